Source: an optimization exercise on an open RTL-to-GDS flow (aim: small area, a short achievable clock period and few clock cycles per item). Production flows keep margins and buffers that such runs may drop. RTL that was checked went through simulation tests only; none was proved equivalent to the original. The runs stand in the order in which they began. Some may have run side by side, so a run need not build on the results above it, and the first need not be the original design. Some runs may be left out. An edit can pass the tests and still lose a function that they never use. No functional check of the RTL was part of runs 2 to 4, 6, 7, 11, 14, 15 and 17.

==> flow/design.v <==
module calc(clk,rst,A,B,C,pushA,stopA,pushB,stopB,pushC,stopC,Z,pushZ);
  input [31:0] A,B,C;
  input pushA,pushB,pushC;
  output stopA,stopB,stopC;
  output [31:0] Z;
  output pushZ;
  input clk,rst;
  reg [2:0] seen,seen_d,newin;
  reg all_in,all_in_d,all_in1,all_in2,all_in3,all_in4,all_in5,all_in6,all_in7;
  integer captA,captA_d,captB,captB_d,captC,captC_d;
  integer res,res_d;
  reg _stopA,_stopB,_stopC;
  reg pushOut;
  reg[31:0] s01,s02,s03,s11,s12,s13,s14,s15,s16,s17,s21,s22,s23,s24,s25,s26,s27,s30,s31,s32,s33,s34,s41,s42,s43,s51,s52,s61,res_temp;
  reg[31:0] f01,f02,f03,f11,f12,f13,f14,f15,f16,f17,f21,f22,f23,f24,f25,f26,f27,f30,f31,f32,f33,f34,f41,f42,f43,f51,f52;
  assign stopA=_stopA;
  assign stopB=_stopB;
  assign stopC=_stopC;
  assign pushZ=pushOut;
  assign Z = res;
  always @(posedge(clk) or posedge(rst)) begin
     if(rst) begin
       seen <=0;
       captA <=0;
       captB <=0;
       captC <=0;
       all_in <= 0;
       pushOut <= 0;
       res <= 0;
       f01 <=0;
       f02 <= 0;
       f03 <=0;
       f11 <=0;
       f12<= 0;
       f13 <= 0;
       f14<=0;
       f15<=0;
       f16<=0;
       f17<=0;
       f21<=0;
       f22<=0;
       f23<=0;
       f24<=0;
       f25<=0;
       f26<=0;
       f27<=0;
       f30<=0;
       f31<=0;
       f32<=0;
       f33<=0;
       f34<=0;
       f41<=0;
       f42<=0;
       f43<=0;
       f51<=0;
       f52<=0;
       res_d <= 0;
       all_in1 <=0;
       all_in2 <=0;
       all_in3 <=0;
       all_in4 <=0;
       all_in5 <=0;
       all_in6 <=0;
       all_in7 <=0;
     end else begin
       seen<= seen_d;
       captA <= captA_d;
       captB <= captB_d;
       captC <= captC_d;
       f01 <= s01;  
       f02 <= s02;  
       f03 <= s03;  
       f11 <= s11;   
       f12 <= s12; 
       f13 <= s13;  
       f14<= s14;  
       f15<= s15;  
       f16 <= s16;  
       f17 <= s17;  
       f21 <= s21;  
       f22 <= s22;  
       f23 <= s23;  
       f24 <= s24;  
       f25 <= s25;  
       f26 <= s26;  
       f27 <= s27; 
       f30 <= s30; 
       f31 <= s31;  
       f32 <= s32; 
       f33 <= s33; 
       f34 <= s34; 
       f41 <= s41;  
       f42 <=s42;   
       f43 <= s43;  
       f51 <= s51;  
       f52 <= s52;  
       res_d <= res_temp; 
       all_in <= all_in_d;
       all_in1 <= all_in;
       all_in2 <= all_in1;
       all_in3 <= all_in2;
       all_in4 <= all_in3;
       all_in5 <= all_in4;
       all_in6 <= all_in5;
       all_in7 <= all_in6;
       pushOut <= all_in7;
       res <= res_d;
     end
  end
  always @(*) begin
    captA_d = captA;
    captB_d = captB;
    captC_d = captC;
    all_in_d=0;
    newin = {pushA,pushB,pushC} & ~seen;
    seen_d = newin | seen;
    if(newin[2]) captA_d = A;
    if(newin[1]) captB_d = B;
    if(newin[0]) captC_d = C;
    if( (newin | seen)==3'b111) begin
      seen_d=0;
      all_in_d=1;
    end
    _stopA=seen[2];
    _stopB=seen[1];
    _stopC=seen[0];
  end
  always @(*) begin
      s01=captA;      
      s02=captB;      
      s03=captC;       
      s11=f01;   
      s12=f01*f01;   
      s13=f02;    
      s14=f02*f02;    
      s15=f03*f03;  
      s16=f01*f03;  
      s17=f02*f03;    
      s21=f11; 	       
      s22=f11*f13;    
      s23=f12*f11;  
      s24=f12*f17;  
      s25=f15;  
      s26=f13*f14;  
      s27=f16+f17;  
      s30=f21; 
      s31=f23*f21;  
      s32=f26+f27;  
      s33=f24+f22;  
      s34=f25;  
      s41=f31*f30;   
      s42=f32;  
      s43=f33+f34; 
      s51= f41+f42;  
      s52 = f43;  
      s61 = (f51+f52);   
      res_temp = s61;
  end
endmodule
==> flow/run.sh <==
#!/bin/bash
# synth_recipe.tcl (not shown) runs the flow's synth.tcl, then flattens the netlist and writes it again
# the make line also repeats each setting of config.mk as NAME=value (left out here)
make -C /OpenROAD-flow-scripts/flow DESIGN_CONFIG=/design/flow/config.mk WORK_HOME=/design/flow/orfs CLKGATE_MAP_FILE= SYNTH_SCRIPT=/design/flow/synth_recipe.tcl finish
==> flow/config.mk <==
export PLATFORM = sky130hd
export DESIGN_NAME = calc
export DESIGN_NICKNAME = calc
export VERILOG_FILES = /design/flow/design.v
export SDC_FILE = /design/flow/constraint.sdc
export NUM_CORES = 4
export LEC_CHECK = 0
export CAP_MARGIN = 20
export CORE_MARGIN = 2
export CORE_UTILIZATION = 40
export SLEW_MARGIN = 20
==> flow/constraint.sdc <==
create_clock -name core_clock -period 9.0 [get_ports {clk}]
set_input_delay 1.8000 -clock core_clock [delete_from_list [all_inputs] [get_ports {clk}]]
set_output_delay 1.8000 -clock core_clock [all_outputs]
set_load 0.01 [all_outputs]
==> impl_metrics.prom, run 1 <==
# TYPE chip_impl_metric gauge
chip_impl_metric{name="total_number_of_cells_along_the_worst_setup_path",unit=""} 24
chip_impl_info{name="cts_tree",value="built"} 1
chip_impl_metric{name="synthArstFlopShare",unit="%"} 100
chip_impl_metric{name="worstSkewPairLatency",unit="ns"} 0.87
chip_impl_info{name="rsz0062_at_grt",value="no"} 1
chip_impl_metric{name="report.final.hold_viol_count",unit=""} 0
chip_impl_metric{name="drive_above_1_share",unit="%"} 4.26
chip_impl_metric{name="post_layout_nets",unit=""} 26173
chip_impl_metric{name="via_count",unit=""} 136956
chip_impl_info{name="critical_path.top_delay_family",value="adder cells"} 1
chip_impl_metric{name="core",unit="um^2"} 497000
chip_impl_info{name="critPathCaptureType",value="flip-flop"} 1
chip_impl_metric{name="grt_pass1_wl",unit="um"} 939000
chip_impl_metric{name="syn-cell-area",unit="um^2"} 199000
chip_impl_metric{name="path_clk_slew",unit="ns"} 0.06
chip_impl_metric{name="number_of_standard_cells_after_synthesis",unit=""} 20416
chip_impl_metric{name="timing.final.crit_period",unit="ns"} 8.07
chip_impl_metric{name="max_transition_margin",unit="%"} 6.53
chip_impl_info{name="top_reg_cell_synth",value="sky130_fd_sc_hd__dfrtp_1"} 1
chip_impl_metric{name="total_die_area",unit="um^2"} 504000
chip_impl_metric{name="required",unit="ns"} 9.77
chip_impl_metric{name="drt_drc_violations_left",unit=""} 0
chip_impl_metric{name="floorplan.io_pins",unit=""} 137
chip_impl_metric{name="worstRegToRegCells",unit=""} 24
chip_impl_metric{name="die_height",unit="um"} 710
chip_impl_metric{name="cts_setup_buffers",unit=""} 0
chip_impl_metric{name="overflow",unit=""} 0
chip_impl_metric{name="effective_utilization_at_floorplan",unit="%"} 40.1
chip_impl_metric{name="port-buffer-count",unit=""} 136
chip_impl_info{name="clockRootBuffer",value="sky130_fd_sc_hd__clkbuf_16"} 1
chip_impl_metric{name="synth_enable_flop_cells",unit=""} 0
chip_impl_metric{name="final_max_slew_viol_count",unit=""} 0
chip_impl_metric{name="timing.clock.skew",unit="ns"} 0.0633
chip_impl_metric{name="max-cap-violations",unit=""} 0
chip_impl_metric{name="synth_top_cell_area_share",unit="%"} 43.3
chip_impl_metric{name="worst_path_largest_cell_delay",unit="ns"} 0.66
chip_impl_info{name="synthMostInstantiatedCell",value="sky130_fd_sc_hd__inv_1"} 1
chip_impl_metric{name="numClockSinks",unit=""} 1027
chip_impl_metric{name="yosysSeqAreaShare",unit="%"} 12.9
chip_impl_metric{name="rows",unit=""} 259
chip_impl_info{name="synthDominantAreaCellType",value="sky130_fd_sc_hd__fa_1"} 1
chip_impl_metric{name="timing.critical_path.buf_inv",unit=""} 5
chip_impl_metric{name="grt_antenna_before_repair",unit=""} 82
chip_impl_metric{name="worst-slew-pin-transition",unit="ns"} 1.39
chip_impl_metric{name="flow.area_growth_from_synthesis",unit="%"} 7.21
chip_impl_metric{name="global_route.usage.total",unit="%"} 24.7
chip_impl_metric{name="synthesized_area_per_cell",unit="um^2"} 9.76
chip_impl_metric{name="setup_viol",unit=""} 0
chip_impl_metric{name="worst-r2r-setup-slack",unit="ns"} 0.93
chip_impl_metric{name="h-tree-depth",unit=""} 4
chip_impl_info{name="cpMaxStageDelayCell",value="sky130_fd_sc_hd__dfrtp_2"} 1
chip_impl_info{name="crit_path_start_kind",value="flip-flop"} 1
chip_impl_metric{name="detailed_route_wl",unit="um"} 604000
chip_impl_metric{name="synth-seq-cells",unit=""} 1027
chip_impl_info{name="timing_worst_setup_path_type",value="flip-flop to flip-flop"} 1
chip_impl_metric{name="vias_per_cell",unit=""} 5.07
chip_impl_metric{name="first_global_vias",unit=""} 150522
chip_impl_metric{name="detailed_place_hpwl",unit="um"} 485000
chip_impl_metric{name="postCtsResizedCells",unit=""} 0
chip_impl_metric{name="fmaxAchievable",unit="GHz"} 0.124
chip_impl_metric{name="chipWidth",unit="um"} 710
chip_impl_metric{name="place.gp.congestion",unit=""} 0.959
chip_impl_info{name="worst_path_most_repeated_cell",value="sky130_fd_sc_hd__fa_1"} 1
chip_impl_info{name="hold_class",value="flip-flop to flip-flop"} 1
chip_impl_metric{name="cts-hold-fix-buffers",unit=""} 0
chip_impl_metric{name="dr.pass1.iters",unit=""} 6
chip_impl_metric{name="wire_per_inst",unit="um"} 22.3
chip_impl_info{name="synth.cells.most_frequent",value="4,453 x sky130_fd_sc_hd__inv_1, 4,308 x sky130_fd_sc_hd__fa_1, 2,572 x sky130_fd_sc_hd__and2_1"} 1
chip_impl_metric{name="synth_cell_types",unit=""} 105
chip_impl_info{name="result_of_the_run",value="finished clean"} 1
chip_impl_metric{name="cts_buffers",unit=""} 139
chip_impl_metric{name="ctsLongestPathBuffers",unit=""} 4
chip_impl_metric{name="largest_net_degree_at_the_start_of_global_routing",unit=""} 169
chip_impl_metric{name="final_antenna_net_count",unit=""} 0
chip_impl_metric{name="yosysWarnings",unit=""} 1
chip_impl_metric{name="crit_fanout",unit=""} 52
chip_impl_metric{name="timing.critical_path.arrival",unit="ns"} 8.84
chip_impl_metric{name="fin_tns_setup",unit="ns"} 0
chip_impl_metric{name="drt_first_iter_violations",unit=""} 9912
chip_impl_info{name="yosys-top-cells-area",value="sky130_fd_sc_hd__fa_1 43%, sky130_fd_sc_hd__dfrtp_1 13%, sky130_fd_sc_hd__ha_1 10%, sky130_fd_sc_hd__inv_1 8.4%, sky130_fd_sc_hd__and2_1 8.1%"} 1
chip_impl_metric{name="min_period_over_period",unit="%"} 89.7
chip_impl_info{name="cp_cell_sequence",value="buf_4 -> and2_1 -> inv_1 -> fa_1 -> fa_1 -> inv_1 -> fa_1 -> inv_1 -> fa_1 -> inv_1 -> ha_1 -> ha_1 -> fa_1 -> fa_1 -> ha_1 -> a21o_1 -> a21oi_1 -> nand2_1 -> o211ai_1 -> o221ai_1 -> a41oi_1 -> o21ai_1 -> o41ai_1 -> xnor2_1"} 1
chip_impl_metric{name="hold_depth",unit=""} 0
cells in the final DEF (no fill, tap or decap), types with 96 or more instances in the layout:
cell,synthesis,layout
sky130_fd_sc_hd__buf_4,0,361
sky130_fd_sc_hd__nor2_1,351,350
sky130_fd_sc_hd__clkbuf_16,0,143
sky130_fd_sc_hd__nand2_1,2376,2376
sky130_fd_sc_hd__diode_2,0,99
sky130_fd_sc_hd__ha_1,1591,1591
sky130_fd_sc_hd__xnor2_1,777,775
sky130_fd_sc_hd__a21oi_1,390,390
sky130_fd_sc_hd__fa_1,4308,4308
sky130_fd_sc_hd__clkdlybuf4s50_1,0,136
sky130_fd_sc_hd__inv_1,4453,4452
sky130_fd_sc_hd__and2_1,2572,2572
sky130_fd_sc_hd__dfrtp_1,1027,946
sky130_fd_sc_hd__o21ai_0,185,185
sky130_fd_sc_hd__a21o_1,194,194
sky130_fd_sc_hd__xor2_1,225,223
sky130_fd_sc_hd__mux2_2,96,96
through the flow:
| stage | hold WS [ns] | utilization [%] | cells | setup slack, ns | area [um^2] |
|---|---|---|---|---|---|
| after floorplan | 0.331 | - | 20450 | -6.96 | 199000 |
| after global placement | 0.332 | 42.0 | 26687 | 1.06 | 209000 |
| after detailed placement | 0.335 | 42.0 | 26687 | 0.952 | 209000 |
| after CTS | 0.337 | 42.9 | 26930 | 0.909 | 213000 |
| after global routing | 0.350 | 42.9 | 26934 | 0.528 | 213000 |
| final | 0.341 | 43.0 | 27029 | 0.929 | 214000 |
layer usage:
metal	GRT usage, %	vias up	share of wire (%)
met5	0	-	0.026
li1	-	59517	-
met1	32.2	71813	40
met2	40.9	4495	47
met3	4.29	1107	7.2
met4	9.82	24	4.9
cell type report:
class,instances,area (um^2)
Antenna cell,99,248
Clock buffer,177,3860
Clock inverter,66,768
Fill cell,48120,283000
Inverter,4464,16800
Multi-Input combinational cell,14031,153000
Sequential cell,1027,25800
Tap cell,6655,8330
Timing Repair Buffer,510,4330
worst paths after layout:
kind	endpoint	startpoint
max	f15[31]	f03[4]
min	f34[22]	f25[22]
max reg2reg	f15[31]	f03[4]
min reg2reg	f34[22]	f25[22]
max in group asynchronous	f01[1]	rst
min in group asynchronous	f12[14]	rst
logic make-up (layout without fill, tap and decap cells):
family	Yosys count	count (layout)	synth area share (%)
adders and majority gates	5899	5899	53.3
and+or+nand+nor	5738	5738	14.5
buffers and inverters	5392	5217	10.2
AOI/OAI and AO/OA	1252	1252	4.12
DFF	1027	1027	12.9
xor gates and xnor gates	1002	1002	4.40
muxes	104	104	0.583
other	2	135	0.00377
Testbench counts, summed over its fixed seeds: cycles 16,064, items 16,000.
Power of run 1 is not shown: default switching activity piles up to over one toggle a cycle in this logic, so the estimate is an artifact.
## Run 2: large edit since run 1, in outline
flow/design.v: 159 -> 10699 lines; modules unchanged: 0
  calc: edited, 159 -> 10699 lines, shown in part
==> module calc as of run 2, first 48 of 10699 lines <==
module calc(clk,rst,A,B,C,pushA,stopA,pushB,stopB,pushC,stopC,Z,pushZ);
  input [31:0] A,B,C;
  input pushA,pushB,pushC;
  output stopA,stopB,stopC;
  output [31:0] Z;
  output pushZ;
  input clk,rst;
  reg [2:0] seen;
  reg [31:0] holdA, holdB, holdC;
  reg [31:0] ra, rb, rc;
  reg [10:0] valid;
  wire [2:0] have = seen | {pushA, pushB, pushC};
  wire fire = &have;
  assign stopA = seen[2];
  assign stopB = seen[1];
  assign stopC = seen[0];
  always @(posedge clk or posedge rst) begin
    if (rst) begin
      seen <= 3'b000;
      valid <= 0;
    end else begin
      seen <= fire ? 3'b000 : have;
      valid <= {valid[9:0], fire};
    end
  end
  always @(posedge clk) begin
    if (!seen[2]) holdA <= A;
    if (!seen[1]) holdB <= B;
    if (!seen[0]) holdC <= C;
    ra <= seen[2] ? holdA : A;
    rb <= seen[1] ? holdB : B;
    rc <= seen[0] ? holdC : C;
  end
  assign pushZ = valid[10];
  assign Z = {p10_sum509931, p10_sum509930, p10_sum509929, p10_sum509928, p10_sum509927, p10_sum509926, p10_sum509925, p10_sum509924, p10_sum509923, p10_sum509922, p10_sum509921, p10_sum509920, p10_sum509919, p10_sum509918, p10_sum509917, p10_sum509916, p10_sum509915, p10_sum509914, p10_sum509913, p10_sum509912, p10_sum509911, p10_sum509910, p10_sum50999, p10_sum50998, p10_sum50997, p10_sum50996, p10_sum50995, p10_sum50994, p10_sum50993, p10_sum50992, p10_sum50991, p10_sum50990};
  wire w96 = p1_ra0 & p1_ra1;
  wire w97 = p1_ra0 & p1_ra2;
  wire w98 = p1_ra0 & p1_ra3;
  wire w99 = p1_ra0 & p1_ra4;
  wire w100 = p1_ra0 & p1_ra5;
  wire w101 = p1_ra0 & p1_ra6;
  wire w102 = p1_ra0 & p1_ra7;
  wire w103 = p1_ra0 & p1_ra8;
  wire w104 = p1_ra0 & p1_ra9;
  wire w105 = p1_ra0 & p1_ra10;
  wire w106 = p1_ra0 & p1_ra11;
  wire w107 = p1_ra0 & p1_ra12;
  wire w108 = p1_ra0 & p1_ra13;
==> impl_metrics.prom, run 2 <==
# TYPE chip_impl_metric gauge
chip_impl_info{name="result_of_the_run",value="finished clean"} 1
chip_impl_metric{name="fmaxAchievable",unit="GHz"} 0.271
chip_impl_metric{name="synth_top_cell_area_share",unit="%"} 36.0
chip_impl_info{name="mostFrequentLayoutCells",value="2,132 x sky130_fd_sc_hd__inv_1, 2,038 x sky130_fd_sc_hd__fa_1, 1,630 x sky130_fd_sc_hd__dfxtp_1, 1,310 x sky130_fd_sc_hd__and2_1, 1,246 x sky130_fd_sc_hd__nand2_1"} 1
chip_impl_info{name="yosys-top-cells-area",value="sky130_fd_sc_hd__fa_1 36%, sky130_fd_sc_hd__dfxtp_1 29%, sky130_fd_sc_hd__and2_1 7.2%, sky130_fd_sc_hd__inv_1 7.1%, sky130_fd_sc_hd__ha_1 4.2%"} 1
chip_impl_metric{name="crit_fanout",unit=""} 3
chip_impl_metric{name="max-cap-violations",unit=""} 0
chip_impl_info{name="layout_commonest_cell",value="sky130_fd_sc_hd__inv_1"} 1
chip_impl_metric{name="cts-hold-fix-buffers",unit=""} 0
chip_impl_metric{name="chipWidth",unit="um"} 536
chip_impl_metric{name="grt_pass1_wl",unit="um"} 503000
chip_impl_metric{name="drt_drc_violations_left",unit=""} 0
chip_impl_metric{name="worstRegToRegCells",unit=""} 6
chip_impl_metric{name="total_die_area",unit="um^2"} 287000
chip_impl_metric{name="first_global_vias",unit=""} 79210
chip_impl_info{name="synth.cells.most_frequent",value="2,133 x sky130_fd_sc_hd__inv_1, 2,038 x sky130_fd_sc_hd__fa_1, 1,666 x sky130_fd_sc_hd__dfxtp_1"} 1
chip_impl_metric{name="number_of_standard_cells_after_synthesis",unit=""} 10512
chip_impl_metric{name="core",unit="um^2"} 282000
chip_impl_info{name="worstReg2RegStart",value="p6_ra1"} 1
chip_impl_info{name="synthDominantAreaCellType",value="sky130_fd_sc_hd__fa_1"} 1
chip_impl_info{name="crit_path_start_kind",value="flip-flop"} 1
chip_impl_metric{name="drive_above_1_share",unit="%"} 4.63
chip_impl_info{name="hold_class",value="flip-flop to flip-flop"} 1
chip_impl_metric{name="timing.critical_path.buf_inv",unit=""} 1
chip_impl_metric{name="floorplan.io_pins",unit=""} 137
chip_impl_metric{name="synth_enable_flop_cells",unit=""} 96
chip_impl_info{name="cpMaxStageDelayCell",value="sky130_fd_sc_hd__clkdlybuf4s50_1"} 1
chip_impl_metric{name="final_antenna_net_count",unit=""} 0
chip_impl_info{name="hold-path-endpoint",value="p1_rb15"} 1
chip_impl_metric{name="dr.pass1.iters",unit=""} 6
chip_impl_metric{name="via_count",unit=""} 71386
chip_impl_metric{name="grt_use_met1",unit="%"} 29.9
chip_impl_metric{name="worstSkewPairLatency",unit="ns"} 0.91
chip_impl_metric{name="path_clk_slew",unit="ns"} 0.07
chip_impl_metric{name="syn-cell-area",unit="um^2"} 113000
chip_impl_metric{name="synth_cell_types",unit=""} 70
chip_impl_metric{name="port-buffer-count",unit=""} 136
chip_impl_metric{name="timing.final.crit_period",unit="ns"} 3.68
chip_impl_metric{name="effective_utilization_at_floorplan",unit="%"} 40.1
chip_impl_info{name="clockRootBuffer",value="sky130_fd_sc_hd__clkbuf_16"} 1
chip_impl_metric{name="yosysWarnings",unit=""} 1
chip_impl_info{name="top_reg_cell_synth",value="sky130_fd_sc_hd__dfxtp_1"} 1
chip_impl_info{name="cts_tree",value="built"} 1
chip_impl_metric{name="overflow",unit=""} 0
chip_impl_metric{name="required",unit="ns"} 7.20
chip_impl_info{name="critical_path.top_delay_family",value="buffers and inverters"} 1
chip_impl_metric{name="place.gp.congestion",unit=""} 0.944
chip_impl_metric{name="largest_net_degree_at_the_start_of_global_routing",unit=""} 42
chip_impl_metric{name="ctsLongestPathBuffers",unit=""} 4
chip_impl_metric{name="synth-seq-cells",unit=""} 1776
chip_impl_metric{name="wire_per_inst",unit="um"} 23.3
chip_impl_metric{name="max_transition_margin",unit="%"} 11.8
chip_impl_metric{name="post_layout_nets",unit=""} 13014
chip_impl_metric{name="numClockSinks",unit=""} 1776
chip_impl_info{name="cp_cell_sequence",value="clkdlybuf4s50_1"} 1
chip_impl_metric{name="final_max_slew_viol_count",unit=""} 0
chip_impl_metric{name="cts_setup_buffers",unit=""} 0
chip_impl_metric{name="rows",unit=""} 195
chip_impl_metric{name="worst_path_largest_cell_delay",unit="ns"} 0.58
chip_impl_metric{name="synthesized_area_per_cell",unit="um^2"} 10.8
chip_impl_metric{name="setup_viol",unit=""} 0
chip_impl_metric{name="hold_depth",unit=""} 0
chip_impl_metric{name="cts_buffers",unit=""} 192
chip_impl_metric{name="h-tree-depth",unit=""} 4
chip_impl_metric{name="report.final.hold_viol_count",unit=""} 0
chip_impl_metric{name="yosysSeqAreaShare",unit="%"} 32.3
chip_impl_metric{name="timing.clock.skew",unit="ns"} 0.0835
chip_impl_metric{name="worst-slew-pin-transition",unit="ns"} 1.32
chip_impl_info{name="synthMostInstantiatedCell",value="sky130_fd_sc_hd__inv_1"} 1
chip_impl_info{name="critPathCaptureType",value="primary output"} 1
chip_impl_metric{name="die_height",unit="um"} 536
chip_impl_info{name="largest_registers",value="holdA: 32 flops, holdC: 32 flops, rb: 32 flops"} 1
chip_impl_metric{name="timing.critical_path.arrival",unit="ns"} 1.88
chip_impl_metric{name="detailed_route_wl",unit="um"} 335000
chip_impl_info{name="rr_endpoint",value="p7_s4991"} 1
chip_impl_info{name="setup.worst_path.start",value="seen[1]"} 1
chip_impl_metric{name="fin_tns_setup",unit="ns"} 0
chip_impl_metric{name="grt_util_met3",unit="%"} 5.30
chip_impl_metric{name="synthArstFlopShare",unit="%"} 0.788
chip_impl_metric{name="worst-r2r-setup-slack",unit="ns"} 5.35
chip_impl_metric{name="min_period_over_period",unit="%"} 40.9
chip_impl_metric{name="met2_track_demand_over_resource",unit="%"} 38.3
chip_impl_info{name="timing_worst_setup_path_type",value="flip-flop to primary output"} 1
chip_impl_info{name="hold_path.startpoint",value="rb[15]"} 1
chip_impl_metric{name="grt_antenna_before_repair",unit=""} 28
chip_impl_metric{name="vias_per_cell",unit=""} 4.96
chip_impl_metric{name="global_route.usage.total",unit="%"} 23.7
chip_impl_metric{name="postCtsResizedCells",unit=""} 0
chip_impl_metric{name="total_number_of_cells_along_the_worst_setup_path",unit=""} 1
chip_impl_info{name="rsz0062_at_grt",value="no"} 1
chip_impl_metric{name="detailed_place_hpwl",unit="um"} 237000
chip_impl_metric{name="drt_first_iter_violations",unit=""} 5230
chip_impl_metric{name="flow.area_growth_from_synthesis",unit="%"} 10.3
chip_impl_info{name="global_route.peak_usage_layer",value="met2"} 1
-- run 2: cell types whose count changed after synthesis, moves of 479 or more --
cell                       change
sky130_fd_sc_hd__dfrtp_1    -1013
sky130_fd_sc_hd__nand2_1    -1130
sky130_fd_sc_hd__dfxtp_1    +1666
sky130_fd_sc_hd__and2_1     -1262
sky130_fd_sc_hd__clkbuf_1    -479
sky130_fd_sc_hd__fa_1       -2270
sky130_fd_sc_hd__inv_1      -2320
sky130_fd_sc_hd__ha_1       -1215
-- run 2: area by class of cell --
type | instances | area [um^2]
fill | 26379 | 157000
antenna | 11 | 27.5
clock buffer | 246 | 5280
clock inverter | 101 | 1230
sequential | 1776 | 36600
inverter | 2133 | 8010
tap | 3743 | 4680
timing repair buffer | 254 | 2250
multi-input combinational | 6142 | 66800
-- run 2: per-stage QoR --
stage                     cells  worst slack, ns  cell area, um^2  util (%)  hold slack, ns
final                     14406             5.32           125000      44.3           0.273
after global routing      14396             5.21           125000      44.3           0.278
after CTS                 14395             5.19           125000      44.3           0.271
after detailed placement  14048             5.42           118000      42.0           0.312
after global placement    14048             5.45           118000      42.0           0.310
after floorplan           10512             5.68           113000         -           0.310
-- run 2: per-layer routing --
metal  vias up  wire length, um
met5         -               32
met4         6            19300
met3       982            29600
met2      3313           154000
met1     36615           132000
li1      30470                -
-- run 2: worst max-delay path by stage --
stage	end	slack, ns
after floorplan	p4_s2506	5.68
after global placement	p10_sum509928	5.45
after detailed placement	p10_sum509924	5.42
after CTS	stopB	5.19
after global routing	stopB	5.21
final	stopB	5.32
-- run 2: cells by family after synthesis --
family,after synthesis,share of synthesized area (%)
compound gates,474,2.73
xor+xnor,465,3.60
fa+ha+maj,2414,40.2
buf+inv,2594,8.71
flops,1776,32.3
mux,5,0.0453
simple gates,2784,12.4
Power of run 2 is left out for the same reason.
## Run 3: large edit since run 2, in outline
flow/design.v: 10699 -> 9047 lines; modules unchanged: 0
  calc: edited, 10699 -> 9047 lines, shown in part
==> module calc, changes in run 3, first 31 of 14117 lines <==
@@ -8,5 +8,4 @@
   reg [2:0] seen;
-  reg [31:0] holdA, holdB, holdC;
   reg [31:0] ra, rb, rc;
-  reg [10:0] valid;
+  reg [9:0] valid;
   wire [2:0] have = seen | {pushA, pushB, pushC};
@@ -22,3 +21,3 @@
       seen <= fire ? 3'b000 : have;
-      valid <= {valid[9:0], fire};
+      valid <= {valid[8:0], fire};
     end
@@ -26,11 +25,8 @@
   always @(posedge clk) begin
-    if (!seen[2]) holdA <= A;
-    if (!seen[1]) holdB <= B;
-    if (!seen[0]) holdC <= C;
-    ra <= seen[2] ? holdA : A;
-    rb <= seen[1] ? holdB : B;
-    rc <= seen[0] ? holdC : C;
+    if (!seen[2]) ra <= A;
+    if (!seen[1]) rb <= B;
+    if (!seen[0]) rc <= C;
   end
-  assign pushZ = valid[10];
-  assign Z = {p10_sum509931, p10_sum509930, p10_sum509929, p10_sum509928, p10_sum509927, p10_sum509926, p10_sum509925, p10_sum509924, p10_sum509923, p10_sum509922, p10_sum509921, p10_sum509920, p10_sum509919, p10_sum509918, p10_sum509917, p10_sum509916, p10_sum509915, p10_sum509914, p10_sum509913, p10_sum509912, p10_sum509911, p10_sum509910, p10_sum50999, p10_sum50998, p10_sum50997, p10_sum50996, p10_sum50995, p10_sum50994, p10_sum50993, p10_sum50992, p10_sum50991, p10_sum50990};
+  assign pushZ = valid[9];
+  assign Z = {p9_sum375031, p9_sum375030, p9_sum375029, p9_sum375028, p9_sum375027, p9_sum375026, p9_sum375025, p9_sum375024, p9_sum375023, p9_sum375022, p9_sum375021, p9_sum375020, p9_sum375019, p9_sum375018, p9_sum375017, p9_sum375016, p9_sum375015, p9_sum375014, p9_sum375013, p9_sum375012, p9_sum375011, p9_sum375010, p9_sum37509, p9_sum37508, p9_sum37507, p9_sum37506, p9_sum37505, p9_sum37504, p9_sum37503, p9_sum37502, p9_sum37501, p9_sum37500};
   wire w96 = p1_ra0 & p1_ra1;
@@ -559,18 +555,18 @@
   wire c482 = (c428 & c429) | (c428 & c430) | (c429 & c430);
removed: flow/run.sh
==> flow/flow/run.sh (new file) <==
#!/bin/bash
set -euo pipefail
bash standard.sh SETUP_SLACK_MARGIN=6.0 finish > standard_make.log 2>&1
==> flow/standard.sh (new file) <==
#!/bin/bash
# synth_recipe.tcl (not shown) runs the flow's synth.tcl, then flattens the netlist and writes it again
# the make line also repeats each setting of config.mk as NAME=value (left out here)
make -C /OpenROAD-flow-scripts/flow DESIGN_CONFIG=/design/flow/config.mk WORK_HOME=/design/flow/orfs CLKGATE_MAP_FILE= SYNTH_SCRIPT=/design/flow/synth_recipe.tcl "${@:-finish}"
--- a/flow/config.mk
+++ b/flow/config.mk
@@ -9,3 +9,3 @@
 export CORE_MARGIN = 2
-export CORE_UTILIZATION = 40
+export CORE_UTILIZATION = 50
 export SLEW_MARGIN = 20
==> impl_metrics.prom, run 3 <==
# TYPE chip_impl_metric gauge
chip_impl_metric{name="final_core_utilization",unit="%"} 55.6
chip_impl_metric{name="h-tree-depth",unit=""} 4
chip_impl_info{name="cpMaxStageDelayCell",value="sky130_fd_sc_hd__dfrtp_1"} 1
chip_impl_info{name="result_of_the_run",value="finished clean"} 1
chip_impl_metric{name="min_period_over_period",unit="%"} 35.2
chip_impl_metric{name="yosysSeqAreaShare",unit="%"} 37.2
chip_impl_metric{name="timing.clock.skew",unit="ns"} 0.0832
chip_impl_metric{name="port-buffer-count",unit=""} 136
chip_impl_metric{name="worstSkewPairLatency",unit="ns"} 0.90
chip_impl_metric{name="chipWidth",unit="um"} 467
chip_impl_metric{name="total_die_area",unit="um^2"} 218000
chip_impl_metric{name="number_of_standard_cells_after_synthesis",unit=""} 9557
chip_impl_metric{name="grt_pass1_wl",unit="um"} 459000
chip_impl_metric{name="worst_path_largest_cell_delay",unit="ns"} 0.37
chip_impl_info{name="critical_path.top_delay_family",value="flip-flops"} 1
chip_impl_info{name="critPathCaptureType",value="primary output"} 1
chip_impl_metric{name="n_fill_cell",unit=""} 18355
chip_impl_metric{name="detailed_route_wl",unit="um"} 304000
chip_impl_metric{name="yosysWarnings",unit=""} 1
chip_impl_metric{name="floorplan.io_pins",unit=""} 137
chip_impl_info{name="hold_class",value="flip-flop to flip-flop"} 1
chip_impl_metric{name="first_global_vias",unit=""} 74012
chip_impl_info{name="synthDominantAreaCellType",value="sky130_fd_sc_hd__dfxtp_1"} 1
chip_impl_metric{name="synth_top_cell_area_share",unit="%"} 34.2
chip_impl_info{name="crit_path_start_kind",value="flip-flop"} 1
chip_impl_metric{name="path_clk_slew",unit="ns"} 0.06
chip_impl_metric{name="synthArstFlopShare",unit="%"} 0.670
chip_impl_metric{name="largest_net_degree_at_the_start_of_global_routing",unit=""} 43
chip_impl_metric{name="fin_tns_setup",unit="ns"} 0
chip_impl_metric{name="drive_above_1_share",unit="%"} 7.55
chip_impl_info{name="rsz0062_at_grt",value="yes"} 1
chip_impl_info{name="cts_tree",value="built"} 1
chip_impl_metric{name="max_transition_margin",unit="%"} 22.0
chip_impl_metric{name="vias_per_cell",unit=""} 5.42
chip_impl_metric{name="synth-seq-cells",unit=""} 1941
chip_impl_metric{name="final_antenna_net_count",unit=""} 0
chip_impl_metric{name="drt_drc_violations_left",unit=""} 0
chip_impl_metric{name="synthesized_area_per_cell",unit="um^2"} 11.2
chip_impl_info{name="timing_worst_setup_path_type",value="flip-flop to primary output"} 1
chip_impl_metric{name="grt_antenna_before_repair",unit=""} 6
chip_impl_metric{name="dp_area",unit="um^2"} 111000
chip_impl_metric{name="timing.final.crit_period",unit="ns"} 3.17
chip_impl_info{name="clockRootBuffer",value="sky130_fd_sc_hd__clkbuf_16"} 1
chip_impl_metric{name="detailed_place_hpwl",unit="um"} 217000
chip_impl_metric{name="syn-cell-area",unit="um^2"} 107000
chip_impl_metric{name="global_route.usage.total",unit="%"} 28.2
chip_impl_info{name="largest_registers",value="ra: 32 flops, rb: 32 flops, rc: 32 flops"} 1
chip_impl_info{name="cp_cell_sequence",value="buf_2"} 1
chip_impl_metric{name="synth_enable_flop_cells",unit=""} 96
chip_impl_info{name="synth.cells.most_frequent",value="1,832 x sky130_fd_sc_hd__dfxtp_1, 1,413 x sky130_fd_sc_hd__fa_1, 1,379 x sky130_fd_sc_hd__inv_1"} 1
chip_impl_metric{name="report.final.hold_viol_count",unit=""} 0
chip_impl_metric{name="dr.pass1.iters",unit=""} 6
chip_impl_metric{name="drt_first_iter_violations",unit=""} 5713
chip_impl_metric{name="timing.critical_path.arrival",unit="ns"} 1.37
chip_impl_metric{name="overflow",unit=""} 0
chip_impl_metric{name="final_design_area_no_fill",unit="um^2"} 119000
chip_impl_metric{name="die_height",unit="um"} 467
chip_impl_metric{name="synth_cell_types",unit=""} 81
chip_impl_metric{name="cts-hold-fix-buffers",unit=""} 0
chip_impl_metric{name="via_count",unit=""} 67712
chip_impl_info{name="layout_commonest_cell",value="sky130_fd_sc_hd__dfxtp_1"} 1
chip_impl_info{name="top_reg_cell_synth",value="sky130_fd_sc_hd__dfxtp_1"} 1
chip_impl_metric{name="numClockSinks",unit=""} 1941
chip_impl_metric{name="effective_utilization_at_floorplan",unit="%"} 50.1
chip_impl_metric{name="timing.critical_path.buf_inv",unit=""} 1
chip_impl_info{name="mostFrequentLayoutCells",value="1,773 x sky130_fd_sc_hd__dfxtp_1, 1,390 x sky130_fd_sc_hd__fa_1, 1,365 x sky130_fd_sc_hd__inv_1, 827 x sky130_fd_sc_hd__xnor2_1, 729 x sky130_fd_sc_hd__a22oi_1"} 1
chip_impl_metric{name="ctsLongestPathBuffers",unit=""} 3
chip_impl_info{name="synthMostInstantiatedCell",value="sky130_fd_sc_hd__dfxtp_1"} 1
chip_impl_metric{name="core",unit="um^2"} 214000
chip_impl_metric{name="required",unit="ns"} 7.20
chip_impl_metric{name="cts_buffers",unit=""} 207
chip_impl_metric{name="rows",unit=""} 170
chip_impl_metric{name="setup_viol",unit=""} 0
chip_impl_metric{name="flow.area_growth_from_synthesis",unit="%"} 10.9
chip_impl_metric{name="max-cap-violations",unit=""} 0
chip_impl_metric{name="post_layout_nets",unit=""} 11335
chip_impl_metric{name="place.gp.congestion",unit=""} 0.888
chip_impl_info{name="yosys-top-cells-area",value="sky130_fd_sc_hd__dfxtp_1 34%, sky130_fd_sc_hd__fa_1 26%, sky130_fd_sc_hd__xnor2_1 6.8%, sky130_fd_sc_hd__a22oi_1 5.1%, sky130_fd_sc_hd__inv_1 4.8%"} 1
chip_impl_metric{name="final_max_slew_viol_count",unit=""} 0
chip_impl_metric{name="wire_per_inst",unit="um"} 24.3
chip_impl_metric{name="fmaxAchievable",unit="GHz"} 0.315
chip_impl_metric{name="worst-slew-pin-transition",unit="ns"} 1.17
chip_impl_metric{name="crit_fanout",unit=""} 2
chip_impl_metric{name="fin_hold_ws",unit="ns"} 0.322
==> run 3: cell types whose count changed in the layout (fill, tap and decap cells not counted), sizes merged, moves of 29 or more <==
| cell | before | now |
|---|---|---|
| fa | 2038 | 1413 |
| nand3b | 5 | 34 |
| dfxtp | 1666 | 1832 |
| o21ai | 102 | 143 |
| clkbuf | 246 | 285 |
| inv | 2152 | 1390 |
| clkdlybuf4s50 | 136 | 100 |
| xor2 | 106 | 406 |
| xnor2 | 359 | 828 |
| nand2b | 24 | 65 |
| buf | 118 | 190 |
| and2 | 1310 | 653 |
| a22oi | 2 | 729 |
| nand2 | 1246 | 438 |
==> run 3: what timing repair did <==
item | CTS | global route
resized for setup | 193 | 97
hold endpoints to repair | 0 | 0
pin swaps | 26 | 40
endpoints found under the setup margin | 88 | 100
buffers inserted | 7 | 11
==> run 3: final timing paths <==
path	from	to	slack [ns]	cells past startpoint
max in group asynchronous	rst	valid[3]	7.41	2
max	seen[2]	stopA	5.83	1
min	p4_rb9	p5_rb9	0.32	0
min in group asynchronous	rst	seen[1]	1.27	2
min reg2reg	p4_rb9	p5_rb9	0.32	0
max reg2reg	p3_c1412	p4_s1943	5.95	7
==> run 3: cell type report <==
| type | instances | area, um^2 | area share (%) |
|---|---|---|---|
| tap | 2838 | 3550 | 2.99 |
| inverter | 1381 | 5190 | 4.36 |
| multi-input combinational | 5649 | 60300 | 50.7 |
| clock inverter | 108 | 1560 | 1.31 |
| antenna | 7 | 17.5 | 0.0147 |
| timing repair buffer | 290 | 2420 | 2.04 |
| clock buffer | 285 | 5950 | 5.00 |
| sequential | 1941 | 40000 | 33.6 |
==> run 3: kinds of logic (layout without fill, tap and decap cells) <==
kind of cell | Yosys count | count (layout) | share of synthesized area (%)
mux | 22 | 22 | 0.227
flops | 1941 | 1941 | 37.2
xor+xnor | 1234 | 1234 | 10.1
other cells | 0 | 7 | 0
buf+inv | 1967 | 2064 | 7.00
simple gates | 1390 | 1390 | 6.91
fa+ha+maj | 1768 | 1768 | 30.5
compound gates | 1235 | 1235 | 8.12
==> run 3: metal layers <==
| metal | share of wire, % | global-route usage (%) | vias up |
|---|---|---|---|
| met3 | 7.2 | 5.10 | 846 |
| met2 | 48 | 46.9 | 2911 |
| met1 | 39 | 35.0 | 34355 |
| met4 | 6.1 | 14.9 | 0 |
| met5 | 0 | 0 | - |
| li1 | - | - | 29600 |
==> run 3: worst register-to-register path, delay by kind of cell (launching register included) <==
family                   cells  cell delay (ns)
buffers and inverters        2             0.10
adder cells (fa/ha/maj)      5             2.57
flip-flops                   1             0.32
==> run 3: metrics by stage <==
| step | cells | setup WS, ns |
|---|---|---|
| floorplan | 9557 | 6.00 |
| global placement | 12081 | 5.83 |
| detailed placement | 12081 | 5.79 |
| CTS | 12481 | 5.76 |
| global route | 12492 | 5.75 |
| finish | 12499 | 5.83 |
Power of run 3 is left out for the same reason.
==> run 4: too many edits to list; what changed since run 3 <==
flow/design.v: 9047 -> 7537 lines; modules unchanged: 0
  calc: edited, 9047 -> 7537 lines, shown in part
==> module calc, changes in run 4, first 33 of 11791 lines <==
@@ -9,3 +9,3 @@
   reg [31:0] ra, rb, rc;
-  reg [9:0] valid;
+  reg [7:0] valid;
   wire [2:0] have = seen | {pushA, pushB, pushC};
@@ -21,3 +21,3 @@
       seen <= fire ? 3'b000 : have;
-      valid <= {valid[8:0], fire};
+      valid <= {valid[6:0], fire};
     end
@@ -29,4 +29,4 @@
   end
-  assign pushZ = valid[9];
-  assign Z = {p9_sum375031, p9_sum375030, p9_sum375029, p9_sum375028, p9_sum375027, p9_sum375026, p9_sum375025, p9_sum375024, p9_sum375023, p9_sum375022, p9_sum375021, p9_sum375020, p9_sum375019, p9_sum375018, p9_sum375017, p9_sum375016, p9_sum375015, p9_sum375014, p9_sum375013, p9_sum375012, p9_sum375011, p9_sum375010, p9_sum37509, p9_sum37508, p9_sum37507, p9_sum37506, p9_sum37505, p9_sum37504, p9_sum37503, p9_sum37502, p9_sum37501, p9_sum37500};
+  assign pushZ = valid[7];
+  assign Z = {p7_sum375031, p7_sum375030, p7_sum375029, p7_sum375028, p7_sum375027, p7_sum375026, p7_sum375025, p7_sum375024, p7_sum375023, p7_sum375022, p7_sum375021, p7_sum375020, p7_sum375019, p7_sum375018, p7_sum375017, p7_sum375016, p7_sum375015, p7_sum375014, p7_sum375013, p7_sum375012, p7_sum375011, p7_sum375010, p7_sum37509, p7_sum37508, p7_sum37507, p7_sum37506, p7_sum37505, p7_sum37504, p7_sum37503, p7_sum37502, p7_sum37501, p7_sum37500};
   wire w96 = p1_ra0 & p1_ra1;
@@ -35,14 +35,14 @@
   wire w99 = p1_ra0 & p1_ra4;
-  wire w100 = p1_ra0 & p1_ra5;
-  wire w101 = p1_ra0 & p1_ra6;
-  wire w102 = p1_ra0 & p1_ra7;
-  wire w103 = p1_ra0 & p1_ra8;
-  wire w104 = p1_ra0 & p1_ra9;
-  wire w105 = p1_ra0 & p1_ra10;
-  wire w106 = p1_ra0 & p1_ra11;
-  wire w107 = p1_ra0 & p1_ra12;
-  wire w108 = p1_ra0 & p1_ra13;
-  wire w109 = p1_ra0 & p1_ra14;
-  wire w110 = p1_ra0 & p1_ra15;
-  wire w111 = p1_ra0 & p1_ra16;
+  wire w100 = ra[0] & ra[5];
+  wire w101 = ra[0] & ra[6];
==> flow/flow/run.sh (replaced) <==
#!/bin/bash
set -euo pipefail
bash standard.sh SETUP_SLACK_MARGIN=5.5 finish > standard_make.log 2>&1
==> impl_metrics.prom, run 4 <==
# TYPE chip_impl_metric gauge
chip_impl_info{name="yosys-top-cells-area",value="sky130_fd_sc_hd__fa_1 31%, sky130_fd_sc_hd__dfxtp_1 23%, sky130_fd_sc_hd__xnor2_1 7.0%, sky130_fd_sc_hd__inv_1 6.2%, sky130_fd_sc_hd__a22oi_1 5.9%"} 1
chip_impl_info{name="layout_commonest_cell",value="sky130_fd_sc_hd__inv_1"} 1
chip_impl_metric{name="routed-wl-met3",unit="um"} 25300
chip_impl_info{name="highest_routing_layer_actually_used",value="met5"} 1
chip_impl_metric{name="vias_per_cell",unit=""} 5.61
chip_impl_info{name="mostFrequentLayoutCells",value="1,513 x sky130_fd_sc_hd__inv_1, 1,394 x sky130_fd_sc_hd__fa_1, 965 x sky130_fd_sc_hd__dfxtp_1, 736 x sky130_fd_sc_hd__xnor2_1, 722 x sky130_fd_sc_hd__a22oi_1"} 1
chip_impl_info{name="worstReg2RegStart",value="p2_rc24"} 1
chip_impl_metric{name="yosysWarnings",unit=""} 1
chip_impl_info{name="timing_worst_setup_path_type",value="flip-flop to flip-flop"} 1
chip_impl_metric{name="largest_net_degree_at_the_start_of_global_routing",unit=""} 57
chip_impl_metric{name="detailroute.wirelength.met2",unit="um"} 134000
chip_impl_metric{name="final-seq-area",unit="um^2"} 25000
chip_impl_metric{name="n_fill_cell",unit=""} 16046
chip_impl_info{name="setup.worst_path.start",value="p2_rc24"} 1
chip_impl_info{name="crit_path_start_kind",value="flip-flop"} 1
chip_impl_metric{name="overflow",unit=""} 0
chip_impl_metric{name="report.final.hold_viol_count",unit=""} 0
chip_impl_metric{name="worst-r2r-setup-slack",unit="ns"} 5.55
chip_impl_metric{name="effective_utilization_at_floorplan",unit="%"} 50.2
chip_impl_metric{name="flow.area_growth_from_synthesis",unit="%"} 11.9
chip_impl_info{name="largest_registers",value="ra: 32 flops, rb: 32 flops, rc: 32 flops"} 1
chip_impl_metric{name="setup_viol",unit=""} 0
chip_impl_metric{name="rows",unit=""} 158
chip_impl_metric{name="yosysSeqAreaShare",unit="%"} 26.7
chip_impl_metric{name="syn-cell-area",unit="um^2"} 92700
chip_impl_metric{name="drt_drc_violations_left",unit=""} 0
chip_impl_metric{name="final_antenna_net_count",unit=""} 0
chip_impl_info{name="clockRootBuffer",value="sky130_fd_sc_hd__clkbuf_16"} 1
chip_impl_info{name="synth.cells.most_frequent",value="1,528 x sky130_fd_sc_hd__inv_1, 1,414 x sky130_fd_sc_hd__fa_1, 1,080 x sky130_fd_sc_hd__dfxtp_1"} 1
chip_impl_metric{name="synth_top_cell_area_share",unit="%"} 30.5
chip_impl_metric{name="total_die_area",unit="um^2"} 189000
chip_impl_metric{name="fin_tns_setup",unit="ns"} 0
chip_impl_info{name="cts_tree",value="built"} 1
chip_impl_metric{name="wl_met1",unit="um"} 112000
chip_impl_metric{name="synth_enable_flop_cells",unit=""} 96
chip_impl_metric{name="worstSkewPairLatency",unit="ns"} 0.84
chip_impl_metric{name="fmaxAchievable",unit="GHz"} 0.290
chip_impl_metric{name="multi_input_comb_area",unit="um^2"} 60100
chip_impl_metric{name="timing.clock.skew",unit="ns"} 0.0785
chip_impl_info{name="rr_endpoint",value="p3_s2592"} 1
chip_impl_metric{name="synthArstFlopShare",unit="%"} 0.927
chip_impl_metric{name="via_count",unit=""} 64739
chip_impl_metric{name="wire_per_inst",unit="um"} 25.2
chip_impl_metric{name="number_of_standard_cells_after_synthesis",unit=""} 9000
chip_impl_metric{name="final_max_slew_viol_count",unit=""} 0
chip_impl_metric{name="drt_first_iter_violations",unit=""} 6121
chip_impl_metric{name="core",unit="um^2"} 185000
chip_impl_metric{name="port-buffer-count",unit=""} 136
chip_impl_metric{name="worst-slew-pin-transition",unit="ns"} 1.08
chip_impl_metric{name="crit_fanout",unit=""} 9
chip_impl_metric{name="worstRegToRegCells",unit=""} 8
chip_impl_metric{name="max-cap-violations",unit=""} 0
chip_impl_metric{name="numClockSinks",unit=""} 1187
chip_impl_info{name="top_reg_cell_synth",value="sky130_fd_sc_hd__dfxtp_1"} 1
chip_impl_metric{name="min_period_over_period",unit="%"} 38.3
chip_impl_metric{name="grt_pass1_wl",unit="um"} 427000
chip_impl_info{name="critPathCaptureType",value="flip-flop"} 1
chip_impl_metric{name="dr.pass1.iters",unit=""} 9
chip_impl_metric{name="timing.final.crit_period",unit="ns"} 3.45
chip_impl_metric{name="floorplan.io_pins",unit=""} 137
chip_impl_metric{name="max_transition_margin",unit="%"} 27.7
chip_impl_metric{name="first_global_vias",unit=""} 68206
chip_impl_metric{name="chipWidth",unit="um"} 435
chip_impl_metric{name="post_layout_nets",unit=""} 10812
chip_impl_metric{name="global_route.usage.total",unit="%"} 30.5
chip_impl_metric{name="worst_slack",unit="ns"} 5.55
chip_impl_metric{name="synth-seq-cells",unit=""} 1187
chip_impl_metric{name="cts_buffers",unit=""} 137
chip_impl_info{name="hold_class",value="flip-flop to flip-flop"} 1
chip_impl_metric{name="ctsLongestPathBuffers",unit=""} 3
chip_impl_metric{name="grt_antenna_before_repair",unit=""} 15
chip_impl_metric{name="h-tree-depth",unit=""} 4
chip_impl_info{name="result_of_the_run",value="finished clean"} 1
chip_impl_metric{name="required",unit="ns"} 9.67
chip_impl_metric{name="die_height",unit="um"} 435
chip_impl_metric{name="drive_above_1_share",unit="%"} 8.08
chip_impl_metric{name="timing.critical_path.arrival",unit="ns"} 4.12
chip_impl_metric{name="path_clk_slew",unit="ns"} 0.06
chip_impl_metric{name="synth_cell_types",unit=""} 80
chip_impl_metric{name="setup_slack_placement",unit="ns"} 4.75
chip_impl_info{name="synthDominantAreaCellType",value="sky130_fd_sc_hd__fa_1"} 1
chip_impl_metric{name="detailed_place_hpwl",unit="um"} 203000
chip_impl_info{name="cp-endpoint",value="p3_s2592"} 1
chip_impl_metric{name="detailed_route_wl",unit="um"} 291000
chip_impl_metric{name="synthesized_area_per_cell",unit="um^2"} 10.3
chip_impl_info{name="rsz0062_at_grt",value="yes"} 1
chip_impl_metric{name="place.gp.congestion",unit=""} 0.966
chip_impl_info{name="synthMostInstantiatedCell",value="sky130_fd_sc_hd__inv_1"} 1
run 4: worst min path at each step:
stage                  start  depth (start not counted)        to
floorplan            p1_rb31                          0   p2_rb31
finish              p5_c3720                          0  p6_c3720
global placement      p2_rb6                          0    p3_rb6
detailed placement   p1_rb31                          0   p2_rb31
global route        p5_c3720                          0  p6_c3720
CTS                  p2_rb15                          0   p3_rb15
run 4: kinds of logic after synthesis:
logic type | after synthesis | synth area share [%]
mux | 22 | 0.251
fa+ha+maj | 1766 | 35.3
xor+xnor | 1212 | 11.5
compound gates | 1220 | 9.27
simple gates | 1449 | 8.21
flops | 1187 | 26.7
buf+inv | 2144 | 8.82
run 4: layout make-up:
cell class	count	share of cell area (%)
clock inverters	58	0.871
repair buffers	421	4.68
clock buffers	192	3.83
multi-input cells	5669	57.9
diodes	6	0.0145
well taps	2480	2.99
flip-flops and latches	1187	24.1
inverters	1532	5.57
run 4: per-layer routing:
| layer | GRT usage [%] | vias up |
|---|---|---|
| met3 | 5.95 | 905 |
| met1 | 38.6 | 32800 |
| met2 | 48.9 | 3253 |
| met4 | 17.6 | 16 |
| li1 | - | 27765 |
| met5 | 0.0768 | - |
run 4: what timing repair did:
item,CTS,global route
pin swaps,6,44
cloned,10,22
gates resized for setup,189,236
setup endpoints to repair,261,148
hold buffers,0,0
setup buffers,53,40
run 4: through the flow:
stage / cell area (um^2) / hold slack, ns / std cells / utilization [%]
after floorplan: 92800 / 0.310 / 9000 / -
after global placement: 96000 / 0.310 / 11164 / 51.9
after detailed placement: 96000 / 0.312 / 11164 / 51.9
after CTS: 102000 / 0.318 / 11477 / 55.3
after global routing: 104000 / 0.325 / 11539 / 56.1
final: 104000 / 0.315 / 11545 / 56.1
run 4: critical path: stages, from the launching register on:
cell and delay [ns]:
sky130_fd_sc_hd__dfxtp_1 0.47, sky130_fd_sc_hd__and2_1 0.26, sky130_fd_sc_hd__fa_1 0.50, sky130_fd_sc_hd__inv_1 0.07
sky130_fd_sc_hd__fa_1 0.44, sky130_fd_sc_hd__fa_1 0.47, sky130_fd_sc_hd__fa_1 0.54, sky130_fd_sc_hd__inv_1 0.05
sky130_fd_sc_hd__fa_1 0.48
Power of run 4 is left out for the same reason.
--- run 5: outline of the changes from run 4 ---
flow/design.v: 7537 -> 7549 lines; modules unchanged: 0
  calc: edited, 7537 -> 7537 lines, shown in part
  calc_fa: new, 6 lines
  calc_ha: new, 6 lines
==> module calc as of run 5, first 50 of 7537 lines <==
module calc(clk,rst,A,B,C,pushA,stopA,pushB,stopB,pushC,stopC,Z,pushZ);
  input [31:0] A,B,C;
  input pushA,pushB,pushC;
  output stopA,stopB,stopC;
  output [31:0] Z;
  output pushZ;
  input clk,rst;
  reg [2:0] seen;
  reg [31:0] ra, rb, rc;
  reg [7:0] valid;
  wire [2:0] have = seen | {pushA, pushB, pushC};
  wire fire = &have;
  assign stopA = seen[2];
  assign stopB = seen[1];
  assign stopC = seen[0];
  always @(posedge clk or posedge rst) begin
    if (rst) begin
      seen <= 3'b000;
      valid <= 0;
    end else begin
      seen <= fire ? 3'b000 : have;
      valid <= {valid[6:0], fire};
    end
  end
  always @(posedge clk) begin
    if (!seen[2]) ra <= A;
    if (!seen[1]) rb <= B;
    if (!seen[0]) rc <= C;
  end
  assign pushZ = valid[7];
  assign Z = {p7_sum375131, p7_sum375130, p7_sum375129, p7_sum375128, p7_sum375127, p7_sum375126, p7_sum375125, p7_sum375124, p7_sum375123, p7_sum375122, p7_sum375121, p7_sum375120, p7_sum375119, p7_sum375118, p7_sum375117, p7_sum375116, p7_sum375115, p7_sum375114, p7_sum375113, p7_sum375112, p7_sum375111, p7_sum375110, p7_sum37519, p7_sum37518, p7_sum37517, p7_sum37516, p7_sum37515, p7_sum37514, p7_sum37513, p7_sum37512, p7_sum37511, p7_sum37510};
  wire w97 = p1_ra0 & p1_ra1;
  wire w98 = p1_ra0 & p1_ra2;
  wire w99 = p1_ra0 & p1_ra3;
  wire w100 = p1_ra0 & p1_ra4;
  wire w101 = ra[0] & ra[5];
  wire w102 = ra[0] & ra[6];
  wire w103 = ra[0] & ra[7];
  wire w104 = ra[0] & ra[8];
  wire w105 = ra[0] & ra[9];
  wire w106 = ra[0] & ra[10];
  wire w107 = ra[0] & ra[11];
  wire w108 = ra[0] & ra[12];
  wire w109 = ra[0] & ra[13];
  wire w110 = ra[0] & ra[14];
  wire w111 = ra[0] & ra[15];
  wire w112 = ra[0] & ra[16];
  wire w113 = ra[0] & ra[17];
  wire w114 = ra[0] & ra[18];
  wire w115 = ra[0] & ra[19];
==> module calc_fa as of run 5 <==
module calc_fa(a, b, c, s, co);
  input a, b, c;
  output s, co;
  assign s = a ^ b ^ c;
  assign co = (a & b) | (c & (a ^ b));
endmodule
==> module calc_ha as of run 5 <==
module calc_ha(a, b, s, co);
  input a, b;
  output s, co;
  assign s = a ^ b;
  assign co = a & b;
endmodule
--- a/flow/flow/run.sh
+++ b/flow/flow/run.sh
@@ -1,2 +1,4 @@
 #!/bin/bash
+# The standard layout (standard.sh: ORFS synthesis, floorplan, placement, CTS and
+# routing, unchanged) with its timing repair aiming for a setup slack of 5.5 ns.
 set -euo pipefail
--- a/flow/config.mk
+++ b/flow/config.mk
@@ -10,2 +10,6 @@
 export CORE_UTILIZATION = 50
+export CTS_CLUSTER_DIAMETER = 80
+export CTS_CLUSTER_SIZE = 24
 export SLEW_MARGIN = 20
+export SYNTH_HIERARCHICAL = 1
+export SYNTH_MINIMUM_KEEP_SIZE = 0
==> impl_metrics.prom, run 5 <==
# TYPE chip_impl_metric gauge
chip_impl_info{name="result_of_the_run",value="finished clean"} 1
chip_impl_metric{name="yosysSeqAreaShare",unit="%"} 28.1
chip_impl_metric{name="effective_utilization_at_floorplan",unit="%"} 50.2
chip_impl_metric{name="synth-seq-cells",unit=""} 1187
chip_impl_metric{name="timing.final.crit_period",unit="ns"} 3.46
chip_impl_info{name="mostFrequentLayoutCells",value="1,496 x sky130_fd_sc_hd__fa_1, 1,042 x sky130_fd_sc_hd__xnor2_1, 992 x sky130_fd_sc_hd__dfxtp_1, 880 x sky130_fd_sc_hd__and2_1, 722 x sky130_fd_sc_hd__a22oi_1"} 1
chip_impl_metric{name="setup_slack_placement",unit="ns"} 5.07
chip_impl_metric{name="rows",unit=""} 154
chip_impl_metric{name="fin_hold_ws",unit="ns"} 0.330
chip_impl_metric{name="floorplan.io_pins",unit=""} 137
chip_impl_info{name="top_reg_cell_synth",value="sky130_fd_sc_hd__dfxtp_1"} 1
chip_impl_info{name="cts_tree",value="built"} 1
chip_impl_metric{name="cts-hold-fix-buffers",unit=""} 0
chip_impl_info{name="critical_path.top_delay_family",value="adder cells"} 1
chip_impl_metric{name="timing.critical_path.buf_inv",unit=""} 0
chip_impl_metric{name="cts_buffers",unit=""} 79
chip_impl_info{name="layout_commonest_cell",value="sky130_fd_sc_hd__fa_1"} 1
chip_impl_metric{name="synthArstFlopShare",unit="%"} 0.927
chip_impl_info{name="clockRootBuffer",value="sky130_fd_sc_hd__clkbuf_16"} 1
chip_impl_metric{name="place.gp.congestion",unit=""} 0.917
chip_impl_metric{name="timing.critical_path.arrival",unit="ns"} 4.08
chip_impl_metric{name="report.final.hold_viol_count",unit=""} 0
chip_impl_metric{name="final_max_slew_viol_count",unit=""} 0
chip_impl_metric{name="timing.clock.skew",unit="ns"} 0.0484
chip_impl_metric{name="fin_tns_setup",unit="ns"} 0
chip_impl_metric{name="grt_pass1_wl",unit="um"} 396000
chip_impl_info{name="synthDominantAreaCellType",value="sky130_fd_sc_hd__fa_1"} 1
chip_impl_metric{name="vias_per_cell",unit=""} 5.88
chip_impl_metric{name="overflow",unit=""} 0
chip_impl_metric{name="dp_area",unit="um^2"} 91500
chip_impl_metric{name="yosysWarnings",unit=""} 7
chip_impl_metric{name="synthesized_area_per_cell",unit="um^2"} 11.9
chip_impl_metric{name="drt_drc_violations_left",unit=""} 0
chip_impl_metric{name="required",unit="ns"} 9.62
chip_impl_metric{name="detailed_route_wl",unit="um"} 263000
chip_impl_metric{name="worstSkewPairLatency",unit="ns"} 0.76
chip_impl_info{name="synthMostInstantiatedCell",value="sky130_fd_sc_hd__fa_1"} 1
chip_impl_metric{name="detailed_place_hpwl",unit="um"} 190000
chip_impl_info{name="cpMaxStageDelayCell",value="sky130_fd_sc_hd__dfxtp_1"} 1
chip_impl_info{name="cp_cell_sequence",value="and2_1 -> fa_1 -> fa_1 -> fa_1 -> fa_1 -> fa_1"} 1
chip_impl_metric{name="dr.pass1.iters",unit=""} 9
chip_impl_metric{name="wire_per_inst",unit="um"} 27.2
chip_impl_metric{name="largest_net_degree_at_the_start_of_global_routing",unit=""} 66
chip_impl_metric{name="core",unit="um^2"} 176000
chip_impl_metric{name="min_period_over_period",unit="%"} 38.5
chip_impl_info{name="worst_path_most_repeated_cell",value="sky130_fd_sc_hd__fa_1"} 1
chip_impl_metric{name="post_layout_nets",unit=""} 9194
chip_impl_metric{name="numClockSinks",unit=""} 1187
chip_impl_metric{name="final_design_area_no_fill",unit="um^2"} 95300
chip_impl_metric{name="drive_above_1_share",unit="%"} 6.59
chip_impl_metric{name="drt_first_iter_violations",unit=""} 5395
chip_impl_metric{name="global_route.usage.total",unit="%"} 29.6
chip_impl_metric{name="max_transition_margin",unit="%"} 22.4
chip_impl_metric{name="max-cap-violations",unit=""} 0
chip_impl_metric{name="final_antenna_net_count",unit=""} 0
chip_impl_metric{name="setup_viol",unit=""} 0
chip_impl_metric{name="number_of_standard_cells_after_synthesis",unit=""} 7428
chip_impl_metric{name="path_clk_slew",unit="ns"} 0.09
chip_impl_metric{name="synth_top_cell_area_share",unit="%"} 33.9
chip_impl_info{name="rsz0062_at_grt",value="yes"} 1
chip_impl_info{name="synth.cells.most_frequent",value="1,497 x sky130_fd_sc_hd__fa_1, 1,080 x sky130_fd_sc_hd__dfxtp_1, 1,048 x sky130_fd_sc_hd__xnor2_1"} 1
chip_impl_metric{name="first_global_vias",unit=""} 61736
chip_impl_info{name="timing_worst_setup_path_type",value="flip-flop to flip-flop"} 1
chip_impl_metric{name="synth_cell_types",unit=""} 94
chip_impl_metric{name="ctsLongestPathBuffers",unit=""} 3
chip_impl_metric{name="flow.area_growth_from_synthesis",unit="%"} 7.94
chip_impl_info{name="crit_path_start_kind",value="flip-flop"} 1
chip_impl_metric{name="h-tree-depth",unit=""} 3
chip_impl_metric{name="chipWidth",unit="um"} 424
chip_impl_metric{name="port-buffer-count",unit=""} 136
chip_impl_info{name="yosys-top-cells-area",value="sky130_fd_sc_hd__fa_1 34%, sky130_fd_sc_hd__dfxtp_1 24%, sky130_fd_sc_hd__xnor2_1 10%, sky130_fd_sc_hd__and2_1 6.2%, sky130_fd_sc_hd__a22oi_1 6.1%"} 1
chip_impl_metric{name="worst-slew-pin-transition",unit="ns"} 1.16
chip_impl_metric{name="worst_slack",unit="ns"} 5.54
chip_impl_metric{name="crit_fanout",unit=""} 13
chip_impl_metric{name="syn-cell-area",unit="um^2"} 88300
chip_impl_metric{name="fmaxAchievable",unit="GHz"} 0.289
chip_impl_info{name="hold_class",value="flip-flop to flip-flop"} 1
chip_impl_metric{name="via_count",unit=""} 56808
chip_impl_info{name="largest_registers",value="ra: 32 flops, rb: 32 flops, rc: 32 flops"} 1
chip_impl_metric{name="grt_antenna_before_repair",unit=""} 7
chip_impl_metric{name="die_height",unit="um"} 424
chip_impl_metric{name="total_die_area",unit="um^2"} 180000
chip_impl_info{name="critPathCaptureType",value="flip-flop"} 1
chip_impl_metric{name="synth_enable_flop_cells",unit=""} 96
chip_impl_metric{name="worst_path_largest_cell_delay",unit="ns"} 0.78
-- run 5: cell count changes after synthesis, moves of 18 or more --
cell,previous run,this run
sky130_fd_sc_hd__o21ai_0,138,78
sky130_fd_sc_hd__fa_1,1414,1497
sky130_fd_sc_hd__xor2_1,467,135
sky130_fd_sc_hd__ha_1,349,327
sky130_fd_sc_hd__nand2_1,462,217
sky130_fd_sc_hd__xnor2_1,745,1048
sky130_fd_sc_hd__and2_1,612,880
sky130_fd_sc_hd__nor2_1,114,94
sky130_fd_sc_hd__nor2b_1,40,22
sky130_fd_sc_hd__inv_1,1528,41
sky130_fd_sc_hd__clkbuf_1,466,448
-- run 5: per-layer routing --
metal  vias to the layer above  GRT usage (%)  routed length, um
li1                      24129              -                  -
met1                     29415           37.1             102000
met2                      2607           48.0             123000
met3                       649           5.63              20100
met4                         8           16.8              17800
met5                         -              0                 57
-- run 5: metrics by stage --
stage | util [%] | std cells
2_1_floorplan | - | 7457
3_3_place_gp | 52.0 | 9483
3_5_place_dp | 52.1 | 9483
4_1_cts | 53.9 | 9636
5_1_grt | 54.2 | 9667
6_report | 54.2 | 9668
-- run 5: cell families (layout without fill, tap and decap cells) --
kind of cell             Yosys count  in the layout  synth area share (%)
XOR/XNOR                        1183           1183                  11.7
AO/OA/AOI/OAI                   1155           1155                  9.41
multiplexers                       1              1                0.0128
AND/OR/NAND/NOR                 1439           1439                  9.36
buffers and inverters            638            508                  2.85
adder cells (fa/ha/maj)         1824           1824                  38.6
other                              1             31               0.00425
flip-flops                      1187           1187                  28.1
-- run 5: final timing paths --
check | end | cells after the start | start | slack [ns]
min in group asynchronous | valid[7] | 2 | rst | 1.34
setup reg to reg | p2_s1531 | 6 | p1_rb19 | 5.54
max in group asynchronous | valid[6] | 2 | rst | 7.38
hold / removal | p3_rb14 | 0 | p2_rb14 | 0.33
hold reg to reg | p3_rb14 | 0 | p2_rb14 | 0.33
setup / recovery | p2_s1531 | 6 | p1_rb19 | 5.54
-- run 5: Yosys stat by module (local to each module, per instance) --
module | copies in the design | cell area, um^2 | cells inside | flip-flops and latches
calc | 1 | 56100 | 5755 | 1187
calc_ha | 178 | 12.5 | 1 | 0
calc_fa | 1495 | 20.0 | 1 | 0
-- run 5: repair_timing --
item / CTS / global route
pin swaps: 5 / 3
endpoints found under the setup margin: 304 / 130
buffers inserted: 14 / 30
cloned: 0 / 1
resized for setup: 93 / 114
-- run 5: cell type report --
| class | count | area (um^2) |
|---|---|---|
| multi-input combinational | 5632 | 61300 |
| timing repair buffer | 328 | 3130 |
| sequential | 1187 | 24900 |
| tap | 2340 | 2930 |
| inverter | 41 | 154 |
| clock buffer | 93 | 2080 |
| antenna | 1 | 2.50 |
| fill | 15042 | 80400 |
| clock inverter | 46 | 752 |
-- run 5: worst register-to-register path: stages, from the launching register on --
cell	delay (ns)
sky130_fd_sc_hd__dfxtp_1	0.78
sky130_fd_sc_hd__and2_1	0.26
sky130_fd_sc_hd__fa_1	0.46
sky130_fd_sc_hd__fa_1	0.47
sky130_fd_sc_hd__fa_1	0.43
sky130_fd_sc_hd__fa_1	0.53
sky130_fd_sc_hd__fa_1	0.42
Testbench counts for the RTL of run 5, summed over its fixed seeds: cycles 16,056, items 16,000.
Power of run 5 is left out for the same reason.
==> inputs of run 6 (changes only) <==
--- a/flow/design.v
+++ b/flow/design.v
@@ -33,4 +33,4 @@
   wire w98 = p1_ra0 & p1_ra2;
-  wire w99 = p1_ra0 & p1_ra3;
-  wire w100 = p1_ra0 & p1_ra4;
+  wire w99 = ra[0] & ra[3];
+  wire w100 = ra[0] & ra[4];
   wire w101 = ra[0] & ra[5];
@@ -61,4 +61,4 @@
   wire w126 = ra[0] & ra[30];
-  wire w127 = p1_ra1 & p1_ra2;
-  wire w128 = p1_ra1 & p1_ra3;
+  wire w127 = ra[1] & ra[2];
+  wire w128 = ra[1] & ra[3];
   wire w129 = ra[1] & ra[4];
@@ -90,3 +90,3 @@
   wire w155 = ra[2] & ra[3];
-  wire w156 = p1_ra2 & p1_ra4;
+  wire w156 = ra[2] & ra[4];
   wire w157 = ra[2] & ra[5];
@@ -618,6 +618,6 @@
   wire s516, c516;
-  calc_fa u516 (.a(c485), .b(c486), .c(s487), .s(s516), .co(c516));
+  calc_fa u516 (.a(p1_c485), .b(p1_c486), .c(p1_s487), .s(s516), .co(c516));
   wire s517, c517;
-  calc_fa u517 (.a(c487), .b(c488), .c(s489), .s(s517), .co(c517));
-  wire w518 = c489 ^ c490 ^ w491;
+  calc_fa u517 (.a(p1_c487), .b(p1_c488), .c(p1_s489), .s(s517), .co(c517));
+  wire w518 = p1_c489 ^ p1_c490 ^ p1_w491;
   wire s519, c519;
@@ -627,5 +627,5 @@
   wire s521, c521;
-  calc_fa u521 (.a(p1_w155), .b(p1_ra3), .c(p1_s493), .s(s521), .co(c521));
+  calc_fa u521 (.a(w155), .b(ra[3]), .c(s493), .s(s521), .co(c521));
   wire s522, c522;
-  calc_fa u522 (.a(w156), .b(p1_c493), .c(p1_s494), .s(s522), .co(c522));
+  calc_fa u522 (.a(w156), .b(c493), .c(s494), .s(s522), .co(c522));
   wire s523, c523;
@@ -657,15 +657,15 @@
   wire s536, c536;
-  calc_fa u536 (.a(s472), .b(c507), .c(s508), .s(s536), .co(c536));
+  calc_fa u536 (.a(p1_s472), .b(p1_c507), .c(p1_s508), .s(s536), .co(c536));
   wire s537, c537;
-  calc_fa u537 (.a(s474), .b(c508), .c(s509), .s(s537), .co(c537));
+  calc_fa u537 (.a(p1_s474), .b(p1_c508), .c(p1_s509), .s(s537), .co(c537));
   wire s538, c538;
-  calc_fa u538 (.a(s476), .b(c509), .c(s510), .s(s538), .co(c538));
+  calc_fa u538 (.a(p1_s476), .b(p1_c509), .c(p1_s510), .s(s538), .co(c538));
   wire s539, c539;
-  calc_fa u539 (.a(s478), .b(c510), .c(s511), .s(s539), .co(c539));
+  calc_fa u539 (.a(p1_s478), .b(p1_c510), .c(p1_s511), .s(s539), .co(c539));
   wire s540, c540;
-  calc_fa u540 (.a(s480), .b(c511), .c(s512), .s(s540), .co(c540));
+  calc_fa u540 (.a(p1_s480), .b(p1_c511), .c(p1_s512), .s(s540), .co(c540));
   wire s541, c541;
-  calc_fa u541 (.a(s482), .b(c512), .c(s513), .s(s541), .co(c541));
+  calc_fa u541 (.a(p1_s482), .b(p1_c512), .c(p1_s513), .s(s541), .co(c541));
   wire s542, c542;
-  calc_fa u542 (.a(s484), .b(c513), .c(s514), .s(s542), .co(c542));
+  calc_fa u542 (.a(p1_s484), .b(p1_c513), .c(p1_s514), .s(s542), .co(c542));
   wire s543, c543;
@@ -673,10 +673,10 @@
   wire s544, c544;
-  calc_fa u544 (.a(p1_s488), .b(p1_c515), .c(p1_s516), .s(s544), .co(c544));
+  calc_fa u544 (.a(p1_s488), .b(p1_c515), .c(s516), .s(s544), .co(c544));
   wire s545, c545;
-  calc_fa u545 (.a(p1_s490), .b(p1_c516), .c(p1_s517), .s(s545), .co(c545));
-  wire w546 = p1_w492 ^ p1_c517 ^ p1_w518;
-  wire [31:0] sum547 = {c545, c544, c543, p1_c542, p1_c541, p1_c540, p1_c539, p1_c538, p1_c537, p1_c536, p1_c535, p1_c534, p1_c533, p1_c532, p1_c531, p1_c530, p1_c529, p1_c528, p1_c527, p1_c526, p1_c525, p1_c524, p1_c523, c522, c521, c520, c519, p1_ra2, w98, w97, 1'b0, p1_ra0} +
-      {w546, s545, s544, s543, p1_s542, p1_s541, p1_s540, p1_s539, p1_s538, p1_s537, p1_s536, p1_s535, p1_s534, p1_s533, p1_s532, p1_s531, p1_s530, p1_s529, p1_s528, p1_s527, p1_s526, p1_s525, p1_s524, p1_s523, s522, s521, s520, s519, 1'b0, p1_ra1, 1'b0, 1'b0};
-  wire w548 = p3_sum5470 & p3_sum5471;
-  wire w549 = p3_sum5470 & p3_sum5472;
+  calc_fa u545 (.a(p1_s490), .b(c516), .c(s517), .s(s545), .co(c545));
+  wire w546 = p1_w492 ^ c517 ^ w518;
+  wire [31:0] sum547 = {c545, c544, c543, c542, c541, c540, c539, c538, c537, c536, p1_c535, p1_c534, p1_c533, p1_c532, p1_c531, p1_c530, p1_c529, p1_c528, p1_c527, p1_c526, p1_c525, p1_c524, p1_c523, p1_c522, p1_c521, p1_c520, p1_c519, p1_ra2, w98, w97, 1'b0, p1_ra0} +
+      {w546, s545, s544, s543, s542, s541, s540, s539, s538, s537, s536, p1_s535, p1_s534, p1_s533, p1_s532, p1_s531, p1_s530, p1_s529, p1_s528, p1_s527, p1_s526, p1_s525, p1_s524, p1_s523, p1_s522, p1_s521, p1_s520, p1_s519, 1'b0, p1_ra1, 1'b0, 1'b0};
+  wire w548 = p2_sum5470 & p2_sum5471;
+  wire w549 = p2_sum5470 & p2_sum5472;
   wire w550 = p2_sum5470 & p2_sum5473;
@@ -1317,16 +1317,16 @@
   wire s993, c993;
-  calc_fa u993 (.a(c958), .b(c959), .c(s960), .s(s993), .co(c993));
+  calc_fa u993 (.a(p3_c958), .b(p3_c959), .c(p3_s960), .s(s993), .co(c993));
   wire s994, c994;
-  calc_fa u994 (.a(c960), .b(c961), .c(s962), .s(s994), .co(c994));
+  calc_fa u994 (.a(p3_c960), .b(p3_c961), .c(p3_s962), .s(s994), .co(c994));
   wire s995, c995;
-  calc_fa u995 (.a(c962), .b(c963), .c(s964), .s(s995), .co(c995));
+  calc_fa u995 (.a(p3_c962), .b(p3_c963), .c(p3_s964), .s(s995), .co(c995));
   wire s996, c996;
-  calc_fa u996 (.a(c964), .b(c965), .c(s966), .s(s996), .co(c996));
-  wire w997 = c966 ^ c967 ^ w968;
+  calc_fa u996 (.a(p3_c964), .b(p3_c965), .c(p3_s966), .s(s996), .co(c996));
+  wire w997 = p3_c966 ^ p3_c967 ^ p3_w968;
   wire s998, c998;
-  calc_ha u998 (.a(w548), .b(p3_sum5471), .s(s998), .co(c998));
+  calc_ha u998 (.a(w548), .b(p2_sum5471), .s(s998), .co(c998));
   wire s999, c999;
-  calc_ha u999 (.a(w549), .b(p3_rc3), .s(s999), .co(c999));
+  calc_ha u999 (.a(w549), .b(p2_rc3), .s(s999), .co(c999));
   wire s1000, c1000;
-  calc_fa u1000 (.a(p3_sum5472), .b(p3_rc4), .c(p3_s970), .s(s1000), .co(c1000));
+  calc_fa u1000 (.a(p2_sum5472), .b(p2_rc4), .c(s970), .s(s1000), .co(c1000));
   wire s1001, c1001;
@@ -1360,15 +1360,15 @@
   wire s1015, c1015;
-  calc_fa u1015 (.a(s945), .b(c984), .c(s985), .s(s1015), .co(c1015));
+  calc_fa u1015 (.a(p3_s945), .b(p3_c984), .c(p3_s985), .s(s1015), .co(c1015));
   wire s1016, c1016;
-  calc_fa u1016 (.a(s947), .b(c985), .c(s986), .s(s1016), .co(c1016));
+  calc_fa u1016 (.a(p3_s947), .b(p3_c985), .c(p3_s986), .s(s1016), .co(c1016));
   wire s1017, c1017;
-  calc_fa u1017 (.a(s949), .b(c986), .c(s987), .s(s1017), .co(c1017));
+  calc_fa u1017 (.a(p3_s949), .b(p3_c986), .c(p3_s987), .s(s1017), .co(c1017));
   wire s1018, c1018;
-  calc_fa u1018 (.a(s951), .b(c987), .c(s988), .s(s1018), .co(c1018));
+  calc_fa u1018 (.a(p3_s951), .b(p3_c987), .c(p3_s988), .s(s1018), .co(c1018));
   wire s1019, c1019;
-  calc_fa u1019 (.a(s953), .b(c988), .c(s989), .s(s1019), .co(c1019));
+  calc_fa u1019 (.a(p3_s953), .b(p3_c988), .c(p3_s989), .s(s1019), .co(c1019));
   wire s1020, c1020;
-  calc_fa u1020 (.a(s955), .b(c989), .c(s990), .s(s1020), .co(c1020));
+  calc_fa u1020 (.a(p3_s955), .b(p3_c989), .c(p3_s990), .s(s1020), .co(c1020));
   wire s1021, c1021;
-  calc_fa u1021 (.a(s957), .b(c990), .c(s991), .s(s1021), .co(c1021));
+  calc_fa u1021 (.a(p3_s957), .b(p3_c990), .c(p3_s991), .s(s1021), .co(c1021));
   wire s1022, c1022;
@@ -1376,12 +1376,12 @@
   wire s1023, c1023;
-  calc_fa u1023 (.a(p3_s961), .b(p3_c992), .c(p3_s993), .s(s1023), .co(c1023));
+  calc_fa u1023 (.a(p3_s961), .b(p3_c992), .c(s993), .s(s1023), .co(c1023));
   wire s1024, c1024;
-  calc_fa u1024 (.a(p3_s963), .b(p3_c993), .c(p3_s994), .s(s1024), .co(c1024));
+  calc_fa u1024 (.a(p3_s963), .b(c993), .c(s994), .s(s1024), .co(c1024));
   wire s1025, c1025;
-  calc_fa u1025 (.a(p3_s965), .b(p3_c994), .c(p3_s995), .s(s1025), .co(c1025));
+  calc_fa u1025 (.a(p3_s965), .b(c994), .c(s995), .s(s1025), .co(c1025));
   wire s1026, c1026;
-  calc_fa u1026 (.a(p3_s967), .b(p3_c995), .c(p3_s996), .s(s1026), .co(c1026));
-  wire w1027 = p3_w969 ^ p3_c996 ^ p3_w997;
-  wire [31:0] sum1028 = {c1026, c1025, c1024, c1023, c1022, p3_c1021, p3_c1020, p3_c1019, p3_c1018, p3_c1017, p3_c1016, p3_c1015, p3_c1014, p3_c1013, p3_c1012, p3_c1011, p3_c1010, p3_c1009, p3_c1008, p3_c1007, p3_c1006, p3_c1005, p3_c1004, p3_c1003, p3_c1002, p3_c1001, c1000, c999, c998, p3_rc2, p3_rc1, p3_sum5470} +
-      {w1027, s1026, s1025, s1024, s1023, s1022, p3_s1021, p3_s1020, p3_s1019, p3_s1018, p3_s1017, p3_s1016, p3_s1015, p3_s1014, p3_s1013, p3_s1012, p3_s1011, p3_s1010, p3_s1009, p3_s1008, p3_s1007, p3_s1006, p3_s1005, p3_s1004, p3_s1003, p3_s1002, p3_s1001, s1000, s999, s998, 1'b0, p3_rc0};
+  calc_fa u1026 (.a(p3_s967), .b(c995), .c(s996), .s(s1026), .co(c1026));
+  wire w1027 = p3_w969 ^ c996 ^ w997;
+  wire [31:0] sum1028 = {c1026, c1025, c1024, c1023, c1022, c1021, c1020, c1019, c1018, c1017, c1016, c1015, p3_c1014, p3_c1013, p3_c1012, p3_c1011, p3_c1010, p3_c1009, p3_c1008, p3_c1007, p3_c1006, p3_c1005, p3_c1004, p3_c1003, p3_c1002, p3_c1001, p3_c1000, p3_c999, p3_c998, p3_rc2, p3_rc1, p3_sum5470} +
+      {w1027, s1026, s1025, s1024, s1023, s1022, s1021, s1020, s1019, s1018, s1017, s1016, s1015, p3_s1014, p3_s1013, p3_s1012, p3_s1011, p3_s1010, p3_s1009, p3_s1008, p3_s1007, p3_s1006, p3_s1005, p3_s1004, p3_s1003, p3_s1002, p3_s1001, p3_s1000, p3_s999, p3_s998, 1'b0, p3_rc0};
   wire w1029 = p2_rb0 & p2_rb1;
@@ -2037,3 +2037,3 @@
   wire s1481, c1481;
-  calc_fa u1481 (.a(p2_rb2), .b(p2_ra4), .c(p2_rc4), .s(s1481), .co(c1481));
+  calc_fa u1481 (.a(p1_rb2), .b(p1_ra4), .c(p1_rc4), .s(s1481), .co(c1481));
   wire s1482, c1482;
@@ -2079,14 +2079,14 @@
   wire s1502, c1502;
-  calc_fa u1502 (.a(c1463), .b(c1464), .c(s1465), .s(s1502), .co(c1502));
+  calc_fa u1502 (.a(p2_c1463), .b(p2_c1464), .c(p2_s1465), .s(s1502), .co(c1502));
   wire s1503, c1503;
-  calc_fa u1503 (.a(c1465), .b(c1466), .c(s1467), .s(s1503), .co(c1503));
+  calc_fa u1503 (.a(p2_c1465), .b(p2_c1466), .c(p2_s1467), .s(s1503), .co(c1503));
   wire s1504, c1504;
-  calc_fa u1504 (.a(c1467), .b(c1468), .c(s1469), .s(s1504), .co(c1504));
+  calc_fa u1504 (.a(p2_c1467), .b(p2_c1468), .c(p2_s1469), .s(s1504), .co(c1504));
   wire s1505, c1505;
-  calc_fa u1505 (.a(c1469), .b(c1470), .c(s1471), .s(s1505), .co(c1505));
+  calc_fa u1505 (.a(p2_c1469), .b(p2_c1470), .c(p2_s1471), .s(s1505), .co(c1505));
   wire s1506, c1506;
-  calc_fa u1506 (.a(c1471), .b(c1472), .c(s1473), .s(s1506), .co(c1506));
+  calc_fa u1506 (.a(p2_c1471), .b(p2_c1472), .c(p2_s1473), .s(s1506), .co(c1506));
   wire s1507, c1507;
-  calc_fa u1507 (.a(c1473), .b(c1474), .c(s1475), .s(s1507), .co(c1507));
-  wire w1508 = c1475 ^ c1476 ^ w1477;
+  calc_fa u1507 (.a(p2_c1473), .b(p2_c1474), .c(p2_s1475), .s(s1507), .co(c1507));
+  wire w1508 = p2_c1475 ^ p2_c1476 ^ p2_w1477;
   wire s1509, c1509;
@@ -2100,5 +2100,5 @@
   wire s1513, c1513;
-  calc_fa u1513 (.a(p2_s1425), .b(c1480), .c(s1481), .s(s1513), .co(c1513));
+  calc_fa u1513 (.a(p2_s1425), .b(c1480), .c(p2_s1481), .s(s1513), .co(c1513));
   wire s1514, c1514;
-  calc_fa u1514 (.a(p2_s1426), .b(c1481), .c(p2_s1482), .s(s1514), .co(c1514));
+  calc_fa u1514 (.a(s1426), .b(c1481), .c(s1482), .s(s1514), .co(c1514));
   wire s1515, c1515;
@@ -2126,15 +2126,15 @@
   wire s1526, c1526;
-  calc_fa u1526 (.a(s1450), .b(c1493), .c(s1494), .s(s1526), .co(c1526));
+  calc_fa u1526 (.a(p2_s1450), .b(p2_c1493), .c(p2_s1494), .s(s1526), .co(c1526));
   wire s1527, c1527;
-  calc_fa u1527 (.a(s1452), .b(c1494), .c(s1495), .s(s1527), .co(c1527));
+  calc_fa u1527 (.a(p2_s1452), .b(p2_c1494), .c(p2_s1495), .s(s1527), .co(c1527));
   wire s1528, c1528;
-  calc_fa u1528 (.a(s1454), .b(c1495), .c(s1496), .s(s1528), .co(c1528));
+  calc_fa u1528 (.a(p2_s1454), .b(p2_c1495), .c(p2_s1496), .s(s1528), .co(c1528));
   wire s1529, c1529;
-  calc_fa u1529 (.a(s1456), .b(c1496), .c(s1497), .s(s1529), .co(c1529));
+  calc_fa u1529 (.a(p2_s1456), .b(p2_c1496), .c(p2_s1497), .s(s1529), .co(c1529));
   wire s1530, c1530;
-  calc_fa u1530 (.a(s1458), .b(c1497), .c(s1498), .s(s1530), .co(c1530));
+  calc_fa u1530 (.a(p2_s1458), .b(p2_c1497), .c(p2_s1498), .s(s1530), .co(c1530));
   wire s1531, c1531;
-  calc_fa u1531 (.a(s1460), .b(c1498), .c(s1499), .s(s1531), .co(c1531));
+  calc_fa u1531 (.a(p2_s1460), .b(p2_c1498), .c(p2_s1499), .s(s1531), .co(c1531));
   wire s1532, c1532;
-  calc_fa u1532 (.a(s1462), .b(c1499), .c(s1500), .s(s1532), .co(c1532));
+  calc_fa u1532 (.a(p2_s1462), .b(p2_c1499), .c(p2_s1500), .s(s1532), .co(c1532));
   wire s1533, c1533;
@@ -2142,14 +2142,14 @@
   wire s1534, c1534;
-  calc_fa u1534 (.a(p2_s1466), .b(p2_c1501), .c(p2_s1502), .s(s1534), .co(c1534));
+  calc_fa u1534 (.a(p2_s1466), .b(p2_c1501), .c(s1502), .s(s1534), .co(c1534));
   wire s1535, c1535;
-  calc_fa u1535 (.a(p2_s1468), .b(p2_c1502), .c(p2_s1503), .s(s1535), .co(c1535));
+  calc_fa u1535 (.a(p2_s1468), .b(c1502), .c(s1503), .s(s1535), .co(c1535));
   wire s1536, c1536;
-  calc_fa u1536 (.a(p2_s1470), .b(p2_c1503), .c(p2_s1504), .s(s1536), .co(c1536));
+  calc_fa u1536 (.a(p2_s1470), .b(c1503), .c(s1504), .s(s1536), .co(c1536));
   wire s1537, c1537;
-  calc_fa u1537 (.a(p2_s1472), .b(p2_c1504), .c(p2_s1505), .s(s1537), .co(c1537));
+  calc_fa u1537 (.a(p2_s1472), .b(c1504), .c(s1505), .s(s1537), .co(c1537));
   wire s1538, c1538;
-  calc_fa u1538 (.a(p2_s1474), .b(p2_c1505), .c(p2_s1506), .s(s1538), .co(c1538));
+  calc_fa u1538 (.a(p2_s1474), .b(c1505), .c(s1506), .s(s1538), .co(c1538));
   wire s1539, c1539;
-  calc_fa u1539 (.a(p2_s1476), .b(p2_c1506), .c(p2_s1507), .s(s1539), .co(c1539));
-  wire w1540 = p2_w1478 ^ p2_c1507 ^ p2_w1508;
+  calc_fa u1539 (.a(p2_s1476), .b(c1506), .c(s1507), .s(s1539), .co(c1539));
+  wire w1540 = p2_w1478 ^ c1507 ^ w1508;
   wire w1541 = p1_rc1 & ~p1_rc0;
@@ -2439,10 +2439,10 @@
   wire w1825 = ((p2_w1816 & p2_sum5477) | (p2_w1817 & p2_sum5476)) ^ p2_rc25;
-  wire w1826 = p1_rc26 ^ p1_rc25;
+  wire w1826 = p2_rc26 ^ p2_rc25;
   wire w1827 = (p2_rc27 & ~p2_rc26 & ~p2_rc25) | (~p2_rc27 & p2_rc26 & p2_rc25);
-  wire w1828 = (p2_w1826 & p2_sum5470) ^ p2_rc27;
-  wire w1829 = ((p2_w1826 & p2_sum5471) | (w1827 & p2_sum5470)) ^ p2_rc27;
-  wire w1830 = ((p2_w1826 & p2_sum5472) | (w1827 & p2_sum5471)) ^ p2_rc27;
-  wire w1831 = ((p2_w1826 & p2_sum5473) | (w1827 & p2_sum5472)) ^ p2_rc27;
-  wire w1832 = ((p2_w1826 & p2_sum5474) | (w1827 & p2_sum5473)) ^ p2_rc27;
-  wire w1833 = ((p2_w1826 & p2_sum5475) | (w1827 & p2_sum5474)) ^ p2_rc27;
+  wire w1828 = (w1826 & p2_sum5470) ^ p2_rc27;
+  wire w1829 = ((w1826 & p2_sum5471) | (w1827 & p2_sum5470)) ^ p2_rc27;
+  wire w1830 = ((w1826 & p2_sum5472) | (w1827 & p2_sum5471)) ^ p2_rc27;
+  wire w1831 = ((w1826 & p2_sum5473) | (w1827 & p2_sum5472)) ^ p2_rc27;
+  wire w1832 = ((w1826 & p2_sum5474) | (w1827 & p2_sum5473)) ^ p2_rc27;
+  wire w1833 = ((w1826 & p2_sum5475) | (w1827 & p2_sum5474)) ^ p2_rc27;
   wire w1834 = p2_rc28 ^ p2_rc27;
@@ -2458,7 +2458,7 @@
   wire s1844, c1844;
-  calc_ha u1844 (.a(p2_c1528), .b(p2_s1529), .s(s1844), .co(c1844));
+  calc_ha u1844 (.a(c1528), .b(s1529), .s(s1844), .co(c1844));
   wire s1845, c1845;
-  calc_ha u1845 (.a(p2_c1529), .b(p2_s1530), .s(s1845), .co(c1845));
+  calc_ha u1845 (.a(c1529), .b(s1530), .s(s1845), .co(c1845));
   wire s1846, c1846;
-  calc_fa u1846 (.a(p2_c1530), .b(p2_s1531), .c(w1564), .s(s1846), .co(c1846));
+  calc_fa u1846 (.a(c1530), .b(s1531), .c(w1564), .s(s1846), .co(c1846));
   wire s1847, c1847;
@@ -2466,3 +2466,3 @@
   wire s1848, c1848;
-  calc_fa u1848 (.a(p2_c1531), .b(p2_s1532), .c(w1565), .s(s1848), .co(c1848));
+  calc_fa u1848 (.a(c1531), .b(s1532), .c(w1565), .s(s1848), .co(c1848));
   wire s1849, c1849;
@@ -2470,3 +2470,3 @@
   wire s1850, c1850;
-  calc_fa u1850 (.a(p2_c1532), .b(s1533), .c(w1566), .s(s1850), .co(c1850));
+  calc_fa u1850 (.a(c1532), .b(s1533), .c(w1566), .s(s1850), .co(c1850));
   wire s1851, c1851;
@@ -2554,3 +2554,3 @@
   wire s1895, c1895;
-  calc_fa u1895 (.a(p2_c1525), .b(p2_s1526), .c(w1559), .s(s1895), .co(c1895));
+  calc_fa u1895 (.a(p2_c1525), .b(s1526), .c(w1559), .s(s1895), .co(c1895));
   wire s1896, c1896;
@@ -2560,3 +2560,3 @@
   wire s1898, c1898;
-  calc_fa u1898 (.a(p2_c1526), .b(p2_s1527), .c(w1560), .s(s1898), .co(c1898));
+  calc_fa u1898 (.a(c1526), .b(s1527), .c(w1560), .s(s1898), .co(c1898));
   wire s1899, c1899;
@@ -2568,3 +2568,3 @@
   wire s1902, c1902;
-  calc_fa u1902 (.a(p2_c1527), .b(p2_s1528), .c(w1561), .s(s1902), .co(c1902));
+  calc_fa u1902 (.a(c1527), .b(s1528), .c(w1561), .s(s1902), .co(c1902));
   wire s1903, c1903;
@@ -2668,5 +2668,5 @@
   wire s1954, c1954;
-  calc_ha u1954 (.a(c1514), .b(p2_s1515), .s(s1954), .co(c1954));
+  calc_ha u1954 (.a(p2_c1514), .b(p2_s1515), .s(s1954), .co(c1954));
   wire s1955, c1955;
-  calc_ha u1955 (.a(c1515), .b(s1516), .s(s1955), .co(c1955));
+  calc_ha u1955 (.a(p2_c1515), .b(p2_s1516), .s(s1955), .co(c1955));
   wire s1956, c1956;
@@ -2817,3 +2817,3 @@
   wire s2030, c2030;
-  calc_fa u2030 (.a(c1513), .b(s1514), .c(w1547), .s(s2030), .co(c2030));
+  calc_fa u2030 (.a(c1513), .b(p2_s1514), .c(w1547), .s(s2030), .co(c2030));
   wire s2031, c2031;
@@ -2827,3 +2827,3 @@
   wire s2035, c2035;
-  calc_fa u2035 (.a(w1639), .b(c1954), .c(p2_s1955), .s(s2035), .co(c2035));
+  calc_fa u2035 (.a(w1639), .b(c1954), .c(s1955), .s(s2035), .co(c2035));
   wire s2036, c2036;
@@ -2831,3 +2831,3 @@
   wire s2037, c2037;
-  calc_fa u2037 (.a(p2_c1955), .b(s1956), .c(s1957), .s(s2037), .co(c2037));
+  calc_fa u2037 (.a(c1955), .b(s1956), .c(s1957), .s(s2037), .co(c2037));
   wire s2038, c2038;
@@ -2921,3 +2921,3 @@
   wire w2082 = c2020 ^ c2021 ^ c2022;
-  wire w2083 = w2023 ^ w2024 ^ w2025;
+  wire w2083 = p3_w2023 ^ p3_w2024 ^ p3_w2025;
   wire s2084, c2084;
@@ -3047,3 +3047,3 @@
   calc_fa u2146 (.a(p3_s2081), .b(c2113), .c(s2114), .s(s2146), .co(c2146));
-  wire w2147 = p3_w2083 ^ c2114 ^ w2115;
+  wire w2147 = w2083 ^ c2114 ^ w2115;
   wire [31:0] sum2148 = {c2146, c2145, c2144, c2143, c2142, c2141, c2140, c2139, c2138, c2137, c2136, c2135, c2134, c2133, c2132, c2131, p3_c2130, p3_c2129, p3_c2128, p3_c2127, p3_c2126, p3_c2125, p3_c2124, p3_c2123, p3_c2122, p3_c2121, p3_c2120, p3_c2119, p3_c2118, p3_c2117, c2116, p3_s2084} +
@@ -3052,4 +3052,4 @@
   wire w2150 = p3_rc0 & p3_rc2;
-  wire w2151 = p3_rc0 & p3_rc3;
-  wire w2152 = p3_rc0 & p3_rc4;
+  wire w2151 = p2_rc0 & p2_rc3;
+  wire w2152 = p2_rc0 & p2_rc4;
   wire w2153 = p2_rc0 & p2_rc5;
@@ -3080,4 +3080,4 @@
   wire w2178 = p2_rc0 & p2_rc30;
-  wire w2179 = p3_rc1 & p3_rc2;
-  wire w2180 = p3_rc1 & p3_rc3;
+  wire w2179 = p2_rc1 & p2_rc2;
+  wire w2180 = p2_rc1 & p2_rc3;
   wire w2181 = p2_rc1 & p2_rc4;
@@ -3637,6 +3637,6 @@
   wire s2568, c2568;
-  calc_fa u2568 (.a(c2537), .b(c2538), .c(s2539), .s(s2568), .co(c2568));
+  calc_fa u2568 (.a(p3_c2537), .b(p3_c2538), .c(p3_s2539), .s(s2568), .co(c2568));
   wire s2569, c2569;
-  calc_fa u2569 (.a(c2539), .b(c2540), .c(s2541), .s(s2569), .co(c2569));
-  wire w2570 = c2541 ^ c2542 ^ w2543;
+  calc_fa u2569 (.a(p3_c2539), .b(p3_c2540), .c(p3_s2541), .s(s2569), .co(c2569));
+  wire w2570 = p3_c2541 ^ p3_c2542 ^ p3_w2543;
   wire s2571, c2571;
@@ -3644,5 +3644,5 @@
   wire s2572, c2572;
-  calc_ha u2572 (.a(w2152), .b(w2180), .s(s2572), .co(c2572));
+  calc_ha u2572 (.a(p3_w2152), .b(p3_w2180), .s(s2572), .co(c2572));
   wire s2573, c2573;
-  calc_fa u2573 (.a(p3_w2207), .b(p3_rc3), .c(p3_s2545), .s(s2573), .co(c2573));
+  calc_fa u2573 (.a(w2207), .b(p2_rc3), .c(s2545), .s(s2573), .co(c2573));
   wire s2574, c2574;
@@ -3676,15 +3676,15 @@
   wire s2588, c2588;
-  calc_fa u2588 (.a(s2524), .b(c2559), .c(s2560), .s(s2588), .co(c2588));
+  calc_fa u2588 (.a(p3_s2524), .b(p3_c2559), .c(p3_s2560), .s(s2588), .co(c2588));
   wire s2589, c2589;
-  calc_fa u2589 (.a(s2526), .b(c2560), .c(s2561), .s(s2589), .co(c2589));
+  calc_fa u2589 (.a(p3_s2526), .b(p3_c2560), .c(p3_s2561), .s(s2589), .co(c2589));
   wire s2590, c2590;
-  calc_fa u2590 (.a(s2528), .b(c2561), .c(s2562), .s(s2590), .co(c2590));
+  calc_fa u2590 (.a(p3_s2528), .b(p3_c2561), .c(p3_s2562), .s(s2590), .co(c2590));
   wire s2591, c2591;
-  calc_fa u2591 (.a(s2530), .b(c2562), .c(s2563), .s(s2591), .co(c2591));
+  calc_fa u2591 (.a(p3_s2530), .b(p3_c2562), .c(p3_s2563), .s(s2591), .co(c2591));
   wire s2592, c2592;
-  calc_fa u2592 (.a(s2532), .b(c2563), .c(s2564), .s(s2592), .co(c2592));
+  calc_fa u2592 (.a(p3_s2532), .b(p3_c2563), .c(p3_s2564), .s(s2592), .co(c2592));
   wire s2593, c2593;
-  calc_fa u2593 (.a(s2534), .b(c2564), .c(s2565), .s(s2593), .co(c2593));
+  calc_fa u2593 (.a(p3_s2534), .b(p3_c2564), .c(p3_s2565), .s(s2593), .co(c2593));
   wire s2594, c2594;
-  calc_fa u2594 (.a(s2536), .b(c2565), .c(s2566), .s(s2594), .co(c2594));
+  calc_fa u2594 (.a(p3_s2536), .b(p3_c2565), .c(p3_s2566), .s(s2594), .co(c2594));
   wire s2595, c2595;
@@ -3692,8 +3692,8 @@
   wire s2596, c2596;
-  calc_fa u2596 (.a(p3_s2540), .b(p3_c2567), .c(p3_s2568), .s(s2596), .co(c2596));
+  calc_fa u2596 (.a(p3_s2540), .b(p3_c2567), .c(s2568), .s(s2596), .co(c2596));
   wire s2597, c2597;
-  calc_fa u2597 (.a(p3_s2542), .b(p3_c2568), .c(p3_s2569), .s(s2597), .co(c2597));
-  wire w2598 = p3_w2544 ^ p3_c2569 ^ p3_w2570;
-  wire [31:0] sum2599 = {c2597, c2596, c2595, p3_c2594, p3_c2593, p3_c2592, p3_c2591, p3_c2590, p3_c2589, p3_c2588, p3_c2587, p3_c2586, p3_c2585, p3_c2584, p3_c2583, p3_c2582, p3_c2581, p3_c2580, p3_c2579, p3_c2578, p3_c2577, p3_c2576, p3_c2575, p3_c2574, c2573, c2572, c2571, p3_rc2, w2150, w2149, 1'b0, p3_rc0} +
-      {w2598, s2597, s2596, s2595, p3_s2594, p3_s2593, p3_s2592, p3_s2591, p3_s2590, p3_s2589, p3_s2588, p3_s2587, p3_s2586, p3_s2585, p3_s2584, p3_s2583, p3_s2582, p3_s2581, p3_s2580, p3_s2579, p3_s2578, p3_s2577, p3_s2576, p3_s2575, p3_s2574, s2573, s2572, s2571, 1'b0, p3_rc1, 1'b0, 1'b0};
+  calc_fa u2597 (.a(p3_s2542), .b(c2568), .c(s2569), .s(s2597), .co(c2597));
+  wire w2598 = p3_w2544 ^ c2569 ^ w2570;
+  wire [31:0] sum2599 = {c2597, c2596, c2595, c2594, c2593, c2592, c2591, c2590, c2589, c2588, p3_c2587, p3_c2586, p3_c2585, p3_c2584, p3_c2583, p3_c2582, p3_c2581, p3_c2580, p3_c2579, p3_c2578, p3_c2577, p3_c2576, p3_c2575, p3_c2574, p3_c2573, c2572, p3_c2571, p3_rc2, w2150, w2149, 1'b0, p3_rc0} +
+      {w2598, s2597, s2596, s2595, s2594, s2593, s2592, s2591, s2590, s2589, s2588, p3_s2587, p3_s2586, p3_s2585, p3_s2584, p3_s2583, p3_s2582, p3_s2581, p3_s2580, p3_s2579, p3_s2578, p3_s2577, p3_s2576, p3_s2575, p3_s2574, p3_s2573, s2572, p3_s2571, 1'b0, p3_rc1, 1'b0, 1'b0};
   wire w2600 = p3_ra1 & ~p3_ra0;
@@ -5300,3 +5300,3 @@
   wire s3719, c3719;
-  calc_ha u3719 (.a(p4_rb1), .b(s3627), .s(s3719), .co(c3719));
+  calc_ha u3719 (.a(p5_rb1), .b(p5_s3627), .s(s3719), .co(c3719));
   wire s3720, c3720;
@@ -5487,2 +5487,3 @@
   reg p4_rb1;
+  reg p5_rb1;
   reg p1_rb2;
@@ -5607,6 +5608,4 @@
   reg p2_rc3;
-  reg p3_rc3;
   reg p1_rc4;
   reg p2_rc4;
-  reg p3_rc4;
   reg p1_rc5;
@@ -5665,10 +5664,36 @@
   reg p2_rc31;
-  reg p1_w155;
+  reg p1_s472;
+  reg p1_s474;
+  reg p1_s476;
+  reg p1_s478;
+  reg p1_s480;
+  reg p1_s482;
+  reg p1_s484;
+  reg p1_c485;
   reg p1_s486;
+  reg p1_c486;
+  reg p1_s487;
+  reg p1_c487;
   reg p1_s488;
+  reg p1_c488;
+  reg p1_s489;
+  reg p1_c489;
   reg p1_s490;
+  reg p1_c490;
+  reg p1_w491;
   reg p1_w492;
-  reg p1_s493;
-  reg p1_c493;
-  reg p1_s494;
+  reg p1_c507;
+  reg p1_s508;
+  reg p1_c508;
+  reg p1_s509;
+  reg p1_c509;
+  reg p1_s510;
+  reg p1_c510;
+  reg p1_s511;
+  reg p1_c511;
+  reg p1_s512;
+  reg p1_c512;
+  reg p1_s513;
+  reg p1_c513;
+  reg p1_s514;
   reg p1_c514;
@@ -5676,7 +5701,10 @@
   reg p1_c515;
-  reg p1_s516;
-  reg p1_c516;
-  reg p1_s517;
-  reg p1_c517;
-  reg p1_w518;
+  reg p1_s519;
+  reg p1_c519;
+  reg p1_s520;
+  reg p1_c520;
+  reg p1_s521;
+  reg p1_c521;
+  reg p1_s522;
+  reg p1_c522;
   reg p1_s523;
@@ -5707,16 +5735,2 @@
   reg p1_c535;
-  reg p1_s536;
-  reg p1_c536;
-  reg p1_s537;
-  reg p1_c537;
-  reg p1_s538;
-  reg p1_c538;
-  reg p1_s539;
-  reg p1_c539;
-  reg p1_s540;
-  reg p1_c540;
-  reg p1_s541;
-  reg p1_c541;
-  reg p1_s542;
-  reg p1_c542;
   reg p2_sum5470;
@@ -5724,5 +5738,3 @@
   reg p2_sum5471;
-  reg p3_sum5471;
   reg p2_sum5472;
-  reg p3_sum5472;
   reg p2_sum5473;
@@ -5756,9 +5768,44 @@
   reg p2_sum54731;
+  reg p3_s945;
+  reg p3_s947;
+  reg p3_s949;
+  reg p3_s951;
+  reg p3_s953;
+  reg p3_s955;
+  reg p3_s957;
+  reg p3_c958;
   reg p3_s959;
+  reg p3_c959;
+  reg p3_s960;
+  reg p3_c960;
   reg p3_s961;
+  reg p3_c961;
+  reg p3_s962;
+  reg p3_c962;
   reg p3_s963;
+  reg p3_c963;
+  reg p3_s964;
+  reg p3_c964;
   reg p3_s965;
+  reg p3_c965;
+  reg p3_s966;
+  reg p3_c966;
   reg p3_s967;
+  reg p3_c967;
+  reg p3_w968;
   reg p3_w969;
-  reg p3_s970;
+  reg p3_c984;
+  reg p3_s985;
+  reg p3_c985;
+  reg p3_s986;
+  reg p3_c986;
+  reg p3_s987;
+  reg p3_c987;
+  reg p3_s988;
+  reg p3_c988;
+  reg p3_s989;
+  reg p3_c989;
+  reg p3_s990;
+  reg p3_c990;
+  reg p3_s991;
   reg p3_c991;
@@ -5766,11 +5813,8 @@
   reg p3_c992;
-  reg p3_s993;
-  reg p3_c993;
-  reg p3_s994;
-  reg p3_c994;
-  reg p3_s995;
-  reg p3_c995;
-  reg p3_s996;
-  reg p3_c996;
-  reg p3_w997;
+  reg p3_s998;
+  reg p3_c998;
+  reg p3_s999;
+  reg p3_c999;
+  reg p3_s1000;
+  reg p3_c1000;
   reg p3_s1001;
@@ -5803,16 +5847,2 @@
   reg p3_c1014;
-  reg p3_s1015;
-  reg p3_c1015;
-  reg p3_s1016;
-  reg p3_c1016;
-  reg p3_s1017;
-  reg p3_c1017;
-  reg p3_s1018;
-  reg p3_c1018;
-  reg p3_s1019;
-  reg p3_c1019;
-  reg p3_s1020;
-  reg p3_c1020;
-  reg p3_s1021;
-  reg p3_c1021;
   reg p4_sum10280;
@@ -5850,12 +5880,53 @@
   reg p2_s1425;
-  reg p2_s1426;
+  reg p2_s1450;
+  reg p2_s1452;
+  reg p2_s1454;
+  reg p2_s1456;
+  reg p2_s1458;
+  reg p2_s1460;
+  reg p2_s1462;
+  reg p2_c1463;
   reg p2_s1464;
+  reg p2_c1464;
+  reg p2_s1465;
+  reg p2_c1465;
   reg p2_s1466;
+  reg p2_c1466;
+  reg p2_s1467;
+  reg p2_c1467;
   reg p2_s1468;
+  reg p2_c1468;
+  reg p2_s1469;
+  reg p2_c1469;
   reg p2_s1470;
+  reg p2_c1470;
+  reg p2_s1471;
+  reg p2_c1471;
   reg p2_s1472;
+  reg p2_c1472;
+  reg p2_s1473;
+  reg p2_c1473;
   reg p2_s1474;
+  reg p2_c1474;
+  reg p2_s1475;
+  reg p2_c1475;
   reg p2_s1476;
+  reg p2_c1476;
+  reg p2_w1477;
   reg p2_w1478;
-  reg p2_s1482;
+  reg p2_s1481;
+  reg p2_c1493;
+  reg p2_s1494;
+  reg p2_c1494;
+  reg p2_s1495;
+  reg p2_c1495;
+  reg p2_s1496;
+  reg p2_c1496;
+  reg p2_s1497;
+  reg p2_c1497;
+  reg p2_s1498;
+  reg p2_c1498;
+  reg p2_s1499;
+  reg p2_c1499;
+  reg p2_s1500;
   reg p2_c1500;
@@ -5863,16 +5934,7 @@
   reg p2_c1501;
-  reg p2_s1502;
-  reg p2_c1502;
-  reg p2_s1503;
-  reg p2_c1503;
-  reg p2_s1504;
-  reg p2_c1504;
-  reg p2_s1505;
-  reg p2_c1505;
-  reg p2_s1506;
-  reg p2_c1506;
-  reg p2_s1507;
-  reg p2_c1507;
-  reg p2_w1508;
+  reg p2_s1514;
+  reg p2_c1514;
   reg p2_s1515;
+  reg p2_c1515;
+  reg p2_s1516;
   reg p2_c1516;
@@ -5896,16 +5958,2 @@
   reg p2_c1525;
-  reg p2_s1526;
-  reg p2_c1526;
-  reg p2_s1527;
-  reg p2_c1527;
-  reg p2_s1528;
-  reg p2_c1528;
-  reg p2_s1529;
-  reg p2_c1529;
-  reg p2_s1530;
-  reg p2_c1530;
-  reg p2_s1531;
-  reg p2_c1531;
-  reg p2_s1532;
-  reg p2_c1532;
   reg p2_w1541;
@@ -5936,5 +5984,5 @@
   reg p2_w1817;
-  reg p2_w1826;
-  reg p2_s1955;
-  reg p2_c1955;
+  reg p3_w2023;
+  reg p3_w2024;
+  reg p3_w2025;
   reg p3_s2051;
@@ -5982,3 +6030,2 @@
   reg p3_w2082;
-  reg p3_w2083;
   reg p3_s2084;
@@ -6061,8 +6108,38 @@
   reg p4_sum214831;
-  reg p3_w2207;
+  reg p3_w2152;
+  reg p3_w2180;
+  reg p3_s2524;
+  reg p3_s2526;
+  reg p3_s2528;
+  reg p3_s2530;
+  reg p3_s2532;
+  reg p3_s2534;
+  reg p3_s2536;
+  reg p3_c2537;
   reg p3_s2538;
+  reg p3_c2538;
+  reg p3_s2539;
+  reg p3_c2539;
   reg p3_s2540;
+  reg p3_c2540;
+  reg p3_s2541;
+  reg p3_c2541;
   reg p3_s2542;
+  reg p3_c2542;
+  reg p3_w2543;
   reg p3_w2544;
-  reg p3_s2545;
+  reg p3_c2559;
+  reg p3_s2560;
+  reg p3_c2560;
+  reg p3_s2561;
+  reg p3_c2561;
+  reg p3_s2562;
+  reg p3_c2562;
+  reg p3_s2563;
+  reg p3_c2563;
+  reg p3_s2564;
+  reg p3_c2564;
+  reg p3_s2565;
+  reg p3_c2565;
+  reg p3_s2566;
   reg p3_c2566;
@@ -6070,7 +6147,6 @@
   reg p3_c2567;
-  reg p3_s2568;
-  reg p3_c2568;
-  reg p3_s2569;
-  reg p3_c2569;
-  reg p3_w2570;
+  reg p3_s2571;
+  reg p3_c2571;
+  reg p3_s2573;
+  reg p3_c2573;
   reg p3_s2574;
@@ -6103,16 +6179,2 @@
   reg p3_c2587;
-  reg p3_s2588;
-  reg p3_c2588;
-  reg p3_s2589;
-  reg p3_c2589;
-  reg p3_s2590;
-  reg p3_c2590;
-  reg p3_s2591;
-  reg p3_c2591;
-  reg p3_s2592;
-  reg p3_c2592;
-  reg p3_s2593;
-  reg p3_c2593;
-  reg p3_s2594;
-  reg p3_c2594;
   reg p4_sum25990;
@@ -6295,2 +6357,3 @@
   reg p5_c3615;
+  reg p5_s3627;
   reg p5_s3640;
@@ -6338,5 +6401,3 @@
   reg p5_c3698;
-  reg p5_s3719;
   reg p6_s3719;
-  reg p5_c3719;
   reg p6_c3719;
@@ -6573,2 +6634,3 @@
     p4_rb1 <= p3_rb1;
+    p5_rb1 <= p4_rb1;
     p1_rb2 <= rb[2];
@@ -6693,6 +6755,4 @@
     p2_rc3 <= p1_rc3;
-    p3_rc3 <= p2_rc3;
     p1_rc4 <= rc[4];
     p2_rc4 <= p1_rc4;
-    p3_rc4 <= p2_rc4;
     p1_rc5 <= rc[5];
@@ -6751,10 +6811,36 @@
     p2_rc31 <= p1_rc31;
-    p1_w155 <= w155;
+    p1_s472 <= s472;
+    p1_s474 <= s474;
+    p1_s476 <= s476;
+    p1_s478 <= s478;
+    p1_s480 <= s480;
+    p1_s482 <= s482;
+    p1_s484 <= s484;
+    p1_c485 <= c485;
     p1_s486 <= s486;
+    p1_c486 <= c486;
+    p1_s487 <= s487;
+    p1_c487 <= c487;
     p1_s488 <= s488;
+    p1_c488 <= c488;
+    p1_s489 <= s489;
+    p1_c489 <= c489;
     p1_s490 <= s490;
+    p1_c490 <= c490;
+    p1_w491 <= w491;
     p1_w492 <= w492;
-    p1_s493 <= s493;
-    p1_c493 <= c493;
-    p1_s494 <= s494;
+    p1_c507 <= c507;
+    p1_s508 <= s508;
+    p1_c508 <= c508;
+    p1_s509 <= s509;
+    p1_c509 <= c509;
+    p1_s510 <= s510;
+    p1_c510 <= c510;
+    p1_s511 <= s511;
+    p1_c511 <= c511;
+    p1_s512 <= s512;
+    p1_c512 <= c512;
+    p1_s513 <= s513;
+    p1_c513 <= c513;
+    p1_s514 <= s514;
     p1_c514 <= c514;
@@ -6762,7 +6848,10 @@
     p1_c515 <= c515;
-    p1_s516 <= s516;
-    p1_c516 <= c516;
-    p1_s517 <= s517;
-    p1_c517 <= c517;
-    p1_w518 <= w518;
+    p1_s519 <= s519;
+    p1_c519 <= c519;
+    p1_s520 <= s520;
+    p1_c520 <= c520;
+    p1_s521 <= s521;
+    p1_c521 <= c521;
+    p1_s522 <= s522;
+    p1_c522 <= c522;
     p1_s523 <= s523;
@@ -6793,16 +6882,2 @@
     p1_c535 <= c535;
-    p1_s536 <= s536;
-    p1_c536 <= c536;
-    p1_s537 <= s537;
-    p1_c537 <= c537;
-    p1_s538 <= s538;
-    p1_c538 <= c538;
-    p1_s539 <= s539;
-    p1_c539 <= c539;
-    p1_s540 <= s540;
-    p1_c540 <= c540;
-    p1_s541 <= s541;
-    p1_c541 <= c541;
-    p1_s542 <= s542;
-    p1_c542 <= c542;
     p2_sum5470 <= sum547[0];
@@ -6810,5 +6885,3 @@
     p2_sum5471 <= sum547[1];
-    p3_sum5471 <= p2_sum5471;
     p2_sum5472 <= sum547[2];
-    p3_sum5472 <= p2_sum5472;
     p2_sum5473 <= sum547[3];
@@ -6842,9 +6915,44 @@
     p2_sum54731 <= sum547[31];
+    p3_s945 <= s945;
+    p3_s947 <= s947;
+    p3_s949 <= s949;
+    p3_s951 <= s951;
+    p3_s953 <= s953;
+    p3_s955 <= s955;
+    p3_s957 <= s957;
+    p3_c958 <= c958;
     p3_s959 <= s959;
+    p3_c959 <= c959;
+    p3_s960 <= s960;
+    p3_c960 <= c960;
     p3_s961 <= s961;
+    p3_c961 <= c961;
+    p3_s962 <= s962;
+    p3_c962 <= c962;
     p3_s963 <= s963;
+    p3_c963 <= c963;
+    p3_s964 <= s964;
+    p3_c964 <= c964;
     p3_s965 <= s965;
+    p3_c965 <= c965;
+    p3_s966 <= s966;
+    p3_c966 <= c966;
     p3_s967 <= s967;
+    p3_c967 <= c967;
+    p3_w968 <= w968;
     p3_w969 <= w969;
-    p3_s970 <= s970;
+    p3_c984 <= c984;
+    p3_s985 <= s985;
+    p3_c985 <= c985;
+    p3_s986 <= s986;
+    p3_c986 <= c986;
+    p3_s987 <= s987;
+    p3_c987 <= c987;
+    p3_s988 <= s988;
+    p3_c988 <= c988;
+    p3_s989 <= s989;
+    p3_c989 <= c989;
+    p3_s990 <= s990;
+    p3_c990 <= c990;
+    p3_s991 <= s991;
     p3_c991 <= c991;
@@ -6852,11 +6960,8 @@
     p3_c992 <= c992;
-    p3_s993 <= s993;
-    p3_c993 <= c993;
-    p3_s994 <= s994;
-    p3_c994 <= c994;
-    p3_s995 <= s995;
-    p3_c995 <= c995;
-    p3_s996 <= s996;
-    p3_c996 <= c996;
-    p3_w997 <= w997;
+    p3_s998 <= s998;
+    p3_c998 <= c998;
+    p3_s999 <= s999;
+    p3_c999 <= c999;
+    p3_s1000 <= s1000;
+    p3_c1000 <= c1000;
     p3_s1001 <= s1001;
@@ -6889,16 +6994,2 @@
     p3_c1014 <= c1014;
-    p3_s1015 <= s1015;
-    p3_c1015 <= c1015;
-    p3_s1016 <= s1016;
-    p3_c1016 <= c1016;
-    p3_s1017 <= s1017;
-    p3_c1017 <= c1017;
-    p3_s1018 <= s1018;
-    p3_c1018 <= c1018;
-    p3_s1019 <= s1019;
-    p3_c1019 <= c1019;
-    p3_s1020 <= s1020;
-    p3_c1020 <= c1020;
-    p3_s1021 <= s1021;
-    p3_c1021 <= c1021;
     p4_sum10280 <= sum1028[0];
@@ -6936,12 +7027,53 @@
     p2_s1425 <= s1425;
-    p2_s1426 <= s1426;
+    p2_s1450 <= s1450;
+    p2_s1452 <= s1452;
+    p2_s1454 <= s1454;
+    p2_s1456 <= s1456;
+    p2_s1458 <= s1458;
+    p2_s1460 <= s1460;
+    p2_s1462 <= s1462;
+    p2_c1463 <= c1463;
     p2_s1464 <= s1464;
+    p2_c1464 <= c1464;
+    p2_s1465 <= s1465;
+    p2_c1465 <= c1465;
     p2_s1466 <= s1466;
+    p2_c1466 <= c1466;
+    p2_s1467 <= s1467;
+    p2_c1467 <= c1467;
     p2_s1468 <= s1468;
+    p2_c1468 <= c1468;
+    p2_s1469 <= s1469;
+    p2_c1469 <= c1469;
     p2_s1470 <= s1470;
+    p2_c1470 <= c1470;
+    p2_s1471 <= s1471;
+    p2_c1471 <= c1471;
     p2_s1472 <= s1472;
+    p2_c1472 <= c1472;
+    p2_s1473 <= s1473;
+    p2_c1473 <= c1473;
     p2_s1474 <= s1474;
+    p2_c1474 <= c1474;
+    p2_s1475 <= s1475;
+    p2_c1475 <= c1475;
     p2_s1476 <= s1476;
+    p2_c1476 <= c1476;
+    p2_w1477 <= w1477;
     p2_w1478 <= w1478;
-    p2_s1482 <= s1482;
+    p2_s1481 <= s1481;
+    p2_c1493 <= c1493;
+    p2_s1494 <= s1494;
+    p2_c1494 <= c1494;
+    p2_s1495 <= s1495;
+    p2_c1495 <= c1495;
+    p2_s1496 <= s1496;
+    p2_c1496 <= c1496;
+    p2_s1497 <= s1497;
+    p2_c1497 <= c1497;
+    p2_s1498 <= s1498;
+    p2_c1498 <= c1498;
+    p2_s1499 <= s1499;
+    p2_c1499 <= c1499;
+    p2_s1500 <= s1500;
     p2_c1500 <= c1500;
@@ -6949,16 +7081,7 @@
     p2_c1501 <= c1501;
-    p2_s1502 <= s1502;
-    p2_c1502 <= c1502;
-    p2_s1503 <= s1503;
-    p2_c1503 <= c1503;
-    p2_s1504 <= s1504;
-    p2_c1504 <= c1504;
-    p2_s1505 <= s1505;
-    p2_c1505 <= c1505;
-    p2_s1506 <= s1506;
-    p2_c1506 <= c1506;
-    p2_s1507 <= s1507;
-    p2_c1507 <= c1507;
-    p2_w1508 <= w1508;
+    p2_s1514 <= s1514;
+    p2_c1514 <= c1514;
     p2_s1515 <= s1515;
+    p2_c1515 <= c1515;
+    p2_s1516 <= s1516;
     p2_c1516 <= c1516;
@@ -6982,16 +7105,2 @@
     p2_c1525 <= c1525;
-    p2_s1526 <= s1526;
-    p2_c1526 <= c1526;
-    p2_s1527 <= s1527;
-    p2_c1527 <= c1527;
-    p2_s1528 <= s1528;
-    p2_c1528 <= c1528;
-    p2_s1529 <= s1529;
-    p2_c1529 <= c1529;
-    p2_s1530 <= s1530;
-    p2_c1530 <= c1530;
-    p2_s1531 <= s1531;
-    p2_c1531 <= c1531;
-    p2_s1532 <= s1532;
-    p2_c1532 <= c1532;
     p2_w1541 <= w1541;
@@ -7022,5 +7131,5 @@
     p2_w1817 <= w1817;
-    p2_w1826 <= w1826;
-    p2_s1955 <= s1955;
-    p2_c1955 <= c1955;
+    p3_w2023 <= w2023;
+    p3_w2024 <= w2024;
+    p3_w2025 <= w2025;
     p3_s2051 <= s2051;
@@ -7068,3 +7177,2 @@
     p3_w2082 <= w2082;
-    p3_w2083 <= w2083;
     p3_s2084 <= s2084;
@@ -7147,8 +7255,38 @@
     p4_sum214831 <= sum2148[31];
-    p3_w2207 <= w2207;
+    p3_w2152 <= w2152;
+    p3_w2180 <= w2180;
+    p3_s2524 <= s2524;
+    p3_s2526 <= s2526;
+    p3_s2528 <= s2528;
+    p3_s2530 <= s2530;
+    p3_s2532 <= s2532;
+    p3_s2534 <= s2534;
+    p3_s2536 <= s2536;
+    p3_c2537 <= c2537;
     p3_s2538 <= s2538;
+    p3_c2538 <= c2538;
+    p3_s2539 <= s2539;
+    p3_c2539 <= c2539;
     p3_s2540 <= s2540;
+    p3_c2540 <= c2540;
+    p3_s2541 <= s2541;
+    p3_c2541 <= c2541;
     p3_s2542 <= s2542;
+    p3_c2542 <= c2542;
+    p3_w2543 <= w2543;
     p3_w2544 <= w2544;
-    p3_s2545 <= s2545;
+    p3_c2559 <= c2559;
+    p3_s2560 <= s2560;
+    p3_c2560 <= c2560;
+    p3_s2561 <= s2561;
+    p3_c2561 <= c2561;
+    p3_s2562 <= s2562;
+    p3_c2562 <= c2562;
+    p3_s2563 <= s2563;
+    p3_c2563 <= c2563;
+    p3_s2564 <= s2564;
+    p3_c2564 <= c2564;
+    p3_s2565 <= s2565;
+    p3_c2565 <= c2565;
+    p3_s2566 <= s2566;
     p3_c2566 <= c2566;
@@ -7156,7 +7294,6 @@
     p3_c2567 <= c2567;
-    p3_s2568 <= s2568;
-    p3_c2568 <= c2568;
-    p3_s2569 <= s2569;
-    p3_c2569 <= c2569;
-    p3_w2570 <= w2570;
+    p3_s2571 <= s2571;
+    p3_c2571 <= c2571;
+    p3_s2573 <= s2573;
+    p3_c2573 <= c2573;
     p3_s2574 <= s2574;
@@ -7189,16 +7326,2 @@
     p3_c2587 <= c2587;
-    p3_s2588 <= s2588;
-    p3_c2588 <= c2588;
-    p3_s2589 <= s2589;
-    p3_c2589 <= c2589;
-    p3_s2590 <= s2590;
-    p3_c2590 <= c2590;
-    p3_s2591 <= s2591;
-    p3_c2591 <= c2591;
-    p3_s2592 <= s2592;
-    p3_c2592 <= c2592;
-    p3_s2593 <= s2593;
-    p3_c2593 <= c2593;
-    p3_s2594 <= s2594;
-    p3_c2594 <= c2594;
     p4_sum25990 <= sum2599[0];
@@ -7381,2 +7504,3 @@
     p5_c3615 <= c3615;
+    p5_s3627 <= s3627;
     p5_s3640 <= s3640;
@@ -7424,6 +7548,4 @@
     p5_c3698 <= c3698;
-    p5_s3719 <= s3719;
-    p6_s3719 <= p5_s3719;
-    p5_c3719 <= c3719;
-    p6_c3719 <= p5_c3719;
+    p6_s3719 <= s3719;
+    p6_c3719 <= c3719;
     p5_s3720 <= s3720;
==> flow/flow/run.sh (replaced) <==
#!/bin/bash
# The standard layout (standard.sh: ORFS synthesis, floorplan, placement, CTS and
# routing, unchanged) with its timing repair aiming for a setup slack of 5.75 ns.
set -euo pipefail
bash standard.sh SETUP_SLACK_MARGIN=5.75 finish > standard_make.log 2>&1
==> impl_metrics.prom, run 6 <==
# TYPE chip_impl_metric gauge
chip_impl_info{name="result_of_the_run",value="finished clean"} 1
chip_impl_info{name="timing_worst_setup_path_type",value="flip-flop to flip-flop"} 1
chip_impl_metric{name="core",unit="um^2"} 178000
chip_impl_metric{name="yosysWarnings",unit=""} 7
chip_impl_metric{name="report.final.hold_viol_count",unit=""} 0
chip_impl_info{name="yosys-top-cells-area",value="sky130_fd_sc_hd__fa_1 33%, sky130_fd_sc_hd__dfxtp_1 26%, sky130_fd_sc_hd__xnor2_1 10%, sky130_fd_sc_hd__and2_1 6.1%, sky130_fd_sc_hd__a22oi_1 6.0%"} 1
chip_impl_info{name="clockRootBuffer",value="sky130_fd_sc_hd__clkbuf_16"} 1
chip_impl_metric{name="worstRegToRegCells",unit=""} 6
chip_impl_metric{name="effective_utilization_at_floorplan",unit="%"} 50.3
chip_impl_info{name="synthMostInstantiatedCell",value="sky130_fd_sc_hd__fa_1"} 1
chip_impl_info{name="synth.cells.most_frequent",value="1,497 x sky130_fd_sc_hd__fa_1, 1,142 x sky130_fd_sc_hd__dfxtp_1, 1,061 x sky130_fd_sc_hd__xnor2_1"} 1
chip_impl_metric{name="yosys.area_share.adder",unit="%"} 38.0
chip_impl_metric{name="final-seq-area",unit="um^2"} 26300
chip_impl_metric{name="global_route.usage.total",unit="%"} 29.6
chip_impl_metric{name="synthArstFlopShare",unit="%"} 0.881
chip_impl_metric{name="drive_above_1_share",unit="%"} 7.75
chip_impl_metric{name="worst-slew-pin-transition",unit="ns"} 1.12
chip_impl_metric{name="grt_antenna_before_repair",unit=""} 6
chip_impl_metric{name="syn-cell-area",unit="um^2"} 89600
chip_impl_metric{name="synth_xor_xnor_area_share",unit="%"} 11.6
chip_impl_metric{name="place.gp.congestion",unit=""} 0.940
chip_impl_metric{name="total_die_area",unit="um^2"} 183000
chip_impl_metric{name="max_transition_margin",unit="%"} 24.6
chip_impl_metric{name="largest_net_degree_at_the_start_of_global_routing",unit=""} 67
chip_impl_metric{name="fmaxAchievable",unit="GHz"} 0.283
chip_impl_metric{name="fin_tns_setup",unit="ns"} 0
chip_impl_metric{name="numClockSinks",unit=""} 1249
chip_impl_metric{name="detailed_route_wl",unit="um"} 270000
chip_impl_metric{name="yosysSeqAreaShare",unit="%"} 29.0
chip_impl_metric{name="wire_per_inst",unit="um"} 27.5
chip_impl_info{name="top_reg_cell_synth",value="sky130_fd_sc_hd__dfxtp_1"} 1
chip_impl_info{name="crit_path_start_kind",value="flip-flop"} 1
chip_impl_metric{name="synth-seq-cells",unit=""} 1249
chip_impl_metric{name="timing.clock.skew",unit="ns"} 0.0484
chip_impl_metric{name="die_height",unit="um"} 427
chip_impl_metric{name="post_layout_nets",unit=""} 9316
chip_impl_metric{name="min_period_over_period",unit="%"} 39.2
chip_impl_metric{name="synth_enable_flop_cells",unit=""} 96
chip_impl_metric{name="rows",unit=""} 155
chip_impl_metric{name="h-tree-depth",unit=""} 3
chip_impl_metric{name="floorplan.io_pins",unit=""} 137
chip_impl_metric{name="drt_first_iter_violations",unit=""} 5188
chip_impl_metric{name="via_count",unit=""} 57844
chip_impl_metric{name="first_global_vias",unit=""} 62839
chip_impl_metric{name="chipWidth",unit="um"} 427
chip_impl_metric{name="muxShareOfSynthArea",unit="%"} 0
chip_impl_info{name="rsz0062_at_grt",value="yes"} 1
chip_impl_metric{name="timing.critical_path.arrival",unit="ns"} 4.16
chip_impl_metric{name="synth-compound-area-share",unit="%"} 9.47
chip_impl_metric{name="dr.pass1.iters",unit=""} 8
chip_impl_metric{name="port-buffer-count",unit=""} 136
chip_impl_metric{name="overflow",unit=""} 0
chip_impl_metric{name="number_of_standard_cells_after_synthesis",unit=""} 7534
chip_impl_info{name="synth_top_family_by_area",value="adder cells"} 1
chip_impl_metric{name="worstSkewPairLatency",unit="ns"} 0.77
chip_impl_metric{name="final_max_slew_viol_count",unit=""} 0
chip_impl_info{name="mostFrequentLayoutCells",value="1,458 x sky130_fd_sc_hd__fa_1, 1,053 x sky130_fd_sc_hd__xnor2_1, 1,029 x sky130_fd_sc_hd__dfxtp_1, 878 x sky130_fd_sc_hd__and2_1, 711 x sky130_fd_sc_hd__a22oi_1"} 1
chip_impl_metric{name="grt_pass1_wl",unit="um"} 400000
chip_impl_metric{name="timing.final.crit_period",unit="ns"} 3.53
chip_impl_info{name="hold_class",value="flip-flop to flip-flop"} 1
chip_impl_metric{name="multi_input_comb_area",unit="um^2"} 61600
chip_impl_metric{name="synth_cell_types",unit=""} 78
chip_impl_metric{name="synth_simple_gate_area_share",unit="%"} 8.99
chip_impl_metric{name="synth_top_cell_area_share",unit="%"} 33.5
chip_impl_metric{name="crit_fanout",unit=""} 1
chip_impl_metric{name="cts_buffers",unit=""} 85
chip_impl_metric{name="vias_per_cell",unit=""} 5.89
chip_impl_info{name="critPathCaptureType",value="flip-flop"} 1
chip_impl_info{name="layout_commonest_cell",value="sky130_fd_sc_hd__fa_1"} 1
chip_impl_info{name="synthDominantAreaCellType",value="sky130_fd_sc_hd__fa_1"} 1
chip_impl_info{name="largest_registers",value="ra: 32 flops, rb: 32 flops, rc: 32 flops"} 1
chip_impl_metric{name="hold_depth",unit=""} 0
chip_impl_info{name="cts_tree",value="built"} 1
chip_impl_metric{name="ctsLongestPathBuffers",unit=""} 3
chip_impl_metric{name="cts-hold-fix-buffers",unit=""} 0
chip_impl_metric{name="required",unit="ns"} 9.63
chip_impl_metric{name="max-cap-violations",unit=""} 0
chip_impl_metric{name="detailed_place_hpwl",unit="um"} 190000
chip_impl_metric{name="n_fill_cell",unit=""} 15046
chip_impl_metric{name="drt_drc_violations_left",unit=""} 0
chip_impl_metric{name="flow.area_growth_from_synthesis",unit="%"} 8.91
chip_impl_metric{name="path_clk_slew",unit="ns"} 0.09
chip_impl_metric{name="final_antenna_net_count",unit=""} 0
chip_impl_metric{name="setup_viol",unit=""} 0
chip_impl_metric{name="synthesized_area_per_cell",unit="um^2"} 11.9
-- run 6: cell types whose count changed after synthesis, sizes merged, moves of 7 or more --
cell,before,now
dfxtp,1080,1142
o21ai,84,114
nand2,217,239
nor2,94,112
a21oi,145,158
xnor2,1048,1061
clkbuf,448,460
nor3,30,22
or3,9,1
a21o,52,59
buf,149,142
o21bai,25,18
xor2,135,128
-- run 6: cells by family (layout without fill, tap and decap cells) --
| logic type | after synthesis | count (layout) |
|---|---|---|
| compound gates | 1200 | 1200 |
| other cells | 1 | 33 |
| simple gates | 1429 | 1429 |
| fa+ha+maj | 1826 | 1826 |
| xor+xnor | 1189 | 1189 |
| buf+inv | 640 | 536 |
| flops | 1249 | 1249 |
-- run 6: timing repair --
action	in CTS	in global routing
buffers inserted	17	40
gates cloned	0	4
pin swaps	14	49
setup endpoints to repair	324	160
resized for setup	204	183
endpoints found under the hold margin	0	0
-- run 6: critical path, cell delays in order (launching register included) --
cell and delay [ns]:
sky130_fd_sc_hd__dfxtp_2 0.33, sky130_fd_sc_hd__fa_2 0.50, sky130_fd_sc_hd__fa_2 0.69, sky130_fd_sc_hd__fa_1 0.47, sky130_fd_sc_hd__fa_1 0.44, sky130_fd_sc_hd__fa_1 0.58, sky130_fd_sc_hd__fa_1 0.41
-- run 6: Yosys stat by module, one instance, submodules excluded --
module   flops+latches  area (um^2)  cells  times used
calc              1249        57400   5861           1
calc_fa              0         20.0      1        1495
calc_ha              0         12.5      1         178
-- run 6: final timing paths --
kind	from	end	slack [ns]
min	p5_s3720	p6_s3720	0.31
max reg2reg	p2_s1473	p3_s2081	5.47
min in group asynchronous	rst	valid[2]	1.33
max	p2_s1473	p3_s2081	5.47
max in group asynchronous	rst	valid[7]	7.39
min reg2reg	p5_s3720	p6_s3720	0.31
-- run 6: per-stage QoR --
| stage | instances | util (%) | worst slack [ns] | hold slack (ns) | area [um^2] |
|---|---|---|---|---|---|
| 2_1_floorplan | 7563 | - | 5.69 | 0.310 | 89700 |
| 3_3_place_gp | 9598 | 52.0 | 5.11 | 0.310 | 92800 |
| 3_5_place_dp | 9598 | 52.0 | 5.10 | 0.312 | 92800 |
| 4_1_cts | 9770 | 54.1 | 5.46 | 0.313 | 96400 |
| 5_1_grt | 9814 | 54.7 | 5.42 | 0.320 | 97600 |
| 6_report | 9817 | 54.7 | 5.47 | 0.312 | 97600 |
-- run 6: metal layers --
| layer | global-route usage (%) | routed length (um) | up-vias |
|---|---|---|---|
| met3 | 5.36 | 21300 | 669 |
| met5 | 0 | 29 | - |
| met4 | 16.5 | 17200 | 4 |
| met2 | 48.2 | 127000 | 2795 |
| met1 | 37.3 | 104000 | 29882 |
| li1 | - | - | 24494 |
-- run 6: area by class of cell --
class | count | area share, %
multi-input cells | 5674 | 63.1
clock inverters | 60 | 0.901
well taps | 2355 | 3.02
diodes | 3 | 0.00769
inverters | 38 | 0.146
repair buffers | 343 | 3.69
clock buffers | 95 | 2.22
flip-flops and latches | 1249 | 26.9
Power of run 6 is left out for the same reason.
==> inputs of run 7 (changes only) <==
--- a/flow/design.v
+++ b/flow/design.v
@@ -9,3 +9,3 @@
   reg [31:0] ra, rb, rc;
-  reg [7:0] valid;
+  reg [6:0] valid;
   wire [2:0] have = seen | {pushA, pushB, pushC};
@@ -21,3 +21,3 @@
       seen <= fire ? 3'b000 : have;
-      valid <= {valid[6:0], fire};
+      valid <= {valid[5:0], fire};
     end
@@ -29,8 +29,8 @@
   end
-  assign pushZ = valid[7];
-  assign Z = {p7_sum375131, p7_sum375130, p7_sum375129, p7_sum375128, p7_sum375127, p7_sum375126, p7_sum375125, p7_sum375124, p7_sum375123, p7_sum375122, p7_sum375121, p7_sum375120, p7_sum375119, p7_sum375118, p7_sum375117, p7_sum375116, p7_sum375115, p7_sum375114, p7_sum375113, p7_sum375112, p7_sum375111, p7_sum375110, p7_sum37519, p7_sum37518, p7_sum37517, p7_sum37516, p7_sum37515, p7_sum37514, p7_sum37513, p7_sum37512, p7_sum37511, p7_sum37510};
+  assign pushZ = valid[6];
+  assign Z = {p6_sum375131, p6_sum375130, p6_sum375129, p6_sum375128, p6_sum375127, p6_sum375126, p6_sum375125, p6_sum375124, p6_sum375123, p6_sum375122, p6_sum375121, p6_sum375120, p6_sum375119, p6_sum375118, p6_sum375117, p6_sum375116, p6_sum375115, p6_sum375114, p6_sum375113, p6_sum375112, p6_sum375111, p6_sum375110, p6_sum37519, p6_sum37518, p6_sum37517, p6_sum37516, p6_sum37515, p6_sum37514, p6_sum37513, p6_sum37512, p6_sum37511, p6_sum37510};
   wire w97 = p1_ra0 & p1_ra1;
   wire w98 = p1_ra0 & p1_ra2;
-  wire w99 = ra[0] & ra[3];
-  wire w100 = ra[0] & ra[4];
+  wire w99 = p1_ra0 & p1_ra3;
+  wire w100 = p1_ra0 & p1_ra4;
   wire w101 = ra[0] & ra[5];
@@ -61,4 +61,4 @@
   wire w126 = ra[0] & ra[30];
-  wire w127 = ra[1] & ra[2];
-  wire w128 = ra[1] & ra[3];
+  wire w127 = p1_ra1 & p1_ra2;
+  wire w128 = p1_ra1 & p1_ra3;
   wire w129 = ra[1] & ra[4];
@@ -89,3 +89,3 @@
   wire w154 = ra[1] & ra[29];
-  wire w155 = ra[2] & ra[3];
+  wire w155 = p1_ra2 & p1_ra3;
   wire w156 = ra[2] & ra[4];
@@ -618,6 +618,6 @@
   wire s516, c516;
-  calc_fa u516 (.a(p1_c485), .b(p1_c486), .c(p1_s487), .s(s516), .co(c516));
+  calc_fa u516 (.a(c485), .b(c486), .c(s487), .s(s516), .co(c516));
   wire s517, c517;
-  calc_fa u517 (.a(p1_c487), .b(p1_c488), .c(p1_s489), .s(s517), .co(c517));
-  wire w518 = p1_c489 ^ p1_c490 ^ p1_w491;
+  calc_fa u517 (.a(c487), .b(c488), .c(s489), .s(s517), .co(c517));
+  wire w518 = c489 ^ c490 ^ w491;
   wire s519, c519;
@@ -627,3 +627,3 @@
   wire s521, c521;
-  calc_fa u521 (.a(w155), .b(ra[3]), .c(s493), .s(s521), .co(c521));
+  calc_fa u521 (.a(w155), .b(p1_ra3), .c(p1_s493), .s(s521), .co(c521));
   wire s522, c522;
@@ -657,15 +657,15 @@
   wire s536, c536;
-  calc_fa u536 (.a(p1_s472), .b(p1_c507), .c(p1_s508), .s(s536), .co(c536));
+  calc_fa u536 (.a(s472), .b(c507), .c(s508), .s(s536), .co(c536));
   wire s537, c537;
-  calc_fa u537 (.a(p1_s474), .b(p1_c508), .c(p1_s509), .s(s537), .co(c537));
+  calc_fa u537 (.a(s474), .b(c508), .c(s509), .s(s537), .co(c537));
   wire s538, c538;
-  calc_fa u538 (.a(p1_s476), .b(p1_c509), .c(p1_s510), .s(s538), .co(c538));
+  calc_fa u538 (.a(s476), .b(c509), .c(s510), .s(s538), .co(c538));
   wire s539, c539;
-  calc_fa u539 (.a(p1_s478), .b(p1_c510), .c(p1_s511), .s(s539), .co(c539));
+  calc_fa u539 (.a(s478), .b(c510), .c(s511), .s(s539), .co(c539));
   wire s540, c540;
-  calc_fa u540 (.a(p1_s480), .b(p1_c511), .c(p1_s512), .s(s540), .co(c540));
+  calc_fa u540 (.a(s480), .b(c511), .c(s512), .s(s540), .co(c540));
   wire s541, c541;
-  calc_fa u541 (.a(p1_s482), .b(p1_c512), .c(p1_s513), .s(s541), .co(c541));
+  calc_fa u541 (.a(s482), .b(c512), .c(s513), .s(s541), .co(c541));
   wire s542, c542;
-  calc_fa u542 (.a(p1_s484), .b(p1_c513), .c(p1_s514), .s(s542), .co(c542));
+  calc_fa u542 (.a(s484), .b(c513), .c(s514), .s(s542), .co(c542));
   wire s543, c543;
@@ -673,8 +673,8 @@
   wire s544, c544;
-  calc_fa u544 (.a(p1_s488), .b(p1_c515), .c(s516), .s(s544), .co(c544));
+  calc_fa u544 (.a(p1_s488), .b(p1_c515), .c(p1_s516), .s(s544), .co(c544));
   wire s545, c545;
-  calc_fa u545 (.a(p1_s490), .b(c516), .c(s517), .s(s545), .co(c545));
-  wire w546 = p1_w492 ^ c517 ^ w518;
-  wire [31:0] sum547 = {c545, c544, c543, c542, c541, c540, c539, c538, c537, c536, p1_c535, p1_c534, p1_c533, p1_c532, p1_c531, p1_c530, p1_c529, p1_c528, p1_c527, p1_c526, p1_c525, p1_c524, p1_c523, p1_c522, p1_c521, p1_c520, p1_c519, p1_ra2, w98, w97, 1'b0, p1_ra0} +
-      {w546, s545, s544, s543, s542, s541, s540, s539, s538, s537, s536, p1_s535, p1_s534, p1_s533, p1_s532, p1_s531, p1_s530, p1_s529, p1_s528, p1_s527, p1_s526, p1_s525, p1_s524, p1_s523, p1_s522, p1_s521, p1_s520, p1_s519, 1'b0, p1_ra1, 1'b0, 1'b0};
+  calc_fa u545 (.a(p1_s490), .b(p1_c516), .c(p1_s517), .s(s545), .co(c545));
+  wire w546 = p1_w492 ^ p1_c517 ^ p1_w518;
+  wire [31:0] sum547 = {c545, c544, c543, p1_c542, p1_c541, p1_c540, p1_c539, p1_c538, p1_c537, p1_c536, p1_c535, p1_c534, p1_c533, p1_c532, p1_c531, p1_c530, p1_c529, p1_c528, p1_c527, p1_c526, p1_c525, p1_c524, p1_c523, p1_c522, c521, c520, c519, p1_ra2, w98, w97, 1'b0, p1_ra0} +
+      {w546, s545, s544, s543, p1_s542, p1_s541, p1_s540, p1_s539, p1_s538, p1_s537, p1_s536, p1_s535, p1_s534, p1_s533, p1_s532, p1_s531, p1_s530, p1_s529, p1_s528, p1_s527, p1_s526, p1_s525, p1_s524, p1_s523, p1_s522, s521, s520, s519, 1'b0, p1_ra1, 1'b0, 1'b0};
   wire w548 = p2_sum5470 & p2_sum5471;
@@ -1317,10 +1317,10 @@
   wire s993, c993;
-  calc_fa u993 (.a(p3_c958), .b(p3_c959), .c(p3_s960), .s(s993), .co(c993));
+  calc_fa u993 (.a(c958), .b(c959), .c(s960), .s(s993), .co(c993));
   wire s994, c994;
-  calc_fa u994 (.a(p3_c960), .b(p3_c961), .c(p3_s962), .s(s994), .co(c994));
+  calc_fa u994 (.a(c960), .b(c961), .c(s962), .s(s994), .co(c994));
   wire s995, c995;
-  calc_fa u995 (.a(p3_c962), .b(p3_c963), .c(p3_s964), .s(s995), .co(c995));
+  calc_fa u995 (.a(c962), .b(c963), .c(s964), .s(s995), .co(c995));
   wire s996, c996;
-  calc_fa u996 (.a(p3_c964), .b(p3_c965), .c(p3_s966), .s(s996), .co(c996));
-  wire w997 = p3_c966 ^ p3_c967 ^ p3_w968;
+  calc_fa u996 (.a(c964), .b(c965), .c(s966), .s(s996), .co(c996));
+  wire w997 = c966 ^ c967 ^ w968;
   wire s998, c998;
@@ -1360,15 +1360,15 @@
   wire s1015, c1015;
-  calc_fa u1015 (.a(p3_s945), .b(p3_c984), .c(p3_s985), .s(s1015), .co(c1015));
+  calc_fa u1015 (.a(s945), .b(c984), .c(s985), .s(s1015), .co(c1015));
   wire s1016, c1016;
-  calc_fa u1016 (.a(p3_s947), .b(p3_c985), .c(p3_s986), .s(s1016), .co(c1016));
+  calc_fa u1016 (.a(s947), .b(c985), .c(s986), .s(s1016), .co(c1016));
   wire s1017, c1017;
-  calc_fa u1017 (.a(p3_s949), .b(p3_c986), .c(p3_s987), .s(s1017), .co(c1017));
+  calc_fa u1017 (.a(s949), .b(c986), .c(s987), .s(s1017), .co(c1017));
   wire s1018, c1018;
-  calc_fa u1018 (.a(p3_s951), .b(p3_c987), .c(p3_s988), .s(s1018), .co(c1018));
+  calc_fa u1018 (.a(s951), .b(c987), .c(s988), .s(s1018), .co(c1018));
   wire s1019, c1019;
-  calc_fa u1019 (.a(p3_s953), .b(p3_c988), .c(p3_s989), .s(s1019), .co(c1019));
+  calc_fa u1019 (.a(s953), .b(c988), .c(s989), .s(s1019), .co(c1019));
   wire s1020, c1020;
-  calc_fa u1020 (.a(p3_s955), .b(p3_c989), .c(p3_s990), .s(s1020), .co(c1020));
+  calc_fa u1020 (.a(s955), .b(c989), .c(s990), .s(s1020), .co(c1020));
   wire s1021, c1021;
-  calc_fa u1021 (.a(p3_s957), .b(p3_c990), .c(p3_s991), .s(s1021), .co(c1021));
+  calc_fa u1021 (.a(s957), .b(c990), .c(s991), .s(s1021), .co(c1021));
   wire s1022, c1022;
@@ -1376,12 +1376,12 @@
   wire s1023, c1023;
-  calc_fa u1023 (.a(p3_s961), .b(p3_c992), .c(s993), .s(s1023), .co(c1023));
+  calc_fa u1023 (.a(p3_s961), .b(p3_c992), .c(p3_s993), .s(s1023), .co(c1023));
   wire s1024, c1024;
-  calc_fa u1024 (.a(p3_s963), .b(c993), .c(s994), .s(s1024), .co(c1024));
+  calc_fa u1024 (.a(p3_s963), .b(p3_c993), .c(p3_s994), .s(s1024), .co(c1024));
   wire s1025, c1025;
-  calc_fa u1025 (.a(p3_s965), .b(c994), .c(s995), .s(s1025), .co(c1025));
+  calc_fa u1025 (.a(p3_s965), .b(p3_c994), .c(p3_s995), .s(s1025), .co(c1025));
   wire s1026, c1026;
-  calc_fa u1026 (.a(p3_s967), .b(c995), .c(s996), .s(s1026), .co(c1026));
-  wire w1027 = p3_w969 ^ c996 ^ w997;
-  wire [31:0] sum1028 = {c1026, c1025, c1024, c1023, c1022, c1021, c1020, c1019, c1018, c1017, c1016, c1015, p3_c1014, p3_c1013, p3_c1012, p3_c1011, p3_c1010, p3_c1009, p3_c1008, p3_c1007, p3_c1006, p3_c1005, p3_c1004, p3_c1003, p3_c1002, p3_c1001, p3_c1000, p3_c999, p3_c998, p3_rc2, p3_rc1, p3_sum5470} +
-      {w1027, s1026, s1025, s1024, s1023, s1022, s1021, s1020, s1019, s1018, s1017, s1016, s1015, p3_s1014, p3_s1013, p3_s1012, p3_s1011, p3_s1010, p3_s1009, p3_s1008, p3_s1007, p3_s1006, p3_s1005, p3_s1004, p3_s1003, p3_s1002, p3_s1001, p3_s1000, p3_s999, p3_s998, 1'b0, p3_rc0};
+  calc_fa u1026 (.a(p3_s967), .b(p3_c995), .c(p3_s996), .s(s1026), .co(c1026));
+  wire w1027 = p3_w969 ^ p3_c996 ^ p3_w997;
+  wire [31:0] sum1028 = {c1026, c1025, c1024, c1023, c1022, p3_c1021, p3_c1020, p3_c1019, p3_c1018, p3_c1017, p3_c1016, p3_c1015, p3_c1014, p3_c1013, p3_c1012, p3_c1011, p3_c1010, p3_c1009, p3_c1008, p3_c1007, p3_c1006, p3_c1005, p3_c1004, p3_c1003, p3_c1002, p3_c1001, p3_c1000, p3_c999, p3_c998, p3_rc2, p3_rc1, p3_sum5470} +
+      {w1027, s1026, s1025, s1024, s1023, s1022, p3_s1021, p3_s1020, p3_s1019, p3_s1018, p3_s1017, p3_s1016, p3_s1015, p3_s1014, p3_s1013, p3_s1012, p3_s1011, p3_s1010, p3_s1009, p3_s1008, p3_s1007, p3_s1006, p3_s1005, p3_s1004, p3_s1003, p3_s1002, p3_s1001, p3_s1000, p3_s999, p3_s998, 1'b0, p3_rc0};
   wire w1029 = p2_rb0 & p2_rb1;
@@ -2037,3 +2037,3 @@
   wire s1481, c1481;
-  calc_fa u1481 (.a(p1_rb2), .b(p1_ra4), .c(p1_rc4), .s(s1481), .co(c1481));
+  calc_fa u1481 (.a(p2_rb2), .b(p2_ra4), .c(p2_rc4), .s(s1481), .co(c1481));
   wire s1482, c1482;
@@ -2079,14 +2079,14 @@
   wire s1502, c1502;
-  calc_fa u1502 (.a(p2_c1463), .b(p2_c1464), .c(p2_s1465), .s(s1502), .co(c1502));
+  calc_fa u1502 (.a(c1463), .b(c1464), .c(s1465), .s(s1502), .co(c1502));
   wire s1503, c1503;
-  calc_fa u1503 (.a(p2_c1465), .b(p2_c1466), .c(p2_s1467), .s(s1503), .co(c1503));
+  calc_fa u1503 (.a(c1465), .b(c1466), .c(s1467), .s(s1503), .co(c1503));
   wire s1504, c1504;
-  calc_fa u1504 (.a(p2_c1467), .b(p2_c1468), .c(p2_s1469), .s(s1504), .co(c1504));
+  calc_fa u1504 (.a(c1467), .b(c1468), .c(s1469), .s(s1504), .co(c1504));
   wire s1505, c1505;
-  calc_fa u1505 (.a(p2_c1469), .b(p2_c1470), .c(p2_s1471), .s(s1505), .co(c1505));
+  calc_fa u1505 (.a(c1469), .b(c1470), .c(s1471), .s(s1505), .co(c1505));
   wire s1506, c1506;
-  calc_fa u1506 (.a(p2_c1471), .b(p2_c1472), .c(p2_s1473), .s(s1506), .co(c1506));
+  calc_fa u1506 (.a(c1471), .b(c1472), .c(s1473), .s(s1506), .co(c1506));
   wire s1507, c1507;
-  calc_fa u1507 (.a(p2_c1473), .b(p2_c1474), .c(p2_s1475), .s(s1507), .co(c1507));
-  wire w1508 = p2_c1475 ^ p2_c1476 ^ p2_w1477;
+  calc_fa u1507 (.a(c1473), .b(c1474), .c(s1475), .s(s1507), .co(c1507));
+  wire w1508 = c1475 ^ c1476 ^ w1477;
   wire s1509, c1509;
@@ -2100,5 +2100,5 @@
   wire s1513, c1513;
-  calc_fa u1513 (.a(p2_s1425), .b(c1480), .c(p2_s1481), .s(s1513), .co(c1513));
+  calc_fa u1513 (.a(p2_s1425), .b(c1480), .c(s1481), .s(s1513), .co(c1513));
   wire s1514, c1514;
-  calc_fa u1514 (.a(s1426), .b(c1481), .c(s1482), .s(s1514), .co(c1514));
+  calc_fa u1514 (.a(p2_s1426), .b(c1481), .c(p2_s1482), .s(s1514), .co(c1514));
   wire s1515, c1515;
@@ -2126,15 +2126,15 @@
   wire s1526, c1526;
-  calc_fa u1526 (.a(p2_s1450), .b(p2_c1493), .c(p2_s1494), .s(s1526), .co(c1526));
+  calc_fa u1526 (.a(s1450), .b(c1493), .c(s1494), .s(s1526), .co(c1526));
   wire s1527, c1527;
-  calc_fa u1527 (.a(p2_s1452), .b(p2_c1494), .c(p2_s1495), .s(s1527), .co(c1527));
+  calc_fa u1527 (.a(s1452), .b(c1494), .c(s1495), .s(s1527), .co(c1527));
   wire s1528, c1528;
-  calc_fa u1528 (.a(p2_s1454), .b(p2_c1495), .c(p2_s1496), .s(s1528), .co(c1528));
+  calc_fa u1528 (.a(s1454), .b(c1495), .c(s1496), .s(s1528), .co(c1528));
   wire s1529, c1529;
-  calc_fa u1529 (.a(p2_s1456), .b(p2_c1496), .c(p2_s1497), .s(s1529), .co(c1529));
+  calc_fa u1529 (.a(s1456), .b(c1496), .c(s1497), .s(s1529), .co(c1529));
   wire s1530, c1530;
-  calc_fa u1530 (.a(p2_s1458), .b(p2_c1497), .c(p2_s1498), .s(s1530), .co(c1530));
+  calc_fa u1530 (.a(s1458), .b(c1497), .c(s1498), .s(s1530), .co(c1530));
   wire s1531, c1531;
-  calc_fa u1531 (.a(p2_s1460), .b(p2_c1498), .c(p2_s1499), .s(s1531), .co(c1531));
+  calc_fa u1531 (.a(s1460), .b(c1498), .c(s1499), .s(s1531), .co(c1531));
   wire s1532, c1532;
-  calc_fa u1532 (.a(p2_s1462), .b(p2_c1499), .c(p2_s1500), .s(s1532), .co(c1532));
+  calc_fa u1532 (.a(s1462), .b(c1499), .c(s1500), .s(s1532), .co(c1532));
   wire s1533, c1533;
@@ -2142,16 +2142,16 @@
   wire s1534, c1534;
-  calc_fa u1534 (.a(p2_s1466), .b(p2_c1501), .c(s1502), .s(s1534), .co(c1534));
+  calc_fa u1534 (.a(p2_s1466), .b(p2_c1501), .c(p2_s1502), .s(s1534), .co(c1534));
   wire s1535, c1535;
-  calc_fa u1535 (.a(p2_s1468), .b(c1502), .c(s1503), .s(s1535), .co(c1535));
+  calc_fa u1535 (.a(p2_s1468), .b(p2_c1502), .c(p2_s1503), .s(s1535), .co(c1535));
   wire s1536, c1536;
-  calc_fa u1536 (.a(p2_s1470), .b(c1503), .c(s1504), .s(s1536), .co(c1536));
+  calc_fa u1536 (.a(p2_s1470), .b(p2_c1503), .c(p2_s1504), .s(s1536), .co(c1536));
   wire s1537, c1537;
-  calc_fa u1537 (.a(p2_s1472), .b(c1504), .c(s1505), .s(s1537), .co(c1537));
+  calc_fa u1537 (.a(p2_s1472), .b(p2_c1504), .c(p2_s1505), .s(s1537), .co(c1537));
   wire s1538, c1538;
-  calc_fa u1538 (.a(p2_s1474), .b(c1505), .c(s1506), .s(s1538), .co(c1538));
+  calc_fa u1538 (.a(p2_s1474), .b(p2_c1505), .c(p2_s1506), .s(s1538), .co(c1538));
   wire s1539, c1539;
-  calc_fa u1539 (.a(p2_s1476), .b(c1506), .c(s1507), .s(s1539), .co(c1539));
-  wire w1540 = p2_w1478 ^ c1507 ^ w1508;
+  calc_fa u1539 (.a(p2_s1476), .b(p2_c1506), .c(p2_s1507), .s(s1539), .co(c1539));
+  wire w1540 = p2_w1478 ^ p2_c1507 ^ p2_w1508;
   wire w1541 = p1_rc1 & ~p1_rc0;
-  wire w1542 = (p2_rc0 & p2_sum5470) ^ p2_rc1;
+  wire w1542 = (p3_rc0 & p3_sum5470) ^ p3_rc1;
   wire w1543 = ((p2_rc0 & p2_sum5471) | (p2_w1541 & p2_sum5470)) ^ p2_rc1;
@@ -2458,7 +2458,7 @@
   wire s1844, c1844;
-  calc_ha u1844 (.a(c1528), .b(s1529), .s(s1844), .co(c1844));
+  calc_ha u1844 (.a(p2_c1528), .b(p2_s1529), .s(s1844), .co(c1844));
   wire s1845, c1845;
-  calc_ha u1845 (.a(c1529), .b(s1530), .s(s1845), .co(c1845));
+  calc_ha u1845 (.a(p2_c1529), .b(p2_s1530), .s(s1845), .co(c1845));
   wire s1846, c1846;
-  calc_fa u1846 (.a(c1530), .b(s1531), .c(w1564), .s(s1846), .co(c1846));
+  calc_fa u1846 (.a(p2_c1530), .b(p2_s1531), .c(w1564), .s(s1846), .co(c1846));
   wire s1847, c1847;
@@ -2466,3 +2466,3 @@
   wire s1848, c1848;
-  calc_fa u1848 (.a(c1531), .b(s1532), .c(w1565), .s(s1848), .co(c1848));
+  calc_fa u1848 (.a(p2_c1531), .b(p2_s1532), .c(w1565), .s(s1848), .co(c1848));
   wire s1849, c1849;
@@ -2470,3 +2470,3 @@
   wire s1850, c1850;
-  calc_fa u1850 (.a(c1532), .b(s1533), .c(w1566), .s(s1850), .co(c1850));
+  calc_fa u1850 (.a(p2_c1532), .b(s1533), .c(w1566), .s(s1850), .co(c1850));
   wire s1851, c1851;
@@ -2554,3 +2554,3 @@
   wire s1895, c1895;
-  calc_fa u1895 (.a(p2_c1525), .b(s1526), .c(w1559), .s(s1895), .co(c1895));
+  calc_fa u1895 (.a(p2_c1525), .b(p2_s1526), .c(w1559), .s(s1895), .co(c1895));
   wire s1896, c1896;
@@ -2560,3 +2560,3 @@
   wire s1898, c1898;
-  calc_fa u1898 (.a(c1526), .b(s1527), .c(w1560), .s(s1898), .co(c1898));
+  calc_fa u1898 (.a(p2_c1526), .b(p2_s1527), .c(w1560), .s(s1898), .co(c1898));
   wire s1899, c1899;
@@ -2568,3 +2568,3 @@
   wire s1902, c1902;
-  calc_fa u1902 (.a(c1527), .b(s1528), .c(w1561), .s(s1902), .co(c1902));
+  calc_fa u1902 (.a(p2_c1527), .b(p2_s1528), .c(w1561), .s(s1902), .co(c1902));
   wire s1903, c1903;
@@ -2668,3 +2668,3 @@
   wire s1954, c1954;
-  calc_ha u1954 (.a(p2_c1514), .b(p2_s1515), .s(s1954), .co(c1954));
+  calc_ha u1954 (.a(c1514), .b(p2_s1515), .s(s1954), .co(c1954));
   wire s1955, c1955;
@@ -2817,3 +2817,3 @@
   wire s2030, c2030;
-  calc_fa u2030 (.a(c1513), .b(p2_s1514), .c(w1547), .s(s2030), .co(c2030));
+  calc_fa u2030 (.a(c1513), .b(s1514), .c(w1547), .s(s2030), .co(c2030));
   wire s2031, c2031;
@@ -2921,3 +2921,3 @@
   wire w2082 = c2020 ^ c2021 ^ c2022;
-  wire w2083 = p3_w2023 ^ p3_w2024 ^ p3_w2025;
+  wire w2083 = w2023 ^ w2024 ^ w2025;
   wire s2084, c2084;
@@ -2986,3 +2986,3 @@
   wire s2116, c2116;
-  calc_ha u2116 (.a(p3_w1542), .b(p3_rc1), .s(s2116), .co(c2116));
+  calc_ha u2116 (.a(w1542), .b(p3_rc1), .s(s2116), .co(c2116));
   wire s2117, c2117;
@@ -3047,3 +3047,3 @@
   calc_fa u2146 (.a(p3_s2081), .b(c2113), .c(s2114), .s(s2146), .co(c2146));
-  wire w2147 = w2083 ^ c2114 ^ w2115;
+  wire w2147 = p3_w2083 ^ c2114 ^ w2115;
   wire [31:0] sum2148 = {c2146, c2145, c2144, c2143, c2142, c2141, c2140, c2139, c2138, c2137, c2136, c2135, c2134, c2133, c2132, c2131, p3_c2130, p3_c2129, p3_c2128, p3_c2127, p3_c2126, p3_c2125, p3_c2124, p3_c2123, p3_c2122, p3_c2121, p3_c2120, p3_c2119, p3_c2118, p3_c2117, c2116, p3_s2084} +
@@ -3052,4 +3052,4 @@
   wire w2150 = p3_rc0 & p3_rc2;
-  wire w2151 = p2_rc0 & p2_rc3;
-  wire w2152 = p2_rc0 & p2_rc4;
+  wire w2151 = p3_rc0 & p3_rc3;
+  wire w2152 = p3_rc0 & p3_rc4;
   wire w2153 = p2_rc0 & p2_rc5;
@@ -3080,4 +3080,4 @@
   wire w2178 = p2_rc0 & p2_rc30;
-  wire w2179 = p2_rc1 & p2_rc2;
-  wire w2180 = p2_rc1 & p2_rc3;
+  wire w2179 = p3_rc1 & p3_rc2;
+  wire w2180 = p3_rc1 & p3_rc3;
   wire w2181 = p2_rc1 & p2_rc4;
@@ -3108,4 +3108,4 @@
   wire w2206 = p2_rc1 & p2_rc29;
-  wire w2207 = p2_rc2 & p2_rc3;
-  wire w2208 = p2_rc2 & p2_rc4;
+  wire w2207 = p3_rc2 & p3_rc3;
+  wire w2208 = p3_rc2 & p3_rc4;
   wire w2209 = p2_rc2 & p2_rc5;
@@ -3637,6 +3637,6 @@
   wire s2568, c2568;
-  calc_fa u2568 (.a(p3_c2537), .b(p3_c2538), .c(p3_s2539), .s(s2568), .co(c2568));
+  calc_fa u2568 (.a(c2537), .b(c2538), .c(s2539), .s(s2568), .co(c2568));
   wire s2569, c2569;
-  calc_fa u2569 (.a(p3_c2539), .b(p3_c2540), .c(p3_s2541), .s(s2569), .co(c2569));
-  wire w2570 = p3_c2541 ^ p3_c2542 ^ p3_w2543;
+  calc_fa u2569 (.a(c2539), .b(c2540), .c(s2541), .s(s2569), .co(c2569));
+  wire w2570 = c2541 ^ c2542 ^ w2543;
   wire s2571, c2571;
@@ -3644,7 +3644,7 @@
   wire s2572, c2572;
-  calc_ha u2572 (.a(p3_w2152), .b(p3_w2180), .s(s2572), .co(c2572));
+  calc_ha u2572 (.a(w2152), .b(w2180), .s(s2572), .co(c2572));
   wire s2573, c2573;
-  calc_fa u2573 (.a(w2207), .b(p2_rc3), .c(s2545), .s(s2573), .co(c2573));
+  calc_fa u2573 (.a(w2207), .b(p3_rc3), .c(p3_s2545), .s(s2573), .co(c2573));
   wire s2574, c2574;
-  calc_fa u2574 (.a(w2208), .b(c2545), .c(s2546), .s(s2574), .co(c2574));
+  calc_fa u2574 (.a(w2208), .b(p3_c2545), .c(p3_s2546), .s(s2574), .co(c2574));
   wire s2575, c2575;
@@ -3676,15 +3676,15 @@
   wire s2588, c2588;
-  calc_fa u2588 (.a(p3_s2524), .b(p3_c2559), .c(p3_s2560), .s(s2588), .co(c2588));
+  calc_fa u2588 (.a(s2524), .b(c2559), .c(s2560), .s(s2588), .co(c2588));
   wire s2589, c2589;
-  calc_fa u2589 (.a(p3_s2526), .b(p3_c2560), .c(p3_s2561), .s(s2589), .co(c2589));
+  calc_fa u2589 (.a(s2526), .b(c2560), .c(s2561), .s(s2589), .co(c2589));
   wire s2590, c2590;
-  calc_fa u2590 (.a(p3_s2528), .b(p3_c2561), .c(p3_s2562), .s(s2590), .co(c2590));
+  calc_fa u2590 (.a(s2528), .b(c2561), .c(s2562), .s(s2590), .co(c2590));
   wire s2591, c2591;
-  calc_fa u2591 (.a(p3_s2530), .b(p3_c2562), .c(p3_s2563), .s(s2591), .co(c2591));
+  calc_fa u2591 (.a(s2530), .b(c2562), .c(s2563), .s(s2591), .co(c2591));
   wire s2592, c2592;
-  calc_fa u2592 (.a(p3_s2532), .b(p3_c2563), .c(p3_s2564), .s(s2592), .co(c2592));
+  calc_fa u2592 (.a(s2532), .b(c2563), .c(s2564), .s(s2592), .co(c2592));
   wire s2593, c2593;
-  calc_fa u2593 (.a(p3_s2534), .b(p3_c2564), .c(p3_s2565), .s(s2593), .co(c2593));
+  calc_fa u2593 (.a(s2534), .b(c2564), .c(s2565), .s(s2593), .co(c2593));
   wire s2594, c2594;
-  calc_fa u2594 (.a(p3_s2536), .b(p3_c2565), .c(p3_s2566), .s(s2594), .co(c2594));
+  calc_fa u2594 (.a(s2536), .b(c2565), .c(s2566), .s(s2594), .co(c2594));
   wire s2595, c2595;
@@ -3692,8 +3692,8 @@
   wire s2596, c2596;
-  calc_fa u2596 (.a(p3_s2540), .b(p3_c2567), .c(s2568), .s(s2596), .co(c2596));
+  calc_fa u2596 (.a(p3_s2540), .b(p3_c2567), .c(p3_s2568), .s(s2596), .co(c2596));
   wire s2597, c2597;
-  calc_fa u2597 (.a(p3_s2542), .b(c2568), .c(s2569), .s(s2597), .co(c2597));
-  wire w2598 = p3_w2544 ^ c2569 ^ w2570;
-  wire [31:0] sum2599 = {c2597, c2596, c2595, c2594, c2593, c2592, c2591, c2590, c2589, c2588, p3_c2587, p3_c2586, p3_c2585, p3_c2584, p3_c2583, p3_c2582, p3_c2581, p3_c2580, p3_c2579, p3_c2578, p3_c2577, p3_c2576, p3_c2575, p3_c2574, p3_c2573, c2572, p3_c2571, p3_rc2, w2150, w2149, 1'b0, p3_rc0} +
-      {w2598, s2597, s2596, s2595, s2594, s2593, s2592, s2591, s2590, s2589, s2588, p3_s2587, p3_s2586, p3_s2585, p3_s2584, p3_s2583, p3_s2582, p3_s2581, p3_s2580, p3_s2579, p3_s2578, p3_s2577, p3_s2576, p3_s2575, p3_s2574, p3_s2573, s2572, p3_s2571, 1'b0, p3_rc1, 1'b0, 1'b0};
+  calc_fa u2597 (.a(p3_s2542), .b(p3_c2568), .c(p3_s2569), .s(s2597), .co(c2597));
+  wire w2598 = p3_w2544 ^ p3_c2569 ^ p3_w2570;
+  wire [31:0] sum2599 = {c2597, c2596, c2595, p3_c2594, p3_c2593, p3_c2592, p3_c2591, p3_c2590, p3_c2589, p3_c2588, p3_c2587, p3_c2586, p3_c2585, p3_c2584, p3_c2583, p3_c2582, p3_c2581, p3_c2580, p3_c2579, p3_c2578, p3_c2577, p3_c2576, p3_c2575, c2574, c2573, c2572, c2571, p3_rc2, w2150, w2149, 1'b0, p3_rc0} +
+      {w2598, s2597, s2596, s2595, p3_s2594, p3_s2593, p3_s2592, p3_s2591, p3_s2590, p3_s2589, p3_s2588, p3_s2587, p3_s2586, p3_s2585, p3_s2584, p3_s2583, p3_s2582, p3_s2581, p3_s2580, p3_s2579, p3_s2578, p3_s2577, p3_s2576, p3_s2575, s2574, s2573, s2572, s2571, 1'b0, p3_rc1, 1'b0, 1'b0};
   wire w2600 = p3_ra1 & ~p3_ra0;
@@ -3715,3 +3715,3 @@
   wire w2616 = ((p4_ra0 & p4_sum102815) | (p4_w2600 & p4_sum102814)) ^ p4_ra1;
-  wire w2617 = ((p4_ra0 & p4_sum102816) | (p4_w2600 & p4_sum102815)) ^ p4_ra1;
+  wire w2617 = ((p3_ra0 & sum1028[16]) | (w2600 & sum1028[15])) ^ p3_ra1;
   wire w2618 = ((p4_ra0 & p4_sum102817) | (p4_w2600 & p4_sum102816)) ^ p4_ra1;
@@ -3725,6 +3725,6 @@
   wire w2626 = ((p4_ra0 & p4_sum102825) | (p4_w2600 & p4_sum102824)) ^ p4_ra1;
-  wire w2627 = ((p4_ra0 & p4_sum102826) | (p4_w2600 & p4_sum102825)) ^ p4_ra1;
-  wire w2628 = ((p4_ra0 & p4_sum102827) | (p4_w2600 & p4_sum102826)) ^ p4_ra1;
-  wire w2629 = ((p4_ra0 & p4_sum102828) | (p4_w2600 & p4_sum102827)) ^ p4_ra1;
-  wire w2630 = ((p4_ra0 & p4_sum102829) | (p4_w2600 & p4_sum102828)) ^ p4_ra1;
+  wire w2627 = ((p3_ra0 & sum1028[26]) | (w2600 & sum1028[25])) ^ p3_ra1;
+  wire w2628 = ((p3_ra0 & sum1028[27]) | (w2600 & sum1028[26])) ^ p3_ra1;
+  wire w2629 = ((p3_ra0 & sum1028[28]) | (w2600 & sum1028[27])) ^ p3_ra1;
+  wire w2630 = ((p3_ra0 & sum1028[29]) | (w2600 & sum1028[28])) ^ p3_ra1;
   wire w2631 = ((p4_ra0 & p4_sum102830) | (p4_w2600 & p4_sum102829)) ^ p4_ra1;
@@ -3747,3 +3747,3 @@
   wire w2648 = ((p4_w2633 & p4_sum102813) | (p4_w2634 & p4_sum102812)) ^ p4_ra3;
-  wire w2649 = ((p4_w2633 & p4_sum102814) | (p4_w2634 & p4_sum102813)) ^ p4_ra3;
+  wire w2649 = ((w2633 & sum1028[14]) | (w2634 & sum1028[13])) ^ p3_ra3;
   wire w2650 = ((p4_w2633 & p4_sum102815) | (p4_w2634 & p4_sum102814)) ^ p4_ra3;
@@ -3757,6 +3757,6 @@
   wire w2658 = ((p4_w2633 & p4_sum102823) | (p4_w2634 & p4_sum102822)) ^ p4_ra3;
-  wire w2659 = ((p4_w2633 & p4_sum102824) | (p4_w2634 & p4_sum102823)) ^ p4_ra3;
-  wire w2660 = ((p4_w2633 & p4_sum102825) | (p4_w2634 & p4_sum102824)) ^ p4_ra3;
-  wire w2661 = ((p4_w2633 & p4_sum102826) | (p4_w2634 & p4_sum102825)) ^ p4_ra3;
-  wire w2662 = ((p4_w2633 & p4_sum102827) | (p4_w2634 & p4_sum102826)) ^ p4_ra3;
+  wire w2659 = ((w2633 & sum1028[24]) | (w2634 & sum1028[23])) ^ p3_ra3;
+  wire w2660 = ((w2633 & sum1028[25]) | (w2634 & sum1028[24])) ^ p3_ra3;
+  wire w2661 = ((w2633 & sum1028[26]) | (w2634 & sum1028[25])) ^ p3_ra3;
+  wire w2662 = ((w2633 & sum1028[27]) | (w2634 & sum1028[26])) ^ p3_ra3;
   wire w2663 = ((p4_w2633 & p4_sum102828) | (p4_w2634 & p4_sum102827)) ^ p4_ra3;
@@ -3789,4 +3789,4 @@
   wire w2690 = ((p4_w2665 & p4_sum102823) | (p4_w2666 & p4_sum102822)) ^ p4_ra5;
-  wire w2691 = ((p4_w2665 & p4_sum102824) | (p4_w2666 & p4_sum102823)) ^ p4_ra5;
-  wire w2692 = ((p4_w2665 & p4_sum102825) | (p4_w2666 & p4_sum102824)) ^ p4_ra5;
+  wire w2691 = ((w2665 & sum1028[24]) | (w2666 & sum1028[23])) ^ p3_ra5;
+  wire w2692 = ((w2665 & sum1028[25]) | (w2666 & sum1028[24])) ^ p3_ra5;
   wire w2693 = ((p4_w2665 & p4_sum102826) | (p4_w2666 & p4_sum102825)) ^ p4_ra5;
@@ -3817,4 +3817,4 @@
   wire w2718 = ((p4_w2695 & p4_sum102821) | (p4_w2696 & p4_sum102820)) ^ p4_ra7;
-  wire w2719 = ((p4_w2695 & p4_sum102822) | (p4_w2696 & p4_sum102821)) ^ p4_ra7;
-  wire w2720 = ((p4_w2695 & p4_sum102823) | (p4_w2696 & p4_sum102822)) ^ p4_ra7;
+  wire w2719 = ((w2695 & sum1028[22]) | (w2696 & sum1028[21])) ^ p3_ra7;
+  wire w2720 = ((w2695 & sum1028[23]) | (w2696 & sum1028[22])) ^ p3_ra7;
   wire w2721 = ((p4_w2695 & p4_sum102824) | (p4_w2696 & p4_sum102823)) ^ p4_ra7;
@@ -3843,4 +3843,4 @@
   wire w2744 = ((p4_w2723 & p4_sum102819) | (p4_w2724 & p4_sum102818)) ^ p4_ra9;
-  wire w2745 = ((p4_w2723 & p4_sum102820) | (p4_w2724 & p4_sum102819)) ^ p4_ra9;
-  wire w2746 = ((p4_w2723 & p4_sum102821) | (p4_w2724 & p4_sum102820)) ^ p4_ra9;
+  wire w2745 = ((w2723 & sum1028[20]) | (w2724 & sum1028[19])) ^ p3_ra9;
+  wire w2746 = ((w2723 & sum1028[21]) | (w2724 & sum1028[20])) ^ p3_ra9;
   wire w2747 = ((p4_w2723 & p4_sum102822) | (p4_w2724 & p4_sum102821)) ^ p4_ra9;
@@ -3867,4 +3867,4 @@
   wire w2768 = ((p4_w2749 & p4_sum102817) | (p4_w2750 & p4_sum102816)) ^ p4_ra11;
-  wire w2769 = ((p4_w2749 & p4_sum102818) | (p4_w2750 & p4_sum102817)) ^ p4_ra11;
-  wire w2770 = ((p4_w2749 & p4_sum102819) | (p4_w2750 & p4_sum102818)) ^ p4_ra11;
+  wire w2769 = ((w2749 & sum1028[18]) | (w2750 & sum1028[17])) ^ p3_ra11;
+  wire w2770 = ((w2749 & sum1028[19]) | (w2750 & sum1028[18])) ^ p3_ra11;
   wire w2771 = ((p4_w2749 & p4_sum102820) | (p4_w2750 & p4_sum102819)) ^ p4_ra11;
@@ -3889,4 +3889,4 @@
   wire w2790 = ((p4_w2773 & p4_sum102815) | (p4_w2774 & p4_sum102814)) ^ p4_ra13;
-  wire w2791 = ((p4_w2773 & p4_sum102816) | (p4_w2774 & p4_sum102815)) ^ p4_ra13;
-  wire w2792 = ((p4_w2773 & p4_sum102817) | (p4_w2774 & p4_sum102816)) ^ p4_ra13;
+  wire w2791 = ((w2773 & sum1028[16]) | (w2774 & sum1028[15])) ^ p3_ra13;
+  wire w2792 = ((w2773 & sum1028[17]) | (w2774 & sum1028[16])) ^ p3_ra13;
   wire w2793 = ((p4_w2773 & p4_sum102818) | (p4_w2774 & p4_sum102817)) ^ p4_ra13;
@@ -4276,20 +4276,20 @@
   wire w3177 = ((p4_w3166 & p4_sum21489) | (p4_w3167 & p4_sum21488)) ^ p4_rb23;
-  wire w3178 = p4_rb24 ^ p4_rb23;
-  wire w3179 = (p4_rb25 & ~p4_rb24 & ~p4_rb23) | (~p4_rb25 & p4_rb24 & p4_rb23);
-  wire w3180 = (w3178 & p4_sum21480) ^ p4_rb25;
-  wire w3181 = ((w3178 & p4_sum21481) | (w3179 & p4_sum21480)) ^ p4_rb25;
-  wire w3182 = ((w3178 & p4_sum21482) | (w3179 & p4_sum21481)) ^ p4_rb25;
-  wire w3183 = ((w3178 & p4_sum21483) | (w3179 & p4_sum21482)) ^ p4_rb25;
-  wire w3184 = ((w3178 & p4_sum21484) | (w3179 & p4_sum21483)) ^ p4_rb25;
-  wire w3185 = ((w3178 & p4_sum21485) | (w3179 & p4_sum21484)) ^ p4_rb25;
-  wire w3186 = ((w3178 & p4_sum21486) | (w3179 & p4_sum21485)) ^ p4_rb25;
-  wire w3187 = ((w3178 & p4_sum21487) | (w3179 & p4_sum21486)) ^ p4_rb25;
-  wire w3188 = p4_rb26 ^ p4_rb25;
-  wire w3189 = (p4_rb27 & ~p4_rb26 & ~p4_rb25) | (~p4_rb27 & p4_rb26 & p4_rb25);
-  wire w3190 = (w3188 & p4_sum21480) ^ p4_rb27;
-  wire w3191 = ((w3188 & p4_sum21481) | (w3189 & p4_sum21480)) ^ p4_rb27;
-  wire w3192 = ((w3188 & p4_sum21482) | (w3189 & p4_sum21481)) ^ p4_rb27;
-  wire w3193 = ((w3188 & p4_sum21483) | (w3189 & p4_sum21482)) ^ p4_rb27;
-  wire w3194 = ((w3188 & p4_sum21484) | (w3189 & p4_sum21483)) ^ p4_rb27;
-  wire w3195 = ((w3188 & p4_sum21485) | (w3189 & p4_sum21484)) ^ p4_rb27;
+  wire w3178 = p3_rb24 ^ p3_rb23;
+  wire w3179 = (p3_rb25 & ~p3_rb24 & ~p3_rb23) | (~p3_rb25 & p3_rb24 & p3_rb23);
+  wire w3180 = (p4_w3178 & p4_sum21480) ^ p4_rb25;
+  wire w3181 = ((p4_w3178 & p4_sum21481) | (p4_w3179 & p4_sum21480)) ^ p4_rb25;
+  wire w3182 = ((p4_w3178 & p4_sum21482) | (p4_w3179 & p4_sum21481)) ^ p4_rb25;
+  wire w3183 = ((p4_w3178 & p4_sum21483) | (p4_w3179 & p4_sum21482)) ^ p4_rb25;
+  wire w3184 = ((p4_w3178 & p4_sum21484) | (p4_w3179 & p4_sum21483)) ^ p4_rb25;
+  wire w3185 = ((p4_w3178 & p4_sum21485) | (p4_w3179 & p4_sum21484)) ^ p4_rb25;
+  wire w3186 = ((p4_w3178 & p4_sum21486) | (p4_w3179 & p4_sum21485)) ^ p4_rb25;
+  wire w3187 = ((p4_w3178 & p4_sum21487) | (p4_w3179 & p4_sum21486)) ^ p4_rb25;
+  wire w3188 = p3_rb26 ^ p3_rb25;
+  wire w3189 = (p3_rb27 & ~p3_rb26 & ~p3_rb25) | (~p3_rb27 & p3_rb26 & p3_rb25);
+  wire w3190 = (p4_w3188 & p4_sum21480) ^ p4_rb27;
+  wire w3191 = ((p4_w3188 & p4_sum21481) | (p4_w3189 & p4_sum21480)) ^ p4_rb27;
+  wire w3192 = ((p4_w3188 & p4_sum21482) | (p4_w3189 & p4_sum21481)) ^ p4_rb27;
+  wire w3193 = ((p4_w3188 & p4_sum21483) | (p4_w3189 & p4_sum21482)) ^ p4_rb27;
+  wire w3194 = ((p4_w3188 & p4_sum21484) | (p4_w3189 & p4_sum21483)) ^ p4_rb27;
+  wire w3195 = ((p4_w3188 & p4_sum21485) | (p4_w3189 & p4_sum21484)) ^ p4_rb27;
   wire w3196 = p4_rb28 ^ p4_rb27;
@@ -4307,3 +4307,3 @@
   wire s3207, c3207;
-  calc_fa u3207 (.a(p4_sum259926), .b(w2627), .c(w2659), .s(s3207), .co(c3207));
+  calc_fa u3207 (.a(p4_sum259926), .b(p4_w2627), .c(p4_w2659), .s(s3207), .co(c3207));
   wire s3208, c3208;
@@ -4311,3 +4311,3 @@
   wire s3209, c3209;
-  calc_fa u3209 (.a(p4_sum259927), .b(w2628), .c(w2660), .s(s3209), .co(c3209));
+  calc_fa u3209 (.a(p4_sum259927), .b(p4_w2628), .c(p4_w2660), .s(s3209), .co(c3209));
   wire s3210, c3210;
@@ -4315,7 +4315,7 @@
   wire s3211, c3211;
-  calc_fa u3211 (.a(p4_sum259928), .b(w2629), .c(w2661), .s(s3211), .co(c3211));
+  calc_fa u3211 (.a(p4_sum259928), .b(p4_w2629), .c(p4_w2661), .s(s3211), .co(c3211));
   wire s3212, c3212;
-  calc_fa u3212 (.a(w2691), .b(w2719), .c(w2745), .s(s3212), .co(c3212));
+  calc_fa u3212 (.a(p4_w2691), .b(p4_w2719), .c(p4_w2745), .s(s3212), .co(c3212));
   wire s3213, c3213;
-  calc_fa u3213 (.a(w2769), .b(w2791), .c(w2811), .s(s3213), .co(c3213));
+  calc_fa u3213 (.a(p4_w2769), .b(p4_w2791), .c(w2811), .s(s3213), .co(c3213));
   wire s3214, c3214;
@@ -4323,7 +4323,7 @@
   wire s3215, c3215;
-  calc_fa u3215 (.a(p4_sum259929), .b(w2630), .c(w2662), .s(s3215), .co(c3215));
+  calc_fa u3215 (.a(p4_sum259929), .b(p4_w2630), .c(p4_w2662), .s(s3215), .co(c3215));
   wire s3216, c3216;
-  calc_fa u3216 (.a(w2692), .b(w2720), .c(w2746), .s(s3216), .co(c3216));
+  calc_fa u3216 (.a(p4_w2692), .b(p4_w2720), .c(p4_w2746), .s(s3216), .co(c3216));
   wire s3217, c3217;
-  calc_fa u3217 (.a(w2770), .b(w2792), .c(w2812), .s(s3217), .co(c3217));
+  calc_fa u3217 (.a(p4_w2770), .b(p4_w2792), .c(w2812), .s(s3217), .co(c3217));
   wire s3218, c3218;
@@ -4349,3 +4349,3 @@
   wire s3231, c3231;
-  calc_fa u3231 (.a(p4_sum259916), .b(w2617), .c(w2649), .s(s3231), .co(c3231));
+  calc_fa u3231 (.a(p4_sum259916), .b(p4_w2617), .c(p4_w2649), .s(s3231), .co(c3231));
   wire s3232, c3232;
@@ -5096,3 +5096,3 @@
   wire s3614, c3614;
-  calc_fa u3614 (.a(p5_s3525), .b(p5_s3526), .c(p5_s3527), .s(s3614), .co(c3614));
+  calc_fa u3614 (.a(s3525), .b(s3526), .c(s3527), .s(s3614), .co(c3614));
   wire s3615, c3615;
@@ -5100,19 +5100,19 @@
   wire s3616, c3616;
-  calc_fa u3616 (.a(p5_c3526), .b(p5_c3527), .c(p5_s3528), .s(s3616), .co(c3616));
+  calc_fa u3616 (.a(c3526), .b(c3527), .c(s3528), .s(s3616), .co(c3616));
   wire s3617, c3617;
-  calc_fa u3617 (.a(p5_s3529), .b(p5_s3530), .c(p5_s3531), .s(s3617), .co(c3617));
+  calc_fa u3617 (.a(s3529), .b(s3530), .c(s3531), .s(s3617), .co(c3617));
   wire s3618, c3618;
-  calc_fa u3618 (.a(p5_s3435), .b(p5_c3528), .c(p5_c3529), .s(s3618), .co(c3618));
+  calc_fa u3618 (.a(s3435), .b(c3528), .c(c3529), .s(s3618), .co(c3618));
   wire s3619, c3619;
-  calc_fa u3619 (.a(p5_c3530), .b(p5_c3531), .c(p5_s3532), .s(s3619), .co(c3619));
+  calc_fa u3619 (.a(c3530), .b(c3531), .c(s3532), .s(s3619), .co(c3619));
   wire s3620, c3620;
-  calc_fa u3620 (.a(p5_s3533), .b(p5_s3534), .c(p5_s3535), .s(s3620), .co(c3620));
+  calc_fa u3620 (.a(s3533), .b(s3534), .c(s3535), .s(s3620), .co(c3620));
   wire s3621, c3621;
-  calc_fa u3621 (.a(p5_s3441), .b(p5_c3532), .c(p5_c3533), .s(s3621), .co(c3621));
+  calc_fa u3621 (.a(s3441), .b(c3532), .c(c3533), .s(s3621), .co(c3621));
   wire s3622, c3622;
-  calc_fa u3622 (.a(p5_c3534), .b(p5_c3535), .c(p5_s3536), .s(s3622), .co(c3622));
+  calc_fa u3622 (.a(c3534), .b(c3535), .c(s3536), .s(s3622), .co(c3622));
   wire s3623, c3623;
-  calc_fa u3623 (.a(p5_s3537), .b(p5_s3538), .c(p5_s3539), .s(s3623), .co(c3623));
-  wire w3624 = p5_w3447 ^ p5_c3536 ^ p5_c3537;
-  wire w3625 = p5_c3538 ^ p5_c3539 ^ p5_w3540;
+  calc_fa u3623 (.a(s3537), .b(s3538), .c(s3539), .s(s3623), .co(c3623));
+  wire w3624 = w3447 ^ c3536 ^ c3537;
+  wire w3625 = c3538 ^ c3539 ^ w3540;
   wire w3626 = p5_w3541 ^ p5_w3542 ^ p5_w3543;
@@ -5185,5 +5185,5 @@
   wire s3660, c3660;
-  calc_fa u3660 (.a(p5_s3585), .b(p5_s3586), .c(p5_s3587), .s(s3660), .co(c3660));
+  calc_fa u3660 (.a(s3585), .b(s3586), .c(s3587), .s(s3660), .co(c3660));
   wire s3661, c3661;
-  calc_fa u3661 (.a(p5_c3585), .b(p5_c3586), .c(p5_c3587), .s(s3661), .co(c3661));
+  calc_fa u3661 (.a(c3585), .b(c3586), .c(c3587), .s(s3661), .co(c3661));
   wire s3662, c3662;
@@ -5221,17 +5221,17 @@
   wire s3678, c3678;
-  calc_fa u3678 (.a(p5_s3612), .b(p5_s3613), .c(s3614), .s(s3678), .co(c3678));
+  calc_fa u3678 (.a(p5_s3612), .b(p5_s3613), .c(p5_s3614), .s(s3678), .co(c3678));
   wire s3679, c3679;
-  calc_fa u3679 (.a(p5_c3612), .b(p5_c3613), .c(c3614), .s(s3679), .co(c3679));
+  calc_fa u3679 (.a(p5_c3612), .b(p5_c3613), .c(p5_c3614), .s(s3679), .co(c3679));
   wire s3680, c3680;
-  calc_fa u3680 (.a(p5_s3615), .b(s3616), .c(s3617), .s(s3680), .co(c3680));
+  calc_fa u3680 (.a(p5_s3615), .b(p5_s3616), .c(p5_s3617), .s(s3680), .co(c3680));
   wire s3681, c3681;
-  calc_fa u3681 (.a(p5_c3615), .b(c3616), .c(c3617), .s(s3681), .co(c3681));
+  calc_fa u3681 (.a(p5_c3615), .b(p5_c3616), .c(p5_c3617), .s(s3681), .co(c3681));
   wire s3682, c3682;
-  calc_fa u3682 (.a(s3618), .b(s3619), .c(s3620), .s(s3682), .co(c3682));
+  calc_fa u3682 (.a(p5_s3618), .b(p5_s3619), .c(p5_s3620), .s(s3682), .co(c3682));
   wire s3683, c3683;
-  calc_fa u3683 (.a(c3618), .b(c3619), .c(c3620), .s(s3683), .co(c3683));
+  calc_fa u3683 (.a(p5_c3618), .b(p5_c3619), .c(p5_c3620), .s(s3683), .co(c3683));
   wire s3684, c3684;
-  calc_fa u3684 (.a(s3621), .b(s3622), .c(s3623), .s(s3684), .co(c3684));
-  wire w3685 = c3621 ^ c3622 ^ c3623;
-  wire w3686 = w3624 ^ w3625 ^ w3626;
+  calc_fa u3684 (.a(p5_s3621), .b(p5_s3622), .c(p5_s3623), .s(s3684), .co(c3684));
+  wire w3685 = p5_c3621 ^ p5_c3622 ^ p5_c3623;
+  wire w3686 = p5_w3624 ^ p5_w3625 ^ w3626;
   wire s3687, c3687;
@@ -5275,5 +5275,5 @@
   wire s3706, c3706;
-  calc_fa u3706 (.a(p5_c3659), .b(c3660), .c(s3661), .s(s3706), .co(c3706));
+  calc_fa u3706 (.a(p5_c3659), .b(p5_c3660), .c(p5_s3661), .s(s3706), .co(c3706));
   wire s3707, c3707;
-  calc_fa u3707 (.a(c3661), .b(c3662), .c(s3663), .s(s3707), .co(c3707));
+  calc_fa u3707 (.a(p5_c3661), .b(c3662), .c(s3663), .s(s3707), .co(c3707));
   wire s3708, c3708;
@@ -5300,3 +5300,3 @@
   wire s3719, c3719;
-  calc_ha u3719 (.a(p5_rb1), .b(p5_s3627), .s(s3719), .co(c3719));
+  calc_ha u3719 (.a(p4_rb1), .b(s3627), .s(s3719), .co(c3719));
   wire s3720, c3720;
@@ -5336,3 +5336,3 @@
   wire s3737, c3737;
-  calc_fa u3737 (.a(s3660), .b(c3704), .c(s3705), .s(s3737), .co(c3737));
+  calc_fa u3737 (.a(p5_s3660), .b(c3704), .c(s3705), .s(s3737), .co(c3737));
   wire s3738, c3738;
@@ -5362,4 +5362,4 @@
   wire w3750 = w3686 ^ c3717 ^ w3718;
-  wire [31:0] sum3751 = {p6_c3749, p6_c3748, p6_c3747, p6_c3746, p6_c3745, p6_c3744, p6_c3743, p6_c3742, p6_c3741, p6_c3740, p6_c3739, p6_c3738, p6_c3737, p6_c3736, p6_c3735, p6_c3734, p6_c3733, p6_c3732, p6_c3731, p6_c3730, p6_c3729, p6_c3728, p6_c3727, p6_c3726, p6_c3725, p6_c3724, p6_c3723, p6_c3722, p6_c3721, p6_c3720, p6_c3719, p6_s3687} +
-      {p6_w3750, p6_s3749, p6_s3748, p6_s3747, p6_s3746, p6_s3745, p6_s3744, p6_s3743, p6_s3742, p6_s3741, p6_s3740, p6_s3739, p6_s3738, p6_s3737, p6_s3736, p6_s3735, p6_s3734, p6_s3733, p6_s3732, p6_s3731, p6_s3730, p6_s3729, p6_s3728, p6_s3727, p6_s3726, p6_s3725, p6_s3724, p6_s3723, p6_s3722, p6_s3721, p6_s3720, p6_s3719};
+  wire [31:0] sum3751 = {c3749, c3748, c3747, c3746, c3745, c3744, c3743, c3742, c3741, c3740, c3739, c3738, c3737, c3736, c3735, c3734, c3733, c3732, c3731, c3730, c3729, c3728, c3727, p5_c3726, p5_c3725, p5_c3724, p5_c3723, p5_c3722, p5_c3721, p5_c3720, p5_c3719, p5_s3687} +
+      {w3750, s3749, s3748, s3747, s3746, s3745, s3744, s3743, s3742, s3741, s3740, s3739, s3738, s3737, s3736, s3735, s3734, s3733, s3732, s3731, s3730, s3729, s3728, s3727, p5_s3726, p5_s3725, p5_s3724, p5_s3723, p5_s3722, p5_s3721, p5_s3720, p5_s3719};
   reg p1_ra0;
@@ -5487,3 +5487,2 @@
   reg p4_rb1;
-  reg p5_rb1;
   reg p1_rb2;
@@ -5568,3 +5567,2 @@
   reg p3_rb24;
-  reg p4_rb24;
   reg p1_rb25;
@@ -5576,3 +5574,2 @@
   reg p3_rb26;
-  reg p4_rb26;
   reg p1_rb27;
@@ -5608,4 +5605,6 @@
   reg p2_rc3;
+  reg p3_rc3;
   reg p1_rc4;
   reg p2_rc4;
+  reg p3_rc4;
   reg p1_rc5;
@@ -5664,36 +5663,7 @@
   reg p2_rc31;
-  reg p1_s472;
-  reg p1_s474;
-  reg p1_s476;
-  reg p1_s478;
-  reg p1_s480;
-  reg p1_s482;
-  reg p1_s484;
-  reg p1_c485;
   reg p1_s486;
-  reg p1_c486;
-  reg p1_s487;
-  reg p1_c487;
   reg p1_s488;
-  reg p1_c488;
-  reg p1_s489;
-  reg p1_c489;
   reg p1_s490;
-  reg p1_c490;
-  reg p1_w491;
   reg p1_w492;
-  reg p1_c507;
-  reg p1_s508;
-  reg p1_c508;
-  reg p1_s509;
-  reg p1_c509;
-  reg p1_s510;
-  reg p1_c510;
-  reg p1_s511;
-  reg p1_c511;
-  reg p1_s512;
-  reg p1_c512;
-  reg p1_s513;
-  reg p1_c513;
-  reg p1_s514;
+  reg p1_s493;
   reg p1_c514;
@@ -5701,8 +5671,7 @@
   reg p1_c515;
-  reg p1_s519;
-  reg p1_c519;
-  reg p1_s520;
-  reg p1_c520;
-  reg p1_s521;
-  reg p1_c521;
+  reg p1_s516;
+  reg p1_c516;
+  reg p1_s517;
+  reg p1_c517;
+  reg p1_w518;
   reg p1_s522;
@@ -5735,2 +5704,16 @@
   reg p1_c535;
+  reg p1_s536;
+  reg p1_c536;
+  reg p1_s537;
+  reg p1_c537;
+  reg p1_s538;
+  reg p1_c538;
+  reg p1_s539;
+  reg p1_c539;
+  reg p1_s540;
+  reg p1_c540;
+  reg p1_s541;
+  reg p1_c541;
+  reg p1_s542;
+  reg p1_c542;
   reg p2_sum5470;
@@ -5768,44 +5751,8 @@
   reg p2_sum54731;
-  reg p3_s945;
-  reg p3_s947;
-  reg p3_s949;
-  reg p3_s951;
-  reg p3_s953;
-  reg p3_s955;
-  reg p3_s957;
-  reg p3_c958;
   reg p3_s959;
-  reg p3_c959;
-  reg p3_s960;
-  reg p3_c960;
   reg p3_s961;
-  reg p3_c961;
-  reg p3_s962;
-  reg p3_c962;
   reg p3_s963;
-  reg p3_c963;
-  reg p3_s964;
-  reg p3_c964;
   reg p3_s965;
-  reg p3_c965;
-  reg p3_s966;
-  reg p3_c966;
   reg p3_s967;
-  reg p3_c967;
-  reg p3_w968;
   reg p3_w969;
-  reg p3_c984;
-  reg p3_s985;
-  reg p3_c985;
-  reg p3_s986;
-  reg p3_c986;
-  reg p3_s987;
-  reg p3_c987;
-  reg p3_s988;
-  reg p3_c988;
-  reg p3_s989;
-  reg p3_c989;
-  reg p3_s990;
-  reg p3_c990;
-  reg p3_s991;
   reg p3_c991;
@@ -5813,2 +5760,11 @@
   reg p3_c992;
+  reg p3_s993;
+  reg p3_c993;
+  reg p3_s994;
+  reg p3_c994;
+  reg p3_s995;
+  reg p3_c995;
+  reg p3_s996;
+  reg p3_c996;
+  reg p3_w997;
   reg p3_s998;
@@ -5847,2 +5803,16 @@
   reg p3_c1014;
+  reg p3_s1015;
+  reg p3_c1015;
+  reg p3_s1016;
+  reg p3_c1016;
+  reg p3_s1017;
+  reg p3_c1017;
+  reg p3_s1018;
+  reg p3_c1018;
+  reg p3_s1019;
+  reg p3_c1019;
+  reg p3_s1020;
+  reg p3_c1020;
+  reg p3_s1021;
+  reg p3_c1021;
   reg p4_sum10280;
@@ -5880,53 +5850,12 @@
   reg p2_s1425;
-  reg p2_s1450;
-  reg p2_s1452;
-  reg p2_s1454;
-  reg p2_s1456;
-  reg p2_s1458;
-  reg p2_s1460;
-  reg p2_s1462;
-  reg p2_c1463;
+  reg p2_s1426;
   reg p2_s1464;
-  reg p2_c1464;
-  reg p2_s1465;
-  reg p2_c1465;
   reg p2_s1466;
-  reg p2_c1466;
-  reg p2_s1467;
-  reg p2_c1467;
   reg p2_s1468;
-  reg p2_c1468;
-  reg p2_s1469;
-  reg p2_c1469;
   reg p2_s1470;
-  reg p2_c1470;
-  reg p2_s1471;
-  reg p2_c1471;
   reg p2_s1472;
-  reg p2_c1472;
-  reg p2_s1473;
-  reg p2_c1473;
   reg p2_s1474;
-  reg p2_c1474;
-  reg p2_s1475;
-  reg p2_c1475;
   reg p2_s1476;
-  reg p2_c1476;
-  reg p2_w1477;
   reg p2_w1478;
-  reg p2_s1481;
-  reg p2_c1493;
-  reg p2_s1494;
-  reg p2_c1494;
-  reg p2_s1495;
-  reg p2_c1495;
-  reg p2_s1496;
-  reg p2_c1496;
-  reg p2_s1497;
-  reg p2_c1497;
-  reg p2_s1498;
-  reg p2_c1498;
-  reg p2_s1499;
-  reg p2_c1499;
-  reg p2_s1500;
+  reg p2_s1482;
   reg p2_c1500;
@@ -5934,4 +5863,15 @@
   reg p2_c1501;
-  reg p2_s1514;
-  reg p2_c1514;
+  reg p2_s1502;
+  reg p2_c1502;
+  reg p2_s1503;
+  reg p2_c1503;
+  reg p2_s1504;
+  reg p2_c1504;
+  reg p2_s1505;
+  reg p2_c1505;
+  reg p2_s1506;
+  reg p2_c1506;
+  reg p2_s1507;
+  reg p2_c1507;
+  reg p2_w1508;
   reg p2_s1515;
@@ -5958,4 +5898,17 @@
   reg p2_c1525;
+  reg p2_s1526;
+  reg p2_c1526;
+  reg p2_s1527;
+  reg p2_c1527;
+  reg p2_s1528;
+  reg p2_c1528;
+  reg p2_s1529;
+  reg p2_c1529;
+  reg p2_s1530;
+  reg p2_c1530;
+  reg p2_s1531;
+  reg p2_c1531;
+  reg p2_s1532;
+  reg p2_c1532;
   reg p2_w1541;
-  reg p3_w1542;
   reg p2_w1574;
@@ -5984,5 +5937,2 @@
   reg p2_w1817;
-  reg p3_w2023;
-  reg p3_w2024;
-  reg p3_w2025;
   reg p3_s2051;
@@ -6030,2 +5980,3 @@
   reg p3_w2082;
+  reg p3_w2083;
   reg p3_s2084;
@@ -6108,38 +6059,9 @@
   reg p4_sum214831;
-  reg p3_w2152;
-  reg p3_w2180;
-  reg p3_s2524;
-  reg p3_s2526;
-  reg p3_s2528;
-  reg p3_s2530;
-  reg p3_s2532;
-  reg p3_s2534;
-  reg p3_s2536;
-  reg p3_c2537;
   reg p3_s2538;
-  reg p3_c2538;
-  reg p3_s2539;
-  reg p3_c2539;
   reg p3_s2540;
-  reg p3_c2540;
-  reg p3_s2541;
-  reg p3_c2541;
   reg p3_s2542;
-  reg p3_c2542;
-  reg p3_w2543;
   reg p3_w2544;
-  reg p3_c2559;
-  reg p3_s2560;
-  reg p3_c2560;
-  reg p3_s2561;
-  reg p3_c2561;
-  reg p3_s2562;
-  reg p3_c2562;
-  reg p3_s2563;
-  reg p3_c2563;
-  reg p3_s2564;
-  reg p3_c2564;
-  reg p3_s2565;
-  reg p3_c2565;
-  reg p3_s2566;
+  reg p3_s2545;
+  reg p3_c2545;
+  reg p3_s2546;
   reg p3_c2566;
@@ -6147,8 +6069,7 @@
   reg p3_c2567;
-  reg p3_s2571;
-  reg p3_c2571;
-  reg p3_s2573;
-  reg p3_c2573;
-  reg p3_s2574;
-  reg p3_c2574;
+  reg p3_s2568;
+  reg p3_c2568;
+  reg p3_s2569;
+  reg p3_c2569;
+  reg p3_w2570;
   reg p3_s2575;
@@ -6179,2 +6100,16 @@
   reg p3_c2587;
+  reg p3_s2588;
+  reg p3_c2588;
+  reg p3_s2589;
+  reg p3_c2589;
+  reg p3_s2590;
+  reg p3_c2590;
+  reg p3_s2591;
+  reg p3_c2591;
+  reg p3_s2592;
+  reg p3_c2592;
+  reg p3_s2593;
+  reg p3_c2593;
+  reg p3_s2594;
+  reg p3_c2594;
   reg p4_sum25990;
@@ -6212,14 +6147,34 @@
   reg p4_w2600;
+  reg p4_w2617;
+  reg p4_w2627;
+  reg p4_w2628;
+  reg p4_w2629;
+  reg p4_w2630;
   reg p4_w2633;
   reg p4_w2634;
+  reg p4_w2649;
+  reg p4_w2659;
+  reg p4_w2660;
+  reg p4_w2661;
+  reg p4_w2662;
   reg p4_w2665;
   reg p4_w2666;
+  reg p4_w2691;
+  reg p4_w2692;
   reg p4_w2695;
   reg p4_w2696;
+  reg p4_w2719;
+  reg p4_w2720;
   reg p4_w2723;
   reg p4_w2724;
+  reg p4_w2745;
+  reg p4_w2746;
   reg p4_w2749;
   reg p4_w2750;
+  reg p4_w2769;
+  reg p4_w2770;
   reg p4_w2773;
   reg p4_w2774;
+  reg p4_w2791;
+  reg p4_w2792;
   reg p4_w2795;
@@ -6261,35 +6216,6 @@
   reg p4_w3167;
-  reg p5_s3435;
-  reg p5_s3441;
-  reg p5_w3447;
-  reg p5_s3525;
-  reg p5_s3526;
-  reg p5_c3526;
-  reg p5_s3527;
-  reg p5_c3527;
-  reg p5_s3528;
-  reg p5_c3528;
-  reg p5_s3529;
-  reg p5_c3529;
-  reg p5_s3530;
-  reg p5_c3530;
-  reg p5_s3531;
-  reg p5_c3531;
-  reg p5_s3532;
-  reg p5_c3532;
-  reg p5_s3533;
-  reg p5_c3533;
-  reg p5_s3534;
-  reg p5_c3534;
-  reg p5_s3535;
-  reg p5_c3535;
-  reg p5_s3536;
-  reg p5_c3536;
-  reg p5_s3537;
-  reg p5_c3537;
-  reg p5_s3538;
-  reg p5_c3538;
-  reg p5_s3539;
-  reg p5_c3539;
-  reg p5_w3540;
+  reg p4_w3178;
+  reg p4_w3179;
+  reg p4_w3188;
+  reg p4_w3189;
   reg p5_w3541;
@@ -6297,8 +6223,2 @@
   reg p5_w3543;
-  reg p5_s3585;
-  reg p5_c3585;
-  reg p5_s3586;
-  reg p5_c3586;
-  reg p5_s3587;
-  reg p5_c3587;
   reg p5_s3588;
@@ -6355,5 +6275,24 @@
   reg p5_c3613;
+  reg p5_s3614;
+  reg p5_c3614;
   reg p5_s3615;
   reg p5_c3615;
-  reg p5_s3627;
+  reg p5_s3616;
+  reg p5_c3616;
+  reg p5_s3617;
+  reg p5_c3617;
+  reg p5_s3618;
+  reg p5_c3618;
+  reg p5_s3619;
+  reg p5_c3619;
+  reg p5_s3620;
+  reg p5_c3620;
+  reg p5_s3621;
+  reg p5_c3621;
+  reg p5_s3622;
+  reg p5_c3622;
+  reg p5_s3623;
+  reg p5_c3623;
+  reg p5_w3624;
+  reg p5_w3625;
   reg p5_s3640;
@@ -6390,4 +6329,7 @@
   reg p5_c3659;
+  reg p5_s3660;
+  reg p5_c3660;
+  reg p5_s3661;
+  reg p5_c3661;
   reg p5_s3687;
-  reg p6_s3687;
   reg p5_c3694;
@@ -6401,111 +6343,50 @@
   reg p5_c3698;
-  reg p6_s3719;
-  reg p6_c3719;
+  reg p5_s3719;
+  reg p5_c3719;
   reg p5_s3720;
-  reg p6_s3720;
   reg p5_c3720;
-  reg p6_c3720;
   reg p5_s3721;
-  reg p6_s3721;
   reg p5_c3721;
-  reg p6_c3721;
   reg p5_s3722;
-  reg p6_s3722;
   reg p5_c3722;
-  reg p6_c3722;
   reg p5_s3723;
-  reg p6_s3723;
   reg p5_c3723;
-  reg p6_c3723;
   reg p5_s3724;
-  reg p6_s3724;
   reg p5_c3724;
-  reg p6_c3724;
   reg p5_s3725;
-  reg p6_s3725;
   reg p5_c3725;
-  reg p6_c3725;
   reg p5_s3726;
-  reg p6_s3726;
   reg p5_c3726;
-  reg p6_c3726;
-  reg p6_s3727;
-  reg p6_c3727;
-  reg p6_s3728;
-  reg p6_c3728;
-  reg p6_s3729;
-  reg p6_c3729;
-  reg p6_s3730;
-  reg p6_c3730;
-  reg p6_s3731;
-  reg p6_c3731;
-  reg p6_s3732;
-  reg p6_c3732;
-  reg p6_s3733;
-  reg p6_c3733;
-  reg p6_s3734;
-  reg p6_c3734;
-  reg p6_s3735;
-  reg p6_c3735;
-  reg p6_s3736;
-  reg p6_c3736;
-  reg p6_s3737;
-  reg p6_c3737;
-  reg p6_s3738;
-  reg p6_c3738;
-  reg p6_s3739;
-  reg p6_c3739;
-  reg p6_s3740;
-  reg p6_c3740;
-  reg p6_s3741;
-  reg p6_c3741;
-  reg p6_s3742;
-  reg p6_c3742;
-  reg p6_s3743;
-  reg p6_c3743;
-  reg p6_s3744;
-  reg p6_c3744;
-  reg p6_s3745;
-  reg p6_c3745;
-  reg p6_s3746;
-  reg p6_c3746;
-  reg p6_s3747;
-  reg p6_c3747;
-  reg p6_s3748;
-  reg p6_c3748;
-  reg p6_s3749;
-  reg p6_c3749;
-  reg p6_w3750;
-  reg p7_sum37510;
-  reg p7_sum37511;
-  reg p7_sum37512;
-  reg p7_sum37513;
-  reg p7_sum37514;
-  reg p7_sum37515;
-  reg p7_sum37516;
-  reg p7_sum37517;
-  reg p7_sum37518;
-  reg p7_sum37519;
-  reg p7_sum375110;
-  reg p7_sum375111;
-  reg p7_sum375112;
-  reg p7_sum375113;
-  reg p7_sum375114;
-  reg p7_sum375115;
-  reg p7_sum375116;
-  reg p7_sum375117;
-  reg p7_sum375118;
-  reg p7_sum375119;
-  reg p7_sum375120;
-  reg p7_sum375121;
-  reg p7_sum375122;
-  reg p7_sum375123;
-  reg p7_sum375124;
-  reg p7_sum375125;
-  reg p7_sum375126;
-  reg p7_sum375127;
-  reg p7_sum375128;
-  reg p7_sum375129;
-  reg p7_sum375130;
-  reg p7_sum375131;
+  reg p6_sum37510;
+  reg p6_sum37511;
+  reg p6_sum37512;
+  reg p6_sum37513;
+  reg p6_sum37514;
+  reg p6_sum37515;
+  reg p6_sum37516;
+  reg p6_sum37517;
+  reg p6_sum37518;
+  reg p6_sum37519;
+  reg p6_sum375110;
+  reg p6_sum375111;
+  reg p6_sum375112;
+  reg p6_sum375113;
+  reg p6_sum375114;
+  reg p6_sum375115;
+  reg p6_sum375116;
+  reg p6_sum375117;
+  reg p6_sum375118;
+  reg p6_sum375119;
+  reg p6_sum375120;
+  reg p6_sum375121;
+  reg p6_sum375122;
+  reg p6_sum375123;
+  reg p6_sum375124;
+  reg p6_sum375125;
+  reg p6_sum375126;
+  reg p6_sum375127;
+  reg p6_sum375128;
+  reg p6_sum375129;
+  reg p6_sum375130;
+  reg p6_sum375131;
   always @(posedge clk) begin
@@ -6634,3 +6515,2 @@
     p4_rb1 <= p3_rb1;
-    p5_rb1 <= p4_rb1;
     p1_rb2 <= rb[2];
@@ -6715,3 +6595,2 @@
     p3_rb24 <= p2_rb24;
-    p4_rb24 <= p3_rb24;
     p1_rb25 <= rb[25];
@@ -6723,3 +6602,2 @@
     p3_rb26 <= p2_rb26;
-    p4_rb26 <= p3_rb26;
     p1_rb27 <= rb[27];
@@ -6755,4 +6633,6 @@
     p2_rc3 <= p1_rc3;
+    p3_rc3 <= p2_rc3;
     p1_rc4 <= rc[4];
     p2_rc4 <= p1_rc4;
+    p3_rc4 <= p2_rc4;
     p1_rc5 <= rc[5];
@@ -6811,36 +6691,7 @@
     p2_rc31 <= p1_rc31;
-    p1_s472 <= s472;
-    p1_s474 <= s474;
-    p1_s476 <= s476;
-    p1_s478 <= s478;
-    p1_s480 <= s480;
-    p1_s482 <= s482;
-    p1_s484 <= s484;
-    p1_c485 <= c485;
     p1_s486 <= s486;
-    p1_c486 <= c486;
-    p1_s487 <= s487;
-    p1_c487 <= c487;
     p1_s488 <= s488;
-    p1_c488 <= c488;
-    p1_s489 <= s489;
-    p1_c489 <= c489;
     p1_s490 <= s490;
-    p1_c490 <= c490;
-    p1_w491 <= w491;
     p1_w492 <= w492;
-    p1_c507 <= c507;
-    p1_s508 <= s508;
-    p1_c508 <= c508;
-    p1_s509 <= s509;
-    p1_c509 <= c509;
-    p1_s510 <= s510;
-    p1_c510 <= c510;
-    p1_s511 <= s511;
-    p1_c511 <= c511;
-    p1_s512 <= s512;
-    p1_c512 <= c512;
-    p1_s513 <= s513;
-    p1_c513 <= c513;
-    p1_s514 <= s514;
+    p1_s493 <= s493;
     p1_c514 <= c514;
@@ -6848,8 +6699,7 @@
     p1_c515 <= c515;
-    p1_s519 <= s519;
-    p1_c519 <= c519;
-    p1_s520 <= s520;
-    p1_c520 <= c520;
-    p1_s521 <= s521;
-    p1_c521 <= c521;
+    p1_s516 <= s516;
+    p1_c516 <= c516;
+    p1_s517 <= s517;
+    p1_c517 <= c517;
+    p1_w518 <= w518;
     p1_s522 <= s522;
@@ -6882,2 +6732,16 @@
     p1_c535 <= c535;
+    p1_s536 <= s536;
+    p1_c536 <= c536;
+    p1_s537 <= s537;
+    p1_c537 <= c537;
+    p1_s538 <= s538;
+    p1_c538 <= c538;
+    p1_s539 <= s539;
+    p1_c539 <= c539;
+    p1_s540 <= s540;
+    p1_c540 <= c540;
+    p1_s541 <= s541;
+    p1_c541 <= c541;
+    p1_s542 <= s542;
+    p1_c542 <= c542;
     p2_sum5470 <= sum547[0];
@@ -6915,44 +6779,8 @@
     p2_sum54731 <= sum547[31];
-    p3_s945 <= s945;
-    p3_s947 <= s947;
-    p3_s949 <= s949;
-    p3_s951 <= s951;
-    p3_s953 <= s953;
-    p3_s955 <= s955;
-    p3_s957 <= s957;
-    p3_c958 <= c958;
     p3_s959 <= s959;
-    p3_c959 <= c959;
-    p3_s960 <= s960;
-    p3_c960 <= c960;
     p3_s961 <= s961;
-    p3_c961 <= c961;
-    p3_s962 <= s962;
-    p3_c962 <= c962;
     p3_s963 <= s963;
-    p3_c963 <= c963;
-    p3_s964 <= s964;
-    p3_c964 <= c964;
     p3_s965 <= s965;
-    p3_c965 <= c965;
-    p3_s966 <= s966;
-    p3_c966 <= c966;
     p3_s967 <= s967;
-    p3_c967 <= c967;
-    p3_w968 <= w968;
     p3_w969 <= w969;
-    p3_c984 <= c984;
-    p3_s985 <= s985;
-    p3_c985 <= c985;
-    p3_s986 <= s986;
-    p3_c986 <= c986;
-    p3_s987 <= s987;
-    p3_c987 <= c987;
-    p3_s988 <= s988;
-    p3_c988 <= c988;
-    p3_s989 <= s989;
-    p3_c989 <= c989;
-    p3_s990 <= s990;
-    p3_c990 <= c990;
-    p3_s991 <= s991;
     p3_c991 <= c991;
@@ -6960,2 +6788,11 @@
     p3_c992 <= c992;
+    p3_s993 <= s993;
+    p3_c993 <= c993;
+    p3_s994 <= s994;
+    p3_c994 <= c994;
+    p3_s995 <= s995;
+    p3_c995 <= c995;
+    p3_s996 <= s996;
+    p3_c996 <= c996;
+    p3_w997 <= w997;
     p3_s998 <= s998;
@@ -6994,2 +6831,16 @@
     p3_c1014 <= c1014;
+    p3_s1015 <= s1015;
+    p3_c1015 <= c1015;
+    p3_s1016 <= s1016;
+    p3_c1016 <= c1016;
+    p3_s1017 <= s1017;
+    p3_c1017 <= c1017;
+    p3_s1018 <= s1018;
+    p3_c1018 <= c1018;
+    p3_s1019 <= s1019;
+    p3_c1019 <= c1019;
+    p3_s1020 <= s1020;
+    p3_c1020 <= c1020;
+    p3_s1021 <= s1021;
+    p3_c1021 <= c1021;
     p4_sum10280 <= sum1028[0];
@@ -7027,53 +6878,12 @@
     p2_s1425 <= s1425;
-    p2_s1450 <= s1450;
-    p2_s1452 <= s1452;
-    p2_s1454 <= s1454;
-    p2_s1456 <= s1456;
-    p2_s1458 <= s1458;
-    p2_s1460 <= s1460;
-    p2_s1462 <= s1462;
-    p2_c1463 <= c1463;
+    p2_s1426 <= s1426;
     p2_s1464 <= s1464;
-    p2_c1464 <= c1464;
-    p2_s1465 <= s1465;
-    p2_c1465 <= c1465;
     p2_s1466 <= s1466;
-    p2_c1466 <= c1466;
-    p2_s1467 <= s1467;
-    p2_c1467 <= c1467;
     p2_s1468 <= s1468;
-    p2_c1468 <= c1468;
-    p2_s1469 <= s1469;
-    p2_c1469 <= c1469;
     p2_s1470 <= s1470;
-    p2_c1470 <= c1470;
-    p2_s1471 <= s1471;
-    p2_c1471 <= c1471;
     p2_s1472 <= s1472;
-    p2_c1472 <= c1472;
-    p2_s1473 <= s1473;
-    p2_c1473 <= c1473;
     p2_s1474 <= s1474;
-    p2_c1474 <= c1474;
-    p2_s1475 <= s1475;
-    p2_c1475 <= c1475;
     p2_s1476 <= s1476;
-    p2_c1476 <= c1476;
-    p2_w1477 <= w1477;
     p2_w1478 <= w1478;
-    p2_s1481 <= s1481;
-    p2_c1493 <= c1493;
-    p2_s1494 <= s1494;
-    p2_c1494 <= c1494;
-    p2_s1495 <= s1495;
-    p2_c1495 <= c1495;
-    p2_s1496 <= s1496;
-    p2_c1496 <= c1496;
-    p2_s1497 <= s1497;
-    p2_c1497 <= c1497;
-    p2_s1498 <= s1498;
-    p2_c1498 <= c1498;
-    p2_s1499 <= s1499;
-    p2_c1499 <= c1499;
-    p2_s1500 <= s1500;
+    p2_s1482 <= s1482;
     p2_c1500 <= c1500;
@@ -7081,4 +6891,15 @@
     p2_c1501 <= c1501;
-    p2_s1514 <= s1514;
-    p2_c1514 <= c1514;
+    p2_s1502 <= s1502;
+    p2_c1502 <= c1502;
+    p2_s1503 <= s1503;
+    p2_c1503 <= c1503;
+    p2_s1504 <= s1504;
+    p2_c1504 <= c1504;
+    p2_s1505 <= s1505;
+    p2_c1505 <= c1505;
+    p2_s1506 <= s1506;
+    p2_c1506 <= c1506;
+    p2_s1507 <= s1507;
+    p2_c1507 <= c1507;
+    p2_w1508 <= w1508;
     p2_s1515 <= s1515;
@@ -7105,4 +6926,17 @@
     p2_c1525 <= c1525;
+    p2_s1526 <= s1526;
+    p2_c1526 <= c1526;
+    p2_s1527 <= s1527;
+    p2_c1527 <= c1527;
+    p2_s1528 <= s1528;
+    p2_c1528 <= c1528;
+    p2_s1529 <= s1529;
+    p2_c1529 <= c1529;
+    p2_s1530 <= s1530;
+    p2_c1530 <= c1530;
+    p2_s1531 <= s1531;
+    p2_c1531 <= c1531;
+    p2_s1532 <= s1532;
+    p2_c1532 <= c1532;
     p2_w1541 <= w1541;
-    p3_w1542 <= w1542;
     p2_w1574 <= w1574;
@@ -7131,5 +6965,2 @@
     p2_w1817 <= w1817;
-    p3_w2023 <= w2023;
-    p3_w2024 <= w2024;
-    p3_w2025 <= w2025;
     p3_s2051 <= s2051;
@@ -7177,2 +7008,3 @@
     p3_w2082 <= w2082;
+    p3_w2083 <= w2083;
     p3_s2084 <= s2084;
@@ -7255,38 +7087,9 @@
     p4_sum214831 <= sum2148[31];
-    p3_w2152 <= w2152;
-    p3_w2180 <= w2180;
-    p3_s2524 <= s2524;
-    p3_s2526 <= s2526;
-    p3_s2528 <= s2528;
-    p3_s2530 <= s2530;
-    p3_s2532 <= s2532;
-    p3_s2534 <= s2534;
-    p3_s2536 <= s2536;
-    p3_c2537 <= c2537;
     p3_s2538 <= s2538;
-    p3_c2538 <= c2538;
-    p3_s2539 <= s2539;
-    p3_c2539 <= c2539;
     p3_s2540 <= s2540;
-    p3_c2540 <= c2540;
-    p3_s2541 <= s2541;
-    p3_c2541 <= c2541;
     p3_s2542 <= s2542;
-    p3_c2542 <= c2542;
-    p3_w2543 <= w2543;
     p3_w2544 <= w2544;
-    p3_c2559 <= c2559;
-    p3_s2560 <= s2560;
-    p3_c2560 <= c2560;
-    p3_s2561 <= s2561;
-    p3_c2561 <= c2561;
-    p3_s2562 <= s2562;
-    p3_c2562 <= c2562;
-    p3_s2563 <= s2563;
-    p3_c2563 <= c2563;
-    p3_s2564 <= s2564;
-    p3_c2564 <= c2564;
-    p3_s2565 <= s2565;
-    p3_c2565 <= c2565;
-    p3_s2566 <= s2566;
+    p3_s2545 <= s2545;
+    p3_c2545 <= c2545;
+    p3_s2546 <= s2546;
     p3_c2566 <= c2566;
@@ -7294,8 +7097,7 @@
     p3_c2567 <= c2567;
-    p3_s2571 <= s2571;
-    p3_c2571 <= c2571;
-    p3_s2573 <= s2573;
-    p3_c2573 <= c2573;
-    p3_s2574 <= s2574;
-    p3_c2574 <= c2574;
+    p3_s2568 <= s2568;
+    p3_c2568 <= c2568;
+    p3_s2569 <= s2569;
+    p3_c2569 <= c2569;
+    p3_w2570 <= w2570;
     p3_s2575 <= s2575;
@@ -7326,2 +7128,16 @@
     p3_c2587 <= c2587;
+    p3_s2588 <= s2588;
+    p3_c2588 <= c2588;
+    p3_s2589 <= s2589;
+    p3_c2589 <= c2589;
+    p3_s2590 <= s2590;
+    p3_c2590 <= c2590;
+    p3_s2591 <= s2591;
+    p3_c2591 <= c2591;
+    p3_s2592 <= s2592;
+    p3_c2592 <= c2592;
+    p3_s2593 <= s2593;
+    p3_c2593 <= c2593;
+    p3_s2594 <= s2594;
+    p3_c2594 <= c2594;
     p4_sum25990 <= sum2599[0];
@@ -7359,14 +7175,34 @@
     p4_w2600 <= w2600;
+    p4_w2617 <= w2617;
+    p4_w2627 <= w2627;
+    p4_w2628 <= w2628;
+    p4_w2629 <= w2629;
+    p4_w2630 <= w2630;
     p4_w2633 <= w2633;
     p4_w2634 <= w2634;
+    p4_w2649 <= w2649;
+    p4_w2659 <= w2659;
+    p4_w2660 <= w2660;
+    p4_w2661 <= w2661;
+    p4_w2662 <= w2662;
     p4_w2665 <= w2665;
     p4_w2666 <= w2666;
+    p4_w2691 <= w2691;
+    p4_w2692 <= w2692;
     p4_w2695 <= w2695;
     p4_w2696 <= w2696;
+    p4_w2719 <= w2719;
+    p4_w2720 <= w2720;
     p4_w2723 <= w2723;
     p4_w2724 <= w2724;
+    p4_w2745 <= w2745;
+    p4_w2746 <= w2746;
     p4_w2749 <= w2749;
     p4_w2750 <= w2750;
+    p4_w2769 <= w2769;
+    p4_w2770 <= w2770;
     p4_w2773 <= w2773;
     p4_w2774 <= w2774;
+    p4_w2791 <= w2791;
+    p4_w2792 <= w2792;
     p4_w2795 <= w2795;
@@ -7408,35 +7244,6 @@
     p4_w3167 <= w3167;
-    p5_s3435 <= s3435;
-    p5_s3441 <= s3441;
-    p5_w3447 <= w3447;
-    p5_s3525 <= s3525;
-    p5_s3526 <= s3526;
-    p5_c3526 <= c3526;
-    p5_s3527 <= s3527;
-    p5_c3527 <= c3527;
-    p5_s3528 <= s3528;
-    p5_c3528 <= c3528;
-    p5_s3529 <= s3529;
-    p5_c3529 <= c3529;
-    p5_s3530 <= s3530;
-    p5_c3530 <= c3530;
-    p5_s3531 <= s3531;
-    p5_c3531 <= c3531;
-    p5_s3532 <= s3532;
-    p5_c3532 <= c3532;
-    p5_s3533 <= s3533;
-    p5_c3533 <= c3533;
-    p5_s3534 <= s3534;
-    p5_c3534 <= c3534;
-    p5_s3535 <= s3535;
-    p5_c3535 <= c3535;
-    p5_s3536 <= s3536;
-    p5_c3536 <= c3536;
-    p5_s3537 <= s3537;
-    p5_c3537 <= c3537;
-    p5_s3538 <= s3538;
-    p5_c3538 <= c3538;
-    p5_s3539 <= s3539;
-    p5_c3539 <= c3539;
-    p5_w3540 <= w3540;
+    p4_w3178 <= w3178;
+    p4_w3179 <= w3179;
+    p4_w3188 <= w3188;
+    p4_w3189 <= w3189;
     p5_w3541 <= w3541;
@@ -7444,8 +7251,2 @@
     p5_w3543 <= w3543;
-    p5_s3585 <= s3585;
-    p5_c3585 <= c3585;
-    p5_s3586 <= s3586;
-    p5_c3586 <= c3586;
-    p5_s3587 <= s3587;
-    p5_c3587 <= c3587;
     p5_s3588 <= s3588;
@@ -7502,5 +7303,24 @@
     p5_c3613 <= c3613;
+    p5_s3614 <= s3614;
+    p5_c3614 <= c3614;
     p5_s3615 <= s3615;
     p5_c3615 <= c3615;
-    p5_s3627 <= s3627;
+    p5_s3616 <= s3616;
+    p5_c3616 <= c3616;
+    p5_s3617 <= s3617;
+    p5_c3617 <= c3617;
+    p5_s3618 <= s3618;
+    p5_c3618 <= c3618;
+    p5_s3619 <= s3619;
+    p5_c3619 <= c3619;
+    p5_s3620 <= s3620;
+    p5_c3620 <= c3620;
+    p5_s3621 <= s3621;
+    p5_c3621 <= c3621;
+    p5_s3622 <= s3622;
+    p5_c3622 <= c3622;
+    p5_s3623 <= s3623;
+    p5_c3623 <= c3623;
+    p5_w3624 <= w3624;
+    p5_w3625 <= w3625;
     p5_s3640 <= s3640;
@@ -7537,4 +7357,7 @@
     p5_c3659 <= c3659;
+    p5_s3660 <= s3660;
+    p5_c3660 <= c3660;
+    p5_s3661 <= s3661;
+    p5_c3661 <= c3661;
     p5_s3687 <= s3687;
-    p6_s3687 <= p5_s3687;
     p5_c3694 <= c3694;
@@ -7548,111 +7371,50 @@
     p5_c3698 <= c3698;
-    p6_s3719 <= s3719;
-    p6_c3719 <= c3719;
+    p5_s3719 <= s3719;
+    p5_c3719 <= c3719;
     p5_s3720 <= s3720;
-    p6_s3720 <= p5_s3720;
     p5_c3720 <= c3720;
-    p6_c3720 <= p5_c3720;
     p5_s3721 <= s3721;
-    p6_s3721 <= p5_s3721;
     p5_c3721 <= c3721;
-    p6_c3721 <= p5_c3721;
     p5_s3722 <= s3722;
-    p6_s3722 <= p5_s3722;
     p5_c3722 <= c3722;
-    p6_c3722 <= p5_c3722;
     p5_s3723 <= s3723;
-    p6_s3723 <= p5_s3723;
     p5_c3723 <= c3723;
-    p6_c3723 <= p5_c3723;
     p5_s3724 <= s3724;
-    p6_s3724 <= p5_s3724;
     p5_c3724 <= c3724;
-    p6_c3724 <= p5_c3724;
     p5_s3725 <= s3725;
-    p6_s3725 <= p5_s3725;
     p5_c3725 <= c3725;
-    p6_c3725 <= p5_c3725;
     p5_s3726 <= s3726;
-    p6_s3726 <= p5_s3726;
     p5_c3726 <= c3726;
-    p6_c3726 <= p5_c3726;
-    p6_s3727 <= s3727;
-    p6_c3727 <= c3727;
-    p6_s3728 <= s3728;
-    p6_c3728 <= c3728;
-    p6_s3729 <= s3729;
-    p6_c3729 <= c3729;
-    p6_s3730 <= s3730;
-    p6_c3730 <= c3730;
-    p6_s3731 <= s3731;
-    p6_c3731 <= c3731;
-    p6_s3732 <= s3732;
-    p6_c3732 <= c3732;
-    p6_s3733 <= s3733;
-    p6_c3733 <= c3733;
-    p6_s3734 <= s3734;
-    p6_c3734 <= c3734;
-    p6_s3735 <= s3735;
-    p6_c3735 <= c3735;
-    p6_s3736 <= s3736;
-    p6_c3736 <= c3736;
-    p6_s3737 <= s3737;
-    p6_c3737 <= c3737;
-    p6_s3738 <= s3738;
-    p6_c3738 <= c3738;
-    p6_s3739 <= s3739;
-    p6_c3739 <= c3739;
-    p6_s3740 <= s3740;
-    p6_c3740 <= c3740;
-    p6_s3741 <= s3741;
-    p6_c3741 <= c3741;
-    p6_s3742 <= s3742;
-    p6_c3742 <= c3742;
-    p6_s3743 <= s3743;
-    p6_c3743 <= c3743;
-    p6_s3744 <= s3744;
-    p6_c3744 <= c3744;
-    p6_s3745 <= s3745;
-    p6_c3745 <= c3745;
-    p6_s3746 <= s3746;
-    p6_c3746 <= c3746;
-    p6_s3747 <= s3747;
-    p6_c3747 <= c3747;
-    p6_s3748 <= s3748;
-    p6_c3748 <= c3748;
-    p6_s3749 <= s3749;
-    p6_c3749 <= c3749;
-    p6_w3750 <= w3750;
-    p7_sum37510 <= sum3751[0];
-    p7_sum37511 <= sum3751[1];
-    p7_sum37512 <= sum3751[2];
-    p7_sum37513 <= sum3751[3];
-    p7_sum37514 <= sum3751[4];
-    p7_sum37515 <= sum3751[5];
-    p7_sum37516 <= sum3751[6];
-    p7_sum37517 <= sum3751[7];
-    p7_sum37518 <= sum3751[8];
-    p7_sum37519 <= sum3751[9];
-    p7_sum375110 <= sum3751[10];
-    p7_sum375111 <= sum3751[11];
-    p7_sum375112 <= sum3751[12];
-    p7_sum375113 <= sum3751[13];
-    p7_sum375114 <= sum3751[14];
-    p7_sum375115 <= sum3751[15];
-    p7_sum375116 <= sum3751[16];
-    p7_sum375117 <= sum3751[17];
-    p7_sum375118 <= sum3751[18];
-    p7_sum375119 <= sum3751[19];
-    p7_sum375120 <= sum3751[20];
-    p7_sum375121 <= sum3751[21];
-    p7_sum375122 <= sum3751[22];
-    p7_sum375123 <= sum3751[23];
-    p7_sum375124 <= sum3751[24];
-    p7_sum375125 <= sum3751[25];
-    p7_sum375126 <= sum3751[26];
-    p7_sum375127 <= sum3751[27];
-    p7_sum375128 <= sum3751[28];
-    p7_sum375129 <= sum3751[29];
-    p7_sum375130 <= sum3751[30];
-    p7_sum375131 <= sum3751[31];
+    p6_sum37510 <= sum3751[0];
+    p6_sum37511 <= sum3751[1];
+    p6_sum37512 <= sum3751[2];
+    p6_sum37513 <= sum3751[3];
+    p6_sum37514 <= sum3751[4];
+    p6_sum37515 <= sum3751[5];
+    p6_sum37516 <= sum3751[6];
+    p6_sum37517 <= sum3751[7];
+    p6_sum37518 <= sum3751[8];
+    p6_sum37519 <= sum3751[9];
+    p6_sum375110 <= sum3751[10];
+    p6_sum375111 <= sum3751[11];
+    p6_sum375112 <= sum3751[12];
+    p6_sum375113 <= sum3751[13];
+    p6_sum375114 <= sum3751[14];
+    p6_sum375115 <= sum3751[15];
+    p6_sum375116 <= sum3751[16];
+    p6_sum375117 <= sum3751[17];
+    p6_sum375118 <= sum3751[18];
+    p6_sum375119 <= sum3751[19];
+    p6_sum375120 <= sum3751[20];
+    p6_sum375121 <= sum3751[21];
+    p6_sum375122 <= sum3751[22];
+    p6_sum375123 <= sum3751[23];
+    p6_sum375124 <= sum3751[24];
+    p6_sum375125 <= sum3751[25];
+    p6_sum375126 <= sum3751[26];
+    p6_sum375127 <= sum3751[27];
+    p6_sum375128 <= sum3751[28];
+    p6_sum375129 <= sum3751[29];
+    p6_sum375130 <= sum3751[30];
+    p6_sum375131 <= sum3751[31];
   end
==> flow/flow/run.sh (replaced) <==
#!/bin/bash
# The standard layout (standard.sh: ORFS synthesis, floorplan, placement, CTS and
# routing, unchanged) with its timing repair aiming for a setup slack of 5.5 ns.
set -euo pipefail
bash standard.sh SETUP_SLACK_MARGIN=5.5 finish > standard_make.log 2>&1
--- a/flow/config.mk
+++ b/flow/config.mk
@@ -9,3 +9,3 @@
 export CORE_MARGIN = 2
-export CORE_UTILIZATION = 50
+export CORE_UTILIZATION = 55
 export CTS_CLUSTER_DIAMETER = 80
==> impl_metrics.prom, run 7 <==
# TYPE chip_impl_metric gauge
chip_impl_info{name="clockRootBuffer",value="sky130_fd_sc_hd__clkbuf_16"} 1
chip_impl_metric{name="path_clk_slew",unit="ns"} 0.09
chip_impl_metric{name="fin_tns_setup",unit="ns"} 0
chip_impl_metric{name="first_global_vias",unit=""} 63006
chip_impl_metric{name="timing.critical_path.buf_inv",unit=""} 0
chip_impl_metric{name="timing.clock.skew",unit="ns"} 0.0496
chip_impl_metric{name="number_of_standard_cells_after_synthesis",unit=""} 7522
chip_impl_metric{name="largest_net_degree_at_the_start_of_global_routing",unit=""} 61
chip_impl_metric{name="max_transition_margin",unit="%"} 35.7
chip_impl_metric{name="drt_drc_violations_left",unit=""} 0
chip_impl_metric{name="required",unit="ns"} 9.63
chip_impl_info{name="cts_tree",value="built"} 1
chip_impl_metric{name="grt_pass1_wl",unit="um"} 413000
chip_impl_info{name="timing_worst_setup_path_type",value="flip-flop to flip-flop"} 1
chip_impl_metric{name="total_die_area",unit="um^2"} 163000
chip_impl_metric{name="ctsLongestPathBuffers",unit=""} 3
chip_impl_metric{name="yosysSeqAreaShare",unit="%"} 26.9
chip_impl_metric{name="synth_cell_types",unit=""} 83
chip_impl_metric{name="die_height",unit="um"} 403
chip_impl_metric{name="n_fill_cell",unit=""} 12904
chip_impl_metric{name="max-cap-violations",unit=""} 0
chip_impl_metric{name="crit_fanout",unit=""} 2
chip_impl_metric{name="final_antenna_net_count",unit=""} 0
chip_impl_metric{name="worst-slew-pin-transition",unit="ns"} 0.958
chip_impl_metric{name="chipWidth",unit="um"} 403
chip_impl_metric{name="flow.area_growth_from_synthesis",unit="%"} 10.2
chip_impl_metric{name="floorplan.io_pins",unit=""} 137
chip_impl_metric{name="via_count",unit=""} 59038
chip_impl_metric{name="synthesized_area_per_cell",unit="um^2"} 11.7
chip_impl_metric{name="rows",unit=""} 146
chip_impl_metric{name="dr.pass1.iters",unit=""} 9
chip_impl_metric{name="timing.final.crit_period",unit="ns"} 3.75
chip_impl_info{name="critPathCaptureType",value="flip-flop"} 1
chip_impl_metric{name="synth-seq-cells",unit=""} 1129
chip_impl_metric{name="port-buffer-count",unit=""} 136
chip_impl_info{name="synth.cells.most_frequent",value="1,497 x sky130_fd_sc_hd__fa_1, 1,049 x sky130_fd_sc_hd__xnor2_1, 1,023 x sky130_fd_sc_hd__dfxtp_1"} 1
chip_impl_metric{name="min_period_over_period",unit="%"} 41.7
chip_impl_metric{name="h-tree-depth",unit=""} 3
chip_impl_metric{name="final_max_slew_viol_count",unit=""} 0
chip_impl_metric{name="detailed_route_wl",unit="um"} 284000
chip_impl_metric{name="synth_top_cell_area_share",unit="%"} 34.2
chip_impl_info{name="synthMostInstantiatedCell",value="sky130_fd_sc_hd__fa_1"} 1
chip_impl_metric{name="cts-hold-fix-buffers",unit=""} 0
chip_impl_metric{name="drt_first_iter_violations",unit=""} 6015
chip_impl_info{name="worst_path_most_repeated_cell",value="sky130_fd_sc_hd__fa_1"} 1
chip_impl_metric{name="setup_viol",unit=""} 0
chip_impl_metric{name="worstSkewPairLatency",unit="ns"} 0.74
chip_impl_info{name="cp_cell_sequence",value="fa_1 -> fa_1 -> fa_1 -> ha_4 -> a21o_1 -> a21o_1 -> or3_4 -> o21ai_4 -> nand2_2 -> o211a_1 -> o21a_1 -> nor2_2 -> xnor2_1"} 1
chip_impl_info{name="crit_path_start_kind",value="flip-flop"} 1
chip_impl_info{name="largest_registers",value="ra: 32 flops, rb: 32 flops, rc: 32 flops"} 1
chip_impl_metric{name="worst_path_largest_cell_delay",unit="ns"} 0.56
chip_impl_info{name="top_reg_cell_synth",value="sky130_fd_sc_hd__dfxtp_1"} 1
chip_impl_metric{name="fmaxAchievable",unit="GHz"} 0.267
chip_impl_metric{name="timing.critical_path.arrival",unit="ns"} 4.38
chip_impl_metric{name="effective_utilization_at_floorplan",unit="%"} 55.4
chip_impl_info{name="synthDominantAreaCellType",value="sky130_fd_sc_hd__fa_1"} 1
chip_impl_metric{name="yosysWarnings",unit=""} 7
chip_impl_metric{name="post_layout_nets",unit=""} 9387
chip_impl_metric{name="report.final.hold_viol_count",unit=""} 0
chip_impl_info{name="yosys-top-cells-area",value="sky130_fd_sc_hd__fa_1 34%, sky130_fd_sc_hd__dfxtp_1 23%, sky130_fd_sc_hd__xnor2_1 10%, sky130_fd_sc_hd__and2_1 6.3%, sky130_fd_sc_hd__a22oi_1 6.1%"} 1
chip_impl_metric{name="wire_per_inst",unit="um"} 29.6
chip_impl_info{name="hold_class",value="flip-flop to flip-flop"} 1
chip_impl_info{name="mostFrequentLayoutCells",value="1,483 x sky130_fd_sc_hd__fa_1, 1,037 x sky130_fd_sc_hd__xnor2_1, 887 x sky130_fd_sc_hd__dfxtp_1, 878 x sky130_fd_sc_hd__and2_1, 703 x sky130_fd_sc_hd__a22oi_1"} 1
chip_impl_info{name="critical_path.top_delay_family",value="adder cells"} 1
chip_impl_metric{name="overflow",unit=""} 0
chip_impl_metric{name="synth_enable_flop_cells",unit=""} 96
chip_impl_metric{name="global_route.usage.total",unit="%"} 34.5
chip_impl_info{name="cpMaxStageDelayCell",value="sky130_fd_sc_hd__fa_1"} 1
chip_impl_metric{name="drive_above_1_share",unit="%"} 9.48
chip_impl_info{name="layout_commonest_cell",value="sky130_fd_sc_hd__fa_1"} 1
chip_impl_metric{name="syn-cell-area",unit="um^2"} 87700
chip_impl_metric{name="cts_buffers",unit=""} 81
chip_impl_metric{name="place.gp.congestion",unit=""} 0.957
chip_impl_info{name="result_of_the_run",value="finished clean"} 1
chip_impl_metric{name="vias_per_cell",unit=""} 6.15
chip_impl_metric{name="numClockSinks",unit=""} 1129
chip_impl_info{name="rsz0062_at_grt",value="yes"} 1
chip_impl_metric{name="core",unit="um^2"} 158000
chip_impl_metric{name="synthArstFlopShare",unit="%"} 0.886
chip_impl_metric{name="detailed_place_hpwl",unit="um"} 198000
chip_impl_metric{name="grt_antenna_before_repair",unit=""} 7
run 7: routing by layer:
metal  global-route usage [%]  vias up  wire, um
met5                        0        -        28
met4                     19.1        4     18600
met3                     5.99      740     23400
met2                     55.6     3141    133000
met1                     44.5    30439    109000
li1                         -    24714         -
run 7: cells by family (layout without fill, tap and decap cells):
group / count (synthesis) / in the layout / synth area share [%]
xor+xnor: 1170 / 1170 / 11.7
other cells: 1 / 33 / 0.00428
simple gates: 1506 / 1506 / 9.60
mux: 3 / 3 / 0.0357
flops: 1129 / 1129 / 26.9
buf+inv: 648 / 621 / 2.91
compound gates: 1227 / 1227 / 9.85
fa+ha+maj: 1838 / 1838 / 39.0
run 7: area by class of cell:
type                            instances  area [um^2]  area share [%]
Inverter                               47          176           0.183
Antenna cell                            3         7.51         0.00777
Sequential cell                      1129        24000            24.8
Clock inverter                         53          741           0.767
Timing Repair Buffer                  429         4690            4.85
Clock buffer                           92         2110            2.18
Multi-Input combinational cell       5774        62300            64.5
Tap cell                             2072         2590            2.68
run 7: final timing paths:
kind	startpoint	end	slack (ns)	cells past startpoint
hold reg to reg	p2_rb4	p3_rb4	0.32	0
setup / recovery	p5_c3590	p6_sum375129	5.25	13
hold / removal	p2_rb4	p3_rb4	0.32	0
setup reg to reg	p5_c3590	p6_sum375129	5.25	13
max in group asynchronous	rst	valid[0]	7.35	2
min in group asynchronous	rst	valid[6]	1.37	2
run 7: Yosys stat by module, one instance, submodules excluded:
module | times used | flops+latches
calc | 1 | 1129
calc_ha | 178 | 0
calc_fa | 1495 | 0
run 7: per-stage QoR:
step	area [um^2]	hold slack (ns)	util [%]	worst slack, ns	std cells
finish	96600	0.318	61.0	5.25	9599
global route	96600	0.329	61.0	5.09	9597
CTS	94600	0.322	59.7	5.25	9500
detailed placement	90600	0.312	57.2	4.83	9304
global placement	90600	0.310	57.2	4.80	9304
floorplan	87900	0.310	-	5.36	7551
run 7: what timing repair did:
action | 4_1_cts | 5_1_grt
pin swaps | 32 | 81
buffers inserted | 49 | 83
gates cloned | 2 | 13
setup endpoints to repair | 295 | 115
gates resized for setup | 216 | 275
run 7: worst register-to-register path: stages (launching register included):
cell and delay [ns]:
sky130_fd_sc_hd__dfxtp_2 0.33, sky130_fd_sc_hd__fa_1 0.55, sky130_fd_sc_hd__fa_1 0.44, sky130_fd_sc_hd__fa_1 0.56, sky130_fd_sc_hd__ha_4 0.21, sky130_fd_sc_hd__a21o_1 0.16
sky130_fd_sc_hd__a21o_1 0.17, sky130_fd_sc_hd__or3_4 0.39, sky130_fd_sc_hd__o21ai_4 0.16, sky130_fd_sc_hd__nand2_2 0.09, sky130_fd_sc_hd__o211a_1 0.23, sky130_fd_sc_hd__o21a_1 0.17
sky130_fd_sc_hd__nor2_2 0.09, sky130_fd_sc_hd__xnor2_1 0.12
Power of run 7 is left out for the same reason.
==> inputs of run 8 (changes only) <==
==> flow/design.v: back to that of run 5 <==
--- a/flow/config.mk
+++ b/flow/config.mk
@@ -9,3 +9,3 @@
 export CORE_MARGIN = 2
-export CORE_UTILIZATION = 55
+export CORE_UTILIZATION = 62
 export CTS_CLUSTER_DIAMETER = 80
==> impl_metrics.prom, run 8 <==
# TYPE chip_impl_metric gauge
chip_impl_metric{name="grt_antenna_before_repair",unit=""} 11
chip_impl_metric{name="timing.clock.skew",unit="ns"} 0.0487
chip_impl_info{name="mostFrequentLayoutCells",value="1,496 x sky130_fd_sc_hd__fa_1, 1,041 x sky130_fd_sc_hd__xnor2_1, 980 x sky130_fd_sc_hd__dfxtp_1, 880 x sky130_fd_sc_hd__and2_1, 722 x sky130_fd_sc_hd__a22oi_1"} 1
chip_impl_metric{name="timing.final.crit_period",unit="ns"} 3.44
chip_impl_metric{name="grt_pass1_wl",unit="um"} 392000
chip_impl_info{name="hold_class",value="flip-flop to flip-flop"} 1
chip_impl_info{name="synthDominantAreaCellType",value="sky130_fd_sc_hd__fa_1"} 1
chip_impl_info{name="clockRootBuffer",value="sky130_fd_sc_hd__clkbuf_16"} 1
chip_impl_metric{name="total_die_area",unit="um^2"} 145000
chip_impl_metric{name="floorplan.io_pins",unit=""} 137
chip_impl_info{name="rsz0062_at_grt",value="yes"} 1
chip_impl_metric{name="via_count",unit=""} 57576
chip_impl_metric{name="min_period_over_period",unit="%"} 38.2
chip_impl_metric{name="numClockSinks",unit=""} 1187
chip_impl_metric{name="drt_first_iter_violations",unit=""} 5761
chip_impl_info{name="largest_registers",value="ra: 32 flops, rb: 32 flops, rc: 32 flops"} 1
chip_impl_metric{name="worst-slew-pin-transition",unit="ns"} 1.06
chip_impl_metric{name="yosysWarnings",unit=""} 7
chip_impl_info{name="result_of_the_run",value="finished clean"} 1
chip_impl_metric{name="place.gp.congestion",unit=""} 0.934
chip_impl_metric{name="max-cap-violations",unit=""} 0
chip_impl_metric{name="dr.pass1.iters",unit=""} 6
chip_impl_metric{name="post_layout_nets",unit=""} 9191
chip_impl_metric{name="yosysSeqAreaShare",unit="%"} 28.1
chip_impl_info{name="yosys-top-cells-area",value="sky130_fd_sc_hd__fa_1 34%, sky130_fd_sc_hd__dfxtp_1 24%, sky130_fd_sc_hd__xnor2_1 10%, sky130_fd_sc_hd__and2_1 6.2%, sky130_fd_sc_hd__a22oi_1 6.1%"} 1
chip_impl_metric{name="cts_buffers",unit=""} 69
chip_impl_metric{name="effective_utilization_at_floorplan",unit="%"} 62.4
chip_impl_metric{name="ctsLongestPathBuffers",unit=""} 3
chip_impl_metric{name="crit_fanout",unit=""} 12
chip_impl_metric{name="core",unit="um^2"} 141000
chip_impl_metric{name="final_antenna_net_count",unit=""} 0
chip_impl_metric{name="path_clk_slew",unit="ns"} 0.09
chip_impl_metric{name="drive_above_1_share",unit="%"} 6.37
chip_impl_info{name="layout_commonest_cell",value="sky130_fd_sc_hd__fa_1"} 1
chip_impl_metric{name="vias_per_cell",unit=""} 6.26
chip_impl_metric{name="rows",unit=""} 138
chip_impl_info{name="timing_worst_setup_path_type",value="flip-flop to flip-flop"} 1
chip_impl_info{name="synthMostInstantiatedCell",value="sky130_fd_sc_hd__fa_1"} 1
chip_impl_metric{name="h-tree-depth",unit=""} 3
chip_impl_metric{name="detailed_route_wl",unit="um"} 261000
chip_impl_metric{name="chipWidth",unit="um"} 381
chip_impl_metric{name="drt_drc_violations_left",unit=""} 0
chip_impl_metric{name="die_height",unit="um"} 381
chip_impl_metric{name="required",unit="ns"} 9.60
chip_impl_metric{name="syn-cell-area",unit="um^2"} 88300
chip_impl_metric{name="fin_hold_ws",unit="ns"} 0.315
chip_impl_metric{name="cts-hold-fix-buffers",unit=""} 0
chip_impl_metric{name="n_fill_cell",unit=""} 10653
chip_impl_metric{name="first_global_vias",unit=""} 62399
chip_impl_metric{name="fin_tns_setup",unit="ns"} 0
chip_impl_metric{name="max_transition_margin",unit="%"} 28.8
chip_impl_metric{name="fmaxAchievable",unit="GHz"} 0.291
chip_impl_metric{name="report.final.hold_viol_count",unit=""} 0
chip_impl_metric{name="overflow",unit=""} 0
chip_impl_metric{name="number_of_standard_cells_after_synthesis",unit=""} 7428
chip_impl_info{name="crit_path_start_kind",value="flip-flop"} 1
chip_impl_metric{name="synth-seq-cells",unit=""} 1187
chip_impl_metric{name="global_route.usage.total",unit="%"} 36.4
chip_impl_info{name="cts_tree",value="built"} 1
chip_impl_metric{name="setup_viol",unit=""} 0
chip_impl_metric{name="port-buffer-count",unit=""} 136
chip_impl_metric{name="worstSkewPairLatency",unit="ns"} 0.73
chip_impl_metric{name="detailed_place_hpwl",unit="um"} 187000
chip_impl_metric{name="synth_cell_types",unit=""} 94
chip_impl_metric{name="synthesized_area_per_cell",unit="um^2"} 11.9
chip_impl_metric{name="synth_enable_flop_cells",unit=""} 96
chip_impl_metric{name="flow.area_growth_from_synthesis",unit="%"} 6.88
chip_impl_info{name="critPathCaptureType",value="flip-flop"} 1
chip_impl_metric{name="wire_per_inst",unit="um"} 28.4
chip_impl_info{name="top_reg_cell_synth",value="sky130_fd_sc_hd__dfxtp_1"} 1
chip_impl_metric{name="synth_top_cell_area_share",unit="%"} 33.9
chip_impl_metric{name="timing.critical_path.arrival",unit="ns"} 4.04
chip_impl_metric{name="final_max_slew_viol_count",unit=""} 0
chip_impl_metric{name="synthArstFlopShare",unit="%"} 0.927
chip_impl_info{name="synth.cells.most_frequent",value="1,497 x sky130_fd_sc_hd__fa_1, 1,080 x sky130_fd_sc_hd__dfxtp_1, 1,048 x sky130_fd_sc_hd__xnor2_1"} 1
chip_impl_metric{name="largest_net_degree_at_the_start_of_global_routing",unit=""} 66
[run 8: final timing paths]
check / start / end / slack (ns) / depth (start not counted)
setup / recovery: ra[11] / p1_s542 / 5.56 / 6
hold / removal: p2_ra9 / p3_ra9 / 0.31 / 0
setup reg to reg: ra[11] / p1_s542 / 5.56 / 6
hold reg to reg: p2_ra9 / p3_ra9 / 0.31 / 0
max in group asynchronous: rst / valid[7] / 7.31 / 2
min in group asynchronous: rst / valid[6] / 1.38 / 2
[run 8: routing by layer]
layer | share of wire (%) | wire length [um] | vias up | global-route usage [%]
met2 | 47 | 122000 | 3018 | 58.7
li1 | - | - | 24109 | -
met1 | 37 | 97600 | 29697 | 45.5
met3 | 8.5 | 22100 | 750 | 7.31
met5 | 0.0061 | 16 | - | 0
met4 | 7.2 | 18800 | 2 | 21.7
[run 8: worst max-delay path, stage by stage (launching register included)]
cell and delay, ns:
sky130_fd_sc_hd__edfxtp_1 0.67, sky130_fd_sc_hd__and2_1 0.27, sky130_fd_sc_hd__fa_1 0.58, sky130_fd_sc_hd__fa_1 0.44, sky130_fd_sc_hd__fa_1 0.40, sky130_fd_sc_hd__fa_1 0.55
sky130_fd_sc_hd__fa_1 0.41
[run 8: timing repair]
| item | in CTS | in global routing |
|---|---|---|
| setup buffers | 38 | 24 |
| resized for setup | 89 | 123 |
| gates cloned | 0 | 3 |
| pin swaps | 1 | 10 |
| endpoints found under the setup margin | 279 | 149 |
[run 8: final cells by class]
cell class	instances	area, um^2	area share [%]
diodes	2	5.00	0.00530
clock buffers	85	1850	1.96
clock inverters	25	417	0.441
inverters	41	154	0.163
multi-input cells	5632	61200	64.9
flip-flops and latches	1187	25000	26.5
well taps	1890	2360	2.51
repair buffers	335	3380	3.58
[run 8: logic make-up (layout without fill, tap and decap cells)]
logic type | count (synthesis) | count (layout) | synth area share, %
adder cells (fa/ha/maj) | 1824 | 1824 | 38.6
AND/OR/NAND/NOR | 1439 | 1439 | 9.36
flip-flops | 1187 | 1187 | 28.1
XOR/XNOR | 1183 | 1183 | 11.7
AO/OA/AOI/OAI | 1155 | 1155 | 9.41
buffers and inverters | 638 | 486 | 2.85
other | 1 | 32 | 0.00425
multiplexers | 1 | 1 | 0.0128
[run 8: stage by stage]
| step | instances | util, % | setup WS, ns | cell area (um^2) |
|---|---|---|---|---|
| after CTS | 9168 | 66.3 | 5.50 | 93700 |
| after global routing | 9195 | 66.7 | 5.46 | 94400 |
| after floorplan | 7457 | - | 5.52 | 88400 |
| after detailed placement | 9020 | 64.2 | 4.96 | 90800 |
| after global placement | 9019 | 64.2 | 5.00 | 90800 |
| final | 9197 | 66.7 | 5.56 | 94400 |
[run 8: Yosys stat by module, one instance, submodules excluded]
module / area (um^2) / times used / flops+latches / cells
calc_fa: 20.0 / 1495 / 0 / 1
calc_ha: 12.5 / 178 / 0 / 1
calc: 56100 / 1 / 1187 / 5755
Testbench counts for the RTL of run 8, summed over its fixed seeds: cycles 16,056, items 16,000.
Power of run 8 is left out for the same reason.
==> run 9: too many edits to list; what changed since run 8 <==
flow/design.v: 7549 -> 7551 lines; modules unchanged: 2
  calc: edited, 7537 -> 7539 lines, shown in part
==> module calc as of run 9, first 50 of 7539 lines <==
module calc(clk,rst,A,B,C,pushA,stopA,pushB,stopB,pushC,stopC,Z,pushZ);
  input [31:0] A,B,C;
  input pushA,pushB,pushC;
  output stopA,stopB,stopC;
  output [31:0] Z;
  output pushZ;
  input clk,rst;
  reg [2:0] seen;
  reg [31:0] ra, rb, rc;
  reg [7:0] valid;
  wire [2:0] have = seen | {pushA, pushB, pushC};
  wire fire = &have;
  assign stopA = seen[2];
  assign stopB = seen[1];
  assign stopC = seen[0];
  always @(posedge clk or posedge rst) begin
    if (rst) begin
      seen <= 3'b000;
      valid <= 0;
    end else begin
      seen <= fire ? 3'b000 : have;
      valid <= {valid[6:0], fire};
    end
  end
  always @(posedge clk) begin
    if (!seen[2]) ra <= A;
    if (!seen[1]) rb <= B;
    if (!seen[0]) rc <= C;
  end
  assign pushZ = valid[7];
  assign Z = {p7_sum375031, p7_sum375030, p7_sum375029, p7_sum375028, p7_sum375027, p7_sum375026, p7_sum375025, p7_sum375024, p7_sum375023, p7_sum375022, p7_sum375021, p7_sum375020, p7_sum375019, p7_sum375018, p7_sum375017, p7_sum375016, p7_sum375015, p7_sum375014, p7_sum375013, p7_sum375012, p7_sum375011, p7_sum375010, p7_sum37509, p7_sum37508, p7_sum37507, p7_sum37506, p7_sum37505, p7_sum37504, p7_sum37503, p7_sum37502, p7_sum37501, p7_sum37500};
  wire w97 = p1_ra0 & p1_ra1;
  wire w98 = p1_ra0 & p1_ra2;
  wire w99 = p1_ra0 & p1_ra3;
  wire w100 = p1_ra0 & p1_ra4;
  wire w101 = ra[0] & ra[5];
  wire w102 = ra[0] & ra[6];
  wire w103 = ra[0] & ra[7];
  wire w104 = ra[0] & ra[8];
  wire w105 = ra[0] & ra[9];
  wire w106 = ra[0] & ra[10];
  wire w107 = ra[0] & ra[11];
  wire w108 = ra[0] & ra[12];
  wire w109 = ra[0] & ra[13];
  wire w110 = ra[0] & ra[14];
  wire w111 = ra[0] & ra[15];
  wire w112 = ra[0] & ra[16];
  wire w113 = ra[0] & ra[17];
  wire w114 = ra[0] & ra[18];
  wire w115 = ra[0] & ra[19];
==> flow/flow/run.sh (replaced) <==
#!/bin/bash
# The standard layout (standard.sh: ORFS synthesis, floorplan, placement, CTS and
# routing, unchanged) with its timing repair aiming for a setup slack of 5.5 ns, and with buf_1 as the cell that buffers each port.
set -euo pipefail
bash standard.sh SETUP_SLACK_MARGIN=5.5 "BUFFER_PORTS_ARGS=-buffer_cell sky130_fd_sc_hd__buf_1" finish > standard_make.log 2>&1
==> impl_metrics.prom, run 9 <==
# TYPE chip_impl_metric gauge
chip_impl_info{name="result_of_the_run",value="finished clean"} 1
chip_impl_metric{name="floorplan.io_pins",unit=""} 137
chip_impl_metric{name="timing.critical_path.arrival",unit="ns"} 4.14
chip_impl_metric{name="fmaxAchievable",unit="GHz"} 0.282
chip_impl_metric{name="total_die_area",unit="um^2"} 143000
chip_impl_metric{name="grt_util_met3",unit="%"} 8.22
chip_impl_info{name="layout_commonest_cell",value="sky130_fd_sc_hd__fa_1"} 1
chip_impl_info{name="synthMostInstantiatedCell",value="sky130_fd_sc_hd__fa_1"} 1
chip_impl_metric{name="port-buffer-count",unit=""} 136
chip_impl_metric{name="min_period_over_period",unit="%"} 39.4
chip_impl_metric{name="drive_above_1_share",unit="%"} 6.31
chip_impl_metric{name="yosysSeqAreaShare",unit="%"} 28.5
chip_impl_metric{name="yosys.area_share.adder",unit="%"} 38.9
chip_impl_metric{name="global_route.usage.total",unit="%"} 38.6
chip_impl_metric{name="synthesized_area_per_cell",unit="um^2"} 12.0
chip_impl_info{name="timing_worst_setup_path_type",value="flip-flop to flip-flop"} 1
chip_impl_metric{name="grt_antenna_before_repair",unit=""} 12
chip_impl_info{name="synth.cells.most_frequent",value="1,524 x sky130_fd_sc_hd__fa_1, 1,083 x sky130_fd_sc_hd__dfxtp_1, 1,044 x sky130_fd_sc_hd__xnor2_1"} 1
chip_impl_metric{name="post_layout_nets",unit=""} 9004
chip_impl_metric{name="vias_per_cell",unit=""} 6.31
chip_impl_info{name="rsz0062_at_grt",value="yes"} 1
chip_impl_info{name="synth_top_family_by_area",value="adder cells"} 1
chip_impl_metric{name="cts_buffers",unit=""} 76
chip_impl_metric{name="synth_top_cell_area_share",unit="%"} 35.0
chip_impl_metric{name="number_of_standard_cells_after_synthesis",unit=""} 7243
chip_impl_metric{name="dr.pass1.iters",unit=""} 10
chip_impl_metric{name="synth_cell_types",unit=""} 63
chip_impl_metric{name="max-cap-violations",unit=""} 0
chip_impl_metric{name="grt_use_met1",unit="%"} 47.9
chip_impl_metric{name="muxShareOfSynthArea",unit="%"} 0.0115
chip_impl_metric{name="ctsLongestPathBuffers",unit=""} 3
chip_impl_metric{name="die_height",unit="um"} 379
chip_impl_metric{name="largest_net_degree_at_the_start_of_global_routing",unit=""} 59
chip_impl_info{name="crit_path_start_kind",value="flip-flop"} 1
chip_impl_metric{name="detailed_route_wl",unit="um"} 271000
chip_impl_metric{name="overflow",unit=""} 0
chip_impl_info{name="cts_tree",value="built"} 1
chip_impl_metric{name="synth_simple_gate_area_share",unit="%"} 9.05
chip_impl_info{name="largest_registers",value="ra: 32 flops, rb: 32 flops, rc: 32 flops"} 1
chip_impl_metric{name="synthArstFlopShare",unit="%"} 0.924
chip_impl_info{name="global_route.peak_usage_layer",value="met2"} 1
chip_impl_metric{name="n_fill_cell",unit=""} 10702
chip_impl_metric{name="timing.clock.skew",unit="ns"} 0.0501
chip_impl_info{name="top_reg_cell_synth",value="sky130_fd_sc_hd__dfxtp_1"} 1
chip_impl_info{name="hold_class",value="flip-flop to flip-flop"} 1
chip_impl_metric{name="final_max_slew_viol_count",unit=""} 0
chip_impl_metric{name="wire_per_inst",unit="um"} 30.0
chip_impl_metric{name="synth-seq-cells",unit=""} 1190
chip_impl_metric{name="via_count",unit=""} 57022
chip_impl_metric{name="drt_first_iter_violations",unit=""} 6058
chip_impl_metric{name="final_antenna_net_count",unit=""} 0
chip_impl_metric{name="synth_enable_flop_cells",unit=""} 96
chip_impl_metric{name="yosysWarnings",unit=""} 7
chip_impl_metric{name="first_global_vias",unit=""} 61170
chip_impl_metric{name="crit_fanout",unit=""} 19
chip_impl_metric{name="worstSkewPairLatency",unit="ns"} 0.74
chip_impl_metric{name="worst-slew-pin-transition",unit="ns"} 0.880
chip_impl_metric{name="rows",unit=""} 137
chip_impl_metric{name="synth_xor_xnor_area_share",unit="%"} 11.7
chip_impl_info{name="yosys-top-cells-area",value="sky130_fd_sc_hd__fa_1 35%, sky130_fd_sc_hd__dfxtp_1 25%, sky130_fd_sc_hd__xnor2_1 11%, sky130_fd_sc_hd__a22oi_1 6.3%, sky130_fd_sc_hd__and2_1 6.3%"} 1
chip_impl_info{name="synthDominantAreaCellType",value="sky130_fd_sc_hd__fa_1"} 1
chip_impl_metric{name="place.gp.congestion",unit=""} 1.00
chip_impl_metric{name="synth-compound-area-share",unit="%"} 8.92
chip_impl_metric{name="grt_pass1_wl",unit="um"} 400000
chip_impl_metric{name="timing.final.crit_period",unit="ns"} 3.55
chip_impl_metric{name="syn-cell-area",unit="um^2"} 87100
chip_impl_metric{name="drt_drc_violations_left",unit=""} 0
chip_impl_metric{name="fin_tns_setup",unit="ns"} 0
chip_impl_metric{name="max_transition_margin",unit="%"} 41.3
chip_impl_metric{name="flow.area_growth_from_synthesis",unit="%"} 6.40
chip_impl_metric{name="numClockSinks",unit=""} 1190
chip_impl_metric{name="path_clk_slew",unit="ns"} 0.09
chip_impl_info{name="mostFrequentLayoutCells",value="1,522 x sky130_fd_sc_hd__fa_1, 1,043 x sky130_fd_sc_hd__xnor2_1, 984 x sky130_fd_sc_hd__dfxtp_1, 877 x sky130_fd_sc_hd__and2_1, 736 x sky130_fd_sc_hd__a22oi_1"} 1
chip_impl_metric{name="effective_utilization_at_floorplan",unit="%"} 62.4
chip_impl_info{name="critPathCaptureType",value="flip-flop"} 1
chip_impl_metric{name="setup_viol",unit=""} 0
chip_impl_metric{name="met2_track_demand_over_resource",unit="%"} 60.2
chip_impl_info{name="clockRootBuffer",value="sky130_fd_sc_hd__clkbuf_16"} 1
chip_impl_metric{name="detailed_place_hpwl",unit="um"} 195000
chip_impl_metric{name="h-tree-depth",unit=""} 3
chip_impl_metric{name="chipWidth",unit="um"} 379
chip_impl_metric{name="core",unit="um^2"} 140000
chip_impl_metric{name="required",unit="ns"} 9.59
chip_impl_metric{name="report.final.hold_viol_count",unit=""} 0
run 9: changes by cell type after synthesis, sizes merged, moves of 16 or more:
cell and delta:
nand2 -20, nand3 -17, a21oi -43, fa +27, ha -55, o21ai +16
a221oi -17
run 9: repair_timing:
action,CTS,global route
pin swaps,6,11
hold buffers,0,0
buffers inserted,31,24
endpoints found under the setup margin,240,110
resized for setup,87,99
run 9: kinds of logic after synthesis:
kind of cell | after synthesis
mux | 1
flops | 1190
buf+inv | 614
fa+ha+maj | 1796
simple gates | 1378
compound gates | 1095
other cells | 1
xor+xnor | 1168
run 9: critical path, stage by stage (launching register included):
cell                      delay (ns)
sky130_fd_sc_hd__dfxtp_1        0.32
sky130_fd_sc_hd__buf_4          0.35
sky130_fd_sc_hd__a22oi_1        0.14
sky130_fd_sc_hd__xnor2_1        0.18
sky130_fd_sc_hd__fa_1           0.73
sky130_fd_sc_hd__fa_1           0.49
sky130_fd_sc_hd__fa_1           0.43
sky130_fd_sc_hd__xnor2_1        0.19
sky130_fd_sc_hd__xnor2_1        0.16
sky130_fd_sc_hd__xnor2_1        0.17
sky130_fd_sc_hd__xnor2_1        0.16
sky130_fd_sc_hd__xnor2_1        0.09
run 9: cell type report:
cell class	count	area [um^2]	area share, %
Inverter	36	135	0.146
Timing Repair Buffer	336	2360	2.55
Sequential cell	1190	25100	27.0
Tap cell	1876	2350	2.53
Antenna cell	3	7.51	0.00810
Clock inverter	42	614	0.663
Clock buffer	90	2030	2.19
Multi-Input combinational cell	5467	60100	64.9
run 9: through the flow:
step | util, % | hold slack [ns] | cell area, um^2 | cells | worst slack (ns)
after floorplan | - | 0.310 | 87200 | 7271 | 5.51
after global placement | 63.7 | 0.310 | 88900 | 8849 | 5.07
after detailed placement | 63.7 | 0.312 | 88900 | 8850 | 5.03
after CTS | 66.0 | 0.323 | 92100 | 9013 | 5.35
after global routing | 66.4 | 0.322 | 92600 | 9037 | 5.37
final | 66.4 | 0.320 | 92600 | 9040 | 5.45
run 9: final timing paths:
check / slack [ns] / to / depth (start not counted) / startpoint
worst max-delay path: 5.45 / p5_w3540 / 11 / p4_sum214813
worst min-delay path: 0.32 / p3_ra8 / 0 / p2_ra8
worst max register to register: 5.45 / p5_w3540 / 11 / p4_sum214813
worst min register to register: 0.32 / p3_ra8 / 0 / p2_ra8
max in group asynchronous: 7.69 / valid[6] / 2 / rst
min in group asynchronous: 1.02 / seen[0] / 2 / rst
run 9: Yosys stat by module (local to each module, per instance):
module   cells  flip-flops and latches  area [um^2]
calc_ha      1                       0         12.5
calc_fa      1                       0         20.0
calc      5570                    1190        54700
run 9: routing by layer:
metal | wire length, um | share of wire (%)
met5 | 26 | 0.0096
met4 | 24600 | 9.0
met3 | 24800 | 9.1
met2 | 123000 | 45
met1 | 99500 | 37
Testbench counts for the RTL of run 9, summed over its fixed seeds: cycles 16,056, items 16,000.
Power of run 9 is left out for the same reason.
==> inputs of run 10 (changes only) <==
==> flow/flow/run.sh (replaced) <==
#!/bin/bash
# The standard layout (standard.sh: ORFS synthesis, floorplan, placement, CTS and
# routing, unchanged) with its timing repair aiming for a setup slack of 5.6 ns.
set -euo pipefail
bash standard.sh SETUP_SLACK_MARGIN=5.6 finish > standard_make.log 2>&1
==> impl_metrics.prom, run 10 <==
# TYPE chip_impl_metric gauge
chip_impl_info{name="crit_path_start_kind",value="flip-flop"} 1
chip_impl_metric{name="min_period_over_period",unit="%"} 37.9
chip_impl_metric{name="wire_per_inst",unit="um"} 31.0
chip_impl_metric{name="number_of_standard_cells_after_synthesis",unit=""} 7243
chip_impl_metric{name="grt_antenna_before_repair",unit=""} 9
chip_impl_metric{name="synth_simple_gate_area_share",unit="%"} 9.05
chip_impl_metric{name="max-cap-violations",unit=""} 0
chip_impl_metric{name="final_max_slew_viol_count",unit=""} 0
chip_impl_info{name="cts_tree",value="built"} 1
chip_impl_info{name="critPathCaptureType",value="flip-flop"} 1
chip_impl_metric{name="synth_top_cell_area_share",unit="%"} 35.0
chip_impl_metric{name="crit_fanout",unit=""} 20
chip_impl_info{name="yosys-top-cells-area",value="sky130_fd_sc_hd__fa_1 35%, sky130_fd_sc_hd__dfxtp_1 25%, sky130_fd_sc_hd__xnor2_1 11%, sky130_fd_sc_hd__a22oi_1 6.3%, sky130_fd_sc_hd__and2_1 6.3%"} 1
chip_impl_metric{name="grt_pass1_wl",unit="um"} 400000
chip_impl_metric{name="h-tree-depth",unit=""} 3
chip_impl_metric{name="dr.pass1.iters",unit=""} 7
chip_impl_metric{name="setup_viol",unit=""} 0
chip_impl_metric{name="overflow",unit=""} 0
chip_impl_metric{name="detailroute.wirelength.met2",unit="um"} 127000
chip_impl_info{name="layout_commonest_cell",value="sky130_fd_sc_hd__fa_1"} 1
chip_impl_metric{name="first_global_vias",unit=""} 61211
chip_impl_metric{name="wl_met1",unit="um"} 101000
chip_impl_metric{name="synth_xor_xnor_area_share",unit="%"} 11.7
chip_impl_metric{name="final_design_area_no_fill",unit="um^2"} 94800
chip_impl_info{name="timing_worst_setup_path_type",value="flip-flop to flip-flop"} 1
chip_impl_metric{name="die_height",unit="um"} 379
chip_impl_metric{name="ctsLongestPathBuffers",unit=""} 3
chip_impl_metric{name="timing.final.crit_period",unit="ns"} 3.41
chip_impl_metric{name="muxShareOfSynthArea",unit="%"} 0.0115
chip_impl_metric{name="timing.critical_path.arrival",unit="ns"} 3.98
chip_impl_metric{name="synthArstFlopShare",unit="%"} 0.924
chip_impl_metric{name="core",unit="um^2"} 140000
chip_impl_metric{name="synth_enable_flop_cells",unit=""} 96
chip_impl_metric{name="rows",unit=""} 137
chip_impl_metric{name="floorplan.io_pins",unit=""} 137
chip_impl_metric{name="synth-seq-cells",unit=""} 1190
chip_impl_metric{name="cts_buffers",unit=""} 73
chip_impl_info{name="mostFrequentLayoutCells",value="1,515 x sky130_fd_sc_hd__fa_1, 1,039 x sky130_fd_sc_hd__xnor2_1, 946 x sky130_fd_sc_hd__dfxtp_1, 876 x sky130_fd_sc_hd__and2_1, 732 x sky130_fd_sc_hd__a22oi_1"} 1
chip_impl_metric{name="report.final.hold_viol_count",unit=""} 0
chip_impl_info{name="cp_cell_sequence",value="buf_6 -> buf_8 -> a22oi_1 -> xnor2_1 -> fa_1 -> fa_1 -> fa_1 -> fa_1"} 1
chip_impl_info{name="rsz0062_at_grt",value="yes"} 1
chip_impl_metric{name="detailed_route_wl",unit="um"} 282000
chip_impl_metric{name="detailed_place_hpwl",unit="um"} 195000
chip_impl_metric{name="total_die_area",unit="um^2"} 143000
chip_impl_metric{name="worstSkewPairLatency",unit="ns"} 0.73
chip_impl_metric{name="worst_path_largest_cell_delay",unit="ns"} 0.65
chip_impl_metric{name="largest_net_degree_at_the_start_of_global_routing",unit=""} 58
chip_impl_metric{name="max_transition_margin",unit="%"} 42.8
chip_impl_metric{name="drt_drc_violations_left",unit=""} 0
chip_impl_info{name="hold_class",value="flip-flop to flip-flop"} 1
chip_impl_metric{name="final_antenna_net_count",unit=""} 0
chip_impl_metric{name="place.gp.congestion",unit=""} 0.997
chip_impl_info{name="synthMostInstantiatedCell",value="sky130_fd_sc_hd__fa_1"} 1
chip_impl_metric{name="post_layout_nets",unit=""} 9055
chip_impl_metric{name="yosysWarnings",unit=""} 7
chip_impl_metric{name="synth_cell_types",unit=""} 63
chip_impl_info{name="worst_path_most_repeated_cell",value="sky130_fd_sc_hd__fa_1"} 1
chip_impl_metric{name="worst-slew-pin-transition",unit="ns"} 0.852
chip_impl_metric{name="drive_above_1_share",unit="%"} 7.71
chip_impl_info{name="result_of_the_run",value="finished clean"} 1
chip_impl_metric{name="chipWidth",unit="um"} 379
chip_impl_metric{name="routed-wl-met3",unit="um"} 27400
chip_impl_metric{name="syn-cell-area",unit="um^2"} 87100
chip_impl_metric{name="dp_area",unit="um^2"} 89800
chip_impl_metric{name="path_clk_slew",unit="ns"} 0.09
chip_impl_info{name="cpMaxStageDelayCell",value="sky130_fd_sc_hd__fa_1"} 1
chip_impl_metric{name="fmaxAchievable",unit="GHz"} 0.294
chip_impl_metric{name="via_count",unit=""} 58024
chip_impl_info{name="synth.cells.most_frequent",value="1,524 x sky130_fd_sc_hd__fa_1, 1,083 x sky130_fd_sc_hd__dfxtp_1, 1,044 x sky130_fd_sc_hd__xnor2_1"} 1
chip_impl_metric{name="yosys.area_share.adder",unit="%"} 38.9
chip_impl_metric{name="fin_tns_setup",unit="ns"} 0
chip_impl_metric{name="yosysSeqAreaShare",unit="%"} 28.5
chip_impl_info{name="synthDominantAreaCellType",value="sky130_fd_sc_hd__fa_1"} 1
chip_impl_metric{name="flow.area_growth_from_synthesis",unit="%"} 8.93
chip_impl_metric{name="vias_per_cell",unit=""} 6.39
chip_impl_metric{name="drt_first_iter_violations",unit=""} 6407
chip_impl_metric{name="required",unit="ns"} 9.58
chip_impl_metric{name="port-buffer-count",unit=""} 136
chip_impl_info{name="synth_top_family_by_area",value="adder cells"} 1
chip_impl_info{name="highest_routing_layer_actually_used",value="met5"} 1
chip_impl_info{name="largest_registers",value="ra: 32 flops, rb: 32 flops, rc: 32 flops"} 1
chip_impl_metric{name="synth-compound-area-share",unit="%"} 8.92
chip_impl_metric{name="timing.clock.skew",unit="ns"} 0.0546
chip_impl_metric{name="synthesized_area_per_cell",unit="um^2"} 12.0
chip_impl_metric{name="global_route.usage.total",unit="%"} 38.6
chip_impl_metric{name="numClockSinks",unit=""} 1190
chip_impl_metric{name="final_core_utilization",unit="%"} 68.0
chip_impl_metric{name="effective_utilization_at_floorplan",unit="%"} 62.4
chip_impl_info{name="clockRootBuffer",value="sky130_fd_sc_hd__clkbuf_16"} 1
chip_impl_info{name="top_reg_cell_synth",value="sky130_fd_sc_hd__dfxtp_1"} 1
chip_impl_metric{name="cts-hold-fix-buffers",unit=""} 0
run 10: Yosys stat by module, one instance, submodules excluded:
module   flip-flops and latches  times used  cells inside
calc                       1190           1          5570
calc_ha                       0         151             1
calc_fa                       0        1522             1
run 10: cell type report:
type / count / area (um^2)
Timing Repair Buffer: 390 / 4540
Clock buffer: 88 / 1960
Sequential cell: 1190 / 25200
Antenna cell: 4 / 10.0
Tap cell: 1876 / 2350
Multi-Input combinational cell: 5467 / 60200
Inverter: 36 / 135
Clock inverter: 32 / 468
Fill cell: 10545 / 44700
run 10: final timing paths:
check / from / end / slack, ns / cells past startpoint
max: p4_sum10282 / p5_s3649 / 5.59 / 8
min: p2_ra14 / p3_ra14 / 0.31 / 0
max reg2reg: p4_sum10282 / p5_s3649 / 5.59 / 8
min reg2reg: p2_ra14 / p3_ra14 / 0.31 / 0
max in group asynchronous: rst / valid[6] / 7.33 / 2
min in group asynchronous: rst / seen[1] / 1.37 / 2
run 10: repair_timing:
action | 4_1_cts | 5_1_grt
pin swaps | 3 | 22
setup buffers | 48 | 45
setup endpoints to repair | 292 | 105
resized for setup | 203 | 267
gates cloned | 0 | 12
run 10: kinds of logic after synthesis:
family / count (synthesis)
adder cells (fa/ha/maj): 1796
AND/OR/NAND/NOR: 1378
flip-flops: 1190
XOR/XNOR: 1168
AO/OA/AOI/OAI: 1095
buffers and inverters: 614
other: 1
multiplexers: 1
run 10: layer usage:
metal	global-route usage, %	vias to the layer above
met5	0	-
met4	26.1	6
met3	7.94	1162
met2	60.8	3666
met1	48.1	29676
li1	-	23514
run 10: worst max-delay path: cells and delay by family, from the launching register on:
family / cells / cell delay [ns]
AOI/OAI and AO/OA: 1 / 0.11
buffers and inverters: 2 / 0.47
DFF: 1 / 0.35
xor gates and xnor gates: 1 / 0.16
adders and majority gates: 4 / 2.16
run 10: stage by stage:
stage	instances	setup WS (ns)	hold slack, ns
finish	9083	5.59	0.314
global route	9079	5.50	0.327
CTS	9022	5.48	0.317
detailed placement	8854	5.00	0.312
global placement	8853	5.01	0.310
floorplan	7271	5.59	0.310
Power of run 10 is left out for the same reason.
## Run 11: large edit since run 10, in outline
flow/design.v: 7551 -> 8171 lines; modules unchanged: 2
  calc: edited, 7539 -> 8159 lines, shown in part
==> module calc, changes in run 11, first 34 of 8855 lines <==
@@ -9,3 +9,3 @@
   reg [31:0] ra, rb, rc;
-  reg [7:0] valid;
+  reg [8:0] valid;
   wire [2:0] have = seen | {pushA, pushB, pushC};
@@ -21,3 +21,3 @@
       seen <= fire ? 3'b000 : have;
-      valid <= {valid[6:0], fire};
+      valid <= {valid[7:0], fire};
     end
@@ -29,8 +29,8 @@
   end
-  assign pushZ = valid[7];
-  assign Z = {p7_sum375031, p7_sum375030, p7_sum375029, p7_sum375028, p7_sum375027, p7_sum375026, p7_sum375025, p7_sum375024, p7_sum375023, p7_sum375022, p7_sum375021, p7_sum375020, p7_sum375019, p7_sum375018, p7_sum375017, p7_sum375016, p7_sum375015, p7_sum375014, p7_sum375013, p7_sum375012, p7_sum375011, p7_sum375010, p7_sum37509, p7_sum37508, p7_sum37507, p7_sum37506, p7_sum37505, p7_sum37504, p7_sum37503, p7_sum37502, p7_sum37501, p7_sum37500};
+  assign pushZ = valid[8];
+  assign Z = {p8_sum375031, p8_sum375030, p8_sum375029, p8_sum375028, p8_sum375027, p8_sum375026, p8_sum375025, p8_sum375024, p8_sum375023, p8_sum375022, p8_sum375021, p8_sum375020, p8_sum375019, p8_sum375018, p8_sum375017, p8_sum375016, p8_sum375015, p8_sum375014, p8_sum375013, p8_sum375012, p8_sum375011, p8_sum375010, p8_sum37509, p8_sum37508, p8_sum37507, p8_sum37506, p8_sum37505, p8_sum37504, p8_sum37503, p8_sum37502, p8_sum37501, p8_sum37500};
   wire w97 = p1_ra0 & p1_ra1;
   wire w98 = p1_ra0 & p1_ra2;
-  wire w99 = p1_ra0 & p1_ra3;
-  wire w100 = p1_ra0 & p1_ra4;
+  wire w99 = ra[0] & ra[3];
+  wire w100 = ra[0] & ra[4];
   wire w101 = ra[0] & ra[5];
@@ -61,4 +61,4 @@
   wire w126 = ra[0] & ra[30];
-  wire w127 = p1_ra1 & p1_ra2;
-  wire w128 = p1_ra1 & p1_ra3;
+  wire w127 = ra[1] & ra[2];
+  wire w128 = ra[1] & ra[3];
   wire w129 = ra[1] & ra[4];
@@ -90,3 +90,3 @@
   wire w155 = ra[2] & ra[3];
-  wire w156 = p1_ra2 & p1_ra4;
+  wire w156 = ra[2] & ra[4];
==> flow/flow/run.sh (replaced) <==
#!/bin/bash
# The standard layout (standard.sh: ORFS synthesis, floorplan, placement, CTS and
# routing, unchanged) with its timing repair aiming for a setup slack of 5.75 ns, and with buf_1 as the cell that buffers each port.
set -euo pipefail
bash standard.sh SETUP_SLACK_MARGIN=5.75 "BUFFER_PORTS_ARGS=-buffer_cell sky130_fd_sc_hd__buf_1" finish > standard_make.log 2>&1
==> impl_metrics.prom, run 11 <==
# TYPE chip_impl_metric gauge
chip_impl_metric{name="post_layout_nets",unit=""} 9650
chip_impl_metric{name="effective_utilization_at_floorplan",unit="%"} 62.4
chip_impl_metric{name="timing.clock.skew",unit="ns"} 0.0312
chip_impl_info{name="rsz0062_at_grt",value="yes"} 1
chip_impl_metric{name="yosysSeqAreaShare",unit="%"} 32.7
chip_impl_info{name="mostFrequentLayoutCells",value="1,488 x sky130_fd_sc_hd__fa_1, 1,327 x sky130_fd_sc_hd__dfxtp_1, 987 x sky130_fd_sc_hd__xnor2_1, 878 x sky130_fd_sc_hd__and2_1, 676 x sky130_fd_sc_hd__a22oi_1"} 1
chip_impl_metric{name="fin_tns_setup",unit="ns"} 0
chip_impl_metric{name="total_die_area",unit="um^2"} 156000
chip_impl_metric{name="final_max_slew_viol_count",unit=""} 0
chip_impl_metric{name="final-seq-area",unit="um^2"} 31100
chip_impl_info{name="critPathCaptureType",value="flip-flop"} 1
chip_impl_metric{name="synth_cell_types",unit=""} 74
chip_impl_metric{name="largest_net_degree_at_the_start_of_global_routing",unit=""} 66
chip_impl_metric{name="final_antenna_net_count",unit=""} 0
chip_impl_metric{name="report.final.hold_viol_count",unit=""} 0
chip_impl_metric{name="synthesized_area_per_cell",unit="um^2"} 11.9
chip_impl_metric{name="worstSkewPairLatency",unit="ns"} 0.77
chip_impl_metric{name="max-cap-violations",unit=""} 0
chip_impl_metric{name="overflow",unit=""} 0
chip_impl_metric{name="crit_fanout",unit=""} 1
chip_impl_metric{name="synth_top_cell_area_share",unit="%"} 32.1
chip_impl_metric{name="grt_pass1_wl",unit="um"} 425000
chip_impl_metric{name="port-buffer-count",unit=""} 136
chip_impl_metric{name="floorplan.io_pins",unit=""} 137
chip_impl_metric{name="drt_drc_violations_left",unit=""} 0
chip_impl_info{name="timing_worst_setup_path_type",value="flip-flop to flip-flop"} 1
chip_impl_metric{name="worst-slew-pin-transition",unit="ns"} 1.20
chip_impl_info{name="synth.cells.most_frequent",value="1,524 x sky130_fd_sc_hd__fa_1, 1,392 x sky130_fd_sc_hd__dfxtp_1, 989 x sky130_fd_sc_hd__xnor2_1"} 1
chip_impl_metric{name="dr.pass1.iters",unit=""} 8
chip_impl_info{name="layout_commonest_cell",value="sky130_fd_sc_hd__fa_1"} 1
chip_impl_info{name="top_reg_cell_synth",value="sky130_fd_sc_hd__dfxtp_1"} 1
chip_impl_metric{name="synth-seq-cells",unit=""} 1500
chip_impl_metric{name="core",unit="um^2"} 152000
chip_impl_info{name="largest_registers",value="ra: 32 flops, rb: 32 flops, rc: 32 flops"} 1
chip_impl_metric{name="chipWidth",unit="um"} 395
chip_impl_metric{name="via_count",unit=""} 61145
chip_impl_info{name="hold_class",value="flip-flop to flip-flop"} 1
chip_impl_metric{name="required",unit="ns"} 9.63
chip_impl_metric{name="max_transition_margin",unit="%"} 20.1
chip_impl_metric{name="detailed_place_hpwl",unit="um"} 206000
chip_impl_metric{name="min_period_over_period",unit="%"} 39.5
chip_impl_metric{name="timing.final.crit_period",unit="ns"} 3.55
chip_impl_metric{name="synthArstFlopShare",unit="%"} 0.800
chip_impl_metric{name="drt_first_iter_violations",unit=""} 5805
chip_impl_metric{name="numClockSinks",unit=""} 1500
chip_impl_metric{name="fmaxAchievable",unit="GHz"} 0.281
chip_impl_metric{name="path_clk_slew",unit="ns"} 0.09
chip_impl_metric{name="h-tree-depth",unit=""} 3
chip_impl_metric{name="ctsLongestPathBuffers",unit=""} 3
chip_impl_metric{name="cts_buffers",unit=""} 93
chip_impl_metric{name="fin_hold_ws",unit="ns"} 0.325
chip_impl_metric{name="n_fill_cell",unit=""} 11705
chip_impl_metric{name="setup_viol",unit=""} 0
chip_impl_metric{name="yosysWarnings",unit=""} 7
chip_impl_metric{name="first_global_vias",unit=""} 65319
chip_impl_metric{name="place.gp.congestion",unit=""} 0.970
chip_impl_metric{name="placed_cells_incl_taps",unit=""} 9677
chip_impl_metric{name="number_of_standard_cells_after_synthesis",unit=""} 7959
chip_impl_metric{name="drive_above_1_share",unit="%"} 5.91
chip_impl_info{name="result_of_the_run",value="finished clean"} 1
chip_impl_metric{name="die_height",unit="um"} 395
chip_impl_info{name="yosys-top-cells-area",value="sky130_fd_sc_hd__fa_1 32%, sky130_fd_sc_hd__dfxtp_1 29%, sky130_fd_sc_hd__xnor2_1 9.1%, sky130_fd_sc_hd__and2_1 5.8%, sky130_fd_sc_hd__a22oi_1 5.4%"} 1
chip_impl_metric{name="final_design_area_no_fill",unit="um^2"} 100000
chip_impl_metric{name="dp_area",unit="um^2"} 96800
chip_impl_metric{name="finalNonFillerCells",unit=""} 9847
chip_impl_metric{name="flow.area_growth_from_synthesis",unit="%"} 5.81
chip_impl_metric{name="rows",unit=""} 143
chip_impl_info{name="synthDominantAreaCellType",value="sky130_fd_sc_hd__fa_1"} 1
chip_impl_info{name="synthMostInstantiatedCell",value="sky130_fd_sc_hd__fa_1"} 1
chip_impl_metric{name="global_route.usage.total",unit="%"} 37.1
chip_impl_metric{name="grt_antenna_before_repair",unit=""} 10
chip_impl_metric{name="vias_per_cell",unit=""} 6.21
chip_impl_metric{name="timing.critical_path.arrival",unit="ns"} 4.19
chip_impl_metric{name="wire_per_inst",unit="um"} 29.1
chip_impl_info{name="cts_tree",value="built"} 1
chip_impl_metric{name="syn-cell-area",unit="um^2"} 94900
chip_impl_metric{name="detailed_route_wl",unit="um"} 287000
chip_impl_info{name="crit_path_start_kind",value="flip-flop"} 1
chip_impl_metric{name="synth_enable_flop_cells",unit=""} 96
chip_impl_info{name="clockRootBuffer",value="sky130_fd_sc_hd__clkbuf_16"} 1
chip_impl_metric{name="multi_input_comb_area",unit="um^2"} 61700
[run 11: through the flow]
| stage | setup slack (ns) | utilization [%] |
|---|---|---|
| global route | 5.45 | 66.1 |
| CTS | 5.46 | 65.8 |
| floorplan | 5.72 | - |
| detailed placement | 5.43 | 63.6 |
| global placement | 5.46 | 63.6 |
| finish | 5.45 | 66.1 |
[run 11: area by class of cell]
| type | instances | area share [%] |
|---|---|---|
| well taps | 2030 | 2.53 |
| diodes | 2 | 0.00498 |
| multi-input cells | 5829 | 61.4 |
| clock inverters | 50 | 0.765 |
| flip-flops and latches | 1500 | 31.0 |
| inverters | 30 | 0.112 |
| clock buffers | 107 | 2.40 |
| repair buffers | 299 | 1.76 |
[run 11: cells by family (layout without fill, tap and decap cells)]
logic type	Yosys count	in the layout	synth area share (%)
adders and majority gates	1840	1840	36.2
and+or+nand+nor	1602	1602	9.15
DFF	1500	1500	32.7
AOI/OAI and AO/OA	1244	1244	8.94
xor gates and xnor gates	1114	1114	10.3
buffers and inverters	658	486	2.74
other	1	31	0.00395
[run 11: final timing paths]
path / start / to / slack (ns) / cells past startpoint
worst max-delay path: p3_s1473 / p4_s2079 / 5.45 / 6
worst min-delay path: rc[3] / p1_rc3 / 0.32 / 0
worst max register to register: p3_s1473 / p4_s2079 / 5.45 / 6
worst min register to register: rc[3] / p1_rc3 / 0.32 / 0
max in group asynchronous: rst / valid[1] / 7.64 / 2
min in group asynchronous: rst / seen[1] / 1.03 / 2
[run 11: worst max-delay path: stages (launching register included)]
cell and delay, ns:
sky130_fd_sc_hd__dfxtp_2 0.33, sky130_fd_sc_hd__fa_1 0.62, sky130_fd_sc_hd__fa_1 0.49, sky130_fd_sc_hd__fa_2 0.59, sky130_fd_sc_hd__fa_1 0.44, sky130_fd_sc_hd__fa_2 0.55, sky130_fd_sc_hd__fa_1 0.42
[run 11: modules after synthesis, one instance, submodules excluded]
module   area, um^2  flip-flops and latches  cells  times used
calc_fa        20.0                       0      1        1522
calc          62600                    1500   6286           1
calc_ha        12.5                       0      1         151
[run 11: repair_timing]
action	4_1_cts	5_1_grt
pin swaps	16	44
resized for setup	44	78
endpoints found under the setup margin	121	139
hold buffers	0	0
endpoints found under the hold margin	0	0
setup buffers	3	8
[run 11: per-layer routing]
metal / track usage, % / wire, um / vias to the layer above
met5: 0 / 13 / -
met2: 61.3 / 138000 / 3302
met1: 46.1 / 106000 / 31295
met3: 6.83 / 23900 / 954
li1: - / - / 25592
met4: 20.7 / 18600 / 2
Power of run 11 is left out for the same reason.
==> inputs of run 12 (changes only) <==
==> flow/design.v: back to that of run 9 <==
==> flow/flow/run.sh (replaced) <==
#!/bin/bash
# The standard layout (standard.sh: ORFS synthesis, floorplan, placement, CTS and
# routing, unchanged) with its timing repair aiming for a setup slack of 5.65 ns, and with buf_1 as the cell that buffers each port.
set -euo pipefail
bash standard.sh SETUP_SLACK_MARGIN=5.65 "BUFFER_PORTS_ARGS=-buffer_cell sky130_fd_sc_hd__buf_1" finish > standard_make.log 2>&1
==> impl_metrics.prom, run 12 <==
# TYPE chip_impl_metric gauge
chip_impl_metric{name="n_fill_cell",unit=""} 10565
chip_impl_metric{name="final_core_utilization",unit="%"} 67.7
chip_impl_metric{name="path_clk_slew",unit="ns"} 0.09
chip_impl_info{name="rsz0062_at_grt",value="yes"} 1
chip_impl_metric{name="cts_buffers",unit=""} 75
chip_impl_metric{name="place.gp.congestion",unit=""} 1.00
chip_impl_metric{name="required",unit="ns"} 9.60
chip_impl_metric{name="report.final.hold_viol_count",unit=""} 0
chip_impl_info{name="clockRootBuffer",value="sky130_fd_sc_hd__clkbuf_16"} 1
chip_impl_metric{name="total_die_area",unit="um^2"} 143000
chip_impl_metric{name="h-tree-depth",unit=""} 3
chip_impl_metric{name="max_transition_margin",unit="%"} 35.0
chip_impl_metric{name="worst-slew-pin-transition",unit="ns"} 0.974
chip_impl_info{name="worst_path_most_repeated_cell",value="sky130_fd_sc_hd__fa_1"} 1
chip_impl_info{name="mostFrequentLayoutCells",value="1,497 x sky130_fd_sc_hd__fa_1, 1,035 x sky130_fd_sc_hd__xnor2_1, 941 x sky130_fd_sc_hd__dfxtp_1, 876 x sky130_fd_sc_hd__and2_1, 735 x sky130_fd_sc_hd__a22oi_1"} 1
chip_impl_metric{name="global_route.usage.total",unit="%"} 38.8
chip_impl_metric{name="muxShareOfSynthArea",unit="%"} 0.0115
chip_impl_info{name="synthMostInstantiatedCell",value="sky130_fd_sc_hd__fa_1"} 1
chip_impl_metric{name="floorplan.io_pins",unit=""} 137
chip_impl_metric{name="timing.critical_path.arrival",unit="ns"} 3.98
chip_impl_metric{name="post_layout_nets",unit=""} 9064
chip_impl_metric{name="overflow",unit=""} 0
chip_impl_metric{name="fmaxAchievable",unit="GHz"} 0.295
chip_impl_metric{name="synth_cell_types",unit=""} 63
chip_impl_info{name="synth.cells.most_frequent",value="1,524 x sky130_fd_sc_hd__fa_1, 1,083 x sky130_fd_sc_hd__dfxtp_1, 1,044 x sky130_fd_sc_hd__xnor2_1"} 1
chip_impl_metric{name="synth_enable_flop_cells",unit=""} 96
chip_impl_metric{name="drt_first_iter_violations",unit=""} 6596
chip_impl_info{name="crit_path_start_kind",value="flip-flop"} 1
chip_impl_metric{name="drt_drc_violations_left",unit=""} 0
chip_impl_info{name="layout_commonest_cell",value="sky130_fd_sc_hd__fa_1"} 1
chip_impl_info{name="yosys-top-cells-area",value="sky130_fd_sc_hd__fa_1 35%, sky130_fd_sc_hd__dfxtp_1 25%, sky130_fd_sc_hd__xnor2_1 11%, sky130_fd_sc_hd__a22oi_1 6.3%, sky130_fd_sc_hd__and2_1 6.3%"} 1
chip_impl_metric{name="drive_above_1_share",unit="%"} 8.34
chip_impl_metric{name="timing.final.crit_period",unit="ns"} 3.38
chip_impl_metric{name="fin_tns_setup",unit="ns"} 0
chip_impl_metric{name="min_period_over_period",unit="%"} 37.6
chip_impl_metric{name="synth-seq-cells",unit=""} 1190
chip_impl_info{name="top_reg_cell_synth",value="sky130_fd_sc_hd__dfxtp_1"} 1
chip_impl_metric{name="ctsLongestPathBuffers",unit=""} 3
chip_impl_metric{name="worst_path_largest_cell_delay",unit="ns"} 0.58
chip_impl_metric{name="synthesized_area_per_cell",unit="um^2"} 12.0
chip_impl_metric{name="grt_antenna_before_repair",unit=""} 15
chip_impl_metric{name="synthArstFlopShare",unit="%"} 0.924
chip_impl_metric{name="via_count",unit=""} 58145
chip_impl_metric{name="chipWidth",unit="um"} 379
chip_impl_metric{name="final_max_slew_viol_count",unit=""} 0
chip_impl_metric{name="vias_per_cell",unit=""} 6.39
chip_impl_metric{name="first_global_vias",unit=""} 61712
chip_impl_metric{name="core",unit="um^2"} 140000
chip_impl_metric{name="dr.pass1.iters",unit=""} 10
chip_impl_metric{name="worstSkewPairLatency",unit="ns"} 0.74
chip_impl_metric{name="worst_slack",unit="ns"} 5.62
chip_impl_info{name="timing_worst_setup_path_type",value="flip-flop to flip-flop"} 1
chip_impl_info{name="hold_class",value="flip-flop to flip-flop"} 1
chip_impl_metric{name="numClockSinks",unit=""} 1190
chip_impl_metric{name="fin_hold_ws",unit="ns"} 0.325
chip_impl_metric{name="setup_viol",unit=""} 0
chip_impl_info{name="cp_cell_sequence",value="buf_8 -> a22oi_1 -> xnor2_2 -> fa_1 -> fa_1 -> fa_1 -> fa_1"} 1
chip_impl_info{name="largest_registers",value="ra: 32 flops, rb: 32 flops, rc: 32 flops"} 1
chip_impl_metric{name="yosysSeqAreaShare",unit="%"} 28.5
chip_impl_info{name="synth_top_family_by_area",value="adder cells"} 1
chip_impl_metric{name="synth_top_cell_area_share",unit="%"} 35.0
chip_impl_metric{name="detailed_place_hpwl",unit="um"} 197000
chip_impl_metric{name="setup_slack_placement",unit="ns"} 5.02
chip_impl_metric{name="synth-compound-area-share",unit="%"} 8.92
chip_impl_info{name="cts_tree",value="built"} 1
chip_impl_metric{name="crit_fanout",unit=""} 32
chip_impl_metric{name="grt_pass1_wl",unit="um"} 402000
chip_impl_metric{name="synth_simple_gate_area_share",unit="%"} 9.05
chip_impl_metric{name="die_height",unit="um"} 379
chip_impl_metric{name="yosysWarnings",unit=""} 7
chip_impl_metric{name="synth_xor_xnor_area_share",unit="%"} 11.7
chip_impl_info{name="result_of_the_run",value="finished clean"} 1
chip_impl_metric{name="effective_utilization_at_floorplan",unit="%"} 62.4
chip_impl_metric{name="final_antenna_net_count",unit=""} 0
chip_impl_metric{name="max-cap-violations",unit=""} 0
chip_impl_metric{name="largest_net_degree_at_the_start_of_global_routing",unit=""} 59
chip_impl_info{name="critPathCaptureType",value="flip-flop"} 1
chip_impl_metric{name="flow.area_growth_from_synthesis",unit="%"} 8.49
chip_impl_metric{name="rows",unit=""} 137
chip_impl_metric{name="number_of_standard_cells_after_synthesis",unit=""} 7243
chip_impl_metric{name="wire_per_inst",unit="um"} 31.0
chip_impl_metric{name="timing.clock.skew",unit="ns"} 0.0423
chip_impl_metric{name="yosys.area_share.adder",unit="%"} 38.9
chip_impl_metric{name="syn-cell-area",unit="um^2"} 87100
chip_impl_info{name="cpMaxStageDelayCell",value="sky130_fd_sc_hd__fa_1"} 1
chip_impl_info{name="synthDominantAreaCellType",value="sky130_fd_sc_hd__fa_1"} 1
chip_impl_metric{name="cts-hold-fix-buffers",unit=""} 0
chip_impl_metric{name="port-buffer-count",unit=""} 136
chip_impl_metric{name="detailed_route_wl",unit="um"} 282000
run 12: critical path, delay by kind of cell (launching register included):
kind	cells	cell delay [ns]
AOI/OAI and AO/OA	1	0.17
xor gates and xnor gates	1	0.40
adders and majority gates	4	1.99
buffers and inverters	1	0.28
DFF	1	0.36
run 12: kinds of logic after synthesis:
family,count (synthesis)
AOI/OAI and AO/OA,1095
xor gates and xnor gates,1168
adders and majority gates,1796
buffers and inverters,614
DFF,1190
muxes,1
other,1
and+or+nand+nor,1378
run 12: layer usage:
layer	GRT usage [%]	wire length (um)	share of wire, %
met5	0	143	0.051
met4	27.8	26200	9.3
met3	9.52	28400	10
met2	60.7	127000	45
met1	47.1	100000	36
run 12: area by class of cell:
| type | instances | area, um^2 | share of cell area, % |
|---|---|---|---|
| multi-input combinational | 5467 | 60300 | 63.8 |
| sequential | 1190 | 25200 | 26.7 |
| timing repair buffer | 397 | 3900 | 4.13 |
| tap | 1876 | 2350 | 2.48 |
| clock buffer | 87 | 1930 | 2.05 |
| clock inverter | 42 | 612 | 0.648 |
| inverter | 36 | 135 | 0.143 |
| antenna | 5 | 12.5 | 0.0132 |
run 12: Yosys stat by module (local to each module, per instance):
module   times used  cell area, um^2  cells inside  flops+latches
calc_fa        1522             20.0             1              0
calc              1            54700          5570           1190
calc_ha         151             12.5             1              0
run 12: through the flow:
stage               cells  cell area [um^2]
detailed placement   8856             88900
floorplan            7271             87200
CTS                  9053             92900
finish               9100             94500
global route         9096             94500
global placement     8856             88900
run 12: what timing repair did:
action                                 4_1_cts  5_1_grt
endpoints found under the hold margin        0        0
setup buffers                               65       27
cloned                                       3       15
pin swaps                                   15       46
gates resized for setup                    263      227
setup endpoints to repair                  318      111
run 12: worst paths after layout:
| check | startpoint | to | slack [ns] | cells past startpoint |
|---|---|---|---|---|
| worst max-delay path | p4_sum21480 | p5_s3592 | 5.62 | 7 |
| worst min-delay path | p2_ra29 | p3_ra29 | 0.32 | 0 |
| worst max register to register | p4_sum21480 | p5_s3592 | 5.62 | 7 |
| worst min register to register | p2_ra29 | p3_ra29 | 0.32 | 0 |
| max in group asynchronous | rst | valid[3] | 7.70 | 2 |
| min in group asynchronous | rst | seen[0] | 1.00 | 2 |
Testbench counts for the RTL of run 12, summed over its fixed seeds: cycles 16,056, items 16,000.
Power of run 12 is left out for the same reason.
==> inputs of run 13 (changes only) <==
==> flow/flow/run.sh (replaced) <==
#!/bin/bash
# The standard layout (standard.sh: ORFS synthesis, floorplan, placement, CTS and
# routing, unchanged) with its timing repair aiming for a setup slack of 5.75 ns, and with buf_1 as the cell that buffers each port.
set -euo pipefail
bash standard.sh SETUP_SLACK_MARGIN=5.75 "BUFFER_PORTS_ARGS=-buffer_cell sky130_fd_sc_hd__buf_1" finish > standard_make.log 2>&1
==> impl_metrics.prom, run 13 <==
# TYPE chip_impl_metric gauge
chip_impl_info{name="result_of_the_run",value="finished clean"} 1
chip_impl_info{name="layout_commonest_cell",value="sky130_fd_sc_hd__fa_1"} 1
chip_impl_metric{name="dr.pass1.iters",unit=""} 9
chip_impl_info{name="mostFrequentLayoutCells",value="1,419 x sky130_fd_sc_hd__fa_1, 1,032 x sky130_fd_sc_hd__xnor2_1, 917 x sky130_fd_sc_hd__dfxtp_1, 864 x sky130_fd_sc_hd__and2_1, 727 x sky130_fd_sc_hd__a22oi_1"} 1
chip_impl_info{name="cpMaxStageDelayCell",value="sky130_fd_sc_hd__dfxtp_4"} 1
chip_impl_metric{name="path_clk_slew",unit="ns"} 0.09
chip_impl_info{name="top_reg_cell_synth",value="sky130_fd_sc_hd__dfxtp_1"} 1
chip_impl_metric{name="synth_xor_xnor_area_share",unit="%"} 11.7
chip_impl_metric{name="rows",unit=""} 137
chip_impl_metric{name="max-cap-violations",unit=""} 0
chip_impl_metric{name="post_layout_nets",unit=""} 9181
chip_impl_info{name="hold_class",value="flip-flop to flip-flop"} 1
chip_impl_info{name="critical_path.top_delay_family",value="adder cells"} 1
chip_impl_metric{name="overflow",unit=""} 0
chip_impl_metric{name="n_fill_cell",unit=""} 10224
chip_impl_metric{name="min_period_over_period",unit="%"} 37.4
chip_impl_metric{name="worst-r2r-setup-slack",unit="ns"} 5.63
chip_impl_metric{name="syn-cell-area",unit="um^2"} 87100
chip_impl_metric{name="place.gp.congestion",unit=""} 0.981
chip_impl_info{name="synthDominantAreaCellType",value="sky130_fd_sc_hd__fa_1"} 1
chip_impl_info{name="synth_top_family_by_area",value="adder cells"} 1
chip_impl_info{name="synth.cells.most_frequent",value="1,524 x sky130_fd_sc_hd__fa_1, 1,083 x sky130_fd_sc_hd__dfxtp_1, 1,044 x sky130_fd_sc_hd__xnor2_1"} 1
chip_impl_metric{name="worstSkewPairLatency",unit="ns"} 0.73
chip_impl_metric{name="synth_cell_types",unit=""} 63
chip_impl_metric{name="effective_utilization_at_floorplan",unit="%"} 62.4
chip_impl_metric{name="timing.final.crit_period",unit="ns"} 3.37
chip_impl_metric{name="timing.clock.skew",unit="ns"} 0.0559
chip_impl_metric{name="chipWidth",unit="um"} 379
chip_impl_metric{name="synth-compound-area-share",unit="%"} 8.92
chip_impl_metric{name="cts_buffers",unit=""} 75
chip_impl_info{name="cp_cell_sequence",value="buf_12 -> and2_1 -> fa_1 -> fa_1 -> fa_1 -> fa_1 -> fa_2"} 1
chip_impl_metric{name="drt_drc_violations_left",unit=""} 0
chip_impl_metric{name="crit_fanout",unit=""} 5
chip_impl_metric{name="setup_viol",unit=""} 0
chip_impl_metric{name="cts-hold-fix-buffers",unit=""} 0
chip_impl_metric{name="synth-seq-cells",unit=""} 1190
chip_impl_metric{name="numClockSinks",unit=""} 1190
chip_impl_metric{name="max_transition_margin",unit="%"} 42.7
chip_impl_metric{name="yosysSeqAreaShare",unit="%"} 28.5
chip_impl_info{name="cts_tree",value="built"} 1
chip_impl_metric{name="worst_path_largest_cell_delay",unit="ns"} 0.53
chip_impl_metric{name="h-tree-depth",unit=""} 3
chip_impl_metric{name="final_antenna_net_count",unit=""} 0
chip_impl_info{name="critPathCaptureType",value="flip-flop"} 1
chip_impl_metric{name="yosysWarnings",unit=""} 7
chip_impl_metric{name="drt_first_iter_violations",unit=""} 7493
chip_impl_metric{name="yosys.area_share.adder",unit="%"} 38.9
chip_impl_metric{name="fin_tns_setup",unit="ns"} 0
chip_impl_metric{name="required",unit="ns"} 9.60
chip_impl_metric{name="synthArstFlopShare",unit="%"} 0.924
chip_impl_metric{name="report.final.hold_viol_count",unit=""} 0
chip_impl_metric{name="synth_top_cell_area_share",unit="%"} 35.0
chip_impl_metric{name="grt_antenna_before_repair",unit=""} 20
chip_impl_metric{name="floorplan.io_pins",unit=""} 137
chip_impl_metric{name="wire_per_inst",unit="um"} 32.2
chip_impl_metric{name="vias_per_cell",unit=""} 6.47
chip_impl_metric{name="grt_pass1_wl",unit="um"} 409000
chip_impl_metric{name="via_count",unit=""} 59724
chip_impl_info{name="clockRootBuffer",value="sky130_fd_sc_hd__clkbuf_16"} 1
chip_impl_metric{name="core",unit="um^2"} 140000
chip_impl_metric{name="port-buffer-count",unit=""} 136
chip_impl_metric{name="synth_enable_flop_cells",unit=""} 96
chip_impl_metric{name="synthesized_area_per_cell",unit="um^2"} 12.0
chip_impl_metric{name="die_height",unit="um"} 379
chip_impl_metric{name="timing.critical_path.arrival",unit="ns"} 3.96
chip_impl_metric{name="timing.critical_path.buf_inv",unit=""} 1
chip_impl_metric{name="total_die_area",unit="um^2"} 143000
chip_impl_info{name="largest_registers",value="ra: 32 flops, rb: 32 flops, rc: 32 flops"} 1
chip_impl_metric{name="drive_above_1_share",unit="%"} 11.7
chip_impl_metric{name="first_global_vias",unit=""} 61379
chip_impl_metric{name="final_max_slew_viol_count",unit=""} 0
chip_impl_metric{name="ctsLongestPathBuffers",unit=""} 3
chip_impl_info{name="worst_path_most_repeated_cell",value="sky130_fd_sc_hd__fa_1"} 1
chip_impl_info{name="rsz0062_at_grt",value="yes"} 1
chip_impl_metric{name="synth_simple_gate_area_share",unit="%"} 9.05
chip_impl_metric{name="flow.area_growth_from_synthesis",unit="%"} 11.4
chip_impl_metric{name="detailed_route_wl",unit="um"} 297000
chip_impl_metric{name="global_route.usage.total",unit="%"} 39.6
chip_impl_info{name="synthMostInstantiatedCell",value="sky130_fd_sc_hd__fa_1"} 1
chip_impl_metric{name="fmaxAchievable",unit="GHz"} 0.297
chip_impl_info{name="crit_path_start_kind",value="flip-flop"} 1
chip_impl_metric{name="detailed_place_hpwl",unit="um"} 195000
chip_impl_info{name="yosys-top-cells-area",value="sky130_fd_sc_hd__fa_1 35%, sky130_fd_sc_hd__dfxtp_1 25%, sky130_fd_sc_hd__xnor2_1 11%, sky130_fd_sc_hd__a22oi_1 6.3%, sky130_fd_sc_hd__and2_1 6.3%"} 1
chip_impl_metric{name="largest_net_degree_at_the_start_of_global_routing",unit=""} 43
chip_impl_metric{name="muxShareOfSynthArea",unit="%"} 0.0115
chip_impl_metric{name="worst-slew-pin-transition",unit="ns"} 0.858
chip_impl_metric{name="number_of_standard_cells_after_synthesis",unit=""} 7243
chip_impl_info{name="timing_worst_setup_path_type",value="flip-flop to flip-flop"} 1
[run 13: cell counts after synthesis]
No cell type changed its count.
[run 13: layout make-up]
class	count	area, um^2	share of cell area (%)
flip-flops and latches	1190	25300	26.1
well taps	1876	2350	2.42
inverters	36	135	0.139
clock inverters	41	648	0.668
diodes	18	45.0	0.0465
repair buffers	514	5760	5.94
multi-input cells	5467	60700	62.6
clock buffers	89	1980	2.04
[run 13: stage by stage]
stage	instance area [um^2]	hold slack, ns	util, %	setup WS (ns)	std cells
6_report	97000	0.322	69.5	5.63	9231
5_1_grt	96900	0.320	69.5	5.56	9218
4_1_cts	93800	0.310	67.2	5.56	9088
3_5_place_dp	89000	0.312	63.8	5.04	8857
3_3_place_gp	89000	0.310	63.8	4.87	8857
2_1_floorplan	87400	0.310	-	5.75	7271
[run 13: metal layers]
layer | up-vias | track usage [%] | part of all wire (%)
met5 | - | 0.309 | 0.027
met3 | 1351 | 8.69 | 11
li1 | 23849 | - | -
met2 | 4309 | 62.3 | 45
met4 | 8 | 26.9 | 9.3
met1 | 30207 | 49.2 | 35
[run 13: path summary, 6_finish.rpt]
check | start | endpoint | depth (start not counted)
max | p4_rc11 | p5_s3651 | 7
min | p2_rb3 | p3_rb3 | 0
max reg2reg | p4_rc11 | p5_s3651 | 7
min reg2reg | p2_rb3 | p3_rb3 | 0
max in group asynchronous | rst | valid[3] | 2
min in group asynchronous | rst | seen[0] | 2
[run 13: cell families after synthesis]
| group | after synthesis |
|---|---|
| fa+ha+maj | 1796 |
| xor+xnor | 1168 |
| other cells | 1 |
| buf+inv | 614 |
| simple gates | 1378 |
| flops | 1190 |
| mux | 1 |
| compound gates | 1095 |
[run 13: per-module statistics from Yosys (local to each module, per instance)]
module   times used  flip-flops and latches  cell area, um^2
calc              1                    1190            54700
calc_ha         151                       0             12.5
calc_fa        1522                       0             20.0
[run 13: what timing repair did]
action / 4_1_cts / 5_1_grt
cloned: 6 / 32
setup endpoints to repair: 370 / 161
resized for setup: 342 / 405
pin swaps: 25 / 126
buffers inserted: 95 / 93
Power of run 13 is left out for the same reason.
==> inputs of run 14 (changes only) <==
--- a/flow/design.v
+++ b/flow/design.v
@@ -89,3 +89,3 @@
   wire w154 = ra[1] & ra[29];
-  wire w155 = ra[2] & ra[3];
+  wire w155 = p1_ra2 & p1_ra3;
   wire w156 = p1_ra2 & p1_ra4;
@@ -618,6 +618,6 @@
   wire s516, c516;
-  calc_fa u516 (.a(c485), .b(c486), .c(s487), .s(s516), .co(c516));
+  calc_fa u516 (.a(p1_c485), .b(p1_c486), .c(p1_s487), .s(s516), .co(c516));
   wire s517, c517;
-  calc_fa u517 (.a(c487), .b(c488), .c(s489), .s(s517), .co(c517));
-  wire w518 = c489 ^ c490 ^ w491;
+  calc_fa u517 (.a(p1_c487), .b(p1_c488), .c(p1_s489), .s(s517), .co(c517));
+  wire w518 = p1_c489 ^ p1_c490 ^ p1_w491;
   wire s519, c519;
@@ -627,3 +627,3 @@
   wire s521, c521;
-  calc_fa u521 (.a(w155), .b(ra[3]), .c(s493), .s(s521), .co(c521));
+  calc_fa u521 (.a(w155), .b(p1_ra3), .c(p1_s493), .s(s521), .co(c521));
   wire s522, c522;
@@ -657,15 +657,15 @@
   wire s536, c536;
-  calc_fa u536 (.a(s472), .b(c507), .c(s508), .s(s536), .co(c536));
+  calc_fa u536 (.a(p1_s472), .b(p1_c507), .c(p1_s508), .s(s536), .co(c536));
   wire s537, c537;
-  calc_fa u537 (.a(s474), .b(c508), .c(s509), .s(s537), .co(c537));
+  calc_fa u537 (.a(p1_s474), .b(p1_c508), .c(p1_s509), .s(s537), .co(c537));
   wire s538, c538;
-  calc_fa u538 (.a(s476), .b(c509), .c(s510), .s(s538), .co(c538));
+  calc_fa u538 (.a(p1_s476), .b(p1_c509), .c(p1_s510), .s(s538), .co(c538));
   wire s539, c539;
-  calc_fa u539 (.a(s478), .b(c510), .c(s511), .s(s539), .co(c539));
+  calc_fa u539 (.a(p1_s478), .b(p1_c510), .c(p1_s511), .s(s539), .co(c539));
   wire s540, c540;
-  calc_fa u540 (.a(s480), .b(c511), .c(s512), .s(s540), .co(c540));
+  calc_fa u540 (.a(p1_s480), .b(p1_c511), .c(p1_s512), .s(s540), .co(c540));
   wire s541, c541;
-  calc_fa u541 (.a(s482), .b(c512), .c(s513), .s(s541), .co(c541));
+  calc_fa u541 (.a(p1_s482), .b(p1_c512), .c(p1_s513), .s(s541), .co(c541));
   wire s542, c542;
-  calc_fa u542 (.a(s484), .b(c513), .c(s514), .s(s542), .co(c542));
+  calc_fa u542 (.a(p1_s484), .b(p1_c513), .c(p1_s514), .s(s542), .co(c542));
   wire s543, c543;
@@ -673,8 +673,8 @@
   wire s544, c544;
-  calc_fa u544 (.a(p1_s488), .b(p1_c515), .c(p1_s516), .s(s544), .co(c544));
+  calc_fa u544 (.a(p1_s488), .b(p1_c515), .c(s516), .s(s544), .co(c544));
   wire s545, c545;
-  calc_fa u545 (.a(p1_s490), .b(p1_c516), .c(p1_s517), .s(s545), .co(c545));
-  wire w546 = p1_w492 ^ p1_c517 ^ p1_w518;
-  wire [31:0] sum547 = {c545, c544, c543, p1_c542, p1_c541, p1_c540, p1_c539, p1_c538, p1_c537, p1_c536, p1_c535, p1_c534, p1_c533, p1_c532, p1_c531, p1_c530, p1_c529, p1_c528, p1_c527, p1_c526, p1_c525, p1_c524, p1_c523, c522, p1_c521, c520, c519, p1_ra2, w98, w97, 1'b0, p1_ra0} +
-      {w546, s545, s544, s543, p1_s542, p1_s541, p1_s540, p1_s539, p1_s538, p1_s537, p1_s536, p1_s535, p1_s534, p1_s533, p1_s532, p1_s531, p1_s530, p1_s529, p1_s528, p1_s527, p1_s526, p1_s525, p1_s524, p1_s523, s522, p1_s521, s520, s519, 1'b0, p1_ra1, 1'b0, 1'b0};
+  calc_fa u545 (.a(p1_s490), .b(c516), .c(s517), .s(s545), .co(c545));
+  wire w546 = p1_w492 ^ c517 ^ w518;
+  wire [31:0] sum547 = {c545, c544, c543, c542, c541, c540, c539, c538, c537, c536, p1_c535, p1_c534, p1_c533, p1_c532, p1_c531, p1_c530, p1_c529, p1_c528, p1_c527, p1_c526, p1_c525, p1_c524, p1_c523, c522, c521, c520, c519, p1_ra2, w98, w97, 1'b0, p1_ra0} +
+      {w546, s545, s544, s543, s542, s541, s540, s539, s538, s537, s536, p1_s535, p1_s534, p1_s533, p1_s532, p1_s531, p1_s530, p1_s529, p1_s528, p1_s527, p1_s526, p1_s525, p1_s524, p1_s523, s522, s521, s520, s519, 1'b0, p1_ra1, 1'b0, 1'b0};
   wire w548 = p3_sum5470 & p3_sum5471;
@@ -1317,10 +1317,10 @@
   wire s993, c993;
-  calc_fa u993 (.a(c958), .b(c959), .c(s960), .s(s993), .co(c993));
+  calc_fa u993 (.a(p3_c958), .b(p3_c959), .c(p3_s960), .s(s993), .co(c993));
   wire s994, c994;
-  calc_fa u994 (.a(c960), .b(c961), .c(s962), .s(s994), .co(c994));
+  calc_fa u994 (.a(p3_c960), .b(p3_c961), .c(p3_s962), .s(s994), .co(c994));
   wire s995, c995;
-  calc_fa u995 (.a(c962), .b(c963), .c(s964), .s(s995), .co(c995));
+  calc_fa u995 (.a(p3_c962), .b(p3_c963), .c(p3_s964), .s(s995), .co(c995));
   wire s996, c996;
-  calc_fa u996 (.a(c964), .b(c965), .c(s966), .s(s996), .co(c996));
-  wire w997 = c966 ^ c967 ^ w968;
+  calc_fa u996 (.a(p3_c964), .b(p3_c965), .c(p3_s966), .s(s996), .co(c996));
+  wire w997 = p3_c966 ^ p3_c967 ^ p3_w968;
   wire s998, c998;
@@ -1332,3 +1332,3 @@
   wire s1001, c1001;
-  calc_fa u1001 (.a(p2_rc5), .b(c970), .c(s971), .s(s1001), .co(c1001));
+  calc_fa u1001 (.a(p3_rc5), .b(p3_c970), .c(p3_s971), .s(s1001), .co(c1001));
   wire s1002, c1002;
@@ -1360,15 +1360,15 @@
   wire s1015, c1015;
-  calc_fa u1015 (.a(s945), .b(c984), .c(s985), .s(s1015), .co(c1015));
+  calc_fa u1015 (.a(p3_s945), .b(p3_c984), .c(p3_s985), .s(s1015), .co(c1015));
   wire s1016, c1016;
-  calc_fa u1016 (.a(s947), .b(c985), .c(s986), .s(s1016), .co(c1016));
+  calc_fa u1016 (.a(p3_s947), .b(p3_c985), .c(p3_s986), .s(s1016), .co(c1016));
   wire s1017, c1017;
-  calc_fa u1017 (.a(s949), .b(c986), .c(s987), .s(s1017), .co(c1017));
+  calc_fa u1017 (.a(p3_s949), .b(p3_c986), .c(p3_s987), .s(s1017), .co(c1017));
   wire s1018, c1018;
-  calc_fa u1018 (.a(s951), .b(c987), .c(s988), .s(s1018), .co(c1018));
+  calc_fa u1018 (.a(p3_s951), .b(p3_c987), .c(p3_s988), .s(s1018), .co(c1018));
   wire s1019, c1019;
-  calc_fa u1019 (.a(s953), .b(c988), .c(s989), .s(s1019), .co(c1019));
+  calc_fa u1019 (.a(p3_s953), .b(p3_c988), .c(p3_s989), .s(s1019), .co(c1019));
   wire s1020, c1020;
-  calc_fa u1020 (.a(s955), .b(c989), .c(s990), .s(s1020), .co(c1020));
+  calc_fa u1020 (.a(p3_s955), .b(p3_c989), .c(p3_s990), .s(s1020), .co(c1020));
   wire s1021, c1021;
-  calc_fa u1021 (.a(s957), .b(c990), .c(s991), .s(s1021), .co(c1021));
+  calc_fa u1021 (.a(p3_s957), .b(p3_c990), .c(p3_s991), .s(s1021), .co(c1021));
   wire s1022, c1022;
@@ -1376,12 +1376,12 @@
   wire s1023, c1023;
-  calc_fa u1023 (.a(p3_s961), .b(p3_c992), .c(p3_s993), .s(s1023), .co(c1023));
+  calc_fa u1023 (.a(p3_s961), .b(p3_c992), .c(s993), .s(s1023), .co(c1023));
   wire s1024, c1024;
-  calc_fa u1024 (.a(p3_s963), .b(p3_c993), .c(p3_s994), .s(s1024), .co(c1024));
+  calc_fa u1024 (.a(p3_s963), .b(c993), .c(s994), .s(s1024), .co(c1024));
   wire s1025, c1025;
-  calc_fa u1025 (.a(p3_s965), .b(p3_c994), .c(p3_s995), .s(s1025), .co(c1025));
+  calc_fa u1025 (.a(p3_s965), .b(c994), .c(s995), .s(s1025), .co(c1025));
   wire s1026, c1026;
-  calc_fa u1026 (.a(p3_s967), .b(p3_c995), .c(p3_s996), .s(s1026), .co(c1026));
-  wire w1027 = p3_w969 ^ p3_c996 ^ p3_w997;
-  wire [31:0] sum1028 = {c1026, c1025, c1024, c1023, c1022, p3_c1021, p3_c1020, p3_c1019, p3_c1018, p3_c1017, p3_c1016, p3_c1015, p3_c1014, p3_c1013, p3_c1012, p3_c1011, p3_c1010, p3_c1009, p3_c1008, p3_c1007, p3_c1006, p3_c1005, p3_c1004, p3_c1003, p3_c1002, p3_c1001, c1000, c999, c998, p3_rc2, p3_rc1, p3_sum5470} +
-      {w1027, s1026, s1025, s1024, s1023, s1022, p3_s1021, p3_s1020, p3_s1019, p3_s1018, p3_s1017, p3_s1016, p3_s1015, p3_s1014, p3_s1013, p3_s1012, p3_s1011, p3_s1010, p3_s1009, p3_s1008, p3_s1007, p3_s1006, p3_s1005, p3_s1004, p3_s1003, p3_s1002, p3_s1001, s1000, s999, s998, 1'b0, p3_rc0};
+  calc_fa u1026 (.a(p3_s967), .b(c995), .c(s996), .s(s1026), .co(c1026));
+  wire w1027 = p3_w969 ^ c996 ^ w997;
+  wire [31:0] sum1028 = {c1026, c1025, c1024, c1023, c1022, c1021, c1020, c1019, c1018, c1017, c1016, c1015, p3_c1014, p3_c1013, p3_c1012, p3_c1011, p3_c1010, p3_c1009, p3_c1008, p3_c1007, p3_c1006, p3_c1005, p3_c1004, p3_c1003, p3_c1002, c1001, c1000, c999, c998, p3_rc2, p3_rc1, p3_sum5470} +
+      {w1027, s1026, s1025, s1024, s1023, s1022, s1021, s1020, s1019, s1018, s1017, s1016, s1015, p3_s1014, p3_s1013, p3_s1012, p3_s1011, p3_s1010, p3_s1009, p3_s1008, p3_s1007, p3_s1006, p3_s1005, p3_s1004, p3_s1003, p3_s1002, s1001, s1000, s999, s998, 1'b0, p3_rc0};
   wire w1029 = p2_rb0 & p2_rb1;
@@ -2037,3 +2037,3 @@
   wire s1481, c1481;
-  calc_fa u1481 (.a(p2_rb2), .b(p2_ra4), .c(p2_rc4), .s(s1481), .co(c1481));
+  calc_fa u1481 (.a(p1_rb2), .b(p1_ra4), .c(p1_rc4), .s(s1481), .co(c1481));
   wire s1482, c1482;
@@ -2079,14 +2079,14 @@
   wire s1502, c1502;
-  calc_fa u1502 (.a(c1463), .b(c1464), .c(s1465), .s(s1502), .co(c1502));
+  calc_fa u1502 (.a(p2_c1463), .b(p2_c1464), .c(p2_s1465), .s(s1502), .co(c1502));
   wire s1503, c1503;
-  calc_fa u1503 (.a(c1465), .b(c1466), .c(s1467), .s(s1503), .co(c1503));
+  calc_fa u1503 (.a(p2_c1465), .b(p2_c1466), .c(p2_s1467), .s(s1503), .co(c1503));
   wire s1504, c1504;
-  calc_fa u1504 (.a(c1467), .b(c1468), .c(s1469), .s(s1504), .co(c1504));
+  calc_fa u1504 (.a(p2_c1467), .b(p2_c1468), .c(p2_s1469), .s(s1504), .co(c1504));
   wire s1505, c1505;
-  calc_fa u1505 (.a(c1469), .b(c1470), .c(s1471), .s(s1505), .co(c1505));
+  calc_fa u1505 (.a(p2_c1469), .b(p2_c1470), .c(p2_s1471), .s(s1505), .co(c1505));
   wire s1506, c1506;
-  calc_fa u1506 (.a(c1471), .b(c1472), .c(s1473), .s(s1506), .co(c1506));
+  calc_fa u1506 (.a(p2_c1471), .b(p2_c1472), .c(p2_s1473), .s(s1506), .co(c1506));
   wire s1507, c1507;
-  calc_fa u1507 (.a(c1473), .b(c1474), .c(s1475), .s(s1507), .co(c1507));
-  wire w1508 = c1475 ^ c1476 ^ w1477;
+  calc_fa u1507 (.a(p2_c1473), .b(p2_c1474), .c(p2_s1475), .s(s1507), .co(c1507));
+  wire w1508 = p2_c1475 ^ p2_c1476 ^ p2_w1477;
   wire s1509, c1509;
@@ -2100,5 +2100,5 @@
   wire s1513, c1513;
-  calc_fa u1513 (.a(p2_s1425), .b(c1480), .c(s1481), .s(s1513), .co(c1513));
+  calc_fa u1513 (.a(p2_s1425), .b(c1480), .c(p2_s1481), .s(s1513), .co(c1513));
   wire s1514, c1514;
-  calc_fa u1514 (.a(p2_s1426), .b(c1481), .c(p2_s1482), .s(s1514), .co(c1514));
+  calc_fa u1514 (.a(s1426), .b(c1481), .c(s1482), .s(s1514), .co(c1514));
   wire s1515, c1515;
@@ -2126,15 +2126,15 @@
   wire s1526, c1526;
-  calc_fa u1526 (.a(s1450), .b(c1493), .c(s1494), .s(s1526), .co(c1526));
+  calc_fa u1526 (.a(p2_s1450), .b(p2_c1493), .c(p2_s1494), .s(s1526), .co(c1526));
   wire s1527, c1527;
-  calc_fa u1527 (.a(s1452), .b(c1494), .c(s1495), .s(s1527), .co(c1527));
+  calc_fa u1527 (.a(p2_s1452), .b(p2_c1494), .c(p2_s1495), .s(s1527), .co(c1527));
   wire s1528, c1528;
-  calc_fa u1528 (.a(s1454), .b(c1495), .c(s1496), .s(s1528), .co(c1528));
+  calc_fa u1528 (.a(p2_s1454), .b(p2_c1495), .c(p2_s1496), .s(s1528), .co(c1528));
   wire s1529, c1529;
-  calc_fa u1529 (.a(s1456), .b(c1496), .c(s1497), .s(s1529), .co(c1529));
+  calc_fa u1529 (.a(p2_s1456), .b(p2_c1496), .c(p2_s1497), .s(s1529), .co(c1529));
   wire s1530, c1530;
-  calc_fa u1530 (.a(s1458), .b(c1497), .c(s1498), .s(s1530), .co(c1530));
+  calc_fa u1530 (.a(p2_s1458), .b(p2_c1497), .c(p2_s1498), .s(s1530), .co(c1530));
   wire s1531, c1531;
-  calc_fa u1531 (.a(s1460), .b(c1498), .c(s1499), .s(s1531), .co(c1531));
+  calc_fa u1531 (.a(p2_s1460), .b(p2_c1498), .c(p2_s1499), .s(s1531), .co(c1531));
   wire s1532, c1532;
-  calc_fa u1532 (.a(s1462), .b(c1499), .c(s1500), .s(s1532), .co(c1532));
+  calc_fa u1532 (.a(p2_s1462), .b(p2_c1499), .c(p2_s1500), .s(s1532), .co(c1532));
   wire s1533, c1533;
@@ -2142,16 +2142,16 @@
   wire s1534, c1534;
-  calc_fa u1534 (.a(p2_s1466), .b(p2_c1501), .c(p2_s1502), .s(s1534), .co(c1534));
+  calc_fa u1534 (.a(p2_s1466), .b(p2_c1501), .c(s1502), .s(s1534), .co(c1534));
   wire s1535, c1535;
-  calc_fa u1535 (.a(p2_s1468), .b(p2_c1502), .c(p2_s1503), .s(s1535), .co(c1535));
+  calc_fa u1535 (.a(p2_s1468), .b(c1502), .c(s1503), .s(s1535), .co(c1535));
   wire s1536, c1536;
-  calc_fa u1536 (.a(p2_s1470), .b(p2_c1503), .c(p2_s1504), .s(s1536), .co(c1536));
+  calc_fa u1536 (.a(p2_s1470), .b(c1503), .c(s1504), .s(s1536), .co(c1536));
   wire s1537, c1537;
-  calc_fa u1537 (.a(p2_s1472), .b(p2_c1504), .c(p2_s1505), .s(s1537), .co(c1537));
+  calc_fa u1537 (.a(p2_s1472), .b(c1504), .c(s1505), .s(s1537), .co(c1537));
   wire s1538, c1538;
-  calc_fa u1538 (.a(p2_s1474), .b(p2_c1505), .c(p2_s1506), .s(s1538), .co(c1538));
+  calc_fa u1538 (.a(p2_s1474), .b(c1505), .c(s1506), .s(s1538), .co(c1538));
   wire s1539, c1539;
-  calc_fa u1539 (.a(p2_s1476), .b(p2_c1506), .c(p2_s1507), .s(s1539), .co(c1539));
-  wire w1540 = p2_w1478 ^ p2_c1507 ^ p2_w1508;
+  calc_fa u1539 (.a(p2_s1476), .b(c1506), .c(s1507), .s(s1539), .co(c1539));
+  wire w1540 = p2_w1478 ^ c1507 ^ w1508;
   wire w1541 = p1_rc1 & ~p1_rc0;
-  wire w1542 = (p2_rc0 & p2_sum5470) ^ p2_rc1;
+  wire w1542 = (p3_rc0 & p3_sum5470) ^ p3_rc1;
   wire w1543 = ((p2_rc0 & p2_sum5471) | (p2_w1541 & p2_sum5470)) ^ p2_rc1;
@@ -2439,10 +2439,10 @@
   wire w1825 = ((p2_w1816 & p2_sum5477) | (p2_w1817 & p2_sum5476)) ^ p2_rc25;
-  wire w1826 = p1_rc26 ^ p1_rc25;
+  wire w1826 = p2_rc26 ^ p2_rc25;
   wire w1827 = (p2_rc27 & ~p2_rc26 & ~p2_rc25) | (~p2_rc27 & p2_rc26 & p2_rc25);
-  wire w1828 = (p2_w1826 & p2_sum5470) ^ p2_rc27;
-  wire w1829 = ((p2_w1826 & p2_sum5471) | (w1827 & p2_sum5470)) ^ p2_rc27;
-  wire w1830 = ((p2_w1826 & p2_sum5472) | (w1827 & p2_sum5471)) ^ p2_rc27;
-  wire w1831 = ((p2_w1826 & p2_sum5473) | (w1827 & p2_sum5472)) ^ p2_rc27;
-  wire w1832 = ((p2_w1826 & p2_sum5474) | (w1827 & p2_sum5473)) ^ p2_rc27;
-  wire w1833 = ((p2_w1826 & p2_sum5475) | (w1827 & p2_sum5474)) ^ p2_rc27;
+  wire w1828 = (w1826 & p2_sum5470) ^ p2_rc27;
+  wire w1829 = ((w1826 & p2_sum5471) | (w1827 & p2_sum5470)) ^ p2_rc27;
+  wire w1830 = ((w1826 & p2_sum5472) | (w1827 & p2_sum5471)) ^ p2_rc27;
+  wire w1831 = ((w1826 & p2_sum5473) | (w1827 & p2_sum5472)) ^ p2_rc27;
+  wire w1832 = ((w1826 & p2_sum5474) | (w1827 & p2_sum5473)) ^ p2_rc27;
+  wire w1833 = ((w1826 & p2_sum5475) | (w1827 & p2_sum5474)) ^ p2_rc27;
   wire w1834 = p2_rc28 ^ p2_rc27;
@@ -2458,7 +2458,7 @@
   wire s1844, c1844;
-  calc_ha u1844 (.a(p2_c1528), .b(p2_s1529), .s(s1844), .co(c1844));
+  calc_ha u1844 (.a(c1528), .b(s1529), .s(s1844), .co(c1844));
   wire s1845, c1845;
-  calc_ha u1845 (.a(p2_c1529), .b(p2_s1530), .s(s1845), .co(c1845));
+  calc_ha u1845 (.a(c1529), .b(s1530), .s(s1845), .co(c1845));
   wire s1846, c1846;
-  calc_fa u1846 (.a(p2_c1530), .b(p2_s1531), .c(w1564), .s(s1846), .co(c1846));
+  calc_fa u1846 (.a(c1530), .b(s1531), .c(w1564), .s(s1846), .co(c1846));
   wire s1847, c1847;
@@ -2466,3 +2466,3 @@
   wire s1848, c1848;
-  calc_fa u1848 (.a(p2_c1531), .b(p2_s1532), .c(w1565), .s(s1848), .co(c1848));
+  calc_fa u1848 (.a(c1531), .b(s1532), .c(w1565), .s(s1848), .co(c1848));
   wire s1849, c1849;
@@ -2470,3 +2470,3 @@
   wire s1850, c1850;
-  calc_fa u1850 (.a(p2_c1532), .b(s1533), .c(w1566), .s(s1850), .co(c1850));
+  calc_fa u1850 (.a(c1532), .b(s1533), .c(w1566), .s(s1850), .co(c1850));
   wire s1851, c1851;
@@ -2536,5 +2536,5 @@
   wire s1886, c1886;
-  calc_ha u1886 (.a(p2_c1520), .b(p2_s1521), .s(s1886), .co(c1886));
+  calc_ha u1886 (.a(c1520), .b(s1521), .s(s1886), .co(c1886));
   wire s1887, c1887;
-  calc_ha u1887 (.a(p2_c1521), .b(p2_s1522), .s(s1887), .co(c1887));
+  calc_ha u1887 (.a(c1521), .b(s1522), .s(s1887), .co(c1887));
   wire s1888, c1888;
@@ -2554,3 +2554,3 @@
   wire s1895, c1895;
-  calc_fa u1895 (.a(p2_c1525), .b(p2_s1526), .c(w1559), .s(s1895), .co(c1895));
+  calc_fa u1895 (.a(p2_c1525), .b(s1526), .c(w1559), .s(s1895), .co(c1895));
   wire s1896, c1896;
@@ -2560,3 +2560,3 @@
   wire s1898, c1898;
-  calc_fa u1898 (.a(p2_c1526), .b(p2_s1527), .c(w1560), .s(s1898), .co(c1898));
+  calc_fa u1898 (.a(c1526), .b(s1527), .c(w1560), .s(s1898), .co(c1898));
   wire s1899, c1899;
@@ -2568,3 +2568,3 @@
   wire s1902, c1902;
-  calc_fa u1902 (.a(p2_c1527), .b(p2_s1528), .c(w1561), .s(s1902), .co(c1902));
+  calc_fa u1902 (.a(c1527), .b(s1528), .c(w1561), .s(s1902), .co(c1902));
   wire s1903, c1903;
@@ -2668,3 +2668,3 @@
   wire s1954, c1954;
-  calc_ha u1954 (.a(c1514), .b(p2_s1515), .s(s1954), .co(c1954));
+  calc_ha u1954 (.a(p2_c1514), .b(p2_s1515), .s(s1954), .co(c1954));
   wire s1955, c1955;
@@ -2696,3 +2696,3 @@
   wire s1968, c1968;
-  calc_fa u1968 (.a(w1716), .b(p2_rc13), .c(s1886), .s(s1968), .co(c1968));
+  calc_fa u1968 (.a(w1716), .b(p2_rc13), .c(p2_s1886), .s(s1968), .co(c1968));
   wire s1969, c1969;
@@ -2702,3 +2702,3 @@
   wire s1971, c1971;
-  calc_fa u1971 (.a(w1717), .b(c1886), .c(s1887), .s(s1971), .co(c1971));
+  calc_fa u1971 (.a(w1717), .b(p2_c1886), .c(p2_s1887), .s(s1971), .co(c1971));
   wire s1972, c1972;
@@ -2708,3 +2708,3 @@
   wire s1974, c1974;
-  calc_fa u1974 (.a(c1887), .b(s1888), .c(s1889), .s(s1974), .co(c1974));
+  calc_fa u1974 (.a(p2_c1887), .b(s1888), .c(s1889), .s(s1974), .co(c1974));
   wire s1975, c1975;
@@ -2817,3 +2817,3 @@
   wire s2030, c2030;
-  calc_fa u2030 (.a(c1513), .b(s1514), .c(w1547), .s(s2030), .co(c2030));
+  calc_fa u2030 (.a(c1513), .b(p2_s1514), .c(w1547), .s(s2030), .co(c2030));
   wire s2031, c2031;
@@ -2921,3 +2921,3 @@
   wire w2082 = c2020 ^ c2021 ^ c2022;
-  wire w2083 = w2023 ^ w2024 ^ w2025;
+  wire w2083 = p3_w2023 ^ p3_w2024 ^ p3_w2025;
   wire s2084, c2084;
@@ -2986,3 +2986,3 @@
   wire s2116, c2116;
-  calc_ha u2116 (.a(p3_w1542), .b(p3_rc1), .s(s2116), .co(c2116));
+  calc_ha u2116 (.a(w1542), .b(p3_rc1), .s(s2116), .co(c2116));
   wire s2117, c2117;
@@ -3047,3 +3047,3 @@
   calc_fa u2146 (.a(p3_s2081), .b(c2113), .c(s2114), .s(s2146), .co(c2146));
-  wire w2147 = p3_w2083 ^ c2114 ^ w2115;
+  wire w2147 = w2083 ^ c2114 ^ w2115;
   wire [31:0] sum2148 = {c2146, c2145, c2144, c2143, c2142, c2141, c2140, c2139, c2138, c2137, c2136, c2135, c2134, c2133, c2132, c2131, p3_c2130, p3_c2129, p3_c2128, p3_c2127, p3_c2126, p3_c2125, p3_c2124, p3_c2123, p3_c2122, p3_c2121, p3_c2120, p3_c2119, p3_c2118, p3_c2117, c2116, p3_s2084} +
@@ -3076,6 +3076,6 @@
   wire w2174 = p4_rc0 & p4_rc26;
-  wire w2175 = p4_rc0 & p4_rc27;
-  wire w2176 = p4_rc0 & p4_rc28;
-  wire w2177 = p4_rc0 & p4_rc29;
-  wire w2178 = p2_rc0 & p2_rc30;
+  wire w2175 = p3_rc0 & p3_rc27;
+  wire w2176 = p3_rc0 & p3_rc28;
+  wire w2177 = p3_rc0 & p3_rc29;
+  wire w2178 = p3_rc0 & p3_rc30;
   wire w2179 = p4_rc1 & p4_rc2;
@@ -3104,6 +3104,6 @@
   wire w2202 = p4_rc1 & p4_rc25;
-  wire w2203 = p4_rc1 & p4_rc26;
-  wire w2204 = p4_rc1 & p4_rc27;
-  wire w2205 = p4_rc1 & p4_rc28;
-  wire w2206 = p4_rc1 & p4_rc29;
+  wire w2203 = p3_rc1 & p3_rc26;
+  wire w2204 = p3_rc1 & p3_rc27;
+  wire w2205 = p3_rc1 & p3_rc28;
+  wire w2206 = p3_rc1 & p3_rc29;
   wire w2207 = p4_rc2 & p4_rc3;
@@ -3130,6 +3130,6 @@
   wire w2228 = p4_rc2 & p4_rc24;
-  wire w2229 = p4_rc2 & p4_rc25;
-  wire w2230 = p4_rc2 & p4_rc26;
-  wire w2231 = p4_rc2 & p4_rc27;
-  wire w2232 = p4_rc2 & p4_rc28;
+  wire w2229 = p3_rc2 & p3_rc25;
+  wire w2230 = p3_rc2 & p3_rc26;
+  wire w2231 = p3_rc2 & p3_rc27;
+  wire w2232 = p3_rc2 & p3_rc28;
   wire w2233 = p4_rc3 & p4_rc4;
@@ -3154,6 +3154,6 @@
   wire w2252 = p4_rc3 & p4_rc23;
-  wire w2253 = p4_rc3 & p4_rc24;
-  wire w2254 = p4_rc3 & p4_rc25;
+  wire w2253 = p3_rc3 & p3_rc24;
+  wire w2254 = p3_rc3 & p3_rc25;
   wire w2255 = p4_rc3 & p4_rc26;
-  wire w2256 = p4_rc3 & p4_rc27;
+  wire w2256 = p3_rc3 & p3_rc27;
   wire w2257 = p4_rc4 & p4_rc5;
@@ -3176,6 +3176,6 @@
   wire w2274 = p4_rc4 & p4_rc22;
-  wire w2275 = p4_rc4 & p4_rc23;
-  wire w2276 = p4_rc4 & p4_rc24;
+  wire w2275 = p3_rc4 & p3_rc23;
+  wire w2276 = p3_rc4 & p3_rc24;
   wire w2277 = p4_rc4 & p4_rc25;
-  wire w2278 = p4_rc4 & p4_rc26;
+  wire w2278 = p3_rc4 & p3_rc26;
   wire w2279 = p4_rc5 & p4_rc6;
@@ -3196,6 +3196,6 @@
   wire w2294 = p4_rc5 & p4_rc21;
-  wire w2295 = p4_rc5 & p4_rc22;
-  wire w2296 = p4_rc5 & p4_rc23;
+  wire w2295 = p3_rc5 & p3_rc22;
+  wire w2296 = p3_rc5 & p3_rc23;
   wire w2297 = p4_rc5 & p4_rc24;
-  wire w2298 = p4_rc5 & p4_rc25;
+  wire w2298 = p3_rc5 & p3_rc25;
   wire w2299 = p4_rc6 & p4_rc7;
@@ -3214,6 +3214,6 @@
   wire w2312 = p4_rc6 & p4_rc20;
-  wire w2313 = p4_rc6 & p4_rc21;
-  wire w2314 = p4_rc6 & p4_rc22;
+  wire w2313 = p3_rc6 & p3_rc21;
+  wire w2314 = p3_rc6 & p3_rc22;
   wire w2315 = p4_rc6 & p4_rc23;
-  wire w2316 = p4_rc6 & p4_rc24;
+  wire w2316 = p3_rc6 & p3_rc24;
   wire w2317 = p4_rc7 & p4_rc8;
@@ -3230,6 +3230,6 @@
   wire w2328 = p4_rc7 & p4_rc19;
-  wire w2329 = p4_rc7 & p4_rc20;
-  wire w2330 = p4_rc7 & p4_rc21;
+  wire w2329 = p3_rc7 & p3_rc20;
+  wire w2330 = p3_rc7 & p3_rc21;
   wire w2331 = p4_rc7 & p4_rc22;
-  wire w2332 = p4_rc7 & p4_rc23;
+  wire w2332 = p3_rc7 & p3_rc23;
   wire w2333 = p4_rc8 & p4_rc9;
@@ -3247,3 +3247,3 @@
   wire w2345 = p4_rc8 & p4_rc21;
-  wire w2346 = p4_rc8 & p4_rc22;
+  wire w2346 = p3_rc8 & p3_rc22;
   wire w2347 = p4_rc9 & p4_rc10;
@@ -3589,6 +3589,6 @@
   wire w2687 = ((p4_w2682 & p4_sum10283) | (p4_w2683 & p4_sum10282)) ^ p4_ra29;
-  wire w2688 = p4_ra30 ^ p4_ra29;
-  wire w2689 = (p4_ra31 & ~p4_ra30 & ~p4_ra29) | (~p4_ra31 & p4_ra30 & p4_ra29);
-  wire w2690 = (w2688 & p4_sum10280) ^ p4_ra31;
-  wire w2691 = ((w2688 & p4_sum10281) | (w2689 & p4_sum10280)) ^ p4_ra31;
+  wire w2688 = p3_ra30 ^ p3_ra29;
+  wire w2689 = (p3_ra31 & ~p3_ra30 & ~p3_ra29) | (~p3_ra31 & p3_ra30 & p3_ra29);
+  wire w2690 = (p4_w2688 & p4_sum10280) ^ p4_ra31;
+  wire w2691 = ((p4_w2688 & p4_sum10281) | (p4_w2689 & p4_sum10280)) ^ p4_ra31;
   wire w2692 = p3_rb1 & ~p3_rb0;
@@ -3922,3 +3922,3 @@
   calc_ha u3007 (.a(p4_rc15), .b(w2420), .s(s3007), .co(c3007));
-  wire w3008 = p4_w2178 ^ w2206 ^ w2232;
+  wire w3008 = w2178 ^ w2206 ^ w2232;
   wire w3009 = w2256 ^ w2278 ^ w2298;
@@ -4169,3 +4169,3 @@
   wire s3134, c3134;
-  calc_fa u3134 (.a(s3002), .b(s3003), .c(s3004), .s(s3134), .co(c3134));
+  calc_fa u3134 (.a(p4_s3002), .b(s3003), .c(s3004), .s(s3134), .co(c3134));
   wire s3135, c3135;
@@ -4182,3 +4182,3 @@
   wire w3145 = w2984 ^ w2990 ^ w2994;
-  wire w3146 = c3002 ^ c3003 ^ c3004;
+  wire w3146 = p4_c3002 ^ c3003 ^ c3004;
   wire w3147 = c3005 ^ c3006 ^ c3007;
@@ -4453,3 +4453,3 @@
   wire s3283, c3283;
-  calc_fa u3283 (.a(c3106), .b(c3107), .c(s3108), .s(s3283), .co(c3283));
+  calc_fa u3283 (.a(c3106), .b(p4_c3107), .c(s3108), .s(s3283), .co(c3283));
   wire s3284, c3284;
@@ -4461,3 +4461,3 @@
   wire s3287, c3287;
-  calc_fa u3287 (.a(s3118), .b(s3119), .c(s3120), .s(s3287), .co(c3287));
+  calc_fa u3287 (.a(s3118), .b(s3119), .c(p4_s3120), .s(s3287), .co(c3287));
   wire s3288, c3288;
@@ -4471,3 +4471,3 @@
   wire s3292, c3292;
-  calc_fa u3292 (.a(c3120), .b(c3121), .c(s3122), .s(s3292), .co(c3292));
+  calc_fa u3292 (.a(p4_c3120), .b(p4_c3121), .c(s3122), .s(s3292), .co(c3292));
   wire s3293, c3293;
@@ -4479,3 +4479,3 @@
   wire s3296, c3296;
-  calc_fa u3296 (.a(s3132), .b(s3133), .c(s3134), .s(s3296), .co(c3296));
+  calc_fa u3296 (.a(s3132), .b(p4_s3133), .c(s3134), .s(s3296), .co(c3296));
   wire w3297 = c3122 ^ c3123 ^ c3124;
@@ -4483,3 +4483,3 @@
   wire w3299 = c3128 ^ c3129 ^ c3130;
-  wire w3300 = c3131 ^ c3132 ^ c3133;
+  wire w3300 = c3131 ^ c3132 ^ p4_c3133;
   wire w3301 = c3134 ^ c3135 ^ w3136;
@@ -4488,3 +4488,3 @@
   wire w3304 = w3143 ^ w3144 ^ w3145;
-  wire w3305 = w3146 ^ w3147 ^ w3148;
+  wire w3305 = w3146 ^ w3147 ^ p4_w3148;
   wire s3306, c3306;
@@ -4710,3 +4710,3 @@
   wire s3416, c3416;
-  calc_fa u3416 (.a(s3107), .b(c3261), .c(c3262), .s(s3416), .co(c3416));
+  calc_fa u3416 (.a(p4_s3107), .b(c3261), .c(c3262), .s(s3416), .co(c3416));
   wire s3417, c3417;
@@ -4722,3 +4722,3 @@
   wire s3422, c3422;
-  calc_fa u3422 (.a(s3121), .b(c3270), .c(c3271), .s(s3422), .co(c3422));
+  calc_fa u3422 (.a(p4_s3121), .b(c3270), .c(c3271), .s(s3422), .co(c3422));
   wire s3423, c3423;
@@ -5052,3 +5052,3 @@
   wire s3592, c3592;
-  calc_fa u3592 (.a(s3495), .b(s3496), .c(s3497), .s(s3592), .co(c3592));
+  calc_fa u3592 (.a(p5_s3495), .b(p5_s3496), .c(p5_s3497), .s(s3592), .co(c3592));
   wire s3593, c3593;
@@ -5056,3 +5056,3 @@
   wire s3594, c3594;
-  calc_fa u3594 (.a(c3496), .b(c3497), .c(s3498), .s(s3594), .co(c3594));
+  calc_fa u3594 (.a(p5_c3496), .b(p5_c3497), .c(p5_s3498), .s(s3594), .co(c3594));
   wire s3595, c3595;
@@ -5060,3 +5060,3 @@
   wire s3596, c3596;
-  calc_fa u3596 (.a(s3385), .b(c3498), .c(c3499), .s(s3596), .co(c3596));
+  calc_fa u3596 (.a(p5_s3385), .b(p5_c3498), .c(p5_c3499), .s(s3596), .co(c3596));
   wire s3597, c3597;
@@ -5167,5 +5167,5 @@
   wire s3651, c3651;
-  calc_fa u3651 (.a(s3572), .b(s3573), .c(s3574), .s(s3651), .co(c3651));
+  calc_fa u3651 (.a(p5_s3572), .b(p5_s3573), .c(p5_s3574), .s(s3651), .co(c3651));
   wire s3652, c3652;
-  calc_fa u3652 (.a(c3572), .b(c3573), .c(c3574), .s(s3652), .co(c3652));
+  calc_fa u3652 (.a(p5_c3572), .b(p5_c3573), .c(p5_c3574), .s(s3652), .co(c3652));
   wire s3653, c3653;
@@ -5191,13 +5191,13 @@
   wire s3663, c3663;
-  calc_fa u3663 (.a(p5_s3590), .b(p5_s3591), .c(p5_s3592), .s(s3663), .co(c3663));
+  calc_fa u3663 (.a(p5_s3590), .b(p5_s3591), .c(s3592), .s(s3663), .co(c3663));
   wire s3664, c3664;
-  calc_fa u3664 (.a(p5_c3590), .b(p5_c3591), .c(p5_c3592), .s(s3664), .co(c3664));
+  calc_fa u3664 (.a(p5_c3590), .b(p5_c3591), .c(c3592), .s(s3664), .co(c3664));
   wire s3665, c3665;
-  calc_fa u3665 (.a(p5_s3593), .b(p5_s3594), .c(s3595), .s(s3665), .co(c3665));
+  calc_fa u3665 (.a(p5_s3593), .b(s3594), .c(s3595), .s(s3665), .co(c3665));
   wire s3666, c3666;
-  calc_fa u3666 (.a(p5_c3593), .b(p5_c3594), .c(c3595), .s(s3666), .co(c3666));
+  calc_fa u3666 (.a(p5_c3593), .b(c3594), .c(c3595), .s(s3666), .co(c3666));
   wire s3667, c3667;
-  calc_fa u3667 (.a(p5_s3596), .b(s3597), .c(s3598), .s(s3667), .co(c3667));
+  calc_fa u3667 (.a(s3596), .b(s3597), .c(s3598), .s(s3667), .co(c3667));
   wire s3668, c3668;
-  calc_fa u3668 (.a(p5_c3596), .b(c3597), .c(c3598), .s(s3668), .co(c3668));
+  calc_fa u3668 (.a(c3596), .b(c3597), .c(c3598), .s(s3668), .co(c3668));
   wire s3669, c3669;
@@ -5265,5 +5265,5 @@
   wire s3701, c3701;
-  calc_fa u3701 (.a(p5_c3650), .b(p5_c3651), .c(p5_s3652), .s(s3701), .co(c3701));
+  calc_fa u3701 (.a(p5_c3650), .b(c3651), .c(s3652), .s(s3701), .co(c3701));
   wire s3702, c3702;
-  calc_fa u3702 (.a(p5_c3652), .b(c3653), .c(s3654), .s(s3702), .co(c3702));
+  calc_fa u3702 (.a(c3652), .b(c3653), .c(s3654), .s(s3702), .co(c3702));
   wire s3703, c3703;
@@ -5298,3 +5298,3 @@
   wire s3718, c3718;
-  calc_ha u3718 (.a(p6_rb1), .b(p6_s3626), .s(s3718), .co(c3718));
+  calc_ha u3718 (.a(p4_rb1), .b(s3626), .s(s3718), .co(c3718));
   wire s3719, c3719;
@@ -5326,3 +5326,3 @@
   wire s3732, c3732;
-  calc_fa u3732 (.a(p5_s3651), .b(c3699), .c(s3700), .s(s3732), .co(c3732));
+  calc_fa u3732 (.a(s3651), .b(c3699), .c(s3700), .s(s3732), .co(c3732));
   wire s3733, c3733;
@@ -5360,4 +5360,4 @@
   wire w3749 = w3685 ^ c3716 ^ w3717;
-  wire [31:0] sum3750 = {p6_c3748, p6_c3747, p6_c3746, p6_c3745, p6_c3744, p6_c3743, p6_c3742, p6_c3741, p6_c3740, p6_c3739, p6_c3738, p6_c3737, p6_c3736, p6_c3735, p6_c3734, p6_c3733, p6_c3732, p6_c3731, p6_c3730, p6_c3729, p6_c3728, p6_c3727, p6_c3726, p6_c3725, p6_c3724, p6_c3723, p6_c3722, p6_c3721, p6_c3720, p6_c3719, c3718, p6_s3686} +
-      {p6_w3749, p6_s3748, p6_s3747, p6_s3746, p6_s3745, p6_s3744, p6_s3743, p6_s3742, p6_s3741, p6_s3740, p6_s3739, p6_s3738, p6_s3737, p6_s3736, p6_s3735, p6_s3734, p6_s3733, p6_s3732, p6_s3731, p6_s3730, p6_s3729, p6_s3728, p6_s3727, p6_s3726, p6_s3725, p6_s3724, p6_s3723, p6_s3722, p6_s3721, p6_s3720, p6_s3719, s3718};
+  wire [31:0] sum3750 = {p6_c3748, p6_c3747, p6_c3746, p6_c3745, p6_c3744, p6_c3743, p6_c3742, p6_c3741, p6_c3740, p6_c3739, p6_c3738, p6_c3737, p6_c3736, p6_c3735, p6_c3734, p6_c3733, p6_c3732, p6_c3731, p6_c3730, p6_c3729, p6_c3728, p6_c3727, p6_c3726, p6_c3725, p6_c3724, p6_c3723, p6_c3722, p6_c3721, p6_c3720, p6_c3719, p6_c3718, p6_s3686} +
+      {p6_w3749, p6_s3748, p6_s3747, p6_s3746, p6_s3745, p6_s3744, p6_s3743, p6_s3742, p6_s3741, p6_s3740, p6_s3739, p6_s3738, p6_s3737, p6_s3736, p6_s3735, p6_s3734, p6_s3733, p6_s3732, p6_s3731, p6_s3730, p6_s3729, p6_s3728, p6_s3727, p6_s3726, p6_s3725, p6_s3724, p6_s3723, p6_s3722, p6_s3721, p6_s3720, p6_s3719, p6_s3718};
   reg p1_ra0;
@@ -5471,3 +5471,2 @@
   reg p3_ra30;
-  reg p4_ra30;
   reg p1_ra31;
@@ -5484,4 +5483,2 @@
   reg p4_rb1;
-  reg p5_rb1;
-  reg p6_rb1;
   reg p1_rb2;
@@ -5703,3 +5700,2 @@
   reg p3_rc27;
-  reg p4_rc27;
   reg p1_rc28;
@@ -5707,3 +5703,2 @@
   reg p3_rc28;
-  reg p4_rc28;
   reg p1_rc29;
@@ -5711,13 +5706,44 @@
   reg p3_rc29;
-  reg p4_rc29;
   reg p1_rc30;
   reg p2_rc30;
+  reg p3_rc30;
   reg p1_rc31;
   reg p2_rc31;
+  reg p1_s472;
+  reg p1_s474;
+  reg p1_s476;
+  reg p1_s478;
+  reg p1_s480;
+  reg p1_s482;
+  reg p1_s484;
+  reg p1_c485;
   reg p1_s486;
+  reg p1_c486;
+  reg p1_s487;
+  reg p1_c487;
   reg p1_s488;
+  reg p1_c488;
+  reg p1_s489;
+  reg p1_c489;
   reg p1_s490;
+  reg p1_c490;
+  reg p1_w491;
   reg p1_w492;
+  reg p1_s493;
   reg p1_c493;
   reg p1_s494;
+  reg p1_c507;
+  reg p1_s508;
+  reg p1_c508;
+  reg p1_s509;
+  reg p1_c509;
+  reg p1_s510;
+  reg p1_c510;
+  reg p1_s511;
+  reg p1_c511;
+  reg p1_s512;
+  reg p1_c512;
+  reg p1_s513;
+  reg p1_c513;
+  reg p1_s514;
   reg p1_c514;
@@ -5725,9 +5751,2 @@
   reg p1_c515;
-  reg p1_s516;
-  reg p1_c516;
-  reg p1_s517;
-  reg p1_c517;
-  reg p1_w518;
-  reg p1_s521;
-  reg p1_c521;
   reg p1_s523;
@@ -5758,16 +5777,2 @@
   reg p1_c535;
-  reg p1_s536;
-  reg p1_c536;
-  reg p1_s537;
-  reg p1_c537;
-  reg p1_s538;
-  reg p1_c538;
-  reg p1_s539;
-  reg p1_c539;
-  reg p1_s540;
-  reg p1_c540;
-  reg p1_s541;
-  reg p1_c541;
-  reg p1_s542;
-  reg p1_c542;
   reg p2_sum5470;
@@ -5807,9 +5812,47 @@
   reg p2_sum54731;
+  reg p3_s945;
+  reg p3_s947;
+  reg p3_s949;
+  reg p3_s951;
+  reg p3_s953;
+  reg p3_s955;
+  reg p3_s957;
+  reg p3_c958;
   reg p3_s959;
+  reg p3_c959;
+  reg p3_s960;
+  reg p3_c960;
   reg p3_s961;
+  reg p3_c961;
+  reg p3_s962;
+  reg p3_c962;
   reg p3_s963;
+  reg p3_c963;
+  reg p3_s964;
+  reg p3_c964;
   reg p3_s965;
+  reg p3_c965;
+  reg p3_s966;
+  reg p3_c966;
   reg p3_s967;
+  reg p3_c967;
+  reg p3_w968;
   reg p3_w969;
   reg p3_s970;
+  reg p3_c970;
+  reg p3_s971;
+  reg p3_c984;
+  reg p3_s985;
+  reg p3_c985;
+  reg p3_s986;
+  reg p3_c986;
+  reg p3_s987;
+  reg p3_c987;
+  reg p3_s988;
+  reg p3_c988;
+  reg p3_s989;
+  reg p3_c989;
+  reg p3_s990;
+  reg p3_c990;
+  reg p3_s991;
   reg p3_c991;
@@ -5817,13 +5860,2 @@
   reg p3_c992;
-  reg p3_s993;
-  reg p3_c993;
-  reg p3_s994;
-  reg p3_c994;
-  reg p3_s995;
-  reg p3_c995;
-  reg p3_s996;
-  reg p3_c996;
-  reg p3_w997;
-  reg p3_s1001;
-  reg p3_c1001;
   reg p3_s1002;
@@ -5854,16 +5886,2 @@
   reg p3_c1014;
-  reg p3_s1015;
-  reg p3_c1015;
-  reg p3_s1016;
-  reg p3_c1016;
-  reg p3_s1017;
-  reg p3_c1017;
-  reg p3_s1018;
-  reg p3_c1018;
-  reg p3_s1019;
-  reg p3_c1019;
-  reg p3_s1020;
-  reg p3_c1020;
-  reg p3_s1021;
-  reg p3_c1021;
   reg p4_sum10280;
@@ -5901,12 +5919,53 @@
   reg p2_s1425;
-  reg p2_s1426;
+  reg p2_s1450;
+  reg p2_s1452;
+  reg p2_s1454;
+  reg p2_s1456;
+  reg p2_s1458;
+  reg p2_s1460;
+  reg p2_s1462;
+  reg p2_c1463;
   reg p2_s1464;
+  reg p2_c1464;
+  reg p2_s1465;
+  reg p2_c1465;
   reg p2_s1466;
+  reg p2_c1466;
+  reg p2_s1467;
+  reg p2_c1467;
   reg p2_s1468;
+  reg p2_c1468;
+  reg p2_s1469;
+  reg p2_c1469;
   reg p2_s1470;
+  reg p2_c1470;
+  reg p2_s1471;
+  reg p2_c1471;
   reg p2_s1472;
+  reg p2_c1472;
+  reg p2_s1473;
+  reg p2_c1473;
   reg p2_s1474;
+  reg p2_c1474;
+  reg p2_s1475;
+  reg p2_c1475;
   reg p2_s1476;
+  reg p2_c1476;
+  reg p2_w1477;
   reg p2_w1478;
-  reg p2_s1482;
+  reg p2_s1481;
+  reg p2_c1493;
+  reg p2_s1494;
+  reg p2_c1494;
+  reg p2_s1495;
+  reg p2_c1495;
+  reg p2_s1496;
+  reg p2_c1496;
+  reg p2_s1497;
+  reg p2_c1497;
+  reg p2_s1498;
+  reg p2_c1498;
+  reg p2_s1499;
+  reg p2_c1499;
+  reg p2_s1500;
   reg p2_c1500;
@@ -5914,15 +5973,4 @@
   reg p2_c1501;
-  reg p2_s1502;
-  reg p2_c1502;
-  reg p2_s1503;
-  reg p2_c1503;
-  reg p2_s1504;
-  reg p2_c1504;
-  reg p2_s1505;
-  reg p2_c1505;
-  reg p2_s1506;
-  reg p2_c1506;
-  reg p2_s1507;
-  reg p2_c1507;
-  reg p2_w1508;
+  reg p2_s1514;
+  reg p2_c1514;
   reg p2_s1515;
@@ -5938,6 +5986,2 @@
   reg p2_s1520;
-  reg p2_c1520;
-  reg p2_s1521;
-  reg p2_c1521;
-  reg p2_s1522;
   reg p2_c1522;
@@ -5949,18 +5993,3 @@
   reg p2_c1525;
-  reg p2_s1526;
-  reg p2_c1526;
-  reg p2_s1527;
-  reg p2_c1527;
-  reg p2_s1528;
-  reg p2_c1528;
-  reg p2_s1529;
-  reg p2_c1529;
-  reg p2_s1530;
-  reg p2_c1530;
-  reg p2_s1531;
-  reg p2_c1531;
-  reg p2_s1532;
-  reg p2_c1532;
   reg p2_w1541;
-  reg p3_w1542;
   reg p2_w1574;
@@ -5989,3 +6018,9 @@
   reg p2_w1817;
-  reg p2_w1826;
+  reg p2_s1886;
+  reg p2_c1886;
+  reg p2_s1887;
+  reg p2_c1887;
+  reg p3_w2023;
+  reg p3_w2024;
+  reg p3_w2025;
   reg p3_s2051;
@@ -6033,3 +6068,2 @@
   reg p3_w2082;
-  reg p3_w2083;
   reg p3_s2084;
@@ -6112,4 +6146,2 @@
   reg p4_sum214831;
-  reg p3_w2178;
-  reg p4_w2178;
   reg p4_w2389;
@@ -6143,2 +6175,4 @@
   reg p4_w2683;
+  reg p4_w2688;
+  reg p4_w2689;
   reg p4_w2692;
@@ -6172,2 +6206,14 @@
   reg p4_w2986;
+  reg p4_s3002;
+  reg p4_c3002;
+  reg p4_s3107;
+  reg p4_c3107;
+  reg p4_s3120;
+  reg p4_c3120;
+  reg p4_s3121;
+  reg p4_c3121;
+  reg p4_s3133;
+  reg p4_c3133;
+  reg p4_w3148;
+  reg p5_s3385;
   reg p5_s3391;
@@ -6184,3 +6230,11 @@
   reg p5_w3439;
+  reg p5_s3495;
+  reg p5_s3496;
+  reg p5_c3496;
+  reg p5_s3497;
+  reg p5_c3497;
+  reg p5_s3498;
+  reg p5_c3498;
   reg p5_s3499;
+  reg p5_c3499;
   reg p5_s3500;
@@ -6264,2 +6318,8 @@
   reg p5_w3540;
+  reg p5_s3572;
+  reg p5_c3572;
+  reg p5_s3573;
+  reg p5_c3573;
+  reg p5_s3574;
+  reg p5_c3574;
   reg p5_s3575;
@@ -6298,12 +6358,4 @@
   reg p5_c3591;
-  reg p5_s3592;
-  reg p5_c3592;
   reg p5_s3593;
   reg p5_c3593;
-  reg p5_s3594;
-  reg p5_c3594;
-  reg p5_s3596;
-  reg p5_c3596;
-  reg p5_s3626;
-  reg p6_s3626;
   reg p5_s3637;
@@ -6331,6 +6383,2 @@
   reg p5_c3650;
-  reg p5_s3651;
-  reg p5_c3651;
-  reg p5_s3652;
-  reg p5_c3652;
   reg p5_s3686;
@@ -6344,2 +6392,6 @@
   reg p5_c3695;
+  reg p5_s3718;
+  reg p6_s3718;
+  reg p5_c3718;
+  reg p6_c3718;
   reg p5_s3719;
@@ -6559,3 +6611,2 @@
     p3_ra30 <= p2_ra30;
-    p4_ra30 <= p3_ra30;
     p1_ra31 <= ra[31];
@@ -6572,4 +6623,2 @@
     p4_rb1 <= p3_rb1;
-    p5_rb1 <= p4_rb1;
-    p6_rb1 <= p5_rb1;
     p1_rb2 <= rb[2];
@@ -6791,3 +6840,2 @@
     p3_rc27 <= p2_rc27;
-    p4_rc27 <= p3_rc27;
     p1_rc28 <= rc[28];
@@ -6795,3 +6843,2 @@
     p3_rc28 <= p2_rc28;
-    p4_rc28 <= p3_rc28;
     p1_rc29 <= rc[29];
@@ -6799,13 +6846,44 @@
     p3_rc29 <= p2_rc29;
-    p4_rc29 <= p3_rc29;
     p1_rc30 <= rc[30];
     p2_rc30 <= p1_rc30;
+    p3_rc30 <= p2_rc30;
     p1_rc31 <= rc[31];
     p2_rc31 <= p1_rc31;
+    p1_s472 <= s472;
+    p1_s474 <= s474;
+    p1_s476 <= s476;
+    p1_s478 <= s478;
+    p1_s480 <= s480;
+    p1_s482 <= s482;
+    p1_s484 <= s484;
+    p1_c485 <= c485;
     p1_s486 <= s486;
+    p1_c486 <= c486;
+    p1_s487 <= s487;
+    p1_c487 <= c487;
     p1_s488 <= s488;
+    p1_c488 <= c488;
+    p1_s489 <= s489;
+    p1_c489 <= c489;
     p1_s490 <= s490;
+    p1_c490 <= c490;
+    p1_w491 <= w491;
     p1_w492 <= w492;
+    p1_s493 <= s493;
     p1_c493 <= c493;
     p1_s494 <= s494;
+    p1_c507 <= c507;
+    p1_s508 <= s508;
+    p1_c508 <= c508;
+    p1_s509 <= s509;
+    p1_c509 <= c509;
+    p1_s510 <= s510;
+    p1_c510 <= c510;
+    p1_s511 <= s511;
+    p1_c511 <= c511;
+    p1_s512 <= s512;
+    p1_c512 <= c512;
+    p1_s513 <= s513;
+    p1_c513 <= c513;
+    p1_s514 <= s514;
     p1_c514 <= c514;
@@ -6813,9 +6891,2 @@
     p1_c515 <= c515;
-    p1_s516 <= s516;
-    p1_c516 <= c516;
-    p1_s517 <= s517;
-    p1_c517 <= c517;
-    p1_w518 <= w518;
-    p1_s521 <= s521;
-    p1_c521 <= c521;
     p1_s523 <= s523;
@@ -6846,16 +6917,2 @@
     p1_c535 <= c535;
-    p1_s536 <= s536;
-    p1_c536 <= c536;
-    p1_s537 <= s537;
-    p1_c537 <= c537;
-    p1_s538 <= s538;
-    p1_c538 <= c538;
-    p1_s539 <= s539;
-    p1_c539 <= c539;
-    p1_s540 <= s540;
-    p1_c540 <= c540;
-    p1_s541 <= s541;
-    p1_c541 <= c541;
-    p1_s542 <= s542;
-    p1_c542 <= c542;
     p2_sum5470 <= sum547[0];
@@ -6895,9 +6952,47 @@
     p2_sum54731 <= sum547[31];
+    p3_s945 <= s945;
+    p3_s947 <= s947;
+    p3_s949 <= s949;
+    p3_s951 <= s951;
+    p3_s953 <= s953;
+    p3_s955 <= s955;
+    p3_s957 <= s957;
+    p3_c958 <= c958;
     p3_s959 <= s959;
+    p3_c959 <= c959;
+    p3_s960 <= s960;
+    p3_c960 <= c960;
     p3_s961 <= s961;
+    p3_c961 <= c961;
+    p3_s962 <= s962;
+    p3_c962 <= c962;
     p3_s963 <= s963;
+    p3_c963 <= c963;
+    p3_s964 <= s964;
+    p3_c964 <= c964;
     p3_s965 <= s965;
+    p3_c965 <= c965;
+    p3_s966 <= s966;
+    p3_c966 <= c966;
     p3_s967 <= s967;
+    p3_c967 <= c967;
+    p3_w968 <= w968;
     p3_w969 <= w969;
     p3_s970 <= s970;
+    p3_c970 <= c970;
+    p3_s971 <= s971;
+    p3_c984 <= c984;
+    p3_s985 <= s985;
+    p3_c985 <= c985;
+    p3_s986 <= s986;
+    p3_c986 <= c986;
+    p3_s987 <= s987;
+    p3_c987 <= c987;
+    p3_s988 <= s988;
+    p3_c988 <= c988;
+    p3_s989 <= s989;
+    p3_c989 <= c989;
+    p3_s990 <= s990;
+    p3_c990 <= c990;
+    p3_s991 <= s991;
     p3_c991 <= c991;
@@ -6905,13 +7000,2 @@
     p3_c992 <= c992;
-    p3_s993 <= s993;
-    p3_c993 <= c993;
-    p3_s994 <= s994;
-    p3_c994 <= c994;
-    p3_s995 <= s995;
-    p3_c995 <= c995;
-    p3_s996 <= s996;
-    p3_c996 <= c996;
-    p3_w997 <= w997;
-    p3_s1001 <= s1001;
-    p3_c1001 <= c1001;
     p3_s1002 <= s1002;
@@ -6942,16 +7026,2 @@
     p3_c1014 <= c1014;
-    p3_s1015 <= s1015;
-    p3_c1015 <= c1015;
-    p3_s1016 <= s1016;
-    p3_c1016 <= c1016;
-    p3_s1017 <= s1017;
-    p3_c1017 <= c1017;
-    p3_s1018 <= s1018;
-    p3_c1018 <= c1018;
-    p3_s1019 <= s1019;
-    p3_c1019 <= c1019;
-    p3_s1020 <= s1020;
-    p3_c1020 <= c1020;
-    p3_s1021 <= s1021;
-    p3_c1021 <= c1021;
     p4_sum10280 <= sum1028[0];
@@ -6989,12 +7059,53 @@
     p2_s1425 <= s1425;
-    p2_s1426 <= s1426;
+    p2_s1450 <= s1450;
+    p2_s1452 <= s1452;
+    p2_s1454 <= s1454;
+    p2_s1456 <= s1456;
+    p2_s1458 <= s1458;
+    p2_s1460 <= s1460;
+    p2_s1462 <= s1462;
+    p2_c1463 <= c1463;
     p2_s1464 <= s1464;
+    p2_c1464 <= c1464;
+    p2_s1465 <= s1465;
+    p2_c1465 <= c1465;
     p2_s1466 <= s1466;
+    p2_c1466 <= c1466;
+    p2_s1467 <= s1467;
+    p2_c1467 <= c1467;
     p2_s1468 <= s1468;
+    p2_c1468 <= c1468;
+    p2_s1469 <= s1469;
+    p2_c1469 <= c1469;
     p2_s1470 <= s1470;
+    p2_c1470 <= c1470;
+    p2_s1471 <= s1471;
+    p2_c1471 <= c1471;
     p2_s1472 <= s1472;
+    p2_c1472 <= c1472;
+    p2_s1473 <= s1473;
+    p2_c1473 <= c1473;
     p2_s1474 <= s1474;
+    p2_c1474 <= c1474;
+    p2_s1475 <= s1475;
+    p2_c1475 <= c1475;
     p2_s1476 <= s1476;
+    p2_c1476 <= c1476;
+    p2_w1477 <= w1477;
     p2_w1478 <= w1478;
-    p2_s1482 <= s1482;
+    p2_s1481 <= s1481;
+    p2_c1493 <= c1493;
+    p2_s1494 <= s1494;
+    p2_c1494 <= c1494;
+    p2_s1495 <= s1495;
+    p2_c1495 <= c1495;
+    p2_s1496 <= s1496;
+    p2_c1496 <= c1496;
+    p2_s1497 <= s1497;
+    p2_c1497 <= c1497;
+    p2_s1498 <= s1498;
+    p2_c1498 <= c1498;
+    p2_s1499 <= s1499;
+    p2_c1499 <= c1499;
+    p2_s1500 <= s1500;
     p2_c1500 <= c1500;
@@ -7002,15 +7113,4 @@
     p2_c1501 <= c1501;
-    p2_s1502 <= s1502;
-    p2_c1502 <= c1502;
-    p2_s1503 <= s1503;
-    p2_c1503 <= c1503;
-    p2_s1504 <= s1504;
-    p2_c1504 <= c1504;
-    p2_s1505 <= s1505;
-    p2_c1505 <= c1505;
-    p2_s1506 <= s1506;
-    p2_c1506 <= c1506;
-    p2_s1507 <= s1507;
-    p2_c1507 <= c1507;
-    p2_w1508 <= w1508;
+    p2_s1514 <= s1514;
+    p2_c1514 <= c1514;
     p2_s1515 <= s1515;
@@ -7026,6 +7126,2 @@
     p2_s1520 <= s1520;
-    p2_c1520 <= c1520;
-    p2_s1521 <= s1521;
-    p2_c1521 <= c1521;
-    p2_s1522 <= s1522;
     p2_c1522 <= c1522;
@@ -7037,18 +7133,3 @@
     p2_c1525 <= c1525;
-    p2_s1526 <= s1526;
-    p2_c1526 <= c1526;
-    p2_s1527 <= s1527;
-    p2_c1527 <= c1527;
-    p2_s1528 <= s1528;
-    p2_c1528 <= c1528;
-    p2_s1529 <= s1529;
-    p2_c1529 <= c1529;
-    p2_s1530 <= s1530;
-    p2_c1530 <= c1530;
-    p2_s1531 <= s1531;
-    p2_c1531 <= c1531;
-    p2_s1532 <= s1532;
-    p2_c1532 <= c1532;
     p2_w1541 <= w1541;
-    p3_w1542 <= w1542;
     p2_w1574 <= w1574;
@@ -7077,3 +7158,9 @@
     p2_w1817 <= w1817;
-    p2_w1826 <= w1826;
+    p2_s1886 <= s1886;
+    p2_c1886 <= c1886;
+    p2_s1887 <= s1887;
+    p2_c1887 <= c1887;
+    p3_w2023 <= w2023;
+    p3_w2024 <= w2024;
+    p3_w2025 <= w2025;
     p3_s2051 <= s2051;
@@ -7121,3 +7208,2 @@
     p3_w2082 <= w2082;
-    p3_w2083 <= w2083;
     p3_s2084 <= s2084;
@@ -7200,4 +7286,2 @@
     p4_sum214831 <= sum2148[31];
-    p3_w2178 <= w2178;
-    p4_w2178 <= p3_w2178;
     p4_w2389 <= w2389;
@@ -7231,2 +7315,4 @@
     p4_w2683 <= w2683;
+    p4_w2688 <= w2688;
+    p4_w2689 <= w2689;
     p4_w2692 <= w2692;
@@ -7260,2 +7346,14 @@
     p4_w2986 <= w2986;
+    p4_s3002 <= s3002;
+    p4_c3002 <= c3002;
+    p4_s3107 <= s3107;
+    p4_c3107 <= c3107;
+    p4_s3120 <= s3120;
+    p4_c3120 <= c3120;
+    p4_s3121 <= s3121;
+    p4_c3121 <= c3121;
+    p4_s3133 <= s3133;
+    p4_c3133 <= c3133;
+    p4_w3148 <= w3148;
+    p5_s3385 <= s3385;
     p5_s3391 <= s3391;
@@ -7272,3 +7370,11 @@
     p5_w3439 <= w3439;
+    p5_s3495 <= s3495;
+    p5_s3496 <= s3496;
+    p5_c3496 <= c3496;
+    p5_s3497 <= s3497;
+    p5_c3497 <= c3497;
+    p5_s3498 <= s3498;
+    p5_c3498 <= c3498;
     p5_s3499 <= s3499;
+    p5_c3499 <= c3499;
     p5_s3500 <= s3500;
@@ -7352,2 +7458,8 @@
     p5_w3540 <= w3540;
+    p5_s3572 <= s3572;
+    p5_c3572 <= c3572;
+    p5_s3573 <= s3573;
+    p5_c3573 <= c3573;
+    p5_s3574 <= s3574;
+    p5_c3574 <= c3574;
     p5_s3575 <= s3575;
@@ -7386,12 +7498,4 @@
     p5_c3591 <= c3591;
-    p5_s3592 <= s3592;
-    p5_c3592 <= c3592;
     p5_s3593 <= s3593;
     p5_c3593 <= c3593;
-    p5_s3594 <= s3594;
-    p5_c3594 <= c3594;
-    p5_s3596 <= s3596;
-    p5_c3596 <= c3596;
-    p5_s3626 <= s3626;
-    p6_s3626 <= p5_s3626;
     p5_s3637 <= s3637;
@@ -7419,6 +7523,2 @@
     p5_c3650 <= c3650;
-    p5_s3651 <= s3651;
-    p5_c3651 <= c3651;
-    p5_s3652 <= s3652;
-    p5_c3652 <= c3652;
     p5_s3686 <= s3686;
@@ -7432,2 +7532,6 @@
     p5_c3695 <= c3695;
+    p5_s3718 <= s3718;
+    p6_s3718 <= p5_s3718;
+    p5_c3718 <= c3718;
+    p6_c3718 <= p5_c3718;
     p5_s3719 <= s3719;
==> impl_metrics.prom, run 14 <==
# TYPE chip_impl_metric gauge
chip_impl_info{name="result_of_the_run",value="finished clean"} 1
chip_impl_metric{name="post_layout_nets",unit=""} 9042
chip_impl_info{name="cp-endpoint",value="p3_s2079"} 1
chip_impl_metric{name="drive_above_1_share",unit="%"} 8.01
chip_impl_metric{name="max-cap-violations",unit=""} 0
chip_impl_metric{name="setup_viol",unit=""} 0
chip_impl_metric{name="core",unit="um^2"} 141000
chip_impl_metric{name="required",unit="ns"} 9.63
chip_impl_info{name="top_reg_cell_synth",value="sky130_fd_sc_hd__dfxtp_1"} 1
chip_impl_info{name="cts_tree",value="built"} 1
chip_impl_metric{name="multi_input_comb_area",unit="um^2"} 60400
chip_impl_metric{name="synth-compound-area-share",unit="%"} 9.00
chip_impl_metric{name="timing.critical_path.arrival",unit="ns"} 4.26
chip_impl_info{name="layout_commonest_cell",value="sky130_fd_sc_hd__fa_1"} 1
chip_impl_metric{name="muxShareOfSynthArea",unit="%"} 0.0114
chip_impl_metric{name="h-tree-depth",unit=""} 3
chip_impl_metric{name="grt_antenna_before_repair",unit=""} 13
chip_impl_metric{name="floorplan.io_pins",unit=""} 137
chip_impl_metric{name="number_of_standard_cells_after_synthesis",unit=""} 7240
chip_impl_info{name="setup.worst_path.start",value="p2_c1471"} 1
chip_impl_metric{name="yosysSeqAreaShare",unit="%"} 29.4
chip_impl_info{name="synthMostInstantiatedCell",value="sky130_fd_sc_hd__fa_1"} 1
chip_impl_metric{name="numClockSinks",unit=""} 1242
chip_impl_metric{name="final_antenna_net_count",unit=""} 0
chip_impl_metric{name="worst-r2r-setup-slack",unit="ns"} 5.37
chip_impl_metric{name="global_route.usage.total",unit="%"} 39.0
chip_impl_metric{name="cts-hold-fix-buffers",unit=""} 0
chip_impl_metric{name="fmaxAchievable",unit="GHz"} 0.275
chip_impl_metric{name="crit_fanout",unit=""} 1
chip_impl_metric{name="rows",unit=""} 138
chip_impl_metric{name="cts_buffers",unit=""} 81
chip_impl_metric{name="die_height",unit="um"} 381
chip_impl_metric{name="synth_simple_gate_area_share",unit="%"} 8.67
chip_impl_metric{name="dr.pass1.iters",unit=""} 10
chip_impl_metric{name="total_die_area",unit="um^2"} 145000
chip_impl_info{name="worstReg2RegStart",value="p2_c1471"} 1
chip_impl_info{name="rr_endpoint",value="p3_s2079"} 1
chip_impl_metric{name="n_fill_cell",unit=""} 10665
chip_impl_metric{name="effective_utilization_at_floorplan",unit="%"} 62.3
chip_impl_metric{name="worst-slew-pin-transition",unit="ns"} 0.986
chip_impl_info{name="synthDominantAreaCellType",value="sky130_fd_sc_hd__fa_1"} 1
chip_impl_metric{name="synth_cell_types",unit=""} 71
chip_impl_metric{name="synth_xor_xnor_area_share",unit="%"} 11.6
chip_impl_info{name="largest_registers",value="ra: 32 flops, rb: 32 flops, rc: 32 flops"} 1
chip_impl_metric{name="yosys.area_share.adder",unit="%"} 38.5
chip_impl_metric{name="synth_top_cell_area_share",unit="%"} 34.7
chip_impl_metric{name="drt_drc_violations_left",unit=""} 0
chip_impl_metric{name="synth_enable_flop_cells",unit=""} 96
chip_impl_metric{name="placed_cells_incl_taps",unit=""} 8879
chip_impl_metric{name="detailed_place_hpwl",unit="um"} 196000
chip_impl_info{name="timing_worst_setup_path_type",value="flip-flop to flip-flop"} 1
chip_impl_metric{name="timing.final.crit_period",unit="ns"} 3.63
chip_impl_metric{name="drt_first_iter_violations",unit=""} 6548
chip_impl_metric{name="place.gp.congestion",unit=""} 0.989
chip_impl_metric{name="min_period_over_period",unit="%"} 40.4
chip_impl_metric{name="report.final.hold_viol_count",unit=""} 0
chip_impl_metric{name="vias_per_cell",unit=""} 6.38
chip_impl_info{name="synth.cells.most_frequent",value="1,524 x sky130_fd_sc_hd__fa_1, 1,135 x sky130_fd_sc_hd__dfxtp_1, 1,043 x sky130_fd_sc_hd__xnor2_1"} 1
chip_impl_metric{name="ctsLongestPathBuffers",unit=""} 3
chip_impl_info{name="hold_path.startpoint",value="p3_rc10"} 1
chip_impl_metric{name="worstRegToRegCells",unit=""} 6
chip_impl_info{name="mostFrequentLayoutCells",value="1,487 x sky130_fd_sc_hd__fa_1, 1,038 x sky130_fd_sc_hd__xnor2_1, 1,030 x sky130_fd_sc_hd__dfxtp_1, 876 x sky130_fd_sc_hd__and2_1, 729 x sky130_fd_sc_hd__a22oi_1"} 1
chip_impl_info{name="yosys-top-cells-area",value="sky130_fd_sc_hd__fa_1 35%, sky130_fd_sc_hd__dfxtp_1 26%, sky130_fd_sc_hd__xnor2_1 10%, sky130_fd_sc_hd__a22oi_1 6.3%, sky130_fd_sc_hd__and2_1 6.2%"} 1
chip_impl_metric{name="worstSkewPairLatency",unit="ns"} 0.74
chip_impl_metric{name="timing.clock.skew",unit="ns"} 0.0468
chip_impl_metric{name="first_global_vias",unit=""} 62161
chip_impl_metric{name="final_max_slew_viol_count",unit=""} 0
chip_impl_metric{name="largest_net_degree_at_the_start_of_global_routing",unit=""} 65
chip_impl_metric{name="flow.area_growth_from_synthesis",unit="%"} 7.88
chip_impl_metric{name="synthArstFlopShare",unit="%"} 0.886
chip_impl_metric{name="detailed_route_wl",unit="um"} 284000
chip_impl_info{name="clockRootBuffer",value="sky130_fd_sc_hd__clkbuf_16"} 1
chip_impl_metric{name="grt_pass1_wl",unit="um"} 412000
chip_impl_metric{name="yosysWarnings",unit=""} 7
chip_impl_info{name="hold_class",value="flip-flop to flip-flop"} 1
chip_impl_metric{name="path_clk_slew",unit="ns"} 0.09
chip_impl_metric{name="final-seq-area",unit="um^2"} 26100
chip_impl_metric{name="synth-seq-cells",unit=""} 1242
chip_impl_info{name="rsz0062_at_grt",value="yes"} 1
chip_impl_metric{name="fin_tns_setup",unit="ns"} 0
chip_impl_info{name="critPathCaptureType",value="flip-flop"} 1
chip_impl_metric{name="max_transition_margin",unit="%"} 34.2
chip_impl_info{name="crit_path_start_kind",value="flip-flop"} 1
chip_impl_metric{name="overflow",unit=""} 0
chip_impl_metric{name="finalNonFillerCells",unit=""} 9102
chip_impl_metric{name="chipWidth",unit="um"} 381
chip_impl_info{name="synth_top_family_by_area",value="adder cells"} 1
chip_impl_metric{name="port-buffer-count",unit=""} 136
chip_impl_metric{name="wire_per_inst",unit="um"} 31.2
chip_impl_metric{name="syn-cell-area",unit="um^2"} 88000
chip_impl_metric{name="via_count",unit=""} 58103
chip_impl_metric{name="synthesized_area_per_cell",unit="um^2"} 12.2
-- run 14: repair_timing --
action                                  4_1_cts  5_1_grt
endpoints found under the setup margin      288      132
pin swaps                                    31       25
setup buffers                                41       31
gates cloned                                  0        1
resized for setup                           171      198
-- run 14: cell families (layout without fill, tap and decap cells) --
kind of cell / Yosys count / in the layout
AO/OA/AOI/OAI: 1106 / 1106
XOR/XNOR: 1169 / 1169
adder cells (fa/ha/maj): 1796 / 1796
buffers and inverters: 608 / 541
flip-flops: 1242 / 1242
multiplexers: 1 / 1
other: 1 / 40
AND/OR/NAND/NOR: 1317 / 1317
-- run 14: Yosys stat by module, one instance, submodules excluded --
module	flip-flops and latches	cell area [um^2]
calc_ha	0	12.5
calc	1242	55600
calc_fa	0	20.0
-- run 14: metal layers --
layer | global-route usage, % | part of all wire (%)
met1 | 48.4 | 36
met3 | 9.47 | 10
met4 | 25.6 | 8.2
met5 | 0 | 0.020
met2 | 61.1 | 46
-- run 14: how the worst min path moves through the flow --
stage / end / slack (ns) / cells after the start
floorplan: p2_rb31 / 0.31 / 0
global placement: p2_rb31 / 0.31 / 0
detailed placement: p3_ra23 / 0.31 / 0
CTS: p4_rc10 / 0.33 / 0
global route: p3_ra5 / 0.34 / 0
finish: p4_rc10 / 0.32 / 0
-- run 14: critical path, stage by stage, from the launching register on --
cell and delay, ns:
sky130_fd_sc_hd__dfxtp_2 0.33, sky130_fd_sc_hd__fa_1 0.59, sky130_fd_sc_hd__fa_2 0.53, sky130_fd_sc_hd__fa_1 0.61
sky130_fd_sc_hd__fa_2 0.47, sky130_fd_sc_hd__fa_2 0.58, sky130_fd_sc_hd__fa_2 0.43
-- run 14: metrics by stage --
| step | hold slack [ns] | utilization [%] | setup WS (ns) | area, um^2 |
|---|---|---|---|---|
| after global routing | 0.337 | 67.2 | 5.35 | 94900 |
| after CTS | 0.326 | 66.4 | 5.41 | 93800 |
| after global placement | 0.310 | 63.7 | 5.09 | 90000 |
| after floorplan | 0.310 | - | 5.71 | 88200 |
| final | 0.322 | 67.2 | 5.37 | 94900 |
| after detailed placement | 0.312 | 63.7 | 5.07 | 90000 |
-- run 14: layout make-up --
type,instances,area share [%]
diodes,11,0.0290
clock buffers,96,2.29
clock inverters,43,0.721
inverters,34,0.134
multi-input cells,5418,63.6
flip-flops and latches,1242,27.5
well taps,1890,2.49
repair buffers,368,3.29
Power of run 14 is left out for the same reason.
==> inputs of run 15 (changes only) <==
==> flow/flow/run.sh (replaced) <==
#!/bin/bash
# The standard layout (standard.sh: ORFS synthesis, floorplan, placement, CTS and
# routing, unchanged) with its timing repair aiming for a setup slack of 5.65 ns, and with buf_1 as the cell that buffers each port.
set -euo pipefail
bash standard.sh SETUP_SLACK_MARGIN=5.65 "BUFFER_PORTS_ARGS=-buffer_cell sky130_fd_sc_hd__buf_1" finish > standard_make.log 2>&1
==> impl_metrics.prom, run 15 <==
# TYPE chip_impl_metric gauge
chip_impl_info{name="result_of_the_run",value="finished clean"} 1
chip_impl_metric{name="drive_above_1_share",unit="%"} 6.97
chip_impl_metric{name="cts-hold-fix-buffers",unit=""} 0
chip_impl_info{name="hold_path.startpoint",value="p3_rc18"} 1
chip_impl_metric{name="max_transition_margin",unit="%"} 30.0
chip_impl_metric{name="cts_buffers",unit=""} 78
chip_impl_metric{name="flow.area_growth_from_synthesis",unit="%"} 6.63
chip_impl_info{name="critPathCaptureType",value="flip-flop"} 1
chip_impl_metric{name="number_of_standard_cells_after_synthesis",unit=""} 7240
chip_impl_metric{name="drt_drc_violations_left",unit=""} 0
chip_impl_metric{name="synthArstFlopShare",unit="%"} 0.886
chip_impl_metric{name="detailed_route_wl",unit="um"} 280000
chip_impl_metric{name="crit_fanout",unit=""} 1
chip_impl_metric{name="worst-r2r-setup-slack",unit="ns"} 5.39
chip_impl_metric{name="required",unit="ns"} 9.63
chip_impl_info{name="synth.cells.most_frequent",value="1,524 x sky130_fd_sc_hd__fa_1, 1,135 x sky130_fd_sc_hd__dfxtp_1, 1,043 x sky130_fd_sc_hd__xnor2_1"} 1
chip_impl_info{name="hold_class",value="flip-flop to flip-flop"} 1
chip_impl_info{name="largest_registers",value="ra: 32 flops, rb: 32 flops, rc: 32 flops"} 1
chip_impl_metric{name="grt_antenna_before_repair",unit=""} 10
chip_impl_metric{name="yosysSeqAreaShare",unit="%"} 29.4
chip_impl_metric{name="worstRegToRegCells",unit=""} 6
chip_impl_metric{name="rows",unit=""} 138
chip_impl_info{name="cts_tree",value="built"} 1
chip_impl_metric{name="path_clk_slew",unit="ns"} 0.09
chip_impl_metric{name="setup_slack_placement",unit="ns"} 5.11
chip_impl_metric{name="worst-slew-pin-transition",unit="ns"} 1.04
chip_impl_metric{name="vias_per_cell",unit=""} 6.38
chip_impl_metric{name="timing.critical_path.arrival",unit="ns"} 4.24
chip_impl_metric{name="timing.final.crit_period",unit="ns"} 3.61
chip_impl_metric{name="max-cap-violations",unit=""} 0
chip_impl_info{name="hold-path-endpoint",value="p4_rc18"} 1
chip_impl_info{name="synthDominantAreaCellType",value="sky130_fd_sc_hd__fa_1"} 1
chip_impl_metric{name="detailed_place_hpwl",unit="um"} 195000
chip_impl_metric{name="synth_top_cell_area_share",unit="%"} 34.7
chip_impl_metric{name="port-buffer-count",unit=""} 136
chip_impl_info{name="crit_path_start_kind",value="flip-flop"} 1
chip_impl_metric{name="total_die_area",unit="um^2"} 145000
chip_impl_metric{name="grt_pass1_wl",unit="um"} 408000
chip_impl_metric{name="chipWidth",unit="um"} 381
chip_impl_metric{name="synth_enable_flop_cells",unit=""} 96
chip_impl_metric{name="multi_input_comb_area",unit="um^2"} 60200
chip_impl_metric{name="floorplan.io_pins",unit=""} 137
chip_impl_metric{name="core",unit="um^2"} 141000
chip_impl_info{name="cp_cell_sequence",value="fa_1 -> fa_2 -> fa_1 -> fa_1 -> fa_2 -> fa_2"} 1
chip_impl_metric{name="drt_first_iter_violations",unit=""} 6163
chip_impl_metric{name="global_route.usage.total",unit="%"} 38.7
chip_impl_metric{name="die_height",unit="um"} 381
chip_impl_metric{name="ctsLongestPathBuffers",unit=""} 3
chip_impl_metric{name="largest_net_degree_at_the_start_of_global_routing",unit=""} 59
chip_impl_info{name="cpMaxStageDelayCell",value="sky130_fd_sc_hd__fa_2"} 1
chip_impl_metric{name="first_global_vias",unit=""} 61292
chip_impl_metric{name="effective_utilization_at_floorplan",unit="%"} 62.3
chip_impl_info{name="yosys-top-cells-area",value="sky130_fd_sc_hd__fa_1 35%, sky130_fd_sc_hd__dfxtp_1 26%, sky130_fd_sc_hd__xnor2_1 10%, sky130_fd_sc_hd__a22oi_1 6.3%, sky130_fd_sc_hd__and2_1 6.2%"} 1
chip_impl_info{name="timing_worst_setup_path_type",value="flip-flop to flip-flop"} 1
chip_impl_metric{name="wire_per_inst",unit="um"} 30.9
chip_impl_info{name="mostFrequentLayoutCells",value="1,501 x sky130_fd_sc_hd__fa_1, 1,042 x sky130_fd_sc_hd__dfxtp_1, 1,039 x sky130_fd_sc_hd__xnor2_1, 877 x sky130_fd_sc_hd__and2_1, 733 x sky130_fd_sc_hd__a22oi_1"} 1
chip_impl_metric{name="n_fill_cell",unit=""} 10847
chip_impl_metric{name="final_antenna_net_count",unit=""} 0
chip_impl_metric{name="final-seq-area",unit="um^2"} 26000
chip_impl_metric{name="post_layout_nets",unit=""} 9006
chip_impl_metric{name="worstSkewPairLatency",unit="ns"} 0.74
chip_impl_metric{name="final_max_slew_viol_count",unit=""} 0
chip_impl_metric{name="report.final.hold_viol_count",unit=""} 0
chip_impl_metric{name="min_period_over_period",unit="%"} 40.1
chip_impl_metric{name="dr.pass1.iters",unit=""} 7
chip_impl_metric{name="synth_cell_types",unit=""} 71
chip_impl_metric{name="h-tree-depth",unit=""} 3
chip_impl_metric{name="fmaxAchievable",unit="GHz"} 0.277
chip_impl_metric{name="hold_depth",unit=""} 0
chip_impl_metric{name="yosysWarnings",unit=""} 7
chip_impl_info{name="rsz0062_at_grt",value="yes"} 1
chip_impl_metric{name="worst_slack",unit="ns"} 5.39
chip_impl_metric{name="via_count",unit=""} 57754
chip_impl_metric{name="setup_viol",unit=""} 0
chip_impl_metric{name="place.gp.congestion",unit=""} 0.998
chip_impl_metric{name="synthesized_area_per_cell",unit="um^2"} 12.2
chip_impl_info{name="top_reg_cell_synth",value="sky130_fd_sc_hd__dfxtp_1"} 1
chip_impl_metric{name="synth-seq-cells",unit=""} 1242
chip_impl_metric{name="timing.critical_path.buf_inv",unit=""} 0
chip_impl_metric{name="timing.clock.skew",unit="ns"} 0.0489
chip_impl_metric{name="worst_path_largest_cell_delay",unit="ns"} 0.69
chip_impl_info{name="clockRootBuffer",value="sky130_fd_sc_hd__clkbuf_16"} 1
chip_impl_metric{name="overflow",unit=""} 0
chip_impl_metric{name="syn-cell-area",unit="um^2"} 88000
chip_impl_info{name="synthMostInstantiatedCell",value="sky130_fd_sc_hd__fa_1"} 1
chip_impl_info{name="worstReg2RegStart",value="p2_c1465"} 1
chip_impl_metric{name="numClockSinks",unit=""} 1242
chip_impl_info{name="layout_commonest_cell",value="sky130_fd_sc_hd__fa_1"} 1
chip_impl_info{name="rr_endpoint",value="p3_s2075"} 1
chip_impl_info{name="critical_path.top_delay_family",value="adder cells"} 1
chip_impl_metric{name="fin_tns_setup",unit="ns"} 0
## run 15: cells by family after synthesis
| family | count (synthesis) | synth area share, % |
|---|---|---|
| other | 1 | 0.00426 |
| buffers and inverters | 608 | 2.73 |
| AND/OR/NAND/NOR | 1317 | 8.67 |
| adder cells (fa/ha/maj) | 1796 | 38.5 |
| multiplexers | 1 | 0.0114 |
| XOR/XNOR | 1169 | 11.6 |
| AO/OA/AOI/OAI | 1106 | 9.00 |
| flip-flops | 1242 | 29.4 |
## run 15: worst max path at each step
stage | start | end | slack [ns] | depth (start not counted)
6_report | p2_c1465 | p3_s2075 | 5.39 | 6
5_1_grt | p2_c1471 | p3_s2079 | 5.38 | 6
4_1_cts | p2_c1465 | p3_s2075 | 5.42 | 6
3_5_place_dp | p4_sum214810 | p5_w3540 | 5.11 | 10
3_3_place_gp | p4_sum214810 | p5_w3540 | 5.15 | 10
2_1_floorplan | p3_rc0 | p4_sum214828 | 5.65 | 14
## run 15: layer usage
metal  share of wire (%)  track usage [%]  vias to the layer above
met1                  36             48.0                    29526
met3                 9.9             9.73                     1079
met2                  46             60.7                     3725
met4                 8.0             24.4                        2
li1                    -                -                    23422
met5              0.0071                0                        -
## run 15: Yosys stat by module (local to each module, per instance)
module / area (um^2) / times used / flops+latches / cells inside
calc: 55600 / 1 / 1242 / 5567
calc_ha: 12.5 / 151 / 0 / 1
calc_fa: 20.0 / 1522 / 0 / 1
## run 15: cell type report
class | instances | share of cell area (%)
multi-input cells | 5418 | 64.2
flip-flops and latches | 1242 | 27.8
repair buffers | 335 | 2.54
well taps | 1890 | 2.52
clock buffers | 88 | 2.15
clock inverters | 44 | 0.712
inverters | 34 | 0.136
diodes | 6 | 0.0160
## run 15: what timing repair did
action | CTS | global route
resized for setup | 90 | 130
pin swaps | 20 | 26
setup endpoints to repair | 243 | 134
setup buffers | 16 | 21
## run 15: per-stage QoR
stage / utilization (%) / cell area [um^2] / hold WS (ns) / instances
final: 66.4 / 93800 / 0.320 / 9057
after CTS: 65.9 / 93100 / 0.325 / 9030
after detailed placement: 63.7 / 90000 / 0.312 / 8882
after floorplan: - / 88200 / 0.310 / 7268
after global routing: 66.4 / 93800 / 0.326 / 9051
after global placement: 63.7 / 90000 / 0.310 / 8881
Power of run 15 is left out for the same reason.
==> inputs of run 16 (changes only) <==
==> flow/design.v: back to that of run 9 <==
--- a/flow/config.mk
+++ b/flow/config.mk
@@ -7,2 +7,3 @@
 export LEC_CHECK = 0
+export ABC_AREA = 1
 export CAP_MARGIN = 20
==> impl_metrics.prom, run 16 <==
# TYPE chip_impl_metric gauge
chip_impl_info{name="critPathCaptureType",value="flip-flop"} 1
chip_impl_metric{name="routed-wl-met3",unit="um"} 36600
chip_impl_info{name="yosys-top-cells-area",value="sky130_fd_sc_hd__fa_1 34%, sky130_fd_sc_hd__dfxtp_1 24%, sky130_fd_sc_hd__xor2_1 8.9%, sky130_fd_sc_hd__nand2_1 6.7%, sky130_fd_sc_hd__inv_1 5.2%"} 1
chip_impl_metric{name="rows",unit=""} 139
chip_impl_info{name="synthMostInstantiatedCell",value="sky130_fd_sc_hd__nand2_1"} 1
chip_impl_metric{name="n_fill_cell",unit=""} 10671
chip_impl_metric{name="floorplan.io_pins",unit=""} 137
chip_impl_metric{name="overflow",unit=""} 0
chip_impl_metric{name="via_count",unit=""} 67607
chip_impl_metric{name="finalNonFillerCells",unit=""} 11196
chip_impl_metric{name="worst-slew-pin-transition",unit="ns"} 1.17
chip_impl_metric{name="worstSkewPairLatency",unit="ns"} 0.76
chip_impl_info{name="cts_tree",value="built"} 1
chip_impl_info{name="synthDominantAreaCellType",value="sky130_fd_sc_hd__fa_1"} 1
chip_impl_info{name="top_reg_cell_synth",value="sky130_fd_sc_hd__dfxtp_1"} 1
chip_impl_metric{name="max-cap-violations",unit=""} 0
chip_impl_metric{name="total_die_area",unit="um^2"} 148000
chip_impl_metric{name="synth_top_cell_area_share",unit="%"} 33.9
chip_impl_metric{name="max_transition_margin",unit="%"} 21.4
chip_impl_metric{name="drt_drc_violations_left",unit=""} 0
chip_impl_metric{name="wire_per_inst",unit="um"} 29.2
chip_impl_metric{name="core",unit="um^2"} 144000
chip_impl_metric{name="worst_slack",unit="ns"} 5.46
chip_impl_metric{name="grt_antenna_before_repair",unit=""} 17
chip_impl_metric{name="required",unit="ns"} 9.62
chip_impl_metric{name="fmaxAchievable",unit="GHz"} 0.283
chip_impl_metric{name="cts-hold-fix-buffers",unit=""} 0
chip_impl_metric{name="effective_utilization_at_floorplan",unit="%"} 62.5
chip_impl_metric{name="min_period_over_period",unit="%"} 39.3
chip_impl_metric{name="synth_cell_types",unit=""} 55
chip_impl_metric{name="numClockSinks",unit=""} 1190
chip_impl_metric{name="synth_enable_flop_cells",unit=""} 96
chip_impl_metric{name="setup_slack_placement",unit="ns"} 4.77
chip_impl_metric{name="wl_met1",unit="um"} 110000
chip_impl_metric{name="yosysSeqAreaShare",unit="%"} 27.6
chip_impl_metric{name="timing.clock.skew",unit="ns"} 0.0377
chip_impl_metric{name="ctsLongestPathBuffers",unit=""} 3
chip_impl_metric{name="setup_viol",unit=""} 0
chip_impl_metric{name="die_height",unit="um"} 385
chip_impl_info{name="hold_class",value="flip-flop to flip-flop"} 1
chip_impl_metric{name="vias_per_cell",unit=""} 6.04
chip_impl_metric{name="final_max_slew_viol_count",unit=""} 0
chip_impl_metric{name="report.final.hold_viol_count",unit=""} 0
chip_impl_metric{name="dr.pass1.iters",unit=""} 10
chip_impl_metric{name="syn-cell-area",unit="um^2"} 89900
chip_impl_info{name="highest_routing_layer_actually_used",value="met5"} 1
chip_impl_metric{name="place.gp.congestion",unit=""} 1.03
chip_impl_info{name="timing_worst_setup_path_type",value="flip-flop to flip-flop"} 1
chip_impl_metric{name="h-tree-depth",unit=""} 3
chip_impl_info{name="largest_registers",value="ra: 32 flops, rb: 32 flops, rc: 32 flops"} 1
chip_impl_info{name="result_of_the_run",value="finished clean"} 1
chip_impl_metric{name="post_layout_nets",unit=""} 11112
chip_impl_info{name="mostFrequentLayoutCells",value="1,606 x sky130_fd_sc_hd__nand2_1, 1,442 x sky130_fd_sc_hd__fa_1, 1,169 x sky130_fd_sc_hd__inv_1, 936 x sky130_fd_sc_hd__dfxtp_1, 874 x sky130_fd_sc_hd__xor2_1"} 1
chip_impl_metric{name="largest_net_degree_at_the_start_of_global_routing",unit=""} 36
chip_impl_metric{name="placed_cells_incl_taps",unit=""} 10622
chip_impl_info{name="crit_path_start_kind",value="flip-flop"} 1
chip_impl_metric{name="final_antenna_net_count",unit=""} 0
chip_impl_metric{name="chipWidth",unit="um"} 385
chip_impl_metric{name="synthArstFlopShare",unit="%"} 0.924
chip_impl_metric{name="flow.area_growth_from_synthesis",unit="%"} 12.6
chip_impl_metric{name="fin_tns_setup",unit="ns"} 0
chip_impl_metric{name="synth-seq-cells",unit=""} 1190
chip_impl_metric{name="crit_fanout",unit=""} 6
chip_impl_info{name="layout_commonest_cell",value="sky130_fd_sc_hd__nand2_1"} 1
chip_impl_metric{name="detailed_place_hpwl",unit="um"} 229000
chip_impl_metric{name="grt_pass1_wl",unit="um"} 462000
chip_impl_metric{name="cts_buffers",unit=""} 80
chip_impl_metric{name="number_of_standard_cells_after_synthesis",unit=""} 8963
chip_impl_info{name="synth.cells.most_frequent",value="1,607 x sky130_fd_sc_hd__nand2_1, 1,524 x sky130_fd_sc_hd__fa_1, 1,253 x sky130_fd_sc_hd__inv_1"} 1
chip_impl_info{name="rsz0062_at_grt",value="yes"} 1
chip_impl_metric{name="detailroute.wirelength.met2",unit="um"} 143000
chip_impl_metric{name="detailed_route_wl",unit="um"} 327000
chip_impl_metric{name="first_global_vias",unit=""} 69025
chip_impl_metric{name="timing.final.crit_period",unit="ns"} 3.54
chip_impl_info{name="clockRootBuffer",value="sky130_fd_sc_hd__clkbuf_16"} 1
chip_impl_metric{name="synthesized_area_per_cell",unit="um^2"} 10.0
chip_impl_metric{name="port-buffer-count",unit=""} 136
chip_impl_metric{name="timing.critical_path.arrival",unit="ns"} 4.16
chip_impl_metric{name="yosysWarnings",unit=""} 7
chip_impl_metric{name="path_clk_slew",unit="ns"} 0.10
chip_impl_metric{name="global_route.usage.total",unit="%"} 43.7
chip_impl_metric{name="drive_above_1_share",unit="%"} 13.4
chip_impl_metric{name="drt_first_iter_violations",unit=""} 8345
## run 16: worst paths after layout
kind | startpoint | end | slack [ns] | cells after the start
worst max-delay path | p4_sum21481 | p5_s3651 | 5.46 | 8
worst min-delay path | p3_rc22 | p4_rc22 | 0.33 | 0
worst max register to register | p4_sum21481 | p5_s3651 | 5.46 | 8
worst min register to register | p3_rc22 | p4_rc22 | 0.33 | 0
max in group asynchronous | rst | valid[7] | 7.73 | 2
min in group asynchronous | rst | seen[1] | 0.98 | 2
## run 16: per-layer routing
| metal | global-route usage (%) | vias up |
|---|---|---|
| met1 | 51.1 | 33288 |
| met4 | 37.1 | 18 |
| met3 | 12.4 | 1458 |
| met5 | 0 | - |
| met2 | 66.7 | 4716 |
| li1 | - | 28127 |
## run 16: timing repair
action / 4_1_cts / 5_1_grt
endpoints found under the setup margin: 322 / 166
pin swaps: 28 / 119
buffers inserted: 235 / 122
endpoints found under the hold margin: 0 / 0
resized for setup: 432 / 375
cloned: 39 / 17
## run 16: final cells by class
class | instances | area [um^2] | area share [%]
tap | 1903 | 2380 | 2.35
antenna | 18 | 45.0 | 0.0445
clock inverter | 54 | 777 | 0.767
sequential | 1190 | 25200 | 24.9
clock buffer | 88 | 2050 | 2.03
multi-input combinational | 5950 | 59100 | 58.4
timing repair inverter | 39 | 282 | 0.278
timing repair buffer | 618 | 5850 | 5.78
inverter | 1336 | 5540 | 5.47
## run 16: Yosys stat by module, one instance, submodules excluded
module / flip-flops and latches / copies in the design / cells / area (um^2)
calc: 1190 / 1 / 7290 / 57600
calc_fa: 0 / 1522 / 1 / 20.0
calc_ha: 0 / 151 / 1 / 12.5
## run 16: logic make-up after synthesis
group                    after synthesis  synth area share, %
AND/OR/NAND/NOR                     2027                 8.82
other                                  1              0.00417
adder cells (fa/ha/maj)             1796                 37.7
buffers and inverters               1851                 8.11
flip-flops                          1190                 27.6
multiplexers                          40                0.501
XOR/XNOR                            1067                 10.4
AO/OA/AOI/OAI                        991                 6.82
## run 16: critical path, cell delays in order, from the launching register on
cell and delay, ns:
sky130_fd_sc_hd__dfxtp_4 0.37, sky130_fd_sc_hd__clkinvlp_4 0.10, sky130_fd_sc_hd__buf_12 0.15, sky130_fd_sc_hd__o22ai_4 0.18, sky130_fd_sc_hd__xor2_1 0.12, sky130_fd_sc_hd__fa_2 1.00
sky130_fd_sc_hd__fa_1 0.55, sky130_fd_sc_hd__fa_1 0.51, sky130_fd_sc_hd__fa_1 0.40
## run 16: stage by stage
step / instance area (um^2) / util, % / hold slack [ns]
final: 101000 / 70.4 / 0.329
after global routing: 101000 / 70.4 / 0.332
after CTS: 98300 / 68.3 / 0.330
after detailed placement: 91500 / 63.6 / 0.312
after global placement: 91500 / 63.6 / 0.310
after floorplan: 90000 / - / 0.310
Testbench counts for the RTL of run 16, summed over its fixed seeds: cycles 16,056, items 16,000.
Power of run 16 is left out for the same reason.
## Run 17: large edit since run 16, in outline
flow/design.v: 7551 -> 8480 lines; modules unchanged: 2
  calc: edited, 7539 -> 8468 lines, shown in part
==> module calc, changes in run 17, first 32 of 13025 lines <==
@@ -30,7 +30,7 @@
   assign pushZ = valid[7];
-  assign Z = {p7_sum375031, p7_sum375030, p7_sum375029, p7_sum375028, p7_sum375027, p7_sum375026, p7_sum375025, p7_sum375024, p7_sum375023, p7_sum375022, p7_sum375021, p7_sum375020, p7_sum375019, p7_sum375018, p7_sum375017, p7_sum375016, p7_sum375015, p7_sum375014, p7_sum375013, p7_sum375012, p7_sum375011, p7_sum375010, p7_sum37509, p7_sum37508, p7_sum37507, p7_sum37506, p7_sum37505, p7_sum37504, p7_sum37503, p7_sum37502, p7_sum37501, p7_sum37500};
-  wire w97 = p1_ra0 & p1_ra1;
-  wire w98 = p1_ra0 & p1_ra2;
-  wire w99 = p1_ra0 & p1_ra3;
-  wire w100 = p1_ra0 & p1_ra4;
+  assign Z = {p7_w4469, p7_w4468, p7_w4467, p7_w4466, p7_w4465, p7_w4464, p7_w4463, p7_w4462, p7_w4461, p7_w4460, p7_w4459, p7_w4458, p7_w4457, p7_w4456, p7_w4455, p7_w4454, p7_w4453, p7_w4452, p7_w4451, p7_w4450, p7_w4449, p7_w4448, p7_w4447, p7_w4446, p7_w4445, p7_w4444, p7_w4443, p7_w4442, p7_w4441, p7_w4440, p7_w4439, p7_s4287};
+  wire w97 = ra[0] & ra[1];
+  wire w98 = ra[0] & ra[2];
+  wire w99 = ra[0] & ra[3];
+  wire w100 = ra[0] & ra[4];
   wire w101 = ra[0] & ra[5];
@@ -61,4 +61,4 @@
   wire w126 = ra[0] & ra[30];
-  wire w127 = p1_ra1 & p1_ra2;
-  wire w128 = p1_ra1 & p1_ra3;
+  wire w127 = ra[1] & ra[2];
+  wire w128 = ra[1] & ra[3];
   wire w129 = ra[1] & ra[4];
@@ -90,3 +90,3 @@
   wire w155 = ra[2] & ra[3];
-  wire w156 = p1_ra2 & p1_ra4;
+  wire w156 = ra[2] & ra[4];
   wire w157 = ra[2] & ra[5];
@@ -618,6 +618,6 @@
   wire s516, c516;
-  calc_fa u516 (.a(c485), .b(c486), .c(s487), .s(s516), .co(c516));
+  calc_fa u516 (.a(p1_c485), .b(p1_c486), .c(p1_s487), .s(s516), .co(c516));
   wire s517, c517;
-  calc_fa u517 (.a(c487), .b(c488), .c(s489), .s(s517), .co(c517));
-  wire w518 = c489 ^ c490 ^ w491;
--- a/flow/config.mk
+++ b/flow/config.mk
@@ -7,3 +7,2 @@
 export LEC_CHECK = 0
-export ABC_AREA = 1
 export CAP_MARGIN = 20
==> impl_metrics.prom, run 17 <==
# TYPE chip_impl_metric gauge
chip_impl_metric{name="detailed_place_hpwl",unit="um"} 191000
chip_impl_info{name="hold-path-endpoint",value="p3_ra6"} 1
chip_impl_metric{name="worst-slew-pin-transition",unit="ns"} 0.933
chip_impl_metric{name="grt_pass1_wl",unit="um"} 397000
chip_impl_metric{name="final_max_slew_viol_count",unit=""} 0
chip_impl_metric{name="cts-hold-fix-buffers",unit=""} 0
chip_impl_metric{name="worstRegToRegCells",unit=""} 10
chip_impl_info{name="result_of_the_run",value="finished clean"} 1
chip_impl_metric{name="post_layout_nets",unit=""} 8952
chip_impl_metric{name="detailed_route_wl",unit="um"} 273000
chip_impl_metric{name="synth-seq-cells",unit=""} 1241
chip_impl_metric{name="timing.clock.skew",unit="ns"} 0.0399
chip_impl_metric{name="first_global_vias",unit=""} 60410
chip_impl_metric{name="required",unit="ns"} 9.61
chip_impl_info{name="global_route.peak_usage_layer",value="met2"} 1
chip_impl_info{name="timing_worst_setup_path_type",value="flip-flop to flip-flop"} 1
chip_impl_metric{name="finalNonFillerCells",unit=""} 8973
chip_impl_metric{name="synthesized_area_per_cell",unit="um^2"} 12.1
chip_impl_metric{name="number_of_standard_cells_after_synthesis",unit=""} 7195
chip_impl_metric{name="timing.critical_path.arrival",unit="ns"} 4.11
chip_impl_info{name="rr_endpoint",value="p6_w4318"} 1
chip_impl_metric{name="place.gp.congestion",unit=""} 0.964
chip_impl_info{name="worstReg2RegStart",value="p5_s3954"} 1
chip_impl_info{name="critPathCaptureType",value="flip-flop"} 1
chip_impl_metric{name="dp_area",unit="um^2"} 89300
chip_impl_info{name="yosys-top-cells-area",value="sky130_fd_sc_hd__fa_1 35%, sky130_fd_sc_hd__dfxtp_1 26%, sky130_fd_sc_hd__xnor2_1 10%, sky130_fd_sc_hd__and2_1 6.4%, sky130_fd_sc_hd__a22oi_1 6.0%"} 1
chip_impl_metric{name="wire_per_inst",unit="um"} 30.4
chip_impl_info{name="layout_commonest_cell",value="sky130_fd_sc_hd__fa_1"} 1
chip_impl_info{name="hold_class",value="flip-flop to flip-flop"} 1
chip_impl_metric{name="effective_utilization_at_floorplan",unit="%"} 62.5
chip_impl_metric{name="chipWidth",unit="um"} 379
chip_impl_metric{name="via_count",unit=""} 56569
chip_impl_metric{name="final_design_area_no_fill",unit="um^2"} 93000
chip_impl_metric{name="worstSkewPairLatency",unit="ns"} 0.73
chip_impl_metric{name="synth_enable_flop_cells",unit=""} 96
chip_impl_metric{name="grt_antenna_before_repair",unit=""} 9
chip_impl_metric{name="fmaxAchievable",unit="GHz"} 0.286
chip_impl_metric{name="ctsLongestPathBuffers",unit=""} 3
chip_impl_metric{name="path_clk_slew",unit="ns"} 0.10
chip_impl_metric{name="max-cap-violations",unit=""} 0
chip_impl_metric{name="numClockSinks",unit=""} 1241
chip_impl_metric{name="max_transition_margin",unit="%"} 37.7
chip_impl_info{name="synth.cells.most_frequent",value="1,522 x sky130_fd_sc_hd__fa_1, 1,134 x sky130_fd_sc_hd__dfxtp_1, 1,004 x sky130_fd_sc_hd__xnor2_1"} 1
chip_impl_info{name="largest_registers",value="ra: 32 flops, rb: 32 flops, rc: 32 flops"} 1
chip_impl_info{name="cts_tree",value="built"} 1
chip_impl_metric{name="setup_viol",unit=""} 0
chip_impl_metric{name="grt_util_met3",unit="%"} 9.59
chip_impl_metric{name="overflow",unit=""} 0
chip_impl_metric{name="cts_buffers",unit=""} 76
chip_impl_metric{name="hold_depth",unit=""} 0
chip_impl_metric{name="final_antenna_net_count",unit=""} 0
chip_impl_metric{name="rows",unit=""} 137
chip_impl_metric{name="vias_per_cell",unit=""} 6.30
chip_impl_info{name="mostFrequentLayoutCells",value="1,511 x sky130_fd_sc_hd__fa_1, 1,039 x sky130_fd_sc_hd__dfxtp_1, 998 x sky130_fd_sc_hd__xnor2_1, 886 x sky130_fd_sc_hd__and2_1, 697 x sky130_fd_sc_hd__a22oi_1"} 1
chip_impl_metric{name="placed_cells_incl_taps",unit=""} 8815
chip_impl_info{name="clockRootBuffer",value="sky130_fd_sc_hd__clkbuf_16"} 1
chip_impl_metric{name="min_period_over_period",unit="%"} 38.9
chip_impl_metric{name="total_die_area",unit="um^2"} 144000
chip_impl_metric{name="fin_tns_setup",unit="ns"} 0
chip_impl_metric{name="synth_top_cell_area_share",unit="%"} 34.9
chip_impl_info{name="hold_path.startpoint",value="p2_ra6"} 1
chip_impl_info{name="top_reg_cell_synth",value="sky130_fd_sc_hd__dfxtp_1"} 1
chip_impl_metric{name="global_route.usage.total",unit="%"} 38.3
chip_impl_metric{name="core",unit="um^2"} 140000
chip_impl_metric{name="h-tree-depth",unit=""} 3
chip_impl_info{name="rsz0062_at_grt",value="yes"} 1
chip_impl_metric{name="port-buffer-count",unit=""} 136
chip_impl_metric{name="grt_use_met1",unit="%"} 48.1
chip_impl_metric{name="drt_first_iter_violations",unit=""} 6410
chip_impl_metric{name="met2_track_demand_over_resource",unit="%"} 59.8
chip_impl_metric{name="synth_cell_types",unit=""} 62
chip_impl_metric{name="worst-r2r-setup-slack",unit="ns"} 5.50
chip_impl_metric{name="drive_above_1_share",unit="%"} 6.56
chip_impl_metric{name="drt_drc_violations_left",unit=""} 0
chip_impl_metric{name="largest_net_degree_at_the_start_of_global_routing",unit=""} 67
chip_impl_metric{name="floorplan.io_pins",unit=""} 137
chip_impl_info{name="crit_path_start_kind",value="flip-flop"} 1
chip_impl_metric{name="report.final.hold_viol_count",unit=""} 0
chip_impl_metric{name="flow.area_growth_from_synthesis",unit="%"} 6.38
chip_impl_metric{name="yosysSeqAreaShare",unit="%"} 29.6
chip_impl_info{name="synthDominantAreaCellType",value="sky130_fd_sc_hd__fa_1"} 1
chip_impl_metric{name="die_height",unit="um"} 379
chip_impl_metric{name="timing.final.crit_period",unit="ns"} 3.50
chip_impl_metric{name="dr.pass1.iters",unit=""} 8
chip_impl_metric{name="yosysWarnings",unit=""} 7
chip_impl_metric{name="syn-cell-area",unit="um^2"} 87400
chip_impl_info{name="synthMostInstantiatedCell",value="sky130_fd_sc_hd__fa_1"} 1
chip_impl_metric{name="crit_fanout",unit=""} 1
chip_impl_metric{name="synthArstFlopShare",unit="%"} 0.886
==> run 17: through the flow <==
stage | hold slack (ns) | setup slack [ns] | utilization (%)
6_report | 0.318 | 5.50 | 66.5
5_1_grt | 0.320 | 5.36 | 66.5
4_1_cts | 0.314 | 5.47 | 66.1
3_5_place_dp | 0.312 | 5.14 | 63.9
3_3_place_gp | 0.310 | 5.20 | 63.9
2_1_floorplan | 0.310 | 5.65 | -
==> run 17: cell type report <==
| cell class | count | area, um^2 |
|---|---|---|
| Clock buffer | 84 | 1930 |
| Sequential cell | 1241 | 26100 |
| Multi-Input combinational cell | 5371 | 59300 |
| Tap cell | 1876 | 2350 |
| Timing Repair Buffer | 336 | 2520 |
| Fill cell | 10635 | 46800 |
| Antenna cell | 5 | 12.5 |
| Inverter | 14 | 52.6 |
| Clock inverter | 46 | 717 |
==> run 17: repair_timing <==
action / CTS / global route
pin swaps: 14 / 3
resized for setup: 106 / 142
buffers inserted: 5 / 17
setup endpoints to repair: 255 / 128
gates cloned: 0 / 1
==> run 17: cells by family (layout without fill, tap and decap cells) <==
family / count (synthesis) / after routing / synth area share [%]
XOR/XNOR: 1121 / 1121 / 11.2
AO/OA/AOI/OAI: 986 / 986 / 8.18
flip-flops: 1241 / 1241 / 29.6
other: 1 / 34 / 0.00429
AND/OR/NAND/NOR: 1423 / 1423 / 9.19
buffers and inverters: 611 / 480 / 2.78
multiplexers: 1 / 1 / 0.0115
adder cells (fa/ha/maj): 1811 / 1811 / 39.0
==> run 17: worst max path at each step <==
stage                  start       end  cells past startpoint
CTS                 p5_c3956  p6_w4318                     10
finish              p5_s3954  p6_w4318                     10
global placement     p4_rb19  p5_s4130                      8
detailed placement   p4_rb19  p5_s4130                      8
global route        p5_c3956  p6_w4318                     10
floorplan             p4_ra7  p5_s4188                      7
==> run 17: critical path, stage by stage, from the launching register on <==
cell,delay (ns)
sky130_fd_sc_hd__dfxtp_2,0.34
sky130_fd_sc_hd__fa_1,0.59
sky130_fd_sc_hd__fa_1,0.49
sky130_fd_sc_hd__fa_2,0.40
sky130_fd_sc_hd__fa_2,0.37
sky130_fd_sc_hd__fa_2,0.39
sky130_fd_sc_hd__xnor2_2,0.16
sky130_fd_sc_hd__xnor2_2,0.15
sky130_fd_sc_hd__xnor2_1,0.19
sky130_fd_sc_hd__xnor2_1,0.15
sky130_fd_sc_hd__xnor2_1,0.18
==> run 17: modules after synthesis (local to each module, per instance) <==
module	copies in the design	cell area [um^2]	cells inside	flops+latches
calc_fa	1522	20.0	1	0
calc_ha	271	12.5	1	0
calc	1	53500	5402	1241
==> run 17: metal layers <==
layer  share of wire (%)  vias to the layer above
met4                 7.4                        4
met5              0.0099                        -
met3                 9.9                      971
met1                  37                    28914
met2                  46                     3579
li1                    -                    23101
Power of run 17 is left out for the same reason.
==> inputs of run 18 (changes only) <==
==> flow/design.v: back to that of run 9 <==
--- a/flow/config.mk
+++ b/flow/config.mk
@@ -10,4 +10,4 @@
 export CORE_UTILIZATION = 62
-export CTS_CLUSTER_DIAMETER = 80
-export CTS_CLUSTER_SIZE = 24
+export CTS_CLUSTER_DIAMETER = 90
+export CTS_CLUSTER_SIZE = 28
 export SLEW_MARGIN = 20
==> impl_metrics.prom, run 18 <==
# TYPE chip_impl_metric gauge
chip_impl_info{name="result_of_the_run",value="finished clean"} 1
chip_impl_metric{name="drt_drc_violations_left",unit=""} 0
chip_impl_metric{name="wire_per_inst",unit="um"} 31.3
chip_impl_metric{name="grt_pass1_wl",unit="um"} 402000
chip_impl_info{name="synthMostInstantiatedCell",value="sky130_fd_sc_hd__fa_1"} 1
chip_impl_metric{name="dr.pass1.iters",unit=""} 7
chip_impl_metric{name="number_of_standard_cells_after_synthesis",unit=""} 7243
chip_impl_metric{name="floorplan.io_pins",unit=""} 137
chip_impl_info{name="cpMaxStageDelayCell",value="sky130_fd_sc_hd__dfxtp_1"} 1
chip_impl_metric{name="synth-seq-cells",unit=""} 1190
chip_impl_metric{name="h-tree-depth",unit=""} 2
chip_impl_metric{name="die_height",unit="um"} 379
chip_impl_metric{name="detailed_route_wl",unit="um"} 284000
chip_impl_metric{name="synthesized_area_per_cell",unit="um^2"} 12.0
chip_impl_info{name="worst_path_most_repeated_cell",value="sky130_fd_sc_hd__fa_1"} 1
chip_impl_metric{name="report.final.hold_viol_count",unit=""} 0
chip_impl_info{name="critPathCaptureType",value="flip-flop"} 1
chip_impl_metric{name="yosysWarnings",unit=""} 7
chip_impl_metric{name="yosys.area_share.adder",unit="%"} 38.9
chip_impl_metric{name="final_antenna_net_count",unit=""} 0
chip_impl_metric{name="multi_input_comb_area",unit="um^2"} 60300
chip_impl_metric{name="port-buffer-count",unit=""} 136
chip_impl_info{name="synth.cells.most_frequent",value="1,524 x sky130_fd_sc_hd__fa_1, 1,083 x sky130_fd_sc_hd__dfxtp_1, 1,044 x sky130_fd_sc_hd__xnor2_1"} 1
chip_impl_metric{name="first_global_vias",unit=""} 61569
chip_impl_metric{name="synth_enable_flop_cells",unit=""} 96
chip_impl_metric{name="synthArstFlopShare",unit="%"} 0.924
chip_impl_metric{name="grt_antenna_before_repair",unit=""} 13
chip_impl_metric{name="path_clk_slew",unit="ns"} 0.10
chip_impl_info{name="largest_registers",value="ra: 32 flops, rb: 32 flops, rc: 32 flops"} 1
chip_impl_metric{name="yosysSeqAreaShare",unit="%"} 28.5
chip_impl_metric{name="fin_tns_setup",unit="ns"} 0
chip_impl_metric{name="min_period_over_period",unit="%"} 37.0
chip_impl_metric{name="setup_viol",unit=""} 0
chip_impl_metric{name="timing.critical_path.arrival",unit="ns"} 3.94
chip_impl_metric{name="timing.clock.skew",unit="ns"} 0.0480
chip_impl_metric{name="flow.area_growth_from_synthesis",unit="%"} 8.22
chip_impl_metric{name="drive_above_1_share",unit="%"} 8.31
chip_impl_metric{name="drt_first_iter_violations",unit=""} 6747
chip_impl_metric{name="synth_xor_xnor_area_share",unit="%"} 11.7
chip_impl_metric{name="worstSkewPairLatency",unit="ns"} 0.75
chip_impl_info{name="yosys-top-cells-area",value="sky130_fd_sc_hd__fa_1 35%, sky130_fd_sc_hd__dfxtp_1 25%, sky130_fd_sc_hd__xnor2_1 11%, sky130_fd_sc_hd__a22oi_1 6.3%, sky130_fd_sc_hd__and2_1 6.3%"} 1
chip_impl_metric{name="cts_buffers",unit=""} 58
chip_impl_metric{name="worst-slew-pin-transition",unit="ns"} 0.997
chip_impl_metric{name="total_die_area",unit="um^2"} 143000
chip_impl_metric{name="synth_top_cell_area_share",unit="%"} 35.0
chip_impl_metric{name="muxShareOfSynthArea",unit="%"} 0.0115
chip_impl_metric{name="cts-hold-fix-buffers",unit=""} 0
chip_impl_metric{name="core",unit="um^2"} 140000
chip_impl_info{name="layout_commonest_cell",value="sky130_fd_sc_hd__fa_1"} 1
chip_impl_metric{name="n_fill_cell",unit=""} 10584
chip_impl_info{name="synth_top_family_by_area",value="adder cells"} 1
chip_impl_metric{name="worst_path_largest_cell_delay",unit="ns"} 0.60
chip_impl_metric{name="ctsLongestPathBuffers",unit=""} 3
chip_impl_metric{name="vias_per_cell",unit=""} 6.39
chip_impl_info{name="cts_tree",value="built"} 1
chip_impl_metric{name="place.gp.congestion",unit=""} 1.00
chip_impl_metric{name="synth-compound-area-share",unit="%"} 8.92
chip_impl_metric{name="global_route.usage.total",unit="%"} 38.7
chip_impl_metric{name="crit_fanout",unit=""} 9
chip_impl_metric{name="effective_utilization_at_floorplan",unit="%"} 62.4
chip_impl_metric{name="chipWidth",unit="um"} 379
chip_impl_metric{name="final_max_slew_viol_count",unit=""} 0
chip_impl_metric{name="worst-r2r-setup-slack",unit="ns"} 5.67
chip_impl_info{name="cp_cell_sequence",value="a22oi_1 -> xnor2_1 -> fa_1 -> fa_1 -> fa_1 -> fa_1"} 1
chip_impl_info{name="hold_class",value="flip-flop to flip-flop"} 1
chip_impl_info{name="timing_worst_setup_path_type",value="flip-flop to flip-flop"} 1
chip_impl_metric{name="synth_cell_types",unit=""} 63
chip_impl_metric{name="post_layout_nets",unit=""} 9069
chip_impl_metric{name="largest_net_degree_at_the_start_of_global_routing",unit=""} 53
chip_impl_metric{name="worst_slack",unit="ns"} 5.67
chip_impl_metric{name="via_count",unit=""} 58093
chip_impl_metric{name="timing.final.crit_period",unit="ns"} 3.33
chip_impl_info{name="clockRootBuffer",value="sky130_fd_sc_hd__clkbuf_16"} 1
chip_impl_metric{name="required",unit="ns"} 9.61
chip_impl_metric{name="max_transition_margin",unit="%"} 33.4
chip_impl_metric{name="rows",unit=""} 137
chip_impl_info{name="crit_path_start_kind",value="flip-flop"} 1
chip_impl_metric{name="detailed_place_hpwl",unit="um"} 197000
chip_impl_metric{name="setup_slack_placement",unit="ns"} 5.02
chip_impl_info{name="synthDominantAreaCellType",value="sky130_fd_sc_hd__fa_1"} 1
chip_impl_info{name="rsz0062_at_grt",value="yes"} 1
chip_impl_metric{name="synth_simple_gate_area_share",unit="%"} 9.05
chip_impl_metric{name="fmaxAchievable",unit="GHz"} 0.300
chip_impl_metric{name="max-cap-violations",unit=""} 0
chip_impl_metric{name="overflow",unit=""} 0
chip_impl_info{name="top_reg_cell_synth",value="sky130_fd_sc_hd__dfxtp_1"} 1
chip_impl_info{name="mostFrequentLayoutCells",value="1,493 x sky130_fd_sc_hd__fa_1, 1,035 x sky130_fd_sc_hd__xnor2_1, 944 x sky130_fd_sc_hd__dfxtp_1, 877 x sky130_fd_sc_hd__and2_1, 734 x sky130_fd_sc_hd__a22oi_1"} 1
chip_impl_metric{name="numClockSinks",unit=""} 1190
chip_impl_metric{name="syn-cell-area",unit="um^2"} 87100
chip_impl_metric{name="final-seq-area",unit="um^2"} 25200
==> run 18: repair_timing <==
item	4_1_cts	5_1_grt
setup buffers	61	52
resized for setup	258	255
cloned	4	15
endpoints found under the setup margin	319	107
pin swaps	15	57
==> run 18: metal layers <==
layer  vias to the layer above  track usage [%]  part of all wire (%)
met1                     29458             47.6                    35
met4                        12             28.5                   9.3
met2                      3858             60.1                    45
met5                         -                0                 0.028
met3                      1173             8.78                    10
li1                      23592                -                     -
==> run 18: cell type report <==
class / count / share of cell area, %
Tap cell: 1876 / 2.49
Multi-Input combinational cell: 5467 / 64.0
Antenna cell: 7 / 0.0186
Timing Repair Buffer: 419 / 4.50
Sequential cell: 1190 / 26.8
Clock inverter: 30 / 0.475
Clock buffer: 65 / 1.58
Inverter: 36 / 0.143
==> run 18: worst max-delay path, delay by kind of cell, from the launching register on <==
kind | cells | cell delay (ns)
compound gates | 1 | 0.18
fa+ha+maj | 4 | 2.02
flops | 1 | 0.60
xor+xnor | 1 | 0.38
==> run 18: final timing paths <==
| kind | from | end | cells after the start |
|---|---|---|---|
| min in group asynchronous | rst | seen[1] | 2 |
| worst max register to register | p4_sum214823 | p5_s3521 | 6 |
| worst min-delay path | p5_s3719 | p6_s3719 | 0 |
| worst min register to register | p5_s3719 | p6_s3719 | 0 |
| max in group asynchronous | rst | seen[0] | 2 |
| worst max-delay path | p4_sum214823 | p5_s3521 | 6 |
==> run 18: cells by family after synthesis <==
logic type / count (synthesis)
mux: 1
simple gates: 1378
compound gates: 1095
fa+ha+maj: 1796
flops: 1190
buf+inv: 614
other cells: 1
xor+xnor: 1168
==> run 18: through the flow <==
stage | cells | hold WS, ns | utilization (%) | instance area, um^2
after floorplan | 7271 | 0.310 | - | 87200
after global placement | 8856 | 0.310 | 63.7 | 88900
after detailed placement | 8856 | 0.312 | 63.7 | 88900
after CTS | 9016 | 0.303 | 66.2 | 92300
after global routing | 9084 | 0.316 | 67.5 | 94200
final | 9090 | 0.320 | 67.5 | 94200
==> run 18: Yosys stat by module (local to each module, per instance) <==
module	cell area [um^2]	times used
calc_ha	12.5	151
calc	54700	1
calc_fa	20.0	1522
Testbench counts for the RTL of run 18, summed over its fixed seeds: cycles 16,056, items 16,000.
Power of run 18 is left out for the same reason.
==> inputs of run 19 (changes only) <==
--- a/flow/config.mk
+++ b/flow/config.mk
@@ -10,4 +10,4 @@
 export CORE_UTILIZATION = 62
-export CTS_CLUSTER_DIAMETER = 90
-export CTS_CLUSTER_SIZE = 28
+export CTS_CLUSTER_DIAMETER = 100
+export CTS_CLUSTER_SIZE = 32
 export SLEW_MARGIN = 20
==> impl_metrics.prom, run 19 <==
# TYPE chip_impl_metric gauge
chip_impl_metric{name="final_antenna_net_count",unit=""} 0
chip_impl_info{name="layout_commonest_cell",value="sky130_fd_sc_hd__fa_1"} 1
chip_impl_metric{name="via_count",unit=""} 57931
chip_impl_metric{name="cts_buffers",unit=""} 48
chip_impl_metric{name="max_transition_margin",unit="%"} 32.2
chip_impl_info{name="rr_endpoint",value="p4_sum102826"} 1
chip_impl_metric{name="fin_hold_ws",unit="ns"} 0.329
chip_impl_info{name="hold-path-endpoint",value="p3_rb30"} 1
chip_impl_metric{name="core",unit="um^2"} 140000
chip_impl_metric{name="global_route.usage.total",unit="%"} 38.4
chip_impl_metric{name="ctsLongestPathBuffers",unit=""} 3
chip_impl_metric{name="synth_top_cell_area_share",unit="%"} 35.0
chip_impl_metric{name="wire_per_inst",unit="um"} 31.1
chip_impl_metric{name="synthesized_area_per_cell",unit="um^2"} 12.0
chip_impl_metric{name="largest_net_degree_at_the_start_of_global_routing",unit=""} 59
chip_impl_info{name="rsz0062_at_grt",value="yes"} 1
chip_impl_metric{name="final_max_slew_viol_count",unit=""} 0
chip_impl_metric{name="finalNonFillerCells",unit=""} 9055
chip_impl_metric{name="rows",unit=""} 137
chip_impl_metric{name="grt_util_met3",unit="%"} 8.32
chip_impl_metric{name="place.gp.congestion",unit=""} 1.00
chip_impl_info{name="critPathCaptureType",value="flip-flop"} 1
chip_impl_metric{name="floorplan.io_pins",unit=""} 137
chip_impl_metric{name="overflow",unit=""} 0
chip_impl_metric{name="timing.clock.skew",unit="ns"} 0.0365
chip_impl_metric{name="dp_area",unit="um^2"} 88900
chip_impl_metric{name="timing.critical_path.arrival",unit="ns"} 3.94
chip_impl_metric{name="grt_use_met1",unit="%"} 47.2
chip_impl_metric{name="flow.area_growth_from_synthesis",unit="%"} 7.32
chip_impl_metric{name="detailed_place_hpwl",unit="um"} 197000
chip_impl_info{name="yosys-top-cells-area",value="sky130_fd_sc_hd__fa_1 35%, sky130_fd_sc_hd__dfxtp_1 25%, sky130_fd_sc_hd__xnor2_1 11%, sky130_fd_sc_hd__a22oi_1 6.3%, sky130_fd_sc_hd__and2_1 6.3%"} 1
chip_impl_metric{name="path_clk_slew",unit="ns"} 0.12
chip_impl_info{name="synthMostInstantiatedCell",value="sky130_fd_sc_hd__fa_1"} 1
chip_impl_metric{name="die_height",unit="um"} 379
chip_impl_metric{name="drt_drc_violations_left",unit=""} 0
chip_impl_metric{name="vias_per_cell",unit=""} 6.40
chip_impl_metric{name="yosysWarnings",unit=""} 7
chip_impl_metric{name="worst-slew-pin-transition",unit="ns"} 1.02
chip_impl_metric{name="total_die_area",unit="um^2"} 143000
chip_impl_metric{name="chipWidth",unit="um"} 379
chip_impl_info{name="top_reg_cell_synth",value="sky130_fd_sc_hd__dfxtp_1"} 1
chip_impl_metric{name="met2_track_demand_over_resource",unit="%"} 60.3
chip_impl_info{name="largest_registers",value="ra: 32 flops, rb: 32 flops, rc: 32 flops"} 1
chip_impl_info{name="mostFrequentLayoutCells",value="1,499 x sky130_fd_sc_hd__fa_1, 1,035 x sky130_fd_sc_hd__xnor2_1, 949 x sky130_fd_sc_hd__dfxtp_1, 875 x sky130_fd_sc_hd__and2_1, 736 x sky130_fd_sc_hd__a22oi_1"} 1
chip_impl_metric{name="drive_above_1_share",unit="%"} 7.70
chip_impl_metric{name="required",unit="ns"} 9.54
chip_impl_metric{name="worstRegToRegCells",unit=""} 11
chip_impl_metric{name="dr.pass1.iters",unit=""} 9
chip_impl_metric{name="report.final.hold_viol_count",unit=""} 0
chip_impl_metric{name="first_global_vias",unit=""} 61177
chip_impl_metric{name="crit_fanout",unit=""} 5
chip_impl_metric{name="setup_viol",unit=""} 0
chip_impl_metric{name="final_design_area_no_fill",unit="um^2"} 93400
chip_impl_info{name="synth.cells.most_frequent",value="1,524 x sky130_fd_sc_hd__fa_1, 1,083 x sky130_fd_sc_hd__dfxtp_1, 1,044 x sky130_fd_sc_hd__xnor2_1"} 1
chip_impl_info{name="crit_path_start_kind",value="flip-flop"} 1
chip_impl_info{name="hold_class",value="flip-flop to flip-flop"} 1
chip_impl_metric{name="grt_pass1_wl",unit="um"} 400000
chip_impl_metric{name="synth_enable_flop_cells",unit=""} 96
chip_impl_metric{name="yosysSeqAreaShare",unit="%"} 28.5
chip_impl_metric{name="numClockSinks",unit=""} 1190
chip_impl_metric{name="post_layout_nets",unit=""} 9044
chip_impl_info{name="result_of_the_run",value="finished clean"} 1
chip_impl_metric{name="fmaxAchievable",unit="GHz"} 0.294
chip_impl_info{name="global_route.peak_usage_layer",value="met2"} 1
chip_impl_metric{name="worst-r2r-setup-slack",unit="ns"} 5.60
chip_impl_metric{name="worstSkewPairLatency",unit="ns"} 0.74
chip_impl_metric{name="min_period_over_period",unit="%"} 37.7
chip_impl_info{name="hold_path.startpoint",value="p2_rb30"} 1
chip_impl_info{name="timing_worst_setup_path_type",value="flip-flop to flip-flop"} 1
chip_impl_metric{name="syn-cell-area",unit="um^2"} 87100
chip_impl_metric{name="synth-seq-cells",unit=""} 1190
chip_impl_metric{name="max-cap-violations",unit=""} 0
chip_impl_metric{name="hold_depth",unit=""} 0
chip_impl_metric{name="drt_first_iter_violations",unit=""} 6736
chip_impl_metric{name="detailed_route_wl",unit="um"} 281000
chip_impl_metric{name="synth_cell_types",unit=""} 63
chip_impl_metric{name="cts-hold-fix-buffers",unit=""} 0
chip_impl_info{name="clockRootBuffer",value="sky130_fd_sc_hd__clkbuf_16"} 1
chip_impl_info{name="cts_tree",value="built"} 1
chip_impl_metric{name="fin_tns_setup",unit="ns"} 0
chip_impl_info{name="setup.worst_path.start",value="p3_sum5472"} 1
chip_impl_metric{name="number_of_standard_cells_after_synthesis",unit=""} 7243
chip_impl_metric{name="grt_antenna_before_repair",unit=""} 8
chip_impl_metric{name="synthArstFlopShare",unit="%"} 0.924
chip_impl_metric{name="h-tree-depth",unit=""} 2
chip_impl_info{name="synthDominantAreaCellType",value="sky130_fd_sc_hd__fa_1"} 1
chip_impl_metric{name="timing.final.crit_period",unit="ns"} 3.40
chip_impl_metric{name="placed_cells_incl_taps",unit=""} 8856
chip_impl_metric{name="port-buffer-count",unit=""} 136
chip_impl_metric{name="effective_utilization_at_floorplan",unit="%"} 62.4
chip_impl_info{name="worstReg2RegStart",value="p3_sum5472"} 1
run 19: layout make-up:
class / instances / area [um^2]
diodes: 6 / 15.0
repair buffers: 404 / 3890
flip-flops and latches: 1190 / 25200
multi-input cells: 5467 / 60300
well taps: 1876 / 2350
clock buffers: 54 / 1250
inverters: 36 / 135
clock inverters: 22 / 318
fillers: 10674 / 46100
run 19: worst max-delay path: stages, from the launching register on:
cell and delay [ns]:
sky130_fd_sc_hd__dfxtp_1 0.35, sky130_fd_sc_hd__and2_1 0.18, sky130_fd_sc_hd__ha_1 0.32, sky130_fd_sc_hd__ha_1 0.35
sky130_fd_sc_hd__o21ai_0 0.29, sky130_fd_sc_hd__nor3_1 0.09, sky130_fd_sc_hd__nor2_1 0.29, sky130_fd_sc_hd__a2111oi_4 0.15
sky130_fd_sc_hd__o211ai_1 0.19, sky130_fd_sc_hd__buf_4 0.18, sky130_fd_sc_hd__a31oi_1 0.10, sky130_fd_sc_hd__xnor2_1 0.73
run 19: what timing repair did:
| action | 4_1_cts | 5_1_grt |
|---|---|---|
| pin swaps | 16 | 38 |
| gates cloned | 0 | 13 |
| resized for setup | 254 | 225 |
| setup endpoints to repair | 322 | 125 |
| setup buffers | 62 | 42 |
| hold endpoints to repair | 0 | 0 |
run 19: cell families after synthesis:
kind of cell               after synthesis  share of synthesized area, %
AOI/OAI and AO/OA                     1095                          8.92
xor gates and xnor gates              1168                          11.7
adders and majority gates             1796                          38.9
buffers and inverters                  614                          2.79
DFF                                   1190                          28.5
muxes                                    1                        0.0115
other                                    1                       0.00431
and+or+nand+nor                       1378                          9.05
run 19: worst max path at each step:
| stage | cells past startpoint | slack (ns) | endpoint |
|---|---|---|---|
| after floorplan | 7 | 5.65 | p5_s3651 |
| after global placement | 10 | 5.07 | p5_w3540 |
| after detailed placement | 12 | 5.02 | p2_sum54731 |
| after CTS | 12 | 5.52 | p2_sum54731 |
| after global routing | 12 | 5.57 | p2_sum54731 |
| final | 11 | 5.60 | p4_sum102826 |
run 19: layer usage:
| layer | routed length, um | vias to the layer above | share of wire (%) |
|---|---|---|---|
| li1 | - | 23517 | - |
| met1 | 101000 | 29452 | 36 |
| met2 | 128000 | 3837 | 45 |
| met3 | 27300 | 1117 | 9.7 |
| met4 | 25300 | 8 | 9.0 |
| met5 | 60 | - | 0.021 |
run 19: Yosys stat by module, one instance, submodules excluded:
module   flip-flops and latches  cell area [um^2]
calc                       1190             54700
calc_ha                       0              12.5
calc_fa                       0              20.0
run 19: stage by stage:
stage | setup slack (ns) | util, %
6_report | 5.60 | 67.0
5_1_grt | 5.57 | 67.0
2_1_floorplan | 5.65 | -
3_5_place_dp | 5.02 | 63.7
3_3_place_gp | 5.07 | 63.7
4_1_cts | 5.52 | 65.8
Power of run 19 is left out for the same reason.
==> inputs of run 20 (changes only) <==
--- a/flow/config.mk
+++ b/flow/config.mk
@@ -9,5 +9,5 @@
 export CORE_MARGIN = 2
-export CORE_UTILIZATION = 62
-export CTS_CLUSTER_DIAMETER = 100
-export CTS_CLUSTER_SIZE = 32
+export CORE_UTILIZATION = 70
+export CTS_CLUSTER_DIAMETER = 80
+export CTS_CLUSTER_SIZE = 24
 export SLEW_MARGIN = 20
==> impl_metrics.prom, run 20 <==
# TYPE chip_impl_metric gauge
chip_impl_metric{name="die_height",unit="um"} 357
chip_impl_metric{name="drt_first_iter_violations",unit=""} 8268
chip_impl_metric{name="core",unit="um^2"} 124000
chip_impl_metric{name="worst-r2r-setup-slack",unit="ns"} 5.59
chip_impl_metric{name="rows",unit=""} 129
chip_impl_info{name="rsz0062_at_grt",value="yes"} 1
chip_impl_metric{name="drive_above_1_share",unit="%"} 7.79
chip_impl_info{name="crit_path_start_kind",value="flip-flop"} 1
chip_impl_metric{name="hold_depth",unit=""} 0
chip_impl_metric{name="timing.critical_path.arrival",unit="ns"} 3.99
chip_impl_metric{name="yosysSeqAreaShare",unit="%"} 28.5
chip_impl_info{name="hold_class",value="flip-flop to flip-flop"} 1
chip_impl_metric{name="number_of_standard_cells_after_synthesis",unit=""} 7243
chip_impl_info{name="hold_path.startpoint",value="p3_rb30"} 1
chip_impl_metric{name="first_global_vias",unit=""} 63493
chip_impl_metric{name="h-tree-depth",unit=""} 3
chip_impl_info{name="global_route.peak_usage_layer",value="met2"} 1
chip_impl_metric{name="largest_net_degree_at_the_start_of_global_routing",unit=""} 58
chip_impl_metric{name="synth_cell_types",unit=""} 63
chip_impl_metric{name="drt_drc_violations_left",unit=""} 0
chip_impl_metric{name="worst-slew-pin-transition",unit="ns"} 1.08
chip_impl_metric{name="via_count",unit=""} 59844
chip_impl_metric{name="cts_buffers",unit=""} 68
chip_impl_info{name="synthDominantAreaCellType",value="sky130_fd_sc_hd__fa_1"} 1
chip_impl_metric{name="numClockSinks",unit=""} 1190
chip_impl_metric{name="worst_path_largest_cell_delay",unit="ns"} 0.69
chip_impl_metric{name="vias_per_cell",unit=""} 6.77
chip_impl_info{name="setup.worst_path.start",value="p4_w2422"} 1
chip_impl_metric{name="wire_per_inst",unit="um"} 32.3
chip_impl_metric{name="cts-hold-fix-buffers",unit=""} 0
chip_impl_metric{name="detailed_route_wl",unit="um"} 286000
chip_impl_metric{name="overflow",unit=""} 0
chip_impl_metric{name="timing.final.crit_period",unit="ns"} 3.41
chip_impl_metric{name="worstSkewPairLatency",unit="ns"} 0.73
chip_impl_metric{name="final-seq-area",unit="um^2"} 25200
chip_impl_info{name="largest_registers",value="ra: 32 flops, rb: 32 flops, rc: 32 flops"} 1
chip_impl_metric{name="synth_top_cell_area_share",unit="%"} 35.0
chip_impl_metric{name="met2_track_demand_over_resource",unit="%"} 66.8
chip_impl_info{name="cpMaxStageDelayCell",value="sky130_fd_sc_hd__dfxtp_4"} 1
chip_impl_metric{name="required",unit="ns"} 9.58
chip_impl_metric{name="setup_viol",unit=""} 0
chip_impl_info{name="cts_tree",value="built"} 1
chip_impl_info{name="worstReg2RegStart",value="p4_w2422"} 1
chip_impl_metric{name="max_transition_margin",unit="%"} 27.2
chip_impl_info{name="yosys-top-cells-area",value="sky130_fd_sc_hd__fa_1 35%, sky130_fd_sc_hd__dfxtp_1 25%, sky130_fd_sc_hd__xnor2_1 11%, sky130_fd_sc_hd__a22oi_1 6.3%, sky130_fd_sc_hd__and2_1 6.3%"} 1
chip_impl_metric{name="grt_use_met1",unit="%"} 52.1
chip_impl_metric{name="chipWidth",unit="um"} 357
chip_impl_metric{name="final_max_slew_viol_count",unit=""} 0
chip_impl_info{name="top_reg_cell_synth",value="sky130_fd_sc_hd__dfxtp_1"} 1
chip_impl_metric{name="port-buffer-count",unit=""} 136
chip_impl_metric{name="report.final.hold_viol_count",unit=""} 0
chip_impl_metric{name="grt_antenna_before_repair",unit=""} 18
chip_impl_metric{name="min_period_over_period",unit="%"} 37.9
chip_impl_metric{name="grt_pass1_wl",unit="um"} 405000
chip_impl_metric{name="floorplan.io_pins",unit=""} 137
chip_impl_metric{name="synthesized_area_per_cell",unit="um^2"} 12.0
chip_impl_metric{name="syn-cell-area",unit="um^2"} 87100
chip_impl_metric{name="yosysWarnings",unit=""} 7
chip_impl_metric{name="multi_input_comb_area",unit="um^2"} 60200
chip_impl_metric{name="total_die_area",unit="um^2"} 127000
chip_impl_info{name="worst_path_most_repeated_cell",value="sky130_fd_sc_hd__fa_1"} 1
chip_impl_metric{name="n_fill_cell",unit=""} 8162
chip_impl_info{name="clockRootBuffer",value="sky130_fd_sc_hd__clkbuf_16"} 1
chip_impl_metric{name="timing.clock.skew",unit="ns"} 0.0405
chip_impl_metric{name="max-cap-violations",unit=""} 0
chip_impl_metric{name="path_clk_slew",unit="ns"} 0.10
chip_impl_info{name="timing_worst_setup_path_type",value="flip-flop to flip-flop"} 1
chip_impl_metric{name="worstRegToRegCells",unit=""} 7
chip_impl_info{name="synth.cells.most_frequent",value="1,524 x sky130_fd_sc_hd__fa_1, 1,083 x sky130_fd_sc_hd__dfxtp_1, 1,044 x sky130_fd_sc_hd__xnor2_1"} 1
chip_impl_info{name="result_of_the_run",value="finished clean"} 1
chip_impl_metric{name="dr.pass1.iters",unit=""} 12
chip_impl_metric{name="effective_utilization_at_floorplan",unit="%"} 70.4
chip_impl_metric{name="flow.area_growth_from_synthesis",unit="%"} 7.71
chip_impl_info{name="critPathCaptureType",value="flip-flop"} 1
chip_impl_metric{name="ctsLongestPathBuffers",unit=""} 3
chip_impl_metric{name="synthArstFlopShare",unit="%"} 0.924
chip_impl_info{name="synthMostInstantiatedCell",value="sky130_fd_sc_hd__fa_1"} 1
chip_impl_metric{name="global_route.usage.total",unit="%"} 44.0
chip_impl_metric{name="place.gp.congestion",unit=""} 1.04
chip_impl_metric{name="fin_tns_setup",unit="ns"} 0
chip_impl_metric{name="detailed_place_hpwl",unit="um"} 191000
chip_impl_info{name="layout_commonest_cell",value="sky130_fd_sc_hd__fa_1"} 1
chip_impl_info{name="mostFrequentLayoutCells",value="1,500 x sky130_fd_sc_hd__fa_1, 1,041 x sky130_fd_sc_hd__xnor2_1, 939 x sky130_fd_sc_hd__dfxtp_1, 876 x sky130_fd_sc_hd__and2_1, 733 x sky130_fd_sc_hd__a22oi_1"} 1
chip_impl_metric{name="synth-seq-cells",unit=""} 1190
chip_impl_metric{name="post_layout_nets",unit=""} 9050
chip_impl_metric{name="grt_util_met3",unit="%"} 13.8
chip_impl_info{name="cp_cell_sequence",value="buf_16 -> a22oi_1 -> xnor2_1 -> fa_1 -> fa_1 -> fa_1 -> fa_1"} 1
chip_impl_metric{name="fmaxAchievable",unit="GHz"} 0.293
chip_impl_metric{name="final_antenna_net_count",unit=""} 0
chip_impl_metric{name="synth_enable_flop_cells",unit=""} 96
chip_impl_info{name="rr_endpoint",value="p5_s3517"} 1
chip_impl_metric{name="crit_fanout",unit=""} 16
chip_impl_info{name="hold-path-endpoint",value="p4_rb30"} 1
## run 20: worst max path at each step
stage,end,cells past startpoint
global route,p4_sum102830,12
detailed placement,p5_w3540,10
floorplan,p5_s3651,7
CTS,p5_w3540,10
finish,p5_s3517,7
global placement,p5_w3540,10
## run 20: routing by layer
layer | routed length, um | up-vias
met5 | 67 | -
met4 | 30200 | 6
met3 | 35100 | 1634
met2 | 126000 | 4761
met1 | 94100 | 29913
li1 | - | 23530
## run 20: layout make-up
| type | instances | share of cell area (%) |
|---|---|---|
| Antenna cell | 13 | 0.0347 |
| Multi-Input combinational cell | 5467 | 64.2 |
| Clock buffer | 81 | 1.92 |
| Inverter | 36 | 0.144 |
| Clock inverter | 27 | 0.430 |
| Tap cell | 1637 | 2.18 |
| Sequential cell | 1190 | 26.9 |
| Timing Repair Buffer | 390 | 4.20 |
## run 20: Yosys stat by module, one instance, submodules excluded
module	copies in the design	cells	cell area (um^2)
calc	1	5570	54700
calc_fa	1522	1	20.0
calc_ha	151	1	12.5
## run 20: cells by family (layout without fill, tap and decap cells)
kind of cell / count (synthesis) / count (layout) / share of synthesized area [%]
AO/OA/AOI/OAI: 1095 / 1095 / 8.92
XOR/XNOR: 1168 / 1168 / 11.7
adder cells (fa/ha/maj): 1796 / 1796 / 38.9
buffers and inverters: 614 / 534 / 2.79
flip-flops: 1190 / 1190 / 28.5
multiplexers: 1 / 1 / 0.0115
other: 1 / 42 / 0.00431
AND/OR/NAND/NOR: 1378 / 1378 / 9.05
## run 20: critical path: cells and delay by family, from the launching register on
kind	cells	cell delay, ns
DFF	1	0.69
AOI/OAI and AO/OA	1	0.13
buffers and inverters	1	0.27
xor gates and xnor gates	1	0.20
adders and majority gates	4	1.98
## run 20: per-stage QoR
stage          util [%]  std cells  instance area, um^2  setup WS [ns]  hold WS [ns]
3_5_place_dp       71.6       8605                88500           5.06         0.312
4_1_cts            74.4       8770                92000           5.47         0.326
3_3_place_gp       71.6       8604                88500           5.10         0.310
5_1_grt            75.8       8832                93800           5.55         0.333
2_1_floorplan         -       7271                87200           5.65         0.310
6_report           75.9       8841                93800           5.59         0.326
## run 20: timing repair
| action | in CTS | in global routing |
|---|---|---|
| cloned | 4 | 16 |
| endpoints found under the hold margin | 0 | 0 |
| setup endpoints to repair | 313 | 140 |
| pin swaps | 14 | 32 |
| resized for setup | 227 | 258 |
| setup buffers | 53 | 41 |
Power of run 20 is left out for the same reason.

## static timing again, ports no longer ideal
The flow's constraints put no driver on any port. The routed layouts listed below were extracted and timed again, unchanged, in two steps. Step 1, drivers: a clkbuf_16 drives clk and a buf_2 each remaining input, both assumed. Step 2 moves the port delays by t, midway between the first and last clock arrival at a register: inputs arrive t later, outputs are due t later. That takes back most of the time a late clock gives input paths. a / b / c = no drivers / after step 1 / after step 2; a / b = the first two.
| run | shift t [ns] | setup WS [ns] | worst setup path at the end | latest minus earliest clock arrival (ns) | worst slew at a driven data input, ns |
|---|---|---|---|---|---|
| run 1 | 0.945 | 0.929 / 0.929 / 0.929 | register to register | 0.087 / 0.087 | 0.13 |
| run 2 | 0.953 | 5.316 / 5.225 / 5.354 | register to register | 0.088 / 0.089 | 0.09 |
| run 3 | 0.953 | 5.830 / 5.740 / 5.952 | register to register | 0.088 / 0.088 | 0.05 |
| run 4 | 0.889 | 5.549 / 5.478 / 5.549 | register to register | 0.080 / 0.079 | 0.04 |
| run 5 | 0.824 | 5.537 / 5.512 / 5.537 | register to register | 0.060 / 0.061 | 0.06 |
| run 6 | 0.825 | 5.469 / 5.469 / 5.469 | register to register | 0.061 / 0.061 | 0.06 |
| run 7 | 0.801 | 5.251 / 5.251 / 5.251 | register to register | 0.049 / 0.050 | 0.06 |
| run 8 | 0.790 | 5.561 / 5.518 / 5.561 | register to register | 0.053 / 0.053 | 0.06 |
| run 9 | 0.796 | 5.454 / 5.454 / 5.454 | register to register | 0.053 / 0.052 | 0.10 |
| run 10 | 0.788 | 5.593 / 5.580 / 5.593 | register to register | 0.059 / 0.060 | 0.11 |
| run 11 | 0.843 | 5.446 / 5.446 / 5.446 | register to register | 0.033 / 0.033 | 0.07 |
| run 12 | 0.806 | 5.616 / 5.616 / 5.616 | register to register | 0.049 / 0.049 | 0.10 |
| run 13 | 0.787 | 5.633 / 5.633 / 5.633 | register to register | 0.056 / 0.056 | 0.10 |
| run 14 | 0.806 | 5.367 / 5.367 / 5.367 | register to register | 0.051 / 0.051 | 0.05 |
| run 15 | 0.800 | 5.391 / 5.391 / 5.391 | register to register | 0.050 / 0.050 | 0.05 |
| run 16 | 0.832 | 5.464 / 5.464 / 5.464 | register to register | 0.044 / 0.043 | 0.07 |
| run 17 | 0.799 | 5.499 / 5.499 / 5.499 | register to register | 0.040 / 0.041 | 0.05 |
| run 18 | 0.809 | 5.667 / 5.667 / 5.667 | register to register | 0.059 / 0.059 | 0.10 |
| run 19 | 0.803 | 5.604 / 5.604 / 5.604 | register to register | 0.037 / 0.037 | 0.10 |
| run 20 | 0.793 | 5.589 / 5.589 / 5.589 | register to register | 0.046 / 0.045 | 0.10 |
After both steps setup and hold are still met in every run listed.
